Source: an optimization exercise on an open RTL-to-GDS flow (aim: small area and a short achievable clock period). Production flows keep margins and buffers that such runs may drop.
Where RTL was checked, it was by simulation tests only, not by an equivalence proof against the original.
Order is by start time. A run may have started before the one above it ended, and the first run may already hold edits.
The series may have gaps, and a smaller design here may also do less where the tests do not look.
No functional check of the RTL was part of runs 7 to 10, 19 and 20.
The flow treats the clock pin as an ideal source. Dropping or thinning the clock tree relies on that and would not hold on a real chip.
Power figures rest on the tool's default switching activity, not on a simulated workload.

<file path="flow/config.mk">
export PLATFORM = sky130hd
export DESIGN_NAME = mini_cnn
export DESIGN_NICKNAME = mini_cnn
export VERILOG_FILES = /design/flow/design.v
export SDC_FILE = /design/flow/constraint.sdc
export NUM_CORES = 4
export LEC_CHECK = 0
export CAP_MARGIN = 20
export CORE_MARGIN = 2
export CORE_UTILIZATION = 40
export SLEW_MARGIN = 20
</file>
<file path="flow/constraint.sdc">
create_clock -name core_clock -period 13.0 [get_ports {clk}]
set_input_delay 2.6000 -clock core_clock [delete_from_list [all_inputs] [get_ports {clk}]]
set_output_delay 2.6000 -clock core_clock [all_outputs]
set_load 0.01 [all_outputs]
</file>
<file path="flow/design.v">
`timescale 1ns / 1ps
module mac (
    input  [7:0]  in,     
    input  [7:0]  w,      
    input  [15:0] b,      
    output [15:0] out     
);
    assign out = (in * w) + b;
endmodule
`timescale 1ns / 1ps
module register (
    input clk,
    input reset,
    input [15:0] d,
    output reg [15:0] q
);
    always @(posedge clk or posedge reset) begin
        if (reset)
            q <= 0;  
        else
            q <= d;
    end
endmodule
`timescale 1ns / 1ps
module shift (
    input clk,
    input [15:0] in,
    output reg [15:0] out
);
    reg [15:0] buffer;
    always @(posedge clk) begin
        out <= buffer;
        buffer <= in;
    end
endmodule
`timescale 1ns / 1ps
module conv(
    input clk,
    input reset,
    input [7:0] pxl_in,   
    input [7:0] kernel_00, input [7:0] kernel_01, input [7:0] kernel_02,
    input [7:0] kernel_10, input [7:0] kernel_11, input [7:0] kernel_12,
    input [7:0] kernel_20, input [7:0] kernel_21, input [7:0] kernel_22,
    output [15:0] reg_00, output [15:0] reg_01, output [15:0] reg_02, output [15:0] sr_0,
    output [15:0] reg_10, output [15:0] reg_11, output [15:0] reg_12, output [15:0] sr_1,
    output [15:0] reg_20, output [15:0] reg_21, output [15:0] reg_22,
    output [15:0] pxl_out,
    output valid
);
    parameter N = 5;   
    parameter M = 5;   
    parameter K = 3;   
    wire [15:0] w00, w01, w02, w10, w11, w12, w20, w21, w22;
    mac m00(pxl_in, kernel_00, 16'd0, w00);
    register r00(clk, reset, w00, reg_00);
    mac m01(pxl_in, kernel_01, reg_00, w01);
    register r01(clk, reset, w01, reg_01);
    mac m02(pxl_in, kernel_02, reg_01, w02);
    register r02(clk, reset, w02, reg_02);
    shift s0(clk, reg_02, sr_0);
    mac m10(pxl_in, kernel_10, sr_0, w10);
    register r10(clk, reset, w10, reg_10);
    mac m11(pxl_in, kernel_11, reg_10, w11);
    register r11(clk, reset, w11, reg_11);
    mac m12(pxl_in, kernel_12, reg_11, w12);
    register r12(clk, reset, w12, reg_12);
    shift s1(clk, reg_12, sr_1);
    mac m20(pxl_in, kernel_20, sr_1, w20);
    register r20(clk, reset, w20, reg_20);
    mac m21(pxl_in, kernel_21, reg_20, w21);
    register r21(clk, reset, w21, reg_21);
    mac m22(pxl_in, kernel_22, reg_21, w22);
    register r22(clk, reset, w22, reg_22);
    assign pxl_out = reg_22;
    reg [8:0] counter;
    reg temp_valid;
    always @(posedge clk or posedge reset) begin
        if (reset) begin
            counter <= 0;
            temp_valid <= 0;
        end else begin
            counter <= (counter == (M * N) - 1) ? 0 : counter + 1;
            if (counter >= ((K - 1) * N + (K - 1)) && (counter % N) >= (K - 1))
                temp_valid <= 1;
            else
                temp_valid <= 0;
        end
    end
    assign valid = temp_valid;
endmodule
module relu (
    input  [15:0] in,
    output [15:0] out
);
    assign out = (in[15] == 1'b1) ? 16'd0 : in;   
endmodule
module maxpool_2x2 (
    input  [15:0] d0, d1, d2, d3,
    output [15:0] out
);
    wire [15:0] max0 = (d0 > d1) ? d0 : d1;
    wire [15:0] max1 = (d2 > d3) ? d2 : d3;
    assign out = (max0 > max1) ? max0 : max1;
endmodule
module fc (
    input [15:0] in0, in1, in2, in3,
    input [15:0] w0, w1, w2, w3,
    input [15:0] bias,
    output [15:0] out
);
    assign out = in0 * w0 + in1 * w1 + in2 * w2 + in3 * w3 + bias;
endmodule
`timescale 1ns / 1ps
module mini_cnn (
    input         clk,
    input         reset,
    input  [7:0]  pxl_in,
    input  [7:0]  k00, k01, k02,
    input  [7:0]  k10, k11, k12,
    input  [7:0]  k20, k21, k22,
    input  [15:0] w0, w1, w2, w3,
    input  [15:0] bias,
    output [15:0] pool_out,
    output [15:0] fc_out,
    output reg    out_valid
);
    wire [15:0] reg_00, reg_01, reg_02, sr_0;
    wire [15:0] reg_10, reg_11, reg_12, sr_1;
    wire [15:0] reg_20, reg_21, reg_22;
    wire [15:0] conv_out;
    wire        conv_valid;
    wire [15:0] relu_out;
    conv conv_inst (
        .clk(clk),
        .reset(reset),
        .pxl_in(pxl_in),
        .kernel_00(k00), .kernel_01(k01), .kernel_02(k02),
        .kernel_10(k10), .kernel_11(k11), .kernel_12(k12),
        .kernel_20(k20), .kernel_21(k21), .kernel_22(k22),
        .reg_00(reg_00), .reg_01(reg_01), .reg_02(reg_02), .sr_0(sr_0),
        .reg_10(reg_10), .reg_11(reg_11), .reg_12(reg_12), .sr_1(sr_1),
        .reg_20(reg_20), .reg_21(reg_21), .reg_22(reg_22),
        .pxl_out(conv_out),
        .valid(conv_valid)
    );
    relu relu_inst (
        .in(conv_out),
        .out(relu_out)
    );
    reg [15:0] pool_in [0:3];
    reg [3:0]  p;
    always @(posedge clk or posedge reset) begin
        if (reset) begin
            p <= 0;
            out_valid <= 0;
            pool_in[0] <= 0;
            pool_in[1] <= 0;
            pool_in[2] <= 0;
            pool_in[3] <= 0;
        end else begin
            out_valid <= 0;
            if (conv_valid) begin
                pool_in[p[1:0]] <= relu_out;
                p <= (p == 8) ? 4'd0 : p + 4'd1;
                if (p == 3 || p == 7)
                    out_valid <= 1;
            end
        end
    end
    maxpool_2x2 maxpool_inst (
        .d0(pool_in[0]),
        .d1(pool_in[1]),
        .d2(pool_in[2]),
        .d3(pool_in[3]),
        .out(pool_out)
    );
    fc fc_inst (
        .in0(pool_in[0]),
        .in1(pool_in[1]),
        .in2(pool_in[2]),
        .in3(pool_in[3]),
        .w0(w0), .w1(w1), .w2(w2), .w3(w3),
        .bias(bias),
        .out(fc_out)
    );
endmodule
</file>
<file path="flow/run.sh">
#!/bin/bash
# synth_recipe.tcl (not shown) runs the flow's synth.tcl, then flattens the netlist and writes it again
# the make line also repeats each setting of config.mk as NAME=value (left out here)
make -C /OpenROAD-flow-scripts/flow DESIGN_CONFIG=/design/flow/config.mk WORK_HOME=/design/flow/orfs CLKGATE_MAP_FILE= SYNTH_SCRIPT=/design/flow/synth_recipe.tcl finish
</file>
==> results of run 1 <==
cell type report:
type	count	share of cell area (%)
sequential	283	12.57
multi-input combinational	3542	67.17
clock inverter	16	0.3257
tap	1612	3.750
inverter	1190	8.318
clock buffer	46	1.835
antenna	1	0.004652
timing repair buffer	346	6.025
repair_timing:
action | in CTS | in global routing
pin swaps | 5 | 59
setup endpoints to repair | 4 | 6
setup buffers | 0 | 8
resized for setup | 11 | 32
per-layer routing:
metal	track usage (%)	share of wire, %
met2	36.42	49
met4	6.052	3.0
met3	3.234	5.5
met1	27.19	42
met5	0	0.12
layout by cell type, fill, tap and decap left out, types with 35 or more instances in the layout:
master	n
sky130_fd_sc_hd__a21oi_1	119
sky130_fd_sc_hd__and2_1	459
sky130_fd_sc_hd__buf_4	137
sky130_fd_sc_hd__clkbuf_16	35
sky130_fd_sc_hd__clkdlybuf4s50_1	169
sky130_fd_sc_hd__dfrtp_1	219
sky130_fd_sc_hd__dfxtp_1	64
sky130_fd_sc_hd__fa_1	835
sky130_fd_sc_hd__ha_1	557
sky130_fd_sc_hd__inv_1	1186
sky130_fd_sc_hd__mux2i_1	48
sky130_fd_sc_hd__nand2_1	759
sky130_fd_sc_hd__nand2b_1	37
sky130_fd_sc_hd__nor2_1	58
sky130_fd_sc_hd__o21ai_0	140
sky130_fd_sc_hd__o21bai_1	36
sky130_fd_sc_hd__xnor2_1	208
sky130_fd_sc_hd__xor2_1	54
critical path, delay by kind of cell:
| family | cells | cell delay, ns |
|---|---|---|
| and+or+nand+nor | 1 | 0.07 |
| AOI/OAI and AO/OA | 7 | 1.04 |
| xor gates and xnor gates | 1 | 0.15 |
| adders and majority gates | 11 | 5.47 |
| buffers and inverters | 4 | 0.86 |
final timing paths:
check	from	endpoint	slack, ns	cells past startpoint
worst min register to register	conv_inst.s1.buffer[11]	conv_inst.s1.out[11]	0.32	0
worst max-delay path	w3[5]	fc_out[15]	0.23	24
max in group asynchronous	reset	pool_in[0][9]	9.05	3
worst max register to register	conv_inst.counter[7]	conv_inst.temp_valid	6.06	24
worst min-delay path	conv_inst.s1.buffer[11]	conv_inst.s1.out[11]	0.32	0
min in group asynchronous	reset	conv_inst.counter[6]	2.53	2
cell families (layout without fill, tap and decap cells):
kind of cell	Yosys count	after routing	share of synthesized area (%)
compound gates	410	410	5.209
fa+ha+maj	1400	1400	49.60
buf+inv	1386	1598	10.91
xor+xnor	266	266	4.878
mux	50	50	1.070
simple gates	1415	1415	14.25
other cells	1	2	0.007806
flops	283	283	14.07
stage by stage:
| stage | util, % | cell area, um^2 | instances | setup TNS, ns | hold slack (ns) |
|---|---|---|---|---|---|
| after floorplan | - | 48040 | 5211 | 0 | 0.3096 |
| after global placement | 43.90 | 52460 | 6965 | -1.057 | 0.3106 |
| after detailed placement | 43.90 | 52460 | 6965 | -1.200 | 0.3128 |
| after CTS | 44.89 | 53640 | 7027 | -0.08067 | 0.3217 |
| after global routing | 45.01 | 53790 | 7035 | -0.1299 | 0.3276 |
| final | 45.01 | 53790 | 7036 | 0 | 0.3204 |
state kept, by name (all words and copies together) (netlist names), 16 cells and up:
| name | count |
|---|---|
| conv_inst.r11.q | 16 |
| conv_inst.r01.q | 16 |
| conv_inst.r22.q | 16 |
| conv_inst.r12.q | 16 |
| conv_inst.r02.q | 16 |
| conv_inst.r21.q | 16 |
| conv_inst.r10.q | 16 |
| conv_inst.r20.q | 16 |
| conv_inst.s0.buffer | 16 |
| pool_in | 60 |
| conv_inst.s0.out | 16 |
| conv_inst.r00.q | 16 |
| conv_inst.s1.out | 16 |
| conv_inst.s1.buffer | 16 |
==> reports/qor.yml, run 1 <==
detailed_routing:
  postRouteAntennaNets: 0
  drcViolationCount: 0
  wl_per_cell_um: 17.62
  wire_length_reported_by_the_detailed_router_um: 124000
  detail_route.vias_per_cell: 4.888
  drt_first_iter_violations: 1762
  detail_route.first_pass.iterations: 5
  routed-via-count: 34390
synth:
  synth.most_common_cell: "sky130_fd_sc_hd__inv_1"
  ys_ff_latch: 283
  synth_largest_area_cell: "sky130_fd_sc_hd__fa_1"
  synth_area_per_cell_um2: 9.219
  ys_async_sr_fraction_pct: 77.39
  synth_top_cell_area_share_pct: 35.05
  netlist_instances: 5211
  synth_ff_type: "sky130_fd_sc_hd__dfrtp_1"
  syn_area_um2: 48040
  ys.warnings.count: 6
  synth-edff-count: 0
  synth.yosys.seq_area_share_pct: 14.07
  synth_common_cells: "sky130_fd_sc_hd__inv_1 (1187), sky130_fd_sc_hd__fa_1 (841), sky130_fd_sc_hd__nand2_1 (759)"
  synth_cell_types: 89
  synth.top_cells.by_area: "sky130_fd_sc_hd__fa_1 (35%), sky130_fd_sc_hd__ha_1 (15%), sky130_fd_sc_hd__dfrtp_1 (11%)"
floorplan:
  die_area_um2: 122900
  floorplan.die.width_um: 350.6
  num_rows: 127
  floorplan.core_area_um2: 119500
  chipHeight_um: 350.6
  floorplan.initialDensity_pct: 40.20
  pin_count: 195
timing:
  slew_violations: 0
  slew-limit-headroom_pct: 25.62
  max_freq_mhz: 78.30
  final_min_period_over_clock_period_pct: 98.24
  rsz0062_at_grt: "true"
  final_critical_path_setup_slack_ns: 0.2286
  maximum_clock_skew_at_final_layout_ns: 0.02130
  finalHoldViolCount: 0
  final-setup-viol-count: 0
  timing.final.crit_period_ns: 12.77
  max_slew.worst_pin.slew_ns: 1.116
final_layout:
  drive_above_1_share_pct: 5.034
  sequential_cell_area_um2: 6761
  multi_input_comb_area_um2: 36130
  final_net_count: 6959
  area.growth.synth_to_final_pct: 11.96
  num-fill-cells: 11630
global_route:
  antenna_found_initial: 13
  grt_remaining_overflow: 0
  wire_length_of_the_first_global_routing_pass_um: 202200
  grt.total_usage_pct: 21.05
  grt_start_max_net_pins: 77
  via_count_of_the_first_global_routing_pass: 37090
clocking:
  cts_htree_levels: 2
  cts_hold_buf: 0
  cts_max_path_buffers: 3
  cts_clock_pin_slew_for_the_worst_setup_and_hold_paths_ns: 0.06
  cts.root.buffer_cell: "sky130_fd_sc_hd__clkbuf_16"
  tritoncts_num_sinks: 283
  tritoncts_clock_tree: "yes"
  cts_buffers: 35
  worst_skew_pair.late_latency_ns: 0.54
min_path:
  hold_path_class: "reg -> reg"
critical_path:
  worst-setup-path-type: "in -> out"
  worst_setup_path_end_kind: "output port"
  cp_common_cell: "sky130_fd_sc_hd__fa_1"
  arrival_time_reported_for_the_critical_path_endpoint_ns: 10.17
  critPathMaxFanout: 7
  critPathRequiredTime_ns: 10.40
  cp_slowest_cell: "sky130_fd_sc_hd__fa_1"
  worst_setup_path_start_kind: "input port"
  cpPeakStageDelay_ns: 0.59
  timing.critical_path.cells: "clkdlybuf4s50_1 -> buf_12 -> nand2_1 -> fa_1 -> fa_1 -> fa_1 -> fa_1 -> fa_1 -> fa_1 -> fa_1 -> fa_1 -> inv_1 -> fa_1 -> fa_1 -> ha_1 -> a21oi_2 -> o21bai_1 -> a21oi_2 -> o21bai_1 -> a21oi_2 -> o21bai_2 -> a21oi_2 -> xnor2_2 -> buf_2"
placement:
  dp_hpwl_um: 100800
  placement.setup.worst_slack_ns: -0.4879
  port-buffer-count: 193
  routabilityCongestion: 0.9462
job:
  cap_violations: 0
outcome:
  outcome: "complete, no violations"
Power of run 1 is left out: the tool's default activity adds up to more than one toggle a clock period on the data nets, which glitch-free logic cannot reach.
==> run 2, diff against run 1 <==
==> flow/design.v (replaced) <==
module csa_fa (
    input  a, b, c,
    output s, co
);
    assign s = a ^ b ^ c;
    assign co = (a & b) | (a & c) | (b & c);
endmodule
`timescale 1ns / 1ps
module mini_cnn (
    input         clk,
    input         reset,
    input  [7:0]  pxl_in,
    input  [7:0]  k00, k01, k02,
    input  [7:0]  k10, k11, k12,
    input  [7:0]  k20, k21, k22,
    input  [15:0] w0, w1, w2, w3,
    input  [15:0] bias,
    output [15:0] pool_out,
    output [15:0] fc_out,
    output reg    out_valid
);
    reg [4:0] ph;       
    reg       full;     
    always @(posedge clk or posedge reset) begin
        if (reset) begin
            ph <= 5'd24;
            full <= 1'b0;
            out_valid <= 1'b0;
        end else begin
            ph <= (ph == 5'd24) ? 5'd0 : ph + 5'd1;
            if (ph == 5'd23) full <= 1'b1;
            out_valid <= full & ((ph == 5'd1) | (ph == 5'd13));
        end
    end
    reg [5:0] tsel;    
    reg [2:0] bsel;    
    always @(*) begin
        case (ph)
            5'd0: begin tsel = 6'b010000; bsel = 3'b001; end
            5'd1: begin tsel = 6'b010000; bsel = 3'b010; end
            5'd2: begin tsel = 6'b010000; bsel = 3'b100; end
            5'd3: begin tsel = 6'b010000; bsel = 3'b001; end
            5'd4: begin tsel = 6'b010000; bsel = 3'b010; end
            5'd5: begin tsel = 6'b010000; bsel = 3'b100; end
            5'd6: begin tsel = 6'b100000; bsel = 3'b001; end
            5'd7: begin tsel = 6'b100000; bsel = 3'b010; end
            5'd8: begin tsel = 6'b100000; bsel = 3'b100; end
            5'd9: begin tsel = 6'b000000; bsel = 3'b000; end
            5'd10: begin tsel = 6'b000001; bsel = 3'b001; end
            5'd11: begin tsel = 6'b000001; bsel = 3'b010; end
            5'd12: begin tsel = 6'b000001; bsel = 3'b100; end
            5'd13: begin tsel = 6'b000010; bsel = 3'b001; end
            5'd14: begin tsel = 6'b000010; bsel = 3'b010; end
            5'd15: begin tsel = 6'b000010; bsel = 3'b100; end
            5'd16: begin tsel = 6'b000100; bsel = 3'b001; end
            5'd17: begin tsel = 6'b000100; bsel = 3'b010; end
            5'd18: begin tsel = 6'b000100; bsel = 3'b100; end
            5'd19: begin tsel = 6'b000100; bsel = 3'b001; end
            5'd20: begin tsel = 6'b000100; bsel = 3'b010; end
            5'd21: begin tsel = 6'b000100; bsel = 3'b100; end
            5'd22: begin tsel = 6'b001000; bsel = 3'b001; end
            5'd23: begin tsel = 6'b001000; bsel = 3'b010; end
            5'd24: begin tsel = 6'b001000; bsel = 3'b100; end
            default: begin tsel = 6'b000000; bsel = 3'b000; end
        endcase
    end
    reg [7:0] sr [1:21];
    integer i;
    always @(posedge clk) begin
        sr[1] <= pxl_in;
        for (i = 2; i <= 21; i = i + 1) sr[i] <= sr[i-1];
    end
    reg [7:0] pa0, pa1, pa2;
    reg [7:0] ka0, ka1, ka2;
    wire [7:0] psel0 = ({8{tsel[0]}} & sr[11]) | ({8{tsel[1]}} & sr[13]) | ({8{tsel[2]}} & sr[15]) | ({8{tsel[3]}} & sr[17]) | ({8{tsel[4]}} & sr[19]) | ({8{tsel[5]}} & sr[21]);
    wire [7:0] ksel0 = ({8{bsel[0]}} & k00) | ({8{bsel[1]}} & k01) | ({8{bsel[2]}} & k02);
    wire [7:0] psel1 = ({8{tsel[0]}} & sr[6]) | ({8{tsel[1]}} & sr[8]) | ({8{tsel[2]}} & sr[10]) | ({8{tsel[3]}} & sr[12]) | ({8{tsel[4]}} & sr[14]) | ({8{tsel[5]}} & sr[16]);
    wire [7:0] ksel1 = ({8{bsel[0]}} & k10) | ({8{bsel[1]}} & k11) | ({8{bsel[2]}} & k12);
    wire [7:0] psel2 = ({8{tsel[0]}} & sr[1]) | ({8{tsel[1]}} & sr[3]) | ({8{tsel[2]}} & sr[5]) | ({8{tsel[3]}} & sr[7]) | ({8{tsel[4]}} & sr[9]) | ({8{tsel[5]}} & sr[11]);
    wire [7:0] ksel2 = ({8{bsel[0]}} & k20) | ({8{bsel[1]}} & k21) | ({8{bsel[2]}} & k22);
    reg initB;
    always @(posedge clk) begin
        pa0 <= psel0; pa1 <= psel1; pa2 <= psel2;
        ka0 <= ksel0; ka1 <= ksel1; ka2 <= ksel2;
        initB <= bsel[0];
    end
    reg [15:0] nacc_s, nacc_c;    
    wire pp0_0_0 = ~(pa0[0] & ka0[0]);
    wire pp0_0_1 = ~(pa0[0] & ka0[1]);
    wire pp0_0_2 = ~(pa0[0] & ka0[2]);
    wire pp0_0_3 = ~(pa0[0] & ka0[3]);
    wire pp0_0_4 = ~(pa0[0] & ka0[4]);
    wire pp0_0_5 = ~(pa0[0] & ka0[5]);
    wire pp0_0_6 = ~(pa0[0] & ka0[6]);
    wire pp0_0_7 = ~(pa0[0] & ka0[7]);
    wire pp0_1_0 = ~(pa0[1] & ka0[0]);
    wire pp0_1_1 = ~(pa0[1] & ka0[1]);
    wire pp0_1_2 = ~(pa0[1] & ka0[2]);
    wire pp0_1_3 = ~(pa0[1] & ka0[3]);
    wire pp0_1_4 = ~(pa0[1] & ka0[4]);
    wire pp0_1_5 = ~(pa0[1] & ka0[5]);
    wire pp0_1_6 = ~(pa0[1] & ka0[6]);
    wire pp0_1_7 = ~(pa0[1] & ka0[7]);
    wire pp0_2_0 = ~(pa0[2] & ka0[0]);
    wire pp0_2_1 = ~(pa0[2] & ka0[1]);
    wire pp0_2_2 = ~(pa0[2] & ka0[2]);
    wire pp0_2_3 = ~(pa0[2] & ka0[3]);
    wire pp0_2_4 = ~(pa0[2] & ka0[4]);
    wire pp0_2_5 = ~(pa0[2] & ka0[5]);
    wire pp0_2_6 = ~(pa0[2] & ka0[6]);
    wire pp0_2_7 = ~(pa0[2] & ka0[7]);
    wire pp0_3_0 = ~(pa0[3] & ka0[0]);
    wire pp0_3_1 = ~(pa0[3] & ka0[1]);
    wire pp0_3_2 = ~(pa0[3] & ka0[2]);
    wire pp0_3_3 = ~(pa0[3] & ka0[3]);
    wire pp0_3_4 = ~(pa0[3] & ka0[4]);
    wire pp0_3_5 = ~(pa0[3] & ka0[5]);
    wire pp0_3_6 = ~(pa0[3] & ka0[6]);
    wire pp0_3_7 = ~(pa0[3] & ka0[7]);
    wire pp0_4_0 = ~(pa0[4] & ka0[0]);
    wire pp0_4_1 = ~(pa0[4] & ka0[1]);
    wire pp0_4_2 = ~(pa0[4] & ka0[2]);
    wire pp0_4_3 = ~(pa0[4] & ka0[3]);
    wire pp0_4_4 = ~(pa0[4] & ka0[4]);
    wire pp0_4_5 = ~(pa0[4] & ka0[5]);
    wire pp0_4_6 = ~(pa0[4] & ka0[6]);
    wire pp0_4_7 = ~(pa0[4] & ka0[7]);
    wire pp0_5_0 = ~(pa0[5] & ka0[0]);
    wire pp0_5_1 = ~(pa0[5] & ka0[1]);
    wire pp0_5_2 = ~(pa0[5] & ka0[2]);
    wire pp0_5_3 = ~(pa0[5] & ka0[3]);
    wire pp0_5_4 = ~(pa0[5] & ka0[4]);
    wire pp0_5_5 = ~(pa0[5] & ka0[5]);
    wire pp0_5_6 = ~(pa0[5] & ka0[6]);
    wire pp0_5_7 = ~(pa0[5] & ka0[7]);
    wire pp0_6_0 = ~(pa0[6] & ka0[0]);
    wire pp0_6_1 = ~(pa0[6] & ka0[1]);
    wire pp0_6_2 = ~(pa0[6] & ka0[2]);
    wire pp0_6_3 = ~(pa0[6] & ka0[3]);
    wire pp0_6_4 = ~(pa0[6] & ka0[4]);
    wire pp0_6_5 = ~(pa0[6] & ka0[5]);
    wire pp0_6_6 = ~(pa0[6] & ka0[6]);
    wire pp0_6_7 = ~(pa0[6] & ka0[7]);
    wire pp0_7_0 = ~(pa0[7] & ka0[0]);
    wire pp0_7_1 = ~(pa0[7] & ka0[1]);
    wire pp0_7_2 = ~(pa0[7] & ka0[2]);
    wire pp0_7_3 = ~(pa0[7] & ka0[3]);
    wire pp0_7_4 = ~(pa0[7] & ka0[4]);
    wire pp0_7_5 = ~(pa0[7] & ka0[5]);
    wire pp0_7_6 = ~(pa0[7] & ka0[6]);
    wire pp0_7_7 = ~(pa0[7] & ka0[7]);
    wire pp1_0_0 = ~(pa1[0] & ka1[0]);
    wire pp1_0_1 = ~(pa1[0] & ka1[1]);
    wire pp1_0_2 = ~(pa1[0] & ka1[2]);
    wire pp1_0_3 = ~(pa1[0] & ka1[3]);
    wire pp1_0_4 = ~(pa1[0] & ka1[4]);
    wire pp1_0_5 = ~(pa1[0] & ka1[5]);
    wire pp1_0_6 = ~(pa1[0] & ka1[6]);
    wire pp1_0_7 = ~(pa1[0] & ka1[7]);
    wire pp1_1_0 = ~(pa1[1] & ka1[0]);
    wire pp1_1_1 = ~(pa1[1] & ka1[1]);
    wire pp1_1_2 = ~(pa1[1] & ka1[2]);
    wire pp1_1_3 = ~(pa1[1] & ka1[3]);
    wire pp1_1_4 = ~(pa1[1] & ka1[4]);
    wire pp1_1_5 = ~(pa1[1] & ka1[5]);
    wire pp1_1_6 = ~(pa1[1] & ka1[6]);
    wire pp1_1_7 = ~(pa1[1] & ka1[7]);
    wire pp1_2_0 = ~(pa1[2] & ka1[0]);
    wire pp1_2_1 = ~(pa1[2] & ka1[1]);
    wire pp1_2_2 = ~(pa1[2] & ka1[2]);
    wire pp1_2_3 = ~(pa1[2] & ka1[3]);
    wire pp1_2_4 = ~(pa1[2] & ka1[4]);
    wire pp1_2_5 = ~(pa1[2] & ka1[5]);
    wire pp1_2_6 = ~(pa1[2] & ka1[6]);
    wire pp1_2_7 = ~(pa1[2] & ka1[7]);
    wire pp1_3_0 = ~(pa1[3] & ka1[0]);
    wire pp1_3_1 = ~(pa1[3] & ka1[1]);
    wire pp1_3_2 = ~(pa1[3] & ka1[2]);
    wire pp1_3_3 = ~(pa1[3] & ka1[3]);
    wire pp1_3_4 = ~(pa1[3] & ka1[4]);
    wire pp1_3_5 = ~(pa1[3] & ka1[5]);
    wire pp1_3_6 = ~(pa1[3] & ka1[6]);
    wire pp1_3_7 = ~(pa1[3] & ka1[7]);
    wire pp1_4_0 = ~(pa1[4] & ka1[0]);
    wire pp1_4_1 = ~(pa1[4] & ka1[1]);
    wire pp1_4_2 = ~(pa1[4] & ka1[2]);
    wire pp1_4_3 = ~(pa1[4] & ka1[3]);
    wire pp1_4_4 = ~(pa1[4] & ka1[4]);
    wire pp1_4_5 = ~(pa1[4] & ka1[5]);
    wire pp1_4_6 = ~(pa1[4] & ka1[6]);
    wire pp1_4_7 = ~(pa1[4] & ka1[7]);
    wire pp1_5_0 = ~(pa1[5] & ka1[0]);
    wire pp1_5_1 = ~(pa1[5] & ka1[1]);
    wire pp1_5_2 = ~(pa1[5] & ka1[2]);
    wire pp1_5_3 = ~(pa1[5] & ka1[3]);
    wire pp1_5_4 = ~(pa1[5] & ka1[4]);
    wire pp1_5_5 = ~(pa1[5] & ka1[5]);
    wire pp1_5_6 = ~(pa1[5] & ka1[6]);
    wire pp1_5_7 = ~(pa1[5] & ka1[7]);
    wire pp1_6_0 = ~(pa1[6] & ka1[0]);
    wire pp1_6_1 = ~(pa1[6] & ka1[1]);
    wire pp1_6_2 = ~(pa1[6] & ka1[2]);
    wire pp1_6_3 = ~(pa1[6] & ka1[3]);
    wire pp1_6_4 = ~(pa1[6] & ka1[4]);
    wire pp1_6_5 = ~(pa1[6] & ka1[5]);
    wire pp1_6_6 = ~(pa1[6] & ka1[6]);
    wire pp1_6_7 = ~(pa1[6] & ka1[7]);
    wire pp1_7_0 = ~(pa1[7] & ka1[0]);
    wire pp1_7_1 = ~(pa1[7] & ka1[1]);
    wire pp1_7_2 = ~(pa1[7] & ka1[2]);
    wire pp1_7_3 = ~(pa1[7] & ka1[3]);
    wire pp1_7_4 = ~(pa1[7] & ka1[4]);
    wire pp1_7_5 = ~(pa1[7] & ka1[5]);
    wire pp1_7_6 = ~(pa1[7] & ka1[6]);
    wire pp1_7_7 = ~(pa1[7] & ka1[7]);
    wire pp2_0_0 = ~(pa2[0] & ka2[0]);
    wire pp2_0_1 = ~(pa2[0] & ka2[1]);
    wire pp2_0_2 = ~(pa2[0] & ka2[2]);
    wire pp2_0_3 = ~(pa2[0] & ka2[3]);
    wire pp2_0_4 = ~(pa2[0] & ka2[4]);
    wire pp2_0_5 = ~(pa2[0] & ka2[5]);
    wire pp2_0_6 = ~(pa2[0] & ka2[6]);
    wire pp2_0_7 = ~(pa2[0] & ka2[7]);
    wire pp2_1_0 = ~(pa2[1] & ka2[0]);
    wire pp2_1_1 = ~(pa2[1] & ka2[1]);
    wire pp2_1_2 = ~(pa2[1] & ka2[2]);
    wire pp2_1_3 = ~(pa2[1] & ka2[3]);
    wire pp2_1_4 = ~(pa2[1] & ka2[4]);
    wire pp2_1_5 = ~(pa2[1] & ka2[5]);
    wire pp2_1_6 = ~(pa2[1] & ka2[6]);
    wire pp2_1_7 = ~(pa2[1] & ka2[7]);
    wire pp2_2_0 = ~(pa2[2] & ka2[0]);
    wire pp2_2_1 = ~(pa2[2] & ka2[1]);
    wire pp2_2_2 = ~(pa2[2] & ka2[2]);
    wire pp2_2_3 = ~(pa2[2] & ka2[3]);
    wire pp2_2_4 = ~(pa2[2] & ka2[4]);
    wire pp2_2_5 = ~(pa2[2] & ka2[5]);
    wire pp2_2_6 = ~(pa2[2] & ka2[6]);
    wire pp2_2_7 = ~(pa2[2] & ka2[7]);
    wire pp2_3_0 = ~(pa2[3] & ka2[0]);
    wire pp2_3_1 = ~(pa2[3] & ka2[1]);
    wire pp2_3_2 = ~(pa2[3] & ka2[2]);
    wire pp2_3_3 = ~(pa2[3] & ka2[3]);
    wire pp2_3_4 = ~(pa2[3] & ka2[4]);
    wire pp2_3_5 = ~(pa2[3] & ka2[5]);
    wire pp2_3_6 = ~(pa2[3] & ka2[6]);
    wire pp2_3_7 = ~(pa2[3] & ka2[7]);
    wire pp2_4_0 = ~(pa2[4] & ka2[0]);
    wire pp2_4_1 = ~(pa2[4] & ka2[1]);
    wire pp2_4_2 = ~(pa2[4] & ka2[2]);
    wire pp2_4_3 = ~(pa2[4] & ka2[3]);
    wire pp2_4_4 = ~(pa2[4] & ka2[4]);
    wire pp2_4_5 = ~(pa2[4] & ka2[5]);
    wire pp2_4_6 = ~(pa2[4] & ka2[6]);
    wire pp2_4_7 = ~(pa2[4] & ka2[7]);
    wire pp2_5_0 = ~(pa2[5] & ka2[0]);
    wire pp2_5_1 = ~(pa2[5] & ka2[1]);
    wire pp2_5_2 = ~(pa2[5] & ka2[2]);
    wire pp2_5_3 = ~(pa2[5] & ka2[3]);
    wire pp2_5_4 = ~(pa2[5] & ka2[4]);
    wire pp2_5_5 = ~(pa2[5] & ka2[5]);
    wire pp2_5_6 = ~(pa2[5] & ka2[6]);
    wire pp2_5_7 = ~(pa2[5] & ka2[7]);
    wire pp2_6_0 = ~(pa2[6] & ka2[0]);
    wire pp2_6_1 = ~(pa2[6] & ka2[1]);
    wire pp2_6_2 = ~(pa2[6] & ka2[2]);
    wire pp2_6_3 = ~(pa2[6] & ka2[3]);
    wire pp2_6_4 = ~(pa2[6] & ka2[4]);
    wire pp2_6_5 = ~(pa2[6] & ka2[5]);
    wire pp2_6_6 = ~(pa2[6] & ka2[6]);
    wire pp2_6_7 = ~(pa2[6] & ka2[7]);
    wire pp2_7_0 = ~(pa2[7] & ka2[0]);
    wire pp2_7_1 = ~(pa2[7] & ka2[1]);
    wire pp2_7_2 = ~(pa2[7] & ka2[2]);
    wire pp2_7_3 = ~(pa2[7] & ka2[3]);
    wire pp2_7_4 = ~(pa2[7] & ka2[4]);
    wire pp2_7_5 = ~(pa2[7] & ka2[5]);
    wire pp2_7_6 = ~(pa2[7] & ka2[6]);
    wire pp2_7_7 = ~(pa2[7] & ka2[7]);
    wire as0 = nacc_s[0] | initB;
    wire ac0 = nacc_c[0] | initB;
    wire as1 = nacc_s[1] | initB;
    wire ac1 = nacc_c[1] | initB;
    wire as2 = nacc_s[2] | initB;
    wire ac2 = nacc_c[2] | initB;
    wire as3 = nacc_s[3] | initB;
    wire ac3 = nacc_c[3] | initB;
    wire as4 = nacc_s[4] | initB;
    wire ac4 = nacc_c[4] | initB;
    wire as5 = nacc_s[5] | initB;
    wire ac5 = nacc_c[5] | initB;
    wire as6 = nacc_s[6] | initB;
    wire ac6 = nacc_c[6] | initB;
    wire as7 = nacc_s[7] | initB;
    wire ac7 = nacc_c[7] | initB;
    wire as8 = nacc_s[8] | initB;
    wire ac8 = nacc_c[8] | initB;
    wire as9 = nacc_s[9] | initB;
    wire ac9 = nacc_c[9] | initB;
    wire as10 = nacc_s[10] | initB;
    wire ac10 = nacc_c[10] | initB;
    wire as11 = nacc_s[11] | initB;
    wire ac11 = nacc_c[11] | initB;
    wire as12 = nacc_s[12] | initB;
    wire ac12 = nacc_c[12] | initB;
    wire as13 = nacc_s[13] | initB;
    wire ac13 = nacc_c[13] | initB;
    wire as14 = nacc_s[14] | initB;
    wire ac14 = nacc_c[14] | initB;
    wire as15 = nacc_s[15] | initB;
    wire ac15 = nacc_c[15] | initB;
    wire cb1, cb2;
    csa_fa u_cb1 (pp0_0_5, pp0_1_4, 1'b1, cb1, cb2);
    wire cb3, cb4;
    csa_fa u_cb3 (pp0_0_6, pp0_1_5, pp0_2_4, cb3, cb4);
    wire cb5, cb6;
    csa_fa u_cb5 (pp0_3_3, pp0_4_2, pp0_5_1, cb5, cb6);
    wire cb7, cb8;
    csa_fa u_cb7 (pp0_6_0, pp1_0_6, 1'b1, cb7, cb8);
    wire cb9, cb10;
    csa_fa u_cb9 (pp0_0_7, pp0_1_6, pp0_2_5, cb9, cb10);
    wire cb11, cb12;
    csa_fa u_cb11 (pp0_3_4, pp0_4_3, pp0_5_2, cb11, cb12);
    wire cb13, cb14;
    csa_fa u_cb13 (pp0_6_1, pp0_7_0, pp1_0_7, cb13, cb14);
    wire cb15, cb16;
    csa_fa u_cb15 (pp1_1_6, pp1_2_5, pp1_3_4, cb15, cb16);
    wire cb17, cb18;
    csa_fa u_cb17 (pp1_4_3, pp1_5_2, pp1_6_1, cb17, cb18);
    wire cb19, cb20;
    csa_fa u_cb19 (pp0_1_7, pp0_2_6, pp0_3_5, cb19, cb20);
    wire cb21, cb22;
    csa_fa u_cb21 (pp0_4_4, pp0_5_3, pp0_6_2, cb21, cb22);
    wire cb23, cb24;
    csa_fa u_cb23 (pp0_7_1, pp1_1_7, pp1_2_6, cb23, cb24);
    wire cb25, cb26;
    csa_fa u_cb25 (pp1_3_5, pp1_4_4, pp1_5_3, cb25, cb26);
    wire cb27, cb28;
    csa_fa u_cb27 (pp1_6_2, pp1_7_1, 1'b1, cb27, cb28);
    wire cb29, cb30;
    csa_fa u_cb29 (pp0_2_7, pp0_3_6, pp0_4_5, cb29, cb30);
    wire cb31, cb32;
    csa_fa u_cb31 (pp0_5_4, pp0_6_3, pp0_7_2, cb31, cb32);
    wire cb33, cb34;
    csa_fa u_cb33 (pp1_2_7, pp1_3_6, pp1_4_5, cb33, cb34);
    wire cb35, cb36;
    csa_fa u_cb35 (pp0_3_7, pp0_4_6, 1'b1, cb35, cb36);
    wire cb37, cb38;
    csa_fa u_cb37 (pp0_0_3, pp0_1_2, 1'b1, cb37, cb38);
    wire cb39, cb40;
    csa_fa u_cb39 (pp0_0_4, pp0_1_3, pp0_2_2, cb39, cb40);
    wire cb41, cb42;
    csa_fa u_cb41 (pp0_3_1, pp0_4_0, pp1_0_4, cb41, cb42);
    wire cb43, cb44;
    csa_fa u_cb43 (pp1_1_3, pp1_2_2, 1'b1, cb43, cb44);
    wire cb45, cb46;
    csa_fa u_cb45 (cb1, pp0_2_3, pp0_3_2, cb45, cb46);
    wire cb47, cb48;
    csa_fa u_cb47 (pp0_4_1, pp0_5_0, pp1_0_5, cb47, cb48);
    wire cb49, cb50;
    csa_fa u_cb49 (pp1_1_4, pp1_2_3, pp1_3_2, cb49, cb50);
    wire cb51, cb52;
    csa_fa u_cb51 (pp1_4_1, pp1_5_0, pp2_0_5, cb51, cb52);
    wire cb53, cb54;
    csa_fa u_cb53 (pp2_1_4, pp2_2_3, 1'b1, cb53, cb54);
    wire cb55, cb56;
    csa_fa u_cb55 (cb3, cb5, cb7, cb55, cb56);
    wire cb57, cb58;
    csa_fa u_cb57 (pp1_1_5, pp1_2_4, pp1_3_3, cb57, cb58);
    wire cb59, cb60;
    csa_fa u_cb59 (pp1_4_2, pp1_5_1, pp1_6_0, cb59, cb60);
    wire cb61, cb62;
    csa_fa u_cb61 (pp2_0_6, pp2_1_5, pp2_2_4, cb61, cb62);
    wire cb63, cb64;
    csa_fa u_cb63 (pp2_3_3, pp2_4_2, pp2_5_1, cb63, cb64);
    wire cb65, cb66;
    csa_fa u_cb65 (pp2_6_0, as6, 1'b1, cb65, cb66);
    wire cb67, cb68;
    csa_fa u_cb67 (cb9, cb11, cb13, cb67, cb68);
    wire cb69, cb70;
    csa_fa u_cb69 (cb15, cb17, pp1_7_0, cb69, cb70);
    wire cb71, cb72;
    csa_fa u_cb71 (pp2_0_7, pp2_1_6, pp2_2_5, cb71, cb72);
    wire cb73, cb74;
    csa_fa u_cb73 (pp2_3_4, pp2_4_3, pp2_5_2, cb73, cb74);
    wire cb75, cb76;
    csa_fa u_cb75 (pp2_6_1, pp2_7_0, as7, cb75, cb76);
    wire cb77, cb78;
    csa_fa u_cb77 (ac7, cb4, cb6, cb77, cb78);
    wire cb79, cb80;
    csa_fa u_cb79 (cb19, cb21, cb23, cb79, cb80);
    wire cb81, cb82;
    csa_fa u_cb81 (cb25, cb27, pp2_1_7, cb81, cb82);
    wire cb83, cb84;
    csa_fa u_cb83 (pp2_2_6, pp2_3_5, pp2_4_4, cb83, cb84);
    wire cb85, cb86;
    csa_fa u_cb85 (pp2_5_3, pp2_6_2, pp2_7_1, cb85, cb86);
    wire cb87, cb88;
    csa_fa u_cb87 (as8, ac8, cb10, cb87, cb88);
    wire cb89, cb90;
    csa_fa u_cb89 (cb12, cb14, cb16, cb89, cb90);
    wire cb91, cb92;
    csa_fa u_cb91 (cb29, cb31, cb33, cb91, cb92);
    wire cb93, cb94;
    csa_fa u_cb93 (pp1_5_4, pp1_6_3, pp1_7_2, cb93, cb94);
    wire cb95, cb96;
    csa_fa u_cb95 (pp2_2_7, pp2_3_6, pp2_4_5, cb95, cb96);
    wire cb97, cb98;
    csa_fa u_cb97 (pp2_5_4, pp2_6_3, pp2_7_2, cb97, cb98);
    wire cb99, cb100;
    csa_fa u_cb99 (as9, ac9, cb20, cb99, cb100);
    wire cb101, cb102;
    csa_fa u_cb101 (cb22, cb24, cb26, cb101, cb102);
    wire cb103, cb104;
    csa_fa u_cb103 (cb35, pp0_5_5, pp0_6_4, cb103, cb104);
    wire cb105, cb106;
    csa_fa u_cb105 (pp0_7_3, pp1_3_7, pp1_4_6, cb105, cb106);
    wire cb107, cb108;
    csa_fa u_cb107 (pp1_5_5, pp1_6_4, pp1_7_3, cb107, cb108);
    wire cb109, cb110;
    csa_fa u_cb109 (pp2_3_7, pp2_4_6, pp2_5_5, cb109, cb110);
    wire cb111, cb112;
    csa_fa u_cb111 (pp2_6_4, pp2_7_3, as10, cb111, cb112);
    wire cb113, cb114;
    csa_fa u_cb113 (ac10, cb30, cb32, cb113, cb114);
    wire cb115, cb116;
    csa_fa u_cb115 (pp0_4_7, pp0_5_6, pp0_6_5, cb115, cb116);
    wire cb117, cb118;
    csa_fa u_cb117 (pp0_7_4, pp1_4_7, pp1_5_6, cb117, cb118);
    wire cb119, cb120;
    csa_fa u_cb119 (pp1_6_5, pp1_7_4, pp2_4_7, cb119, cb120);
    wire cb121, cb122;
    csa_fa u_cb121 (pp2_5_6, pp2_6_5, pp2_7_4, cb121, cb122);
    wire cb123, cb124;
    csa_fa u_cb123 (pp0_5_7, pp0_6_6, pp0_7_5, cb123, cb124);
    wire cb125, cb126;
    csa_fa u_cb125 (pp0_0_2, pp0_1_1, pp0_2_0, cb125, cb126);
    wire cb127, cb128;
    csa_fa u_cb127 (cb37, pp0_2_1, pp0_3_0, cb127, cb128);
    wire cb129, cb130;
    csa_fa u_cb129 (pp1_0_3, pp1_1_2, pp1_2_1, cb129, cb130);
    wire cb131, cb132;
    csa_fa u_cb131 (pp1_3_0, pp2_0_3, 1'b1, cb131, cb132);
    wire cb133, cb134;
    csa_fa u_cb133 (cb39, cb41, cb43, cb133, cb134);
    wire cb135, cb136;
    csa_fa u_cb135 (pp1_3_1, pp1_4_0, pp2_0_4, cb135, cb136);
    wire cb137, cb138;
    csa_fa u_cb137 (pp2_1_3, pp2_2_2, pp2_3_1, cb137, cb138);
    wire cb139, cb140;
    csa_fa u_cb139 (pp2_4_0, as4, 1'b1, cb139, cb140);
    wire cb141, cb142;
    csa_fa u_cb141 (cb45, cb47, cb49, cb141, cb142);
    wire cb143, cb144;
    csa_fa u_cb143 (cb51, cb53, pp2_3_2, cb143, cb144);
    wire cb145, cb146;
    csa_fa u_cb145 (pp2_4_1, pp2_5_0, as5, cb145, cb146);
    wire cb147, cb148;
    csa_fa u_cb147 (ac5, cb40, cb42, cb147, cb148);
    wire cb149, cb150;
    csa_fa u_cb149 (cb55, cb57, cb59, cb149, cb150);
    wire cb151, cb152;
    csa_fa u_cb151 (cb61, cb63, cb65, cb151, cb152);
    wire cb153, cb154;
    csa_fa u_cb153 (ac6, cb2, cb46, cb153, cb154);
    wire cb155, cb156;
    csa_fa u_cb155 (cb48, cb50, cb52, cb155, cb156);
    wire cb157, cb158;
    csa_fa u_cb157 (cb67, cb69, cb71, cb157, cb158);
    wire cb159, cb160;
    csa_fa u_cb159 (cb73, cb75, cb77, cb159, cb160);
    wire cb161, cb162;
    csa_fa u_cb161 (cb8, cb56, cb58, cb161, cb162);
    wire cb163, cb164;
    csa_fa u_cb163 (cb60, cb62, cb64, cb163, cb164);
    wire cb165, cb166;
    csa_fa u_cb165 (cb79, cb81, cb83, cb165, cb166);
    wire cb167, cb168;
    csa_fa u_cb167 (cb85, cb87, cb89, cb167, cb168);
    wire cb169, cb170;
    csa_fa u_cb169 (cb18, cb68, cb70, cb169, cb170);
    wire cb171, cb172;
    csa_fa u_cb171 (cb72, cb74, cb76, cb171, cb172);
    wire cb173, cb174;
    csa_fa u_cb173 (cb91, cb93, cb95, cb173, cb174);
    wire cb175, cb176;
    csa_fa u_cb175 (cb97, cb99, cb101, cb175, cb176);
    wire cb177, cb178;
    csa_fa u_cb177 (cb28, cb80, cb82, cb177, cb178);
    wire cb179, cb180;
    csa_fa u_cb179 (cb84, cb86, cb88, cb179, cb180);
    wire cb181, cb182;
    csa_fa u_cb181 (cb103, cb105, cb107, cb181, cb182);
    wire cb183, cb184;
    csa_fa u_cb183 (cb109, cb111, cb113, cb183, cb184);
    wire cb185, cb186;
    csa_fa u_cb185 (cb34, cb92, cb94, cb185, cb186);
    wire cb187, cb188;
    csa_fa u_cb187 (cb96, cb98, cb100, cb187, cb188);
    wire cb189, cb190;
    csa_fa u_cb189 (cb115, cb117, cb119, cb189, cb190);
    wire cb191, cb192;
    csa_fa u_cb191 (cb121, as11, ac11, cb191, cb192);
    wire cb193, cb194;
    csa_fa u_cb193 (cb36, cb104, cb106, cb193, cb194);
    wire cb195, cb196;
    csa_fa u_cb195 (cb108, cb110, cb112, cb195, cb196);
    wire cb197, cb198;
    csa_fa u_cb197 (cb123, pp1_5_7, pp1_6_6, cb197, cb198);
    wire cb199, cb200;
    csa_fa u_cb199 (pp1_7_5, pp2_5_7, pp2_6_6, cb199, cb200);
    wire cb201, cb202;
    csa_fa u_cb201 (pp2_7_5, as12, ac12, cb201, cb202);
    wire cb203, cb204;
    csa_fa u_cb203 (cb116, cb118, cb120, cb203, cb204);
    wire cb205, cb206;
    csa_fa u_cb205 (pp0_6_7, pp0_7_6, pp1_6_7, cb205, cb206);
    wire cb207, cb208;
    csa_fa u_cb207 (pp1_7_6, pp2_6_7, pp2_7_6, cb207, cb208);
    wire cb209, cb210;
    csa_fa u_cb209 (pp0_0_1, pp0_1_0, pp1_0_1, cb209, cb210);
    wire cb211, cb212;
    csa_fa u_cb211 (cb125, pp1_0_2, pp1_1_1, cb211, cb212);
    wire cb213, cb214;
    csa_fa u_cb213 (pp1_2_0, pp2_0_2, pp2_1_1, cb213, cb214);
    wire cb215, cb216;
    csa_fa u_cb215 (cb127, cb129, cb131, cb215, cb216);
    wire cb217, cb218;
    csa_fa u_cb217 (pp2_1_2, pp2_2_1, pp2_3_0, cb217, cb218);
    wire cb219, cb220;
    csa_fa u_cb219 (as3, ac3, 1'b1, cb219, cb220);
    wire cb221, cb222;
    csa_fa u_cb221 (cb133, cb135, cb137, cb221, cb222);
    wire cb223, cb224;
    csa_fa u_cb223 (cb139, ac4, cb38, cb223, cb224);
    wire cb225, cb226;
    csa_fa u_cb225 (cb128, cb130, cb132, cb225, cb226);
    wire cb227, cb228;
    csa_fa u_cb227 (cb141, cb143, cb145, cb227, cb228);
    wire cb229, cb230;
    csa_fa u_cb229 (cb147, cb44, cb134, cb229, cb230);
    wire cb231, cb232;
    csa_fa u_cb231 (cb136, cb138, cb140, cb231, cb232);
    wire cb233, cb234;
    csa_fa u_cb233 (cb149, cb151, cb153, cb233, cb234);
    wire cb235, cb236;
    csa_fa u_cb235 (cb155, cb54, cb142, cb235, cb236);
    wire cb237, cb238;
    csa_fa u_cb237 (cb144, cb146, cb148, cb237, cb238);
    wire cb239, cb240;
    csa_fa u_cb239 (cb157, cb159, cb161, cb239, cb240);
    wire cb241, cb242;
    csa_fa u_cb241 (cb163, cb66, cb150, cb241, cb242);
    wire cb243, cb244;
    csa_fa u_cb243 (cb152, cb154, cb156, cb243, cb244);
    wire cb245, cb246;
    csa_fa u_cb245 (cb165, cb167, cb169, cb245, cb246);
    wire cb247, cb248;
    csa_fa u_cb247 (cb171, cb78, cb158, cb247, cb248);
    wire cb249, cb250;
    csa_fa u_cb249 (cb160, cb162, cb164, cb249, cb250);
    wire cb251, cb252;
    csa_fa u_cb251 (cb173, cb175, cb177, cb251, cb252);
    wire cb253, cb254;
    csa_fa u_cb253 (cb179, cb90, cb166, cb253, cb254);
    wire cb255, cb256;
    csa_fa u_cb255 (cb168, cb170, cb172, cb255, cb256);
    wire cb257, cb258;
    csa_fa u_cb257 (cb181, cb183, cb185, cb257, cb258);
    wire cb259, cb260;
    csa_fa u_cb259 (cb187, cb102, cb174, cb259, cb260);
    wire cb261, cb262;
    csa_fa u_cb261 (cb176, cb178, cb180, cb261, cb262);
    wire cb263, cb264;
    csa_fa u_cb263 (cb189, cb191, cb193, cb263, cb264);
    wire cb265, cb266;
    csa_fa u_cb265 (cb195, cb114, cb182, cb265, cb266);
    wire cb267, cb268;
    csa_fa u_cb267 (cb184, cb186, cb188, cb267, cb268);
    wire cb269, cb270;
    csa_fa u_cb269 (cb197, cb199, cb201, cb269, cb270);
    wire cb271, cb272;
    csa_fa u_cb271 (cb203, cb122, cb190, cb271, cb272);
    wire cb273, cb274;
    csa_fa u_cb273 (cb192, cb194, cb196, cb273, cb274);
    wire cb275, cb276;
    csa_fa u_cb275 (cb205, cb207, as13, cb275, cb276);
    wire cb277, cb278;
    csa_fa u_cb277 (ac13, cb124, cb198, cb277, cb278);
    wire cb279, cb280;
    csa_fa u_cb279 (cb200, cb202, cb204, cb279, cb280);
    wire cb281, cb282;
    csa_fa u_cb281 (pp0_7_7, pp1_7_7, pp2_7_7, cb281, cb282);
    wire cb283, cb284;
    csa_fa u_cb283 (as14, ac14, cb206, cb283, cb284);
    wire cb285, cb286;
    csa_fa u_cb285 (pp0_0_0, pp1_0_0, 1'b1, cb285, cb286);
    wire cb287, cb288;
    csa_fa u_cb287 (cb209, pp1_1_0, pp2_0_1, cb287, cb288);
    wire cb289, cb290;
    csa_fa u_cb289 (pp2_1_0, as1, 1'b1, cb289, cb290);
    wire cb291, cb292;
    csa_fa u_cb291 (cb211, cb213, pp2_2_0, cb291, cb292);
    wire cb293, cb294;
    csa_fa u_cb293 (as2, ac2, cb210, cb293, cb294);
    wire cb295, cb296;
    csa_fa u_cb295 (cb215, cb217, cb219, cb295, cb296);
    wire cb297, cb298;
    csa_fa u_cb297 (cb126, cb212, cb214, cb297, cb298);
    wire cb299, cb300;
    csa_fa u_cb299 (cb221, cb223, cb225, cb299, cb300);
    wire cb301, cb302;
    csa_fa u_cb301 (cb216, cb218, cb220, cb301, cb302);
    wire cb303, cb304;
    csa_fa u_cb303 (cb227, cb229, cb231, cb303, cb304);
    wire cb305, cb306;
    csa_fa u_cb305 (cb222, cb224, cb226, cb305, cb306);
    wire cb307, cb308;
    csa_fa u_cb307 (cb233, cb235, cb237, cb307, cb308);
    wire cb309, cb310;
    csa_fa u_cb309 (cb228, cb230, cb232, cb309, cb310);
    wire cb311, cb312;
    csa_fa u_cb311 (cb239, cb241, cb243, cb311, cb312);
    wire cb313, cb314;
    csa_fa u_cb313 (cb234, cb236, cb238, cb313, cb314);
    wire cb315, cb316;
    csa_fa u_cb315 (cb245, cb247, cb249, cb315, cb316);
    wire cb317, cb318;
    csa_fa u_cb317 (cb240, cb242, cb244, cb317, cb318);
    wire cb319, cb320;
    csa_fa u_cb319 (cb251, cb253, cb255, cb319, cb320);
    wire cb321, cb322;
    csa_fa u_cb321 (cb246, cb248, cb250, cb321, cb322);
    wire cb323, cb324;
    csa_fa u_cb323 (cb257, cb259, cb261, cb323, cb324);
    wire cb325, cb326;
    csa_fa u_cb325 (cb252, cb254, cb256, cb325, cb326);
    wire cb327, cb328;
    csa_fa u_cb327 (cb263, cb265, cb267, cb327, cb328);
    wire cb329, cb330;
    csa_fa u_cb329 (cb258, cb260, cb262, cb329, cb330);
    wire cb331, cb332;
    csa_fa u_cb331 (cb269, cb271, cb273, cb331, cb332);
    wire cb333, cb334;
    csa_fa u_cb333 (cb264, cb266, cb268, cb333, cb334);
    wire cb335, cb336;
    csa_fa u_cb335 (cb275, cb277, cb279, cb335, cb336);
    wire cb337, cb338;
    csa_fa u_cb337 (cb270, cb272, cb274, cb337, cb338);
    wire cb339, cb340;
    csa_fa u_cb339 (cb281, cb283, cb208, cb339, cb340);
    wire cb341, cb342;
    csa_fa u_cb341 (cb276, cb278, cb280, cb341, cb342);
    wire cb343, cb344;
    csa_fa u_cb343 (as15, ac15, cb282, cb343, cb344);
    wire cb345, cb346;
    csa_fa u_cb345 (cb285, pp2_0_0, 1'b1, cb345, cb346);
    wire cb347, cb348;
    csa_fa u_cb347 (cb287, cb289, ac1, cb347, cb348);
    wire cb349, cb350;
    csa_fa u_cb349 (cb291, cb293, cb288, cb349, cb350);
    wire cb351, cb352;
    csa_fa u_cb351 (cb295, cb297, cb292, cb351, cb352);
    wire cb353, cb354;
    csa_fa u_cb353 (cb299, cb301, cb296, cb353, cb354);
    wire cb355, cb356;
    csa_fa u_cb355 (cb303, cb305, cb300, cb355, cb356);
    wire cb357, cb358;
    csa_fa u_cb357 (cb307, cb309, cb304, cb357, cb358);
    wire cb359, cb360;
    csa_fa u_cb359 (cb311, cb313, cb308, cb359, cb360);
    wire cb361, cb362;
    csa_fa u_cb361 (cb315, cb317, cb312, cb361, cb362);
    wire cb363, cb364;
    csa_fa u_cb363 (cb319, cb321, cb316, cb363, cb364);
    wire cb365, cb366;
    csa_fa u_cb365 (cb323, cb325, cb320, cb365, cb366);
    wire cb367, cb368;
    csa_fa u_cb367 (cb327, cb329, cb324, cb367, cb368);
    wire cb369, cb370;
    csa_fa u_cb369 (cb331, cb333, cb328, cb369, cb370);
    wire cb371, cb372;
    csa_fa u_cb371 (cb335, cb337, cb332, cb371, cb372);
    wire cb373, cb374;
    csa_fa u_cb373 (cb339, cb341, cb336, cb373, cb374);
    wire cb375, cb376;
    csa_fa u_cb375 (cb343, cb284, cb340, cb375, cb376);
    wire cb377, cb378;
    csa_fa u_cb377 (cb345, as0, 1'b1, cb377, cb378);
    wire cb379, cb380;
    csa_fa u_cb379 (cb347, cb286, cb346, cb379, cb380);
    wire cb381, cb382;
    csa_fa u_cb381 (cb349, cb290, cb348, cb381, cb382);
    wire cb383, cb384;
    csa_fa u_cb383 (cb351, cb294, cb350, cb383, cb384);
    wire cb385, cb386;
    csa_fa u_cb385 (cb353, cb298, cb352, cb385, cb386);
    wire cb387, cb388;
    csa_fa u_cb387 (cb355, cb302, cb354, cb387, cb388);
    wire cb389, cb390;
    csa_fa u_cb389 (cb357, cb306, cb356, cb389, cb390);
    wire cb391, cb392;
    csa_fa u_cb391 (cb359, cb310, cb358, cb391, cb392);
    wire cb393, cb394;
    csa_fa u_cb393 (cb361, cb314, cb360, cb393, cb394);
    wire cb395, cb396;
    csa_fa u_cb395 (cb363, cb318, cb362, cb395, cb396);
    wire cb397, cb398;
    csa_fa u_cb397 (cb365, cb322, cb364, cb397, cb398);
    wire cb399, cb400;
    csa_fa u_cb399 (cb367, cb326, cb366, cb399, cb400);
    wire cb401, cb402;
    csa_fa u_cb401 (cb369, cb330, cb368, cb401, cb402);
    wire cb403, cb404;
    csa_fa u_cb403 (cb371, cb334, cb370, cb403, cb404);
    wire cb405, cb406;
    csa_fa u_cb405 (cb373, cb338, cb372, cb405, cb406);
    wire cb407, cb408;
    csa_fa u_cb407 (cb375, cb342, cb374, cb407, cb408);
    wire [15:0] nb_s = {cb407, cb405, cb403, cb401, cb399, cb397, cb395, cb393, cb391, cb389, cb387, cb385, cb383, cb381, cb379, cb377};
    wire [15:0] nb_c = {cb406, cb404, cb402, cb400, cb398, cb396, cb394, cb392, cb390, cb388, cb386, cb384, cb382, cb380, cb378, ac0};
    always @(posedge clk) begin
        nacc_s <= nb_s;
        nacc_c <= nb_c;
    end
    wire [15:0] S = ~(nacc_s + nacc_c + 16'd1);
    wire [14:0] relu = S[15] ? 15'd0 : S[14:0];
    reg ld;            
    reg [1:0] widx;    
    always @(*) begin
        case (ph)
            5'd14: begin ld = 1'b1; widx = 2'd0; end
            5'd17: begin ld = 1'b1; widx = 2'd1; end
            5'd20: begin ld = 1'b1; widx = 2'd2; end
            5'd23: begin ld = 1'b1; widx = 2'd3; end
            5'd1: begin ld = 1'b1; widx = 2'd0; end
            5'd4: begin ld = 1'b1; widx = 2'd1; end
            5'd7: begin ld = 1'b1; widx = 2'd2; end
            5'd10: begin ld = 1'b1; widx = 2'd3; end
            default: begin ld = 1'b0; widx = 2'd0; end
        endcase
    end
    wire [15:0] wsel = (widx == 2'd0) ? w0 : (widx == 2'd1) ? w1 : (widx == 2'd2) ? w2 : w3;
    reg [14:0] d;      
    reg [15:0] ws;     
    always @(posedge clk) begin
        d  <= ld ? relu : {5'd0, d[14:5]};
        ws <= ld ? wsel : {ws[10:0], 5'd0};
    end
    reg grp_first;     
    always @(posedge clk) grp_first <= (ph == 5'd14) | (ph == 5'd1);
    wire m_en = (ph == 5'd15) | (ph == 5'd18) | (ph == 5'd21) | (ph == 5'd24) | (ph == 5'd2) | (ph == 5'd5) | (ph == 5'd8) | (ph == 5'd11);
    reg [15:0] bias_r;
    reg [15:0] acc_fc;
    reg [14:0] m;
    wire [15:0] fbase = grp_first ? bias_r : acc_fc;
    wire fb0 = ~fbase[0];
    wire fb1 = ~fbase[1];
    wire fb2 = ~fbase[2];
    wire fb3 = ~fbase[3];
    wire fb4 = ~fbase[4];
    wire fb5 = ~fbase[5];
    wire fb6 = ~fbase[6];
    wire fb7 = ~fbase[7];
    wire fb8 = ~fbase[8];
    wire fb9 = ~fbase[9];
    wire fb10 = ~fbase[10];
    wire fb11 = ~fbase[11];
    wire fb12 = ~fbase[12];
    wire fb13 = ~fbase[13];
    wire fb14 = ~fbase[14];
    wire fb15 = ~fbase[15];
    wire fp0_0 = ~(d[0] & ws[0]);
    wire fp0_1 = ~(d[0] & ws[1]);
    wire fp0_2 = ~(d[0] & ws[2]);
    wire fp0_3 = ~(d[0] & ws[3]);
    wire fp0_4 = ~(d[0] & ws[4]);
    wire fp0_5 = ~(d[0] & ws[5]);
    wire fp0_6 = ~(d[0] & ws[6]);
    wire fp0_7 = ~(d[0] & ws[7]);
    wire fp0_8 = ~(d[0] & ws[8]);
    wire fp0_9 = ~(d[0] & ws[9]);
    wire fp0_10 = ~(d[0] & ws[10]);
    wire fp0_11 = ~(d[0] & ws[11]);
    wire fp0_12 = ~(d[0] & ws[12]);
    wire fp0_13 = ~(d[0] & ws[13]);
    wire fp0_14 = ~(d[0] & ws[14]);
    wire fp0_15 = ~(d[0] & ws[15]);
    wire fp1_1 = ~(d[1] & ws[0]);
    wire fp1_2 = ~(d[1] & ws[1]);
    wire fp1_3 = ~(d[1] & ws[2]);
    wire fp1_4 = ~(d[1] & ws[3]);
    wire fp1_5 = ~(d[1] & ws[4]);
    wire fp1_6 = ~(d[1] & ws[5]);
    wire fp1_7 = ~(d[1] & ws[6]);
    wire fp1_8 = ~(d[1] & ws[7]);
    wire fp1_9 = ~(d[1] & ws[8]);
    wire fp1_10 = ~(d[1] & ws[9]);
    wire fp1_11 = ~(d[1] & ws[10]);
    wire fp1_12 = ~(d[1] & ws[11]);
    wire fp1_13 = ~(d[1] & ws[12]);
    wire fp1_14 = ~(d[1] & ws[13]);
    wire fp1_15 = ~(d[1] & ws[14]);
    wire fp2_2 = ~(d[2] & ws[0]);
    wire fp2_3 = ~(d[2] & ws[1]);
    wire fp2_4 = ~(d[2] & ws[2]);
    wire fp2_5 = ~(d[2] & ws[3]);
    wire fp2_6 = ~(d[2] & ws[4]);
    wire fp2_7 = ~(d[2] & ws[5]);
    wire fp2_8 = ~(d[2] & ws[6]);
    wire fp2_9 = ~(d[2] & ws[7]);
    wire fp2_10 = ~(d[2] & ws[8]);
    wire fp2_11 = ~(d[2] & ws[9]);
    wire fp2_12 = ~(d[2] & ws[10]);
    wire fp2_13 = ~(d[2] & ws[11]);
    wire fp2_14 = ~(d[2] & ws[12]);
    wire fp2_15 = ~(d[2] & ws[13]);
    wire fp3_3 = ~(d[3] & ws[0]);
    wire fp3_4 = ~(d[3] & ws[1]);
    wire fp3_5 = ~(d[3] & ws[2]);
    wire fp3_6 = ~(d[3] & ws[3]);
    wire fp3_7 = ~(d[3] & ws[4]);
    wire fp3_8 = ~(d[3] & ws[5]);
    wire fp3_9 = ~(d[3] & ws[6]);
    wire fp3_10 = ~(d[3] & ws[7]);
    wire fp3_11 = ~(d[3] & ws[8]);
    wire fp3_12 = ~(d[3] & ws[9]);
    wire fp3_13 = ~(d[3] & ws[10]);
    wire fp3_14 = ~(d[3] & ws[11]);
    wire fp3_15 = ~(d[3] & ws[12]);
    wire fp4_4 = ~(d[4] & ws[0]);
    wire fp4_5 = ~(d[4] & ws[1]);
    wire fp4_6 = ~(d[4] & ws[2]);
    wire fp4_7 = ~(d[4] & ws[3]);
    wire fp4_8 = ~(d[4] & ws[4]);
    wire fp4_9 = ~(d[4] & ws[5]);
    wire fp4_10 = ~(d[4] & ws[6]);
    wire fp4_11 = ~(d[4] & ws[7]);
    wire fp4_12 = ~(d[4] & ws[8]);
    wire fp4_13 = ~(d[4] & ws[9]);
    wire fp4_14 = ~(d[4] & ws[10]);
    wire fp4_15 = ~(d[4] & ws[11]);
    wire cf1, cf2;
    csa_fa u_cf1 (fb3, fp0_3, 1'b1, cf1, cf2);
    wire cf3, cf4;
    csa_fa u_cf3 (fb4, fp0_4, fp1_4, cf3, cf4);
    wire cf5, cf6;
    csa_fa u_cf5 (fp2_4, fp3_4, 1'b1, cf5, cf6);
    wire cf7, cf8;
    csa_fa u_cf7 (fb5, fp0_5, fp1_5, cf7, cf8);
    wire cf9, cf10;
    csa_fa u_cf9 (fp2_5, fp3_5, fp4_5, cf9, cf10);
    wire cf11, cf12;
    csa_fa u_cf11 (fb6, fp0_6, fp1_6, cf11, cf12);
    wire cf13, cf14;
    csa_fa u_cf13 (fp2_6, fp3_6, fp4_6, cf13, cf14);
    wire cf15, cf16;
    csa_fa u_cf15 (fb7, fp0_7, fp1_7, cf15, cf16);
    wire cf17, cf18;
    csa_fa u_cf17 (fp2_7, fp3_7, fp4_7, cf17, cf18);
    wire cf19, cf20;
    csa_fa u_cf19 (fb8, fp0_8, fp1_8, cf19, cf20);
    wire cf21, cf22;
    csa_fa u_cf21 (fp2_8, fp3_8, fp4_8, cf21, cf22);
    wire cf23, cf24;
    csa_fa u_cf23 (fb9, fp0_9, fp1_9, cf23, cf24);
    wire cf25, cf26;
    csa_fa u_cf25 (fp2_9, fp3_9, fp4_9, cf25, cf26);
    wire cf27, cf28;
    csa_fa u_cf27 (fb10, fp0_10, fp1_10, cf27, cf28);
    wire cf29, cf30;
    csa_fa u_cf29 (fp2_10, fp3_10, fp4_10, cf29, cf30);
    wire cf31, cf32;
    csa_fa u_cf31 (fb11, fp0_11, fp1_11, cf31, cf32);
    wire cf33, cf34;
    csa_fa u_cf33 (fp2_11, fp3_11, fp4_11, cf33, cf34);
    wire cf35, cf36;
    csa_fa u_cf35 (fb12, fp0_12, fp1_12, cf35, cf36);
    wire cf37, cf38;
    csa_fa u_cf37 (fp2_12, fp3_12, fp4_12, cf37, cf38);
    wire cf39, cf40;
    csa_fa u_cf39 (fb13, fp0_13, fp1_13, cf39, cf40);
    wire cf41, cf42;
    csa_fa u_cf41 (fp2_13, fp3_13, fp4_13, cf41, cf42);
    wire cf43, cf44;
    csa_fa u_cf43 (fb14, fp0_14, fp1_14, cf43, cf44);
    wire cf45, cf46;
    csa_fa u_cf45 (fp2_14, fp3_14, fp4_14, cf45, cf46);
    wire cf47, cf48;
    csa_fa u_cf47 (fb15, fp0_15, fp1_15, cf47, cf48);
    wire cf49, cf50;
    csa_fa u_cf49 (fp2_15, fp3_15, fp4_15, cf49, cf50);
    wire cf51, cf52;
    csa_fa u_cf51 (fb2, fp0_2, 1'b1, cf51, cf52);
    wire cf53, cf54;
    csa_fa u_cf53 (cf1, fp1_3, fp2_3, cf53, cf54);
    wire cf55, cf56;
    csa_fa u_cf55 (cf3, cf5, fp4_4, cf55, cf56);
    wire cf57, cf58;
    csa_fa u_cf57 (cf7, cf9, cf4, cf57, cf58);
    wire cf59, cf60;
    csa_fa u_cf59 (cf11, cf13, cf8, cf59, cf60);
    wire cf61, cf62;
    csa_fa u_cf61 (cf15, cf17, cf12, cf61, cf62);
    wire cf63, cf64;
    csa_fa u_cf63 (cf19, cf21, cf16, cf63, cf64);
    wire cf65, cf66;
    csa_fa u_cf65 (cf23, cf25, cf20, cf65, cf66);
    wire cf67, cf68;
    csa_fa u_cf67 (cf27, cf29, cf24, cf67, cf68);
    wire cf69, cf70;
    csa_fa u_cf69 (cf31, cf33, cf28, cf69, cf70);
    wire cf71, cf72;
    csa_fa u_cf71 (cf35, cf37, cf32, cf71, cf72);
    wire cf73, cf74;
    csa_fa u_cf73 (cf39, cf41, cf36, cf73, cf74);
    wire cf75, cf76;
    csa_fa u_cf75 (cf43, cf45, cf40, cf75, cf76);
    wire cf77, cf78;
    csa_fa u_cf77 (cf47, cf49, cf44, cf77, cf78);
    wire cf79, cf80;
    csa_fa u_cf79 (fb1, fp0_1, 1'b1, cf79, cf80);
    wire cf81, cf82;
    csa_fa u_cf81 (cf51, fp1_2, fp2_2, cf81, cf82);
    wire cf83, cf84;
    csa_fa u_cf83 (cf53, fp3_3, cf52, cf83, cf84);
    wire cf85, cf86;
    csa_fa u_cf85 (cf55, cf2, cf54, cf85, cf86);
    wire cf87, cf88;
    csa_fa u_cf87 (cf57, cf6, cf56, cf87, cf88);
    wire cf89, cf90;
    csa_fa u_cf89 (cf59, cf10, cf58, cf89, cf90);
    wire cf91, cf92;
    csa_fa u_cf91 (cf61, cf14, cf60, cf91, cf92);
    wire cf93, cf94;
    csa_fa u_cf93 (cf63, cf18, cf62, cf93, cf94);
    wire cf95, cf96;
    csa_fa u_cf95 (cf65, cf22, cf64, cf95, cf96);
    wire cf97, cf98;
    csa_fa u_cf97 (cf67, cf26, cf66, cf97, cf98);
    wire cf99, cf100;
    csa_fa u_cf99 (cf69, cf30, cf68, cf99, cf100);
    wire cf101, cf102;
    csa_fa u_cf101 (cf71, cf34, cf70, cf101, cf102);
    wire cf103, cf104;
    csa_fa u_cf103 (cf73, cf38, cf72, cf103, cf104);
    wire cf105, cf106;
    csa_fa u_cf105 (cf75, cf42, cf74, cf105, cf106);
    wire cf107, cf108;
    csa_fa u_cf107 (cf77, cf46, cf76, cf107, cf108);
    wire [15:0] nf = ~({cf107, cf105, cf103, cf101, cf99, cf97, cf95, cf93, cf91, cf89, cf87, cf85, cf83, cf81, cf79, fb0} + {cf106, cf104, cf102, cf100, cf98, cf96, cf94, cf92, cf90, cf88, cf86, cf84, cf82, cf80, fp1_1, fp0_0} + 16'd1);
    always @(posedge clk) begin
        bias_r <= bias;
        acc_fc <= nf;
        if (grp_first | (m_en & (d > m))) m <= d;
    end
    assign pool_out = {1'b0, m};
    assign fc_out = acc_fc;
endmodule
--- a/flow/config.mk
+++ b/flow/config.mk
@@ -11 +11,3 @@
 export SLEW_MARGIN = 20
+export SYNTH_HIERARCHICAL = 1
+export SYNTH_MINIMUM_KEEP_SIZE = 0
==> run 2 against run 1 <==
Effect of this change:
- still clean on timing, DRC and antenna
- setup slack gained 7.7 ns
- first-iteration DRC count fell by 50%
- via count decreased by 66%
- fmax rose to 2.5 times the previous value
- highest routed layer is now met4
- wire length fell by 64%
==> reports/qor.yml, run 2 <==
clocking:
  cts_clock_pin_slew_for_the_worst_setup_and_hold_paths_ns: 0.06
  post_cts.resized_instances: 0
  worst_skew_pair.late_latency_ns: 0.57
  cts_buffers: 37
  cts_htree_levels: 2
  cts.root.buffer_cell: "sky130_fd_sc_hd__clkbuf_16"
  tritoncts_clock_tree: "yes"
  cts_hold_buf: 0
  postCtsSetupRepairBufs: 0
  tritoncts_num_sinks: 335
  cts_max_path_buffers: 3
timing:
  final-setup-viol-count: 0
  timing.final.crit_period_ns: 5.025
  slew-limit-headroom_pct: 28.48
  finalHoldViolCount: 0
  slew_violations: 0
  max_slew.worst_pin.slew_ns: 1.071
  max_freq_mhz: 199.0
  maximum_clock_skew_at_final_layout_ns: 0.02139
  final_min_period_over_clock_period_pct: 38.65
  rsz0062_at_grt: "false"
  setup_tns_ns: 0
final_layout:
  final_net_count: 2169
  drive_above_1_share_pct: 9.302
  layout.cells.most_common_list: "sky130_fd_sc_hd__nand2_1 (326), sky130_fd_sc_hd__dfxtp_1 (313), sky130_fd_sc_hd__fa_1 (260)"
  num-fill-cells: 4050
  top_register: "sr"
  n_antenna_cell: 0
  final_common_cell: "sky130_fd_sc_hd__nand2_1"
  largest_register_ff_count: 168
  area.growth.synth_to_final_pct: 20.85
detailed_routing:
  detail_route.vias_per_cell: 5.074
  routed-via-count: 11730
  wl_per_cell_um: 19.20
  drcViolationCount: 0
  wire_length_reported_by_the_detailed_router_um: 44390
  drt_first_iter_violations: 882
  detail_route.first_pass.iterations: 8
  postRouteAntennaNets: 0
floorplan:
  floorplan.initialDensity_pct: 40.50
  floorplan.die.width_um: 215.4
  chipHeight_um: 215.4
  floorplan.core_area_um2: 44120
  num_rows: 77
  pin_count: 195
  die_area_um2: 46380
critical_path:
  critPathMaxFanout: 17
  regToRegEndpoint: "acc_fc[15]"
  arrival_time_reported_for_the_critical_path_endpoint_ns: 5.45
  cpPeakStageDelay_ns: 1.02
  worst_setup_path_start_kind: "flop"
  setup.worst_path.end: "acc_fc[15]"
  reg2regPathDepth: 11
  cp_slowest_cell: "sky130_fd_sc_hd__dfxtp_1"
  critPathLaunch: "grp_first"
  timing.critical_path.cells: "mux2i_1 -> fa_1 -> fa_1 -> fa_1 -> ha_1 -> or3_1 -> o21ai_0 -> a211oi_1 -> a41oi_1 -> o41ai_1 -> xnor2_1"
  critPathRequiredTime_ns: 13.42
  worst_setup_path_end_kind: "flop"
  cp_common_cell: "sky130_fd_sc_hd__fa_1"
  worst-setup-path-type: "reg -> reg"
  r2r_slack_ns: 7.98
  r2r_start: "grp_first"
global_route:
  antenna_found_initial: 0
  grt_remaining_overflow: 0
  grt_start_max_net_pins: 53
  wire_length_of_the_first_global_routing_pass_um: 71940
  via_count_of_the_first_global_routing_pass: 12830
  grt.total_usage_pct: 19.69
synth:
  synth_ff_type: "sky130_fd_sc_hd__dfxtp_1"
  synth-edff-count: 15
  ys_ff_latch: 335
  synth_cell_types: 69
  synth_largest_area_cell: "sky130_fd_sc_hd__dfxtp_1"
  netlist_instances: 1533
  ys_async_sr_fraction_pct: 2.090
  synth.yosys.seq_area_share_pct: 38.58
  ys.warnings.count: 8
  synth_common_cells: "sky130_fd_sc_hd__nand2_1 (326), sky130_fd_sc_hd__dfxtp_1 (313), sky130_fd_sc_hd__fa_1 (260)"
  synth_area_per_cell_um2: 11.66
  syn_area_um2: 17870
  synth_top_cell_area_share_pct: 35.06
  synth.top_cells.by_area: "sky130_fd_sc_hd__dfxtp_1 (35%), sky130_fd_sc_hd__fa_1 (29%), sky130_fd_sc_hd__nand2_1 (6.8%)"
  synth.most_common_cell: "sky130_fd_sc_hd__nand2_1"
outcome:
  outcome: "complete, no violations"
placement:
  port-buffer-count: 193
  dp_hpwl_um: 34460
  routabilityCongestion: 0.8772
min_path:
  hold_path_class: "reg -> reg"
job:
  cap_violations: 0
run 2: cell count changes after synthesis, moves of 117 or more:
| cell | change |
|---|---|
| sky130_fd_sc_hd__and2_1 | -458 |
| sky130_fd_sc_hd__dfrtp_1 | -214 |
| sky130_fd_sc_hd__dfxtp_1 | +249 |
| sky130_fd_sc_hd__fa_1 | -581 |
| sky130_fd_sc_hd__ha_1 | -507 |
| sky130_fd_sc_hd__inv_1 | -1131 |
| sky130_fd_sc_hd__nand2_1 | -433 |
| sky130_fd_sc_hd__o21ai_0 | -117 |
| sky130_fd_sc_hd__xnor2_1 | -192 |
run 2: kinds of logic after synthesis:
group | after synthesis | share of synthesized area (%)
buf+inv | 153 | 3.501
fa+ha+maj | 311 | 32.70
xor+xnor | 31 | 1.561
mux | 82 | 5.202
flops | 335 | 38.58
other cells | 2 | 0.04202
compound gates | 187 | 8.220
simple gates | 432 | 10.20
run 2: through the flow:
step                area [um^2]  cells  hold slack [ns]  util, %  setup slack [ns]
detailed placement        20320   2249           0.3121    46.04             8.000
CTS                       21580   2312           0.3259    48.90             7.939
finish                    21600   2312           0.3259    48.95             7.975
global route              21600   2312           0.3292    48.95             7.694
floorplan                 17940   1551           0.3096        -             8.504
global placement          20320   2249           0.3102    46.04             8.291
run 2: critical path: cells and delay by family (launching register included):
kind | cells | cell delay [ns]
fa+ha+maj | 4 | 1.85
compound gates | 4 | 1.43
flops | 1 | 1.02
mux | 1 | 0.34
xor+xnor | 1 | 0.13
simple gates | 1 | 0.12
run 2: Yosys stat by module, one instance, submodules excluded:
module    cell area, um^2  cells  times used
mini_cnn            12710   1275           1
csa_fa              20.02      1         258
run 2: final cells by class:
class	instances	area [um^2]	area share, %
Tap cell	592	740.7	3.430
Clock inverter	14	227.7	1.054
Clock buffer	49	1032	4.780
Multi-Input combinational cell	1063	10490	48.57
Timing Repair Buffer	202	1999	9.258
Inverter	57	214.0	0.9907
Sequential cell	335	6894	31.92
run 2: worst min path at each step:
| stage | start | to | slack (ns) | cells past startpoint |
|---|---|---|---|---|
| final | sr[4][0] | sr[5][0] | 0.33 | 0 |
| after global routing | sr[4][0] | sr[5][0] | 0.33 | 0 |
| after CTS | sr[2][0] | sr[3][0] | 0.33 | 0 |
| after detailed placement | sr[2][0] | sr[3][0] | 0.31 | 0 |
| after global placement | sr[2][1] | sr[3][1] | 0.31 | 0 |
| after floorplan | sr[18][0] | sr[19][0] | 0.31 | 0 |
run 2: routing by layer:
layer / vias to the layer above / wire length (um) / global-route usage, % / share of wire (%)
met2: 396 / 20390 / 31.60 / 46
li1: 5414 / - / - / -
met5: - / 0 / 0 / 0
met4: 0 / 891 / 5.471 / 2.0
met1: 5861 / 19900 / 26.96 / 45
met3: 61 / 3214 / 4.355 / 7.2
Power of run 2 is not shown: the default activity estimate is doubtful for this run.
==> run 3, diff against run 2 <==
--- a/flow/config.mk
+++ b/flow/config.mk
@@ -7,6 +7,7 @@
 export LEC_CHECK = 0
-export CAP_MARGIN = 20
+export CAP_MARGIN = 50
 export CORE_MARGIN = 2
-export CORE_UTILIZATION = 40
-export SLEW_MARGIN = 20
+export CORE_UTILIZATION = 65
+export CTS_BUF_LIST = sky130_fd_sc_hd__clkbuf_4 sky130_fd_sc_hd__clkbuf_8
+export SLEW_MARGIN = 70
 export SYNTH_HIERARCHICAL = 1
==> run 3 against run 2 <==
Effect of this change:
- synthesized area unchanged
- register-to-register slack better by 0.55 ns
- hold slack worse by 0.0043 ns
- synthesized cell count unchanged
- sequential share of layout area up 0.34 points
- die area down 38%
- critical path depth down 3
- highest routed layer unchanged
==> reports/qor.yml, run 3 <==
detailed_routing:
  routed-via-count: 12390
  drt_first_iter_violations: 1195
  wire_length_reported_by_the_detailed_router_um: 42890
  detail_route.vias_per_cell: 5.889
  postRouteAntennaNets: 0
  wl_per_cell_um: 20.39
  detail_route.first_pass.iterations: 9
  drcViolationCount: 0
synth:
  ys_async_sr_fraction_pct: 2.090
  synth.top_cells.by_area: "sky130_fd_sc_hd__dfxtp_1 (35%), sky130_fd_sc_hd__fa_1 (29%), sky130_fd_sc_hd__nand2_1 (6.8%)"
  synth_ff_type: "sky130_fd_sc_hd__dfxtp_1"
  synth.most_common_cell: "sky130_fd_sc_hd__nand2_1"
  synth-edff-count: 15
  synth_cell_types: 69
  synth_largest_area_cell: "sky130_fd_sc_hd__dfxtp_1"
  ys_ff_latch: 335
  synth.yosys.seq_area_share_pct: 38.58
  synth_common_cells: "sky130_fd_sc_hd__nand2_1 (326), sky130_fd_sc_hd__dfxtp_1 (313), sky130_fd_sc_hd__fa_1 (260)"
  ys.warnings.count: 8
  synth_area_per_cell_um2: 11.66
  synth_top_cell_area_share_pct: 35.06
  netlist_instances: 1533
  syn_area_um2: 17870
final_layout:
  postLayoutCellArea_um2: 21440
  top_register: "sr"
  sequential_cell_area_um2: 6919
  drive_above_1_share_pct: 13.11
  num-fill-cells: 1676
  area.growth.synth_to_final_pct: 20.00
  final_net_count: 2196
  largest_register_ff_count: 168
  multi_input_comb_area_um2: 10580
  n_antenna_cell: 0
  layout.cells.most_common_list: "sky130_fd_sc_hd__nand2_1 (326), sky130_fd_sc_hd__dfxtp_1 (303), sky130_fd_sc_hd__fa_1 (260)"
  final_common_cell: "sky130_fd_sc_hd__nand2_1"
  fin_util_pct: 79.57
timing:
  final_min_period_over_clock_period_pct: 34.45
  setup_tns_ns: 0
  final_critical_path_setup_slack_ns: 8.522
  rsz0062_at_grt: "false"
  final-setup-viol-count: 0
  timing.final.crit_period_ns: 4.478
  slew_violations: 0
  maximum_clock_skew_at_final_layout_ns: 0.02685
  finalHoldViolCount: 0
  max_freq_mhz: 223.3
global_route:
  grt_start_max_net_pins: 53
  grt.total_usage_pct: 31.07
  grt_remaining_overflow: 0
  wire_length_of_the_first_global_routing_pass_um: 69480
  via_count_of_the_first_global_routing_pass: 13370
  antenna_found_initial: 0
min_path:
  worstHoldStart: "sr[18][1]"
  hold_path_class: "reg -> reg"
outcome:
  outcome: "complete, no violations"
critical_path:
  cp_depth: 8
  r2r_start: "ka1[2]"
  r2r_slack_ns: 8.52
  setup.worst_path.end: "nacc_s[7]"
  critPathLaunch: "ka1[2]"
  worst_setup_path_start_kind: "flop"
  cp_slowest_cell: "sky130_fd_sc_hd__dfxtp_1"
  reg2regPathDepth: 8
  worst_setup_path_end_kind: "flop"
  timing.critical_path.cells: "nand2_1 -> fa_1 -> fa_1 -> fa_1 -> fa_1 -> fa_1 -> fa_1 -> fa_1"
  critPathRequiredTime_ns: 13.48
  cp_common_cell: "sky130_fd_sc_hd__fa_1"
  cpPeakStageDelay_ns: 0.58
  regToRegEndpoint: "nacc_s[7]"
  arrival_time_reported_for_the_critical_path_endpoint_ns: 4.96
  worst-setup-path-type: "reg -> reg"
  cpLargestDelayFamily: "adder cells"
  critPathMaxFanout: 8
  worst-path-buf-inv: 0
placement:
  routabilityCongestion: 0.9362
  postPlaceCellArea_um2: 20180
  port-buffer-count: 193
  dp_hpwl_um: 32710
  placement.setup.worst_slack_ns: 8.546
floorplan:
  floorplan.initialDensity_pct: 66.31
  pin_count: 195
  num_rows: 60
  die_area_um2: 28840
  floorplan.core_area_um2: 26950
  chipHeight_um: 169.8
  floorplan.die.width_um: 169.8
clocking:
  worst_skew_pair.late_latency_ns: 0.63
  tritoncts_clock_tree: "yes"
  cts_max_path_buffers: 3
  cts_hold_buf: 0
  cts_htree_levels: 2
  postCtsSetupRepairBufs: 0
  cts.root.buffer_cell: "sky130_fd_sc_hd__clkbuf_8"
  cts_clock_pin_slew_for_the_worst_setup_and_hold_paths_ns: 0.07
  post_cts.resized_instances: 0
  cts_buffers: 52
  tritoncts_num_sinks: 335
job:
  cap_violations: 0
-- run 3: cell counts after synthesis --
No cell type changed its count.
-- run 3: cell type report --
type | instances | area share [%]
Multi-Input combinational cell | 1063 | 49.31
Sequential cell | 335 | 32.27
Timing Repair Buffer | 214 | 9.831
Clock buffer | 79 | 4.662
Tap cell | 341 | 1.990
Inverter | 57 | 0.9977
Clock inverter | 14 | 0.9394
-- run 3: through the flow --
stage | instances | hold WS (ns)
floorplan | 1551 | 0.3096
global placement | 1997 | 0.3103
detailed placement | 2009 | 0.3128
CTS | 2102 | 0.3149
global route | 2103 | 0.3250
finish | 2103 | 0.3216
-- run 3: layer usage --
layer / wire length (um) / vias up / GRT usage [%] / part of all wire, %
met4: 1856 / 0 / 13.68 / 4.3
li1: - / 5479 / - / -
met2: 21420 / 557 / 53.91 / 50
met1: 16790 / 6210 / 38.79 / 39
met3: 2819 / 139 / 4.953 / 6.6
met5: 0 / - / 0 / 0
-- run 3: cell families (layout without fill, tap and decap cells) --
| group | count (synthesis) | after routing | synth area share [%] |
|---|---|---|---|
| other | 2 | 20 | 0.04202 |
| DFF | 335 | 335 | 38.58 |
| xor gates and xnor gates | 31 | 31 | 1.561 |
| adders and majority gates | 311 | 311 | 32.70 |
| and+or+nand+nor | 432 | 432 | 10.20 |
| muxes | 82 | 82 | 5.202 |
| AOI/OAI and AO/OA | 187 | 187 | 8.220 |
| buffers and inverters | 153 | 364 | 3.501 |
-- run 3: worst min-delay path by stage --
stage                      endpoint  slack [ns]  cells after the start
final                     sr[19][1]        0.32                      0
after global placement     sr[3][4]        0.31                      0
after CTS                 sr[19][1]        0.31                      0
after detailed placement   sr[3][3]        0.31                      0
after global routing      sr[19][1]        0.32                      0
after floorplan           sr[19][0]        0.31                      0
-- run 3: Yosys stat by module, one instance, submodules excluded --
module / copies in the design / cells inside / flip-flops and latches
csa_fa: 258 / 1 / 0
mini_cnn: 1 / 1275 / 335
Power of run 3 is not shown: the default activity estimate is doubtful for this run.
==> run 4, diff against run 3 <==
--- a/flow/config.mk
+++ b/flow/config.mk
@@ -7,2 +7,3 @@
 export LEC_CHECK = 0
+export ABC_CLOCK_PERIOD_IN_PS = 3000
 export CAP_MARGIN = 50
==> run 4 against run 3 <==
Effect of this change:
- register-to-register slack about the same
- synthesized area unchanged
- critical path depth unchanged
- clock skew stayed put
- wire length unchanged
- flip-flop and latch count unchanged
- setup slack unchanged
- final area unchanged
- highest routed layer unchanged
- critical endpoint unchanged
==> reports/qor.yml, run 4 <==
final_layout:
  sequential_cell_area_um2: 6919
  top_register: "sr"
  num-fill-cells: 1676
  final_common_cell: "sky130_fd_sc_hd__nand2_1"
  final_net_count: 2196
  multi_input_comb_area_um2: 10580
  area.growth.synth_to_final_pct: 20.00
  layout.cells.most_common_list: "sky130_fd_sc_hd__nand2_1 (326), sky130_fd_sc_hd__dfxtp_1 (303), sky130_fd_sc_hd__fa_1 (260)"
  n_antenna_cell: 0
  largest_register_ff_count: 168
  drive_above_1_share_pct: 13.11
global_route:
  via_count_of_the_first_global_routing_pass: 13370
  antenna_found_initial: 0
  use_met2_pct: 53.91
  gr_met3_demand_resource_pct: 4.953
  grt_remaining_overflow: 0
  grt.total_usage_pct: 31.07
  grt_use_met1_pct: 38.79
  grt_start_max_net_pins: 53
  wire_length_of_the_first_global_routing_pass_um: 69480
  top_usage_layer: "met2"
clocking:
  cts_clock_pin_slew_for_the_worst_setup_and_hold_paths_ns: 0.07
  postCtsSetupRepairBufs: 0
  post_cts.resized_instances: 0
  worst_skew_pair.late_latency_ns: 0.63
  cts.root.buffer_cell: "sky130_fd_sc_hd__clkbuf_8"
  cts_hold_buf: 0
  tritoncts_num_sinks: 335
  cts_htree_levels: 2
  cts_buffers: 52
  cts_max_path_buffers: 3
  tritoncts_clock_tree: "yes"
critical_path:
  worst-setup-path-type: "reg -> reg"
  critPathRequiredTime_ns: 13.48
  timing.critical_path.cells: "nand2_1 -> fa_1 -> fa_1 -> fa_1 -> fa_1 -> fa_1 -> fa_1 -> fa_1"
  cp_common_cell: "sky130_fd_sc_hd__fa_1"
  critPathMaxFanout: 8
  cpPeakStageDelay_ns: 0.58
  cpLargestDelayFamily: "adder cells"
  cp_slowest_cell: "sky130_fd_sc_hd__dfxtp_1"
  r2r_slack_ns: 8.52
  worst-path-buf-inv: 0
  arrival_time_reported_for_the_critical_path_endpoint_ns: 4.96
  worst_setup_path_start_kind: "flop"
  worst_setup_path_end_kind: "flop"
floorplan:
  num_rows: 60
  chipHeight_um: 169.8
  floorplan.initialDensity_pct: 66.31
  pin_count: 195
  floorplan.core_area_um2: 26950
  floorplan.die.width_um: 169.8
  die_area_um2: 28840
timing:
  finalHoldViolCount: 0
  setup_tns_ns: 0
  max_freq_mhz: 223.3
  maximum_clock_skew_at_final_layout_ns: 0.02685
  slew_violations: 0
  rsz0062_at_grt: "false"
  final_min_period_over_clock_period_pct: 34.45
  final_critical_path_setup_slack_ns: 8.522
  final-setup-viol-count: 0
  timing.final.crit_period_ns: 4.478
synth:
  synth_top_cell_area_share_pct: 35.06
  synth.yosys.seq_area_share_pct: 38.58
  synth_area_per_cell_um2: 11.66
  ys.warnings.count: 8
  synth.top_cells.by_area: "sky130_fd_sc_hd__dfxtp_1 (35%), sky130_fd_sc_hd__fa_1 (29%), sky130_fd_sc_hd__nand2_1 (6.8%)"
  synth.most_common_cell: "sky130_fd_sc_hd__nand2_1"
  synth_cell_types: 69
  ys_ff_latch: 335
  synth-edff-count: 15
  netlist_instances: 1533
  syn_area_um2: 17870
  ys_async_sr_fraction_pct: 2.090
  synth_ff_type: "sky130_fd_sc_hd__dfxtp_1"
  synth_common_cells: "sky130_fd_sc_hd__nand2_1 (326), sky130_fd_sc_hd__dfxtp_1 (313), sky130_fd_sc_hd__fa_1 (260)"
  synth_largest_area_cell: "sky130_fd_sc_hd__dfxtp_1"
detailed_routing:
  wire_length_reported_by_the_detailed_router_um: 42890
  postRouteAntennaNets: 0
  detail_route.first_pass.iterations: 9
  detail_route.vias_per_cell: 5.889
  routed-via-count: 12390
  drt_first_iter_violations: 1195
  drcViolationCount: 0
  wl_per_cell_um: 20.39
placement:
  dp_hpwl_um: 32710
  port-buffer-count: 193
  routabilityCongestion: 0.9362
  placement.setup.worst_slack_ns: 8.546
min_path:
  hold_path_class: "reg -> reg"
outcome:
  outcome: "complete, no violations"
job:
  cap_violations: 0
-- run 4: cell counts after synthesis --
No cell type changed its count.
-- run 4: kinds of logic after synthesis --
kind of cell	synth area share, %
AO/OA/AOI/OAI	8.220
XOR/XNOR	1.561
adder cells (fa/ha/maj)	32.70
buffers and inverters	3.501
flip-flops	38.58
multiplexers	5.202
other	0.04202
AND/OR/NAND/NOR	10.20
-- run 4: path summary, 6_finish.rpt --
kind,start,endpoint,cells past startpoint
worst max-delay path,ka1[2],nacc_s[7],8
worst min-delay path,sr[18][1],sr[19][1],0
worst max register to register,ka1[2],nacc_s[7],8
worst min register to register,sr[18][1],sr[19][1],0
max in group asynchronous,reset,ph[3],2
min in group asynchronous,reset,ph[1],2
-- run 4: through the flow --
stage | hold WS, ns | instance area (um^2) | utilization, % | instances
after floorplan | 0.3096 | 17940 | - | 1551
after global placement | 0.3103 | 19990 | 74.18 | 1997
after detailed placement | 0.3128 | 20180 | 74.87 | 2009
after CTS | 0.3149 | 21380 | 79.32 | 2102
after global routing | 0.3250 | 21440 | 79.57 | 2103
final | 0.3216 | 21440 | 79.57 | 2103
-- run 4: cell type report --
cell class / instances / share of cell area (%)
Multi-Input combinational cell: 1063 / 49.31
Inverter: 57 / 0.9977
Clock inverter: 14 / 0.9394
Tap cell: 341 / 1.990
Sequential cell: 335 / 32.27
Timing Repair Buffer: 214 / 9.831
Clock buffer: 79 / 4.662
-- run 4: modules after synthesis, one instance, submodules excluded --
module / flops+latches / times used / cell area (um^2)
csa_fa: 0 / 258 / 20.02
mini_cnn: 335 / 1 / 12710
-- run 4: per-layer routing --
| layer | routed length, um | vias to the layer above |
|---|---|---|
| met3 | 2819 | 139 |
| met1 | 16790 | 6210 |
| met2 | 21420 | 557 |
| li1 | - | 5479 |
| met5 | 0 | - |
| met4 | 1856 | 0 |
Power of run 4 is not shown: the default activity estimate is doubtful for this run.
==> run 5, diff against run 4 <==
==> flow/flow/run.sh (new file) <==
#!/bin/bash
# Standard ORFS layout, except that the port buffers are the smallest buffer
# (buf_1) instead of the resizer's default choice.
set -uo pipefail
bash standard.sh synth > synth.log 2>&1 || exit 1
bash standard.sh "BUFFER_PORTS_ARGS=-buffer_cell sky130_fd_sc_hd__buf_1" finish > layout.log 2>&1 || exit 1
==> flow/standard.sh (new file) <==
#!/bin/bash
# synth_recipe.tcl (not shown) runs the flow's synth.tcl, then flattens the netlist and writes it again
# the make line also repeats each setting of config.mk as NAME=value (left out here)
make -C /OpenROAD-flow-scripts/flow DESIGN_CONFIG=/design/flow/config.mk WORK_HOME=/design/flow/orfs CLKGATE_MAP_FILE= SYNTH_SCRIPT=/design/flow/synth_recipe.tcl "${@:-finish}"
--- a/flow/config.mk
+++ b/flow/config.mk
@@ -7,3 +7,2 @@
 export LEC_CHECK = 0
-export ABC_CLOCK_PERIOD_IN_PS = 3000
 export CAP_MARGIN = 50
removed: flow/run.sh
==> run 5 against run 4 <==
Effect of this change:
- register-to-register slack improved by 0.07 ns
- clock skew rose by 0.0043 ns
- core utilization is 4.9 points lower
- critical path type unchanged
- synthesized area did not move
- hold slack better by 0.0017 ns
- final cell count decreased by 0.14%
==> reports/qor.yml, run 5 <==
synth:
  synth.top_cells.by_area: "sky130_fd_sc_hd__dfxtp_1 (35%), sky130_fd_sc_hd__fa_1 (29%), sky130_fd_sc_hd__nand2_1 (6.8%)"
  syn_area_um2: 17870
  synth.yosys.seq_area_share_pct: 38.58
  synth_largest_area_cell: "sky130_fd_sc_hd__dfxtp_1"
  ys_async_sr_fraction_pct: 2.090
  synth_common_cells: "sky130_fd_sc_hd__nand2_1 (326), sky130_fd_sc_hd__dfxtp_1 (313), sky130_fd_sc_hd__fa_1 (260)"
  synth_area_per_cell_um2: 11.66
  netlist_instances: 1533
  synth-edff-count: 15
  synth_ff_type: "sky130_fd_sc_hd__dfxtp_1"
  synth_top_cell_area_share_pct: 35.06
  ys.warnings.count: 8
  ys_ff_latch: 335
  synth_cell_types: 69
  synth.most_common_cell: "sky130_fd_sc_hd__nand2_1"
final_layout:
  sequential_cell_area_um2: 6923
  drive_above_1_share_pct: 13.30
  num-fill-cells: 1910
  final_cells: 2100
  n_antenna_cell: 0
  final_common_cell: "sky130_fd_sc_hd__nand2_1"
  final_net_count: 2193
  layout.cells.most_common_list: "sky130_fd_sc_hd__nand2_1 (326), sky130_fd_sc_hd__dfxtp_1 (298), sky130_fd_sc_hd__fa_1 (260)"
  multi_input_comb_area_um2: 10570
  top_register: "sr"
  largest_register_ff_count: 168
  area.growth.synth_to_final_pct: 12.55
detailed_routing:
  wl_per_cell_um: 19.25
  postRouteAntennaNets: 0
  routed-via-count: 12050
  wire_length_reported_by_the_detailed_router_um: 40430
  drcViolationCount: 0
  detail_route.first_pass.iterations: 6
  drt_first_iter_violations: 905
  detail_route.vias_per_cell: 5.739
timing:
  final_min_period_over_clock_period_pct: 33.93
  final-setup-viol-count: 0
  setup_tns_ns: 0
  rsz0062_at_grt: "false"
  timing.final.crit_period_ns: 4.411
  fin_hold_ws_ns: 0.3233
  slew_violations: 0
  max_freq_mhz: 226.7
  maximum_clock_skew_at_final_layout_ns: 0.03110
  finalHoldViolCount: 0
clocking:
  tritoncts_num_sinks: 335
  cts_htree_levels: 2
  postCtsSetupRepairBufs: 0
  cts.root.buffer_cell: "sky130_fd_sc_hd__clkbuf_8"
  worst_skew_pair.late_latency_ns: 0.61
  post_cts.resized_instances: 0
  cts_max_path_buffers: 3
  cts_buffers: 53
  cts_clock_pin_slew_for_the_worst_setup_and_hold_paths_ns: 0.07
  tritoncts_clock_tree: "yes"
  cts_hold_buf: 0
floorplan:
  die_area_um2: 28840
  num_rows: 60
  pin_count: 195
  chipHeight_um: 169.8
  floorplan.die.width_um: 169.8
  floorplan.initialDensity_pct: 66.31
  floorplan.core_area_um2: 26950
critical_path:
  reg2regPathDepth: 8
  worst_setup_path_end_kind: "flop"
  r2r_start: "ka1[2]"
  regToRegEndpoint: "nacc_s[8]"
  worst-setup-path-type: "reg -> reg"
  r2r_slack_ns: 8.59
  critPathRequiredTime_ns: 13.47
  worst_setup_path_start_kind: "flop"
  critPathMaxFanout: 8
  arrival_time_reported_for_the_critical_path_endpoint_ns: 4.88
min_path:
  worstHoldStart: "sr[4][7]"
  whs_endpoint: "sr[5][7]"
  min_delay_path_depth: 0
  hold_path_class: "reg -> reg"
global_route:
  grt.total_usage_pct: 29.49
  grt_start_max_net_pins: 53
  wire_length_of_the_first_global_routing_pass_um: 65790
  via_count_of_the_first_global_routing_pass: 12750
  antenna_found_initial: 0
  grt_remaining_overflow: 0
job:
  cap_violations: 0
outcome:
  outcome: "complete, no violations"
placement:
  port-buffer-count: 193
  dp_hpwl_um: 31260
  dp.cells: 2006
  routabilityCongestion: 0.9122
==> run 5: cell types whose count changed in the layout (fill, tap and decap cells not counted), sizes merged <==
cell and change:
bufinv -3, clkinv +3, clkinvlp -2, clkbuf +1, inv +2, clkdlybuf4s50 -194, buf +190
==> run 5: area by class of cell <==
| type | count | area share [%] |
|---|---|---|
| clock inverter | 14 | 0.4665 |
| multi-input combinational | 1063 | 52.56 |
| timing repair buffer | 210 | 4.361 |
| clock buffer | 80 | 5.007 |
| tap | 341 | 2.121 |
| sequential | 335 | 34.42 |
| inverter | 57 | 1.064 |
==> run 5: worst max-delay path, cell delays in order (launching register included) <==
cell and delay, ns:
sky130_fd_sc_hd__dfxtp_1 0.56, sky130_fd_sc_hd__nand2_1 0.15, sky130_fd_sc_hd__fa_1 0.59, sky130_fd_sc_hd__fa_1 0.45
sky130_fd_sc_hd__fa_1 0.52, sky130_fd_sc_hd__fa_1 0.53, sky130_fd_sc_hd__fa_1 0.52, sky130_fd_sc_hd__fa_1 0.51
sky130_fd_sc_hd__fa_1 0.47
==> run 5: how the worst max path moves through the flow <==
stage / start / to / slack, ns / cells past startpoint
after floorplan: grp_first / acc_fc[15] / 8.50 / 13
after global placement: grp_first / acc_fc[15] / 8.54 / 12
after detailed placement: grp_first / acc_fc[15] / 8.42 / 12
after CTS: grp_first / acc_fc[15] / 8.35 / 12
after global routing: ka0[4] / nacc_s[5] / 8.39 / 8
final: ka1[2] / nacc_s[8] / 8.59 / 8
==> run 5: logic make-up after synthesis <==
group           count (synthesis)  share of synthesized area (%)
compound gates                187                          8.220
xor+xnor                       31                          1.561
fa+ha+maj                     311                          32.70
buf+inv                       153                          3.501
flops                         335                          38.58
mux                            82                          5.202
other cells                     2                        0.04202
simple gates                  432                          10.20
==> run 5: layer usage <==
layer / part of all wire (%) / vias up / wire [um] / track usage, %
met5: 0 / - / 0 / 0
met4: 3.5 / 0 / 1415 / 10.59
met3: 5.8 / 95 / 2353 / 4.488
met2: 49 / 472 / 19840 / 50.72
met1: 42 / 6017 / 16830 / 38.39
li1: - / 5468 / - / -
==> run 5: modules after synthesis (local to each module, per instance) <==
| module | area (um^2) | flip-flops and latches |
|---|---|---|
| csa_fa | 20.02 | 0 |
| mini_cnn | 12710 | 335 |
==> run 5: stage by stage <==
stage / worst slack (ns) / cell area, um^2 / util [%]
3_5_place_dp: 8.421 / 18970 / 70.38
5_1_grt: 8.395 / 20110 / 74.63
6_report: 8.589 / 20110 / 74.63
3_3_place_gp: 8.538 / 18800 / 69.74
2_1_floorplan: 8.504 / 17940 / -
4_1_cts: 8.347 / 20070 / 74.46
Power of run 5 is not shown: the default activity estimate is doubtful for this run.
==> run 6, diff against run 5 <==
--- a/flow/design.v
+++ b/flow/design.v
@@ -7,2 +7,30 @@
 endmodule
+module g_xor2 (input a, b, output y);
+    assign y = a ^ b;
+endmodule
+module g_xnor2 (input a, b, output y);
+    assign y = ~(a ^ b);
+endmodule
+module g_maj3 (input a, b, c, output y);
+    assign y = (a & b) | (a & c) | (b & c);
+endmodule
+module g_or2 (input a, b, output y);
+    assign y = a | b;
+endmodule
+module csa_ffa (
+    input  a, b, c,
+    output s, co
+);
+    wire t;
+    g_xor2 x0 (a, b, t);
+    g_xor2 x1 (t, c, s);
+    g_maj3 m0 (a, b, c, co);
+endmodule
+module csa_han (
+    input  a, b,
+    output s, co
+);
+    g_xnor2 x0 (a, b, s);
+    g_or2   o0 (a, b, co);
+endmodule
 `timescale 1ns / 1ps
@@ -312,3 +340,3 @@
     wire cb1, cb2;
-    csa_fa u_cb1 (pp0_0_5, pp0_1_4, 1'b1, cb1, cb2);
+    csa_han u_cb1 (pp0_0_5, pp0_1_4, cb1, cb2);
     wire cb3, cb4;
@@ -318,3 +346,3 @@
     wire cb7, cb8;
-    csa_fa u_cb7 (pp0_6_0, pp1_0_6, 1'b1, cb7, cb8);
+    csa_han u_cb7 (pp0_6_0, pp1_0_6, cb7, cb8);
     wire cb9, cb10;
@@ -322,7 +350,7 @@
     wire cb11, cb12;
-    csa_fa u_cb11 (pp0_3_4, pp0_4_3, pp0_5_2, cb11, cb12);
+    csa_ffa u_cb11 (pp0_3_4, pp0_4_3, pp0_5_2, cb11, cb12);
     wire cb13, cb14;
-    csa_fa u_cb13 (pp0_6_1, pp0_7_0, pp1_0_7, cb13, cb14);
+    csa_ffa u_cb13 (pp0_6_1, pp0_7_0, pp1_0_7, cb13, cb14);
     wire cb15, cb16;
-    csa_fa u_cb15 (pp1_1_6, pp1_2_5, pp1_3_4, cb15, cb16);
+    csa_ffa u_cb15 (pp1_1_6, pp1_2_5, pp1_3_4, cb15, cb16);
     wire cb17, cb18;
@@ -338,3 +366,3 @@
     wire cb27, cb28;
-    csa_fa u_cb27 (pp1_6_2, pp1_7_1, 1'b1, cb27, cb28);
+    csa_han u_cb27 (pp1_6_2, pp1_7_1, cb27, cb28);
     wire cb29, cb30;
@@ -346,5 +374,5 @@
     wire cb35, cb36;
-    csa_fa u_cb35 (pp0_3_7, pp0_4_6, 1'b1, cb35, cb36);
+    csa_han u_cb35 (pp0_3_7, pp0_4_6, cb35, cb36);
     wire cb37, cb38;
-    csa_fa u_cb37 (pp0_0_3, pp0_1_2, 1'b1, cb37, cb38);
+    csa_han u_cb37 (pp0_0_3, pp0_1_2, cb37, cb38);
     wire cb39, cb40;
@@ -354,73 +382,73 @@
     wire cb43, cb44;
-    csa_fa u_cb43 (pp1_1_3, pp1_2_2, 1'b1, cb43, cb44);
+    csa_han u_cb43 (pp1_1_3, pp1_2_2, cb43, cb44);
     wire cb45, cb46;
-    csa_fa u_cb45 (cb1, pp0_2_3, pp0_3_2, cb45, cb46);
+    csa_fa u_cb45 (pp0_2_3, pp0_3_2, pp0_4_1, cb45, cb46);
     wire cb47, cb48;
-    csa_fa u_cb47 (pp0_4_1, pp0_5_0, pp1_0_5, cb47, cb48);
+    csa_fa u_cb47 (pp0_5_0, pp1_0_5, pp1_1_4, cb47, cb48);
     wire cb49, cb50;
-    csa_fa u_cb49 (pp1_1_4, pp1_2_3, pp1_3_2, cb49, cb50);
+    csa_fa u_cb49 (pp1_2_3, pp1_3_2, pp1_4_1, cb49, cb50);
     wire cb51, cb52;
-    csa_fa u_cb51 (pp1_4_1, pp1_5_0, pp2_0_5, cb51, cb52);
+    csa_fa u_cb51 (pp1_5_0, pp2_0_5, pp2_1_4, cb51, cb52);
     wire cb53, cb54;
-    csa_fa u_cb53 (pp2_1_4, pp2_2_3, 1'b1, cb53, cb54);
+    csa_han u_cb53 (pp2_2_3, pp2_3_2, cb53, cb54);
     wire cb55, cb56;
-    csa_fa u_cb55 (cb3, cb5, cb7, cb55, cb56);
+    csa_fa u_cb55 (pp1_1_5, pp1_2_4, pp1_3_3, cb55, cb56);
     wire cb57, cb58;
-    csa_fa u_cb57 (pp1_1_5, pp1_2_4, pp1_3_3, cb57, cb58);
+    csa_fa u_cb57 (pp1_4_2, pp1_5_1, pp1_6_0, cb57, cb58);
     wire cb59, cb60;
-    csa_fa u_cb59 (pp1_4_2, pp1_5_1, pp1_6_0, cb59, cb60);
+    csa_fa u_cb59 (pp2_0_6, pp2_1_5, pp2_2_4, cb59, cb60);
     wire cb61, cb62;
-    csa_fa u_cb61 (pp2_0_6, pp2_1_5, pp2_2_4, cb61, cb62);
+    csa_fa u_cb61 (pp2_3_3, pp2_4_2, pp2_5_1, cb61, cb62);
     wire cb63, cb64;
-    csa_fa u_cb63 (pp2_3_3, pp2_4_2, pp2_5_1, cb63, cb64);
+    csa_fa u_cb63 (pp2_6_0, as6, ac6, cb63, cb64);
     wire cb65, cb66;
-    csa_fa u_cb65 (pp2_6_0, as6, 1'b1, cb65, cb66);
+    csa_han u_cb65 (cb7, cb2, cb65, cb66);
     wire cb67, cb68;
-    csa_fa u_cb67 (cb9, cb11, cb13, cb67, cb68);
+    csa_fa u_cb67 (pp1_7_0, pp2_0_7, pp2_1_6, cb67, cb68);
     wire cb69, cb70;
-    csa_fa u_cb69 (cb15, cb17, pp1_7_0, cb69, cb70);
+    csa_fa u_cb69 (pp2_2_5, pp2_3_4, pp2_4_3, cb69, cb70);
     wire cb71, cb72;
-    csa_fa u_cb71 (pp2_0_7, pp2_1_6, pp2_2_5, cb71, cb72);
+    csa_fa u_cb71 (pp2_5_2, pp2_6_1, pp2_7_0, cb71, cb72);
     wire cb73, cb74;
-    csa_fa u_cb73 (pp2_3_4, pp2_4_3, pp2_5_2, cb73, cb74);
+    csa_fa u_cb73 (as7, ac7, cb8, cb73, cb74);
     wire cb75, cb76;
-    csa_fa u_cb75 (pp2_6_1, pp2_7_0, as7, cb75, cb76);
+    csa_ffa u_cb75 (cb4, cb6, cb9, cb75, cb76);
     wire cb77, cb78;
-    csa_fa u_cb77 (ac7, cb4, cb6, cb77, cb78);
+    csa_fa u_cb77 (cb11, cb13, cb15, cb77, cb78);
     wire cb79, cb80;
-    csa_fa u_cb79 (cb19, cb21, cb23, cb79, cb80);
+    csa_fa u_cb79 (pp2_1_7, pp2_2_6, pp2_3_5, cb79, cb80);
     wire cb81, cb82;
-    csa_fa u_cb81 (cb25, cb27, pp2_1_7, cb81, cb82);
+    csa_fa u_cb81 (pp2_4_4, pp2_5_3, pp2_6_2, cb81, cb82);
     wire cb83, cb84;
-    csa_fa u_cb83 (pp2_2_6, pp2_3_5, pp2_4_4, cb83, cb84);
+    csa_fa u_cb83 (pp2_7_1, as8, ac8, cb83, cb84);
     wire cb85, cb86;
-    csa_fa u_cb85 (pp2_5_3, pp2_6_2, pp2_7_1, cb85, cb86);
+    csa_ffa u_cb85 (cb27, cb10, cb12, cb85, cb86);
     wire cb87, cb88;
-    csa_fa u_cb87 (as8, ac8, cb10, cb87, cb88);
+    csa_ffa u_cb87 (cb14, cb16, cb18, cb87, cb88);
     wire cb89, cb90;
-    csa_fa u_cb89 (cb12, cb14, cb16, cb89, cb90);
+    csa_fa u_cb89 (cb19, cb21, cb23, cb89, cb90);
     wire cb91, cb92;
-    csa_fa u_cb91 (cb29, cb31, cb33, cb91, cb92);
+    csa_fa u_cb91 (pp1_5_4, pp1_6_3, pp1_7_2, cb91, cb92);
     wire cb93, cb94;
-    csa_fa u_cb93 (pp1_5_4, pp1_6_3, pp1_7_2, cb93, cb94);
+    csa_fa u_cb93 (pp2_2_7, pp2_3_6, pp2_4_5, cb93, cb94);
     wire cb95, cb96;
-    csa_fa u_cb95 (pp2_2_7, pp2_3_6, pp2_4_5, cb95, cb96);
+    csa_fa u_cb95 (pp2_5_4, pp2_6_3, pp2_7_2, cb95, cb96);
     wire cb97, cb98;
-    csa_fa u_cb97 (pp2_5_4, pp2_6_3, pp2_7_2, cb97, cb98);
+    csa_fa u_cb97 (as9, ac9, cb28, cb97, cb98);
     wire cb99, cb100;
-    csa_fa u_cb99 (as9, ac9, cb20, cb99, cb100);
+    csa_fa u_cb99 (cb20, cb22, cb24, cb99, cb100);
     wire cb101, cb102;
-    csa_fa u_cb101 (cb22, cb24, cb26, cb101, cb102);
+    csa_fa u_cb101 (cb26, cb29, cb31, cb101, cb102);
     wire cb103, cb104;
-    csa_fa u_cb103 (cb35, pp0_5_5, pp0_6_4, cb103, cb104);
+    csa_fa u_cb103 (pp0_5_5, pp0_6_4, pp0_7_3, cb103, cb104);
     wire cb105, cb106;
-    csa_fa u_cb105 (pp0_7_3, pp1_3_7, pp1_4_6, cb105, cb106);
+    csa_fa u_cb105 (pp1_3_7, pp1_4_6, pp1_5_5, cb105, cb106);
     wire cb107, cb108;
-    csa_fa u_cb107 (pp1_5_5, pp1_6_4, pp1_7_3, cb107, cb108);
+    csa_fa u_cb107 (pp1_6_4, pp1_7_3, pp2_3_7, cb107, cb108);
     wire cb109, cb110;
-    csa_fa u_cb109 (pp2_3_7, pp2_4_6, pp2_5_5, cb109, cb110);
+    csa_fa u_cb109 (pp2_4_6, pp2_5_5, pp2_6_4, cb109, cb110);
     wire cb111, cb112;
-    csa_fa u_cb111 (pp2_6_4, pp2_7_3, as10, cb111, cb112);
+    csa_fa u_cb111 (pp2_7_3, as10, ac10, cb111, cb112);
     wire cb113, cb114;
-    csa_fa u_cb113 (ac10, cb30, cb32, cb113, cb114);
+    csa_fa u_cb113 (cb35, cb30, cb32, cb113, cb114);
     wire cb115, cb116;
@@ -438,79 +466,79 @@
     wire cb127, cb128;
-    csa_fa u_cb127 (cb37, pp0_2_1, pp0_3_0, cb127, cb128);
+    csa_fa u_cb127 (pp0_2_1, pp0_3_0, pp1_0_3, cb127, cb128);
     wire cb129, cb130;
-    csa_fa u_cb129 (pp1_0_3, pp1_1_2, pp1_2_1, cb129, cb130);
+    csa_fa u_cb129 (pp1_1_2, pp1_2_1, pp1_3_0, cb129, cb130);
     wire cb131, cb132;
-    csa_fa u_cb131 (pp1_3_0, pp2_0_3, 1'b1, cb131, cb132);
+    csa_han u_cb131 (pp2_0_3, pp2_1_2, cb131, cb132);
     wire cb133, cb134;
-    csa_fa u_cb133 (cb39, cb41, cb43, cb133, cb134);
+    csa_fa u_cb133 (pp1_3_1, pp1_4_0, pp2_0_4, cb133, cb134);
     wire cb135, cb136;
-    csa_fa u_cb135 (pp1_3_1, pp1_4_0, pp2_0_4, cb135, cb136);
+    csa_fa u_cb135 (pp2_1_3, pp2_2_2, pp2_3_1, cb135, cb136);
     wire cb137, cb138;
-    csa_fa u_cb137 (pp2_1_3, pp2_2_2, pp2_3_1, cb137, cb138);
+    csa_fa u_cb137 (pp2_4_0, as4, ac4, cb137, cb138);
     wire cb139, cb140;
-    csa_fa u_cb139 (pp2_4_0, as4, 1'b1, cb139, cb140);
+    csa_han u_cb139 (cb43, cb38, cb139, cb140);
     wire cb141, cb142;
-    csa_fa u_cb141 (cb45, cb47, cb49, cb141, cb142);
+    csa_fa u_cb141 (pp2_4_1, pp2_5_0, as5, cb141, cb142);
     wire cb143, cb144;
-    csa_fa u_cb143 (cb51, cb53, pp2_3_2, cb143, cb144);
+    csa_fa u_cb143 (ac5, cb53, cb1, cb143, cb144);
     wire cb145, cb146;
-    csa_fa u_cb145 (pp2_4_1, pp2_5_0, as5, cb145, cb146);
+    csa_fa u_cb145 (cb44, cb40, cb42, cb145, cb146);
     wire cb147, cb148;
-    csa_fa u_cb147 (ac5, cb40, cb42, cb147, cb148);
+    csa_fa u_cb147 (cb45, cb47, cb49, cb147, cb148);
     wire cb149, cb150;
-    csa_fa u_cb149 (cb55, cb57, cb59, cb149, cb150);
+    csa_fa u_cb149 (cb54, cb46, cb48, cb149, cb150);
     wire cb151, cb152;
-    csa_fa u_cb151 (cb61, cb63, cb65, cb151, cb152);
+    csa_fa u_cb151 (cb50, cb52, cb55, cb151, cb152);
     wire cb153, cb154;
-    csa_fa u_cb153 (ac6, cb2, cb46, cb153, cb154);
+    csa_fa u_cb153 (cb57, cb59, cb61, cb153, cb154);
     wire cb155, cb156;
-    csa_fa u_cb155 (cb48, cb50, cb52, cb155, cb156);
+    csa_fa u_cb155 (cb63, cb3, cb5, cb155, cb156);
     wire cb157, cb158;
-    csa_fa u_cb157 (cb67, cb69, cb71, cb157, cb158);
+    csa_fa u_cb157 (cb56, cb58, cb60, cb157, cb158);
     wire cb159, cb160;
-    csa_fa u_cb159 (cb73, cb75, cb77, cb159, cb160);
+    csa_fa u_cb159 (cb62, cb64, cb67, cb159, cb160);
     wire cb161, cb162;
-    csa_fa u_cb161 (cb8, cb56, cb58, cb161, cb162);
+    csa_fa u_cb161 (cb69, cb71, cb17, cb161, cb162);
     wire cb163, cb164;
-    csa_fa u_cb163 (cb60, cb62, cb64, cb163, cb164);
+    csa_ffa u_cb163 (cb73, cb66, cb75, cb163, cb164);
     wire cb165, cb166;
-    csa_fa u_cb165 (cb79, cb81, cb83, cb165, cb166);
+    csa_fa u_cb165 (cb68, cb70, cb72, cb165, cb166);
     wire cb167, cb168;
-    csa_fa u_cb167 (cb85, cb87, cb89, cb167, cb168);
+    csa_fa u_cb167 (cb79, cb81, cb83, cb167, cb168);
     wire cb169, cb170;
-    csa_fa u_cb169 (cb18, cb68, cb70, cb169, cb170);
+    csa_ffa u_cb169 (cb25, cb74, cb85, cb169, cb170);
     wire cb171, cb172;
-    csa_fa u_cb171 (cb72, cb74, cb76, cb171, cb172);
+    csa_ffa u_cb171 (cb87, cb76, cb78, cb171, cb172);
     wire cb173, cb174;
-    csa_fa u_cb173 (cb91, cb93, cb95, cb173, cb174);
+    csa_fa u_cb173 (cb80, cb82, cb84, cb173, cb174);
     wire cb175, cb176;
-    csa_fa u_cb175 (cb97, cb99, cb101, cb175, cb176);
+    csa_fa u_cb175 (cb91, cb93, cb95, cb175, cb176);
     wire cb177, cb178;
-    csa_fa u_cb177 (cb28, cb80, cb82, cb177, cb178);
+    csa_fa u_cb177 (cb33, cb97, cb86, cb177, cb178);
     wire cb179, cb180;
-    csa_fa u_cb179 (cb84, cb86, cb88, cb179, cb180);
+    csa_ffa u_cb179 (cb88, cb99, cb90, cb179, cb180);
     wire cb181, cb182;
-    csa_fa u_cb181 (cb103, cb105, cb107, cb181, cb182);
+    csa_fa u_cb181 (cb34, cb92, cb94, cb181, cb182);
     wire cb183, cb184;
-    csa_fa u_cb183 (cb109, cb111, cb113, cb183, cb184);
+    csa_fa u_cb183 (cb96, cb103, cb105, cb183, cb184);
     wire cb185, cb186;
-    csa_fa u_cb185 (cb34, cb92, cb94, cb185, cb186);
+    csa_fa u_cb185 (cb107, cb109, cb111, cb185, cb186);
     wire cb187, cb188;
-    csa_fa u_cb187 (cb96, cb98, cb100, cb187, cb188);
+    csa_ffa u_cb187 (cb98, cb100, cb113, cb187, cb188);
     wire cb189, cb190;
-    csa_fa u_cb189 (cb115, cb117, cb119, cb189, cb190);
+    csa_fa u_cb189 (as11, ac11, cb36, cb189, cb190);
     wire cb191, cb192;
-    csa_fa u_cb191 (cb121, as11, ac11, cb191, cb192);
+    csa_fa u_cb191 (cb104, cb106, cb108, cb191, cb192);
     wire cb193, cb194;
-    csa_fa u_cb193 (cb36, cb104, cb106, cb193, cb194);
+    csa_fa u_cb193 (cb110, cb112, cb115, cb193, cb194);
     wire cb195, cb196;
-    csa_fa u_cb195 (cb108, cb110, cb112, cb195, cb196);
+    csa_fa u_cb195 (cb117, cb119, cb121, cb195, cb196);
     wire cb197, cb198;
-    csa_fa u_cb197 (cb123, pp1_5_7, pp1_6_6, cb197, cb198);
+    csa_fa u_cb197 (pp1_5_7, pp1_6_6, pp1_7_5, cb197, cb198);
     wire cb199, cb200;
-    csa_fa u_cb199 (pp1_7_5, pp2_5_7, pp2_6_6, cb199, cb200);
+    csa_fa u_cb199 (pp2_5_7, pp2_6_6, pp2_7_5, cb199, cb200);
     wire cb201, cb202;
-    csa_fa u_cb201 (pp2_7_5, as12, ac12, cb201, cb202);
+    csa_fa u_cb201 (as12, ac12, cb116, cb201, cb202);
     wire cb203, cb204;
-    csa_fa u_cb203 (cb116, cb118, cb120, cb203, cb204);
+    csa_fa u_cb203 (cb118, cb120, cb122, cb203, cb204);
     wire cb205, cb206;
@@ -522,71 +550,71 @@
     wire cb211, cb212;
-    csa_fa u_cb211 (cb125, pp1_0_2, pp1_1_1, cb211, cb212);
+    csa_fa u_cb211 (pp1_0_2, pp1_1_1, pp1_2_0, cb211, cb212);
     wire cb213, cb214;
-    csa_fa u_cb213 (pp1_2_0, pp2_0_2, pp2_1_1, cb213, cb214);
+    csa_fa u_cb213 (pp2_0_2, pp2_1_1, pp2_2_0, cb213, cb214);
     wire cb215, cb216;
-    csa_fa u_cb215 (cb127, cb129, cb131, cb215, cb216);
+    csa_fa u_cb215 (pp2_2_1, pp2_3_0, as3, cb215, cb216);
     wire cb217, cb218;
-    csa_fa u_cb217 (pp2_1_2, pp2_2_1, pp2_3_0, cb217, cb218);
+    csa_fa u_cb217 (ac3, cb131, cb37, cb217, cb218);
     wire cb219, cb220;
-    csa_fa u_cb219 (as3, ac3, 1'b1, cb219, cb220);
+    csa_han u_cb219 (cb126, cb127, cb219, cb220);
     wire cb221, cb222;
-    csa_fa u_cb221 (cb133, cb135, cb137, cb221, cb222);
+    csa_fa u_cb221 (cb132, cb128, cb130, cb221, cb222);
     wire cb223, cb224;
-    csa_fa u_cb223 (cb139, ac4, cb38, cb223, cb224);
+    csa_fa u_cb223 (cb133, cb135, cb137, cb223, cb224);
     wire cb225, cb226;
-    csa_fa u_cb225 (cb128, cb130, cb132, cb225, cb226);
+    csa_fa u_cb225 (cb39, cb41, cb139, cb225, cb226);
     wire cb227, cb228;
-    csa_fa u_cb227 (cb141, cb143, cb145, cb227, cb228);
+    csa_fa u_cb227 (cb134, cb136, cb138, cb227, cb228);
     wire cb229, cb230;
-    csa_fa u_cb229 (cb147, cb44, cb134, cb229, cb230);
+    csa_fa u_cb229 (cb141, cb51, cb140, cb229, cb230);
     wire cb231, cb232;
-    csa_fa u_cb231 (cb136, cb138, cb140, cb231, cb232);
+    csa_ffa u_cb231 (cb143, cb145, cb147, cb231, cb232);
     wire cb233, cb234;
-    csa_fa u_cb233 (cb149, cb151, cb153, cb233, cb234);
+    csa_fa u_cb233 (cb142, cb65, cb144, cb233, cb234);
     wire cb235, cb236;
-    csa_fa u_cb235 (cb155, cb54, cb142, cb235, cb236);
+    csa_ffa u_cb235 (cb146, cb149, cb151, cb235, cb236);
     wire cb237, cb238;
-    csa_fa u_cb237 (cb144, cb146, cb148, cb237, cb238);
+    csa_ffa u_cb237 (cb148, cb153, cb155, cb237, cb238);
     wire cb239, cb240;
-    csa_fa u_cb239 (cb157, cb159, cb161, cb239, cb240);
+    csa_fa u_cb239 (cb150, cb157, cb159, cb239, cb240);
     wire cb241, cb242;
-    csa_fa u_cb241 (cb163, cb66, cb150, cb241, cb242);
+    csa_fa u_cb241 (cb152, cb154, cb156, cb241, cb242);
     wire cb243, cb244;
-    csa_fa u_cb243 (cb152, cb154, cb156, cb243, cb244);
+    csa_ffa u_cb243 (cb161, cb77, cb163, cb243, cb244);
     wire cb245, cb246;
-    csa_fa u_cb245 (cb165, cb167, cb169, cb245, cb246);
+    csa_fa u_cb245 (cb158, cb165, cb160, cb245, cb246);
     wire cb247, cb248;
-    csa_fa u_cb247 (cb171, cb78, cb158, cb247, cb248);
+    csa_fa u_cb247 (cb162, cb167, cb89, cb247, cb248);
     wire cb249, cb250;
-    csa_fa u_cb249 (cb160, cb162, cb164, cb249, cb250);
+    csa_ffa u_cb249 (cb169, cb164, cb171, cb249, cb250);
     wire cb251, cb252;
-    csa_fa u_cb251 (cb173, cb175, cb177, cb251, cb252);
+    csa_fa u_cb251 (cb166, cb173, cb168, cb251, cb252);
     wire cb253, cb254;
-    csa_fa u_cb253 (cb179, cb90, cb166, cb253, cb254);
+    csa_ffa u_cb253 (cb175, cb101, cb177, cb253, cb254);
     wire cb255, cb256;
-    csa_fa u_cb255 (cb168, cb170, cb172, cb255, cb256);
+    csa_ffa u_cb255 (cb170, cb172, cb179, cb255, cb256);
     wire cb257, cb258;
-    csa_fa u_cb257 (cb181, cb183, cb185, cb257, cb258);
+    csa_fa u_cb257 (cb174, cb181, cb102, cb257, cb258);
     wire cb259, cb260;
-    csa_fa u_cb259 (cb187, cb102, cb174, cb259, cb260);
+    csa_ffa u_cb259 (cb176, cb183, cb185, cb259, cb260);
     wire cb261, cb262;
-    csa_fa u_cb261 (cb176, cb178, cb180, cb261, cb262);
+    csa_ffa u_cb261 (cb178, cb187, cb180, cb261, cb262);
     wire cb263, cb264;
-    csa_fa u_cb263 (cb189, cb191, cb193, cb263, cb264);
+    csa_fa u_cb263 (cb189, cb114, cb182, cb263, cb264);
     wire cb265, cb266;
-    csa_fa u_cb265 (cb195, cb114, cb182, cb265, cb266);
+    csa_ffa u_cb265 (cb191, cb193, cb184, cb265, cb266);
     wire cb267, cb268;
-    csa_fa u_cb267 (cb184, cb186, cb188, cb267, cb268);
+    csa_ffa u_cb267 (cb186, cb195, cb188, cb267, cb268);
     wire cb269, cb270;
-    csa_fa u_cb269 (cb197, cb199, cb201, cb269, cb270);
+    csa_fa u_cb269 (cb197, cb199, cb123, cb269, cb270);
     wire cb271, cb272;
-    csa_fa u_cb271 (cb203, cb122, cb190, cb271, cb272);
+    csa_ffa u_cb271 (cb201, cb190, cb192, cb271, cb272);
     wire cb273, cb274;
-    csa_fa u_cb273 (cb192, cb194, cb196, cb273, cb274);
+    csa_fa u_cb273 (cb203, cb194, cb196, cb273, cb274);
     wire cb275, cb276;
-    csa_fa u_cb275 (cb205, cb207, as13, cb275, cb276);
+    csa_fa u_cb275 (as13, ac13, cb124, cb275, cb276);
     wire cb277, cb278;
-    csa_fa u_cb277 (ac13, cb124, cb198, cb277, cb278);
+    csa_fa u_cb277 (cb198, cb200, cb205, cb277, cb278);
     wire cb279, cb280;
-    csa_fa u_cb279 (cb200, cb202, cb204, cb279, cb280);
+    csa_fa u_cb279 (cb207, cb202, cb204, cb279, cb280);
     wire cb281, cb282;
@@ -596,57 +624,57 @@
     wire cb285, cb286;
-    csa_fa u_cb285 (pp0_0_0, pp1_0_0, 1'b1, cb285, cb286);
+    csa_han u_cb285 (pp0_0_0, pp1_0_0, cb285, cb286);
     wire cb287, cb288;
-    csa_fa u_cb287 (cb209, pp1_1_0, pp2_0_1, cb287, cb288);
+    csa_fa u_cb287 (pp1_1_0, pp2_0_1, pp2_1_0, cb287, cb288);
     wire cb289, cb290;
-    csa_fa u_cb289 (pp2_1_0, as1, 1'b1, cb289, cb290);
+    csa_han u_cb289 (as1, ac1, cb289, cb290);
     wire cb291, cb292;
-    csa_fa u_cb291 (cb211, cb213, pp2_2_0, cb291, cb292);
+    csa_fa u_cb291 (as2, ac2, cb210, cb291, cb292);
     wire cb293, cb294;
-    csa_fa u_cb293 (as2, ac2, cb210, cb293, cb294);
+    csa_fa u_cb293 (cb211, cb213, cb125, cb293, cb294);
     wire cb295, cb296;
-    csa_fa u_cb295 (cb215, cb217, cb219, cb295, cb296);
+    csa_fa u_cb295 (cb212, cb214, cb215, cb295, cb296);
     wire cb297, cb298;
-    csa_fa u_cb297 (cb126, cb212, cb214, cb297, cb298);
+    csa_fa u_cb297 (cb129, cb217, cb219, cb297, cb298);
     wire cb299, cb300;
-    csa_fa u_cb299 (cb221, cb223, cb225, cb299, cb300);
+    csa_fa u_cb299 (cb216, cb218, cb220, cb299, cb300);
     wire cb301, cb302;
-    csa_fa u_cb301 (cb216, cb218, cb220, cb301, cb302);
+    csa_fa u_cb301 (cb221, cb223, cb225, cb301, cb302);
     wire cb303, cb304;
-    csa_fa u_cb303 (cb227, cb229, cb231, cb303, cb304);
+    csa_fa u_cb303 (cb222, cb227, cb224, cb303, cb304);
     wire cb305, cb306;
-    csa_fa u_cb305 (cb222, cb224, cb226, cb305, cb306);
+    csa_fa u_cb305 (cb229, cb226, cb231, cb305, cb306);
     wire cb307, cb308;
-    csa_fa u_cb307 (cb233, cb235, cb237, cb307, cb308);
+    csa_fa u_cb307 (cb228, cb230, cb233, cb307, cb308);
     wire cb309, cb310;
-    csa_fa u_cb309 (cb228, cb230, cb232, cb309, cb310);
+    csa_fa u_cb309 (cb235, cb232, cb237, cb309, cb310);
     wire cb311, cb312;
-    csa_fa u_cb311 (cb239, cb241, cb243, cb311, cb312);
+    csa_ffa u_cb311 (cb234, cb236, cb239, cb311, cb312);
     wire cb313, cb314;
-    csa_fa u_cb313 (cb234, cb236, cb238, cb313, cb314);
+    csa_fa u_cb313 (cb241, cb238, cb243, cb313, cb314);
     wire cb315, cb316;
-    csa_fa u_cb315 (cb245, cb247, cb249, cb315, cb316);
+    csa_ffa u_cb315 (cb240, cb242, cb245, cb315, cb316);
     wire cb317, cb318;
-    csa_fa u_cb317 (cb240, cb242, cb244, cb317, cb318);
+    csa_ffa u_cb317 (cb247, cb244, cb249, cb317, cb318);
     wire cb319, cb320;
-    csa_fa u_cb319 (cb251, cb253, cb255, cb319, cb320);
+    csa_ffa u_cb319 (cb246, cb251, cb248, cb319, cb320);
     wire cb321, cb322;
-    csa_fa u_cb321 (cb246, cb248, cb250, cb321, cb322);
+    csa_ffa u_cb321 (cb253, cb250, cb255, cb321, cb322);
     wire cb323, cb324;
-    csa_fa u_cb323 (cb257, cb259, cb261, cb323, cb324);
+    csa_ffa u_cb323 (cb252, cb257, cb259, cb323, cb324);
     wire cb325, cb326;
-    csa_fa u_cb325 (cb252, cb254, cb256, cb325, cb326);
+    csa_fa u_cb325 (cb254, cb256, cb261, cb325, cb326);
     wire cb327, cb328;
-    csa_fa u_cb327 (cb263, cb265, cb267, cb327, cb328);
+    csa_ffa u_cb327 (cb263, cb258, cb265, cb327, cb328);
     wire cb329, cb330;
-    csa_fa u_cb329 (cb258, cb260, cb262, cb329, cb330);
+    csa_ffa u_cb329 (cb260, cb267, cb262, cb329, cb330);
     wire cb331, cb332;
-    csa_fa u_cb331 (cb269, cb271, cb273, cb331, cb332);
+    csa_fa u_cb331 (cb269, cb271, cb264, cb331, cb332);
     wire cb333, cb334;
-    csa_fa u_cb333 (cb264, cb266, cb268, cb333, cb334);
+    csa_ffa u_cb333 (cb266, cb273, cb268, cb333, cb334);
     wire cb335, cb336;
-    csa_fa u_cb335 (cb275, cb277, cb279, cb335, cb336);
+    csa_fa u_cb335 (cb275, cb277, cb270, cb335, cb336);
     wire cb337, cb338;
-    csa_fa u_cb337 (cb270, cb272, cb274, cb337, cb338);
+    csa_fa u_cb337 (cb272, cb279, cb274, cb337, cb338);
     wire cb339, cb340;
-    csa_fa u_cb339 (cb281, cb283, cb208, cb339, cb340);
+    csa_fa u_cb339 (cb208, cb281, cb283, cb339, cb340);
     wire cb341, cb342;
@@ -656,31 +684,31 @@
     wire cb345, cb346;
-    csa_fa u_cb345 (cb285, pp2_0_0, 1'b1, cb345, cb346);
+    csa_han u_cb345 (pp2_0_0, as0, cb345, cb346);
     wire cb347, cb348;
-    csa_fa u_cb347 (cb287, cb289, ac1, cb347, cb348);
+    csa_fa u_cb347 (cb289, cb286, cb287, cb347, cb348);
     wire cb349, cb350;
-    csa_fa u_cb349 (cb291, cb293, cb288, cb349, cb350);
+    csa_fa u_cb349 (cb290, cb288, cb291, cb349, cb350);
     wire cb351, cb352;
-    csa_fa u_cb351 (cb295, cb297, cb292, cb351, cb352);
+    csa_fa u_cb351 (cb292, cb295, cb294, cb351, cb352);
     wire cb353, cb354;
-    csa_fa u_cb353 (cb299, cb301, cb296, cb353, cb354);
+    csa_fa u_cb353 (cb296, cb299, cb298, cb353, cb354);
     wire cb355, cb356;
-    csa_fa u_cb355 (cb303, cb305, cb300, cb355, cb356);
+    csa_fa u_cb355 (cb300, cb303, cb302, cb355, cb356);
     wire cb357, cb358;
-    csa_fa u_cb357 (cb307, cb309, cb304, cb357, cb358);
+    csa_ffa u_cb357 (cb304, cb307, cb306, cb357, cb358);
     wire cb359, cb360;
-    csa_fa u_cb359 (cb311, cb313, cb308, cb359, cb360);
+    csa_ffa u_cb359 (cb308, cb311, cb310, cb359, cb360);
     wire cb361, cb362;
-    csa_fa u_cb361 (cb315, cb317, cb312, cb361, cb362);
+    csa_ffa u_cb361 (cb312, cb315, cb314, cb361, cb362);
     wire cb363, cb364;
-    csa_fa u_cb363 (cb319, cb321, cb316, cb363, cb364);
+    csa_ffa u_cb363 (cb316, cb319, cb318, cb363, cb364);
     wire cb365, cb366;
-    csa_fa u_cb365 (cb323, cb325, cb320, cb365, cb366);
+    csa_ffa u_cb365 (cb320, cb323, cb322, cb365, cb366);
     wire cb367, cb368;
-    csa_fa u_cb367 (cb327, cb329, cb324, cb367, cb368);
+    csa_ffa u_cb367 (cb327, cb324, cb329, cb367, cb368);
     wire cb369, cb370;
-    csa_fa u_cb369 (cb331, cb333, cb328, cb369, cb370);
+    csa_ffa u_cb369 (cb331, cb328, cb333, cb369, cb370);
     wire cb371, cb372;
-    csa_fa u_cb371 (cb335, cb337, cb332, cb371, cb372);
+    csa_ffa u_cb371 (cb335, cb332, cb337, cb371, cb372);
     wire cb373, cb374;
-    csa_fa u_cb373 (cb339, cb341, cb336, cb373, cb374);
+    csa_ffa u_cb373 (cb339, cb336, cb341, cb373, cb374);
     wire cb375, cb376;
@@ -688,31 +716,31 @@
     wire cb377, cb378;
-    csa_fa u_cb377 (cb345, as0, 1'b1, cb377, cb378);
+    csa_han u_cb377 (ac0, cb345, cb377, cb378);
     wire cb379, cb380;
-    csa_fa u_cb379 (cb347, cb286, cb346, cb379, cb380);
+    csa_fa u_cb379 (cb346, cb209, cb347, cb379, cb380);
     wire cb381, cb382;
-    csa_fa u_cb381 (cb349, cb290, cb348, cb381, cb382);
+    csa_fa u_cb381 (cb349, cb348, cb293, cb381, cb382);
     wire cb383, cb384;
-    csa_fa u_cb383 (cb351, cb294, cb350, cb383, cb384);
+    csa_fa u_cb383 (cb350, cb297, cb351, cb383, cb384);
     wire cb385, cb386;
-    csa_fa u_cb385 (cb353, cb298, cb352, cb385, cb386);
+    csa_fa u_cb385 (cb352, cb301, cb353, cb385, cb386);
     wire cb387, cb388;
-    csa_fa u_cb387 (cb355, cb302, cb354, cb387, cb388);
+    csa_fa u_cb387 (cb305, cb354, cb355, cb387, cb388);
     wire cb389, cb390;
-    csa_fa u_cb389 (cb357, cb306, cb356, cb389, cb390);
+    csa_fa u_cb389 (cb356, cb309, cb357, cb389, cb390);
     wire cb391, cb392;
-    csa_fa u_cb391 (cb359, cb310, cb358, cb391, cb392);
+    csa_ffa u_cb391 (cb313, cb358, cb359, cb391, cb392);
     wire cb393, cb394;
-    csa_fa u_cb393 (cb361, cb314, cb360, cb393, cb394);
+    csa_ffa u_cb393 (cb317, cb360, cb361, cb393, cb394);
     wire cb395, cb396;
-    csa_fa u_cb395 (cb363, cb318, cb362, cb395, cb396);
+    csa_ffa u_cb395 (cb362, cb321, cb363, cb395, cb396);
     wire cb397, cb398;
-    csa_fa u_cb397 (cb365, cb322, cb364, cb397, cb398);
+    csa_ffa u_cb397 (cb325, cb365, cb364, cb397, cb398);
     wire cb399, cb400;
-    csa_fa u_cb399 (cb367, cb326, cb366, cb399, cb400);
+    csa_ffa u_cb399 (cb326, cb367, cb366, cb399, cb400);
     wire cb401, cb402;
-    csa_fa u_cb401 (cb369, cb330, cb368, cb401, cb402);
+    csa_ffa u_cb401 (cb330, cb369, cb368, cb401, cb402);
     wire cb403, cb404;
-    csa_fa u_cb403 (cb371, cb334, cb370, cb403, cb404);
+    csa_ffa u_cb403 (cb334, cb371, cb370, cb403, cb404);
     wire cb405, cb406;
-    csa_fa u_cb405 (cb373, cb338, cb372, cb405, cb406);
+    csa_ffa u_cb405 (cb338, cb373, cb372, cb405, cb406);
     wire cb407, cb408;
@@ -720,3 +748,3 @@
     wire [15:0] nb_s = {cb407, cb405, cb403, cb401, cb399, cb397, cb395, cb393, cb391, cb389, cb387, cb385, cb383, cb381, cb379, cb377};
-    wire [15:0] nb_c = {cb406, cb404, cb402, cb400, cb398, cb396, cb394, cb392, cb390, cb388, cb386, cb384, cb382, cb380, cb378, ac0};
+    wire [15:0] nb_c = {cb406, cb404, cb402, cb400, cb398, cb396, cb394, cb392, cb390, cb388, cb386, cb384, cb382, cb380, cb378, cb285};
     always @(posedge clk) begin
@@ -843,110 +871,110 @@
     wire cf1, cf2;
-    csa_fa u_cf1 (fb3, fp0_3, 1'b1, cf1, cf2);
+    csa_han u_cf1 (fp0_3, fp1_3, cf1, cf2);
     wire cf3, cf4;
-    csa_fa u_cf3 (fb4, fp0_4, fp1_4, cf3, cf4);
+    csa_fa u_cf3 (fp0_4, fp1_4, fp2_4, cf3, cf4);
     wire cf5, cf6;
-    csa_fa u_cf5 (fp2_4, fp3_4, 1'b1, cf5, cf6);
+    csa_han u_cf5 (fp3_4, fp4_4, cf5, cf6);
     wire cf7, cf8;
-    csa_fa u_cf7 (fb5, fp0_5, fp1_5, cf7, cf8);
+    csa_fa u_cf7 (fp0_5, fp1_5, fp2_5, cf7, cf8);
     wire cf9, cf10;
-    csa_fa u_cf9 (fp2_5, fp3_5, fp4_5, cf9, cf10);
+    csa_fa u_cf9 (fp3_5, fp4_5, fb5, cf9, cf10);
     wire cf11, cf12;
-    csa_fa u_cf11 (fb6, fp0_6, fp1_6, cf11, cf12);
+    csa_fa u_cf11 (fp0_6, fp1_6, fp2_6, cf11, cf12);
     wire cf13, cf14;
-    csa_fa u_cf13 (fp2_6, fp3_6, fp4_6, cf13, cf14);
+    csa_ffa u_cf13 (fp3_6, fp4_6, fb6, cf13, cf14);
     wire cf15, cf16;
-    csa_fa u_cf15 (fb7, fp0_7, fp1_7, cf15, cf16);
+    csa_fa u_cf15 (fp0_7, fp1_7, fp2_7, cf15, cf16);
     wire cf17, cf18;
-    csa_fa u_cf17 (fp2_7, fp3_7, fp4_7, cf17, cf18);
+    csa_ffa u_cf17 (fp3_7, fp4_7, fb7, cf17, cf18);
     wire cf19, cf20;
-    csa_fa u_cf19 (fb8, fp0_8, fp1_8, cf19, cf20);
+    csa_fa u_cf19 (fp0_8, fp1_8, fp2_8, cf19, cf20);
     wire cf21, cf22;
-    csa_fa u_cf21 (fp2_8, fp3_8, fp4_8, cf21, cf22);
+    csa_ffa u_cf21 (fp3_8, fp4_8, fb8, cf21, cf22);
     wire cf23, cf24;
-    csa_fa u_cf23 (fb9, fp0_9, fp1_9, cf23, cf24);
+    csa_fa u_cf23 (fp0_9, fp1_9, fp2_9, cf23, cf24);
     wire cf25, cf26;
-    csa_fa u_cf25 (fp2_9, fp3_9, fp4_9, cf25, cf26);
+    csa_ffa u_cf25 (fp3_9, fp4_9, fb9, cf25, cf26);
     wire cf27, cf28;
-    csa_fa u_cf27 (fb10, fp0_10, fp1_10, cf27, cf28);
+    csa_fa u_cf27 (fp0_10, fp1_10, fp2_10, cf27, cf28);
     wire cf29, cf30;
-    csa_fa u_cf29 (fp2_10, fp3_10, fp4_10, cf29, cf30);
+    csa_ffa u_cf29 (fp3_10, fp4_10, fb10, cf29, cf30);
     wire cf31, cf32;
-    csa_fa u_cf31 (fb11, fp0_11, fp1_11, cf31, cf32);
+    csa_fa u_cf31 (fp0_11, fp1_11, fp2_11, cf31, cf32);
     wire cf33, cf34;
-    csa_fa u_cf33 (fp2_11, fp3_11, fp4_11, cf33, cf34);
+    csa_ffa u_cf33 (fp3_11, fp4_11, fb11, cf33, cf34);
     wire cf35, cf36;
-    csa_fa u_cf35 (fb12, fp0_12, fp1_12, cf35, cf36);
+    csa_fa u_cf35 (fp0_12, fp1_12, fp2_12, cf35, cf36);
     wire cf37, cf38;
-    csa_fa u_cf37 (fp2_12, fp3_12, fp4_12, cf37, cf38);
+    csa_ffa u_cf37 (fp3_12, fp4_12, fb12, cf37, cf38);
     wire cf39, cf40;
-    csa_fa u_cf39 (fb13, fp0_13, fp1_13, cf39, cf40);
+    csa_fa u_cf39 (fp0_13, fp1_13, fp2_13, cf39, cf40);
     wire cf41, cf42;
-    csa_fa u_cf41 (fp2_13, fp3_13, fp4_13, cf41, cf42);
+    csa_ffa u_cf41 (fp3_13, fp4_13, fb13, cf41, cf42);
     wire cf43, cf44;
-    csa_fa u_cf43 (fb14, fp0_14, fp1_14, cf43, cf44);
+    csa_fa u_cf43 (fp0_14, fp1_14, fp2_14, cf43, cf44);
     wire cf45, cf46;
-    csa_fa u_cf45 (fp2_14, fp3_14, fp4_14, cf45, cf46);
+    csa_ffa u_cf45 (fp3_14, fp4_14, fb14, cf45, cf46);
     wire cf47, cf48;
-    csa_fa u_cf47 (fb15, fp0_15, fp1_15, cf47, cf48);
+    csa_fa u_cf47 (fp0_15, fp1_15, fp2_15, cf47, cf48);
     wire cf49, cf50;
-    csa_fa u_cf49 (fp2_15, fp3_15, fp4_15, cf49, cf50);
+    csa_fa u_cf49 (fp3_15, fp4_15, fb15, cf49, cf50);
     wire cf51, cf52;
-    csa_fa u_cf51 (fb2, fp0_2, 1'b1, cf51, cf52);
+    csa_han u_cf51 (fp0_2, fp1_2, cf51, cf52);
     wire cf53, cf54;
-    csa_fa u_cf53 (cf1, fp1_3, fp2_3, cf53, cf54);
+    csa_fa u_cf53 (fp2_3, fp3_3, fb3, cf53, cf54);
     wire cf55, cf56;
-    csa_fa u_cf55 (cf3, cf5, fp4_4, cf55, cf56);
+    csa_fa u_cf55 (fb4, cf5, cf2, cf55, cf56);
     wire cf57, cf58;
-    csa_fa u_cf57 (cf7, cf9, cf4, cf57, cf58);
+    csa_ffa u_cf57 (cf6, cf4, cf7, cf57, cf58);
     wire cf59, cf60;
-    csa_fa u_cf59 (cf11, cf13, cf8, cf59, cf60);
+    csa_ffa u_cf59 (cf8, cf11, cf13, cf59, cf60);
     wire cf61, cf62;
-    csa_fa u_cf61 (cf15, cf17, cf12, cf61, cf62);
+    csa_ffa u_cf61 (cf12, cf15, cf17, cf61, cf62);
     wire cf63, cf64;
-    csa_fa u_cf63 (cf19, cf21, cf16, cf63, cf64);
+    csa_ffa u_cf63 (cf16, cf19, cf21, cf63, cf64);
     wire cf65, cf66;
-    csa_fa u_cf65 (cf23, cf25, cf20, cf65, cf66);
+    csa_ffa u_cf65 (cf20, cf23, cf25, cf65, cf66);
     wire cf67, cf68;
-    csa_fa u_cf67 (cf27, cf29, cf24, cf67, cf68);
+    csa_ffa u_cf67 (cf24, cf27, cf29, cf67, cf68);
     wire cf69, cf70;
-    csa_fa u_cf69 (cf31, cf33, cf28, cf69, cf70);
+    csa_ffa u_cf69 (cf28, cf31, cf33, cf69, cf70);
     wire cf71, cf72;
-    csa_fa u_cf71 (cf35, cf37, cf32, cf71, cf72);
+    csa_ffa u_cf71 (cf32, cf35, cf37, cf71, cf72);
     wire cf73, cf74;
-    csa_fa u_cf73 (cf39, cf41, cf36, cf73, cf74);
+    csa_ffa u_cf73 (cf36, cf39, cf41, cf73, cf74);
     wire cf75, cf76;
-    csa_fa u_cf75 (cf43, cf45, cf40, cf75, cf76);
+    csa_ffa u_cf75 (cf40, cf43, cf45, cf75, cf76);
     wire cf77, cf78;
-    csa_fa u_cf77 (cf47, cf49, cf44, cf77, cf78);
+    csa_ffa u_cf77 (cf44, cf47, cf49, cf77, cf78);
     wire cf79, cf80;
-    csa_fa u_cf79 (fb1, fp0_1, 1'b1, cf79, cf80);
+    csa_han u_cf79 (fp0_1, fp1_1, cf79, cf80);
     wire cf81, cf82;
-    csa_fa u_cf81 (cf51, fp1_2, fp2_2, cf81, cf82);
+    csa_fa u_cf81 (fp2_2, fb2, cf51, cf81, cf82);
     wire cf83, cf84;
-    csa_fa u_cf83 (cf53, fp3_3, cf52, cf83, cf84);
+    csa_fa u_cf83 (cf1, cf52, cf53, cf83, cf84);
     wire cf85, cf86;
-    csa_fa u_cf85 (cf55, cf2, cf54, cf85, cf86);
+    csa_ffa u_cf85 (cf3, cf54, cf55, cf85, cf86);
     wire cf87, cf88;
-    csa_fa u_cf87 (cf57, cf6, cf56, cf87, cf88);
+    csa_ffa u_cf87 (cf9, cf56, cf57, cf87, cf88);
     wire cf89, cf90;
-    csa_fa u_cf89 (cf59, cf10, cf58, cf89, cf90);
+    csa_ffa u_cf89 (cf10, cf58, cf59, cf89, cf90);
     wire cf91, cf92;
-    csa_fa u_cf91 (cf61, cf14, cf60, cf91, cf92);
+    csa_ffa u_cf91 (cf14, cf60, cf61, cf91, cf92);
     wire cf93, cf94;
-    csa_fa u_cf93 (cf63, cf18, cf62, cf93, cf94);
+    csa_ffa u_cf93 (cf18, cf62, cf63, cf93, cf94);
     wire cf95, cf96;
-    csa_fa u_cf95 (cf65, cf22, cf64, cf95, cf96);
+    csa_ffa u_cf95 (cf22, cf64, cf65, cf95, cf96);
     wire cf97, cf98;
-    csa_fa u_cf97 (cf67, cf26, cf66, cf97, cf98);
+    csa_ffa u_cf97 (cf26, cf66, cf67, cf97, cf98);
     wire cf99, cf100;
-    csa_fa u_cf99 (cf69, cf30, cf68, cf99, cf100);
+    csa_ffa u_cf99 (cf30, cf68, cf69, cf99, cf100);
     wire cf101, cf102;
-    csa_fa u_cf101 (cf71, cf34, cf70, cf101, cf102);
+    csa_ffa u_cf101 (cf34, cf70, cf71, cf101, cf102);
     wire cf103, cf104;
-    csa_fa u_cf103 (cf73, cf38, cf72, cf103, cf104);
+    csa_ffa u_cf103 (cf38, cf72, cf73, cf103, cf104);
     wire cf105, cf106;
-    csa_fa u_cf105 (cf75, cf42, cf74, cf105, cf106);
+    csa_ffa u_cf105 (cf42, cf74, cf75, cf105, cf106);
     wire cf107, cf108;
-    csa_fa u_cf107 (cf77, cf46, cf76, cf107, cf108);
-    wire [15:0] nf = ~({cf107, cf105, cf103, cf101, cf99, cf97, cf95, cf93, cf91, cf89, cf87, cf85, cf83, cf81, cf79, fb0} + {cf106, cf104, cf102, cf100, cf98, cf96, cf94, cf92, cf90, cf88, cf86, cf84, cf82, cf80, fp1_1, fp0_0} + 16'd1);
+    csa_ffa u_cf107 (cf46, cf76, cf77, cf107, cf108);
+    wire [15:0] nf = ~({cf107, cf105, cf103, cf101, cf99, cf97, cf95, cf93, cf91, cf89, cf87, cf85, cf83, cf81, cf79, fp0_0} + {cf106, cf104, cf102, cf100, cf98, cf96, cf94, cf92, cf90, cf88, cf86, cf84, cf82, cf80, fb1, fb0} + 16'd1);
     always @(posedge clk) begin
==> run 6 against run 5 <==
Effect of this change:
- setup slack improved by 0.65 ns
- critical path type is now reg -> out
- die area is 2.4% higher
- wire length grew 6.7%
- clock skew up 0.022 ns
- final area rose by 2.4%
- first-iteration DRC count grew 12%
- register-to-register slack gained 0.65 ns
- global-route usage increased by 0.75 points
- sequential share of layout area decreased by 0.79 points
- critical path depth is 7 lower
- count of clock-buffer cells in the layout down 5
==> reports/qor.yml, run 6 <==
pwr:
  sw_share_pct: 41.72
  peakVddDrop_mv: 0.2451
  netSwitchingPower_uw: 2506
  combinationalPowerShare_pct: 60.2
  power.sequential.fraction_pct: 23.3
  total_leakage_power_uw: 0.007969
  pwr_per_cell_area_nw_per_um2: 291.7
  power_frac_clock_pct: 16.5
  total_power_uw: 6008
  internal_power_uw: 3501
floorplan:
  pin_count: 195
  num_rows: 61
  floorplan.initialDensity_pct: 65.92
  floorplan.die.width_um: 171.9
  die_area_um2: 29530
  chipHeight_um: 171.9
  floorplan.core_area_um2: 27780
critical_path:
  cpLargestDelayFamily: "flip-flops"
  worst-setup-path-type: "reg -> out"
  cp_slowest_cell: "sky130_fd_sc_hd__dfxtp_1"
  critPathLaunch: "acc_fc[12]"
  reg2regPathDepth: 13
  regToRegEndpoint: "acc_fc[15]"
  r2r_start: "grp_first"
  worst_setup_path_end_kind: "output port"
  arrival_time_reported_for_the_critical_path_endpoint_ns: 1.16
  critPathMaxFanout: 2
  critPathRequiredTime_ns: 10.40
  timing.critical_path.cells: "buf_1"
  r2r_slack_ns: 9.24
  worst-path-buf-inv: 1
  worst_setup_path_start_kind: "flop"
  cpPeakStageDelay_ns: 0.38
final_layout:
  largest_register_ff_count: 168
  top_register: "sr"
  drive_above_1_share_pct: 15.02
  final_cells: 2302
  final_common_cell: "sky130_fd_sc_hd__nand2_1"
  final_net_count: 2258
  layout.cells.most_common_list: "sky130_fd_sc_hd__nand2_1 (311), sky130_fd_sc_hd__dfxtp_1 (297), sky130_fd_sc_hd__buf_1 (193)"
  num-fill-cells: 2020
  area.growth.synth_to_final_pct: 12.44
  n_antenna_cell: 0
timing:
  final_critical_path_setup_slack_ns: 9.239
  finalHoldViolCount: 0
  slew_violations: 0
  maximum_clock_skew_at_final_layout_ns: 0.05343
  rsz0062_at_grt: "false"
  setup_tns_ns: 0
  final-setup-viol-count: 0
  timing.final.crit_period_ns: 3.761
  final_min_period_over_clock_period_pct: 28.93
  max_freq_mhz: 265.9
clocking:
  post_cts.resized_instances: 0
  tritoncts_clock_tree: "yes"
  tritoncts_num_sinks: 335
  cts_max_path_buffers: 3
  cts_hold_buf: 0
  cts_clock_pin_slew_for_the_worst_setup_and_hold_paths_ns: 0.06
  cts_buffers: 53
  cts_htree_levels: 2
  worst_skew_pair.late_latency_ns: 0.62
  cts.root.buffer_cell: "sky130_fd_sc_hd__clkbuf_8"
  postCtsSetupRepairBufs: 0
detailed_routing:
  drt_first_iter_violations: 1015
  wl_per_cell_um: 18.75
  detail_route.vias_per_cell: 5.671
  routed-via-count: 13060
  detail_route.first_pass.iterations: 8
  wire_length_reported_by_the_detailed_router_um: 43160
  postRouteAntennaNets: 0
  drcViolationCount: 0
placement:
  dp_hpwl_um: 32980
  routabilityCongestion: 0.9408
  placement.setup.worst_slack_ns: 9.344
  port-buffer-count: 193
  dp.cells: 2208
min_path:
  hold_path_class: "reg -> reg"
  min_delay_path_depth: 0
  whs_endpoint: "sr[3][6]"
  worstHoldStart: "sr[2][6]"
synth:
  ys.warnings.count: 8
  syn_area_um2: 18310
  synth_area_per_cell_um2: 10.68
  netlist_instances: 1714
outcome:
  outcome: "complete, no violations"
global_route:
  grt_start_max_net_pins: 33
  grt.total_usage_pct: 30.24
  wire_length_of_the_first_global_routing_pass_um: 69060
  antenna_found_initial: 0
  grt_remaining_overflow: 0
  via_count_of_the_first_global_routing_pass: 13340
job:
  cap_violations: 0
==> run 6: routing by layer <==
layer | up-vias | routed length, um | track usage, % | share of wire [%]
met5 | - | 0 | 0 | 0
met4 | 0 | 1333 | 10.60 | 3.1
met3 | 89 | 3057 | 5.585 | 7.1
met2 | 559 | 20640 | 50.90 | 48
met1 | 6311 | 18130 | 39.41 | 42
li1 | 6096 | - | - | -
==> run 6: area by class of cell <==
class	instances	area, um^2	share of cell area (%)
Clock inverter	19	262.8	1.276
Timing Repair Buffer	209	879.6	4.271
Multi-Input combinational cell	1231	10910	52.97
Inverter	55	206.4	1.003
Tap cell	378	473.0	2.297
Clock buffer	75	938.4	4.557
Sequential cell	335	6925	33.63
==> run 6: metrics by stage <==
| step | hold WS [ns] | cell area (um^2) | utilization, % |
|---|---|---|---|
| after floorplan | 0.3096 | 18310 | - |
| after global placement | 0.3100 | 19190 | 69.07 |
| after detailed placement | 0.3121 | 19370 | 69.72 |
| after CTS | 0.3193 | 20570 | 74.05 |
| after global routing | 0.3300 | 20590 | 74.12 |
| final | 0.3117 | 20590 | 74.12 |
==> run 6: worst max-delay path by stage <==
| stage | slack, ns | to | cells after the start |
|---|---|---|---|
| global route | 8.89 | acc_fc[15] | 13 |
| global placement | 9.28 | nacc_s[9] | 8 |
| CTS | 9.21 | fc_out[12] | 1 |
| finish | 9.24 | fc_out[12] | 1 |
| floorplan | 9.27 | acc_fc[15] | 13 |
| detailed placement | 9.34 | acc_fc[12] | 14 |
==> run 6: power by group through the flow <==
| stage | combinational (uW) | sequential (uW) | clock, uW |
|---|---|---|---|
| after CTS | 3610 | 1400 | 1010 |
| after floorplan | 2960 | 1340 | 0 |
| after global placement | 3480 | 1420 | 0 |
| after detailed placement | 3580 | 1420 | 0 |
| after global routing | 4070 | 1420 | 1050 |
| final | 3620 | 1400 | 991 |
==> run 7, diff against run 6 <==
--- a/flow/design.v
+++ b/flow/design.v
@@ -350,7 +350,7 @@
     wire cb11, cb12;
-    csa_ffa u_cb11 (pp0_3_4, pp0_4_3, pp0_5_2, cb11, cb12);
+    csa_fa u_cb11 (pp0_3_4, pp0_4_3, pp0_5_2, cb11, cb12);
     wire cb13, cb14;
-    csa_ffa u_cb13 (pp0_6_1, pp0_7_0, pp1_0_7, cb13, cb14);
+    csa_fa u_cb13 (pp0_6_1, pp0_7_0, pp1_0_7, cb13, cb14);
     wire cb15, cb16;
-    csa_ffa u_cb15 (pp1_1_6, pp1_2_5, pp1_3_4, cb15, cb16);
+    csa_fa u_cb15 (pp1_1_6, pp1_2_5, pp1_3_4, cb15, cb16);
     wire cb17, cb18;
@@ -424,5 +424,5 @@
     wire cb85, cb86;
-    csa_ffa u_cb85 (cb27, cb10, cb12, cb85, cb86);
+    csa_fa u_cb85 (cb27, cb10, cb12, cb85, cb86);
     wire cb87, cb88;
-    csa_ffa u_cb87 (cb14, cb16, cb18, cb87, cb88);
+    csa_fa u_cb87 (cb14, cb16, cb18, cb87, cb88);
     wire cb89, cb90;
@@ -502,3 +502,3 @@
     wire cb163, cb164;
-    csa_ffa u_cb163 (cb73, cb66, cb75, cb163, cb164);
+    csa_fa u_cb163 (cb73, cb66, cb75, cb163, cb164);
     wire cb165, cb166;
@@ -518,3 +518,3 @@
     wire cb179, cb180;
-    csa_ffa u_cb179 (cb88, cb99, cb90, cb179, cb180);
+    csa_fa u_cb179 (cb88, cb99, cb90, cb179, cb180);
     wire cb181, cb182;
@@ -526,3 +526,3 @@
     wire cb187, cb188;
-    csa_ffa u_cb187 (cb98, cb100, cb113, cb187, cb188);
+    csa_fa u_cb187 (cb98, cb100, cb113, cb187, cb188);
     wire cb189, cb190;
@@ -574,5 +574,5 @@
     wire cb235, cb236;
-    csa_ffa u_cb235 (cb146, cb149, cb151, cb235, cb236);
+    csa_fa u_cb235 (cb146, cb149, cb151, cb235, cb236);
     wire cb237, cb238;
-    csa_ffa u_cb237 (cb148, cb153, cb155, cb237, cb238);
+    csa_fa u_cb237 (cb148, cb153, cb155, cb237, cb238);
     wire cb239, cb240;
@@ -598,3 +598,3 @@
     wire cb259, cb260;
-    csa_ffa u_cb259 (cb176, cb183, cb185, cb259, cb260);
+    csa_fa u_cb259 (cb176, cb183, cb185, cb259, cb260);
     wire cb261, cb262;
@@ -604,3 +604,3 @@
     wire cb265, cb266;
-    csa_ffa u_cb265 (cb191, cb193, cb184, cb265, cb266);
+    csa_fa u_cb265 (cb191, cb193, cb184, cb265, cb266);
     wire cb267, cb268;
@@ -610,3 +610,3 @@
     wire cb271, cb272;
-    csa_ffa u_cb271 (cb201, cb190, cb192, cb271, cb272);
+    csa_fa u_cb271 (cb201, cb190, cb192, cb271, cb272);
     wire cb273, cb274;
@@ -654,9 +654,9 @@
     wire cb315, cb316;
-    csa_ffa u_cb315 (cb240, cb242, cb245, cb315, cb316);
+    csa_fa u_cb315 (cb240, cb242, cb245, cb315, cb316);
     wire cb317, cb318;
-    csa_ffa u_cb317 (cb247, cb244, cb249, cb317, cb318);
+    csa_fa u_cb317 (cb247, cb244, cb249, cb317, cb318);
     wire cb319, cb320;
-    csa_ffa u_cb319 (cb246, cb251, cb248, cb319, cb320);
+    csa_fa u_cb319 (cb246, cb251, cb248, cb319, cb320);
     wire cb321, cb322;
-    csa_ffa u_cb321 (cb253, cb250, cb255, cb321, cb322);
+    csa_fa u_cb321 (cb253, cb250, cb255, cb321, cb322);
     wire cb323, cb324;
@@ -696,3 +696,3 @@
     wire cb357, cb358;
-    csa_ffa u_cb357 (cb304, cb307, cb306, cb357, cb358);
+    csa_fa u_cb357 (cb304, cb307, cb306, cb357, cb358);
     wire cb359, cb360;
@@ -710,5 +710,5 @@
     wire cb371, cb372;
-    csa_ffa u_cb371 (cb335, cb332, cb337, cb371, cb372);
+    csa_fa u_cb371 (cb335, cb332, cb337, cb371, cb372);
     wire cb373, cb374;
-    csa_ffa u_cb373 (cb339, cb336, cb341, cb373, cb374);
+    csa_fa u_cb373 (cb339, cb336, cb341, cb373, cb374);
     wire cb375, cb376;
@@ -730,3 +730,3 @@
     wire cb391, cb392;
-    csa_ffa u_cb391 (cb313, cb358, cb359, cb391, cb392);
+    csa_fa u_cb391 (cb313, cb358, cb359, cb391, cb392);
     wire cb393, cb394;
@@ -744,3 +744,3 @@
     wire cb405, cb406;
-    csa_ffa u_cb405 (cb338, cb373, cb372, cb405, cb406);
+    csa_fa u_cb405 (cb338, cb373, cb372, cb405, cb406);
     wire cb407, cb408;
@@ -777,4 +777,8 @@
     end
-    reg grp_first;     
-    always @(posedge clk) grp_first <= (ph == 5'd14) | (ph == 5'd1);
+    reg grp_first0, grp_first1;     
+    always @(posedge clk) begin
+        grp_first0 <= (ph == 5'd14) | (ph == 5'd1);
+        grp_first1 <= (ph == 5'd14) | (ph == 5'd1) | (ph == 5'd13);
+    end
+    wire m_first = (ph == 5'd15) | (ph == 5'd2);
     wire m_en = (ph == 5'd15) | (ph == 5'd18) | (ph == 5'd21) | (ph == 5'd24) | (ph == 5'd2) | (ph == 5'd5) | (ph == 5'd8) | (ph == 5'd11);
@@ -783,3 +787,3 @@
     reg [14:0] m;
-    wire [15:0] fbase = grp_first ? bias_r : acc_fc;
+    wire [15:0] fbase = {grp_first1 ? bias_r[15:8] : acc_fc[15:8], grp_first0 ? bias_r[7:0] : acc_fc[7:0]};
     wire fb0 = ~fbase[0];
@@ -982,3 +986,3 @@
         acc_fc <= nf;
-        if (grp_first | (m_en & (d > m))) m <= d;
+        if (m_first | (m_en & (d > m))) m <= d;
     end
--- a/flow/config.mk
+++ b/flow/config.mk
@@ -10,3 +10,5 @@
 export CORE_UTILIZATION = 65
-export CTS_BUF_LIST = sky130_fd_sc_hd__clkbuf_4 sky130_fd_sc_hd__clkbuf_8
+export CTS_BUF_LIST = sky130_fd_sc_hd__clkbuf_8 sky130_fd_sc_hd__clkbuf_16
+export CTS_CLUSTER_DIAMETER = 60
+export CTS_CLUSTER_SIZE = 30
 export SLEW_MARGIN = 70
==> run 7 against run 6 <==
Effect of this change:
- power decreased by 5.6%
- sequential share of layout area rose by 0.82 points
- critical path depth did not move
- still clean
- final cell count decreased by 3.6%
- global-route usage decreased by 0.86 points
- critical path type unchanged
- setup slack improved by 0.030 ns
- synthesized cell count is 2.3% lower
- largest cell class unchanged
- first-iteration DRC count is 0.30% higher
==> reports/qor.yml, run 7 <==
placement:
  postPlaceCellArea_um2: 19180
  dp_hpwl_um: 32040
  port-buffer-count: 193
  placement.setup.worst_slack_ns: 9.362
  routabilityCongestion: 0.8981
clocking:
  tritoncts_num_sinks: 336
  cts_max_path_buffers: 3
  cts_clock_pin_slew_for_the_worst_setup_and_hold_paths_ns: 0.09
  cts_htree_levels: 1
  cts_buffers: 25
  tritoncts_clock_tree: "yes"
  worst_skew_pair.late_latency_ns: 0.57
  cts_hold_buf: 0
  post_cts.resized_instances: 0
  cts.root.buffer_cell: "sky130_fd_sc_hd__clkbuf_16"
  postCtsSetupRepairBufs: 0
final_layout:
  fin_util_pct: 72.96
  postLayoutCellArea_um2: 20160
  largest_register_ff_count: 168
  area.growth.synth_to_final_pct: 11.19
  layout.cells.most_common_list: "sky130_fd_sc_hd__nand2_1 (312), sky130_fd_sc_hd__dfxtp_1 (297), sky130_fd_sc_hd__buf_1 (194)"
  top_register: "sr"
  drive_above_1_share_pct: 12.77
  final_net_count: 2219
  num-fill-cells: 2113
  n_antenna_cell: 0
  final_common_cell: "sky130_fd_sc_hd__nand2_1"
critical_path:
  worst-setup-path-type: "reg -> out"
  cpLargestDelayFamily: "flip-flops"
  worst_setup_path_end_kind: "output port"
  cp_slowest_cell: "sky130_fd_sc_hd__edfxtp_1"
  timing.critical_path.cells: "buf_1"
  worst-path-buf-inv: 1
  cp_depth: 1
  critPathMaxFanout: 2
  cpPeakStageDelay_ns: 0.41
  critPathRequiredTime_ns: 10.40
  worst_setup_path_start_kind: "flop"
  arrival_time_reported_for_the_critical_path_endpoint_ns: 1.13
  reg2regPathDepth: 9
pwr:
  sw_share_pct: 42.36
  pwr_per_cell_area_nw_per_um2: 281.4
  peakVddDrop_mv: 0.2329
  internal_power_uw: 3270
  power_frac_clock_pct: 14.5
  power.sequential.fraction_pct: 24.6
  total_power_uw: 5673
  total_leakage_power_uw: 0.007684
  netSwitchingPower_uw: 2403
  combinationalPowerShare_pct: 60.8
timing:
  setup_tns_ns: 0
  final_min_period_over_clock_period_pct: 28.70
  finalHoldViolCount: 0
  slew_violations: 0
  final-setup-viol-count: 0
  final_critical_path_setup_slack_ns: 9.269
  max_freq_mhz: 268.0
  rsz0062_at_grt: "false"
  timing.final.crit_period_ns: 3.731
  maximum_clock_skew_at_final_layout_ns: 0.02785
floorplan:
  chipHeight_um: 171.0
  num_rows: 61
  floorplan.die.width_um: 171.0
  floorplan.core_area_um2: 27630
  die_area_um2: 29240
  pin_count: 195
  floorplan.initialDensity_pct: 65.62
global_route:
  antenna_found_initial: 0
  grt_start_max_net_pins: 36
  via_count_of_the_first_global_routing_pass: 12990
  grt.total_usage_pct: 29.38
  grt_remaining_overflow: 0
  wire_length_of_the_first_global_routing_pass_um: 66740
detailed_routing:
  drcViolationCount: 0
  detail_route.first_pass.iterations: 9
  wl_per_cell_um: 18.89
  drt_first_iter_violations: 1018
  routed-via-count: 12640
  wire_length_reported_by_the_detailed_router_um: 41890
  postRouteAntennaNets: 0
  detail_route.vias_per_cell: 5.697
synth:
  netlist_instances: 1674
  ys.warnings.count: 8
  synth_area_per_cell_um2: 10.83
  syn_area_um2: 18130
min_path:
  hold_path_class: "reg -> reg"
  min_delay_path_depth: 0
outcome:
  outcome: "complete, no violations"
job:
  cap_violations: 0
run 7: worst paths after layout:
kind / slack (ns) / from / end
worst max-delay path: 9.27 / m[0] / pool_out[0]
worst min-delay path: 0.31 / sr[20][0] / sr[21][0]
worst max register to register: 9.30 / ka0[6] / nacc_c[11]
worst min register to register: 0.31 / sr[20][0] / sr[21][0]
max in group asynchronous: 10.80 / reset / ph[3]
min in group asynchronous: 1.92 / reset / ph[0]
run 7: power groups by stage:
stage / sequential (uW) / combinational (uW) / clock [uW]
floorplan: 1340 / 2830 / 0
global placement: 1410 / 3310 / 0
detailed placement: 1410 / 3430 / 0
CTS: 1390 / 3450 / 840
global route: 1410 / 3900 / 883
finish: 1400 / 3450 / 825
run 7: metal layers:
metal / global-route usage, % / wire length [um] / vias up
met2: 51.93 / 20740 / 517
met3: 4.372 / 2829 / 80
met1: 37.09 / 17010 / 6140
met4: 9.580 / 1312 / 0
met5: 0 / 0 / -
li1: - / - / 5900
run 7: layout make-up:
cell class              instances  area [um^2]  share of cell area [%]
clock inverters                19        277.8                   1.378
well taps                     378        473.0                   2.346
flip-flops and latches        336         6945                   34.45
multi-input cells            1191        10750                   53.30
clock buffers                  25        625.6                   3.103
repair buffers                214        885.9                   4.394
inverters                      55        206.4                   1.024
run 7: per-stage QoR:
step / instances / hold WS, ns
2_1_floorplan: 1674 / 0.3096
3_3_place_gp: 2162 / 0.3105
3_5_place_dp: 2172 / 0.3121
4_1_cts: 2216 / 0.3153
5_1_grt: 2218 / 0.3203
6_report: 2218 / 0.3113
==> run 8, diff against run 7 <==
--- a/flow/config.mk
+++ b/flow/config.mk
@@ -7,2 +7,3 @@
 export LEC_CHECK = 0
+export ABC_AREA = 1
 export CAP_MARGIN = 50
@@ -10,5 +11,3 @@
 export CORE_UTILIZATION = 65
-export CTS_BUF_LIST = sky130_fd_sc_hd__clkbuf_8 sky130_fd_sc_hd__clkbuf_16
-export CTS_CLUSTER_DIAMETER = 60
-export CTS_CLUSTER_SIZE = 30
+export CTS_BUF_LIST = sky130_fd_sc_hd__clkbuf_4 sky130_fd_sc_hd__clkbuf_8
 export SLEW_MARGIN = 70
==> run 8 against run 7 <==
Effect of this change:
- critical path type unchanged
- via count increased by 41%
- combinational power increased by 5%
- synthesized area increased by 15%
- count of clock-buffer cells in the layout increased by 53
- global-route usage increased by 2.7 points
- sequential share of layout area decreased by 4.4 points
- critical endpoint is now fc_out[14]
- largest power group unchanged
==> reports/qor.yml, run 8 <==
global_route:
  grt_remaining_overflow: 0
  use_met2_pct: 57.42
  grt.total_usage_pct: 32.12
  gr_met3_demand_resource_pct: 4.210
  wire_length_of_the_first_global_routing_pass_um: 86230
  antenna_found_initial: 0
  top_usage_layer: "met2"
  grt_use_met1_pct: 39.31
  grt_start_max_net_pins: 38
  via_count_of_the_first_global_routing_pass: 17930
floorplan:
  floorplan.initialDensity_pct: 66.13
  floorplan.core_area_um2: 31560
  die_area_um2: 33550
  chipHeight_um: 183.2
  pin_count: 195
  floorplan.die.width_um: 183.2
  num_rows: 65
timing:
  final-setup-viol-count: 0
  fin_hold_ws_ns: 0.3175
  rsz0062_at_grt: "false"
  max_freq_mhz: 259.7
  setup_tns_ns: 0
  maximum_clock_skew_at_final_layout_ns: 0.02677
  timing.final.crit_period_ns: 3.851
  slew_violations: 0
  finalHoldViolCount: 0
  final_min_period_over_clock_period_pct: 29.62
critical_path:
  arrival_time_reported_for_the_critical_path_endpoint_ns: 1.25
  cp_depth: 1
  worst-path-buf-inv: 1
  reg2regPathDepth: 12
  timing.critical_path.cells: "buf_1"
  regToRegEndpoint: "nacc_s[13]"
  worst_setup_path_start_kind: "flop"
  worst_setup_path_end_kind: "output port"
  r2r_start: "pa0[4]"
  cp_slowest_cell: "sky130_fd_sc_hd__dfxtp_1"
  cpPeakStageDelay_ns: 0.43
  critPathMaxFanout: 2
  worst-setup-path-type: "reg -> out"
  critPathRequiredTime_ns: 10.40
  r2r_slack_ns: 9.39
  cpLargestDelayFamily: "flip-flops"
clocking:
  cts.root.buffer_cell: "sky130_fd_sc_hd__clkbuf_8"
  cts_hold_buf: 0
  post_cts.resized_instances: 0
  tritoncts_num_sinks: 336
  cts_clock_pin_slew_for_the_worst_setup_and_hold_paths_ns: 0.06
  postCtsSetupRepairBufs: 0
  cts_buffers: 53
  tritoncts_clock_tree: "yes"
  worst_skew_pair.late_latency_ns: 0.61
  cts_htree_levels: 2
  cts_max_path_buffers: 3
detailed_routing:
  wire_length_reported_by_the_detailed_router_um: 52380
  detail_route.vias_per_cell: 5.265
  postRouteAntennaNets: 0
  routed-via-count: 17800
  drcViolationCount: 0
  wl_per_cell_um: 15.49
  drt_first_iter_violations: 1035
  detail_route.first_pass.iterations: 6
final_layout:
  multi_input_comb_area_um2: 11830
  n_antenna_cell: 0
  final_net_count: 3335
  largest_register_ff_count: 168
  final_common_cell: "sky130_fd_sc_hd__nand2_1"
  top_register: "sr"
  layout.cells.most_common_list: "sky130_fd_sc_hd__nand2_1 (1124), sky130_fd_sc_hd__inv_1 (472), sky130_fd_sc_hd__dfxtp_1 (301)"
  drive_above_1_share_pct: 8.560
  area.growth.synth_to_final_pct: 10.54
  sequential_cell_area_um2: 6940
  num-fill-cells: 2533
  postLayoutCellArea_um2: 23060
placement:
  port-buffer-count: 193
  routabilityCongestion: 0.9031
  dp_hpwl_um: 40810
  postPlaceCellArea_um2: 21860
synth:
  netlist_instances: 2777
  syn_area_um2: 20870
  ys.warnings.count: 8
  synth_area_per_cell_um2: 7.514
min_path:
  worstHoldStart: "sr[20][6]"
  hold_path_class: "reg -> reg"
  min_delay_path_depth: 0
  whs_endpoint: "sr[21][6]"
outcome:
  outcome: "complete, no violations"
job:
  cap_violations: 0
pwr:
  total_power_uw: 5976
  pwr_per_cell_area_nw_per_um2: 259.1
  peakVddDrop_mv: 0.3626
  total_leakage_power_uw: 0.01207
## run 8: final cells by class
cell class / instances / area share, %
clock buffer: 78 / 4.248
clock inverter: 17 / 0.8246
inverter: 484 / 7.920
multi-input combinational: 1861 / 51.30
sequential: 336 / 30.09
tap: 402 / 2.181
timing repair buffer: 203 / 3.434
## run 8: per-stage QoR
stage | utilization [%] | worst slack, ns | cells
floorplan | - | 9.612 | 2777
global placement | 68.83 | 9.385 | 3279
detailed placement | 69.28 | 9.429 | 3285
CTS | 72.99 | 9.119 | 3380
global route | 73.09 | 9.091 | 3381
finish | 73.09 | 9.149 | 3381
## run 8: power by group
group / internal, uW / switching [uW]
Clock: 548 / 429
Sequential: 1220 / 141
Combinational: 1390 / 2250
Total: 3160 / 2820
## run 8: layer usage
layer | vias up | wire length, um
li1 | 8706 | -
met1 | 8313 | 21750
met2 | 657 | 25290
met3 | 126 | 3214
met4 | 0 | 2122
met5 | - | 0
## run 8: how the worst max path moves through the flow
stage	start	endpoint	slack (ns)
global route	acc_fc[14]	fc_out[14]	9.09
CTS	acc_fc[14]	fc_out[14]	9.12
global placement	initB	nacc_s[13]	9.39
finish	acc_fc[14]	fc_out[14]	9.15
floorplan	pa0[4]	nacc_s[14]	9.61
detailed placement	pa0[4]	nacc_s[13]	9.43
==> run 9, diff against run 8 <==
--- a/flow/design.v
+++ b/flow/design.v
@@ -770,8 +770,37 @@
     end
-    wire [15:0] wsel = (widx == 2'd0) ? w0 : (widx == 2'd1) ? w1 : (widx == 2'd2) ? w2 : w3;
-    reg [14:0] d;      
-    reg [15:0] ws;     
+    reg [5:0] wdig;    
+    always @(*) begin
+        case (ph)
+            5'd14: wdig = {1'b0, w0[4:0]};
+            5'd15: wdig = {1'b0, w0[9:5]};
+            5'd16: wdig = w0[15:10];
+            5'd17: wdig = {1'b0, w1[4:0]};
+            5'd18: wdig = {1'b0, w1[9:5]};
+            5'd19: wdig = w1[15:10];
+            5'd20: wdig = {1'b0, w2[4:0]};
+            5'd21: wdig = {1'b0, w2[9:5]};
+            5'd22: wdig = w2[15:10];
+            5'd23: wdig = {1'b0, w3[4:0]};
+            5'd24: wdig = {1'b0, w3[9:5]};
+            5'd0: wdig = w3[15:10];
+            5'd1: wdig = {1'b0, w0[4:0]};
+            5'd2: wdig = {1'b0, w0[9:5]};
+            5'd3: wdig = w0[15:10];
+            5'd4: wdig = {1'b0, w1[4:0]};
+            5'd5: wdig = {1'b0, w1[9:5]};
+            5'd6: wdig = w1[15:10];
+            5'd7: wdig = {1'b0, w2[4:0]};
+            5'd8: wdig = {1'b0, w2[9:5]};
+            5'd9: wdig = w2[15:10];
+            5'd10: wdig = {1'b0, w3[4:0]};
+            5'd11: wdig = {1'b0, w3[9:5]};
+            5'd12: wdig = w3[15:10];
+            default: wdig = 6'd0;
+        endcase
+    end
+    reg [15:0] dsh;    
+    reg [5:0] wd;      
     always @(posedge clk) begin
-        d  <= ld ? relu : {5'd0, d[14:5]};
-        ws <= ld ? wsel : {ws[10:0], 5'd0};
+        dsh <= ld ? {1'b0, relu} : {dsh[10:0], 5'd0};
+        wd  <= wdig;
     end
@@ -804,181 +833,184 @@
     wire fb15 = ~fbase[15];
-    wire fp0_0 = ~(d[0] & ws[0]);
-    wire fp0_1 = ~(d[0] & ws[1]);
-    wire fp0_2 = ~(d[0] & ws[2]);
-    wire fp0_3 = ~(d[0] & ws[3]);
-    wire fp0_4 = ~(d[0] & ws[4]);
-    wire fp0_5 = ~(d[0] & ws[5]);
-    wire fp0_6 = ~(d[0] & ws[6]);
-    wire fp0_7 = ~(d[0] & ws[7]);
-    wire fp0_8 = ~(d[0] & ws[8]);
-    wire fp0_9 = ~(d[0] & ws[9]);
-    wire fp0_10 = ~(d[0] & ws[10]);
-    wire fp0_11 = ~(d[0] & ws[11]);
-    wire fp0_12 = ~(d[0] & ws[12]);
-    wire fp0_13 = ~(d[0] & ws[13]);
-    wire fp0_14 = ~(d[0] & ws[14]);
-    wire fp0_15 = ~(d[0] & ws[15]);
-    wire fp1_1 = ~(d[1] & ws[0]);
-    wire fp1_2 = ~(d[1] & ws[1]);
-    wire fp1_3 = ~(d[1] & ws[2]);
-    wire fp1_4 = ~(d[1] & ws[3]);
-    wire fp1_5 = ~(d[1] & ws[4]);
-    wire fp1_6 = ~(d[1] & ws[5]);
-    wire fp1_7 = ~(d[1] & ws[6]);
-    wire fp1_8 = ~(d[1] & ws[7]);
-    wire fp1_9 = ~(d[1] & ws[8]);
-    wire fp1_10 = ~(d[1] & ws[9]);
-    wire fp1_11 = ~(d[1] & ws[10]);
-    wire fp1_12 = ~(d[1] & ws[11]);
-    wire fp1_13 = ~(d[1] & ws[12]);
-    wire fp1_14 = ~(d[1] & ws[13]);
-    wire fp1_15 = ~(d[1] & ws[14]);
-    wire fp2_2 = ~(d[2] & ws[0]);
-    wire fp2_3 = ~(d[2] & ws[1]);
-    wire fp2_4 = ~(d[2] & ws[2]);
-    wire fp2_5 = ~(d[2] & ws[3]);
-    wire fp2_6 = ~(d[2] & ws[4]);
-    wire fp2_7 = ~(d[2] & ws[5]);
-    wire fp2_8 = ~(d[2] & ws[6]);
-    wire fp2_9 = ~(d[2] & ws[7]);
-    wire fp2_10 = ~(d[2] & ws[8]);
-    wire fp2_11 = ~(d[2] & ws[9]);
-    wire fp2_12 = ~(d[2] & ws[10]);
-    wire fp2_13 = ~(d[2] & ws[11]);
-    wire fp2_14 = ~(d[2] & ws[12]);
-    wire fp2_15 = ~(d[2] & ws[13]);
-    wire fp3_3 = ~(d[3] & ws[0]);
-    wire fp3_4 = ~(d[3] & ws[1]);
-    wire fp3_5 = ~(d[3] & ws[2]);
-    wire fp3_6 = ~(d[3] & ws[3]);
-    wire fp3_7 = ~(d[3] & ws[4]);
-    wire fp3_8 = ~(d[3] & ws[5]);
-    wire fp3_9 = ~(d[3] & ws[6]);
-    wire fp3_10 = ~(d[3] & ws[7]);
-    wire fp3_11 = ~(d[3] & ws[8]);
-    wire fp3_12 = ~(d[3] & ws[9]);
-    wire fp3_13 = ~(d[3] & ws[10]);
-    wire fp3_14 = ~(d[3] & ws[11]);
-    wire fp3_15 = ~(d[3] & ws[12]);
-    wire fp4_4 = ~(d[4] & ws[0]);
-    wire fp4_5 = ~(d[4] & ws[1]);
-    wire fp4_6 = ~(d[4] & ws[2]);
-    wire fp4_7 = ~(d[4] & ws[3]);
-    wire fp4_8 = ~(d[4] & ws[4]);
-    wire fp4_9 = ~(d[4] & ws[5]);
-    wire fp4_10 = ~(d[4] & ws[6]);
-    wire fp4_11 = ~(d[4] & ws[7]);
-    wire fp4_12 = ~(d[4] & ws[8]);
-    wire fp4_13 = ~(d[4] & ws[9]);
-    wire fp4_14 = ~(d[4] & ws[10]);
-    wire fp4_15 = ~(d[4] & ws[11]);
+    wire fp0_0 = ~(wd[0] & dsh[0]);
+    wire fp0_1 = ~(wd[0] & dsh[1]);
+    wire fp0_2 = ~(wd[0] & dsh[2]);
+    wire fp0_3 = ~(wd[0] & dsh[3]);
+    wire fp0_4 = ~(wd[0] & dsh[4]);
+    wire fp0_5 = ~(wd[0] & dsh[5]);
+    wire fp0_6 = ~(wd[0] & dsh[6]);
+    wire fp0_7 = ~(wd[0] & dsh[7]);
+    wire fp0_8 = ~(wd[0] & dsh[8]);
+    wire fp0_9 = ~(wd[0] & dsh[9]);
+    wire fp0_10 = ~(wd[0] & dsh[10]);
+    wire fp0_11 = ~(wd[0] & dsh[11]);
+    wire fp0_12 = ~(wd[0] & dsh[12]);
+    wire fp0_13 = ~(wd[0] & dsh[13]);
+    wire fp0_14 = ~(wd[0] & dsh[14]);
+    wire fp0_15 = ~(wd[0] & dsh[15]);
+    wire fp1_1 = ~(wd[1] & dsh[0]);
+    wire fp1_2 = ~(wd[1] & dsh[1]);
+    wire fp1_3 = ~(wd[1] & dsh[2]);
+    wire fp1_4 = ~(wd[1] & dsh[3]);
+    wire fp1_5 = ~(wd[1] & dsh[4]);
+    wire fp1_6 = ~(wd[1] & dsh[5]);
+    wire fp1_7 = ~(wd[1] & dsh[6]);
+    wire fp1_8 = ~(wd[1] & dsh[7]);
+    wire fp1_9 = ~(wd[1] & dsh[8]);
+    wire fp1_10 = ~(wd[1] & dsh[9]);
+    wire fp1_11 = ~(wd[1] & dsh[10]);
+    wire fp1_12 = ~(wd[1] & dsh[11]);
+    wire fp1_13 = ~(wd[1] & dsh[12]);
+    wire fp1_14 = ~(wd[1] & dsh[13]);
+    wire fp1_15 = ~(wd[1] & dsh[14]);
+    wire fp2_2 = ~(wd[2] & dsh[0]);
+    wire fp2_3 = ~(wd[2] & dsh[1]);
+    wire fp2_4 = ~(wd[2] & dsh[2]);
+    wire fp2_5 = ~(wd[2] & dsh[3]);
+    wire fp2_6 = ~(wd[2] & dsh[4]);
+    wire fp2_7 = ~(wd[2] & dsh[5]);
+    wire fp2_8 = ~(wd[2] & dsh[6]);
+    wire fp2_9 = ~(wd[2] & dsh[7]);
+    wire fp2_10 = ~(wd[2] & dsh[8]);
+    wire fp2_11 = ~(wd[2] & dsh[9]);
+    wire fp2_12 = ~(wd[2] & dsh[10]);
+    wire fp2_13 = ~(wd[2] & dsh[11]);
+    wire fp2_14 = ~(wd[2] & dsh[12]);
+    wire fp2_15 = ~(wd[2] & dsh[13]);
+    wire fp3_3 = ~(wd[3] & dsh[0]);
+    wire fp3_4 = ~(wd[3] & dsh[1]);
+    wire fp3_5 = ~(wd[3] & dsh[2]);
+    wire fp3_6 = ~(wd[3] & dsh[3]);
+    wire fp3_7 = ~(wd[3] & dsh[4]);
+    wire fp3_8 = ~(wd[3] & dsh[5]);
+    wire fp3_9 = ~(wd[3] & dsh[6]);
+    wire fp3_10 = ~(wd[3] & dsh[7]);
+    wire fp3_11 = ~(wd[3] & dsh[8]);
+    wire fp3_12 = ~(wd[3] & dsh[9]);
+    wire fp3_13 = ~(wd[3] & dsh[10]);
+    wire fp3_14 = ~(wd[3] & dsh[11]);
+    wire fp3_15 = ~(wd[3] & dsh[12]);
+    wire fp4_4 = ~(wd[4] & dsh[0]);
+    wire fp4_5 = ~(wd[4] & dsh[1]);
+    wire fp4_6 = ~(wd[4] & dsh[2]);
+    wire fp4_7 = ~(wd[4] & dsh[3]);
+    wire fp4_8 = ~(wd[4] & dsh[4]);
+    wire fp4_9 = ~(wd[4] & dsh[5]);
+    wire fp4_10 = ~(wd[4] & dsh[6]);
+    wire fp4_11 = ~(wd[4] & dsh[7]);
+    wire fp4_12 = ~(wd[4] & dsh[8]);
+    wire fp4_13 = ~(wd[4] & dsh[9]);
+    wire fp4_14 = ~(wd[4] & dsh[10]);
+    wire fp4_15 = ~(wd[4] & dsh[11]);
+    wire fp5_15 = ~(wd[5] & dsh[10]);
     wire cf1, cf2;
-    csa_han u_cf1 (fp0_3, fp1_3, cf1, cf2);
+    csa_han u_cf1 (fp0_15, fp1_15, cf1, cf2);
     wire cf3, cf4;
-    csa_fa u_cf3 (fp0_4, fp1_4, fp2_4, cf3, cf4);
+    csa_han u_cf3 (fp0_3, fp1_3, cf3, cf4);
     wire cf5, cf6;
-    csa_han u_cf5 (fp3_4, fp4_4, cf5, cf6);
+    csa_fa u_cf5 (fp0_4, fp1_4, fp2_4, cf5, cf6);
     wire cf7, cf8;
-    csa_fa u_cf7 (fp0_5, fp1_5, fp2_5, cf7, cf8);
+    csa_han u_cf7 (fp3_4, fp4_4, cf7, cf8);
     wire cf9, cf10;
-    csa_fa u_cf9 (fp3_5, fp4_5, fb5, cf9, cf10);
+    csa_fa u_cf9 (fp0_5, fp1_5, fp2_5, cf9, cf10);
     wire cf11, cf12;
-    csa_fa u_cf11 (fp0_6, fp1_6, fp2_6, cf11, cf12);
+    csa_fa u_cf11 (fp3_5, fp4_5, fb5, cf11, cf12);
     wire cf13, cf14;
-    csa_ffa u_cf13 (fp3_6, fp4_6, fb6, cf13, cf14);
+    csa_fa u_cf13 (fp0_6, fp1_6, fp2_6, cf13, cf14);
     wire cf15, cf16;
-    csa_fa u_cf15 (fp0_7, fp1_7, fp2_7, cf15, cf16);
+    csa_ffa u_cf15 (fp3_6, fp4_6, fb6, cf15, cf16);
     wire cf17, cf18;
-    csa_ffa u_cf17 (fp3_7, fp4_7, fb7, cf17, cf18);
+    csa_fa u_cf17 (fp0_7, fp1_7, fp2_7, cf17, cf18);
     wire cf19, cf20;
-    csa_fa u_cf19 (fp0_8, fp1_8, fp2_8, cf19, cf20);
+    csa_ffa u_cf19 (fp3_7, fp4_7, fb7, cf19, cf20);
     wire cf21, cf22;
-    csa_ffa u_cf21 (fp3_8, fp4_8, fb8, cf21, cf22);
+    csa_fa u_cf21 (fp0_8, fp1_8, fp2_8, cf21, cf22);
     wire cf23, cf24;
-    csa_fa u_cf23 (fp0_9, fp1_9, fp2_9, cf23, cf24);
+    csa_ffa u_cf23 (fp3_8, fp4_8, fb8, cf23, cf24);
     wire cf25, cf26;
-    csa_ffa u_cf25 (fp3_9, fp4_9, fb9, cf25, cf26);
+    csa_fa u_cf25 (fp0_9, fp1_9, fp2_9, cf25, cf26);
     wire cf27, cf28;
-    csa_fa u_cf27 (fp0_10, fp1_10, fp2_10, cf27, cf28);
+    csa_ffa u_cf27 (fp3_9, fp4_9, fb9, cf27, cf28);
     wire cf29, cf30;
-    csa_ffa u_cf29 (fp3_10, fp4_10, fb10, cf29, cf30);
+    csa_fa u_cf29 (fp0_10, fp1_10, fp2_10, cf29, cf30);
     wire cf31, cf32;
-    csa_fa u_cf31 (fp0_11, fp1_11, fp2_11, cf31, cf32);
+    csa_ffa u_cf31 (fp3_10, fp4_10, fb10, cf31, cf32);
     wire cf33, cf34;
-    csa_ffa u_cf33 (fp3_11, fp4_11, fb11, cf33, cf34);
+    csa_fa u_cf33 (fp0_11, fp1_11, fp2_11, cf33, cf34);
     wire cf35, cf36;
-    csa_fa u_cf35 (fp0_12, fp1_12, fp2_12, cf35, cf36);
+    csa_ffa u_cf35 (fp3_11, fp4_11, fb11, cf35, cf36);
     wire cf37, cf38;
-    csa_ffa u_cf37 (fp3_12, fp4_12, fb12, cf37, cf38);
+    csa_fa u_cf37 (fp0_12, fp1_12, fp2_12, cf37, cf38);
     wire cf39, cf40;
-    csa_fa u_cf39 (fp0_13, fp1_13, fp2_13, cf39, cf40);
+    csa_ffa u_cf39 (fp3_12, fp4_12, fb12, cf39, cf40);
     wire cf41, cf42;
-    csa_ffa u_cf41 (fp3_13, fp4_13, fb13, cf41, cf42);
+    csa_fa u_cf41 (fp0_13, fp1_13, fp2_13, cf41, cf42);
     wire cf43, cf44;
-    csa_fa u_cf43 (fp0_14, fp1_14, fp2_14, cf43, cf44);
+    csa_ffa u_cf43 (fp3_13, fp4_13, fb13, cf43, cf44);
     wire cf45, cf46;
-    csa_ffa u_cf45 (fp3_14, fp4_14, fb14, cf45, cf46);
+    csa_fa u_cf45 (fp0_14, fp1_14, fp2_14, cf45, cf46);
     wire cf47, cf48;
-    csa_fa u_cf47 (fp0_15, fp1_15, fp2_15, cf47, cf48);
+    csa_ffa u_cf47 (fp3_14, fp4_14, fb14, cf47, cf48);
     wire cf49, cf50;
-    csa_fa u_cf49 (fp3_15, fp4_15, fb15, cf49, cf50);
+    csa_fa u_cf49 (fp2_15, fp3_15, fp4_15, cf49, cf50);
     wire cf51, cf52;
-    csa_han u_cf51 (fp0_2, fp1_2, cf51, cf52);
+    csa_fa u_cf51 (fp5_15, fb15, cf1, cf51, cf52);
     wire cf53, cf54;
-    csa_fa u_cf53 (fp2_3, fp3_3, fb3, cf53, cf54);
+    csa_han u_cf53 (fp0_2, fp1_2, cf53, cf54);
     wire cf55, cf56;
-    csa_fa u_cf55 (fb4, cf5, cf2, cf55, cf56);
+    csa_fa u_cf55 (fp2_3, fp3_3, fb3, cf55, cf56);
     wire cf57, cf58;
-    csa_ffa u_cf57 (cf6, cf4, cf7, cf57, cf58);
+    csa_fa u_cf57 (fb4, cf7, cf4, cf57, cf58);
     wire cf59, cf60;
-    csa_ffa u_cf59 (cf8, cf11, cf13, cf59, cf60);
+    csa_ffa u_cf59 (cf8, cf6, cf9, cf59, cf60);
     wire cf61, cf62;
-    csa_ffa u_cf61 (cf12, cf15, cf17, cf61, cf62);
+    csa_ffa u_cf61 (cf10, cf13, cf15, cf61, cf62);
     wire cf63, cf64;
-    csa_ffa u_cf63 (cf16, cf19, cf21, cf63, cf64);
+    csa_ffa u_cf63 (cf14, cf17, cf19, cf63, cf64);
     wire cf65, cf66;
-    csa_ffa u_cf65 (cf20, cf23, cf25, cf65, cf66);
+    csa_ffa u_cf65 (cf18, cf21, cf23, cf65, cf66);
     wire cf67, cf68;
-    csa_ffa u_cf67 (cf24, cf27, cf29, cf67, cf68);
+    csa_ffa u_cf67 (cf22, cf25, cf27, cf67, cf68);
     wire cf69, cf70;
-    csa_ffa u_cf69 (cf28, cf31, cf33, cf69, cf70);
+    csa_ffa u_cf69 (cf26, cf29, cf31, cf69, cf70);
     wire cf71, cf72;
-    csa_ffa u_cf71 (cf32, cf35, cf37, cf71, cf72);
+    csa_ffa u_cf71 (cf30, cf33, cf35, cf71, cf72);
     wire cf73, cf74;
-    csa_ffa u_cf73 (cf36, cf39, cf41, cf73, cf74);
+    csa_ffa u_cf73 (cf34, cf37, cf39, cf73, cf74);
     wire cf75, cf76;
-    csa_ffa u_cf75 (cf40, cf43, cf45, cf75, cf76);
+    csa_ffa u_cf75 (cf38, cf41, cf43, cf75, cf76);
     wire cf77, cf78;
-    csa_ffa u_cf77 (cf44, cf47, cf49, cf77, cf78);
+    csa_ffa u_cf77 (cf42, cf45, cf47, cf77, cf78);
     wire cf79, cf80;
-    csa_han u_cf79 (fp0_1, fp1_1, cf79, cf80);
+    csa_fa u_cf79 (cf46, cf49, cf48, cf79, cf80);
     wire cf81, cf82;
-    csa_fa u_cf81 (fp2_2, fb2, cf51, cf81, cf82);
+    csa_han u_cf81 (fp0_1, fp1_1, cf81, cf82);
     wire cf83, cf84;
-    csa_fa u_cf83 (cf1, cf52, cf53, cf83, cf84);
+    csa_fa u_cf83 (fp2_2, fb2, cf53, cf83, cf84);
     wire cf85, cf86;
-    csa_ffa u_cf85 (cf3, cf54, cf55, cf85, cf86);
+    csa_fa u_cf85 (cf3, cf54, cf55, cf85, cf86);
     wire cf87, cf88;
-    csa_ffa u_cf87 (cf9, cf56, cf57, cf87, cf88);
+    csa_ffa u_cf87 (cf5, cf56, cf57, cf87, cf88);
     wire cf89, cf90;
-    csa_ffa u_cf89 (cf10, cf58, cf59, cf89, cf90);
+    csa_ffa u_cf89 (cf11, cf58, cf59, cf89, cf90);
     wire cf91, cf92;
-    csa_ffa u_cf91 (cf14, cf60, cf61, cf91, cf92);
+    csa_ffa u_cf91 (cf12, cf60, cf61, cf91, cf92);
     wire cf93, cf94;
-    csa_ffa u_cf93 (cf18, cf62, cf63, cf93, cf94);
+    csa_ffa u_cf93 (cf16, cf62, cf63, cf93, cf94);
     wire cf95, cf96;
-    csa_ffa u_cf95 (cf22, cf64, cf65, cf95, cf96);
+    csa_ffa u_cf95 (cf20, cf64, cf65, cf95, cf96);
     wire cf97, cf98;
-    csa_ffa u_cf97 (cf26, cf66, cf67, cf97, cf98);
+    csa_ffa u_cf97 (cf24, cf66, cf67, cf97, cf98);
     wire cf99, cf100;
-    csa_ffa u_cf99 (cf30, cf68, cf69, cf99, cf100);
+    csa_ffa u_cf99 (cf28, cf68, cf69, cf99, cf100);
     wire cf101, cf102;
-    csa_ffa u_cf101 (cf34, cf70, cf71, cf101, cf102);
+    csa_ffa u_cf101 (cf32, cf70, cf71, cf101, cf102);
     wire cf103, cf104;
-    csa_ffa u_cf103 (cf38, cf72, cf73, cf103, cf104);
+    csa_ffa u_cf103 (cf36, cf72, cf73, cf103, cf104);
     wire cf105, cf106;
-    csa_ffa u_cf105 (cf42, cf74, cf75, cf105, cf106);
+    csa_ffa u_cf105 (cf40, cf74, cf75, cf105, cf106);
     wire cf107, cf108;
-    csa_ffa u_cf107 (cf46, cf76, cf77, cf107, cf108);
-    wire [15:0] nf = ~({cf107, cf105, cf103, cf101, cf99, cf97, cf95, cf93, cf91, cf89, cf87, cf85, cf83, cf81, cf79, fp0_0} + {cf106, cf104, cf102, cf100, cf98, cf96, cf94, cf92, cf90, cf88, cf86, cf84, cf82, cf80, fb1, fb0} + 16'd1);
+    csa_ffa u_cf107 (cf44, cf76, cf77, cf107, cf108);
+    wire cf109, cf110;
+    csa_ffa u_cf109 (cf51, cf78, cf79, cf109, cf110);
+    wire [15:0] nf = ~({cf109, cf107, cf105, cf103, cf101, cf99, cf97, cf95, cf93, cf91, cf89, cf87, cf85, cf83, cf81, fp0_0} + {cf108, cf106, cf104, cf102, cf100, cf98, cf96, cf94, cf92, cf90, cf88, cf86, cf84, cf82, fb1, fb0} + 16'd1);
     always @(posedge clk) begin
@@ -986,3 +1018,3 @@
         acc_fc <= nf;
-        if (m_first | (m_en & (d > m))) m <= d;
+        if (m_first | (m_en & (dsh[14:0] > m))) m <= dsh[14:0];
     end
--- a/flow/config.mk
+++ b/flow/config.mk
@@ -7,3 +7,2 @@
 export LEC_CHECK = 0
-export ABC_AREA = 1
 export CAP_MARGIN = 50
@@ -11,3 +10,5 @@
 export CORE_UTILIZATION = 65
-export CTS_BUF_LIST = sky130_fd_sc_hd__clkbuf_4 sky130_fd_sc_hd__clkbuf_8
+export CTS_BUF_LIST = sky130_fd_sc_hd__clkbuf_8 sky130_fd_sc_hd__clkbuf_16
+export CTS_CLUSTER_DIAMETER = 60
+export CTS_CLUSTER_SIZE = 30
 export SLEW_MARGIN = 70
==> run 9 against run 8 <==
Effect of this change:
- core utilization increased by 0.17 points
- combinational power shrank 1%
- non-clock buffer count did not move
- power is 4.0% lower
- clock skew is 0.014 ns higher
- global-route usage is 2.1 points lower
- sequential share of layout area increased by 4.1 points
- first-iteration DRC count about the same
- clock power decreased by 19%
- final area shrank 14%
- synthesized cell count is 40% lower
- wire length fell by 18%
- largest power group unchanged
- highest routed layer unchanged
==> reports/qor.yml, run 9 <==
critical_path:
  worst_setup_path_start_kind: "flop"
  cp_slowest_cell: "sky130_fd_sc_hd__edfxtp_1"
  arrival_time_reported_for_the_critical_path_endpoint_ns: 1.18
  timing.critical_path.cells: "buf_1"
  worst_setup_path_end_kind: "output port"
  critPathRequiredTime_ns: 10.40
  cpPeakStageDelay_ns: 0.37
  worst-setup-path-type: "reg -> out"
  worst-path-buf-inv: 1
  critPathMaxFanout: 2
  cpLargestDelayFamily: "flip-flops"
placement:
  port-buffer-count: 193
  routabilityCongestion: 0.9730
  dp_hpwl_um: 33020
  postPlaceCellArea_um2: 18870
clocking:
  worst_skew_pair.late_latency_ns: 0.57
  cts_htree_levels: 1
  tritoncts_clock_tree: "yes"
  cts_max_path_buffers: 3
  postCtsSetupRepairBufs: 0
  cts_clock_pin_slew_for_the_worst_setup_and_hold_paths_ns: 0.09
  cts_buffers: 24
  tritoncts_num_sinks: 327
  cts.root.buffer_cell: "sky130_fd_sc_hd__clkbuf_16"
  cts_hold_buf: 0
  post_cts.resized_instances: 0
final_layout:
  drive_above_1_share_pct: 11.79
  final_common_cell: "sky130_fd_sc_hd__nand2_1"
  postLayoutCellArea_um2: 19800
  area.growth.synth_to_final_pct: 10.60
  final_net_count: 2204
  layout.cells.most_common_list: "sky130_fd_sc_hd__nand2_1 (324), sky130_fd_sc_hd__dfxtp_1 (284), sky130_fd_sc_hd__buf_1 (193)"
  largest_register_ff_count: 168
  top_register: "sr"
detailed_routing:
  met2WireLength_um: 20280
  met3WireLength_um: 3480
  postRouteAntennaNets: 0
  routed-via-count: 12630
  wl_per_cell_um: 19.80
  detail_route.vias_per_cell: 5.826
  highest_layer: "met4"
  drcViolationCount: 0
  wire_length_reported_by_the_detailed_router_um: 42910
  drt_first_iter_violations: 1034
  detail_route.first_pass.iterations: 5
  wl_met1_um: 17760
synth:
  syn_area_um2: 17900
  ys.warnings.count: 8
  netlist_instances: 1670
  synth_area_per_cell_um2: 10.72
timing:
  finalHoldViolCount: 0
  final-setup-viol-count: 0
  setup_tns_ns: 0
  timing.final.crit_period_ns: 3.781
  final_min_period_over_clock_period_pct: 29.08
  slew_violations: 0
  max_freq_mhz: 264.5
  maximum_clock_skew_at_final_layout_ns: 0.04109
  fin_hold_ws_ns: 0.3254
  rsz0062_at_grt: "false"
global_route:
  via_count_of_the_first_global_routing_pass: 12770
  grt_start_max_net_pins: 33
  grt_remaining_overflow: 0
  wire_length_of_the_first_global_routing_pass_um: 67250
  grt.total_usage_pct: 30.07
  antenna_found_initial: 2
floorplan:
  die_area_um2: 28880
  floorplan.initialDensity_pct: 66.24
  floorplan.core_area_um2: 27030
  chipHeight_um: 170.0
  num_rows: 60
  pin_count: 195
  floorplan.die.width_um: 170.0
job:
  cap_violations: 0
min_path:
  hold_path_class: "reg -> reg"
outcome:
  outcome: "complete, no violations"
pwr:
  pwr_per_cell_area_nw_per_um2: 289.8
  peakVddDrop_mv: 0.1659
  total_leakage_power_uw: 0.007476
run 9: final cells by class:
| class | instances | area [um^2] |
|---|---|---|
| well taps | 341 | 426.7 |
| multi-input cells | 1193 | 10670 |
| clock buffers | 24 | 600.6 |
| clock inverters | 18 | 279.0 |
| diodes | 2 | 5.005 |
| inverters | 59 | 221.5 |
| flip-flops and latches | 327 | 6774 |
| repair buffers | 203 | 819.5 |
| fillers | 1946 | 7226 |
run 9: worst paths after layout:
| kind | startpoint | end | slack, ns | depth (start not counted) |
|---|---|---|---|---|
| setup / recovery | m[13] | pool_out[13] | 9.22 | 1 |
| hold / removal | sr[18][7] | sr[19][7] | 0.33 | 0 |
| setup reg to reg | pa1[1] | nacc_c[12] | 9.25 | 9 |
| hold reg to reg | sr[18][7] | sr[19][7] | 0.33 | 0 |
| max in group asynchronous | reset | ph[4] | 10.80 | 2 |
| min in group asynchronous | reset | ph[2] | 1.92 | 2 |
run 9: per-stage QoR:
stage          total power, uW  util, %  cells  setup WS (ns)
2_1_floorplan             4224        -   1670          9.552
3_3_place_gp              4794    69.49   2122          9.258
3_5_place_dp              4932    69.83   2123          9.319
4_1_cts                   5756    73.09   2165          9.219
5_1_grt                   6267    73.26   2167          9.085
6_report                  5739    73.26   2167          9.219
run 9: power breakdown:
group | internal, uW | switching (uW) | total, uW
sequential | 1230 | 134 | 1360
combinational | 1660 | 1930 | 3590
clock | 375 | 417 | 793
total | 3260 | 2480 | 5740
run 9: routing by layer:
metal / track usage, % / vias up
met5: 0 / -
met3: 5.698 / 110
met4: 10.33 / 0
met1: 38.91 / 6085
li1: - / 5855
met2: 51.04 / 575
==> run 10, diff against run 9 <==
--- a/flow/design.v
+++ b/flow/design.v
@@ -59,3 +59,3 @@
             if (ph == 5'd23) full <= 1'b1;
-            out_valid <= full & ((ph == 5'd1) | (ph == 5'd13));
+            out_valid <= full & ((ph == 5'd0) | (ph == 5'd12));
         end
@@ -66,27 +66,27 @@
         case (ph)
-            5'd0: begin tsel = 6'b010000; bsel = 3'b001; end
-            5'd1: begin tsel = 6'b010000; bsel = 3'b010; end
-            5'd2: begin tsel = 6'b010000; bsel = 3'b100; end
-            5'd3: begin tsel = 6'b010000; bsel = 3'b001; end
-            5'd4: begin tsel = 6'b010000; bsel = 3'b010; end
-            5'd5: begin tsel = 6'b010000; bsel = 3'b100; end
-            5'd6: begin tsel = 6'b100000; bsel = 3'b001; end
-            5'd7: begin tsel = 6'b100000; bsel = 3'b010; end
-            5'd8: begin tsel = 6'b100000; bsel = 3'b100; end
-            5'd9: begin tsel = 6'b000000; bsel = 3'b000; end
-            5'd10: begin tsel = 6'b000001; bsel = 3'b001; end
-            5'd11: begin tsel = 6'b000001; bsel = 3'b010; end
-            5'd12: begin tsel = 6'b000001; bsel = 3'b100; end
-            5'd13: begin tsel = 6'b000010; bsel = 3'b001; end
-            5'd14: begin tsel = 6'b000010; bsel = 3'b010; end
-            5'd15: begin tsel = 6'b000010; bsel = 3'b100; end
-            5'd16: begin tsel = 6'b000100; bsel = 3'b001; end
-            5'd17: begin tsel = 6'b000100; bsel = 3'b010; end
-            5'd18: begin tsel = 6'b000100; bsel = 3'b100; end
-            5'd19: begin tsel = 6'b000100; bsel = 3'b001; end
-            5'd20: begin tsel = 6'b000100; bsel = 3'b010; end
-            5'd21: begin tsel = 6'b000100; bsel = 3'b100; end
-            5'd22: begin tsel = 6'b001000; bsel = 3'b001; end
-            5'd23: begin tsel = 6'b001000; bsel = 3'b010; end
-            5'd24: begin tsel = 6'b001000; bsel = 3'b100; end
+            5'd0: begin tsel = 6'b010000; bsel = 3'b010; end
+            5'd1: begin tsel = 6'b010000; bsel = 3'b100; end
+            5'd2: begin tsel = 6'b010000; bsel = 3'b001; end
+            5'd3: begin tsel = 6'b010000; bsel = 3'b010; end
+            5'd4: begin tsel = 6'b010000; bsel = 3'b100; end
+            5'd5: begin tsel = 6'b100000; bsel = 3'b001; end
+            5'd6: begin tsel = 6'b100000; bsel = 3'b010; end
+            5'd7: begin tsel = 6'b100000; bsel = 3'b100; end
+            5'd8: begin tsel = 6'b000000; bsel = 3'b000; end
+            5'd9: begin tsel = 6'b000001; bsel = 3'b001; end
+            5'd10: begin tsel = 6'b000001; bsel = 3'b010; end
+            5'd11: begin tsel = 6'b000001; bsel = 3'b100; end
+            5'd12: begin tsel = 6'b000010; bsel = 3'b001; end
+            5'd13: begin tsel = 6'b000010; bsel = 3'b010; end
+            5'd14: begin tsel = 6'b000010; bsel = 3'b100; end
+            5'd15: begin tsel = 6'b000100; bsel = 3'b001; end
+            5'd16: begin tsel = 6'b000100; bsel = 3'b010; end
+            5'd17: begin tsel = 6'b000100; bsel = 3'b100; end
+            5'd18: begin tsel = 6'b000100; bsel = 3'b001; end
+            5'd19: begin tsel = 6'b000100; bsel = 3'b010; end
+            5'd20: begin tsel = 6'b000100; bsel = 3'b100; end
+            5'd21: begin tsel = 6'b001000; bsel = 3'b001; end
+            5'd22: begin tsel = 6'b001000; bsel = 3'b010; end
+            5'd23: begin tsel = 6'b001000; bsel = 3'b100; end
+            5'd24: begin tsel = 6'b010000; bsel = 3'b001; end
             default: begin tsel = 6'b000000; bsel = 3'b000; end
@@ -94,3 +94,3 @@
     end
-    reg [7:0] sr [1:21];
+    reg [7:0] sr [1:20];
     integer i;
@@ -98,3 +98,3 @@
         sr[1] <= pxl_in;
-        for (i = 2; i <= 21; i = i + 1) sr[i] <= sr[i-1];
+        for (i = 2; i <= 20; i = i + 1) sr[i] <= sr[i-1];
     end
@@ -102,7 +102,7 @@
     reg [7:0] ka0, ka1, ka2;
-    wire [7:0] psel0 = ({8{tsel[0]}} & sr[11]) | ({8{tsel[1]}} & sr[13]) | ({8{tsel[2]}} & sr[15]) | ({8{tsel[3]}} & sr[17]) | ({8{tsel[4]}} & sr[19]) | ({8{tsel[5]}} & sr[21]);
+    wire [7:0] psel0 = ({8{tsel[0]}} & sr[10]) | ({8{tsel[1]}} & sr[12]) | ({8{tsel[2]}} & sr[14]) | ({8{tsel[3]}} & sr[16]) | ({8{tsel[4]}} & sr[18]) | ({8{tsel[5]}} & sr[20]);
     wire [7:0] ksel0 = ({8{bsel[0]}} & k00) | ({8{bsel[1]}} & k01) | ({8{bsel[2]}} & k02);
-    wire [7:0] psel1 = ({8{tsel[0]}} & sr[6]) | ({8{tsel[1]}} & sr[8]) | ({8{tsel[2]}} & sr[10]) | ({8{tsel[3]}} & sr[12]) | ({8{tsel[4]}} & sr[14]) | ({8{tsel[5]}} & sr[16]);
+    wire [7:0] psel1 = ({8{tsel[0]}} & sr[5]) | ({8{tsel[1]}} & sr[7]) | ({8{tsel[2]}} & sr[9]) | ({8{tsel[3]}} & sr[11]) | ({8{tsel[4]}} & sr[13]) | ({8{tsel[5]}} & sr[15]);
     wire [7:0] ksel1 = ({8{bsel[0]}} & k10) | ({8{bsel[1]}} & k11) | ({8{bsel[2]}} & k12);
-    wire [7:0] psel2 = ({8{tsel[0]}} & sr[1]) | ({8{tsel[1]}} & sr[3]) | ({8{tsel[2]}} & sr[5]) | ({8{tsel[3]}} & sr[7]) | ({8{tsel[4]}} & sr[9]) | ({8{tsel[5]}} & sr[11]);
+    wire [7:0] psel2 = ({8{tsel[0]}} & pxl_in) | ({8{tsel[1]}} & sr[2]) | ({8{tsel[2]}} & sr[4]) | ({8{tsel[3]}} & sr[6]) | ({8{tsel[4]}} & sr[8]) | ({8{tsel[5]}} & sr[10]);
     wire [7:0] ksel2 = ({8{bsel[0]}} & k20) | ({8{bsel[1]}} & k21) | ({8{bsel[2]}} & k22);
@@ -759,10 +759,10 @@
         case (ph)
-            5'd14: begin ld = 1'b1; widx = 2'd0; end
-            5'd17: begin ld = 1'b1; widx = 2'd1; end
-            5'd20: begin ld = 1'b1; widx = 2'd2; end
-            5'd23: begin ld = 1'b1; widx = 2'd3; end
-            5'd1: begin ld = 1'b1; widx = 2'd0; end
-            5'd4: begin ld = 1'b1; widx = 2'd1; end
-            5'd7: begin ld = 1'b1; widx = 2'd2; end
-            5'd10: begin ld = 1'b1; widx = 2'd3; end
+            5'd13: begin ld = 1'b1; widx = 2'd0; end
+            5'd16: begin ld = 1'b1; widx = 2'd1; end
+            5'd19: begin ld = 1'b1; widx = 2'd2; end
+            5'd22: begin ld = 1'b1; widx = 2'd3; end
+            5'd0: begin ld = 1'b1; widx = 2'd0; end
+            5'd3: begin ld = 1'b1; widx = 2'd1; end
+            5'd6: begin ld = 1'b1; widx = 2'd2; end
+            5'd9: begin ld = 1'b1; widx = 2'd3; end
             default: begin ld = 1'b0; widx = 2'd0; end
@@ -773,26 +773,26 @@
         case (ph)
-            5'd14: wdig = {1'b0, w0[4:0]};
-            5'd15: wdig = {1'b0, w0[9:5]};
-            5'd16: wdig = w0[15:10];
-            5'd17: wdig = {1'b0, w1[4:0]};
-            5'd18: wdig = {1'b0, w1[9:5]};
-            5'd19: wdig = w1[15:10];
-            5'd20: wdig = {1'b0, w2[4:0]};
-            5'd21: wdig = {1'b0, w2[9:5]};
-            5'd22: wdig = w2[15:10];
-            5'd23: wdig = {1'b0, w3[4:0]};
-            5'd24: wdig = {1'b0, w3[9:5]};
-            5'd0: wdig = w3[15:10];
-            5'd1: wdig = {1'b0, w0[4:0]};
-            5'd2: wdig = {1'b0, w0[9:5]};
-            5'd3: wdig = w0[15:10];
-            5'd4: wdig = {1'b0, w1[4:0]};
-            5'd5: wdig = {1'b0, w1[9:5]};
-            5'd6: wdig = w1[15:10];
-            5'd7: wdig = {1'b0, w2[4:0]};
-            5'd8: wdig = {1'b0, w2[9:5]};
-            5'd9: wdig = w2[15:10];
-            5'd10: wdig = {1'b0, w3[4:0]};
-            5'd11: wdig = {1'b0, w3[9:5]};
-            5'd12: wdig = w3[15:10];
+            5'd13: wdig = {1'b0, w0[4:0]};
+            5'd14: wdig = {1'b0, w0[9:5]};
+            5'd15: wdig = w0[15:10];
+            5'd16: wdig = {1'b0, w1[4:0]};
+            5'd17: wdig = {1'b0, w1[9:5]};
+            5'd18: wdig = w1[15:10];
+            5'd19: wdig = {1'b0, w2[4:0]};
+            5'd20: wdig = {1'b0, w2[9:5]};
+            5'd21: wdig = w2[15:10];
+            5'd22: wdig = {1'b0, w3[4:0]};
+            5'd23: wdig = {1'b0, w3[9:5]};
+            5'd24: wdig = w3[15:10];
+            5'd0: wdig = {1'b0, w0[4:0]};
+            5'd1: wdig = {1'b0, w0[9:5]};
+            5'd2: wdig = w0[15:10];
+            5'd3: wdig = {1'b0, w1[4:0]};
+            5'd4: wdig = {1'b0, w1[9:5]};
+            5'd5: wdig = w1[15:10];
+            5'd6: wdig = {1'b0, w2[4:0]};
+            5'd7: wdig = {1'b0, w2[9:5]};
+            5'd8: wdig = w2[15:10];
+            5'd9: wdig = {1'b0, w3[4:0]};
+            5'd10: wdig = {1'b0, w3[9:5]};
+            5'd11: wdig = w3[15:10];
             default: wdig = 6'd0;
@@ -808,7 +808,7 @@
     always @(posedge clk) begin
-        grp_first0 <= (ph == 5'd14) | (ph == 5'd1);
-        grp_first1 <= (ph == 5'd14) | (ph == 5'd1) | (ph == 5'd13);
+        grp_first0 <= (ph == 5'd13) | (ph == 5'd0);
+        grp_first1 <= (ph == 5'd13) | (ph == 5'd0) | (ph == 5'd12);
     end
-    wire m_first = (ph == 5'd15) | (ph == 5'd2);
-    wire m_en = (ph == 5'd15) | (ph == 5'd18) | (ph == 5'd21) | (ph == 5'd24) | (ph == 5'd2) | (ph == 5'd5) | (ph == 5'd8) | (ph == 5'd11);
+    wire m_first = (ph == 5'd14) | (ph == 5'd1);
+    wire m_en = (ph == 5'd14) | (ph == 5'd17) | (ph == 5'd20) | (ph == 5'd23) | (ph == 5'd1) | (ph == 5'd4) | (ph == 5'd7) | (ph == 5'd10);
     reg [15:0] bias_r;
==> run 10 against run 9 <==
Effect of this change:
- register-to-register slack about the same
- via count increased by 0.81%
- count of clock-buffer cells in the layout increased by 3
- power decreased by 3.8%
- fmax grew 0.19%
- critical path type unchanged
- largest cell class unchanged
==> reports/qor.yml, run 10 <==
critical_path:
  r2r_slack_ns: 9.25
  critPathMaxFanout: 2
  cpLargestDelayFamily: "flip-flops"
  worst_setup_path_end_kind: "output port"
  worst-setup-path-type: "reg -> out"
  cp_slowest_cell: "sky130_fd_sc_hd__edfxtp_1"
  r2r_start: "pa1[1]"
  regToRegEndpoint: "nacc_s[7]"
  cpPeakStageDelay_ns: 0.45
  worst_setup_path_start_kind: "flop"
  critPathRequiredTime_ns: 10.40
  worst-path-buf-inv: 1
  arrival_time_reported_for_the_critical_path_endpoint_ns: 1.17
  timing.critical_path.cells: "buf_1"
  reg2regPathDepth: 9
detailed_routing:
  routed-via-count: 12730
  drt_first_iter_violations: 817
  detail_route.vias_per_cell: 5.909
  postRouteAntennaNets: 0
  wire_length_reported_by_the_detailed_router_um: 43330
  detail_route.first_pass.iterations: 5
  wl_per_cell_um: 20.12
  drcViolationCount: 0
min_path:
  whs_endpoint: "sr[20][6]"
  min_delay_path_depth: 0
  worstHoldStart: "sr[19][6]"
  hold_path_class: "reg -> reg"
pwr:
  combinationalPowerShare_pct: 59.4
  sw_share_pct: 42.47
  total_leakage_power_uw: 0.007473
  power_frac_clock_pct: 16.6
  pwr_per_cell_area_nw_per_um2: 278.4
  peakVddDrop_mv: 0.1825
  internal_power_uw: 3176
  power.sequential.fraction_pct: 23.9
  netSwitchingPower_uw: 2345
clocking:
  postCtsSetupRepairBufs: 0
  tritoncts_clock_tree: "yes"
  cts_buffers: 27
  post_cts.resized_instances: 0
  tritoncts_num_sinks: 319
  cts_clock_pin_slew_for_the_worst_setup_and_hold_paths_ns: 0.10
  cts.root.buffer_cell: "sky130_fd_sc_hd__clkbuf_16"
  cts_hold_buf: 0
  cts_max_path_buffers: 3
  worst_skew_pair.late_latency_ns: 0.58
  cts_htree_levels: 1
synth:
  ys.warnings.count: 8
  syn_area_um2: 17650
  synth_area_per_cell_um2: 10.75
  netlist_instances: 1642
placement:
  dp_hpwl_um: 33090
  routabilityCongestion: 0.9335
  dp.cells: 2102
  port-buffer-count: 193
final_layout:
  layout.cells.most_common_list: "sky130_fd_sc_hd__nand2_1 (318), sky130_fd_sc_hd__dfxtp_1 (275), sky130_fd_sc_hd__buf_1 (193)"
  area.growth.synth_to_final_pct: 12.37
  final_cells: 2154
  drive_above_1_share_pct: 12.15
  fin_util_pct: 73.99
  final_common_cell: "sky130_fd_sc_hd__nand2_1"
  top_register: "sr"
  final_net_count: 2188
  largest_register_ff_count: 160
timing:
  final-setup-viol-count: 0
  maximum_clock_skew_at_final_layout_ns: 0.03164
  timing.final.crit_period_ns: 3.774
  fin_hold_ws_ns: 0.3136
  max_freq_mhz: 265.0
  slew_violations: 0
  final_min_period_over_clock_period_pct: 29.03
  rsz0062_at_grt: "false"
  finalHoldViolCount: 0
  setup_tns_ns: 0
floorplan:
  floorplan.core_area_um2: 26800
  floorplan.initialDensity_pct: 65.85
  floorplan.die.width_um: 168.8
  chipHeight_um: 168.8
  die_area_um2: 28480
  pin_count: 195
  num_rows: 60
global_route:
  wire_length_of_the_first_global_routing_pass_um: 68590
  grt.total_usage_pct: 30.87
  via_count_of_the_first_global_routing_pass: 13000
  grt_remaining_overflow: 0
  grt_start_max_net_pins: 33
  antenna_found_initial: 3
outcome:
  outcome: "complete, no violations"
job:
  cap_violations: 0
-- run 10: layout make-up --
class	count	area, um^2
sequential	319	6611
timing repair buffer	205	817.0
clock inverter	22	407.9
inverter	55	206.4
tap	341	426.7
fill	1891	6972
multi-input combinational	1182	10680
antenna	3	7.507
clock buffer	27	675.6
-- run 10: routing by layer --
metal	wire length [um]	up-vias	part of all wire [%]	track usage (%)
met4	1143	0	2.6	9.708
met3	3700	80	8.5	6.173
li1	-	5845	-	-
met5	0	-	0	0
met2	21200	599	49	53.37
met1	17290	6203	40	39.27
-- run 10: power by group through the flow --
stage	Clock, uW	Sequential (uW)	Combinational [uW]
after floorplan	0	1300	2600
after global placement	0	1340	3080
after detailed placement	0	1340	3230
after CTS	935	1320	3250
after global routing	973	1340	3670
final	919	1320	3280
-- run 10: worst max-delay path by stage --
stage                   end  cells past startpoint  slack, ns  startpoint
2_1_floorplan         wd[3]                      4       9.57      w3[13]
3_3_place_gp     nacc_c[11]                      7       9.27       initB
3_5_place_dp         ka0[7]                      4       9.27      k00[7]
4_1_cts        pool_out[11]                      1       9.21       m[11]
5_1_grt          nacc_s[11]                     10       9.13      pa0[2]
6_report       pool_out[11]                      1       9.23       m[11]
-- run 10: metrics by stage --
step,total power [uW],cell area [um^2],worst slack [ns]
3_5_place_dp,4568,18680,9.266
2_1_floorplan,3900,17650,9.573
4_1_cts,5505,19760,9.209
3_3_place_gp,4414,18570,9.272
6_report,5520,19830,9.226
5_1_grt,5984,19830,9.127
==> run 11, diff against run 10 <==
--- a/flow/design.v
+++ b/flow/design.v
@@ -350,7 +350,7 @@
     wire cb11, cb12;
-    csa_fa u_cb11 (pp0_3_4, pp0_4_3, pp0_5_2, cb11, cb12);
+    csa_ffa u_cb11 (pp0_3_4, pp0_4_3, pp0_5_2, cb11, cb12);
     wire cb13, cb14;
-    csa_fa u_cb13 (pp0_6_1, pp0_7_0, pp1_0_7, cb13, cb14);
+    csa_ffa u_cb13 (pp0_6_1, pp0_7_0, pp1_0_7, cb13, cb14);
     wire cb15, cb16;
-    csa_fa u_cb15 (pp1_1_6, pp1_2_5, pp1_3_4, cb15, cb16);
+    csa_ffa u_cb15 (pp1_1_6, pp1_2_5, pp1_3_4, cb15, cb16);
     wire cb17, cb18;
@@ -424,5 +424,5 @@
     wire cb85, cb86;
-    csa_fa u_cb85 (cb27, cb10, cb12, cb85, cb86);
+    csa_ffa u_cb85 (cb27, cb10, cb12, cb85, cb86);
     wire cb87, cb88;
-    csa_fa u_cb87 (cb14, cb16, cb18, cb87, cb88);
+    csa_ffa u_cb87 (cb14, cb16, cb18, cb87, cb88);
     wire cb89, cb90;
@@ -502,3 +502,3 @@
     wire cb163, cb164;
-    csa_fa u_cb163 (cb73, cb66, cb75, cb163, cb164);
+    csa_ffa u_cb163 (cb73, cb66, cb75, cb163, cb164);
     wire cb165, cb166;
@@ -518,3 +518,3 @@
     wire cb179, cb180;
-    csa_fa u_cb179 (cb88, cb99, cb90, cb179, cb180);
+    csa_ffa u_cb179 (cb88, cb99, cb90, cb179, cb180);
     wire cb181, cb182;
@@ -526,3 +526,3 @@
     wire cb187, cb188;
-    csa_fa u_cb187 (cb98, cb100, cb113, cb187, cb188);
+    csa_ffa u_cb187 (cb98, cb100, cb113, cb187, cb188);
     wire cb189, cb190;
@@ -574,5 +574,5 @@
     wire cb235, cb236;
-    csa_fa u_cb235 (cb146, cb149, cb151, cb235, cb236);
+    csa_ffa u_cb235 (cb146, cb149, cb151, cb235, cb236);
     wire cb237, cb238;
-    csa_fa u_cb237 (cb148, cb153, cb155, cb237, cb238);
+    csa_ffa u_cb237 (cb148, cb153, cb155, cb237, cb238);
     wire cb239, cb240;
@@ -610,3 +610,3 @@
     wire cb271, cb272;
-    csa_fa u_cb271 (cb201, cb190, cb192, cb271, cb272);
+    csa_ffa u_cb271 (cb201, cb190, cb192, cb271, cb272);
     wire cb273, cb274;
@@ -654,3 +654,3 @@
     wire cb315, cb316;
-    csa_fa u_cb315 (cb240, cb242, cb245, cb315, cb316);
+    csa_ffa u_cb315 (cb240, cb242, cb245, cb315, cb316);
     wire cb317, cb318;
@@ -658,5 +658,5 @@
     wire cb319, cb320;
-    csa_fa u_cb319 (cb246, cb251, cb248, cb319, cb320);
+    csa_ffa u_cb319 (cb246, cb251, cb248, cb319, cb320);
     wire cb321, cb322;
-    csa_fa u_cb321 (cb253, cb250, cb255, cb321, cb322);
+    csa_ffa u_cb321 (cb253, cb250, cb255, cb321, cb322);
     wire cb323, cb324;
@@ -696,3 +696,3 @@
     wire cb357, cb358;
-    csa_fa u_cb357 (cb304, cb307, cb306, cb357, cb358);
+    csa_ffa u_cb357 (cb304, cb307, cb306, cb357, cb358);
     wire cb359, cb360;
@@ -710,5 +710,5 @@
     wire cb371, cb372;
-    csa_fa u_cb371 (cb335, cb332, cb337, cb371, cb372);
+    csa_ffa u_cb371 (cb335, cb332, cb337, cb371, cb372);
     wire cb373, cb374;
-    csa_fa u_cb373 (cb339, cb336, cb341, cb373, cb374);
+    csa_ffa u_cb373 (cb339, cb336, cb341, cb373, cb374);
     wire cb375, cb376;
@@ -744,3 +744,3 @@
     wire cb405, cb406;
-    csa_fa u_cb405 (cb338, cb373, cb372, cb405, cb406);
+    csa_ffa u_cb405 (cb338, cb373, cb372, cb405, cb406);
     wire cb407, cb408;
@@ -816,2 +816,3 @@
     reg [14:0] m;
+    wire m_take = m_first | (m_en & (dsh[14:0] > m));    
     wire [15:0] fbase = {grp_first1 ? bias_r[15:8] : acc_fc[15:8], grp_first0 ? bias_r[7:0] : acc_fc[7:0]};
@@ -1018,3 +1019,3 @@
         acc_fc <= nf;
-        if (m_first | (m_en & (dsh[14:0] > m))) m <= dsh[14:0];
+        m <= ({15{m_take}} & dsh[14:0]) | ({15{~m_take}} & m);
     end
==> run 11 against run 10 <==
Effect of this change:
- count of clock-buffer cells in the layout fell by 1
- largest power group unchanged
- synthesized cell count increased by 2.1%
- global-route usage shrank 0.98 points
==> reports/qor.yml, run 11 <==
job:
  cap_violations: 0
critical_path:
  arrival_time_reported_for_the_critical_path_endpoint_ns: 1.14
  critPathMaxFanout: 2
  cp_slowest_cell: "sky130_fd_sc_hd__edfxtp_1"
  worst_setup_path_start_kind: "flop"
  critPathRequiredTime_ns: 10.40
  cpPeakStageDelay_ns: 0.42
  worst-setup-path-type: "reg -> out"
  worst-path-buf-inv: 1
  worst_setup_path_end_kind: "output port"
  timing.critical_path.cells: "buf_1"
  cpLargestDelayFamily: "flip-flops"
pwr:
  total_power_uw: 5522
  pwr_per_cell_area_nw_per_um2: 278.7
  power.sequential.fraction_pct: 24.0
  sw_share_pct: 42.52
  power_frac_clock_pct: 15.8
  internal_power_uw: 3174
  netSwitchingPower_uw: 2348
  combinationalPowerShare_pct: 60.2
  total_leakage_power_uw: 0.007473
  peakVddDrop_mv: 0.1603
outcome:
  outcome: "complete, no violations"
timing:
  timing.final.crit_period_ns: 3.738
  fin_hold_ws_ns: 0.3141
  rsz0062_at_grt: "false"
  maximum_clock_skew_at_final_layout_ns: 0.02905
  setup_tns_ns: 0
  final_min_period_over_clock_period_pct: 28.75
  slew_violations: 0
  final-setup-viol-count: 0
  max_freq_mhz: 267.5
  finalHoldViolCount: 0
final_layout:
  num-fill-cells: 1970
  fin_util_pct: 73.71
  top_register: "sr"
  final_cells: 2188
  final_common_cell: "sky130_fd_sc_hd__nand2_1"
  largest_register_ff_count: 160
  area.growth.synth_to_final_pct: 11.67
  drive_above_1_share_pct: 12.15
  final_net_count: 2205
  layout.cells.most_common_list: "sky130_fd_sc_hd__nand2_1 (324), sky130_fd_sc_hd__dfxtp_1 (276), sky130_fd_sc_hd__buf_1 (195)"
floorplan:
  floorplan.core_area_um2: 26880
  floorplan.die.width_um: 169.2
  floorplan.initialDensity_pct: 66.00
  chipHeight_um: 169.2
  die_area_um2: 28630
  num_rows: 60
  pin_count: 195
clocking:
  cts_buffers: 25
  cts_htree_levels: 1
  tritoncts_num_sinks: 319
  tritoncts_clock_tree: "yes"
  cts_max_path_buffers: 3
  cts_clock_pin_slew_for_the_worst_setup_and_hold_paths_ns: 0.10
  post_cts.resized_instances: 0
  cts_hold_buf: 0
  worst_skew_pair.late_latency_ns: 0.57
  cts.root.buffer_cell: "sky130_fd_sc_hd__clkbuf_16"
  postCtsSetupRepairBufs: 0
placement:
  routabilityCongestion: 0.9271
  dp.cells: 2139
  port-buffer-count: 193
  dp_hpwl_um: 33050
global_route:
  wire_length_of_the_first_global_routing_pass_um: 66990
  antenna_found_initial: 2
  via_count_of_the_first_global_routing_pass: 13030
  grt_start_max_net_pins: 33
  grt.total_usage_pct: 29.88
  grt_remaining_overflow: 0
detailed_routing:
  postRouteAntennaNets: 0
  detail_route.first_pass.iterations: 5
  drcViolationCount: 0
  drt_first_iter_violations: 1129
  wl_per_cell_um: 19.48
  wire_length_reported_by_the_detailed_router_um: 42630
  routed-via-count: 12850
  detail_route.vias_per_cell: 5.871
min_path:
  hold_path_class: "reg -> reg"
synth:
  netlist_instances: 1677
  syn_area_um2: 17740
  ys.warnings.count: 8
  synth_area_per_cell_um2: 10.58
==> run 11: worst reg2reg max path, delay by kind of cell (launching register included) <==
family        cells  cell delay (ns)
flops             1             0.56
fa+ha+maj         6             2.75
simple gates      1             0.18
==> run 11: worst paths after layout <==
kind / startpoint / end / slack [ns] / cells after the start
hold / removal: sr[1][5] / sr[2][5] / 0.31 / 0
min in group asynchronous: reset / ph[1] / 1.93 / 2
max in group asynchronous: reset / ph[4] / 10.81 / 2
setup / recovery: flop / pool_out[10] / 9.26 / 1
hold reg to reg: sr[1][5] / sr[2][5] / 0.31 / 0
setup reg to reg: pa0[1] / nacc_c[11] / 9.39 / 7
==> run 11: power groups by stage <==
stage	combinational [uW]	sequential (uW)	clock, uW
6_report	3320	1330	875
5_1_grt	3730	1340	926
4_1_cts	3330	1320	891
3_5_place_dp	3310	1340	0
3_3_place_gp	3180	1340	0
2_1_floorplan	2700	1300	0
==> run 11: per-layer routing <==
layer | track usage, % | part of all wire, % | vias up | routed length, um
met5 | 0 | 0 | - | 0
met3 | 4.967 | 7.7 | 114 | 3281
met4 | 11.00 | 3.8 | 0 | 1608
li1 | - | - | 5942 | -
met1 | 38.82 | 41 | 6180 | 17660
met2 | 50.72 | 47 | 610 | 20070
==> run 11: cell type report <==
type                    count  area (um^2)  area share (%)
diodes                      3        7.507         0.03790
inverters                  52        195.2          0.9853
repair buffers            211        834.6           4.213
clock buffers              26        639.4           3.228
flip-flops and latches    319         6610           33.37
well taps                 341        426.7           2.154
clock inverters            20        360.3           1.819
multi-input cells        1216        10740           54.19
==> run 11: metrics by stage <==
| step | worst slack (ns) | cell area [um^2] |
|---|---|---|
| CTS | 9.247 | 19780 |
| finish | 9.262 | 19810 |
| detailed placement | 9.234 | 18780 |
| floorplan | 9.582 | 17740 |
| global placement | 9.133 | 18620 |
| global route | 9.224 | 19810 |
==> run 12, diff against run 11 <==
--- a/flow/design.v
+++ b/flow/design.v
@@ -342,5 +342,5 @@
     wire cb3, cb4;
-    csa_fa u_cb3 (pp0_0_6, pp0_1_5, pp0_2_4, cb3, cb4);
+    csa_ffa u_cb3 (pp0_0_6, pp0_1_5, pp0_2_4, cb3, cb4);
     wire cb5, cb6;
-    csa_fa u_cb5 (pp0_3_3, pp0_4_2, pp0_5_1, cb5, cb6);
+    csa_ffa u_cb5 (pp0_3_3, pp0_4_2, pp0_5_1, cb5, cb6);
     wire cb7, cb8;
@@ -348,3 +348,3 @@
     wire cb9, cb10;
-    csa_fa u_cb9 (pp0_0_7, pp0_1_6, pp0_2_5, cb9, cb10);
+    csa_ffa u_cb9 (pp0_0_7, pp0_1_6, pp0_2_5, cb9, cb10);
     wire cb11, cb12;
@@ -416,3 +416,3 @@
     wire cb77, cb78;
-    csa_fa u_cb77 (cb11, cb13, cb15, cb77, cb78);
+    csa_ffa u_cb77 (cb11, cb13, cb15, cb77, cb78);
     wire cb79, cb80;
@@ -428,3 +428,3 @@
     wire cb89, cb90;
-    csa_fa u_cb89 (cb19, cb21, cb23, cb89, cb90);
+    csa_ffa u_cb89 (cb19, cb21, cb23, cb89, cb90);
     wire cb91, cb92;
@@ -438,3 +438,3 @@
     wire cb99, cb100;
-    csa_fa u_cb99 (cb20, cb22, cb24, cb99, cb100);
+    csa_ffa u_cb99 (cb20, cb22, cb24, cb99, cb100);
     wire cb101, cb102;
@@ -492,3 +492,3 @@
     wire cb153, cb154;
-    csa_fa u_cb153 (cb57, cb59, cb61, cb153, cb154);
+    csa_ffa u_cb153 (cb57, cb59, cb61, cb153, cb154);
     wire cb155, cb156;
@@ -500,3 +500,3 @@
     wire cb161, cb162;
-    csa_fa u_cb161 (cb69, cb71, cb17, cb161, cb162);
+    csa_ffa u_cb161 (cb69, cb71, cb17, cb161, cb162);
     wire cb163, cb164;
@@ -506,3 +506,3 @@
     wire cb167, cb168;
-    csa_fa u_cb167 (cb79, cb81, cb83, cb167, cb168);
+    csa_ffa u_cb167 (cb79, cb81, cb83, cb167, cb168);
     wire cb169, cb170;
@@ -540,3 +540,3 @@
     wire cb201, cb202;
-    csa_fa u_cb201 (as12, ac12, cb116, cb201, cb202);
+    csa_ffa u_cb201 (as12, ac12, cb116, cb201, cb202);
     wire cb203, cb204;
@@ -578,5 +578,5 @@
     wire cb239, cb240;
-    csa_fa u_cb239 (cb150, cb157, cb159, cb239, cb240);
+    csa_ffa u_cb239 (cb150, cb157, cb159, cb239, cb240);
     wire cb241, cb242;
-    csa_fa u_cb241 (cb152, cb154, cb156, cb241, cb242);
+    csa_ffa u_cb241 (cb152, cb154, cb156, cb241, cb242);
     wire cb243, cb244;
@@ -590,3 +590,3 @@
     wire cb251, cb252;
-    csa_fa u_cb251 (cb166, cb173, cb168, cb251, cb252);
+    csa_ffa u_cb251 (cb166, cb173, cb168, cb251, cb252);
     wire cb253, cb254;
@@ -596,5 +596,5 @@
     wire cb257, cb258;
-    csa_fa u_cb257 (cb174, cb181, cb102, cb257, cb258);
+    csa_ffa u_cb257 (cb174, cb181, cb102, cb257, cb258);
     wire cb259, cb260;
-    csa_fa u_cb259 (cb176, cb183, cb185, cb259, cb260);
+    csa_ffa u_cb259 (cb176, cb183, cb185, cb259, cb260);
     wire cb261, cb262;
@@ -604,3 +604,3 @@
     wire cb265, cb266;
-    csa_fa u_cb265 (cb191, cb193, cb184, cb265, cb266);
+    csa_ffa u_cb265 (cb191, cb193, cb184, cb265, cb266);
     wire cb267, cb268;
@@ -646,3 +646,3 @@
     wire cb307, cb308;
-    csa_fa u_cb307 (cb228, cb230, cb233, cb307, cb308);
+    csa_ffa u_cb307 (cb228, cb230, cb233, cb307, cb308);
     wire cb309, cb310;
@@ -656,3 +656,3 @@
     wire cb317, cb318;
-    csa_fa u_cb317 (cb247, cb244, cb249, cb317, cb318);
+    csa_ffa u_cb317 (cb247, cb244, cb249, cb317, cb318);
     wire cb319, cb320;
@@ -676,3 +676,3 @@
     wire cb337, cb338;
-    csa_fa u_cb337 (cb272, cb279, cb274, cb337, cb338);
+    csa_ffa u_cb337 (cb272, cb279, cb274, cb337, cb338);
     wire cb339, cb340;
@@ -730,3 +730,3 @@
     wire cb391, cb392;
-    csa_fa u_cb391 (cb313, cb358, cb359, cb391, cb392);
+    csa_ffa u_cb391 (cb313, cb358, cb359, cb391, cb392);
     wire cb393, cb394;
@@ -746,3 +746,3 @@
     wire cb407, cb408;
-    csa_fa u_cb407 (cb375, cb342, cb374, cb407, cb408);
+    csa_ffa u_cb407 (cb375, cb342, cb374, cb407, cb408);
     wire [15:0] nb_s = {cb407, cb405, cb403, cb401, cb399, cb397, cb395, cb393, cb391, cb389, cb387, cb385, cb383, cb381, cb379, cb377};
@@ -910,3 +910,3 @@
     wire cf5, cf6;
-    csa_fa u_cf5 (fp0_4, fp1_4, fp2_4, cf5, cf6);
+    csa_ffa u_cf5 (fp0_4, fp1_4, fp2_4, cf5, cf6);
     wire cf7, cf8;
@@ -914,3 +914,3 @@
     wire cf9, cf10;
-    csa_fa u_cf9 (fp0_5, fp1_5, fp2_5, cf9, cf10);
+    csa_ffa u_cf9 (fp0_5, fp1_5, fp2_5, cf9, cf10);
     wire cf11, cf12;
@@ -918,3 +918,3 @@
     wire cf13, cf14;
-    csa_fa u_cf13 (fp0_6, fp1_6, fp2_6, cf13, cf14);
+    csa_ffa u_cf13 (fp0_6, fp1_6, fp2_6, cf13, cf14);
     wire cf15, cf16;
@@ -922,3 +922,3 @@
     wire cf17, cf18;
-    csa_fa u_cf17 (fp0_7, fp1_7, fp2_7, cf17, cf18);
+    csa_ffa u_cf17 (fp0_7, fp1_7, fp2_7, cf17, cf18);
     wire cf19, cf20;
@@ -926,3 +926,3 @@
     wire cf21, cf22;
-    csa_fa u_cf21 (fp0_8, fp1_8, fp2_8, cf21, cf22);
+    csa_ffa u_cf21 (fp0_8, fp1_8, fp2_8, cf21, cf22);
     wire cf23, cf24;
@@ -930,3 +930,3 @@
     wire cf25, cf26;
-    csa_fa u_cf25 (fp0_9, fp1_9, fp2_9, cf25, cf26);
+    csa_ffa u_cf25 (fp0_9, fp1_9, fp2_9, cf25, cf26);
     wire cf27, cf28;
@@ -934,3 +934,3 @@
     wire cf29, cf30;
-    csa_fa u_cf29 (fp0_10, fp1_10, fp2_10, cf29, cf30);
+    csa_ffa u_cf29 (fp0_10, fp1_10, fp2_10, cf29, cf30);
     wire cf31, cf32;
@@ -938,3 +938,3 @@
     wire cf33, cf34;
-    csa_fa u_cf33 (fp0_11, fp1_11, fp2_11, cf33, cf34);
+    csa_ffa u_cf33 (fp0_11, fp1_11, fp2_11, cf33, cf34);
     wire cf35, cf36;
@@ -942,3 +942,3 @@
     wire cf37, cf38;
-    csa_fa u_cf37 (fp0_12, fp1_12, fp2_12, cf37, cf38);
+    csa_ffa u_cf37 (fp0_12, fp1_12, fp2_12, cf37, cf38);
     wire cf39, cf40;
@@ -946,3 +946,3 @@
     wire cf41, cf42;
-    csa_fa u_cf41 (fp0_13, fp1_13, fp2_13, cf41, cf42);
+    csa_ffa u_cf41 (fp0_13, fp1_13, fp2_13, cf41, cf42);
     wire cf43, cf44;
@@ -950,3 +950,3 @@
     wire cf45, cf46;
-    csa_fa u_cf45 (fp0_14, fp1_14, fp2_14, cf45, cf46);
+    csa_ffa u_cf45 (fp0_14, fp1_14, fp2_14, cf45, cf46);
     wire cf47, cf48;
@@ -956,3 +956,3 @@
     wire cf51, cf52;
-    csa_fa u_cf51 (fp5_15, fb15, cf1, cf51, cf52);
+    csa_ffa u_cf51 (fp5_15, fb15, cf1, cf51, cf52);
     wire cf53, cf54;
@@ -960,3 +960,3 @@
     wire cf55, cf56;
-    csa_fa u_cf55 (fp2_3, fp3_3, fb3, cf55, cf56);
+    csa_ffa u_cf55 (fp2_3, fp3_3, fb3, cf55, cf56);
     wire cf57, cf58;
@@ -984,3 +984,3 @@
     wire cf79, cf80;
-    csa_fa u_cf79 (cf46, cf49, cf48, cf79, cf80);
+    csa_ffa u_cf79 (cf46, cf49, cf48, cf79, cf80);
     wire cf81, cf82;
==> flow/flow/run.sh (replaced) <==
#!/bin/bash
# The standard ORFS layout with three changes:
#  - port buffers are the smallest buffer (buf_1),
#  - clock tree synthesis without dummy loads,
#  - after clock tree synthesis the tree's root buffer is removed, so the clock
#    port drives the tree's two first-level buffers directly (flow/noroot.tcl).
# Each tool's output goes to its own log here.
set -uo pipefail
bash standard.sh synth > synth.log 2>&1 || exit 1
CTS="-sink_clustering_enable -repair_clock_nets -sink_clustering_size 30 -sink_clustering_max_diameter 60"
CTS="$CTS -buf_list {sky130_fd_sc_hd__clkbuf_8 sky130_fd_sc_hd__clkbuf_16} -dont_use_dummy_load"
bash standard.sh "BUFFER_PORTS_ARGS=-buffer_cell sky130_fd_sc_hd__buf_1" \
  "CTS_ARGS=$CTS" "POST_CTS_TCL=$PWD/flow/noroot.tcl" finish > layout.log 2>&1 || exit 1
==> flow/flow/noroot.tcl (new file) <==
# Drop the clock tree's root buffer: the clock port then drives the tree's
# first-level buffers (two of them) directly.
set block [ord::get_db_block]
set clk [[$block findBTerm clk] getNet]
set roots {}
foreach it [$clk getITerms] { if {[$it isInputSignal]} { lappend roots [$it getInst] } }
if {[llength $roots] == 1} {
  set root [lindex $roots 0]
  set rn [[$root findITerm X] getNet]
  set loads {}
  foreach it [$rn getITerms] { if {[$it isInputSignal]} { lappend loads $it } }
  if {[llength $loads] <= 4} {
    foreach it $loads { $it disconnect; $it connect $clk }
    [$root findITerm A] disconnect
    odb::dbInst_destroy $root
    odb::dbNet_destroy $rn
    puts "noroot: removed [$root getName], clock port now drives [llength $loads] buffers"
  }
}
==> run 12 against run 11 <==
Effect of this change:
- power decreased by 3.2%
- count of clock-buffer cells in the layout shrank 2
- clock skew increased by 0.045 ns
- largest power group unchanged
- highest routed layer unchanged
- setup slack improved by 0.17 ns
- global-route usage rose by 0.13 points
- still clean on timing, DRC and antenna
- combinational power is 2% higher
- critical path type unchanged
- sequential share of layout area increased by 0.16 points
- register-to-register slack gained 0.04 ns
- largest cell class unchanged
==> reports/qor.yml, run 12 <==
pwr:
  total_power_uw: 5347
  pwr_per_cell_area_nw_per_um2: 270.8
  peakVddDrop_mv: 0.1797
  total_leakage_power_uw: 0.007410
placement:
  port-buffer-count: 193
  routabilityCongestion: 0.9077
  dp_hpwl_um: 33520
  postPlaceCellArea_um2: 19100
floorplan:
  pin_count: 195
  num_rows: 60
  floorplan.core_area_um2: 27100
  die_area_um2: 29060
  floorplan.die.width_um: 170.5
  chipHeight_um: 170.5
  floorplan.initialDensity_pct: 66.46
final_layout:
  layout.cells.most_common_list: "sky130_fd_sc_hd__nand2_1 (324), sky130_fd_sc_hd__dfxtp_1 (267), sky130_fd_sc_hd__xor2_1 (234)"
  postLayoutCellArea_um2: 19750
  drive_above_1_share_pct: 13.02
  top_register: "sr"
  final_net_count: 2237
  area.growth.synth_to_final_pct: 9.649
  largest_register_ff_count: 160
  final_common_cell: "sky130_fd_sc_hd__nand2_1"
timing:
  maximum_clock_skew_at_final_layout_ns: 0.07407
  max_freq_mhz: 279.9
  rsz0062_at_grt: "false"
  finalHoldViolCount: 0
  setup_tns_ns: 0
  final_min_period_over_clock_period_pct: 27.48
  slew_violations: 0
  timing.final.crit_period_ns: 3.573
  final-setup-viol-count: 0
synth:
  synth_area_per_cell_um2: 10.33
  netlist_instances: 1744
  syn_area_um2: 18010
  ys.warnings.count: 8
global_route:
  via_count_of_the_first_global_routing_pass: 13380
  grt.total_usage_pct: 30.01
  grt_remaining_overflow: 0
  wire_length_of_the_first_global_routing_pass_um: 68370
  grt_start_max_net_pins: 33
  antenna_found_initial: 2
critical_path:
  regToRegEndpoint: "nacc_s[10]"
  worst-path-buf-inv: 1
  timing.critical_path.cells: "buf_1"
  r2r_start: "pa1[2]"
  arrival_time_reported_for_the_critical_path_endpoint_ns: 0.97
  worst-setup-path-type: "reg -> out"
  critPathRequiredTime_ns: 10.40
  worst_setup_path_end_kind: "output port"
  cpPeakStageDelay_ns: 0.43
  reg2regPathDepth: 11
  critPathMaxFanout: 2
  worst_setup_path_start_kind: "flop"
  r2r_slack_ns: 9.43
  cp_slowest_cell: "sky130_fd_sc_hd__edfxtp_1"
  cpLargestDelayFamily: "flip-flops"
detailed_routing:
  wl_per_cell_um: 19.03
  detail_route.first_pass.iterations: 6
  wire_length_reported_by_the_detailed_router_um: 43070
  drt_first_iter_violations: 1101
  detail_route.vias_per_cell: 5.820
  drcViolationCount: 0
  routed-via-count: 13180
  postRouteAntennaNets: 0
outcome:
  outcome: "complete, no violations"
clocking:
  worst_skew_pair.late_latency_ns: 0.44
  cts_clock_pin_slew_for_the_worst_setup_and_hold_paths_ns: 0.09
  tritoncts_num_sinks: 319
min_path:
  hold_path_class: "reg -> reg"
  whs_endpoint: "sr[20][6]"
  min_delay_path_depth: 0
  worstHoldStart: "sr[19][6]"
job:
  cap_violations: 0
## run 12: worst max-delay path by stage
stage	to	cells past startpoint	slack, ns
2_1_floorplan	wd[1]	4	9.70
3_5_place_dp	wd[1]	6	9.22
5_1_grt	nacc_s[10]	11	9.14
3_3_place_gp	wd[1]	5	9.15
6_report	pool_out[14]	1	9.43
## run 12: per-stage QoR
step	utilization (%)	setup slack (ns)	hold WS [ns]	std cells
floorplan	-	9.701	0.3096	1744
global placement	69.87	9.147	0.3099	2224
detailed placement	70.49	9.222	0.3121	2238
global route	72.87	9.142	0.2584	2264
finish	72.87	9.427	0.2616	2264
## run 12: where the power goes
part	switching [uW]	leakage (uW)	total, uW	internal [uW]
combinational	1800	0.00438	3380	1580
sequential	131	0.00273	1330	1200
clock	312	0.000296	636	324
## run 12: layout make-up
cell class	count	area [um^2]
Clock buffer	24	600.6
Inverter	52	195.2
Multi-Input combinational cell	1283	11020
Sequential cell	319	6621
Timing Repair Buffer	212	838.3
Antenna cell	2	5.005
Fill cell	2011	7352
Tap cell	372	465.4
## run 12: layer usage
metal | part of all wire [%] | track usage (%)
met2 | 47 | 51.56
met3 | 8.3 | 4.953
met1 | 41 | 38.64
met5 | 0 | 0
met4 | 3.1 | 10.07
==> run 13, diff against run 12 <==
--- a/flow/flow/run.sh
+++ b/flow/flow/run.sh
@@ -5,3 +5,4 @@
 #  - after clock tree synthesis the tree's root buffer is removed, so the clock
-#    port drives the tree's two first-level buffers directly (flow/noroot.tcl).
+#    port drives the tree's two first-level buffers directly (flow/noroot.tcl),
+#    and the multiplier operand flops get drive strength 2 (flow/upsize.tcl).
 # Each tool's output goes to its own log here.
@@ -12,2 +13,2 @@
 bash standard.sh "BUFFER_PORTS_ARGS=-buffer_cell sky130_fd_sc_hd__buf_1" \
-  "CTS_ARGS=$CTS" "POST_CTS_TCL=$PWD/flow/noroot.tcl" finish > layout.log 2>&1 || exit 1
+  "CTS_ARGS=$CTS" "POST_CTS_TCL=$PWD/flow/post_cts.tcl" finish > layout.log 2>&1 || exit 1
==> flow/flow/post_cts.tcl (new file) <==
# Run after clock tree synthesis (ORFS POST_CTS_TCL hook).
set here [file dirname [info script]]
source $here/noroot.tcl
source $here/upsize.tcl
==> flow/flow/upsize.tcl (new file) <==
set n 0
foreach c [get_cells -quiet {pa* ka*}] {
  if {[get_property [get_lib_cells -of_objects $c] name] eq "sky130_fd_sc_hd__dfxtp_1"} {
    replace_cell $c sky130_fd_sc_hd__dfxtp_2
    incr n
  }
}
puts "upsize: $n stage-A flops to dfxtp_2"
if {$n > 0} {
  detailed_placement
  estimate_parasitics -placement
}
--- a/flow/config.mk
+++ b/flow/config.mk
@@ -7,3 +7,3 @@
 export LEC_CHECK = 0
-export CAP_MARGIN = 50
+export CAP_MARGIN = 20
 export CORE_MARGIN = 2
@@ -13,3 +13,3 @@
 export CTS_CLUSTER_SIZE = 30
-export SLEW_MARGIN = 70
+export SLEW_MARGIN = 40
 export SYNTH_HIERARCHICAL = 1
==> run 13 against run 12 <==
Effect of this change:
- still clean on timing, DRC and antenna
- fmax shrank 0.31%
- final cell count shrank 0.49%
- register-to-register slack is essentially flat
- largest power group unchanged
==> reports/qor.yml, run 13 <==
timing:
  rsz0062_at_grt: "false"
  fin_hold_ws_ns: 0.2684
  final_min_period_over_clock_period_pct: 27.57
  max_slew.worst_pin.slew_ns: 0.7953
  final-setup-viol-count: 0
  finalHoldViolCount: 0
  slew-limit-headroom_pct: 46.98
  setup_tns_ns: 0
  slew_violations: 0
  maximum_clock_skew_at_final_layout_ns: 0.08125
  max_freq_mhz: 279.0
  timing.final.crit_period_ns: 3.584
floorplan:
  num_rows: 60
  pin_count: 195
  floorplan.core_area_um2: 27100
  die_area_um2: 29060
  floorplan.die.width_um: 170.5
  floorplan.initialDensity_pct: 66.46
  chipHeight_um: 170.5
critical_path:
  cp_slowest_cell: "sky130_fd_sc_hd__edfxtp_1"
  timing.critical_path.cells: "buf_1"
  cpLargestDelayFamily: "flip-flops"
  worst-setup-path-type: "reg -> out"
  r2r_start: "wd[0]"
  worst-path-buf-inv: 1
  critPathRequiredTime_ns: 10.40
  arrival_time_reported_for_the_critical_path_endpoint_ns: 0.98
  worst_setup_path_start_kind: "flop"
  worst_setup_path_end_kind: "output port"
  cpPeakStageDelay_ns: 0.45
  critPathMaxFanout: 2
final_layout:
  final_net_count: 2225
  top_register: "sr"
  drive_above_1_share_pct: 12.99
  final_cells: 2253
  sequential_cell_area_um2: 6636
  largest_register_ff_count: 160
  multi_input_comb_area_um2: 10950
  postLayoutCellArea_um2: 19620
  layout.cells.most_common_list: "sky130_fd_sc_hd__nand2_1 (324), sky130_fd_sc_hd__dfxtp_1 (248), sky130_fd_sc_hd__xor2_1 (235)"
  final_common_cell: "sky130_fd_sc_hd__nand2_1"
  area.growth.synth_to_final_pct: 8.927
  num-fill-cells: 2048
global_route:
  antenna_found_initial: 2
  via_count_of_the_first_global_routing_pass: 13340
  grt_start_max_net_pins: 33
  grt.total_usage_pct: 30.22
  top_usage_layer: "met2"
  grt_use_met1_pct: 39.84
  wire_length_of_the_first_global_routing_pass_um: 68780
  gr_met3_demand_resource_pct: 4.302
  grt_remaining_overflow: 0
  use_met2_pct: 52.07
detailed_routing:
  drt_first_iter_violations: 1279
  wire_length_reported_by_the_detailed_router_um: 43080
  detail_route.vias_per_cell: 5.814
  routed-via-count: 13100
  drcViolationCount: 0
  wl_per_cell_um: 19.12
  postRouteAntennaNets: 0
  detail_route.first_pass.iterations: 6
synth:
  ys.warnings.count: 8
  syn_area_um2: 18010
  netlist_instances: 1744
  synth_area_per_cell_um2: 10.33
pwr:
  peakVddDrop_mv: 0.1831
  total_leakage_power_uw: 0.007343
  pwr_per_cell_area_nw_per_um2: 272.5
  total_power_uw: 5346
min_path:
  hold_path_class: "reg -> reg"
  worstHoldStart: "sr[19][6]"
clocking:
  worst_skew_pair.late_latency_ns: 0.44
  tritoncts_num_sinks: 319
  cts_clock_pin_slew_for_the_worst_setup_and_hold_paths_ns: 0.08
outcome:
  outcome: "complete, no violations"
placement:
  dp.cells: 2227
  routabilityCongestion: 0.9077
  dp_hpwl_um: 33360
  postPlaceCellArea_um2: 18970
  port-buffer-count: 193
job:
  cap_violations: 0
==> run 13: per-layer routing <==
layer	up-vias	share of wire, %
met4	0	2.4
met1	6307	43
met5	-	0
met3	70	7.1
li1	6143	-
met2	578	48
==> run 13: worst paths after layout <==
kind	endpoint	slack [ns]	depth (start not counted)
worst min-delay path	sr[20][6]	0.27	0
worst max-delay path	pool_out[14]	9.42	1
worst max register to register	acc_fc[13]	9.43	11
worst min register to register	sr[20][6]	0.27	0
min in group asynchronous	ph[0]	2.09	2
max in group asynchronous	ph[4]	10.64	2
==> run 13: area by class of cell <==
class	instances	area share [%]
Inverter	52	0.9949
Sequential cell	319	33.83
Multi-Input combinational cell	1283	55.84
Timing Repair Buffer	201	3.999
Tap cell	372	2.372
Clock buffer	23	2.934
Antenna cell	3	0.03827
==> run 13: power breakdown <==
part	internal [uW]	switching [uW]
clock network	310	308
logic	1580	1820
registers	1200	128
total	3090	2250
==> run 13: metrics by stage <==
stage	utilization (%)	setup WS, ns
2_1_floorplan	-	9.701
3_3_place_gp	69.87	9.147
5_1_grt	72.38	9.205
3_5_place_dp	70.01	9.092
6_report	72.39	9.416
==> run 14, diff against run 13 <==
--- a/flow/config.mk
+++ b/flow/config.mk
@@ -7,3 +7,3 @@
 export LEC_CHECK = 0
-export CAP_MARGIN = 20
+export CAP_MARGIN = 50
 export CORE_MARGIN = 2
@@ -13,3 +13,3 @@
 export CTS_CLUSTER_SIZE = 30
-export SLEW_MARGIN = 40
+export SLEW_MARGIN = 70
 export SYNTH_HIERARCHICAL = 1
==> run 14 against run 13 <==
Effect of this change:
- via count grew 0.85%
- largest power group unchanged
- critical path type unchanged
- clock power increased by 2%
- sequential power hardly changed
- setup slack improved by 0.011 ns
- hold slack worse by 0.0067 ns
- synthesized cell count is the same
- final area up 0.84%
- non-clock buffer count is 11 higher
==> reports/qor.yml, run 14 <==
outcome:
  outcome: "complete, no violations"
timing:
  setup_tns_ns: 0
  rsz0062_at_grt: "false"
  max_freq_mhz: 279.9
  final_min_period_over_clock_period_pct: 27.48
  final_critical_path_setup_slack_ns: 9.427
  finalHoldViolCount: 0
  timing.final.crit_period_ns: 3.573
  final-setup-viol-count: 0
  maximum_clock_skew_at_final_layout_ns: 0.07302
  slew_violations: 0
final_layout:
  multi_input_comb_area_um2: 11020
  area.growth.synth_to_final_pct: 9.844
  top_register: "sr"
  largest_register_ff_count: 160
  fin_util_pct: 73.00
  final_common_cell: "sky130_fd_sc_hd__nand2_1"
  layout.cells.most_common_list: "sky130_fd_sc_hd__nand2_1 (324), sky130_fd_sc_hd__dfxtp_1 (239), sky130_fd_sc_hd__xor2_1 (234)"
  drive_above_1_share_pct: 14.50
  num-fill-cells: 2006
  sequential_cell_area_um2: 6656
  final_net_count: 2237
clocking:
  worst_skew_pair.late_latency_ns: 0.44
  cts_clock_pin_slew_for_the_worst_setup_and_hold_paths_ns: 0.09
  tritoncts_num_sinks: 319
placement:
  routabilityCongestion: 0.9077
  placement.setup.worst_slack_ns: 9.222
  dp_hpwl_um: 33520
  port-buffer-count: 193
min_path:
  hold_path_class: "reg -> reg"
  min_delay_path_depth: 0
  whs_endpoint: "sr[20][6]"
  worstHoldStart: "sr[19][6]"
floorplan:
  floorplan.initialDensity_pct: 66.46
  chipHeight_um: 170.5
  pin_count: 195
  floorplan.die.width_um: 170.5
  floorplan.core_area_um2: 27100
  die_area_um2: 29060
  num_rows: 60
critical_path:
  timing.critical_path.cells: "buf_1"
  worst-path-buf-inv: 1
  regToRegEndpoint: "nacc_s[10]"
  cp_slowest_cell: "sky130_fd_sc_hd__edfxtp_1"
  worst-setup-path-type: "reg -> out"
  worst_setup_path_start_kind: "flop"
  cpPeakStageDelay_ns: 0.43
  worst_setup_path_end_kind: "output port"
  cpLargestDelayFamily: "flip-flops"
  r2r_start: "pa1[2]"
  r2r_slack_ns: 9.56
  critPathRequiredTime_ns: 10.40
  critPathMaxFanout: 2
  reg2regPathDepth: 11
  arrival_time_reported_for_the_critical_path_endpoint_ns: 0.97
detailed_routing:
  drt_first_iter_violations: 1085
  postRouteAntennaNets: 0
  wire_length_reported_by_the_detailed_router_um: 43050
  drcViolationCount: 0
  detail_route.vias_per_cell: 5.834
  routed-via-count: 13210
  detail_route.first_pass.iterations: 7
  wl_per_cell_um: 19.02
global_route:
  wire_length_of_the_first_global_routing_pass_um: 68460
  grt_start_max_net_pins: 33
  via_count_of_the_first_global_routing_pass: 13400
  antenna_found_initial: 2
  grt_remaining_overflow: 0
  grt.total_usage_pct: 30.05
pwr:
  internal_power_uw: 3105
  pwr_per_cell_area_nw_per_um2: 270.3
  power_frac_clock_pct: 11.9
  power.sequential.fraction_pct: 24.9
  combinationalPowerShare_pct: 63.3
  sw_share_pct: 41.95
  peakVddDrop_mv: 0.1791
  netSwitchingPower_uw: 2244
  total_leakage_power_uw: 0.007410
job:
  cap_violations: 0
synth:
  synth_area_per_cell_um2: 10.33
  ys.warnings.count: 8
  netlist_instances: 1744
  syn_area_um2: 18010
[run 14: worst max-delay path by stage]
| stage | startpoint | to | depth (start not counted) |
|---|---|---|---|
| detailed placement | w3[11] | wd[1] | 6 |
| global route | pa1[2] | nacc_s[10] | 11 |
| finish | flop | pool_out[14] | 1 |
| floorplan | w3[11] | wd[1] | 4 |
| global placement | w3[11] | wd[1] | 5 |
[run 14: stage by stage]
step / power, uW / cell area [um^2] / hold slack (ns) / std cells
floorplan: 4091 / 18010 / 0.3096 / 1744
detailed placement: 4732 / 19100 / 0.3121 / 2238
global placement: 4613 / 18930 / 0.3099 / 2224
global route: 5823 / 19780 / 0.2583 / 2264
finish: 5349 / 19780 / 0.2617 / 2264
[run 14: area by class of cell]
class,instances,area share (%)
sequential,319,33.65
antenna,2,0.02530
multi-input combinational,1283,55.72
inverter,52,0.9866
timing repair buffer,212,4.237
tap,372,2.353
clock buffer,24,3.036
[run 14: layer usage]
layer  up-vias  global-route usage [%]  wire [um]
met5         -                       0          0
met3       107                   4.860       3517
li1       6153                       -          -
met4         0                   10.07       1363
met1      6312                   38.77      17740
met2       637                   51.61      20430
[run 14: power by group through the flow]
stage          logic, uW  registers [uW]  clock network, uW
2_1_floorplan       2790            1300                  0
3_3_place_gp        3270            1340                  0
3_5_place_dp        3380            1350                  0
5_1_grt             3800            1350                678
6_report            3380            1330                634
==> run 15, diff against run 14 <==
--- a/flow/flow/run.sh
+++ b/flow/flow/run.sh
@@ -1,3 +1,3 @@
 #!/bin/bash
-# The standard ORFS layout with three changes:
+# The standard ORFS layout with these changes:
 #  - port buffers are the smallest buffer (buf_1),
==> run 15 against run 14 <==
Effect of this change:
- still clean
- sequential power about the same
- count of clock-buffer cells in the layout unchanged
- non-clock buffer count unchanged
- synthesized area unchanged
- combinational power about the same
- flip-flop and latch count unchanged
- synthesized cell count unchanged
- global-route usage unchanged
- power unchanged
- critical path type unchanged
- critical endpoint unchanged
- largest power group unchanged
==> reports/qor.yml, run 15 <==
pwr:
  total_leakage_power_uw: 0.007410
  pwr_per_cell_area_nw_per_um2: 270.3
  peakVddDrop_mv: 0.1791
synth:
  synth_area_per_cell_um2: 10.33
  syn_area_um2: 18010
  ys.warnings.count: 8
  netlist_instances: 1744
timing:
  rsz0062_at_grt: "false"
  slew_violations: 0
  max_freq_mhz: 279.9
  final_critical_path_setup_slack_ns: 9.427
  final_min_period_over_clock_period_pct: 27.48
  maximum_clock_skew_at_final_layout_ns: 0.07302
  setup_tns_ns: 0
  finalHoldViolCount: 0
  final-setup-viol-count: 0
  timing.final.crit_period_ns: 3.573
global_route:
  wire_length_of_the_first_global_routing_pass_um: 68460
  grt_remaining_overflow: 0
  grt.total_usage_pct: 30.05
  antenna_found_initial: 2
  grt_start_max_net_pins: 33
  via_count_of_the_first_global_routing_pass: 13400
final_layout:
  postLayoutCellArea_um2: 19780
  top_register: "sr"
  fin_util_pct: 73.00
  final_net_count: 2237
  area.growth.synth_to_final_pct: 9.844
  drive_above_1_share_pct: 14.50
  largest_register_ff_count: 160
  layout.cells.most_common_list: "sky130_fd_sc_hd__nand2_1 (324), sky130_fd_sc_hd__dfxtp_1 (239), sky130_fd_sc_hd__xor2_1 (234)"
  final_common_cell: "sky130_fd_sc_hd__nand2_1"
floorplan:
  pin_count: 195
  floorplan.initialDensity_pct: 66.46
  chipHeight_um: 170.5
  floorplan.core_area_um2: 27100
  num_rows: 60
  floorplan.die.width_um: 170.5
  die_area_um2: 29060
critical_path:
  worst_setup_path_end_kind: "output port"
  cp_slowest_cell: "sky130_fd_sc_hd__edfxtp_1"
  timing.critical_path.cells: "buf_1"
  arrival_time_reported_for_the_critical_path_endpoint_ns: 0.97
  r2r_slack_ns: 9.56
  cpPeakStageDelay_ns: 0.43
  worst-setup-path-type: "reg -> out"
  worst_setup_path_start_kind: "flop"
  critPathMaxFanout: 2
  cpLargestDelayFamily: "flip-flops"
  critPathRequiredTime_ns: 10.40
  worst-path-buf-inv: 1
detailed_routing:
  detail_route.first_pass.iterations: 7
  postRouteAntennaNets: 0
  routed-via-count: 13210
  wl_per_cell_um: 19.02
  drcViolationCount: 0
  detail_route.vias_per_cell: 5.834
  drt_first_iter_violations: 1085
  wire_length_reported_by_the_detailed_router_um: 43050
clocking:
  tritoncts_num_sinks: 319
  cts_clock_pin_slew_for_the_worst_setup_and_hold_paths_ns: 0.09
  worst_skew_pair.late_latency_ns: 0.44
placement:
  routabilityCongestion: 0.9077
  placement.setup.worst_slack_ns: 9.222
  postPlaceCellArea_um2: 19100
  dp_hpwl_um: 33520
  port-buffer-count: 193
min_path:
  hold_path_class: "reg -> reg"
job:
  cap_violations: 0
outcome:
  outcome: "complete, no violations"
[run 15: final cells by class]
cell class	count	area, um^2
inverters	52	195.2
multi-input cells	1283	11020
flip-flops and latches	319	6656
fillers	2006	7317
well taps	372	465.4
clock buffers	24	600.6
repair buffers	212	838.3
diodes	2	5.005
[run 15: power by group]
group / internal (uW) / switching (uW) / total, uW / leakage (uW)
Combinational: 1580 / 1800 / 3380 / 0.00438
Clock: 323 / 311 / 634 / 0.000296
Sequential: 1200 / 130 / 1330 / 0.00273
[run 15: final timing paths]
kind	cells past startpoint	from	endpoint
max in group asynchronous	2	reset	ph[4]
hold / removal	0	sr[19][6]	sr[20][6]
hold reg to reg	0	sr[19][6]	sr[20][6]
setup reg to reg	11	pa1[2]	nacc_s[10]
min in group asynchronous	2	reset	ph[2]
setup / recovery	1	flop	pool_out[14]
[run 15: per-layer routing]
layer | track usage (%) | up-vias | part of all wire [%]
li1 | - | 6153 | -
met1 | 38.77 | 6312 | 41
met2 | 51.61 | 637 | 47
met3 | 4.860 | 107 | 8.2
met4 | 10.07 | 0 | 3.2
met5 | 0 | - | 0
[run 15: per-stage QoR]
stage / hold slack [ns] / cells / total power (uW)
3_5_place_dp: 0.3121 / 2238 / 4732
5_1_grt: 0.2583 / 2264 / 5823
3_3_place_gp: 0.3099 / 2224 / 4613
6_report: 0.2617 / 2264 / 5349
2_1_floorplan: 0.3096 / 1744 / 4091
==> run 16, diff against run 15 <==
--- a/flow/flow/run.sh
+++ b/flow/flow/run.sh
@@ -5,4 +5,7 @@
 #  - after clock tree synthesis the tree's root buffer is removed, so the clock
-#    port drives the tree's two first-level buffers directly (flow/noroot.tcl),
-#    and the multiplier operand flops get drive strength 2 (flow/upsize.tcl).
+#    port drives the tree's first-level buffers directly (flow/noroot.tcl), and
+#    each of these is split in two, so that the port drives four buffers, each
+#    driving the nearer half of the leaf buffers (flow/split.tcl),
+#  - the multiplier operand flops get drive strength 2 (flow/upsize.tcl),
+#  - the output port buffers get drive strength 2 (flow/outbuf.tcl).
 # Each tool's output goes to its own log here.
==> flow/flow/outbuf.tcl (new file) <==
# Output port buffers: drive strength 2.
set n 0
foreach bt [[ord::get_db_block] getBTerms] {
  if {[$bt getIoType] ne "OUTPUT"} continue
  set net [$bt getNet]
  foreach it [$net getITerms] {
    if {[$it isOutputSignal] && [[[$it getInst] getMaster] getName] eq "sky130_fd_sc_hd__buf_1"} {
      replace_cell [get_cells [[$it getInst] getName]] sky130_fd_sc_hd__buf_2
      incr n
    }
  }
}
puts "outbuf: $n output buffers to buf_2"
if {$n > 0} { detailed_placement; estimate_parasitics -placement }
--- a/flow/flow/post_cts.tcl
+++ b/flow/flow/post_cts.tcl
@@ -3,2 +3,4 @@
 source $here/noroot.tcl
+source $here/split.tcl
 source $here/upsize.tcl
+source $here/outbuf.tcl
==> flow/flow/split.tcl (new file) <==
set block [ord::get_db_block]
set clk [[$block findBTerm clk] getNet]
set mids {}
foreach it [$clk getITerms] { if {[$it isInputSignal]} { lappend mids [$it getInst] } }
if {[llength $mids] == 2} {
  set made 0
  foreach m $mids {
    set out [[$m findITerm X] getNet]
    set loads {}
    foreach it [$out getITerms] { if {[$it isInputSignal]} { lappend loads $it } }
    if {[llength $loads] < 4} continue
    set xs {}; set ys {}
    foreach it $loads { lassign [[$it getInst] getLocation] x y; lappend xs $x; lappend ys $y }
    set sx [expr {[tcl::mathfunc::max {*}$xs] - [tcl::mathfunc::min {*}$xs]}]
    set sy [expr {[tcl::mathfunc::max {*}$ys] - [tcl::mathfunc::min {*}$ys]}]
    set idx [expr {$sx >= $sy ? 0 : 1}]
    set keyed {}
    foreach it $loads { lappend keyed [list [lindex [[$it getInst] getLocation] $idx] $it] }
    set keyed [lsort -integer -index 0 $keyed]
    set half [expr {[llength $keyed] / 2}]
    set first [lrange $keyed 0 [expr {$half - 1}]]
    set second [lrange $keyed $half end]
    set name "[$m getName]_split"
    set nb [odb::dbInst_create $block [$m getMaster] $name]
    set nn [odb::dbNet_create $block "${name}_net"]
    $nn setSigType CLOCK
    [$nb findITerm A] connect $clk
    [$nb findITerm X] connect $nn
    set cx 0; set cy 0
    foreach e $second { set it [lindex $e 1]; $it disconnect; $it connect $nn
      lassign [[$it getInst] getLocation] x y; set cx [expr {$cx + $x}]; set cy [expr {$cy + $y}] }
    set n2 [llength $second]
    $nb setLocation [expr {$cx / $n2}] [expr {$cy / $n2}]
    $nb setPlacementStatus PLACED
    set cx 0; set cy 0
    foreach e $first { lassign [[[lindex $e 1] getInst] getLocation] x y; set cx [expr {$cx + $x}]; set cy [expr {$cy + $y}] }
    set n1 [llength $first]
    $m setLocation [expr {$cx / $n1}] [expr {$cy / $n1}]
    incr made
  }
  if {$made} {
    global_connect
    detailed_placement
    estimate_parasitics -placement
  }
  puts "split: clock port now drives [expr {2 + $made}] buffers"
}
==> run 16 against run 15 <==
Effect of this change:
- final cell count about the same
- critical path type unchanged
- critical endpoint unchanged
- combinational power about the same
- flip-flop and latch count unchanged
- still clean on timing, DRC and antenna
==> reports/qor.yml, run 16 <==
final_layout:
  largest_register_ff_count: 160
  sequential_cell_area_um2: 6656
  layout.cells.most_common_list: "sky130_fd_sc_hd__nand2_1 (324), sky130_fd_sc_hd__dfxtp_1 (239), sky130_fd_sc_hd__xor2_1 (234)"
  fin_util_pct: 73.32
  multi_input_comb_area_um2: 11020
  final_common_cell: "sky130_fd_sc_hd__nand2_1"
  drive_above_1_share_pct: 16.28
  final_net_count: 2239
  top_register: "sr"
  num-fill-cells: 2005
  final_cells: 2265
  area.growth.synth_to_final_pct: 10.33
timing:
  final_critical_path_setup_slack_ns: 9.480
  max_freq_mhz: 284.1
  fin_hold_ws_ns: 0.2603
  finalHoldViolCount: 0
  slew_violations: 0
  timing.final.crit_period_ns: 3.520
  rsz0062_at_grt: "false"
  final-setup-viol-count: 0
  maximum_clock_skew_at_final_layout_ns: 0.06090
  final_min_period_over_clock_period_pct: 27.08
  setup_tns_ns: 0
placement:
  dp_hpwl_um: 33520
  dp.cells: 2238
  routabilityCongestion: 0.9077
  port-buffer-count: 193
  placement.setup.worst_slack_ns: 9.222
critical_path:
  cpPeakStageDelay_ns: 0.44
  cpLargestDelayFamily: "flip-flops"
  worst-setup-path-type: "reg -> out"
  arrival_time_reported_for_the_critical_path_endpoint_ns: 0.92
  worst_setup_path_end_kind: "output port"
  cp_slowest_cell: "sky130_fd_sc_hd__edfxtp_1"
  regToRegEndpoint: "nacc_s[10]"
  critPathRequiredTime_ns: 10.40
  r2r_slack_ns: 9.60
  worst-path-buf-inv: 1
  r2r_start: "pa1[2]"
  timing.critical_path.cells: "buf_2"
  setup.worst_path.end: "pool_out[14]"
  critPathMaxFanout: 2
  cp_depth: 1
  worst_setup_path_start_kind: "flop"
  reg2regPathDepth: 11
detailed_routing:
  drcViolationCount: 0
  detail_route.vias_per_cell: 5.826
  wire_length_reported_by_the_detailed_router_um: 43420
  wl_per_cell_um: 19.17
  drt_first_iter_violations: 1120
  detail_route.first_pass.iterations: 6
  postRouteAntennaNets: 0
  routed-via-count: 13200
outcome:
  outcome: "complete, no violations"
clocking:
  tritoncts_num_sinks: 319
  cts_clock_pin_slew_for_the_worst_setup_and_hold_paths_ns: 0.09
  worst_skew_pair.late_latency_ns: 0.34
floorplan:
  floorplan.core_area_um2: 27100
  floorplan.die.width_um: 170.5
  chipHeight_um: 170.5
  pin_count: 195
  num_rows: 60
  die_area_um2: 29060
  floorplan.initialDensity_pct: 66.46
pwr:
  peakVddDrop_mv: 0.1805
  internal_power_uw: 3146
  total_leakage_power_uw: 0.007528
  combinationalPowerShare_pct: 63.0
  sw_share_pct: 41.59
  power_frac_clock_pct: 12.3
  power.sequential.fraction_pct: 24.7
  pwr_per_cell_area_nw_per_um2: 271.0
  netSwitchingPower_uw: 2240
synth:
  netlist_instances: 1744
  syn_area_um2: 18010
  ys.warnings.count: 8
  synth_area_per_cell_um2: 10.33
global_route:
  grt_start_max_net_pins: 33
  grt_remaining_overflow: 0
  wire_length_of_the_first_global_routing_pass_um: 69230
  grt.total_usage_pct: 30.54
  antenna_found_initial: 1
  via_count_of_the_first_global_routing_pass: 13420
min_path:
  hold_path_class: "reg -> reg"
job:
  cap_violations: 0
==> run 16: final cells by class, clock buffers not listed <==
type                    instances  area share (%)
flip-flops and latches        319           33.50
well taps                     372           2.342
multi-input cells            1283           55.47
plain buffers                   2          0.2519
diodes                          1         0.01259
repair buffers                212           4.420
inverters                      52          0.9822
==> run 16: through the flow <==
step	power [uW]	instance area [um^2]
finish	5386	19870
global route	5863	19870
detailed placement	4732	19100
global placement	4613	18930
floorplan	4091	18010
==> run 16: power groups by stage <==
stage / sequential, uW / combinational, uW / clock (uW)
after floorplan: 1300 / 2790 / 0
after global placement: 1340 / 3270 / 0
after detailed placement: 1350 / 3380 / 0
after global routing: 1350 / 3810 / 709
final: 1330 / 3390 / 664
==> run 16: per-layer routing <==
layer | global-route usage, % | up-vias | wire length, um
met2 | 53.20 | 611 | 21010
met4 | 9.513 | 0 | 1052
met5 | 0 | - | 0
li1 | - | 6155 | -
met1 | 39.41 | 6356 | 18030
met3 | 4.395 | 75 | 3330
==> run 16: how the worst min path moves through the flow <==
stage                end  slack [ns]  cells past startpoint  startpoint
3_3_place_gp   sr[18][1]        0.31                      0   sr[17][1]
5_1_grt        sr[20][6]        0.26                      0   sr[19][6]
2_1_floorplan  sr[18][0]        0.31                      0   sr[17][0]
6_report       sr[20][6]        0.26                      0   sr[19][6]
3_5_place_dp   sr[18][7]        0.31                      0   sr[17][7]
==> run 17, diff against run 16 <==
--- a/flow/design.v
+++ b/flow/design.v
@@ -770,32 +770,45 @@
     end
-    reg [5:0] wdig;    
+    reg [11:0] dsel;   
     always @(*) begin
+        dsel = 12'd0;
         case (ph)
-            5'd13: wdig = {1'b0, w0[4:0]};
-            5'd14: wdig = {1'b0, w0[9:5]};
-            5'd15: wdig = w0[15:10];
-            5'd16: wdig = {1'b0, w1[4:0]};
-            5'd17: wdig = {1'b0, w1[9:5]};
-            5'd18: wdig = w1[15:10];
-            5'd19: wdig = {1'b0, w2[4:0]};
-            5'd20: wdig = {1'b0, w2[9:5]};
-            5'd21: wdig = w2[15:10];
-            5'd22: wdig = {1'b0, w3[4:0]};
-            5'd23: wdig = {1'b0, w3[9:5]};
-            5'd24: wdig = w3[15:10];
-            5'd0: wdig = {1'b0, w0[4:0]};
-            5'd1: wdig = {1'b0, w0[9:5]};
-            5'd2: wdig = w0[15:10];
-            5'd3: wdig = {1'b0, w1[4:0]};
-            5'd4: wdig = {1'b0, w1[9:5]};
-            5'd5: wdig = w1[15:10];
-            5'd6: wdig = {1'b0, w2[4:0]};
-            5'd7: wdig = {1'b0, w2[9:5]};
-            5'd8: wdig = w2[15:10];
-            5'd9: wdig = {1'b0, w3[4:0]};
-            5'd10: wdig = {1'b0, w3[9:5]};
-            5'd11: wdig = w3[15:10];
-            default: wdig = 6'd0;
+            5'd13: dsel[0] = 1'b1;
+            5'd14: dsel[1] = 1'b1;
+            5'd15: dsel[2] = 1'b1;
+            5'd16: dsel[3] = 1'b1;
+            5'd17: dsel[4] = 1'b1;
+            5'd18: dsel[5] = 1'b1;
+            5'd19: dsel[6] = 1'b1;
+            5'd20: dsel[7] = 1'b1;
+            5'd21: dsel[8] = 1'b1;
+            5'd22: dsel[9] = 1'b1;
+            5'd23: dsel[10] = 1'b1;
+            5'd24: dsel[11] = 1'b1;
+            5'd0: dsel[0] = 1'b1;
+            5'd1: dsel[1] = 1'b1;
+            5'd2: dsel[2] = 1'b1;
+            5'd3: dsel[3] = 1'b1;
+            5'd4: dsel[4] = 1'b1;
+            5'd5: dsel[5] = 1'b1;
+            5'd6: dsel[6] = 1'b1;
+            5'd7: dsel[7] = 1'b1;
+            5'd8: dsel[8] = 1'b1;
+            5'd9: dsel[9] = 1'b1;
+            5'd10: dsel[10] = 1'b1;
+            5'd11: dsel[11] = 1'b1;
+            default: ;
         endcase
     end
+    wire [5:0] wdig = ({6{dsel[0]}} & {1'b0, w0[4:0]})
+        | ({6{dsel[1]}} & {1'b0, w0[9:5]})
+        | ({6{dsel[2]}} & w0[15:10])
+        | ({6{dsel[3]}} & {1'b0, w1[4:0]})
+        | ({6{dsel[4]}} & {1'b0, w1[9:5]})
+        | ({6{dsel[5]}} & w1[15:10])
+        | ({6{dsel[6]}} & {1'b0, w2[4:0]})
+        | ({6{dsel[7]}} & {1'b0, w2[9:5]})
+        | ({6{dsel[8]}} & w2[15:10])
+        | ({6{dsel[9]}} & {1'b0, w3[4:0]})
+        | ({6{dsel[10]}} & {1'b0, w3[9:5]})
+        | ({6{dsel[11]}} & w3[15:10]);
     reg [15:0] dsh;    
==> flow/flow/run.sh (replaced) <==
#!/bin/bash
# The standard ORFS layout with these changes:
#  - port buffers are the smallest buffer (buf_1),
#  - clock tree synthesis with clkbuf_8 buffers, clusters of at most 16 sinks,
#    and without dummy loads,
#  - after clock tree synthesis the tree's root buffer is removed, so the clock
#    port drives the tree's first-level buffers directly (flow/noroot.tcl), and
#    if there are two of them, each is split in two, so that the port drives
#    four buffers, each driving the nearer half of the leaf buffers; these
#    first-level buffers are then clkbuf_16 (flow/split.tcl),
#  - the multiplier operand flops get drive strength 2 (flow/upsize.tcl),
#  - the output port buffers get drive strength 2 (flow/outbuf.tcl).
# Each tool's output goes to its own log here.
set -uo pipefail
bash standard.sh synth > synth.log 2>&1 || exit 1
CTS="-sink_clustering_enable -repair_clock_nets -sink_clustering_size 16 -sink_clustering_max_diameter 50"
CTS="$CTS -buf_list {sky130_fd_sc_hd__clkbuf_8} -dont_use_dummy_load"
bash standard.sh "BUFFER_PORTS_ARGS=-buffer_cell sky130_fd_sc_hd__buf_1" \
  "CTS_ARGS=$CTS" "POST_CTS_TCL=$PWD/flow/post_cts.tcl" finish > layout.log 2>&1 || exit 1
--- a/flow/flow/split.tcl
+++ b/flow/flow/split.tcl
@@ -47 +47,13 @@
 }
+
+# The buffers the clock port drives get the largest clock buffer.
+set clk [[[ord::get_db_block] findBTerm clk] getNet]
+set up 0
+foreach it [$clk getITerms] {
+  if {[$it isInputSignal] && [[[$it getInst] getMaster] getName] ne "sky130_fd_sc_hd__clkbuf_16"} {
+    replace_cell [get_cells [[$it getInst] getName]] sky130_fd_sc_hd__clkbuf_16
+    incr up
+  }
+}
+if {$up} { detailed_placement; estimate_parasitics -placement }
+puts "split: $up first-level clock buffers to clkbuf_16"
==> run 17 against run 16 <==
Effect of this change:
- critical path depth stayed put
- wire length is 1.8% lower
- global-route usage is 1.4 points lower
- final cell count is 0.93% higher
- final area is 0.67% lower
- flip-flop and latch count stayed put
- sequential share of layout area is 0.24 points higher
- critical path type unchanged
- synthesized cell count is 1.2% higher
- power is 2.5% lower
- largest cell class unchanged
- synthesized area is 0.58% higher
==> reports/qor.yml, run 17 <==
placement:
  routabilityCongestion: 0.9314
  dp_hpwl_um: 33080
  port-buffer-count: 193
  dp.cells: 2252
timing:
  slew_violations: 0
  final-setup-viol-count: 0
  max_freq_mhz: 282.2
  final_min_period_over_clock_period_pct: 27.26
  maximum_clock_skew_at_final_layout_ns: 0.05289
  setup_tns_ns: 0
  fin_hold_ws_ns: 0.3004
  rsz0062_at_grt: "false"
  finalHoldViolCount: 0
  timing.final.crit_period_ns: 3.544
outcome:
  outcome: "complete, no violations"
critical_path:
  r2r_start: "dsh[3]"
  timing.critical_path.cells: "buf_2"
  worst_setup_path_start_kind: "flop"
  worst-setup-path-type: "reg -> out"
  regToRegEndpoint: "acc_fc[14]"
  worst_setup_path_end_kind: "output port"
  critPathMaxFanout: 2
  r2r_slack_ns: 9.47
  cpLargestDelayFamily: "flip-flops"
  worst-path-buf-inv: 1
  critPathRequiredTime_ns: 10.40
  reg2regPathDepth: 11
  arrival_time_reported_for_the_critical_path_endpoint_ns: 0.94
  cpPeakStageDelay_ns: 0.45
  cp_slowest_cell: "sky130_fd_sc_hd__edfxtp_1"
synth:
  syn_area_um2: 18110
  synth_area_per_cell_um2: 10.26
  netlist_instances: 1765
  ys.warnings.count: 8
final_layout:
  final_cells: 2286
  layout.cells.most_common_list: "sky130_fd_sc_hd__nand2_1 (325), sky130_fd_sc_hd__dfxtp_1 (240), sky130_fd_sc_hd__xor2_1 (233)"
  largest_register_ff_count: 160
  drive_above_1_share_pct: 16.00
  top_register: "sr"
  area.growth.synth_to_final_pct: 8.959
  final_common_cell: "sky130_fd_sc_hd__nand2_1"
  fin_util_pct: 71.44
  final_net_count: 2253
pwr:
  internal_power_uw: 3003
  power_frac_clock_pct: 10.3
  pwr_per_cell_area_nw_per_um2: 266.0
  total_leakage_power_uw: 0.007391
  peakVddDrop_mv: 0.1478
  netSwitchingPower_uw: 2248
  sw_share_pct: 42.81
  total_power_uw: 5250
  power.sequential.fraction_pct: 25.1
  combinationalPowerShare_pct: 64.6
detailed_routing:
  detail_route.first_pass.iterations: 8
  routed-via-count: 13190
  detail_route.vias_per_cell: 5.771
  wire_length_reported_by_the_detailed_router_um: 42630
  drcViolationCount: 0
  wl_per_cell_um: 18.65
  postRouteAntennaNets: 0
  drt_first_iter_violations: 1096
floorplan:
  chipHeight_um: 170.9
  floorplan.initialDensity_pct: 65.56
  die_area_um2: 29220
  floorplan.core_area_um2: 27630
  pin_count: 195
  floorplan.die.width_um: 170.9
  num_rows: 61
min_path:
  min_delay_path_depth: 0
  hold_path_class: "reg -> reg"
  whs_endpoint: "sr[15][6]"
  worstHoldStart: "sr[14][6]"
global_route:
  grt_start_max_net_pins: 34
  wire_length_of_the_first_global_routing_pass_um: 66350
  antenna_found_initial: 2
  grt_remaining_overflow: 0
  via_count_of_the_first_global_routing_pass: 12940
  grt.total_usage_pct: 29.12
clocking:
  tritoncts_num_sinks: 319
  worst_skew_pair.late_latency_ns: 0.33
  cts_clock_pin_slew_for_the_worst_setup_and_hold_paths_ns: 0.09
job:
  cap_violations: 0
-- run 17: cell count changes in the layout (fill, tap and decap cells not counted), moves of 7 or more --
cell	change
sky130_fd_sc_hd__a21oi_1	+10
sky130_fd_sc_hd__clkbuf_16	-22
sky130_fd_sc_hd__buf_2	-7
sky130_fd_sc_hd__o21ai_1	+9
sky130_fd_sc_hd__nor2_1	-7
sky130_fd_sc_hd__clkbuf_8	+28
-- run 17: how the worst max path moves through the flow --
stage,from,cells after the start,endpoint
3_5_place_dp,wd[4],11,acc_fc[14]
6_report,flop,1,pool_out[0]
5_1_grt,dsh[6],13,acc_fc[14]
2_1_floorplan,wd[1],12,acc_fc[14]
3_3_place_gp,wd[1],11,acc_fc[14]
-- run 17: final cells by class, clock buffers not listed --
cell class / instances / area, um^2
multi-input combinational: 1295 / 11060
tap: 378 / 473.0
antenna: 2 / 5.005
inverter: 58 / 217.7
fill: 2120 / 7891
sequential: 319 / 6659
buffer: 2 / 50.05
timing repair buffer: 202 / 835.8
-- run 17: routing by layer --
metal | global-route usage, % | vias up | part of all wire [%]
met5 | 0 | - | 0
met4 | 9.690 | 0 | 2.8
met3 | 4.811 | 92 | 6.9
met2 | 50.48 | 526 | 48
met1 | 37.17 | 6330 | 42
li1 | - | 6245 | -
-- run 17: power groups by stage --
stage	logic, uW	clock network [uW]	registers, uW
finish	3390	541	1320
global route	3780	595	1340
detailed placement	3360	0	1340
global placement	3230	0	1340
floorplan	2780	0	1300
-- run 17: stage by stage --
step                      setup WS (ns)  area [um^2]
final                             9.456        19740
after global routing              9.244        19740
after detailed placement          9.453        19140
after global placement            9.396        19020
after floorplan                   9.545        18110
==> run 18, diff against run 17 <==
--- a/flow/config.mk
+++ b/flow/config.mk
@@ -9,3 +9,3 @@
 export CORE_MARGIN = 2
-export CORE_UTILIZATION = 65
+export CORE_UTILIZATION = 80
 export CTS_BUF_LIST = sky130_fd_sc_hd__clkbuf_8 sky130_fd_sc_hd__clkbuf_16
==> run 18 against run 17 <==
Effect of this change:
- global-route usage increased by 12 points
- setup slack got worse by 0.086 ns
- fmax fell by 2.4%
- still clean
- critical endpoint is now acc_fc[14]
- final area decreased by 0.49%
- first-iteration DRC count grew 38%
==> reports/qor.yml, run 18 <==
global_route:
  grt_use_met1_pct: 45.76
  grt_start_max_net_pins: 34
  top_usage_layer: "met2"
  grt_remaining_overflow: 0
  via_count_of_the_first_global_routing_pass: 14940
  wire_length_of_the_first_global_routing_pass_um: 76650
  grt.total_usage_pct: 41.52
  gr_met3_demand_resource_pct: 11.91
  use_met2_pct: 71.58
  antenna_found_initial: 2
floorplan:
  num_rows: 55
  floorplan.core_area_um2: 22430
  floorplan.initialDensity_pct: 80.75
  pin_count: 195
  floorplan.die.width_um: 154.5
  chipHeight_um: 154.5
  die_area_um2: 23860
placement:
  dp_hpwl_um: 36450
  port-buffer-count: 193
  dp.cells: 2160
  routabilityCongestion: 0.9607
final_layout:
  sequential_cell_area_um2: 6659
  largest_register_ff_count: 160
  drive_above_1_share_pct: 16.05
  multi_input_comb_area_um2: 11080
  area.growth.synth_to_final_pct: 8.426
  num-fill-cells: 1122
  final_cells: 2193
  layout.cells.most_common_list: "sky130_fd_sc_hd__nand2_1 (325), sky130_fd_sc_hd__dfxtp_1 (240), sky130_fd_sc_hd__xor2_1 (233)"
  final_common_cell: "sky130_fd_sc_hd__nand2_1"
  final_net_count: 2254
  top_register: "sr"
synth:
  netlist_instances: 1765
  synth_area_per_cell_um2: 10.26
  ys.warnings.count: 8
  syn_area_um2: 18110
timing:
  max_freq_mhz: 275.5
  setup_tns_ns: 0
  timing.final.crit_period_ns: 3.630
  finalHoldViolCount: 0
  final-setup-viol-count: 0
  slew_violations: 0
  maximum_clock_skew_at_final_layout_ns: 0.05712
  final_min_period_over_clock_period_pct: 27.92
  rsz0062_at_grt: "false"
detailed_routing:
  postRouteAntennaNets: 0
  wl_per_cell_um: 22.44
  routed-via-count: 14170
  drcViolationCount: 0
  drt_first_iter_violations: 1517
  detail_route.first_pass.iterations: 9
  wire_length_reported_by_the_detailed_router_um: 49200
  detail_route.vias_per_cell: 6.462
critical_path:
  r2r_start: "dsh[0]"
  r2r_slack_ns: 9.37
  arrival_time_reported_for_the_critical_path_endpoint_ns: 3.87
  critPathMaxFanout: 8
  worst-setup-path-type: "reg -> reg"
  worst_setup_path_start_kind: "flop"
  regToRegEndpoint: "acc_fc[14]"
  critPathRequiredTime_ns: 13.24
  worst_setup_path_end_kind: "flop"
  reg2regPathDepth: 11
  timing.critical_path.cells: "nand2_1 -> xnor2_1 -> fa_1 -> maj3_2 -> ha_1 -> and3_1 -> a221o_2 -> a2111oi_4 -> o31ai_2 -> a21oi_2 -> xor2_1"
  cp_slowest_cell: "sky130_fd_sc_hd__dfxtp_1"
  cpPeakStageDelay_ns: 0.55
clocking:
  worst_skew_pair.late_latency_ns: 0.33
  cts_clock_pin_slew_for_the_worst_setup_and_hold_paths_ns: 0.10
  tritoncts_num_sinks: 319
job:
  cap_violations: 0
pwr:
  peakVddDrop_mv: 0.2413
  total_leakage_power_uw: 0.007407
  pwr_per_cell_area_nw_per_um2: 278.3
min_path:
  min_delay_path_depth: 0
  whs_endpoint: "sr[3][2]"
  worstHoldStart: "sr[2][2]"
  hold_path_class: "reg -> reg"
outcome:
  outcome: "complete, no violations"
==> run 18: power breakdown <==
part	total (uW)	switching, uW	internal [uW]
Combinational	3580	2000	1580
Clock	545	297	248
Sequential	1340	136	1200
Total	5470	2440	3030
==> run 18: critical path, delay by kind of cell (launching register included) <==
family	cells	cell delay, ns
AOI/OAI and AO/OA	4	1.03
xor gates and xnor gates	2	0.43
DFF	1	0.55
adders and majority gates	3	1.22
and+or+nand+nor	2	0.32
==> run 18: routing by layer <==
metal	vias up	share of wire (%)	wire [um]
met5	-	0.022	11
met4	2	6.5	3191
met3	282	10	5033
met2	935	49	23870
met1	6703	35	17100
li1	6250	-	-
==> run 18: worst max path at each step <==
stage / startpoint / end / slack (ns) / cells past startpoint
finish: dsh[0] / acc_fc[14] / 9.37 / 11
global route: dsh[0] / acc_fc[14] / 9.20 / 11
detailed placement: w1[5] / wd[0] / 9.37 / 5
global placement: w1[5] / wd[0] / 9.36 / 5
floorplan: wd[1] / acc_fc[14] / 9.55 / 12
==> run 18: cell type report, clock buffers not listed <==
class	instances	share of cell area, %
Multi-Input combinational cell	1295	56.43
Sequential cell	319	33.90
Timing Repair Buffer	203	4.255
Tap cell	285	1.816
Inverter	58	1.108
Buffer	2	0.2548
Antenna cell	1	0.01274
==> run 18: through the flow <==
step,utilization [%],total power [uW],worst slack (ns),area (um^2),hold slack (ns)
floorplan,-,4075,9.545,18110,0.3096
global placement,84.23,4541,9.361,18900,0.3100
detailed placement,84.71,4820,9.372,19000,0.3121
global route,87.55,5839,9.199,19640,0.3351
finish,87.55,5466,9.370,19640,0.3257
==> run 19, diff against run 18 <==
--- a/flow/design.v
+++ b/flow/design.v
@@ -929,3 +929,3 @@
     wire cf11, cf12;
-    csa_fa u_cf11 (fp3_5, fp4_5, fb5, cf11, cf12);
+    csa_ffa u_cf11 (fp3_5, fp4_5, fb5, cf11, cf12);
     wire cf13, cf14;
@@ -967,3 +967,3 @@
     wire cf49, cf50;
-    csa_fa u_cf49 (fp2_15, fp3_15, fp4_15, cf49, cf50);
+    csa_ffa u_cf49 (fp2_15, fp3_15, fp4_15, cf49, cf50);
     wire cf51, cf52;
@@ -975,3 +975,3 @@
     wire cf57, cf58;
-    csa_fa u_cf57 (fb4, cf7, cf4, cf57, cf58);
+    csa_ffa u_cf57 (fb4, cf7, cf4, cf57, cf58);
     wire cf59, cf60;
--- a/flow/config.mk
+++ b/flow/config.mk
@@ -9,3 +9,3 @@
 export CORE_MARGIN = 2
-export CORE_UTILIZATION = 80
+export CORE_UTILIZATION = 65
 export CTS_BUF_LIST = sky130_fd_sc_hd__clkbuf_8 sky130_fd_sc_hd__clkbuf_16
==> run 19 against run 18 <==
Effect of this change:
- still clean
- sequential power about the same
- fmax up 2.9%
- register-to-register slack better by 0.12 ns
- via count down 5.7%
- synthesized area about the same
- critical path depth down 10
- die area up 23%
- clock skew up 0.028 ns
- power down 3.8%
- wire length down 12%
- setup slack better by 0.10 ns
- critical path type is now reg -> out
==> reports/qor.yml, run 19 <==
floorplan:
  floorplan.die.width_um: 171.0
  die_area_um2: 29240
  floorplan.core_area_um2: 27630
  chipHeight_um: 171.0
  pin_count: 195
  num_rows: 61
  floorplan.initialDensity_pct: 65.62
final_layout:
  postLayoutCellArea_um2: 19780
  final_net_count: 2256
  drive_above_1_share_pct: 16.42
  largest_register_ff_count: 160
  final_common_cell: "sky130_fd_sc_hd__nand2_1"
  num-fill-cells: 2193
  top_register: "sr"
  layout.cells.most_common_list: "sky130_fd_sc_hd__nand2_1 (325), sky130_fd_sc_hd__xor2_1 (239), sky130_fd_sc_hd__dfxtp_1 (237)"
  area.growth.synth_to_final_pct: 9.096
min_path:
  worstHoldStart: "sr[4][6]"
  whs_endpoint: "sr[5][6]"
  min_delay_path_depth: 0
  hold_path_class: "reg -> reg"
critical_path:
  regToRegEndpoint: "nacc_s[10]"
  cp_slowest_cell: "sky130_fd_sc_hd__edfxtp_1"
  reg2regPathDepth: 11
  r2r_start: "pa1[2]"
  worst_setup_path_end_kind: "output port"
  worst-path-buf-inv: 1
  critPathMaxFanout: 2
  critPathRequiredTime_ns: 10.40
  timing.critical_path.cells: "buf_2"
  cpLargestDelayFamily: "flip-flops"
  worst-setup-path-type: "reg -> out"
  cpPeakStageDelay_ns: 0.45
  r2r_slack_ns: 9.49
  worst_setup_path_start_kind: "flop"
  arrival_time_reported_for_the_critical_path_endpoint_ns: 0.93
clocking:
  cts_clock_pin_slew_for_the_worst_setup_and_hold_paths_ns: 0.09
  worst_skew_pair.late_latency_ns: 0.35
  tritoncts_num_sinks: 319
detailed_routing:
  drcViolationCount: 0
  detail_route.first_pass.iterations: 8
  detail_route.vias_per_cell: 5.832
  drt_first_iter_violations: 1008
  postRouteAntennaNets: 0
  wl_per_cell_um: 18.88
  routed-via-count: 13370
  wire_length_reported_by_the_detailed_router_um: 43280
global_route:
  grt_remaining_overflow: 0
  wire_length_of_the_first_global_routing_pass_um: 67910
  grt.total_usage_pct: 29.53
  grt_start_max_net_pins: 34
  via_count_of_the_first_global_routing_pass: 13130
  antenna_found_initial: 2
pwr:
  total_leakage_power_uw: 0.007408
  pwr_per_cell_area_nw_per_um2: 265.9
  peakVddDrop_mv: 0.2072
timing:
  max_freq_mhz: 283.6
  finalHoldViolCount: 0
  rsz0062_at_grt: "false"
  setup_tns_ns: 0
  maximum_clock_skew_at_final_layout_ns: 0.08482
  slew_violations: 0
  timing.final.crit_period_ns: 3.527
  final-setup-viol-count: 0
  final_min_period_over_clock_period_pct: 27.13
placement:
  port-buffer-count: 193
  postPlaceCellArea_um2: 19160
  dp_hpwl_um: 33490
  routabilityCongestion: 0.9191
synth:
  syn_area_um2: 18130
  netlist_instances: 1770
  ys.warnings.count: 8
  synth_area_per_cell_um2: 10.24
outcome:
  outcome: "complete, no violations"
job:
  cap_violations: 0
run 19: how the worst max path moves through the flow:
stage	start	end	cells past startpoint
6_report	flop	pool_out[10]	1
2_1_floorplan	w1[5]	wd[0]	4
3_3_place_gp	w1[5]	wd[0]	5
5_1_grt	pa1[2]	nacc_s[10]	11
3_5_place_dp	w0[14]	wd[4]	5
run 19: routing by layer:
metal / GRT usage [%] / wire (um)
met4: 8.659 / 978
met2: 52.05 / 21050
met3: 4.927 / 3129
met1: 37.32 / 18130
met5: 0 / 0
run 19: through the flow:
step	hold WS (ns)	total power [uW]	worst slack, ns	instances	utilization (%)
floorplan	0.3096	4077	9.646	1770	-
detailed placement	0.3121	4692	9.401	2257	69.34
global placement	0.3103	4570	9.402	2255	68.88
finish	0.3120	5260	9.473	2292	71.59
global route	0.3164	5715	9.246	2292	71.59
run 19: cell type report, clock buffers not listed:
class	instances	area [um^2]	area share [%]
repair buffers	202	835.8	4.226
diodes	2	5.005	0.02530
inverters	58	217.7	1.101
well taps	378	473.0	2.391
multi-input cells	1300	11090	56.05
flip-flops and latches	319	6663	33.69
run 19: power breakdown:
group          internal [uW]  switching (uW)
logic                   1560            1830
registers               1200             124
clock network            255             295
total                   3010            2240
==> run 20, diff against run 19 <==
--- a/flow/design.v
+++ b/flow/design.v
@@ -342,5 +342,5 @@
     wire cb3, cb4;
-    csa_ffa u_cb3 (pp0_0_6, pp0_1_5, pp0_2_4, cb3, cb4);
+    csa_fa u_cb3 (pp0_0_6, pp0_1_5, pp0_2_4, cb3, cb4);
     wire cb5, cb6;
-    csa_ffa u_cb5 (pp0_3_3, pp0_4_2, pp0_5_1, cb5, cb6);
+    csa_fa u_cb5 (pp0_3_3, pp0_4_2, pp0_5_1, cb5, cb6);
     wire cb7, cb8;
@@ -348,3 +348,3 @@
     wire cb9, cb10;
-    csa_ffa u_cb9 (pp0_0_7, pp0_1_6, pp0_2_5, cb9, cb10);
+    csa_fa u_cb9 (pp0_0_7, pp0_1_6, pp0_2_5, cb9, cb10);
     wire cb11, cb12;
@@ -416,3 +416,3 @@
     wire cb77, cb78;
-    csa_ffa u_cb77 (cb11, cb13, cb15, cb77, cb78);
+    csa_fa u_cb77 (cb11, cb13, cb15, cb77, cb78);
     wire cb79, cb80;
@@ -428,3 +428,3 @@
     wire cb89, cb90;
-    csa_ffa u_cb89 (cb19, cb21, cb23, cb89, cb90);
+    csa_fa u_cb89 (cb19, cb21, cb23, cb89, cb90);
     wire cb91, cb92;
@@ -438,3 +438,3 @@
     wire cb99, cb100;
-    csa_ffa u_cb99 (cb20, cb22, cb24, cb99, cb100);
+    csa_fa u_cb99 (cb20, cb22, cb24, cb99, cb100);
     wire cb101, cb102;
@@ -492,3 +492,3 @@
     wire cb153, cb154;
-    csa_ffa u_cb153 (cb57, cb59, cb61, cb153, cb154);
+    csa_fa u_cb153 (cb57, cb59, cb61, cb153, cb154);
     wire cb155, cb156;
@@ -500,3 +500,3 @@
     wire cb161, cb162;
-    csa_ffa u_cb161 (cb69, cb71, cb17, cb161, cb162);
+    csa_fa u_cb161 (cb69, cb71, cb17, cb161, cb162);
     wire cb163, cb164;
@@ -506,3 +506,3 @@
     wire cb167, cb168;
-    csa_ffa u_cb167 (cb79, cb81, cb83, cb167, cb168);
+    csa_fa u_cb167 (cb79, cb81, cb83, cb167, cb168);
     wire cb169, cb170;
@@ -540,3 +540,3 @@
     wire cb201, cb202;
-    csa_ffa u_cb201 (as12, ac12, cb116, cb201, cb202);
+    csa_fa u_cb201 (as12, ac12, cb116, cb201, cb202);
     wire cb203, cb204;
@@ -578,5 +578,5 @@
     wire cb239, cb240;
-    csa_ffa u_cb239 (cb150, cb157, cb159, cb239, cb240);
+    csa_fa u_cb239 (cb150, cb157, cb159, cb239, cb240);
     wire cb241, cb242;
-    csa_ffa u_cb241 (cb152, cb154, cb156, cb241, cb242);
+    csa_fa u_cb241 (cb152, cb154, cb156, cb241, cb242);
     wire cb243, cb244;
@@ -590,3 +590,3 @@
     wire cb251, cb252;
-    csa_ffa u_cb251 (cb166, cb173, cb168, cb251, cb252);
+    csa_fa u_cb251 (cb166, cb173, cb168, cb251, cb252);
     wire cb253, cb254;
@@ -596,3 +596,3 @@
     wire cb257, cb258;
-    csa_ffa u_cb257 (cb174, cb181, cb102, cb257, cb258);
+    csa_fa u_cb257 (cb174, cb181, cb102, cb257, cb258);
     wire cb259, cb260;
@@ -646,3 +646,3 @@
     wire cb307, cb308;
-    csa_ffa u_cb307 (cb228, cb230, cb233, cb307, cb308);
+    csa_fa u_cb307 (cb228, cb230, cb233, cb307, cb308);
     wire cb309, cb310;
@@ -676,3 +676,3 @@
     wire cb337, cb338;
-    csa_ffa u_cb337 (cb272, cb279, cb274, cb337, cb338);
+    csa_fa u_cb337 (cb272, cb279, cb274, cb337, cb338);
     wire cb339, cb340;
@@ -746,3 +746,3 @@
     wire cb407, cb408;
-    csa_ffa u_cb407 (cb375, cb342, cb374, cb407, cb408);
+    csa_fa u_cb407 (cb375, cb342, cb374, cb407, cb408);
     wire [15:0] nb_s = {cb407, cb405, cb403, cb401, cb399, cb397, cb395, cb393, cb391, cb389, cb387, cb385, cb383, cb381, cb379, cb377};
@@ -923,3 +923,3 @@
     wire cf5, cf6;
-    csa_ffa u_cf5 (fp0_4, fp1_4, fp2_4, cf5, cf6);
+    csa_fa u_cf5 (fp0_4, fp1_4, fp2_4, cf5, cf6);
     wire cf7, cf8;
@@ -927,7 +927,7 @@
     wire cf9, cf10;
-    csa_ffa u_cf9 (fp0_5, fp1_5, fp2_5, cf9, cf10);
+    csa_fa u_cf9 (fp0_5, fp1_5, fp2_5, cf9, cf10);
     wire cf11, cf12;
-    csa_ffa u_cf11 (fp3_5, fp4_5, fb5, cf11, cf12);
+    csa_fa u_cf11 (fp3_5, fp4_5, fb5, cf11, cf12);
     wire cf13, cf14;
-    csa_ffa u_cf13 (fp0_6, fp1_6, fp2_6, cf13, cf14);
+    csa_fa u_cf13 (fp0_6, fp1_6, fp2_6, cf13, cf14);
     wire cf15, cf16;
@@ -935,3 +935,3 @@
     wire cf17, cf18;
-    csa_ffa u_cf17 (fp0_7, fp1_7, fp2_7, cf17, cf18);
+    csa_fa u_cf17 (fp0_7, fp1_7, fp2_7, cf17, cf18);
     wire cf19, cf20;
@@ -939,3 +939,3 @@
     wire cf21, cf22;
-    csa_ffa u_cf21 (fp0_8, fp1_8, fp2_8, cf21, cf22);
+    csa_fa u_cf21 (fp0_8, fp1_8, fp2_8, cf21, cf22);
     wire cf23, cf24;
@@ -943,3 +943,3 @@
     wire cf25, cf26;
-    csa_ffa u_cf25 (fp0_9, fp1_9, fp2_9, cf25, cf26);
+    csa_fa u_cf25 (fp0_9, fp1_9, fp2_9, cf25, cf26);
     wire cf27, cf28;
@@ -947,3 +947,3 @@
     wire cf29, cf30;
-    csa_ffa u_cf29 (fp0_10, fp1_10, fp2_10, cf29, cf30);
+    csa_fa u_cf29 (fp0_10, fp1_10, fp2_10, cf29, cf30);
     wire cf31, cf32;
@@ -951,3 +951,3 @@
     wire cf33, cf34;
-    csa_ffa u_cf33 (fp0_11, fp1_11, fp2_11, cf33, cf34);
+    csa_fa u_cf33 (fp0_11, fp1_11, fp2_11, cf33, cf34);
     wire cf35, cf36;
@@ -955,3 +955,3 @@
     wire cf37, cf38;
-    csa_ffa u_cf37 (fp0_12, fp1_12, fp2_12, cf37, cf38);
+    csa_fa u_cf37 (fp0_12, fp1_12, fp2_12, cf37, cf38);
     wire cf39, cf40;
@@ -959,3 +959,3 @@
     wire cf41, cf42;
-    csa_ffa u_cf41 (fp0_13, fp1_13, fp2_13, cf41, cf42);
+    csa_fa u_cf41 (fp0_13, fp1_13, fp2_13, cf41, cf42);
     wire cf43, cf44;
@@ -963,3 +963,3 @@
     wire cf45, cf46;
-    csa_ffa u_cf45 (fp0_14, fp1_14, fp2_14, cf45, cf46);
+    csa_fa u_cf45 (fp0_14, fp1_14, fp2_14, cf45, cf46);
     wire cf47, cf48;
@@ -967,5 +967,5 @@
     wire cf49, cf50;
-    csa_ffa u_cf49 (fp2_15, fp3_15, fp4_15, cf49, cf50);
+    csa_fa u_cf49 (fp2_15, fp3_15, fp4_15, cf49, cf50);
     wire cf51, cf52;
-    csa_ffa u_cf51 (fp5_15, fb15, cf1, cf51, cf52);
+    csa_fa u_cf51 (fp5_15, fb15, cf1, cf51, cf52);
     wire cf53, cf54;
@@ -973,5 +973,5 @@
     wire cf55, cf56;
-    csa_ffa u_cf55 (fp2_3, fp3_3, fb3, cf55, cf56);
+    csa_fa u_cf55 (fp2_3, fp3_3, fb3, cf55, cf56);
     wire cf57, cf58;
-    csa_ffa u_cf57 (fb4, cf7, cf4, cf57, cf58);
+    csa_fa u_cf57 (fb4, cf7, cf4, cf57, cf58);
     wire cf59, cf60;
@@ -997,3 +997,3 @@
     wire cf79, cf80;
-    csa_ffa u_cf79 (cf46, cf49, cf48, cf79, cf80);
+    csa_fa u_cf79 (cf46, cf49, cf48, cf79, cf80);
     wire cf81, cf82;
==> flow/flow/upsize.tcl (replaced) <==
set n 0
foreach c [get_cells -quiet {pa* ka* dsh* wd* grp_first*}] {
  if {[get_property [get_lib_cells -of_objects $c] name] eq "sky130_fd_sc_hd__dfxtp_1"} {
    replace_cell $c sky130_fd_sc_hd__dfxtp_2
    incr n
  }
}
puts "upsize: $n flops to dfxtp_2"
if {$n > 0} {
  detailed_placement
  estimate_parasitics -placement
}
==> run 20 against run 19 <==
Effect of this change:
- die area shrank 1.4%
- via count down 2.1%
- power down 0.14%
- largest cell class unchanged
- core utilization rose by 0.77 points
- wire length is 1.2% lower
==> reports/qor.yml, run 20 <==
outcome:
  outcome: "complete, no violations"
final_layout:
  num-fill-cells: 2046
  final_common_cell: "sky130_fd_sc_hd__nand2_1"
  final_cells: 2192
  layout.cells.most_common_list: "sky130_fd_sc_hd__nand2_1 (325), sky130_fd_sc_hd__dfxtp_1 (224), sky130_fd_sc_hd__xor2_1 (171)"
  final_net_count: 2227
  largest_register_ff_count: 160
  top_register: "sr"
  area.growth.synth_to_final_pct: 9.085
  drive_above_1_share_pct: 15.95
floorplan:
  die_area_um2: 28850
  pin_count: 195
  chipHeight_um: 169.8
  num_rows: 60
  floorplan.die.width_um: 169.8
  floorplan.core_area_um2: 26950
  floorplan.initialDensity_pct: 66.33
timing:
  rsz0062_at_grt: "false"
  slew_violations: 0
  maximum_clock_skew_at_final_layout_ns: 0.06864
  final-setup-viol-count: 0
  final_min_period_over_clock_period_pct: 27.61
  final_critical_path_setup_slack_ns: 9.410
  max_freq_mhz: 278.6
  timing.final.crit_period_ns: 3.590
  finalHoldViolCount: 0
  setup_tns_ns: 0
clocking:
  tritoncts_num_sinks: 319
  worst_skew_pair.late_latency_ns: 0.35
  cts_clock_pin_slew_for_the_worst_setup_and_hold_paths_ns: 0.09
detailed_routing:
  detail_route.first_pass.iterations: 7
  postRouteAntennaNets: 0
  drt_first_iter_violations: 1214
  detail_route.vias_per_cell: 5.971
  wl_per_cell_um: 19.51
  wire_length_reported_by_the_detailed_router_um: 42770
  routed-via-count: 13090
  drcViolationCount: 0
synth:
  netlist_instances: 1706
  syn_area_um2: 17880
  ys.warnings.count: 8
  synth_area_per_cell_um2: 10.48
global_route:
  grt.total_usage_pct: 30.08
  via_count_of_the_first_global_routing_pass: 13220
  antenna_found_initial: 2
  grt_start_max_net_pins: 34
  wire_length_of_the_first_global_routing_pass_um: 68120
  grt_remaining_overflow: 0
critical_path:
  worst-setup-path-type: "reg -> reg"
  critPathRequiredTime_ns: 13.23
  worst_setup_path_start_kind: "flop"
  timing.critical_path.cells: "nand2_1 -> or2_1 -> fa_1 -> maj3_2 -> ha_1 -> and3_1 -> a221o_2 -> a2111oi_4 -> o31ai_2 -> a21oi_2 -> xor2_1"
  worst_setup_path_end_kind: "flop"
  critPathMaxFanout: 15
  arrival_time_reported_for_the_critical_path_endpoint_ns: 3.82
  cpPeakStageDelay_ns: 0.54
  cp_slowest_cell: "sky130_fd_sc_hd__dfxtp_2"
placement:
  port-buffer-count: 193
  placement.setup.worst_slack_ns: 9.363
  routabilityCongestion: 0.9484
  dp_hpwl_um: 33110
  dp.cells: 2156
pwr:
  netSwitchingPower_uw: 2243
  sw_share_pct: 42.70
  internal_power_uw: 3010
  total_leakage_power_uw: 0.007314
  peakVddDrop_mv: 0.1777
  power_frac_clock_pct: 10.5
  power.sequential.fraction_pct: 25.3
  pwr_per_cell_area_nw_per_um2: 269.3
  combinationalPowerShare_pct: 64.2
min_path:
  hold_path_class: "reg -> reg"
job:
  cap_violations: 0
run 20: path summary, 6_finish.rpt:
check	from	to	slack [ns]	depth (start not counted)
max in group asynchronous	reset	ph[4]	10.56	2
hold reg to reg	sr[17][4]	sr[18][4]	0.31	0
min in group asynchronous	reset	ph[0]	2.18	2
setup reg to reg	wd[1]	acc_fc[14]	9.41	11
hold / removal	sr[17][4]	sr[18][4]	0.31	0
setup / recovery	wd[1]	acc_fc[14]	9.41	11
run 20: layout make-up, clock buffers not listed:
type	count	area, um^2	share of cell area [%]
Inverter	58	217.7	1.116
Timing Repair Buffer	203	842.1	4.318
Tap cell	341	426.7	2.188
Sequential cell	319	6679	34.25
Antenna cell	2	5.005	0.02566
Multi-Input combinational cell	1236	10830	55.54
run 20: power by group through the flow:
stage	clock (uW)	combinational, uW	sequential [uW]
3_5_place_dp	0	3350	1340
5_1_grt	602	3780	1340
6_report	552	3370	1330
3_3_place_gp	0	3210	1340
2_1_floorplan	0	2740	1300
run 20: metrics by stage:
step | power [uW] | hold WS (ns) | cell area (um^2) | utilization, %
floorplan | 4034 | 0.3096 | 17880 | -
global placement | 4546 | 0.3099 | 18730 | 69.50
detailed placement | 4689 | 0.3121 | 18840 | 69.92
global route | 5719 | 0.3118 | 19500 | 72.35
finish | 5253 | 0.3134 | 19500 | 72.36
run 20: worst max-delay path: cells and delay by family, from the launching register on:
family | cells | cell delay, ns
XOR/XNOR | 1 | 0.15
AND/OR/NAND/NOR | 3 | 0.58
adder cells (fa/ha/maj) | 3 | 1.17
AO/OA/AOI/OAI | 4 | 1.05
flip-flops | 1 | 0.54
run 20: per-layer routing:
metal	up-vias	routed length (um)	global-route usage, %
met1	6340	17930	39.65
met5	-	0	0
met3	123	3162	4.698
met2	608	20270	51.09
met4	0	1406	10.03
li1	6018	-	-
==> run 21, diff against run 20 <==
==> flow/design.v: back to that of run 17 <==
==> run 21 against run 20 <==
Effect of this change:
- power hardly changed
- wire length is 0.22% lower
- via count is 1.1% higher
- largest cell class unchanged
- die area is 1.3% higher
- combinational power hardly changed
- final area is 1.3% higher
==> reports/qor.yml, run 21 <==
final_layout:
  layout.cells.most_common_list: "sky130_fd_sc_hd__nand2_1 (325), sky130_fd_sc_hd__xor2_1 (233), sky130_fd_sc_hd__dfxtp_1 (224)"
  area.growth.synth_to_final_pct: 9.069
  final_net_count: 2253
  num-fill-cells: 2121
  postLayoutCellArea_um2: 19760
  largest_register_ff_count: 160
  sequential_cell_area_um2: 6679
  drive_above_1_share_pct: 16.84
  final_common_cell: "sky130_fd_sc_hd__nand2_1"
  multi_input_comb_area_um2: 11060
  top_register: "sr"
placement:
  routabilityCongestion: 0.9314
  dp_hpwl_um: 33080
  postPlaceCellArea_um2: 19140
  port-buffer-count: 193
detailed_routing:
  wl_per_cell_um: 18.67
  postRouteAntennaNets: 0
  detail_route.first_pass.iterations: 10
  drcViolationCount: 0
  drt_first_iter_violations: 1089
  routed-via-count: 13240
  wire_length_reported_by_the_detailed_router_um: 42670
  detail_route.vias_per_cell: 5.790
clocking:
  cts_clock_pin_slew_for_the_worst_setup_and_hold_paths_ns: 0.09
  tritoncts_num_sinks: 319
  worst_skew_pair.late_latency_ns: 0.33
global_route:
  antenna_found_initial: 2
  grt_remaining_overflow: 0
  grt.total_usage_pct: 29.15
  wire_length_of_the_first_global_routing_pass_um: 66410
  grt_start_max_net_pins: 34
  via_count_of_the_first_global_routing_pass: 12940
timing:
  setup_tns_ns: 0
  final-setup-viol-count: 0
  maximum_clock_skew_at_final_layout_ns: 0.05293
  final_min_period_over_clock_period_pct: 27.25
  finalHoldViolCount: 0
  slew_violations: 0
  rsz0062_at_grt: "false"
  timing.final.crit_period_ns: 3.543
  max_freq_mhz: 282.3
pwr:
  sw_share_pct: 42.76
  netSwitchingPower_uw: 2246
  peakVddDrop_mv: 0.1484
  internal_power_uw: 3006
  combinationalPowerShare_pct: 64.5
  total_leakage_power_uw: 0.007397
  power.sequential.fraction_pct: 25.2
  power_frac_clock_pct: 10.3
  pwr_per_cell_area_nw_per_um2: 265.8
critical_path:
  cpPeakStageDelay_ns: 0.45
  critPathRequiredTime_ns: 10.40
  worst-path-buf-inv: 1
  worst_setup_path_end_kind: "output port"
  cp_slowest_cell: "sky130_fd_sc_hd__edfxtp_1"
  critPathMaxFanout: 2
  worst-setup-path-type: "reg -> out"
  arrival_time_reported_for_the_critical_path_endpoint_ns: 0.94
  cpLargestDelayFamily: "flip-flops"
  timing.critical_path.cells: "buf_2"
  worst_setup_path_start_kind: "flop"
synth:
  syn_area_um2: 18110
  ys.warnings.count: 8
  netlist_instances: 1765
  synth_area_per_cell_um2: 10.26
floorplan:
  pin_count: 195
  die_area_um2: 29220
  num_rows: 61
  chipHeight_um: 170.9
  floorplan.initialDensity_pct: 65.56
  floorplan.core_area_um2: 27630
  floorplan.die.width_um: 170.9
outcome:
  outcome: "complete, no violations"
job:
  cap_violations: 0
min_path:
  hold_path_class: "reg -> reg"
-- run 21: cell count changes in the layout (fill, tap and decap cells not counted), moves of 2 or more --
cell                      before  now
sky130_fd_sc_hd__fa_1        161  130
sky130_fd_sc_hd__a21oi_1      35   33
sky130_fd_sc_hd__maj3_2       79  107
sky130_fd_sc_hd__a21oi_2       7    9
sky130_fd_sc_hd__xor2_1      171  233
-- run 21: path summary, 6_finish.rpt --
kind / startpoint / to / slack, ns / cells past startpoint
setup / recovery: flop / pool_out[0] / 9.46 / 1
hold / removal: sr[14][6] / sr[15][6] / 0.29 / 0
setup reg to reg: wd[1] / acc_fc[14] / 9.51 / 11
hold reg to reg: sr[14][6] / sr[15][6] / 0.29 / 0
max in group asynchronous: reset / ph[4] / 10.53 / 2
min in group asynchronous: reset / ph[1] / 2.18 / 2
-- run 21: cell type report, clock buffers not listed --
cell class / count / area share, %
Timing Repair Buffer: 202 / 4.230
Sequential cell: 319 / 33.80
Tap cell: 378 / 2.394
Inverter: 58 / 1.102
Buffer: 2 / 0.2533
Antenna cell: 2 / 0.02533
Multi-Input combinational cell: 1295 / 55.99
-- run 21: power by group through the flow --
stage          clock (uW)  sequential [uW]  combinational, uW
2_1_floorplan           0             1300               2780
3_3_place_gp            0             1340               3230
3_5_place_dp            0             1340               3360
5_1_grt               595             1340               3780
6_report              541             1320               3390
-- run 21: routing by layer --
layer	wire [um]	track usage [%]	part of all wire (%)
met2	20490	50.62	48
met3	2915	4.811	6.8
met5	0	0	0
met1	17910	37.16	42
met4	1359	9.690	3.2
-- run 21: worst register-to-register path, delay by kind of cell, from the launching register on --
| kind | cells | cell delay, ns |
|---|---|---|
| AND/OR/NAND/NOR | 3 | 0.58 |
| adder cells (fa/ha/maj) | 3 | 1.17 |
| AO/OA/AOI/OAI | 4 | 1.03 |
| XOR/XNOR | 1 | 0.14 |
| flip-flops | 1 | 0.52 |
-- run 21: metrics by stage --
step	power (uW)	setup slack [ns]	hold slack [ns]	util (%)	cells
floorplan	4075	9.545	0.3096	-	1765
global placement	4565	9.396	0.3104	68.83	2250
detailed placement	4699	9.453	0.3147	69.27	2252
global route	5718	9.335	0.2745	71.51	2286
finish	5252	9.457	0.2912	71.51	2286
==> run 22, diff against run 21 <==
--- a/flow/flow/run.sh
+++ b/flow/flow/run.sh
@@ -11,3 +11,4 @@
 #  - the multiplier operand flops get drive strength 2 (flow/upsize.tcl),
-#  - the output port buffers get drive strength 2 (flow/outbuf.tcl).
+#  - the output port buffers get drive strength 2 (flow/outbuf.tcl),
+#  - the fast adders' majority gates are maj3_1 (flow/downsize.tcl).
 # Each tool's output goes to its own log here.
@@ -15,3 +16,3 @@
 bash standard.sh synth > synth.log 2>&1 || exit 1
-CTS="-sink_clustering_enable -repair_clock_nets -sink_clustering_size 16 -sink_clustering_max_diameter 50"
+CTS="-sink_clustering_enable -repair_clock_nets -sink_clustering_size 16 -sink_clustering_max_diameter 60"
 CTS="$CTS -buf_list {sky130_fd_sc_hd__clkbuf_8} -dont_use_dummy_load"
==> flow/flow/downsize.tcl (new file) <==
# The fast adders' majority gates were modelled (gen/gen.py) as maj3_1; synthesis
# maps the one-gate module to maj3_2. Use maj3_1.
set n 0
foreach c [get_cells -quiet -hierarchical *] {
  if {[get_property [get_lib_cells -of_objects $c] name] eq "sky130_fd_sc_hd__maj3_2"} {
    replace_cell $c sky130_fd_sc_hd__maj3_1
    incr n
  }
}
puts "downsize: $n maj3_2 to maj3_1"
if {$n > 0} { detailed_placement; estimate_parasitics -placement }
--- a/flow/flow/post_cts.tcl
+++ b/flow/flow/post_cts.tcl
@@ -6 +6,2 @@
 source $here/outbuf.tcl
+source $here/downsize.tcl
==> run 22 against run 21 <==
Effect of this change:
- the run now fails in clock tree synthesis
- synthesized cell count stayed put
- synthesized area is the same
==> reports/qor.yml, run 22 <==
floorplan:
  pin_count: 195
  chipHeight_um: 170.9
  floorplan.die.width_um: 170.9
  floorplan.initialDensity_pct: 65.56
  num_rows: 61
placement:
  routabilityCongestion: 0.9314
  port-buffer-count: 193
  dp_hpwl_um: 33080
outcome:
  stop_stage: "clock tree synthesis"
  error: "[ERROR STA-2201] get_property -object_type must be specified with object name argument."
  outcome: "stopped before the end"
synth:
  netlist_instances: 1765
  syn_area_um2: 18110
  synth_area_per_cell_um2: 10.26
  ys.warnings.count: 8
clocking:
  tritoncts_num_sinks: 319
## run 22: worst min path at each step
stage | startpoint | to | slack (ns)
3_3_place_gp | sr[17][5] | sr[18][5] | 0.31
3_5_place_dp | sr[1][7] | sr[2][7] | 0.31
2_1_floorplan | sr[17][0] | sr[18][0] | 0.31
## run 22: through the flow
stage               instances  hold WS [ns]  worst slack, ns  cell area (um^2)
global placement         2250        0.3104            9.396             19020
floorplan                1765        0.3096            9.545             18110
detailed placement       2252        0.3147            9.453             19140
==> run 23, diff against run 22 <==
==> flow/flow/downsize.tcl (replaced) <==
# The fast adders' majority gates were modelled (gen/gen.py) as maj3_1; synthesis
# maps the one-gate module to maj3_2. Use maj3_1.
set n 0
foreach inst [[ord::get_db_block] getInsts] {
  if {[[$inst getMaster] getName] eq "sky130_fd_sc_hd__maj3_2"} {
    replace_cell [get_cells [$inst getName]] sky130_fd_sc_hd__maj3_1
    incr n
  }
}
puts "downsize: $n maj3_2 to maj3_1"
if {$n > 0} { detailed_placement; estimate_parasitics -placement }
==> run 23 against run 22 <==
Effect of this change:
- synthesized area unchanged
- synthesized cell count unchanged
- the run now finishes clean
==> reports/qor.yml, run 23 <==
pwr:
  power.sequential.fraction_pct: 25.8
  internal_power_uw: 2909
  netSwitchingPower_uw: 2201
  peakVddDrop_mv: 0.1511
  pwr_per_cell_area_nw_per_um2: 261.0
  sw_share_pct: 43.08
  power_frac_clock_pct: 10.1
  total_power_uw: 5110
  combinationalPowerShare_pct: 64.0
  total_leakage_power_uw: 0.007290
placement:
  placement.setup.worst_slack_ns: 9.453
  dp_hpwl_um: 33080
  routabilityCongestion: 0.9314
  port-buffer-count: 193
final_layout:
  final_net_count: 2250
  drive_above_1_share_pct: 11.04
  top_register: "sr"
  final_common_cell: "sky130_fd_sc_hd__nand2_1"
  layout.cells.most_common_list: "sky130_fd_sc_hd__nand2_1 (325), sky130_fd_sc_hd__xor2_1 (233), sky130_fd_sc_hd__dfxtp_1 (224)"
  area.growth.synth_to_final_pct: 8.068
  largest_register_ff_count: 160
global_route:
  wire_length_of_the_first_global_routing_pass_um: 65870
  antenna_found_initial: 1
  grt_remaining_overflow: 0
  via_count_of_the_first_global_routing_pass: 12850
  grt_start_max_net_pins: 34
  grt.total_usage_pct: 28.94
timing:
  final-setup-viol-count: 0
  final_min_period_over_clock_period_pct: 27.39
  rsz0062_at_grt: "false"
  slew_violations: 0
  timing.final.crit_period_ns: 3.561
  setup_tns_ns: 0
  final_critical_path_setup_slack_ns: 9.439
  finalHoldViolCount: 0
  maximum_clock_skew_at_final_layout_ns: 0.06458
  max_freq_mhz: 280.8
detailed_routing:
  wl_per_cell_um: 18.61
  wire_length_reported_by_the_detailed_router_um: 42470
  routed-via-count: 13190
  drt_first_iter_violations: 1036
  detail_route.vias_per_cell: 5.782
  drcViolationCount: 0
  postRouteAntennaNets: 0
  detail_route.first_pass.iterations: 8
floorplan:
  floorplan.initialDensity_pct: 65.56
  floorplan.core_area_um2: 27630
  pin_count: 195
  num_rows: 61
  floorplan.die.width_um: 170.9
  chipHeight_um: 170.9
  die_area_um2: 29220
synth:
  ys.warnings.count: 8
  synth_area_per_cell_um2: 10.26
  netlist_instances: 1765
  syn_area_um2: 18110
outcome:
  outcome: "complete, no violations"
critical_path:
  arrival_time_reported_for_the_critical_path_endpoint_ns: 3.75
  worst_setup_path_end_kind: "flop"
  worst_setup_path_start_kind: "flop"
  critPathMaxFanout: 8
  worst-setup-path-type: "reg -> reg"
  critPathRequiredTime_ns: 13.19
clocking:
  worst_skew_pair.late_latency_ns: 0.33
  cts_clock_pin_slew_for_the_worst_setup_and_hold_paths_ns: 0.10
  tritoncts_num_sinks: 319
job:
  cap_violations: 0
min_path:
  hold_path_class: "reg -> reg"
==> run 23: metal layers <==
metal	wire [um]	track usage, %	vias up
met4	1247	8.622	0
met2	20350	50.71	510
met3	2827	5.158	91
met5	0	0	-
li1	-	-	6222
met1	18040	36.67	6371
==> run 23: worst paths after layout <==
check,end,cells after the start,slack [ns],from
max,nacc_c[12],9,9.44,pa0[0]
min,sr[4][2],0,0.30,sr[3][2]
max reg2reg,nacc_c[12],9,9.44,pa0[0]
min reg2reg,sr[4][2],0,0.30,sr[3][2]
max in group asynchronous,ph[4],2,10.52,reset
min in group asynchronous,ph[1],2,2.15,reset
==> run 23: final cells by class, clock buffers not listed <==
class | instances | area [um^2]
inverters | 58 | 217.7
plain buffers | 2 | 50.05
diodes | 1 | 2.502
repair buffers | 202 | 835.8
multi-input cells | 1295 | 10920
well taps | 378 | 473.0
flip-flops and latches | 319 | 6679
fillers | 2178 | 8053
==> run 23: power groups by stage <==
stage | combinational, uW | clock (uW) | sequential [uW]
floorplan | 2780 | 0 | 1300
global placement | 3230 | 0 | 1340
detailed placement | 3360 | 0 | 1340
global route | 3660 | 568 | 1340
finish | 3270 | 518 | 1320
==> run 23: critical path: stages (launching register included) <==
cell and delay [ns]:
sky130_fd_sc_hd__dfxtp_2 0.49, sky130_fd_sc_hd__nand2_1 0.13, sky130_fd_sc_hd__maj3_1 0.38, sky130_fd_sc_hd__maj3_1 0.39
sky130_fd_sc_hd__maj3_1 0.43, sky130_fd_sc_hd__xor2_1 0.20, sky130_fd_sc_hd__xor2_1 0.18, sky130_fd_sc_hd__maj3_1 0.43
sky130_fd_sc_hd__maj3_1 0.41, sky130_fd_sc_hd__maj3_1 0.37
==> run 23: metrics by stage <==
stage                     util [%]  instances  area, um^2  hold WS, ns
final                        70.85       2282       19580       0.3018
after floorplan                  -       1765       18110       0.3096
after detailed placement     69.27       2252       19140       0.3147
after global placement       68.83       2250       19020       0.3104
after global routing         70.85       2282       19580       0.3020

[re-timing with driven ports]
The results above use ideal ports. As a check the final layouts listed here were re-extracted and re-timed, cells and wires unchanged.
Step 1, drivers: a clkbuf_16 drives clk and a buf_2 each remaining input, both assumed.
Step 2 also shifts input and output timing later by t, the mid clock arrival at the registers, as if the neighbouring blocks saw the same clock.
Three values: no drivers, after step 1, after step 2; two values: the first two.
run	shift t [ns]	setup WS [ns]	worst hold slack (ns)
run 1	0.601	0.229 / 0.194 / 0.194	0.320 / 0.320 / 0.320
run 2	0.617	7.975 / 7.975 / 7.975	0.326 / 0.326 / 0.326
run 3	0.663	8.522 / 8.522 / 8.522	0.322 / 0.322 / 0.322
run 4	0.663	8.522 / 8.522 / 8.522	0.322 / 0.322 / 0.322
run 5	0.637	8.589 / 8.589 / 8.589	0.323 / 0.323 / 0.323
run 6	0.647	9.239 / 9.188 / 9.245	0.312 / 0.312 / 0.312
run 7	0.611	9.269 / 9.216 / 9.296	0.311 / 0.311 / 0.311
run 8	0.648	9.149 / 9.099 / 9.394	0.317 / 0.317 / 0.317
run 9	0.603	9.219 / 9.167 / 9.247	0.325 / 0.325 / 0.325
run 10	0.614	9.226 / 9.174 / 9.247	0.314 / 0.314 / 0.314
run 11	0.603	9.262 / 9.212 / 9.230	0.314 / 0.314 / 0.314
run 12	0.473	9.427 / 9.359 / 9.155	0.262 / 0.262 / 0.262
run 13	0.468	9.416 / 9.351 / 9.058	0.268 / 0.268 / 0.268
run 14	0.473	9.427 / 9.359 / 9.162	0.262 / 0.262 / 0.262
run 15	0.473	9.427 / 9.359 / 9.162	0.262 / 0.262 / 0.262
run 16	0.422	9.480 / 9.368 / 9.170	0.260 / 0.260 / 0.260
run 17	0.407	9.456 / 9.351 / 9.403	0.300 / 0.300 / 0.300
run 18	0.412	9.370 / 9.263 / 9.330	0.326 / 0.326 / 0.326
run 19	0.391	9.473 / 9.385 / 9.353	0.312 / 0.312 / 0.312
run 20	0.400	9.410 / 9.343 / 9.360	0.313 / 0.313 / 0.313
run 21	0.407	9.457 / 9.352 / 9.409	0.291 / 0.291 / 0.291
run 23	0.404	9.439 / 9.346 / 9.407	0.302 / 0.302 / 0.302
After both steps setup and hold are still met in every run listed. For run 13, which loses most, drivers alone change the setup slack by -0.065 ns; drivers and shift together by -0.358 ns.
